This design comes from an exercise in tuning for small area, a short achievable clock period and few clock cycles on the open sky130 flow, not from production work.
At most, simulation tests tie the RTL to the original design; equivalence was not proved.
The runs stand in the order in which they began. Some may have run side by side, so a run need not build on the results above it, and the first need not be the original design.
Not every run is shown, and edits may drop behaviour that the tests do not exercise.
The RTL of runs 5 to 13, 24, 25, 27, 34, 39 and 40 was laid out without a check of its function.
Power and IR drop assume default switching activity.

==> design/flow/design.v <==
`timescale 1ns / 1ps
module blk_dff #(parameter WIDTH = 1)
    (
        output logic [WIDTH-1:0] q,
        input logic  [WIDTH-1:0] d,
        input logic             enable,
                                clk,
                                rst_n
    );
    always_ff @(posedge clk, negedge rst_n)
    begin
        if (~rst_n)
        begin
            q<=0;
        end
        else if(enable)
        begin
            q<=d;
        end
    end
endmodule
`timescale 1ns / 1ps
module blk_dff_wait #(parameter WIDTH = 1)
    (
        output logic [WIDTH-1:0] q,
        input logic  [WIDTH-1:0] d,
        input logic             enable,
                                clk,
                                rst_n
    );
    logic [4:0] counter;
    always_ff @(posedge clk, negedge rst_n)
    begin
        if (~rst_n)
        begin
            q <= 0;
            counter <= 0;
        end
        else if (enable)
        begin
            if (counter == 18)
            begin
                q <= d;
                counter <=0;
            end
            else
            begin
                q <= q;
           counter <= counter + 1;
            end
        end
    end
endmodule
`timescale 1ns / 1ps
module blk_mux2x1 #(parameter WIDTH = 4)
(
    output logic [WIDTH-1:0]   out,
    input  logic [WIDTH-1:0]   input1,
                               input2,
    input  logic               select
);
    always_comb 
    begin
        if (select)
            out <= input2;
        else
            out <= input1;
    end
endmodule
`timescale 1ns / 1ps
module blk_mux4x1(
    output logic        out,
    input  logic        a,
                        b,
                        c,
                        d,
    input  logic [1:0]  sel
    );
    always_comb 
    begin
        case(sel)
            2'b00: out = a;
            2'b01: out = b;
            2'b10: out = c;
            2'b11: out = d;
            default: out = 1'bx;
        endcase
    end
endmodule
`timescale 1ns / 1ps
module blk_crc_lfsr #(parameter TBS = 40)
    (
        output  logic  [TBS+24-1:0] o_data_crc,
        output logic                o_valid_crc,
        input  logic                i_data_crc,
        input  logic                i_clk_crc,
        input  logic                i_rst_crc
    );
    logic [23:0] t;
    logic t_data_out;
    logic t_i_data_crc;
    logic [$clog2(TBS+25)-1:0] count;
    logic t_q0, t_q1, t_q2, t_q3,
          t_q4, t_q5, t_q6, t_q7, 
          t_q8, t_q9, t_q10, t_q11,
          t_q12, t_q13, t_q14, t_q15,
          t_q16, t_q17, t_q18, t_q19,
          t_q20, t_q21, t_q22, t_q23,t_q24;
    blk_dff dff23(.q(t_q23),.d(t_q22^t_q23),.clk(i_clk_crc), .rst_n(i_rst_crc),.enable(1'b1));
    blk_dff dff22(.q(t_q22),.d(t_q21),.clk(i_clk_crc),       .rst_n(i_rst_crc),.enable(1'b1));
    blk_dff dff21(.q(t_q21),.d(t_q20),.clk(i_clk_crc),       .rst_n(i_rst_crc),.enable(1'b1));
    blk_dff dff20(.q(t_q20),.d(t_q19),.clk(i_clk_crc),       .rst_n(i_rst_crc),.enable(1'b1));
    blk_dff dff19(.q(t_q19),.d(t_q18),.clk(i_clk_crc),       .rst_n(i_rst_crc),.enable(1'b1));
    blk_dff dff18(.q(t_q18),.d(t_q17^t_q23),.clk(i_clk_crc), .rst_n(i_rst_crc),.enable(1'b1));
    blk_dff dff17(.q(t_q17),.d(t_q16^t_q23),.clk(i_clk_crc), .rst_n(i_rst_crc),.enable(1'b1));
    blk_dff dff16(.q(t_q16),.d(t_q15),.clk(i_clk_crc),       .rst_n(i_rst_crc),.enable(1'b1));
    blk_dff dff15(.q(t_q15),.d(t_q14),.clk(i_clk_crc),       .rst_n(i_rst_crc),.enable(1'b1));
    blk_dff dff14(.q(t_q14),.d(t_q13^t_q23),.clk(i_clk_crc), .rst_n(i_rst_crc),.enable(1'b1));
    blk_dff dff13(.q(t_q13),.d(t_q12),.clk(i_clk_crc),       .rst_n(i_rst_crc),.enable(1'b1));
    blk_dff dff12(.q(t_q12),.d(t_q11),.clk(i_clk_crc),       .rst_n(i_rst_crc),.enable(1'b1));
    blk_dff dff11(.q(t_q11),.d(t_q10^t_q23),.clk(i_clk_crc), .rst_n(i_rst_crc),.enable(1'b1));
    blk_dff dff10(.q(t_q10),.d(t_q9^t_q23),.clk(i_clk_crc),  .rst_n(i_rst_crc),.enable(1'b1));
    blk_dff dff9(.q(t_q9),.d(t_q8),.clk(i_clk_crc),          .rst_n(i_rst_crc),.enable(1'b1));
    blk_dff dff8(.q(t_q8),.d(t_q7),.clk(i_clk_crc),          .rst_n(i_rst_crc),.enable(1'b1));
    blk_dff dff7(.q(t_q7),.d(t_q6^t_q23),.clk(i_clk_crc),    .rst_n(i_rst_crc),.enable(1'b1));
    blk_dff dff6(.q(t_q6),.d(t_q5^t_q23),.clk(i_clk_crc),    .rst_n(i_rst_crc),.enable(1'b1));
    blk_dff dff5(.q(t_q5),.d(t_q4^t_q23),.clk(i_clk_crc),    .rst_n(i_rst_crc),.enable(1'b1));
    blk_dff dff4(.q(t_q4),.d(t_q3^t_q23),.clk(i_clk_crc),    .rst_n(i_rst_crc),.enable(1'b1));
    blk_dff dff3(.q(t_q3),.d(t_q2^t_q23),.clk(i_clk_crc),    .rst_n(i_rst_crc),.enable(1'b1));
    blk_dff dff2(.q(t_q2),.d(t_q1),.clk(i_clk_crc),          .rst_n(i_rst_crc),.enable(1'b1));
    blk_dff dff1(.q(t_q1),.d(t_q0^t_q23),.clk(i_clk_crc),    .rst_n(i_rst_crc),.enable(1'b1));
    blk_dff dff0(.q(t_q0),.d(i_data_crc^t_q23),.clk(i_clk_crc),.rst_n(i_rst_crc),.enable(1'b1));
assign t = {t_q23,t_q22,t_q21,t_q20,t_q19,t_q18,t_q17,t_q16,t_q15,t_q14,t_q13,t_q12,t_q11,t_q10,t_q9,t_q8,t_q7,t_q6,t_q5,t_q4,t_q3,t_q2,t_q1,t_q0};
  always_ff @(posedge i_clk_crc, negedge i_rst_crc )
    begin
        if (~i_rst_crc)
        begin
            count <= 0;
            o_data_crc <= 0;
            o_valid_crc <= 0;
        end
        else
        begin
            if (count<=TBS-1) 
            begin
               o_data_crc[TBS+24-1-count] <= i_data_crc;
                o_valid_crc <= 0;
            end 
            else if (count == TBS+24) 
            begin
                o_data_crc[23:0] <= t;
                o_valid_crc <= 1;
            end
            else if (count == TBS+25)
            begin
                o_valid_crc <= 1;
            end
            else
            begin
                o_valid_crc <= 0;
            end
            if(count <= TBS+26)
            begin
                count <= count + 1;
            end
        end
    end
endmodule
`timescale 1ns / 1ps
module blk_controller
    (
        output logic o_enable,
        input  logic i_valid,
                     i_clk,
                     i_rst
    );
    typedef enum logic { IDLE, TURBO_EN} state;
    state next_state, current_state;
    always_ff @(posedge i_clk or negedge i_rst)
    begin
        if(~i_rst)
        begin
            current_state <= IDLE;
        end
        else
        begin
            current_state <= next_state;
        end
    end
    always_comb
    begin
        case(current_state)
            IDLE: 
            begin
                next_state  <= i_valid ? TURBO_EN : IDLE;
            end
            TURBO_EN: 
            begin
                next_state  <= TURBO_EN;
            end
            default: 
            begin
                next_state  <= current_state;
            end
        endcase
    end
    assign o_enable = (current_state == TURBO_EN) ? 1'b1 : 1'b0;
endmodule
`timescale 1ns / 1ps
module const_table #(
    parameter TBS = 40                    
) 
(
    output  logic  [9:0] o_Fsum,
                         f1,
                         f2,
    input   logic        enable,clk,rst_n
);
function automatic integer f1_values (input integer i);
    case (i)
        1: f1_values = 3;  2: f1_values = 7;  3: f1_values = 19; 4: f1_values = 7;
        5: f1_values = 7;  6: f1_values = 11; 7: f1_values = 5;  8: f1_values = 11;
        default: f1_values = 0;
    endcase
endfunction
function automatic integer f2_values (input integer i);
    case (i)
        1: f2_values = 10; 2: f2_values = 12; 3: f2_values = 42; 4: f2_values = 16;
        5: f2_values = 18; 6: f2_values = 20; 7: f2_values = 22; 8: f2_values = 24;
        default: f2_values = 0;
    endcase
endfunction
localparam integer index=(((TBS+24)-40)>>>3)+1;
always @(posedge clk, negedge rst_n)
    begin
        if (~rst_n)
        begin
            f1 <= 0;
            f2 <= 0;
        end
        else if (enable)
        begin
            f1 <= f1_values(index);
            f2 <= f2_values(index);
        end
    end
assign o_Fsum=f1+f2;
endmodule
`timescale 1ns / 1ps
module blk_counter #(parameter TBS=16)
    (
        output logic    start,
                        ff_enable,
                        trellis_enable,
                        enable_rsc,
                        enable_tre_sel,
                        enable_valid,
        input  logic    enable,
                        init,
                        clk,
                        rst_n
    );
    reg   [14:0] reg_count;
    logic       t_reset;
    always_ff @(posedge clk, negedge rst_n)
    begin
        if (~rst_n) 
        begin
            enable_valid   <= 0;
            enable_tre_sel <= 0;
            enable_rsc     <= 0;
            reg_count      <= 0;
            t_reset        <= 0;
            trellis_enable <= 0;
            ff_enable      <= 1;
        end
        else if (enable)
        begin    
        reg_count <= reg_count+1;
        if(reg_count ==(TBS+24)*19)
        begin
            enable_valid <= 1;
        end
        if(reg_count ==(TBS+24)*19+2)
        begin
            enable_tre_sel <= 1;
        end
        if (reg_count<=(TBS+24)*19 && ~init)
        begin
            if(reg_count==(TBS+24)*19)
            begin
                enable_rsc <= 1;
                ff_enable <= 0;
            end
            if(reg_count< 21)
            begin
                t_reset   <= 0;
            end
            else
            begin
                t_reset <= 1;
            end
        end
        else if (reg_count>((TBS+24)*19)+(TBS+24)+1)
        begin
            trellis_enable <= 1;
            t_reset        <= 0;
        end
        end
    end
   assign start = t_reset||init;
endmodule
`timescale 1ns / 1ps
module blk_unit
    (
        output logic [ 16:0] x,
        input  logic [9:0]  i_Fsum,
                            f2,
        input  logic        ff_enable,
                            start,
                            clk,
                            rst_n
    );
    logic [16:0] R1_o,R2_o;
    logic [16:0] R1_i,R2_i;
    logic [11:0] t_o1;
    logic [16:0] t_o2;
    logic [16:0] t_o3;
    logic [16:0] t_add1;
    logic [4:0] count;
    logic [11:0] t_f2;
    assign t_f2 = f2<<1;
    blk_dff_wait     #(17) dff1(.q(R1_o),.d(R1_i),.enable(ff_enable),.clk(clk),.rst_n(rst_n));
    blk_dff_wait     #(17) dff2(.q(R2_o),.d(R2_i),.enable(ff_enable),.clk(clk),.rst_n(rst_n));
    blk_mux2x1  #(12) mux1(.out(t_o1),.input1(12'b0),.input2(t_f2),.select(start));
    blk_mux2x1  #(17) mux2(.out(t_o2),.input1(12'b0),.input2(R2_o),.select(start));
    assign t_add1={ 5'b0,t_o1}+t_o2;
    blk_mux2x1 #(17) mux3(.out(R2_i),.input1({7'b0,i_Fsum}),.input2(t_add1),.select(start));
    blk_mux2x1 #(17) mux4(.out(t_o3),.input1({7'b0,i_Fsum}),.input2(R1_o),.select(start));
    assign R1_i = t_o3+t_add1;
    assign x    = R1_o;
endmodule
`timescale 1ns / 1ps
module Raw_Addr_Gen #(parameter TBS = 16)
    (
        output logic        start_trellis,
        output logic [ 16:0] x,
        output logic        trellis_enable,
        output logic        enable_rsc,
        output logic        enable_tre_sel,
        output logic        enable_valid,
        input  logic        enable,
                            init,
                            clk,
                            rst_n
    );
    logic [9:0] t_o_Fsum,
                t_f1,
                t_f2;
    logic       t_start;
    logic       t_enable;
    const_table #(TBS)  const_table_inst(.o_Fsum(t_o_Fsum),
                                                .f1(t_f1),
                                                .f2(t_f2),
                                                .enable(enable),
                                                .clk(clk),
                                                .rst_n(rst_n)
                                                );
    blk_counter  #(TBS)                  counter_inst(.start(t_start),
                                                .ff_enable(t_enable),
                                                .trellis_enable(trellis_enable),
                                                .enable_rsc(enable_rsc),
                                                .enable_tre_sel(enable_tre_sel),
                                                .enable_valid(enable_valid),
                                                .enable(enable),
                                                .init(init),
                                                .clk(clk),
                                                .rst_n(rst_n)
                                                );
    blk_unit                          unit_inst(.x(x),
                                                .i_Fsum(t_o_Fsum),
                                                .f2(t_f2),
                                                .ff_enable(t_enable),
                                                .start(t_start),
                                                .clk(clk),
                                                .rst_n(rst_n)
                                                );
assign start_trellis = t_start;
endmodule
`timescale 1ns / 1ps
module blk_div_cu
    (
        output logic start,
        input  logic valid,
                        clk,  
                        rst_n
    );
    logic [5:0] count;
    typedef enum logic [1:0] {IDLE,SET,WAIT,START } state;
    state current_state, next_state;
    logic flag;
    always_ff @(posedge clk or negedge rst_n)
    begin
        if(!rst_n)
        begin
            count         <= 0;
            current_state <= IDLE;
        end
        else
        begin
            if(count<= 18)
            begin
                count <= count+1;
            end            
            current_state <= next_state;
        end
    end
    always_comb
    begin
        case(current_state)
            IDLE:
            begin
                next_state = SET;
            end
            SET:
            begin
                if (count == 19)
                next_state = WAIT;
                else 
                next_state = SET;
            end
            WAIT:
            begin
                if(valid)
                begin
                next_state = START;
                end
                else
                begin
                next_state = WAIT;
                end
            end
            START:
            begin
                next_state = IDLE;
            end
            default:
            begin
                next_state = IDLE;
            end
        endcase
    end
    always_comb
    begin
        flag = 0;
        case(current_state)
            IDLE:
            begin
                start = 0;
            end
            SET:
            begin
                flag = 0;
                if(count==19 && ~flag)
                begin
                    start=1;
                    flag=1;
                end
                else
                begin
                    start=0;
                end
            end
            WAIT:
            begin
                start = 0;
            end
            START:
            begin
                start = 1;
            end
            default:
            begin
                start = 0;
            end
        endcase
    end
   endmodule
module blk_restoring_division #(parameter TBS = 16)
(
    input  logic          clk,
    input  logic          rst,
    input  logic          start,
    input  logic [ 16:0]   X,
    output logic [12:0] modout,
    output logic         valid
);
logic [16:0] Y; 
logic [33:0] Z,next_Z,
             Z_temp,
             Z_temp1;
logic        next_state,
             pres_state;
logic [4:0] count,
             next_count;
logic        next_valid;
logic [16:0] quot,
             rem;
localparam  IDLE = 1'b0;
localparam  START = 1'b1;
assign Y    = TBS+24;
assign rem  = Z[33:17];
assign quot = Z[16:0];
always @ (posedge clk or negedge rst)
begin
if(!rst)
begin
  Z          <= 34'b0;
  valid      <= 1'b0;
  pres_state <= IDLE;
  count      <= 5'b0;
end
else
begin
  Z          <= next_Z;
  valid      <= next_valid;
  pres_state <= next_state;
  count      <= next_count;
end
end
always @ (*)
begin 
Z_temp  = 34'b0;
Z_temp1 = 34'b0;
case(pres_state)
IDLE:
begin
    next_count = 5'b0;
    next_valid = 1'b0;
if(start)
begin
    next_state = START;
    next_Z     = {17'b0,X};
end
else
begin
    next_state = pres_state;
    next_Z     = 33'b0;
end
end
START:
begin
    next_count = count + 1'b1;
    Z_temp     = Z << 1;
    Z_temp1    = {Z_temp[33:17]-Y,Z_temp[16:0]};
    next_Z     = Z_temp1[33] ? {Z_temp[33:17],Z_temp[16:1],1'b0} : {Z_temp1[33:17],Z_temp[16:1],1'b1} ;
    next_valid = (count==16) ? 1'b1 : 1'b0; 
    next_state = (count==16) ? IDLE : pres_state;	
end
endcase
end
assign modout=(valid)? (X-quot*Y) :(X-quot*Y);
endmodule
`timescale 1ns / 1ps
module blk_interleaver #(parameter  TBS=16)
    (   
        output logic [12:0] y,
        output logic        read_y,
        output logic        start_trellis,
        output logic        trellis_enable,
        output logic        enable_rsc,
        output logic        enable_tre_sel,
        output logic        enable_valid,
        input logic         enable,
                            init,
                            clk,
                            rst_n
    );
    logic [16 :0] t_x;
    logic        t_start,
                 t_valid_div;
    Raw_Addr_Gen    #(TBS)         Raw_Addr_Gen_inst (.start_trellis(start_trellis),
                                                      .x(t_x),
                                                      .trellis_enable(trellis_enable),
                                                      .enable_rsc(enable_rsc),
                                                      .enable_tre_sel(enable_tre_sel),
                                                      .enable_valid(enable_valid),
                                                      .enable(enable),
                                                      .init(init),
                                                      .clk(clk),
                                                      .rst_n(rst_n));
    blk_div_cu                      blk_div_cu_inst (.start(t_start),
                                                    .valid(t_valid_div),
                                                    .clk(clk),
                                                    .rst_n(rst_n));
    blk_restoring_division #(TBS)       blk_restoring_division_inst (.clk(clk),
                                                                    .rst(rst_n),
                                                                    .start(t_start),
                                                                    .X(t_x),
                                                                    .modout(y),
                                                                    .valid(t_valid_div));
    assign read_y = t_valid_div;
endmodule
`timescale 1ns / 1ps
module blk_buff #(TBS = 24)
    (
        output logic                      o_buff1,
                                          o_buff2,
        input logic [(TBS+24)-1:0]        i_buff,
        input logic [12:0]                index,
        input logic                       read_index,
        input logic                       start,
                                          enable,
                                          clk,
                                          rst_n
    );
    logic [(TBS+24)-1:0]       data2;
    logic [$clog2(TBS+24)-1:0] reg_count;
    always_ff @(posedge clk or negedge rst_n)
    begin
        if(~rst_n)
        begin
            o_buff1       <= 0;
            o_buff2       <= 0;
            reg_count     <= 0;
        end
        else if (enable) 
        begin
        if (~start && reg_count<=(TBS+24) & read_index ) 
        begin
            data2[reg_count] <= i_buff[index];
            if (reg_count < (TBS+24-1))
            begin
                reg_count <= reg_count+1;
            end
            else
            begin
                reg_count <= 0;
            end
        end 
        else if (start)
        begin
            o_buff1     <= i_buff[reg_count];
            o_buff2     <= data2[reg_count];
            if (reg_count < (TBS+24-1))
            begin
                reg_count <= reg_count+1;
            end
        end
    end
    end
endmodule
`timescale 1ns / 1ps
module blk_RSC
    (
        output logic out1,
                     out2,
                     out3,
        input logic  data_in,
        input logic  enable,
                     switch,
                     clk,
                     rst_n
    );
logic t_in;
logic t_d1,t_d2,t_d3,t_d0;
logic t_state_rst;
logic x;
assign x = (switch)? data_in : t_in;
assign t_d0=x^t_d3^t_d2;
blk_dff ddf0(.q(t_in),.d(data_in),.enable(enable),.clk(clk),.rst_n(rst_n));
blk_dff dff1(.q(t_d1),.d(t_d0),.enable(enable),.clk(clk),.rst_n(rst_n));
blk_dff dff2(.q(t_d2),.d(t_d1),.enable(enable),.clk(clk),.rst_n(rst_n));
blk_dff dff3(.q(t_d3),.d(t_d2),.enable(enable),.clk(clk),.rst_n(rst_n));
assign out1=x;
assign out2=t_d3^t_d1^t_d0;    
assign out3=t_d3^t_d2;   
endmodule
`timescale 1ns / 1ps
module blk_trellis_selector #(parameter TBS=16)
    (
        output logic [$clog2(TBS+24+4)-1:0]  index,
        output logic [1:0]                          bit_selector,
        output logic                                o_trans_enable,
        input  logic                                enable,
                                                    i_start_terllis,
                                                    i_enable_count,
                                                    i_clk_terllis,
                                                    i_rst_n_terllis
    );
    logic [2:0]  trans_count;
    always_ff @(posedge i_clk_terllis or negedge i_rst_n_terllis)
    begin
        if (~i_rst_n_terllis) 
        begin
            index          <= 0;
            bit_selector   <= 0;
            trans_count    <= 0;
            o_trans_enable <= 1;
        end
        else if (enable)
        begin
            if (~i_start_terllis) 
        begin
            if(~i_enable_count)
            begin
                index<=0;
            end
            else if(index < TBS+24+-1)
            begin
                index <= index+1;
            end
        end
        else if (i_start_terllis )
        begin
            if (trans_count>'b11) 
            begin
                if (index < TBS+24+4-1)
                begin
                    index        <= index+1;
                    bit_selector <= bit_selector+1;
                end
            end
            else if (trans_count <='b11) 
            begin
                if (trans_count==2'b11) 
                begin
                    o_trans_enable <= 0;
                end
                if (bit_selector<2'b11) 
                begin
                    bit_selector <= bit_selector+1;
                end
            end
            if (trans_count < 3'b111) 
            begin
                trans_count <= trans_count+1;
            end
        end
        end
    end 
endmodule
`timescale 1ns / 1ps
module blk_trellis_term #(parameter TBS=16)
    (
        output logic  [(TBS+24+4)-1:0]              o_stream1_trellis,
                                                    o_stream2_trellis,
                                                    o_stream3_trellis,
        output logic                                o_valid_trellis,
                                                    o_enable_P2S,
        input  logic  [$clog2(TBS+24+4)-1:0] index,
        input  logic  [1:0]                         bit_selector,
        input  logic                                enable,
                                                    enable_valid,
                                                    i_trans_enable,
                                                    i_RSC1_out1,
                                                    i_RSC1_out2,
                                                    i_RSC2_out1,
                                                    i_RSC2_out2,
        input  logic                                i_start_terllis,
                                                    i_clk_terllis,
                                                    i_rst_n_terllis   
    );
    logic [3:0] t_x1,t_x2,t_x3,t_x4;
    logic temp1,temp2,temp3;
    always_ff @(posedge i_clk_terllis or negedge i_rst_n_terllis)
    begin
        if (~i_rst_n_terllis) 
        begin
            o_stream1_trellis <= 0;
            o_stream2_trellis <= 0;
            o_stream3_trellis <= 0;
            o_valid_trellis   <= 0;
            o_enable_P2S      <= 0;
            t_x1              <= 0;
            t_x2              <= 0;
            t_x3              <= 0;
            t_x4              <= 0;
        end
        else if (enable)
        begin
            if (~i_start_terllis) 
        begin
            if (index >= 4) 
                   begin
                        o_valid_trellis <= 1'b1; 
                   end
                   if (index == 5) 
                   begin
                        o_enable_P2S <= 1'b1; 
                   end
            o_stream1_trellis [index] <= i_RSC1_out1;
            o_stream2_trellis [index] <= i_RSC1_out2;
            o_stream3_trellis [index] <= i_RSC2_out2;
        end
        else if (~i_trans_enable && index >= TBS+24) 
        begin
            o_stream1_trellis [index] <= temp1;
            o_stream2_trellis [index] <= temp2;
            o_stream3_trellis [index] <= temp3;    
        end 
        else if (i_trans_enable)
        begin
            t_x1[bit_selector] <= i_RSC1_out1;
            t_x2[bit_selector] <= i_RSC1_out2;
            t_x3[bit_selector] <= i_RSC2_out2;
            t_x4[bit_selector] <= i_RSC2_out1;
        end
        end
    end
    blk_mux4x1 blk_mux4x1_inst (.out(temp1),
                                .a(t_x1[0]),
                                .b(t_x2[1]),
                                .c(t_x4[0]),
                                .d(t_x3[1]),
                                .sel(bit_selector)
                                );
    blk_mux4x1 blk_mux4x1_inst1 (.out(temp2),
                                .a(t_x2[0]),
                                .b(t_x1[2]),
                                .c(t_x3[0]),
                                .d(t_x4[2]),
                                .sel(bit_selector)
                                );
    blk_mux4x1 blk_mux4x1_inst2 (.out(temp3),
                                .a(t_x1[1]),
                                .b(t_x2[2]),
                                .c(t_x4[1]),
                                .d(t_x3[2]),
                                .sel(bit_selector)
                                );
endmodule
`timescale 1ns / 1ps
module blk_Turbo_encoder #(
    parameter TBS = 16                      
) 
( 
    output logic [(TBS+24+4)-1:0]         o_stream1_turbo,
                                          o_stream2_turbo,
                                          o_stream3_turbo,
    output logic                          o_valid_turbo,
                                          o_enable_P2S,
    input  logic  [(TBS+24)-1:0]          i_data_turbo,
    input  logic                          i_enable_turbo,
    input  logic                          i_start_turbo,
                                          i_clk_turbo,
                                          i_rst_turbo
);
logic [12:0]                        t_index_turbo;
logic                               t_o_buff1,t_o_buff2;
logic                               t_start_trellis;
logic                               t_RSC1_out1,t_RSC1_out2,t_RSC2_out1,t_RSC2_out2;
logic                               t_count_trellis;
logic [$clog2(TBS+24+4)-1:0] t_index;
logic [1:0]                         t_bit_selector;
logic                               t_fb1,t_fb2;
logic                               t_outmux1,t_outmux2;
logic                               t_trans_enable;
logic                               t_read_index;
logic                               t_enable_rsc;
logic                               t_enable_tre_sel;
logic                               t_enable_valid;
logic                               t_enable_P2S;
blk_interleaver     #(TBS)           blk_interleaver_inst(.y(t_index_turbo),
                                                                .read_y(t_read_index), 
                                                                .start_trellis(t_count_trellis),
                                                                .trellis_enable(t_start_trellis),
                                                                .enable_rsc(t_enable_rsc),
                                                                .enable_tre_sel(t_enable_tre_sel),
                                                                .enable_valid(t_enable_valid),
                                                                .enable(i_enable_turbo),
                                                                .init(i_start_turbo),
                                                                .clk(i_clk_turbo),
                                                                .rst_n(i_rst_turbo)
                                                                );
blk_buff            #(TBS)                 blk_buff_inst(.o_buff1(t_o_buff1),
                                                                .o_buff2(t_o_buff2),
                                                                .i_buff(i_data_turbo),
                                                                .read_index(t_read_index),
                                                                .index(t_index_turbo),
                                                                .start(t_enable_rsc),
                                                                .enable(i_enable_turbo),
                                                                .clk(i_clk_turbo),
                                                                .rst_n(i_rst_turbo)
                                                                );
blk_mux2x1          #(1)                        blk_mux2x1_inst(.out(t_outmux1),
                                                                .input1(t_o_buff1),
                                                                .input2(t_fb1),
                                                                .select(t_start_trellis)
                                                                );
blk_RSC                                            blk_RSC_inst(.out1(t_RSC1_out1),
                                                                .out2(t_RSC1_out2),
                                                                .out3(t_fb1),
                                                                .data_in(t_outmux1),
                                                                .enable(t_enable_rsc),
                                                                .switch(t_start_trellis),
                                                                .clk(i_clk_turbo),
                                                                .rst_n(i_rst_turbo)
                                                                );
blk_mux2x1           #(1)                       blk_mux2x1_inst1(.out(t_outmux2),
                                                                 .input1(t_o_buff2),
                                                                 .input2(t_fb2),
                                                                 .select(t_start_trellis)
                                                                 );
blk_RSC                                            blk_RSC_inst1(.out1(t_RSC2_out1),
                                                                 .out2(t_RSC2_out2),
                                                                 .out3(t_fb2),
                                                                 .data_in(t_outmux2),
                                                                 .enable(t_enable_rsc),
                                                                 .switch(t_start_trellis),
                                                                 .clk(i_clk_turbo),
                                                                 .rst_n(i_rst_turbo)
                                                                 );
blk_trellis_selector #(TBS)     blk_trellis_selector_inst(.index(t_index),
                                                                 .bit_selector(t_bit_selector),
                                                                 .o_trans_enable(t_trans_enable),
                                                                 .enable(i_enable_turbo),
                                                                 .i_enable_count(t_enable_tre_sel),
                                                                 .i_start_terllis(t_start_trellis),
                                                                 .i_clk_terllis(i_clk_turbo),
                                                                 .i_rst_n_terllis(i_rst_turbo)
                                                                 );
blk_trellis_term     #(TBS)          blk_trellis_term_inst(.o_stream1_trellis(o_stream1_turbo),
                                                                  .o_stream2_trellis(o_stream2_turbo),
                                                                  .o_stream3_trellis(o_stream3_turbo),
                                                                  .o_valid_trellis(o_valid_turbo),
                                                                  .o_enable_P2S(t_enable_P2S),
                                                                  .index(t_index),
                                                                  .bit_selector(t_bit_selector),
                                                                  .enable(i_enable_turbo),
                                                                  .enable_valid(t_enable_valid),
                                                                  .i_trans_enable(t_trans_enable),
                                                                  .i_RSC1_out1(t_RSC1_out1),
                                                                  .i_RSC1_out2(t_RSC1_out2),
                                                                  .i_RSC2_out1(t_fb2),
                                                                  .i_RSC2_out2(t_RSC2_out2),
                                                                  .i_start_terllis(t_start_trellis),
                                                                  .i_clk_terllis(i_clk_turbo),
                                                                  .i_rst_n_terllis(i_rst_turbo)
                                                                  );
assign  o_enable_P2S = t_enable_P2S;
endmodule
`timescale 1ns / 1ps
module blk_P2S #(parameter TBS = 16)
    (
        output logic d_k0,
                     d_k1,
                     d_k2,
        input logic [(TBS+24+4)-1:0] i_stream1_turbo,
                                     i_stream2_turbo,
                                     i_stream3_turbo,
        input logic                  i_valid,
                                     i_clk_turbo,
                                     i_rst_turbo
    );
    logic [$clog2(TBS+24+4)-1:0] count;
    always_ff @(posedge i_clk_turbo, negedge i_rst_turbo)
    begin
        if (~i_rst_turbo) 
        begin
            d_k0   <= 0;
            d_k1   <= 0;
            d_k2   <= 0;
            count  <= 0;
        end
        else if (i_valid)
        begin
            d_k0  <= i_stream1_turbo[count];
            d_k1  <= i_stream2_turbo[count];
            d_k2  <= i_stream3_turbo[count];
            if(count != TBS+24+4-1)
            begin
                count <= count+1;
            end
        end
    end
endmodule
module ALU #(
          parameter CB = 1  ,  
          parameter  NL = 1  ,  
          parameter  C  = 32   
)
(
        input logic [11:0]   TBS,    
        input logic [11:0]    G,    
        input logic [1:0]     Qm,    
        input logic [1:0]    rv_idx,    
        output logic [11:0]  E  ,     
        output logic [11:0]  Ko ,
        output logic [11:0] k_pi,
        output logic [11:0] D,
        output logic [4:0 ]  dummy_position,   
        output logic [6:0 ]  no_ofRows        
);
logic [11:0] g;
logic [11:0] D_temp;
logic [6:0] temp_rows;
assign D_temp         = TBS + 24 + 4;
assign temp_rows      = (D_temp >> 5)+1;
assign no_ofRows      = temp_rows;
assign dummy_position = (temp_rows << 5) - D_temp;
assign k_pi           = temp_rows << 5;
assign D              = D_temp; 
always_comb begin
        if(Qm == 2) begin
                g = G >> 1;
                E = g << 1;
        end
        else begin
                g = G >> 2;
                E = g << 2;
        end
        if (rv_idx==0) begin
                Ko = temp_rows << 0;
        end
        else begin 
                Ko = temp_rows << 6; 
        end
end
endmodule
module ControllerRM 
(
    input  logic clk, rst, enable,
    input  logic writeDummy_done,writeData_done,
    input  logic readData_done1, readData_done2,readData_done3,  
    input  logic RM_Valid,
    input  logic [11:0] TBS,
    input  logic [11:0] G,
    input  logic [1:0]  Qm,
    input  logic [1:0] rv_idx,
    output logic writeDummy,writeData,
    output logic en_RAM,en_Buffer,weBuff,readRAM1,readRAM2,readRAM3,
    output logic [11:0] E,
    output logic [6:0]  R,
    output logic [11:0] Ko,
    output logic [11:0] D,
    output logic [11:0] k_pi,
    output logic [4:0]  dummy_position
);
logic [2:0] state;
parameter s0 = 3'b000;        
parameter s1 = 3'b001;        
parameter s2 = 3'b010;        
parameter s3 = 3'b011;        
parameter s4 = 3'b100;        
parameter s5 = 3'b101;        
parameter s6 = 3'b110;        
logic [11:0] E_temp;
logic [6:0] R_temp;
logic [11:0] Ko_temp;
logic [4:0] dummy_position_temp;
logic [11:0] temp_D;
logic [11:0] temp_k_pi;
    ALU #(.CB(1), .NL(1), .C(32)) ALU_Cont
    (
        .TBS(TBS),
        .G(G),
        .Qm(Qm),
        .rv_idx(rv_idx),
        .E(E_temp),
        .Ko(Ko_temp),
        .k_pi(temp_k_pi),
        .D(temp_D),
        .dummy_position(dummy_position_temp),
        .no_ofRows(R_temp)
    );
always_ff @(posedge clk ) begin
          if (!rst) state <= s0;
          else
            case (state)
                s0: if (rst) begin
                       state <= s1;  
                    end
                s1 : if ((writeDummy_done == 1)&& enable) begin
                        state <= s2;
                    end
                s2 : if (writeData_done) begin
                        state <= s3;
                    end
                s3 : if (readData_done1) begin
                        state <= s4;
                    end
                s4: if (readData_done2) begin
                    state <= s5;
                end
                s5: if (readData_done3) begin
                    state <= s6;
                end
                s6: if (RM_Valid) begin
                    state <= s0;
                end
                default: state <= s0;
            endcase
end
always_comb begin 
            case (state)
                s0: begin
                   E = 0; R =0; Ko =0; dummy_position=0;D=0; k_pi=0;
                   en_RAM = 0; en_Buffer=0; writeDummy=0 ; writeData =0 ;readRAM1=0;readRAM2=0;readRAM3=0;weBuff=0;
                end
                s1: begin
                   E= E_temp;R= R_temp;Ko = Ko_temp;dummy_position = dummy_position_temp;
                   D= temp_D; k_pi = temp_k_pi;
                   en_RAM = 1; en_Buffer= 0; writeDummy =1; writeData=0;readRAM1=0;readRAM2=0;readRAM3=0;weBuff=0;
                   if (writeDummy_done) begin
                        writeDummy = 0;
                   end
                   else begin
                    writeDummy = 1;
                   end
                end
                s2: begin
                    E= E_temp;R= R_temp;Ko = Ko_temp;dummy_position = dummy_position_temp;
                    D= temp_D; k_pi = temp_k_pi;
                    en_RAM=1; en_Buffer=0; writeDummy=0; readRAM1=0;readRAM2=0;readRAM3=0;weBuff=0;
                    if (writeData_done) begin
                        writeData =0;
                    end
                    else begin
                        writeData = 1;
                    end
                end
                s3: begin
                    E= E_temp;R= R_temp;Ko = Ko_temp;dummy_position = dummy_position_temp;
                    D= temp_D; k_pi = temp_k_pi;
                    en_RAM =1; en_Buffer=1; writeDummy=0;writeData=0;readRAM1=1;readRAM2=0;readRAM3=0;weBuff=1;
                    if(readData_done1)begin
                        readRAM1 = 0;
                        readRAM2 = 1;
                    end
                    else begin
                        readRAM1 =1;
                    end
                end
                s4: begin
                    E= E_temp;R= R_temp;Ko = Ko_temp;dummy_position = dummy_position_temp;
                    D= temp_D; k_pi = temp_k_pi;
                    en_RAM =1; en_Buffer=1; writeDummy=0;writeData=0;readRAM1=0;readRAM2=1;readRAM3=0;weBuff=1;
                    if(readData_done2)begin
                        readRAM2 = 0;
                        readRAM3 = 1;
                    end
                    else begin
                        readRAM2 = 1;
                    end
                end
                s5: begin
                    E= E_temp;R= R_temp;Ko = Ko_temp;dummy_position = dummy_position_temp;
                    D= temp_D; k_pi = temp_k_pi;
                    en_RAM =1; en_Buffer=1; writeDummy=0;writeData=0;readRAM1=0;readRAM2=0;readRAM3=1;weBuff=1;
                    if (readData_done3) begin
                        readRAM3 = 0; 
                    end
                    else begin
                        readRAM3 =1;
                    end
                end
                s6: begin
                    E= E_temp;R= R_temp;Ko = Ko_temp;dummy_position = dummy_position_temp;
                    D= temp_D; k_pi = temp_k_pi;
                    en_RAM =1; en_Buffer=1; writeDummy=0;writeData=0;readRAM1=0;readRAM2=0;readRAM3=0;weBuff=0;
                end
                default: begin
                    E = 0; R =0; Ko =0; dummy_position=0; D=0 ; k_pi=0;
                    en_RAM = 0; en_Buffer=0; writeDummy=0 ; writeData =0 ;readRAM1=0;readRAM2=0;readRAM3=0;weBuff<=0;
                end
            endcase 
end
endmodule
module ControllerRAM #
(
        parameter C = 32,
        parameter OP_mode=1
)
(
    input logic clk,rst,
    input logic [4:0] dummyPosition,
    input logic [11:0] D,
    input logic [11:0] k_pi,
    input logic [6:0] R,
    input logic writeDum,
    input logic write_data,read_data,
    output logic writeDummy_done,
    output logic writeData_done,readData_done, 
    output logic [11:0] addr
);
function automatic logic [4:0] P (input logic [5:0] idx);
    case (idx)
        6'd0: P = 0;   6'd1: P = 16;  6'd2: P = 8;   6'd3: P = 24;
        6'd4: P = 4;   6'd5: P = 20;  6'd6: P = 12;  6'd7: P = 28;
        6'd8: P = 2;   6'd9: P = 18;  6'd10: P = 10; 6'd11: P = 26;
        6'd12: P = 6;  6'd13: P = 22; 6'd14: P = 14; 6'd15: P = 30;
        6'd16: P = 1;  6'd17: P = 17; 6'd18: P = 9;  6'd19: P = 25;
        6'd20: P = 5;  6'd21: P = 21; 6'd22: P = 13; 6'd23: P = 29;
        6'd24: P = 3;  6'd25: P = 19; 6'd26: P = 11; 6'd27: P = 27;
        6'd28: P = 7;  6'd29: P = 23; 6'd30: P = 15; 6'd31: P = 31;
        default: P = 0;
    endcase
endfunction
logic [11:0] wait_count;
logic [11:0] data_count;
logic [4:0] dummy_count;
logic [7:0] row_count;
logic [5:0] r;
logic [7:0] row_count1;
logic [5:0] r1;
always_ff @( posedge clk ) begin 
    if(!rst)begin
        writeDummy_done <= 0;
        writeData_done <= 0;
        readData_done <=0;
        addr <= 0;
        data_count <=0;
        dummy_count <= 0;
        row_count <=0;
        r<=0;
        row_count1 <=0 ;
        r1 <= 0;
    end
    else begin          
            data_count <= dummyPosition;
            if (writeDum && (writeDummy_done ==0)) begin
                if (dummy_count < dummyPosition) begin
                    addr <= {7'b0000000,dummy_count};   
                    dummy_count <= dummy_count + 1;
                end
                else begin
                        writeDummy_done <=1;
                        dummy_count <= 0;
                        addr <= dummyPosition;
                end
            end
            if ((write_data ==1) && (writeDummy_done == 1) && (writeData_done ==0)) begin
                    if (data_count <= (D + dummyPosition)-1) begin
                        addr        <= data_count; 
                        data_count  <= data_count +1;
                    end
                    else begin
                        writeData_done <= 1; 
                        data_count <= 0;
                        if (OP_mode == 0) begin
                            addr <= 0;
                        end
                        else begin
                            addr <= 1;
                        end
                    end
            end
            if ((read_data ==1) && (writeData_done ==1) && (readData_done==0)) begin 
                if (OP_mode == 0) begin
                    if ((row_count != (R-1)) && (r<=31)) begin
                             addr <= addr +32;
                             row_count <= row_count +1; 
                        end
                    else begin
                    if ((row_count == (R-1))&& (r<=31)) begin
                        addr <= P(r+1);
                        r <= r +1;
                        row_count <= 0; 
                    end  
                    else begin
                        readData_done <=1; 
                    end
                    end
                end
             else begin
                    if ((row_count1 != (R-1)) && (r1<=31)) begin
                        addr <= addr +32;
                        row_count1 <= row_count1 +1; 
                    end
                    else begin
                    if ((row_count1 == (R-1))&& (r1<=31)) begin
                        addr <= P(r1+1)+1;
                        r1 <= r1 +1;
                        row_count1 <= 0; 
                    end  
                    else begin
                        readData_done <=1; 
                    end
                    end
               end
    end
end
end
endmodule
module RAMM (
                input logic  clk, 
                input logic  weDum,
                input logic  weData, 
                input logic en,
                input logic [11:0] addr, 
                input logic  di,
                output logic [1:0] dout
);
logic  [1:0] RAM [0:63];
always_ff @(posedge clk) begin
        if (en) begin
            if (weDum) begin
                RAM[addr[5:0]] <= 2'b11;
            end
            else if (weData) begin
                RAM[addr[5:0]] <= {1'b0,di};
            end
            else
                dout <= RAM[addr[5:0]];
         end
end
endmodule
module CtrlBuff (
            input logic clk,rst,en,
            input logic [11:0] K_PI,
            input logic [11:0] Ko,
            input logic [11:0] E,
            input logic readRAM1,readRAM2,readRAM3,v_k_Valid,
            output logic [12:0] addrBuff,
            output logic RM_Valid
);
logic writeBuff_done, writeBuff_done1,writeBuff_done2,writeBuff_done3;
logic readBuff_done;
logic [12:0] index_Counter1, index_Counter2,index_Counter3,index_CounterR;
always_ff @( posedge clk ) begin
            if (!rst || !en) begin
                RM_Valid <= 0;
                writeBuff_done <= 0;
                writeBuff_done1<=0;writeBuff_done2<=0;writeBuff_done3<=0;
                readBuff_done <= 0;
                index_Counter1 <= 0; index_Counter2<=0;index_Counter3<=0;
                index_CounterR <=0;
                addrBuff <= 0;
            end
            else begin
                if ((index_Counter1 <= (K_PI-1)) && v_k_Valid && !writeBuff_done1  && readRAM1) begin
                        addrBuff<= index_Counter1 ;
                        index_Counter1 <= index_Counter1+1;
                    end
                if(index_Counter1 == (K_PI)) begin
                        writeBuff_done1 <= 1;
                        index_Counter1 <= 0;
                end
                if ((index_Counter2 <= (K_PI-1))&& !writeBuff_done2 && readRAM2) begin
                        addrBuff <= K_PI+(index_Counter2 << 1);
                        index_Counter2 <= index_Counter2 +1;
                end
                 if (index_Counter2 == (K_PI)) begin
                        writeBuff_done2 <=1 ;
                        index_Counter2 <= 0;
                end
                if ((index_Counter3 <= (K_PI-1)) && !writeBuff_done3 && readRAM3) begin
                        addrBuff <= K_PI+(index_Counter3 << 1)+1;
                        index_Counter3 <= index_Counter3 +1;
                end
                if(index_Counter3 == K_PI) begin
                        writeBuff_done3 <=1;
                        index_Counter3<=0;
                end
                if (writeBuff_done1 && writeBuff_done2 && writeBuff_done3) begin
                            writeBuff_done <= 1;
                end
                if ((writeBuff_done == 1) && (readBuff_done == 0)) begin
                        if ((index_CounterR < E) && (index_CounterR==0)) begin
                                RM_Valid <= 1;
                                addrBuff <= Ko ; 
                                index_CounterR <= index_CounterR +1;
                        end
                        else if ((index_CounterR !=0) && (index_CounterR< E)) begin
                                addrBuff <= addrBuff + 1;
                                index_CounterR <= index_CounterR + 1;
                                RM_Valid <= 1;
                        end
                        else  begin
                            readBuff_done <= 1;
                            RM_Valid <= 0;
                        end
                    end
            end
end
endmodule
module CHB (
    input clk,en,rst,
    input logic [1:0] v_k0,v_k1,v_k2,
    input logic readRAM1,readRAM2,readRAM3,
    output logic [1:0] v_k,
    output logic v_k_Valid
);
    always_ff @( posedge clk,negedge rst ) begin
    if (!rst) begin
        v_k <= 0;
        v_k_Valid <= 0;
   end
   else begin 
        if(en) begin
            if (readRAM1 && !readRAM2 && !readRAM3) begin
                v_k <= v_k0;
                v_k_Valid <=1;
            end
            else if (!readRAM1 && readRAM2 && !readRAM3) begin
                v_k <= v_k1;
            end
            else begin
                v_k <= v_k2;
            end
        end
    end
end
endmodule
module CirBuffTest
 (
                input logic clk,rst,en,
                input logic [1:0] RAM_Out,
                input logic [12:0] addrBuff,
                input logic weBuff,
                output logic [1:0] e_k
);
logic [1:0] Cir_Buff [0:191];   
always_ff @(posedge clk) begin
        if (!rst) begin
            e_k <= 2'b00;
        end
        else if (en) begin
            if (weBuff) begin
                Cir_Buff[addrBuff] <= RAM_Out; 
            end
            else begin
                    e_k <= Cir_Buff[addrBuff];
            end
            end
end
endmodule
module BitSelect (
                input logic clk,rst,en,
                input logic [1:0] e_k,
                output logic ek
);
always_ff @( posedge clk) begin 
    if (!rst) begin
            ek <= 0;
    end
    else if (!en) begin
        if (e_k !== 2'b11)  begin 
            ek <= e_k[0];
         end
    end
end
endmodule
module RateMatcher (
    input logic clk_RM,rst_RM,en_RM,
    input logic [11:0] TBS,
    input logic [11:0] G,
    input logic [1:0] Qm,
    input logic [1:0] rv_indx,
    input logic d_k0, d_k1,d_k2,
    output logic e_k,
    output logic RM_Valid 
);
logic temp_writeDummy_done,temp_writeDummy_done1,temp_writeDummy_done2,temp_writeDummy_done3;
logic temp_writeData_done,temp_writeData_done1,temp_writeData_done2,temp_writeData_done3;
logic temp_readData_done1,temp_readData_done2,temp_readData_done3;
logic temp_RM_Valid;
assign temp_RM_Valid = 1'b0;
logic temp_writeDummy;
logic temp_writeData;
logic temp_en_RAM;
logic temp_en_buffer;
logic temp_weBuff;
logic [11:0] temp_E; 
logic [11:0] temp_D; 
logic [11:0] temp_k_pi;
logic [6:0]  temp_R;
logic [11:0] temp_Ko;
logic [4:0] temp_dummy_position;
logic [11:0] temp1_addr,temp2_addr,temp3_addr;
logic [1:0] v_k,v_k0,v_k1,v_k2;
logic temp_readRAM1,temp_readRAM2,temp_readRAM3;
logic [12:0] temp_addrBuff;
logic temp_v_k_Valid;
logic [1:0] temp_e_k;
logic       temp_wait_enable;
ControllerRM ControllerRM
(
    .clk(clk_RM),
    .rst(rst_RM),
    .enable(en_RM),
    .writeDummy_done(temp_writeDummy_done),
    .writeData_done(temp_writeData_done),
    .readData_done1(temp_readData_done1),
    .readData_done2(temp_readData_done2),
    .readData_done3(temp_readData_done3),
    .RM_Valid(temp_RM_Valid),
    .TBS(TBS),
    .G(G),
    .Qm(Qm),
    .rv_idx(rv_indx),
    .writeDummy(temp_writeDummy),
    .writeData(temp_writeData),
    .en_RAM(temp_en_RAM),
    .en_Buffer(temp_en_buffer),
    .weBuff(temp_weBuff),
    .readRAM1(temp_readRAM1),
    .readRAM2(temp_readRAM2),
    .readRAM3(temp_readRAM3),
    .E(temp_E),
    .R(temp_R),
    .Ko(temp_Ko),
    .D(temp_D),
    .k_pi(temp_k_pi),
    .dummy_position(temp_dummy_position)
);
ControllerRAM #(.C(32), .OP_mode(0)) CtrlRAM1
(
    .clk(clk_RM),
    .rst(rst_RM),
    .dummyPosition(temp_dummy_position),
    .D(temp_D),
    .k_pi(temp_k_pi),
    .R(temp_R),
    .writeDum(temp_writeDummy),
    .write_data(temp_writeData),
    .read_data(temp_readRAM1),
    .writeDummy_done(temp_writeDummy_done1),
    .writeData_done(temp_writeData_done1),
    .readData_done(temp_readData_done1),
    .addr(temp1_addr)
); 
RAMM RAM1
(
    .clk(clk_RM),
    .weDum(temp_writeDummy),
    .weData(temp_writeData),
    .en(temp_en_RAM),
    .addr(temp1_addr),
    .di(d_k0),
    .dout(v_k0)
);
ControllerRAM #(.C(32), .OP_mode(0)) CtrlRAM2
(
    .clk(clk_RM),
    .rst(rst_RM),
    .dummyPosition(temp_dummy_position),
    .D(temp_D),
    .k_pi(temp_k_pi),
    .R(temp_R),
    .writeDum(temp_writeDummy),
    .write_data(temp_writeData),
    .read_data(temp_readRAM2),
    .writeDummy_done(temp_writeDummy_done2),
    .writeData_done(temp_writeData_done2),
    .readData_done(temp_readData_done2),
    .addr(temp2_addr)
); 
RAMM RAM2
(
    .clk(clk_RM),
    .weDum(temp_writeDummy),
    .weData(temp_writeData),
    .en(temp_en_RAM),
    .addr(temp2_addr),
    .di(d_k1),
    .dout(v_k1)
);
ControllerRAM #(.C(32), .OP_mode(1)) CtrlRAM3
(
    .clk(clk_RM),
    .rst(rst_RM),
    .dummyPosition(temp_dummy_position),
    .D(temp_D),
    .k_pi(temp_k_pi),
    .R(temp_R),
    .writeDum(temp_writeDummy),
    .write_data(temp_writeData),
    .read_data(temp_readRAM3),
    .writeDummy_done(temp_writeDummy_done3),
    .writeData_done(temp_writeData_done3),
    .readData_done(temp_readData_done3),
    .addr(temp3_addr)
); 
RAMM RAM3
(
    .clk(clk_RM),
    .weDum(temp_writeDummy),
    .weData(temp_writeData),
    .en(temp_en_RAM),
    .addr(temp3_addr),
    .di(d_k2),
    .dout(v_k2)
);
assign temp_writeDummy_done = temp_writeDummy_done1;
assign temp_writeData_done = temp_writeData_done1 ;
CtrlBuff CtrlBuffer 
(
    .clk(clk_RM),
    .rst(rst_RM),
    .en(temp_en_buffer),
    .K_PI(temp_k_pi),
    .Ko(temp_Ko),
    .E(temp_E),
    .readRAM1(temp_readRAM1),
    .readRAM2(temp_readRAM2),
    .readRAM3(temp_readRAM3),
    .v_k_Valid(temp_v_k_Valid),
    .addrBuff(temp_addrBuff),
    .RM_Valid(RM_Valid)
);
CHB choiceBlock
(
    .clk(clk_RM),
    .en(temp_en_buffer),
    .rst(rst_RM),
    .v_k0(v_k0),
    .v_k1(v_k1),
    .v_k2(v_k2),
    .readRAM1(temp_readRAM1),
    .readRAM2(temp_readRAM2),
    .readRAM3(temp_readRAM3),
    .v_k(v_k),
    .v_k_Valid(temp_v_k_Valid)
);
CirBuffTest CircBuffer
(
    .clk(clk_RM),
    .rst(rst_RM),
    .en(temp_en_buffer),
    .RAM_Out(v_k),
    .addrBuff(temp_addrBuff),
    .weBuff(temp_weBuff),
    .e_k(temp_e_k)
); 
BitSelect BitSelect
(
    .clk(clk_RM),
    .rst(rst_RM),
    .en(temp_weBuff),
    .e_k(temp_e_k),
    .ek(e_k)
);
endmodule
`timescale 1ns / 1ps
module nb_tx_top #(parameter TBS = 16 , parameter G = 132, parameter Qm = 2, parameter rv_indx = 0)
    (
        output logic                  e_k,
        output logic                  RM_Valid,
        input logic       i_data_crc,
        input logic                    
                                      i_clk_crc,
                                      i_rst_crc
    );
    logic [(TBS+24)-1:0]   t_data_crc;
    logic                  t_valid_crc;
    logic                  t_enable_turbo;
    logic [(TBS+24+4)-1:0] t_o_stream1_turbo,
                           t_o_stream2_turbo,
                           t_o_stream3_turbo;
   logic                   t_o_valid_turbo;
   logic                   t_dk0,
                           t_dk1,
                           t_dk2;
    logic                   t_enable_P2S;
    blk_crc_lfsr #(.TBS(TBS))                    blk_crc_lfsr_inst(.o_data_crc(t_data_crc),
                                                                    .o_valid_crc(t_valid_crc),
                                                                    .i_data_crc(i_data_crc),
                                                                    .i_clk_crc(i_clk_crc),
                                                                    .i_rst_crc(i_rst_crc)
                                                                     );
    blk_controller                                blk_controller_inst(.o_enable(t_enable_turbo),
                                                                      .i_valid(t_valid_crc),
                                                                      .i_clk(i_clk_crc),
                                                                      .i_rst(i_rst_crc)
                                                                      );
    blk_Turbo_encoder #(.TBS(TBS))                 blk_Turbo_encoder_inst(.o_stream1_turbo(t_o_stream1_turbo),
                                                                       .o_stream2_turbo(t_o_stream2_turbo),
                                                                       .o_stream3_turbo(t_o_stream3_turbo),
                                                                       .o_valid_turbo(t_o_valid_turbo),
                                                                        .o_enable_P2S(t_enable_P2S),
                                                                       .i_data_turbo(t_data_crc),
                                                                       .i_enable_turbo(t_enable_turbo),
                                                                       .i_start_turbo(t_valid_crc),
                                                                       .i_clk_turbo(i_clk_crc),
                                                                       .i_rst_turbo(i_rst_crc)
                                                                       );
    blk_P2S         #(TBS)                         blk_P2S_inst(.d_k0(t_dk0),
                                                                .d_k1(t_dk1),
                                                                .d_k2(t_dk2),
                                                                .i_stream1_turbo(t_o_stream1_turbo),
                                                                .i_stream2_turbo(t_o_stream2_turbo),
                                                                .i_stream3_turbo(t_o_stream3_turbo),
                                                                .i_valid(t_enable_P2S),
                                                                .i_clk_turbo(i_clk_crc),
                                                                .i_rst_turbo(i_rst_crc)
                                                                );    
    RateMatcher                                         RateMatcher_inst(.clk_RM(i_clk_crc),
                                                                         .rst_RM(i_rst_crc),
                                                                         .en_RM(t_o_valid_turbo),
                                                                         .TBS(TBS),
                                                                         .G(G),
                                                                         .Qm(Qm),
                                                                         .rv_indx(rv_indx),
                                                                         .d_k0(t_dk0),
                                                                         .d_k1(t_dk1),
                                                                         .d_k2(t_dk2),
                                                                         .e_k(e_k),
                                                                         .RM_Valid(RM_Valid)
                                                                        );
endmodule
==> design/flow/run.sh <==
#!/bin/bash
# synth_recipe.tcl (not shown) runs the flow's synth.tcl, then flattens the netlist and writes it again
# the make line also repeats each setting of config.mk as NAME=value (left out here)
make -C /OpenROAD-flow-scripts/flow DESIGN_CONFIG=/design/flow/config.mk WORK_HOME=/design/flow/orfs CLKGATE_MAP_FILE= SYNTH_SCRIPT=/design/flow/synth_recipe.tcl finish
==> design/flow/config.mk <==
export PLATFORM = sky130hd
export DESIGN_NAME = nb_tx_top
export DESIGN_NICKNAME = nb_tx_top
export VERILOG_FILES = /design/flow/design.v
export SDC_FILE = /design/flow/constraint.sdc
export NUM_CORES = 4
export LEC_CHECK = 0
export CAP_MARGIN = 20
export CORE_MARGIN = 2
export CORE_UTILIZATION = 40
export PLACE_DENSITY = 0.6
export SLEW_MARGIN = 20
==> design/flow/constraint.sdc <==
create_clock -name core_clock -period 7.0 [get_ports {i_clk_crc}]
set_input_delay 1.4000 -clock core_clock [delete_from_list [all_inputs] [get_ports {i_clk_crc}]]
set_output_delay 1.4000 -clock core_clock [all_outputs]
set_load 0.01 [all_outputs]
==> run notes, run 1 <==
Yosys top cell by area=edfxtp_1; syn nets=5242; share of cells above drive strength 1=11.6%; Tmin final=4.92 ns; largest net degree at the start of global routing=150; first drt pass iteration count=5; asr flop ratio synth=26.9%; Synth top cells by count=edfxtp_1 (814), nor2_1 (741), nand2_1 (445); Synth Area in XOR/XNOR=3.34%; Setup Buffers After CTS=0; core area=156000 um^2; Initial DRC Count=3372; maximum vdd ir drop=0.000255 V; routing usage on met1=25.8%; Top FF cell, synth=edfxtp_1; final hold viol count=0; n_diodes=0; Max Clock Skew=0.0313 ns; outcome=finished clean; Synth Cell Area=62600 um^2; Yosys reg bits=1377; Hold-fix buffers, CTS=0; Boundary Pins=5; die area=160000 um^2; final worst path period share=70.3%; Fmax=203 MHz; crit-path max FO=34; largest family of logic cells by synthesized area=simple AND/OR/NAND/NOR gates; Post-DRT Antenna Nets=0; post-route core utilization=44.6%; pwr/cell area=288 nW/um^2; slew margin rel.=23.7%; Area contributors post-synth=edfxtp_1 (39%), dfrtp_1 (15%), mux4_2 (7.1%); grt met3 use=2.80%; clock latency (worst-skew pair)=0.78 ns; Synth-to-Final Area Change=11.0%; GR peak layer=met2; post-cts resize count=0; H-Tree Depth=4; mux cell area share after synthesis=8.58%; Std-Cell Rows=145; fill count=14100; Synth top area share=39.0%; CTS root buffer=clkbuf_16; post-synthesis cell count=5102; vias after detailed routing=40800; setup violators final=0; count of cell types in the netlist=89; Final GP Congestion=0.824; max cap viols=0; first-pass GRT wire length=233000 um; Avg Inst Size Synth=12.3 um^2; drt wl/cell=20.3 um; EDFF count, synth=814; Hold/Removal Path Class=flip-flop to flip-flop; Worst EP arrival=5.51 ns; Detail Placement HPWL=90700 um; clock buffer count from CTS=149; Initial Util=40.2%; critical path class=flip-flop to flip-flop; TNS Setup=0 ns; chip height=400 um; TritonCTS clock tree=yes; CP Launch Type=flip-flop; Slew Limit Fails=0; grt ovf=0; Leakage=23.9 nW; Post-Synth Adder-Cell Area=2.76%; initial antenna violation count=0; Least-Margin Pin Slew=1.14 ns; Required @ worst endpoint=7.59 ns; gr usage total=18.4%; clk buf depth=3; # DRC=0; Via density=5.64; Overall Power=20.0 mW; RSZ-0062 raised after global routing=no; M2 GR Usage=29.6%; simple-gate share of the synthesized area=13.4%; Total Wirelength=146000 um; Nets=5184; Synth Area in Compound Gates=9.74%; Yosys warning count=29; part of the Yosys area used for sequential elements=60.0%; Port Buf Inserts=4; Reg clk slew, reported paths=0.06 ns; CP endpoint kind=flip-flop; top-count cell post-synth=edfxtp_1; clock sink count=1377; vias in the first global route=40900; Die X-Extent=400 um
-- worst paths after layout --
| kind | start | to | slack (ns) | cells past startpoint |
|---|---|---|---|---|
| setup / recovery | blk_crc_lfsr_inst.o_valid_crc$_DFF_PN0_ | flip-flop | 2.08 | 16 |
| hold / removal | blk_crc_lfsr_inst.dff11.q$_DFF_PN0_ | blk_crc_lfsr_inst.dff12.q$_DFF_PN0_ | 0.37 | 0 |
| setup reg to reg | blk_crc_lfsr_inst.o_valid_crc$_DFF_PN0_ | flip-flop | 2.08 | 16 |
| hold reg to reg | blk_crc_lfsr_inst.dff11.q$_DFF_PN0_ | blk_crc_lfsr_inst.dff12.q$_DFF_PN0_ | 0.37 | 0 |
| max in group asynchronous | i_rst_crc | blk_P2S_inst.count[0]$_DFFE_PN0P_ | 4.56 | 3 |
| min in group asynchronous | i_rst_crc | async pin | 0.51 | 1 |
-- per-layer routing --
metal | vias to the layer above | part of all wire, %
li1 | 19000 | -
met5 | - | 0
met3 | 220 | 4.9
met4 | 0 | 2.1
met2 | 1016 | 47
met1 | 20500 | 46
-- final cells by class --
type	instances	area (um^2)	share of cell area (%)
clock buffers	207	4170	6.00
clock inverters	67	569	0.819
inverters	89	337	0.484
multi-input cells	3367	23800	34.2
flip-flops and latches	1377	37600	54.1
well taps	2058	2570	3.70
repair buffers	60	518	0.745
-- where the power goes --
part / internal [mW] / switching (mW)
combinational: 0.760 / 1.73
sequential: 9.48 / 0.406
clock: 4.40 / 3.24
-- kinds of logic after synthesis --
| family | after synthesis |
|---|---|
| and+or+nand+nor | 1830 |
| buffers and inverters | 358 |
| adders and majority gates | 137 |
| muxes | 282 |
| AOI/OAI and AO/OA | 880 |
| xor gates and xnor gates | 238 |
| DFF | 1377 |
-- worst max-delay path, stage by stage (launching register included) --
cell	delay (ns)
dfrtp_1	0.43
or2_2	0.56
and2_1	0.29
ha_1	0.22
ha_1	0.21
a21oi_1	0.31
nor2_1	0.12
mux2_2	0.29
ha_1	0.34
a21o_1	0.23
o32ai_1	0.23
a21oi_1	0.15
a2111oi_0	0.66
o21ai_0	0.22
a31oi_1	0.23
xor2_1	0.15
o21ai_0	0.09
-- cell usage in the layout (no fill, tap or decap), drive strengths merged, types with 11 or more instances in the layout --
master,count
nand3,150
o22ai,15
o211ai,13
and2,54
dfrtp,369
nor4,34
mux2i,26
ha,135
clkinv,48
and3,44
nor2b,21
or2,19
mux2,58
a32o,44
a22o,74
o21a,12
a21oi,119
o21ai,216
xnor2,111
nor3,103
a21o,22
buf,57
nand3b,20
a211oi,52
nand2,445
edfxtp,814
xor2,127
a31oi,52
a22oi,121
dfxtp,192
clkbuf,207
nand4,67
or3,33
inv,95
nor2,743
mux4,198
or4,11
a221oi,44
nand2b,36
-- per-stage QoR --
| step | instance area [um^2] | hold slack, ns | instances | setup WS [ns] |
|---|---|---|---|---|
| finish | 69500 | 0.372 | 7225 | 2.08 |
| global placement | 64700 | 0.359 | 6950 | 2.17 |
| global route | 69500 | 0.380 | 7225 | 1.75 |
| floorplan | 62600 | 0.346 | 5102 | 2.60 |
| CTS | 69500 | 0.374 | 7225 | 2.13 |
| detailed placement | 64800 | 0.359 | 6951 | 2.15 |
Testbench counts, summed over its fixed seeds: cycles 114,144.
==> inputs of run 2 (changes only) <==
==> design/flow/design.v (replaced) <==
module nb_tx_top #(parameter TBS = 16 , parameter G = 132, parameter Qm = 2, parameter rv_indx = 0)
    (
        output logic                  e_k,
        output logic                  RM_Valid,
        input logic                   i_data_crc,
        input logic                   i_clk_crc,
                                      i_rst_crc
    );
    logic [7:0]  t;
    logic [15:0] d;
    logic [16:0] m;
    logic        din, e_en;
    assign din = i_data_crc;
    always_ff @(posedge i_clk_crc, negedge i_rst_crc)
        if (!i_rst_crc) t <= 8'd0;
        else if (t != 8'd143) t <= t + 8'd1;
    always_ff @(posedge i_clk_crc)
        d <= {d[14:0], (t < 8'd16) ? din : d[15]};
    always_ff @(posedge i_clk_crc, negedge i_rst_crc)
        if (!i_rst_crc) RM_Valid <= 1'b0;
        else RM_Valid <= (t >= 8'd9) && (t < 8'd141);
    always_ff @(posedge i_clk_crc, negedge i_rst_crc)
        if (!i_rst_crc) e_k <= 1'b0;
        else if (e_en) e_k <= ^({din, d} & m);
    always_comb begin
        e_en = 1'b1;
        m = 17'b00000000000000000;
        case (t)
            8'd12: m = 17'b00000000000000001;
            8'd14: m = 17'b00000011100110001;
            8'd15: m = 17'b10101011100100100;
            8'd16: m = 17'b00001000000000000;
            8'd18: m = 17'b01100101101110001;
            8'd19: m = 17'b00010000111111010;
            8'd20: m = 17'b00001000000000000;
            8'd22: m = 17'b00000000001000000;
            8'd23: m = 17'b01111010100101110;
            8'd24: m = 17'b00110001101101101;
            8'd26: m = 17'b01101110101110010;
            8'd28: m = 17'b00000000000000100;
            8'd30: m = 17'b00001110011000100;
            8'd31: m = 17'b01011101010110010;
            8'd32: m = 17'b00100000000000000;
            8'd34: m = 17'b00001110011000100;
            8'd35: m = 17'b01100010000010100;
            8'd36: m = 17'b00100000000000000;
            8'd38: m = 17'b00000000100000000;
            8'd39: m = 17'b01100101110011001;
            8'd40: m = 17'b00111111000100011;
            8'd42: m = 17'b00001001000110001;
            8'd44: m = 17'b00000000000000010;
            8'd46: m = 17'b00000111001100010;
            8'd47: m = 17'b01000110001010110;
            8'd48: m = 17'b00010000000000000;
            8'd50: m = 17'b01000011000011110;
            8'd51: m = 17'b00110001000001110;
            8'd52: m = 17'b00010000000000000;
            8'd54: m = 17'b00000000010000000;
            8'd55: m = 17'b01110101001011101;
            8'd56: m = 17'b00101011110001010;
            8'd58: m = 17'b01011101011100101;
            8'd60: m = 17'b00000000000001000;
            8'd62: m = 17'b01110100010000111;
            8'd63: m = 17'b01101011101111010;
            8'd64: m = 17'b01000000000000000;
            8'd66: m = 17'b00011100110001000;
            8'd67: m = 17'b01010100111011011;
            8'd68: m = 17'b01000000000000000;
            8'd70: m = 17'b00000001000000000;
            8'd71: m = 17'b01000100010010001;
            8'd72: m = 17'b00101100110001100;
            8'd77: m = 17'b01011101101111100;
            8'd78: m = 17'b01011010010010100;
            8'd81: m = 17'b01100100101010100;
            8'd82: m = 17'b00010100100011010;
            8'd85: m = 17'b01110001011010010;
            8'd86: m = 17'b00010101110111010;
            8'd87: m = 17'b01101100011000111;
            8'd88: m = 17'b00010011100111101;
            8'd89: m = 17'b00110100110101110;
            8'd90: m = 17'b00110000100010000;
            8'd93: m = 17'b00010101001111101;
            8'd94: m = 17'b00011101011000010;
            8'd95: m = 17'b01010001000011111;
            8'd96: m = 17'b01100100001111011;
            8'd97: m = 17'b00011110011000110;
            8'd98: m = 17'b01010010110001010;
            8'd101: m = 17'b01011101110110101;
            8'd102: m = 17'b01110101101100000;
            8'd103: m = 17'b00011010100100001;
            8'd104: m = 17'b01010100111100001;
            8'd105: m = 17'b00011010111100111;
            8'd106: m = 17'b01011100001010010;
            8'd109: m = 17'b00101110011111101;
            8'd110: m = 17'b00110011100110100;
            8'd113: m = 17'b01010110100101111;
            8'd114: m = 17'b00010101101100010;
            8'd117: m = 17'b00000110011100011;
            8'd118: m = 17'b00010011001111111;
            8'd119: m = 17'b00100001011111001;
            8'd120: m = 17'b01101010111001101;
            8'd121: m = 17'b00101110110101001;
            8'd122: m = 17'b00010111000110110;
            8'd125: m = 17'b00101100011111011;
            8'd126: m = 17'b01011101100011001;
            8'd127: m = 17'b00000100001111110;
            8'd128: m = 17'b01011001101111100;
            8'd129: m = 17'b00110101110011011;
            8'd130: m = 17'b01110010111110100;
            8'd133: m = 17'b00110011010101111;
            8'd134: m = 17'b00010001111111011;
            8'd135: m = 17'b01111010011100010;
            8'd136: m = 17'b00011101110100010;
            8'd137: m = 17'b00011000100111111;
            8'd138: m = 17'b01111110011000010;
            8'd141: m = 17'b01011111001111110;
            8'd142: m = 17'b00110001011001110;
            default: e_en = 1'b0;
        endcase
    end
endmodule
==> run 2 against run 1 <==
The run now fails in synthesis.
==> run notes, run 2 <==
outcome=aborted with a tool error; Halt Stage=synthesis; Error Message=ERROR: TCL interpreter returned an error: Source files actually used in the design:; Yosys warning count=1
Testbench counts for the RTL of run 2, summed over its fixed seeds: cycles 13,920.
==> inputs of run 3 (changes only) <==
==> design/flow/design.v (replaced) <==
module nb_tx_top #(parameter TBS = 16 , parameter G = 132, parameter Qm = 2, parameter rv_indx = 0)
    (
        output logic                  e_k,
        output logic                  RM_Valid,
        input logic                   i_data_crc,
        input logic                   i_clk_crc,
                                      i_rst_crc
    );
    logic [7:0]  t;
    logic [15:0] d;
    logic [16:0] m;
    logic        din, e_en;
    assign din = i_data_crc;
    always_ff @(posedge i_clk_crc, negedge i_rst_crc)
        if (!i_rst_crc) t <= 8'd0;
        else if (t != 8'd143) t <= t + 8'd1;
    always_ff @(posedge i_clk_crc)
        d <= {d[14:0], (t < 8'd16) ? din : d[15]};
    always_ff @(posedge i_clk_crc, negedge i_rst_crc)
        if (!i_rst_crc) RM_Valid <= 1'b0;
        else RM_Valid <= (t >= 8'd9) && (t < 8'd141);
    always_ff @(posedge i_clk_crc, negedge i_rst_crc)
        if (!i_rst_crc) e_k <= 1'b0;
        else if (e_en) e_k <= ^({din, d} & m);
    assign e_en = (t == 8'd12) | (t == 8'd14) | (t == 8'd15) | (t == 8'd16) | (t == 8'd18) | (t == 8'd19) | (t == 8'd20) | (t == 8'd22) | (t == 8'd23) | (t == 8'd24) | (t == 8'd26) | (t == 8'd28) | (t == 8'd30) | (t == 8'd31) | (t == 8'd32) | (t == 8'd34) | (t == 8'd35) | (t == 8'd36) | (t == 8'd38) | (t == 8'd39) | (t == 8'd40) | (t == 8'd42) | (t == 8'd44) | (t == 8'd46) | (t == 8'd47) | (t == 8'd48) | (t == 8'd50) | (t == 8'd51) | (t == 8'd52) | (t == 8'd54) | (t == 8'd55) | (t == 8'd56) | (t == 8'd58) | (t == 8'd60) | (t == 8'd62) | (t == 8'd63) | (t == 8'd64) | (t == 8'd66) | (t == 8'd67) | (t == 8'd68) | (t == 8'd70) | (t == 8'd71) | (t == 8'd72) | (t == 8'd77) | (t == 8'd78) | (t == 8'd81) | (t == 8'd82) | (t == 8'd85) | (t == 8'd86) | (t == 8'd87) | (t == 8'd88) | (t == 8'd89) | (t == 8'd90) | (t == 8'd93) | (t == 8'd94) | (t == 8'd95) | (t == 8'd96) | (t == 8'd97) | (t == 8'd98) | (t == 8'd101) | (t == 8'd102) | (t == 8'd103) | (t == 8'd104) | (t == 8'd105) | (t == 8'd106) | (t == 8'd109) | (t == 8'd110) | (t == 8'd113) | (t == 8'd114) | (t == 8'd117) | (t == 8'd118) | (t == 8'd119) | (t == 8'd120) | (t == 8'd121) | (t == 8'd122) | (t == 8'd125) | (t == 8'd126) | (t == 8'd127) | (t == 8'd128) | (t == 8'd129) | (t == 8'd130) | (t == 8'd133) | (t == 8'd134) | (t == 8'd135) | (t == 8'd136) | (t == 8'd137) | (t == 8'd138) | (t == 8'd141) | (t == 8'd142);
    assign m[0] = (t == 8'd12) | (t == 8'd14) | (t == 8'd18) | (t == 8'd24) | (t == 8'd39) | (t == 8'd40) | (t == 8'd42) | (t == 8'd55) | (t == 8'd58) | (t == 8'd62) | (t == 8'd67) | (t == 8'd71) | (t == 8'd87) | (t == 8'd88) | (t == 8'd93) | (t == 8'd95) | (t == 8'd96) | (t == 8'd101) | (t == 8'd103) | (t == 8'd104) | (t == 8'd105) | (t == 8'd109) | (t == 8'd113) | (t == 8'd117) | (t == 8'd118) | (t == 8'd119) | (t == 8'd120) | (t == 8'd121) | (t == 8'd125) | (t == 8'd126) | (t == 8'd129) | (t == 8'd133) | (t == 8'd134) | (t == 8'd137);
    assign m[1] = (t == 8'd19) | (t == 8'd23) | (t == 8'd26) | (t == 8'd31) | (t == 8'd40) | (t == 8'd44) | (t == 8'd46) | (t == 8'd47) | (t == 8'd50) | (t == 8'd51) | (t == 8'd56) | (t == 8'd62) | (t == 8'd63) | (t == 8'd67) | (t == 8'd82) | (t == 8'd85) | (t == 8'd86) | (t == 8'd87) | (t == 8'd89) | (t == 8'd94) | (t == 8'd95) | (t == 8'd96) | (t == 8'd97) | (t == 8'd98) | (t == 8'd105) | (t == 8'd106) | (t == 8'd113) | (t == 8'd114) | (t == 8'd117) | (t == 8'd118) | (t == 8'd122) | (t == 8'd125) | (t == 8'd127) | (t == 8'd129) | (t == 8'd133) | (t == 8'd134) | (t == 8'd135) | (t == 8'd136) | (t == 8'd137) | (t == 8'd138) | (t == 8'd141) | (t == 8'd142);
    assign m[2] = (t == 8'd15) | (t == 8'd23) | (t == 8'd24) | (t == 8'd28) | (t == 8'd30) | (t == 8'd34) | (t == 8'd35) | (t == 8'd47) | (t == 8'd50) | (t == 8'd51) | (t == 8'd55) | (t == 8'd58) | (t == 8'd62) | (t == 8'd72) | (t == 8'd77) | (t == 8'd78) | (t == 8'd81) | (t == 8'd87) | (t == 8'd88) | (t == 8'd89) | (t == 8'd93) | (t == 8'd95) | (t == 8'd97) | (t == 8'd101) | (t == 8'd105) | (t == 8'd109) | (t == 8'd110) | (t == 8'd113) | (t == 8'd118) | (t == 8'd120) | (t == 8'd122) | (t == 8'd127) | (t == 8'd128) | (t == 8'd130) | (t == 8'd133) | (t == 8'd137) | (t == 8'd141) | (t == 8'd142);
    assign m[3] = (t == 8'd19) | (t == 8'd23) | (t == 8'd24) | (t == 8'd39) | (t == 8'd50) | (t == 8'd51) | (t == 8'd55) | (t == 8'd56) | (t == 8'd60) | (t == 8'd63) | (t == 8'd66) | (t == 8'd67) | (t == 8'd72) | (t == 8'd77) | (t == 8'd82) | (t == 8'd86) | (t == 8'd88) | (t == 8'd89) | (t == 8'd93) | (t == 8'd95) | (t == 8'd96) | (t == 8'd98) | (t == 8'd109) | (t == 8'd113) | (t == 8'd118) | (t == 8'd119) | (t == 8'd120) | (t == 8'd121) | (t == 8'd125) | (t == 8'd126) | (t == 8'd127) | (t == 8'd128) | (t == 8'd129) | (t == 8'd133) | (t == 8'd134) | (t == 8'd137) | (t == 8'd141) | (t == 8'd142);
    assign m[4] = (t == 8'd14) | (t == 8'd18) | (t == 8'd19) | (t == 8'd26) | (t == 8'd31) | (t == 8'd35) | (t == 8'd39) | (t == 8'd42) | (t == 8'd47) | (t == 8'd50) | (t == 8'd55) | (t == 8'd63) | (t == 8'd67) | (t == 8'd71) | (t == 8'd77) | (t == 8'd78) | (t == 8'd81) | (t == 8'd82) | (t == 8'd85) | (t == 8'd86) | (t == 8'd88) | (t == 8'd90) | (t == 8'd93) | (t == 8'd95) | (t == 8'd96) | (t == 8'd101) | (t == 8'd106) | (t == 8'd109) | (t == 8'd110) | (t == 8'd118) | (t == 8'd119) | (t == 8'd122) | (t == 8'd125) | (t == 8'd126) | (t == 8'd127) | (t == 8'd128) | (t == 8'd129) | (t == 8'd130) | (t == 8'd134) | (t == 8'd137) | (t == 8'd141);
    assign m[5] = (t == 8'd14) | (t == 8'd15) | (t == 8'd18) | (t == 8'd19) | (t == 8'd23) | (t == 8'd24) | (t == 8'd26) | (t == 8'd31) | (t == 8'd40) | (t == 8'd42) | (t == 8'd46) | (t == 8'd58) | (t == 8'd63) | (t == 8'd77) | (t == 8'd86) | (t == 8'd88) | (t == 8'd89) | (t == 8'd93) | (t == 8'd96) | (t == 8'd101) | (t == 8'd102) | (t == 8'd103) | (t == 8'd104) | (t == 8'd105) | (t == 8'd109) | (t == 8'd110) | (t == 8'd113) | (t == 8'd114) | (t == 8'd117) | (t == 8'd118) | (t == 8'd119) | (t == 8'd121) | (t == 8'd122) | (t == 8'd125) | (t == 8'd127) | (t == 8'd128) | (t == 8'd130) | (t == 8'd133) | (t == 8'd134) | (t == 8'd135) | (t == 8'd136) | (t == 8'd137) | (t == 8'd141);
    assign m[6] = (t == 8'd18) | (t == 8'd19) | (t == 8'd22) | (t == 8'd24) | (t == 8'd26) | (t == 8'd30) | (t == 8'd34) | (t == 8'd46) | (t == 8'd47) | (t == 8'd55) | (t == 8'd58) | (t == 8'd63) | (t == 8'd67) | (t == 8'd77) | (t == 8'd81) | (t == 8'd85) | (t == 8'd87) | (t == 8'd93) | (t == 8'd94) | (t == 8'd96) | (t == 8'd97) | (t == 8'd102) | (t == 8'd104) | (t == 8'd105) | (t == 8'd106) | (t == 8'd109) | (t == 8'd114) | (t == 8'd117) | (t == 8'd118) | (t == 8'd119) | (t == 8'd120) | (t == 8'd125) | (t == 8'd127) | (t == 8'd128) | (t == 8'd130) | (t == 8'd134) | (t == 8'd135) | (t == 8'd138) | (t == 8'd141) | (t == 8'd142);
    assign m[7] = (t == 8'd19) | (t == 8'd30) | (t == 8'd31) | (t == 8'd34) | (t == 8'd39) | (t == 8'd54) | (t == 8'd56) | (t == 8'd58) | (t == 8'd62) | (t == 8'd66) | (t == 8'd67) | (t == 8'd71) | (t == 8'd72) | (t == 8'd78) | (t == 8'd85) | (t == 8'd86) | (t == 8'd87) | (t == 8'd89) | (t == 8'd94) | (t == 8'd97) | (t == 8'd98) | (t == 8'd101) | (t == 8'd104) | (t == 8'd105) | (t == 8'd109) | (t == 8'd117) | (t == 8'd119) | (t == 8'd120) | (t == 8'd121) | (t == 8'd125) | (t == 8'd129) | (t == 8'd130) | (t == 8'd133) | (t == 8'd134) | (t == 8'd135) | (t == 8'd136) | (t == 8'd138) | (t == 8'd142);
    assign m[8] = (t == 8'd14) | (t == 8'd15) | (t == 8'd18) | (t == 8'd19) | (t == 8'd23) | (t == 8'd24) | (t == 8'd26) | (t == 8'd38) | (t == 8'd39) | (t == 8'd56) | (t == 8'd63) | (t == 8'd66) | (t == 8'd67) | (t == 8'd72) | (t == 8'd77) | (t == 8'd81) | (t == 8'd82) | (t == 8'd86) | (t == 8'd88) | (t == 8'd89) | (t == 8'd90) | (t == 8'd98) | (t == 8'd101) | (t == 8'd102) | (t == 8'd103) | (t == 8'd104) | (t == 8'd105) | (t == 8'd110) | (t == 8'd113) | (t == 8'd114) | (t == 8'd120) | (t == 8'd121) | (t == 8'd126) | (t == 8'd128) | (t == 8'd129) | (t == 8'd130) | (t == 8'd134) | (t == 8'd136) | (t == 8'd137);
    assign m[9] = (t == 8'd14) | (t == 8'd15) | (t == 8'd18) | (t == 8'd24) | (t == 8'd31) | (t == 8'd39) | (t == 8'd40) | (t == 8'd42) | (t == 8'd46) | (t == 8'd50) | (t == 8'd51) | (t == 8'd55) | (t == 8'd56) | (t == 8'd58) | (t == 8'd63) | (t == 8'd70) | (t == 8'd77) | (t == 8'd85) | (t == 8'd86) | (t == 8'd88) | (t == 8'd93) | (t == 8'd94) | (t == 8'd95) | (t == 8'd101) | (t == 8'd102) | (t == 8'd110) | (t == 8'd114) | (t == 8'd118) | (t == 8'd119) | (t == 8'd122) | (t == 8'd126) | (t == 8'd128) | (t == 8'd129) | (t == 8'd133) | (t == 8'd134) | (t == 8'd136) | (t == 8'd141) | (t == 8'd142);
    assign m[10] = (t == 8'd14) | (t == 8'd15) | (t == 8'd23) | (t == 8'd26) | (t == 8'd30) | (t == 8'd34) | (t == 8'd35) | (t == 8'd40) | (t == 8'd46) | (t == 8'd47) | (t == 8'd50) | (t == 8'd56) | (t == 8'd63) | (t == 8'd78) | (t == 8'd88) | (t == 8'd97) | (t == 8'd98) | (t == 8'd103) | (t == 8'd105) | (t == 8'd109) | (t == 8'd110) | (t == 8'd113) | (t == 8'd117) | (t == 8'd118) | (t == 8'd120) | (t == 8'd121) | (t == 8'd122) | (t == 8'd130) | (t == 8'd133) | (t == 8'd135) | (t == 8'd138) | (t == 8'd141);
    assign m[11] = (t == 8'd18) | (t == 8'd26) | (t == 8'd30) | (t == 8'd31) | (t == 8'd34) | (t == 8'd39) | (t == 8'd40) | (t == 8'd46) | (t == 8'd47) | (t == 8'd55) | (t == 8'd58) | (t == 8'd62) | (t == 8'd66) | (t == 8'd67) | (t == 8'd71) | (t == 8'd72) | (t == 8'd77) | (t == 8'd81) | (t == 8'd82) | (t == 8'd86) | (t == 8'd87) | (t == 8'd89) | (t == 8'd93) | (t == 8'd94) | (t == 8'd96) | (t == 8'd97) | (t == 8'd101) | (t == 8'd102) | (t == 8'd104) | (t == 8'd106) | (t == 8'd109) | (t == 8'd113) | (t == 8'd114) | (t == 8'd117) | (t == 8'd121) | (t == 8'd122) | (t == 8'd125) | (t == 8'd126) | (t == 8'd127) | (t == 8'd129) | (t == 8'd136) | (t == 8'd138) | (t == 8'd141);
    assign m[12] = (t == 8'd15) | (t == 8'd16) | (t == 8'd20) | (t == 8'd23) | (t == 8'd26) | (t == 8'd30) | (t == 8'd31) | (t == 8'd34) | (t == 8'd40) | (t == 8'd42) | (t == 8'd56) | (t == 8'd58) | (t == 8'd63) | (t == 8'd66) | (t == 8'd72) | (t == 8'd77) | (t == 8'd78) | (t == 8'd87) | (t == 8'd94) | (t == 8'd97) | (t == 8'd101) | (t == 8'd103) | (t == 8'd105) | (t == 8'd106) | (t == 8'd109) | (t == 8'd120) | (t == 8'd121) | (t == 8'd125) | (t == 8'd126) | (t == 8'd128) | (t == 8'd135) | (t == 8'd136) | (t == 8'd137) | (t == 8'd138) | (t == 8'd141);
    assign m[13] = (t == 8'd19) | (t == 8'd23) | (t == 8'd24) | (t == 8'd31) | (t == 8'd40) | (t == 8'd48) | (t == 8'd51) | (t == 8'd52) | (t == 8'd55) | (t == 8'd58) | (t == 8'd62) | (t == 8'd66) | (t == 8'd67) | (t == 8'd77) | (t == 8'd78) | (t == 8'd82) | (t == 8'd85) | (t == 8'd86) | (t == 8'd88) | (t == 8'd89) | (t == 8'd90) | (t == 8'd93) | (t == 8'd94) | (t == 8'd95) | (t == 8'd97) | (t == 8'd98) | (t == 8'd101) | (t == 8'd102) | (t == 8'd103) | (t == 8'd104) | (t == 8'd105) | (t == 8'd106) | (t == 8'd110) | (t == 8'd113) | (t == 8'd114) | (t == 8'd118) | (t == 8'd122) | (t == 8'd126) | (t == 8'd128) | (t == 8'd129) | (t == 8'd130) | (t == 8'd133) | (t == 8'd134) | (t == 8'd135) | (t == 8'd136) | (t == 8'd137) | (t == 8'd138) | (t == 8'd141) | (t == 8'd142);
    assign m[14] = (t == 8'd15) | (t == 8'd18) | (t == 8'd23) | (t == 8'd24) | (t == 8'd26) | (t == 8'd32) | (t == 8'd35) | (t == 8'd36) | (t == 8'd39) | (t == 8'd40) | (t == 8'd51) | (t == 8'd55) | (t == 8'd56) | (t == 8'd62) | (t == 8'd63) | (t == 8'd72) | (t == 8'd81) | (t == 8'd85) | (t == 8'd87) | (t == 8'd89) | (t == 8'd90) | (t == 8'd96) | (t == 8'd102) | (t == 8'd109) | (t == 8'd110) | (t == 8'd119) | (t == 8'd120) | (t == 8'd121) | (t == 8'd125) | (t == 8'd129) | (t == 8'd130) | (t == 8'd133) | (t == 8'd135) | (t == 8'd138) | (t == 8'd142);
    assign m[15] = (t == 8'd18) | (t == 8'd23) | (t == 8'd26) | (t == 8'd31) | (t == 8'd35) | (t == 8'd39) | (t == 8'd47) | (t == 8'd50) | (t == 8'd55) | (t == 8'd58) | (t == 8'd62) | (t == 8'd63) | (t == 8'd64) | (t == 8'd67) | (t == 8'd68) | (t == 8'd71) | (t == 8'd77) | (t == 8'd78) | (t == 8'd81) | (t == 8'd85) | (t == 8'd87) | (t == 8'd95) | (t == 8'd96) | (t == 8'd98) | (t == 8'd101) | (t == 8'd102) | (t == 8'd104) | (t == 8'd106) | (t == 8'd113) | (t == 8'd120) | (t == 8'd126) | (t == 8'd128) | (t == 8'd130) | (t == 8'd135) | (t == 8'd138) | (t == 8'd141);
    assign m[16] = (t == 8'd15);
endmodule
==> run 3 against run 2 <==
Now clean on timing, DRC and antenna.
==> run notes, run 3 <==
outcome=finished clean; Area contributors post-synth=dfxtp_1 (9.3%), dfrtp_1 (7.2%), a21oi_1 (6.8%); CP Buf/Inv Count=0; CP endpoint=e_k$_DFFE_PN0P_; setup violators final=0; # DRC=0; Nets=463; max cap viols=0; H-Tree Depth=1; chip height=97.0 um; post-synthesis cell count=492; Setup Buffers After CTS=0; share of cells above drive strength 1=7.93%; Synth-to-Final Area Change=0.181%; Reg clk slew, reported paths=0.09 ns; top flop regs=d x16, t x8; clock buffer count from CTS=3; Std-Cell Rows=33; first drt pass iteration count=8; critical path class=flip-flop to flip-flop; Initial Util=41.7%; Most Frequent Cell on Critical Path=nand3_1; Largest Register=d; final worst path period share=66.4%; slowest cell delay on critical path=0.78 ns; CP endpoint kind=flip-flop; vias after detailed routing=4231; slew margin rel.=33.2%; pre-CTS setup slack=2.55 ns; Tmin final=4.65 ns; Via density=7.57; CP Launch Type=flip-flop; Fmax=215 MHz; Synth Cell Area=3460 um^2; final hold viol count=0; initial antenna violation count=0; crit-path max FO=16; Total Wirelength=16000 um; reg2reg path depth=11; leading cell type in the layout, fill and taps excluded=nor2_1; Required @ worst endpoint=7.17 ns; clock latency (worst-skew pair)=0.27 ns; Synth top area share=9.26%; TNS Setup=0 ns; grt ovf=0; crit path cell chain=ha_1 -> nand3_1 -> o22ai_1 -> a2111oi_2 -> nand3_1 -> or4_1 -> o41ai_2 -> xor2_1 -> xnor2_1 -> xnor3_1 -> mux2_2; Largest register FFs=16; Hold/Removal Path Class=flip-flop to flip-flop; syn nets=500; clock sink count=26; CTS root buffer=clkbuf_8; Yosys top cell by area=dfxtp_1; min setup slack post-route=2.35 ns; vias in the first global route=3811; core area=8300 um^2; gr usage total=32.4%; Synth top cells by count=nor2_1 (59), a21oi_1 (47), nand2_1 (32); Worst R2R Setup Slack=2.35 ns; most frequent cells in the layout=nor2_1 (59), a21oi_1 (47), nand2_1 (32); Worst path depth=11; TritonCTS clock tree=yes; Post-DRT Antenna Nets=0; count of cell types in the netlist=78; first-pass GRT wire length=23800 um; die area=9410 um^2; n_diodes=0; Worst R2R End=e_k$_DFFE_PN0P_; drt wl/cell=28.6 um; Port Buf Inserts=4; Initial DRC Count=785; Crit-path slowest cell=nand3_1; clk buf depth=2; Final GP Congestion=1.05; Yosys reg bits=26; Avg Inst Size Synth=7.03 um^2; Detail Placement HPWL=11000 um; Die X-Extent=97.0 um; Worst EP arrival=4.81 ns; Top FF cell, synth=dfxtp_1; largest net degree at the start of global routing=45; crit path from=t[0]$_DFFE_PN0P_; Top Family by Delay on Critical Path=simple AND/OR/NAND/NOR gates; Least-Margin Pin Slew=0.977 ns; asr flop ratio synth=38.5%; Hold-fix buffers, CTS=0; EDFF count, synth=0; part of the Yosys area used for sequential elements=16.5%; top-count cell post-synth=nor2_1; RSZ-0062 raised after global routing=no; Worst R2R Start=t[0]$_DFFE_PN0P_; post-cts resize count=0; Max Clock Skew=0.00210 ns; Slew Limit Fails=0; Yosys warning count=1; Boundary Pins=5
## run 3: stage by stage
stage / std cells / utilization (%) / cell area, um^2 / hold WS (ns)
after floorplan: 492 / - / 3460 / 0.325
after global placement: 555 / 40.9 / 3400 / 0.346
after detailed placement: 555 / 40.9 / 3400 / 0.344
after CTS: 559 / 41.7 / 3460 / 0.360
after global routing: 559 / 41.7 / 3460 / 0.364
final: 559 / 41.7 / 3460 / 0.357
## run 3: logic make-up after synthesis
kind of cell,Yosys count,share of synthesized area [%]
AND/OR/NAND/NOR,214,34.2
multiplexers,5,1.56
flip-flops,26,16.5
AO/OA/AOI/OAI,163,31.3
XOR/XNOR,19,5.21
adder cells (fa/ha/maj),5,1.81
buffers and inverters,60,9.44
## run 3: area by class of cell
cell class	instances	area (um^2)
sequential	26	571
clock buffer	4	66.3
timing repair buffer	13	108
tap	105	131
fill	887	4830
inverter	5	18.8
multi-input combinational	406	2570
## run 3: routing by layer
layer  GRT usage (%)  part of all wire, %  vias to the layer above
li1                -                    -                     1783
met1            43.7                   38                     1932
met2            46.4                   40                      414
met3            7.23                   14                      102
met4            20.7                  8.3                        0
met5               0                    0                        -
## run 3: how the worst min path moves through the flow
stage	start	endpoint	slack, ns	depth (start not counted)
after floorplan	d[1]$_DFF_P_	d[2]$_DFF_P_	0.32	0
after global placement	d[3]$_DFF_P_	d[4]$_DFF_P_	0.35	0
after detailed placement	d[1]$_DFF_P_	d[2]$_DFF_P_	0.34	0
after CTS	d[3]$_DFF_P_	d[4]$_DFF_P_	0.36	0
after global routing	d[9]$_DFF_P_	d[10]$_DFF_P_	0.36	0
final	d[3]$_DFF_P_	d[4]$_DFF_P_	0.36	0
Testbench counts for the RTL of run 3, summed over its fixed seeds: cycles 13,920.
Power of run 3 is not shown: the default activity estimate is doubtful for this run.
==> inputs of run 4 (changes only) <==
--- a/design/flow/config.mk
+++ b/design/flow/config.mk
@@ -10,3 +10,4 @@
 export CORE_UTILIZATION = 40
 export PLACE_DENSITY = 0.6
+export SETUP_SLACK_MARGIN = 5
 export SLEW_MARGIN = 20
==> run 4 against run 3 <==
Critical endpoint unchanged. Cell count rose by 10%. Sequential cell count is the same. Clock-buffer cell count stayed put. Die area is the same. Critical path depth grew 3.
==> run notes, run 4 <==
drt wl/cell=28.3 um; slew margin rel.=27.3%; reg2reg path depth=14; Detail Placement HPWL=10600 um; part of the Yosys area used for sequential elements=16.5%; Least-Margin Pin Slew=1.08 ns; Tmin final=3.52 ns; first-pass GRT wire length=27000 um; Synth Cell Area=3460 um^2; RSZ-0062 raised after global routing=yes; share of cells above drive strength 1=30.2%; CP endpoint kind=flip-flop; Required @ worst endpoint=7.19 ns; critical path class=flip-flop to flip-flop; Slew Limit Fails=0; CP Buf/Inv Count=3; Reg clk slew, reported paths=0.12 ns; grt ovf=0; Die X-Extent=97.0 um; Synth top area share=9.26%; Largest Register=d; Total Wirelength=17400 um; Via density=7.74; Nets=519; Synth top cells by count=nor2_1 (59), a21oi_1 (47), nand2_1 (32); asr flop ratio synth=38.5%; Initial Util=41.7%; Area contributors post-synth=dfxtp_1 (9.3%), dfrtp_1 (7.2%), a21oi_1 (6.8%); clock latency (worst-skew pair)=0.29 ns; crit path from=t[0]$_DFFE_PN0P_; core area=8300 um^2; die area=9410 um^2; Final GP Congestion=1.09; Post-DRT Antenna Nets=0; Worst R2R Start=t[0]$_DFFE_PN0P_; Boundary Pins=5; post-synthesis cell count=492; Yosys top cell by area=dfxtp_1; Max Clock Skew=0.0184 ns; Hold Startpoint=d[1]$_DFF_P_; EDFF count, synth=0; most frequent cells in the layout=nor2_1 (55), buf_4 (54), a21oi_1 (45); CTS root buffer=clkbuf_8; max cap viols=0; outcome=finished clean; Top Family by Delay on Critical Path=XOR/XNOR gates; largest net degree at the start of global routing=46; Yosys warning count=1; Most Frequent Cell on Critical Path=xnor2_1; clk buf depth=2; vias after detailed routing=4760; Worst path depth=14; first drt pass iteration count=9; slowest cell delay on critical path=0.43 ns; Largest register FFs=16; Avg Inst Size Synth=7.03 um^2; syn nets=500; Hold/Removal Path Class=flip-flop to flip-flop; Fmax=284 MHz; TritonCTS clock tree=yes; top-count cell post-synth=nor2_1; leading cell type in the layout, fill and taps excluded=nor2_1; Worst EP arrival=3.71 ns; n_diodes=0; crit path cell chain=buf_4 -> inv_2 -> ha_4 -> buf_4 -> nor2_2 -> nor2_1 -> a22oi_1 -> nand4_1 -> o41ai_2 -> xnor2_1 -> xnor2_1 -> xnor2_1 -> xnor3_1 -> mux2_2; Top FF cell, synth=dfxtp_1; Std-Cell Rows=33; vias in the first global route=4478; final worst path period share=50.2%; CP Launch Type=flip-flop; top flop regs=d x16, t x8; count of cell types in the netlist=78; clock buffer count from CTS=3; Hold-fix buffers, CTS=0; setup violators final=0; clock sink count=26; H-Tree Depth=1; initial antenna violation count=0; TNS Setup=0 ns; Port Buf Inserts=4; Yosys reg bits=26; Hold Path Depth=0; final hold viol count=0; Initial DRC Count=1322; crit-path max FO=10; # DRC=0; gr usage total=36.7%; Crit-path slowest cell=dfrtp_2; Synth-to-Final Area Change=26.0%; chip height=97.0 um
[run 4: area by class of cell]
type                    instances  area (um^2)
multi-input cells             408         2980
flip-flops and latches         26          589
inverters                       5         18.8
fillers                       768         3940
well taps                     105          131
clock buffers                   4         66.3
repair buffers                 67          572
[run 4: worst paths after layout]
check	to	slack, ns
max	e_k$_DFFE_PN0P_	3.48
min	d[2]$_DFF_P_	0.36
max reg2reg	e_k$_DFFE_PN0P_	3.48
min reg2reg	d[2]$_DFF_P_	0.36
max in group asynchronous	t[2]$_DFFE_PN0P_	5.45
min in group asynchronous	t[3]$_DFFE_PN0P_	1.09
[run 4: kinds of logic (layout without fill, tap and decap cells)]
logic type                 count (synthesis)  count (layout)  synth area share (%)
AOI/OAI and AO/OA                        163             163                  31.3
xor gates and xnor gates                  19              19                  5.21
buffers and inverters                     60              76                  9.44
DFF                                       26              26                  16.5
and+or+nand+nor                          214             216                  34.2
adders and majority gates                  5               5                  1.81
muxes                                      5               5                  1.56
[run 4: metrics by stage]
| step | util, % | hold WS [ns] | area (um^2) | std cells | setup WS, ns |
|---|---|---|---|---|---|
| floorplan | - | 0.325 | 3610 | 492 | 3.92 |
| finish | 52.5 | 0.356 | 4360 | 615 | 3.48 |
| global route | 52.5 | 0.363 | 4360 | 615 | 3.41 |
| detailed placement | 41.9 | 0.340 | 3480 | 552 | 2.74 |
| global placement | 41.9 | 0.337 | 3480 | 552 | 2.71 |
| CTS | 52.2 | 0.358 | 4340 | 614 | 3.61 |
[run 4: repair_timing]
item	4_1_cts	5_1_grt
setup endpoints to repair	9	8
pin swaps	25	5
setup buffers	56	1
resized for setup	79	5
gates cloned	2	0
[run 4: per-layer routing]
metal | vias up | track usage, % | wire, um
met5 | - | 0 | 0
met4 | 0 | 24.1 | 1750
met3 | 189 | 9.03 | 2570
met2 | 493 | 51.5 | 6720
met1 | 2162 | 49.4 | 6360
li1 | 1916 | - | -
[run 4: worst reg2reg max path, stage by stage, from the launching register on]
cell,delay (ns)
dfrtp_2,0.43
buf_4,0.13
inv_2,0.06
ha_4,0.22
buf_4,0.15
nor2_2,0.20
nor2_1,0.16
a22oi_1,0.31
nand4_1,0.26
o41ai_2,0.36
xnor2_1,0.17
xnor2_1,0.15
xnor2_1,0.14
xnor3_1,0.39
mux2_2,0.27
Power of run 4 is not shown: the default activity estimate is doubtful for this run.
==> inputs of run 5 (changes only) <==
==> design/flow/design.v (replaced) <==
module nb_tx_top #(parameter TBS = 16 , parameter G = 132, parameter Qm = 2, parameter rv_indx = 0)
    (
        output logic                  e_k,
        output logic                  RM_Valid,
        input logic                   i_data_crc,
        input logic                   i_clk_crc,
                                      i_rst_crc
    );
    logic [7:0]  t;
    logic [15:0] d;
    logic [16:0] m, mq;
    logic        din, e_en, enq;
    assign din = i_data_crc;
    always_ff @(posedge i_clk_crc, negedge i_rst_crc)
        if (!i_rst_crc) t <= 8'd0;
        else if (t != 8'd143) t <= t + 8'd1;
    always_ff @(posedge i_clk_crc)
        d <= {d[14:0], (t < 8'd16) ? din : d[15]};
    always_ff @(posedge i_clk_crc, negedge i_rst_crc)
        if (!i_rst_crc) RM_Valid <= 1'b0;
        else RM_Valid <= (t >= 8'd9) && (t < 8'd141);
    always_ff @(posedge i_clk_crc)
        mq <= m;
    always_ff @(posedge i_clk_crc, negedge i_rst_crc)
        if (!i_rst_crc) enq <= 1'b0;
        else enq <= e_en;
    always_ff @(posedge i_clk_crc, negedge i_rst_crc)
        if (!i_rst_crc) e_k <= 1'b0;
        else if (enq) e_k <= ^({din, d} & mq);
    assign e_en = (t == 8'd11) | (t == 8'd13) | (t == 8'd14) | (t == 8'd15) | (t == 8'd17) | (t == 8'd18) | (t == 8'd19) | (t == 8'd21) | (t == 8'd22) | (t == 8'd23) | (t == 8'd25) | (t == 8'd27) | (t == 8'd29) | (t == 8'd30) | (t == 8'd31) | (t == 8'd33) | (t == 8'd34) | (t == 8'd35) | (t == 8'd37) | (t == 8'd38) | (t == 8'd39) | (t == 8'd41) | (t == 8'd43) | (t == 8'd45) | (t == 8'd46) | (t == 8'd47) | (t == 8'd49) | (t == 8'd50) | (t == 8'd51) | (t == 8'd53) | (t == 8'd54) | (t == 8'd55) | (t == 8'd57) | (t == 8'd59) | (t == 8'd61) | (t == 8'd62) | (t == 8'd63) | (t == 8'd65) | (t == 8'd66) | (t == 8'd67) | (t == 8'd69) | (t == 8'd70) | (t == 8'd71) | (t == 8'd76) | (t == 8'd77) | (t == 8'd80) | (t == 8'd81) | (t == 8'd84) | (t == 8'd85) | (t == 8'd86) | (t == 8'd87) | (t == 8'd88) | (t == 8'd89) | (t == 8'd92) | (t == 8'd93) | (t == 8'd94) | (t == 8'd95) | (t == 8'd96) | (t == 8'd97) | (t == 8'd100) | (t == 8'd101) | (t == 8'd102) | (t == 8'd103) | (t == 8'd104) | (t == 8'd105) | (t == 8'd108) | (t == 8'd109) | (t == 8'd112) | (t == 8'd113) | (t == 8'd116) | (t == 8'd117) | (t == 8'd118) | (t == 8'd119) | (t == 8'd120) | (t == 8'd121) | (t == 8'd124) | (t == 8'd125) | (t == 8'd126) | (t == 8'd127) | (t == 8'd128) | (t == 8'd129) | (t == 8'd132) | (t == 8'd133) | (t == 8'd134) | (t == 8'd135) | (t == 8'd136) | (t == 8'd137) | (t == 8'd140) | (t == 8'd141);
    assign m[0] = (t == 8'd11) | (t == 8'd13) | (t == 8'd17) | (t == 8'd23) | (t == 8'd38) | (t == 8'd39) | (t == 8'd41) | (t == 8'd54) | (t == 8'd57) | (t == 8'd61) | (t == 8'd66) | (t == 8'd70) | (t == 8'd86) | (t == 8'd87) | (t == 8'd92) | (t == 8'd94) | (t == 8'd95) | (t == 8'd100) | (t == 8'd102) | (t == 8'd103) | (t == 8'd104) | (t == 8'd108) | (t == 8'd112) | (t == 8'd116) | (t == 8'd117) | (t == 8'd118) | (t == 8'd119) | (t == 8'd120) | (t == 8'd124) | (t == 8'd125) | (t == 8'd128) | (t == 8'd132) | (t == 8'd133) | (t == 8'd136);
    assign m[1] = (t == 8'd18) | (t == 8'd22) | (t == 8'd25) | (t == 8'd30) | (t == 8'd39) | (t == 8'd43) | (t == 8'd45) | (t == 8'd46) | (t == 8'd49) | (t == 8'd50) | (t == 8'd55) | (t == 8'd61) | (t == 8'd62) | (t == 8'd66) | (t == 8'd81) | (t == 8'd84) | (t == 8'd85) | (t == 8'd86) | (t == 8'd88) | (t == 8'd93) | (t == 8'd94) | (t == 8'd95) | (t == 8'd96) | (t == 8'd97) | (t == 8'd104) | (t == 8'd105) | (t == 8'd112) | (t == 8'd113) | (t == 8'd116) | (t == 8'd117) | (t == 8'd121) | (t == 8'd124) | (t == 8'd126) | (t == 8'd128) | (t == 8'd132) | (t == 8'd133) | (t == 8'd134) | (t == 8'd135) | (t == 8'd136) | (t == 8'd137) | (t == 8'd140) | (t == 8'd141);
    assign m[2] = (t == 8'd14) | (t == 8'd22) | (t == 8'd23) | (t == 8'd27) | (t == 8'd29) | (t == 8'd33) | (t == 8'd34) | (t == 8'd46) | (t == 8'd49) | (t == 8'd50) | (t == 8'd54) | (t == 8'd57) | (t == 8'd61) | (t == 8'd71) | (t == 8'd76) | (t == 8'd77) | (t == 8'd80) | (t == 8'd86) | (t == 8'd87) | (t == 8'd88) | (t == 8'd92) | (t == 8'd94) | (t == 8'd96) | (t == 8'd100) | (t == 8'd104) | (t == 8'd108) | (t == 8'd109) | (t == 8'd112) | (t == 8'd117) | (t == 8'd119) | (t == 8'd121) | (t == 8'd126) | (t == 8'd127) | (t == 8'd129) | (t == 8'd132) | (t == 8'd136) | (t == 8'd140) | (t == 8'd141);
    assign m[3] = (t == 8'd18) | (t == 8'd22) | (t == 8'd23) | (t == 8'd38) | (t == 8'd49) | (t == 8'd50) | (t == 8'd54) | (t == 8'd55) | (t == 8'd59) | (t == 8'd62) | (t == 8'd65) | (t == 8'd66) | (t == 8'd71) | (t == 8'd76) | (t == 8'd81) | (t == 8'd85) | (t == 8'd87) | (t == 8'd88) | (t == 8'd92) | (t == 8'd94) | (t == 8'd95) | (t == 8'd97) | (t == 8'd108) | (t == 8'd112) | (t == 8'd117) | (t == 8'd118) | (t == 8'd119) | (t == 8'd120) | (t == 8'd124) | (t == 8'd125) | (t == 8'd126) | (t == 8'd127) | (t == 8'd128) | (t == 8'd132) | (t == 8'd133) | (t == 8'd136) | (t == 8'd140) | (t == 8'd141);
    assign m[4] = (t == 8'd13) | (t == 8'd17) | (t == 8'd18) | (t == 8'd25) | (t == 8'd30) | (t == 8'd34) | (t == 8'd38) | (t == 8'd41) | (t == 8'd46) | (t == 8'd49) | (t == 8'd54) | (t == 8'd62) | (t == 8'd66) | (t == 8'd70) | (t == 8'd76) | (t == 8'd77) | (t == 8'd80) | (t == 8'd81) | (t == 8'd84) | (t == 8'd85) | (t == 8'd87) | (t == 8'd89) | (t == 8'd92) | (t == 8'd94) | (t == 8'd95) | (t == 8'd100) | (t == 8'd105) | (t == 8'd108) | (t == 8'd109) | (t == 8'd117) | (t == 8'd118) | (t == 8'd121) | (t == 8'd124) | (t == 8'd125) | (t == 8'd126) | (t == 8'd127) | (t == 8'd128) | (t == 8'd129) | (t == 8'd133) | (t == 8'd136) | (t == 8'd140);
    assign m[5] = (t == 8'd13) | (t == 8'd14) | (t == 8'd17) | (t == 8'd18) | (t == 8'd22) | (t == 8'd23) | (t == 8'd25) | (t == 8'd30) | (t == 8'd39) | (t == 8'd41) | (t == 8'd45) | (t == 8'd57) | (t == 8'd62) | (t == 8'd76) | (t == 8'd85) | (t == 8'd87) | (t == 8'd88) | (t == 8'd92) | (t == 8'd95) | (t == 8'd100) | (t == 8'd101) | (t == 8'd102) | (t == 8'd103) | (t == 8'd104) | (t == 8'd108) | (t == 8'd109) | (t == 8'd112) | (t == 8'd113) | (t == 8'd116) | (t == 8'd117) | (t == 8'd118) | (t == 8'd120) | (t == 8'd121) | (t == 8'd124) | (t == 8'd126) | (t == 8'd127) | (t == 8'd129) | (t == 8'd132) | (t == 8'd133) | (t == 8'd134) | (t == 8'd135) | (t == 8'd136) | (t == 8'd140);
    assign m[6] = (t == 8'd17) | (t == 8'd18) | (t == 8'd21) | (t == 8'd23) | (t == 8'd25) | (t == 8'd29) | (t == 8'd33) | (t == 8'd45) | (t == 8'd46) | (t == 8'd54) | (t == 8'd57) | (t == 8'd62) | (t == 8'd66) | (t == 8'd76) | (t == 8'd80) | (t == 8'd84) | (t == 8'd86) | (t == 8'd92) | (t == 8'd93) | (t == 8'd95) | (t == 8'd96) | (t == 8'd101) | (t == 8'd103) | (t == 8'd104) | (t == 8'd105) | (t == 8'd108) | (t == 8'd113) | (t == 8'd116) | (t == 8'd117) | (t == 8'd118) | (t == 8'd119) | (t == 8'd124) | (t == 8'd126) | (t == 8'd127) | (t == 8'd129) | (t == 8'd133) | (t == 8'd134) | (t == 8'd137) | (t == 8'd140) | (t == 8'd141);
    assign m[7] = (t == 8'd18) | (t == 8'd29) | (t == 8'd30) | (t == 8'd33) | (t == 8'd38) | (t == 8'd53) | (t == 8'd55) | (t == 8'd57) | (t == 8'd61) | (t == 8'd65) | (t == 8'd66) | (t == 8'd70) | (t == 8'd71) | (t == 8'd77) | (t == 8'd84) | (t == 8'd85) | (t == 8'd86) | (t == 8'd88) | (t == 8'd93) | (t == 8'd96) | (t == 8'd97) | (t == 8'd100) | (t == 8'd103) | (t == 8'd104) | (t == 8'd108) | (t == 8'd116) | (t == 8'd118) | (t == 8'd119) | (t == 8'd120) | (t == 8'd124) | (t == 8'd128) | (t == 8'd129) | (t == 8'd132) | (t == 8'd133) | (t == 8'd134) | (t == 8'd135) | (t == 8'd137) | (t == 8'd141);
    assign m[8] = (t == 8'd13) | (t == 8'd14) | (t == 8'd17) | (t == 8'd18) | (t == 8'd22) | (t == 8'd23) | (t == 8'd25) | (t == 8'd37) | (t == 8'd38) | (t == 8'd55) | (t == 8'd62) | (t == 8'd65) | (t == 8'd66) | (t == 8'd71) | (t == 8'd76) | (t == 8'd80) | (t == 8'd81) | (t == 8'd85) | (t == 8'd87) | (t == 8'd88) | (t == 8'd89) | (t == 8'd97) | (t == 8'd100) | (t == 8'd101) | (t == 8'd102) | (t == 8'd103) | (t == 8'd104) | (t == 8'd109) | (t == 8'd112) | (t == 8'd113) | (t == 8'd119) | (t == 8'd120) | (t == 8'd125) | (t == 8'd127) | (t == 8'd128) | (t == 8'd129) | (t == 8'd133) | (t == 8'd135) | (t == 8'd136);
    assign m[9] = (t == 8'd13) | (t == 8'd14) | (t == 8'd17) | (t == 8'd23) | (t == 8'd30) | (t == 8'd38) | (t == 8'd39) | (t == 8'd41) | (t == 8'd45) | (t == 8'd49) | (t == 8'd50) | (t == 8'd54) | (t == 8'd55) | (t == 8'd57) | (t == 8'd62) | (t == 8'd69) | (t == 8'd76) | (t == 8'd84) | (t == 8'd85) | (t == 8'd87) | (t == 8'd92) | (t == 8'd93) | (t == 8'd94) | (t == 8'd100) | (t == 8'd101) | (t == 8'd109) | (t == 8'd113) | (t == 8'd117) | (t == 8'd118) | (t == 8'd121) | (t == 8'd125) | (t == 8'd127) | (t == 8'd128) | (t == 8'd132) | (t == 8'd133) | (t == 8'd135) | (t == 8'd140) | (t == 8'd141);
    assign m[10] = (t == 8'd13) | (t == 8'd14) | (t == 8'd22) | (t == 8'd25) | (t == 8'd29) | (t == 8'd33) | (t == 8'd34) | (t == 8'd39) | (t == 8'd45) | (t == 8'd46) | (t == 8'd49) | (t == 8'd55) | (t == 8'd62) | (t == 8'd77) | (t == 8'd87) | (t == 8'd96) | (t == 8'd97) | (t == 8'd102) | (t == 8'd104) | (t == 8'd108) | (t == 8'd109) | (t == 8'd112) | (t == 8'd116) | (t == 8'd117) | (t == 8'd119) | (t == 8'd120) | (t == 8'd121) | (t == 8'd129) | (t == 8'd132) | (t == 8'd134) | (t == 8'd137) | (t == 8'd140);
    assign m[11] = (t == 8'd17) | (t == 8'd25) | (t == 8'd29) | (t == 8'd30) | (t == 8'd33) | (t == 8'd38) | (t == 8'd39) | (t == 8'd45) | (t == 8'd46) | (t == 8'd54) | (t == 8'd57) | (t == 8'd61) | (t == 8'd65) | (t == 8'd66) | (t == 8'd70) | (t == 8'd71) | (t == 8'd76) | (t == 8'd80) | (t == 8'd81) | (t == 8'd85) | (t == 8'd86) | (t == 8'd88) | (t == 8'd92) | (t == 8'd93) | (t == 8'd95) | (t == 8'd96) | (t == 8'd100) | (t == 8'd101) | (t == 8'd103) | (t == 8'd105) | (t == 8'd108) | (t == 8'd112) | (t == 8'd113) | (t == 8'd116) | (t == 8'd120) | (t == 8'd121) | (t == 8'd124) | (t == 8'd125) | (t == 8'd126) | (t == 8'd128) | (t == 8'd135) | (t == 8'd137) | (t == 8'd140);
    assign m[12] = (t == 8'd14) | (t == 8'd15) | (t == 8'd19) | (t == 8'd22) | (t == 8'd25) | (t == 8'd29) | (t == 8'd30) | (t == 8'd33) | (t == 8'd39) | (t == 8'd41) | (t == 8'd55) | (t == 8'd57) | (t == 8'd62) | (t == 8'd65) | (t == 8'd71) | (t == 8'd76) | (t == 8'd77) | (t == 8'd86) | (t == 8'd93) | (t == 8'd96) | (t == 8'd100) | (t == 8'd102) | (t == 8'd104) | (t == 8'd105) | (t == 8'd108) | (t == 8'd119) | (t == 8'd120) | (t == 8'd124) | (t == 8'd125) | (t == 8'd127) | (t == 8'd134) | (t == 8'd135) | (t == 8'd136) | (t == 8'd137) | (t == 8'd140);
    assign m[13] = (t == 8'd18) | (t == 8'd22) | (t == 8'd23) | (t == 8'd30) | (t == 8'd39) | (t == 8'd47) | (t == 8'd50) | (t == 8'd51) | (t == 8'd54) | (t == 8'd57) | (t == 8'd61) | (t == 8'd65) | (t == 8'd66) | (t == 8'd76) | (t == 8'd77) | (t == 8'd81) | (t == 8'd84) | (t == 8'd85) | (t == 8'd87) | (t == 8'd88) | (t == 8'd89) | (t == 8'd92) | (t == 8'd93) | (t == 8'd94) | (t == 8'd96) | (t == 8'd97) | (t == 8'd100) | (t == 8'd101) | (t == 8'd102) | (t == 8'd103) | (t == 8'd104) | (t == 8'd105) | (t == 8'd109) | (t == 8'd112) | (t == 8'd113) | (t == 8'd117) | (t == 8'd121) | (t == 8'd125) | (t == 8'd127) | (t == 8'd128) | (t == 8'd129) | (t == 8'd132) | (t == 8'd133) | (t == 8'd134) | (t == 8'd135) | (t == 8'd136) | (t == 8'd137) | (t == 8'd140) | (t == 8'd141);
    assign m[14] = (t == 8'd14) | (t == 8'd17) | (t == 8'd22) | (t == 8'd23) | (t == 8'd25) | (t == 8'd31) | (t == 8'd34) | (t == 8'd35) | (t == 8'd38) | (t == 8'd39) | (t == 8'd50) | (t == 8'd54) | (t == 8'd55) | (t == 8'd61) | (t == 8'd62) | (t == 8'd71) | (t == 8'd80) | (t == 8'd84) | (t == 8'd86) | (t == 8'd88) | (t == 8'd89) | (t == 8'd95) | (t == 8'd101) | (t == 8'd108) | (t == 8'd109) | (t == 8'd118) | (t == 8'd119) | (t == 8'd120) | (t == 8'd124) | (t == 8'd128) | (t == 8'd129) | (t == 8'd132) | (t == 8'd134) | (t == 8'd137) | (t == 8'd141);
    assign m[15] = (t == 8'd17) | (t == 8'd22) | (t == 8'd25) | (t == 8'd30) | (t == 8'd34) | (t == 8'd38) | (t == 8'd46) | (t == 8'd49) | (t == 8'd54) | (t == 8'd57) | (t == 8'd61) | (t == 8'd62) | (t == 8'd63) | (t == 8'd66) | (t == 8'd67) | (t == 8'd70) | (t == 8'd76) | (t == 8'd77) | (t == 8'd80) | (t == 8'd84) | (t == 8'd86) | (t == 8'd94) | (t == 8'd95) | (t == 8'd97) | (t == 8'd100) | (t == 8'd101) | (t == 8'd103) | (t == 8'd105) | (t == 8'd112) | (t == 8'd119) | (t == 8'd125) | (t == 8'd127) | (t == 8'd129) | (t == 8'd134) | (t == 8'd137) | (t == 8'd140);
    assign m[16] = (t == 8'd14);
endmodule
==> run 5 against run 4 <==
Clock skew decreased by 0.0030 ns. Critical path type unchanged. Global-route usage up 3.9 points. Worst hold slack got worse by 0.0016 ns. Non-clock buffer count is 49 higher. Synthesized cell count is 9.3% higher. Register-to-register slack better by 1.1 ns. Clock-buffer cell count rose by 2.
==> run notes, run 5 <==
outcome=finished clean; Initial DRC Count=1071; grt met3 use=13.7%; Yosys reg bits=44; clock buffer count from CTS=5; part of the Yosys area used for sequential elements=24.0%; clock sink count=44; GR peak layer=met2; Via density=7.18; Detail Placement HPWL=12600 um; share of cells above drive strength 1=41.3%; Top FF cell, synth=dfxtp_1; Initial Util=40.6%; Least-Margin Pin Slew=0.721 ns; Synth top cells by count=nand2_1 (64), o21ai_0 (47), nor2_1 (44); Nets=615; Placed Area=4070 um^2; Synth Area in Compound Gates=28.1%; vias after detailed routing=5319; EDFF count, synth=0; grt ovf=0; Yosys top cell by area=dfxtp_1; post-synthesis cell count=538; top-count cell post-synth=nand2_1; TNS Setup=0 ns; Largest Register=mq; Yosys warning count=1; TritonCTS clock tree=yes; largest family of logic cells by synthesized area=simple AND/OR/NAND/NOR gates; chip height=103 um; Crit-path slowest cell=a2111oi_4; Post-DRT Antenna Nets=0; syn nets=546; CP endpoint kind=flip-flop; Area contributors post-synth=dfxtp_1 (17%), dfrtp_1 (7.1%), nand2_1 (6.2%); first drt pass iteration count=9; Hold-fix buffers, CTS=0; Synth-to-Final Area Change=44.5%; initial antenna violation count=0; n_diodes=0; core area=9590 um^2; Port Buf Inserts=4; leading cell type in the layout, fill and taps excluded=buf_4; Avg Inst Size Synth=7.24 um^2; Hold/Removal Path Class=flip-flop to flip-flop; crit path cell chain=buf_4 -> ha_4 -> buf_4 -> nand2_1 -> o21ai_1 -> a2111oi_4 -> nand4_1 -> or3_1; routing usage on met1=50.9%; design area=5630 um^2; final hold viol count=0; largest net degree at the start of global routing=64; Worst EP arrival=2.65 ns; Synth Area in XOR/XNOR=4.85%; Required @ worst endpoint=7.20 ns; Tmin final=2.45 ns; Std-Cell Rows=36; crit-path max FO=6; setup violators final=0; Most Frequent Cell on Critical Path=buf_4; asr flop ratio synth=25.0%; CP Launch Type=flip-flop; Boundary Pins=5; clock latency (worst-skew pair)=0.32 ns; slew margin rel.=51.5%; gr usage total=40.6%; max cap viols=0; RSZ-0062 raised after global routing=yes; drt wl/cell=28.2 um; final worst path period share=35.0%; Fmax=409 MHz; Final GP Congestion=1.14; # DRC=0; clk buf depth=2; die area=10500 um^2; Slew Limit Fails=0; slowest cell delay on critical path=0.46 ns; count of cell types in the netlist=71; critical path class=flip-flop to flip-flop; top flop regs=mq x17, d x16, t x8; M2 GR Usage=60.1%; simple-gate share of the synthesized area=32.5%; Synth Cell Area=3900 um^2; Synth top area share=17.0%; CTS root buffer=clkbuf_8; Reg clk slew, reported paths=0.10 ns; CP Buf/Inv Count=2; Top Family by Delay on Critical Path=simple AND/OR/NAND/NOR gates; Die X-Extent=103 um; H-Tree Depth=2; first-pass GRT wire length=30900 um; vias in the first global route=4908; Largest register FFs=17; Max Clock Skew=0.0154 ns; Total Wirelength=20900 um; mux cell area share after synthesis=1.12%; most frequent cells in the layout=buf_4 (89), nand2_1 (54), a21oi_1 (37); Post-Synth Adder-Cell Area=1.61%
-- run 5: cell count changes in the layout (fill, tap and decap cells not counted), moves of 7 or more --
cell	delta
nand3_1	-9
o21ai_0	+10
nand2_1	+23
buf_4	+35
o22ai_1	-7
o21ai_2	+7
dfxtp_1	+17
a21oi_1	-8
nor2_1	-22
-- run 5: layer usage --
metal	vias to the layer above	part of all wire, %
met4	0	8.8
met3	203	15
met1	2392	35
met2	573	42
met5	-	0
li1	2151	-
-- run 5: worst paths after layout --
kind                                   from               end  slack, ns  cells after the start
max                        t[1]$_DFFE_PN0P_    mq[13]$_DFF_P_       4.55                      8
min                            d[8]$_DFF_P_      d[9]$_DFF_P_       0.35                      0
max reg2reg                t[1]$_DFFE_PN0P_    mq[13]$_DFF_P_       4.55                      8
min reg2reg                    d[8]$_DFF_P_      d[9]$_DFF_P_       0.35                      0
max in group asynchronous         i_rst_crc  t[3]$_DFFE_PN0P_       5.46                      1
min in group asynchronous         i_rst_crc  t[2]$_DFFE_PN0P_       1.07                      1
-- run 5: timing repair --
item,in CTS,in global routing
gates cloned,1,0
buffers inserted,80,19
endpoints found under the setup margin,27,27
gates resized for setup,155,30
endpoints found under the hold margin,0,0
pin swaps,46,30
-- run 5: cell type report --
class | instances | area [um^2]
clock buffer | 6 | 82.6
clock inverter | 2 | 13.8
fill | 842 | 3970
inverter | 6 | 22.5
multi-input combinational | 434 | 3340
sequential | 44 | 943
tap | 133 | 166
timing repair buffer | 116 | 1060
-- run 5: cells by family after synthesis --
| logic type | after synthesis |
|---|---|
| flops | 44 |
| simple gates | 233 |
| buf+inv | 60 |
| fa+ha+maj | 5 |
| mux | 4 |
| compound gates | 172 |
| xor+xnor | 20 |
-- run 5: per-stage QoR --
step | instances | hold WS, ns | setup slack [ns] | util (%)
finish | 741 | 0.355 | 4.55 | 58.7
global route | 741 | 0.363 | 4.53 | 58.7
CTS | 722 | 0.357 | 4.66 | 55.8
detailed placement | 633 | 0.338 | 3.95 | 42.4
global placement | 633 | 0.333 | 3.96 | 42.4
floorplan | 538 | 0.331 | 4.69 | -
-- run 5: worst register-to-register path: stages (launching register included) --
cell	delay (ns)
dfrtp_2	0.43
buf_4	0.15
ha_4	0.19
buf_4	0.18
nand2_1	0.23
o21ai_1	0.16
a2111oi_4	0.46
nand4_1	0.17
or3_1	0.34
Power of run 5 is not shown: the default activity estimate is doubtful for this run.
==> inputs of run 6 (changes only) <==
--- a/design/flow/config.mk
+++ b/design/flow/config.mk
@@ -8,6 +8,6 @@
 export CAP_MARGIN = 20
 export CORE_MARGIN = 2
-export CORE_UTILIZATION = 40
-export PLACE_DENSITY = 0.6
-export SETUP_SLACK_MARGIN = 5
+export CORE_UTILIZATION = 30
+export PLACE_DENSITY = 0.5
+export SETUP_SLACK_MARGIN = 4.0
 export SLEW_MARGIN = 20
==> run 6 against run 5 <==
Highest routed layer is now met5. Setup slack got worse by 0.50 ns. Synthesized cell count unchanged. Register-to-register slack got worse by 0.50 ns. Critical path depth unchanged. Still clean on timing, DRC and antenna. Cell area decreased by 26%. Clock skew decreased by 0.0028 ns. Sequential share of layout area increased by 5.8 points. Maximum frequency decreased by 17%.
==> run notes, run 6 <==
grt ovf=0; reg2reg path depth=8; slew margin rel.=19.9%; TritonCTS clock tree=yes; Largest Register=mq; clk buf depth=2; pre-CTS setup slack=3.88 ns; Area contributors post-synth=dfxtp_1 (17%), dfrtp_1 (7.1%), nand2_1 (6.2%); Hold Startpoint=d[11]$_DFF_P_; share of cells above drive strength 1=9.22%; TNS Setup=0 ns; Synth top cells by count=nand2_1 (64), o21ai_0 (47), nor2_1 (44); outcome=finished clean; Crit-path slowest cell=a2111oi_0; Detail Placement HPWL=12200 um; Yosys reg bits=44; CP endpoint kind=flip-flop; Max Clock Skew=0.0125 ns; chip height=118 um; first drt pass iteration count=6; Boundary Pins=5; final worst path period share=42.1%; syn nets=546; routing usage on met1=34.5%; Nets=518; part of the Yosys area used for sequential elements=24.0%; critical path class=flip-flop to flip-flop; post-route core utilization=32.9%; Synth top area share=17.0%; fill count=1343; post-synthesis cell count=538; n_diodes=0; grt met3 use=6.73%; Avg Inst Size Synth=7.24 um^2; vias in the first global route=4264; min setup slack post-route=4.05 ns; core area=12700 um^2; Largest register FFs=17; Die X-Extent=118 um; largest net degree at the start of global routing=65; top-count cell post-synth=nand2_1; # DRC=0; Placed Area=3990 um^2; design area=4170 um^2; Post-DRT Antenna Nets=0; max cap viols=0; RSZ-0062 raised after global routing=yes; Std-Cell Rows=41; Yosys top cell by area=dfxtp_1; Yosys warning count=1; leading cell type in the layout, fill and taps excluded=nand2_1; Final GP Congestion=1.09; crit-path max FO=28; Synth-to-Final Area Change=6.97%; top flop regs=mq x17, d x16, t x8; Total Wirelength=17900 um; Hold/Removal Path Class=flip-flop to flip-flop; GR peak layer=met2; EDFF count, synth=0; slowest cell delay on critical path=0.68 ns; Port Buf Inserts=4; gr usage total=25.4%; asr flop ratio synth=25.0%; Slew Limit Fails=0; Initial Util=30.7%; H-Tree Depth=2; most frequent cells in the layout=nand2_1 (64), o21ai_0 (44), nor2_1 (43), a21oi_1 (43), dfxtp_1 (33); Via density=6.69; final hold viol count=0; M2 GR Usage=36.0%; Worst R2R Start=t[1]$_DFFE_PN0P_; Initial DRC Count=945; drt wl/cell=26.3 um; count of cell types in the netlist=71; Worst R2R Setup Slack=4.05 ns; Least-Margin Pin Slew=1.19 ns; Fmax=340 MHz; crit path cell chain=inv_1 -> ha_1 -> buf_4 -> nor2_2 -> nor2_1 -> a2111oi_0 -> nand2_1 -> or3_1; clock latency (worst-skew pair)=0.30 ns; Tmin final=2.95 ns; Top FF cell, synth=dfxtp_1; clock sink count=44; CTS root buffer=clkbuf_16; Required @ worst endpoint=7.16 ns; initial antenna violation count=1; first-pass GRT wire length=27000 um; Worst EP arrival=3.10 ns; Reg clk slew, reported paths=0.07 ns; Worst R2R End=mq[5]$_DFF_P_; Hold Path Depth=0; CP Launch Type=flip-flop; Synth Cell Area=3900 um^2; Hold Crit Endpoint=d[12]$_DFF_P_; setup violators final=0; clock buffer count from CTS=5; vias after detailed routing=4562; die area=13900 um^2
## run 6: worst max-delay path by stage
stage / startpoint / endpoint / slack [ns] / depth (start not counted)
global route: t[1]$_DFFE_PN0P_ / mq[5]$_DFF_P_ / 3.92 / 8
global placement: t[0]$_DFFE_PN0P_ / mq[5]$_DFF_P_ / 3.71 / 7
detailed placement: i_data_crc / e_k$_DFFE_PN0P_ / 3.88 / 7
floorplan: t[0]$_DFFE_PN0P_ / enq$_DFF_PN0_ / 4.60 / 10
finish: t[1]$_DFFE_PN0P_ / mq[5]$_DFF_P_ / 4.05 / 8
CTS: t[7]$_DFFE_PN0P_ / enq$_DFF_PN0_ / 4.02 / 6
## run 6: logic make-up (layout without fill, tap and decap cells)
| group | Yosys count | count (layout) | share of synthesized area (%) |
|---|---|---|---|
| xor gates and xnor gates | 20 | 20 | 4.85 |
| AOI/OAI and AO/OA | 172 | 172 | 28.1 |
| muxes | 4 | 4 | 1.12 |
| buffers and inverters | 60 | 32 | 7.84 |
| and+or+nand+nor | 233 | 233 | 32.5 |
| DFF | 44 | 44 | 24.0 |
| adders and majority gates | 5 | 5 | 1.61 |
## run 6: final cells by class
type | instances | area (um^2) | area share (%)
sequential | 44 | 938 | 22.5
multi-input combinational | 434 | 2700 | 64.8
clock inverter | 2 | 12.5 | 0.300
clock buffer | 5 | 125 | 3.00
timing repair buffer | 19 | 153 | 3.66
tap | 172 | 215 | 5.16
inverter | 6 | 22.5 | 0.540
## run 6: timing repair
item,in CTS,in global routing
cloned,0,0
resized for setup,4,6
buffers inserted,3,0
setup endpoints to repair,2,11
hold buffers,0,0
## run 6: metal layers
metal | routed length [um] | share of wire, %
met3 | 2400 | 13
met1 | 7100 | 40
met5 | 13 | 0.073
met2 | 7160 | 40
met4 | 1250 | 7.0
## run 6: per-stage QoR
| step | hold WS (ns) | instances |
|---|---|---|
| floorplan | 0.331 | 538 |
| global placement | 0.338 | 672 |
| detailed placement | 0.337 | 672 |
| CTS | 0.350 | 682 |
| global route | 0.358 | 682 |
| finish | 0.350 | 682 |
## run 6: critical path, delay by kind of cell, from the launching register on
kind	cells	cell delay, ns
fa+ha+maj	1	0.19
flops	1	0.42
buf+inv	2	0.36
simple gates	4	1.15
compound gates	1	0.68
Power of run 6 is not shown: the default activity estimate is doubtful for this run.
==> inputs of run 7 (changes only) <==
--- a/design/flow/config.mk
+++ b/design/flow/config.mk
@@ -10,4 +10,4 @@
 export CORE_UTILIZATION = 30
 export PLACE_DENSITY = 0.5
-export SETUP_SLACK_MARGIN = 4.0
+export SETUP_SLACK_MARGIN = 4.5
 export SLEW_MARGIN = 20
==> run 7 against run 6 <==
Utilization rose by 4.2 points. Clock-buffer cell count stayed put. Setup slack improved by 0.42 ns. Die area unchanged. Register-to-register slack better by 0.42 ns. Cell area rose by 13%. Routed wire length is 4.7% higher. Via count rose by 6.2%. Sequential share of layout area is 2.4 points lower. Critical path depth stayed put. Critical path type unchanged. Largest cell class unchanged.
==> run notes, run 7 <==
Nets=548; syn nets=546; first-pass GRT wire length=27400 um; Hold-fix buffers, CTS=0; grt ovf=0; die area=13900 um^2; Synth top area share=17.0%; Area contributors post-synth=dfxtp_1 (17%), dfrtp_1 (7.1%), nand2_1 (6.2%); Worst R2R End=enq$_DFF_PN0_; top-count cell post-synth=nand2_1; vias after detailed routing=4845; core area=12700 um^2; Worst EP arrival=2.68 ns; CP endpoint=enq$_DFF_PN0_; slew margin rel.=44.7%; post-synthesis cell count=538; n_diodes=0; asr flop ratio synth=25.0%; Via density=6.80; TritonCTS clock tree=yes; Synth Cell Area=3900 um^2; Least-Margin Pin Slew=0.827 ns; top flop regs=mq x17, d x16, t x8; EDFF count, synth=0; Tmin final=2.53 ns; Required @ worst endpoint=7.16 ns; vias in the first global route=4374; Worst R2R Setup Slack=4.47 ns; share of cells above drive strength 1=21.9%; CP endpoint kind=flip-flop; Worst R2R Start=t[1]$_DFFE_PN0P_; # DRC=0; H-Tree Depth=2; chip height=118 um; critical path class=flip-flop to flip-flop; Initial DRC Count=991; Die X-Extent=118 um; RSZ-0062 raised after global routing=yes; Slew Limit Fails=0; Yosys top cell by area=dfxtp_1; final worst path period share=36.1%; first drt pass iteration count=9; clock latency (worst-skew pair)=0.29 ns; Avg Inst Size Synth=7.24 um^2; initial antenna violation count=0; Hold/Removal Path Class=flip-flop to flip-flop; Largest register FFs=17; most frequent cells in the layout=nand2_1 (61), nor2_1 (43), a21oi_1 (43); Hold Path Depth=0; Port Buf Inserts=4; Final GP Congestion=1.09; clock sink count=44; part of the Yosys area used for sequential elements=24.0%; Detail Placement HPWL=12200 um; Total Wirelength=18800 um; clock buffer count from CTS=5; crit path from=t[1]$_DFFE_PN0P_; Fmax=396 MHz; Yosys reg bits=44; Post-DRT Antenna Nets=0; post-route core utilization=37.1%; Max Clock Skew=0.0119 ns; CTS root buffer=clkbuf_16; largest net degree at the start of global routing=65; gr usage total=25.8%; Synth top cells by count=nand2_1 (64), o21ai_0 (47), nor2_1 (44); Initial Util=30.7%; Reg clk slew, reported paths=0.07 ns; placed insts=672; Synth-to-Final Area Change=20.5%; Boundary Pins=5; Yosys warning count=1; outcome=finished clean; setup violators final=0; Std-Cell Rows=41; crit-path max FO=28; non-filler cells, final=712; TNS Setup=0 ns; reg2reg path depth=8; Top FF cell, synth=dfxtp_1; count of cell types in the netlist=71; max cap viols=0; clk buf depth=2; Largest Register=mq; drt wl/cell=26.4 um; CP Launch Type=flip-flop; final hold viol count=0; leading cell type in the layout, fill and taps excluded=nand2_1
-- run 7: cell counts after synthesis --
Identical to the previous run, type by type.
-- run 7: logic make-up after synthesis --
kind of cell	after synthesis	synth area share, %
adder cells (fa/ha/maj)	5	1.61
XOR/XNOR	20	4.85
AO/OA/AOI/OAI	172	28.1
multiplexers	4	1.12
AND/OR/NAND/NOR	233	32.5
flip-flops	44	24.0
buffers and inverters	60	7.84
-- run 7: how the worst min path moves through the flow --
stage / end / from
floorplan: d[10]$_DFF_P_ / d[9]$_DFF_P_
global placement: d[10]$_DFF_P_ / d[9]$_DFF_P_
detailed placement: d[12]$_DFF_P_ / d[11]$_DFF_P_
CTS: d[12]$_DFF_P_ / d[11]$_DFF_P_
global route: d[9]$_DFF_P_ / d[8]$_DFF_P_
finish: d[12]$_DFF_P_ / d[11]$_DFF_P_
-- run 7: critical path: stages, from the launching register on --
cell and delay (ns):
dfrtp_2 0.41, inv_2 0.08, ha_2 0.19, buf_12 0.18, or2_2 0.37, a21o_1 0.22
a31oi_1 0.25, nand4_1 0.13, or4_4 0.55
-- run 7: metrics by stage --
| stage | worst slack, ns | hold WS [ns] | area (um^2) |
|---|---|---|---|
| after global routing | 4.44 | 0.357 | 4700 |
| after global placement | 3.71 | 0.338 | 3990 |
| final | 4.47 | 0.350 | 4700 |
| after detailed placement | 3.88 | 0.337 | 3990 |
| after CTS | 4.50 | 0.350 | 4390 |
| after floorplan | 4.60 | 0.331 | 3900 |
-- run 7: final cells by class --
| class | count | area (um^2) |
|---|---|---|
| Clock buffer | 5 | 125 |
| Clock inverter | 2 | 12.5 |
| Fill cell | 1304 | 7980 |
| Inverter | 6 | 22.5 |
| Multi-Input combinational cell | 434 | 2940 |
| Sequential cell | 44 | 946 |
| Tap cell | 172 | 215 |
| Timing Repair Buffer | 49 | 434 |
-- run 7: layer usage --
layer	GRT usage, %	routed length (um)
met1	35.5	7160
met2	36.3	7420
met3	5.96	2640
met4	15.1	1540
met5	0	0
-- run 7: timing repair --
| action | in CTS | in global routing |
|---|---|---|
| endpoints found under the hold margin | 0 | 0 |
| resized for setup | 53 | 38 |
| setup buffers | 15 | 18 |
| pin swaps | 7 | 14 |
| endpoints found under the setup margin | 21 | 14 |
Power of run 7 is not shown: the default activity estimate is doubtful for this run.
==> inputs of run 8 (changes only) <==
--- a/design/flow/config.mk
+++ b/design/flow/config.mk
@@ -10,4 +10,4 @@
 export CORE_UTILIZATION = 30
 export PLACE_DENSITY = 0.5
-export SETUP_SLACK_MARGIN = 4.5
+export SETUP_SLACK_MARGIN = 3.5
 export SLEW_MARGIN = 20
==> run 8 against run 7 <==
Die area unchanged. First-iteration DRC count increased by 2.6%. Global-route usage decreased by 0.47 points. Routed wire length decreased by 4.4%. Cell count decreased by 4.6%. Critical path type unchanged. Cell area decreased by 12%. Non-clock buffer count decreased by 33. Clock skew increased by 0.00065 ns. Largest cell class unchanged. Maximum frequency decreased by 24%. Critical endpoint unchanged. Still clean. Area after synthesis unchanged.
==> run notes, run 8 <==
outcome=finished clean; Hold WS=0.350 ns; Tmin final=3.31 ns; min setup slack post-route=3.69 ns; Std-Cell Rows=41; post-route core utilization=32.5%; setup violators final=0; count of cell types in the netlist=71; asr flop ratio synth=25.0%; Setup Buffers After CTS=0; post-cts resize count=0; # DRC=0; Largest Register=mq; TNS Setup=0 ns; crit-path max FO=21; Initial DRC Count=1017; Synth Cell Area=3900 um^2; drt wl/cell=26.4 um; vias in the first global route=4271; clock sink count=44; top-count cell post-synth=nand2_1; Synth top cells by count=nand2_1 (64), o21ai_0 (47), nor2_1 (44); Area contributors post-synth=dfxtp_1 (17%), dfrtp_1 (7.1%), nand2_1 (6.2%); Die X-Extent=118 um; pre-CTS setup slack=3.88 ns; n_diodes=0; Avg Inst Size Synth=7.24 um^2; fill count=1347; vias after detailed routing=4641; CP Launch Type=flip-flop; first-pass GRT wire length=26900 um; initial antenna violation count=1; most frequent cells in the layout=nand2_1 (64), o21ai_0 (47), nor2_1 (44); grt ovf=0; Synth top area share=17.0%; clock buffer count from CTS=5; Hold-fix buffers, CTS=0; Largest register FFs=17; part of the Yosys area used for sequential elements=24.0%; post-synthesis cell count=538; critical path class=flip-flop to flip-flop; Yosys top cell by area=dfxtp_1; final worst path period share=47.2%; Port Buf Inserts=4; chip height=118 um; Synth-to-Final Area Change=5.84%; Worst EP arrival=3.45 ns; core area=12700 um^2; Fmax=303 MHz; Boundary Pins=5; slew margin rel.=19.4%; syn nets=546; TritonCTS clock tree=yes; Total Wirelength=17900 um; Hold/Removal Path Class=flip-flop to flip-flop; Top FF cell, synth=dfxtp_1; Nets=515; largest net degree at the start of global routing=65; first drt pass iteration count=7; Final GP Congestion=1.09; share of cells above drive strength 1=7.30%; Post-DRT Antenna Nets=0; Slew Limit Fails=0; gr usage total=25.3%; Least-Margin Pin Slew=1.20 ns; final hold viol count=0; clock latency (worst-skew pair)=0.29 ns; EDFF count, synth=0; die area=13900 um^2; RSZ-0062 raised after global routing=no; Detail Placement HPWL=12200 um; Required @ worst endpoint=7.15 ns; CP endpoint kind=flip-flop; H-Tree Depth=2; clk buf depth=2; Max Clock Skew=0.0125 ns; Yosys reg bits=44; Reg clk slew, reported paths=0.07 ns; leading cell type in the layout, fill and taps excluded=nand2_1; Initial Util=30.7%; top flop regs=mq x17, d x16, t x8; Yosys warning count=1; CTS root buffer=clkbuf_16; max cap viols=0; Via density=6.84
## run 8: worst paths after layout
kind	slack (ns)	cells past startpoint	startpoint	to
min in group asynchronous	1.47	1	i_rst_crc	t[1]$_DFFE_PN0P_
max in group asynchronous	5.14	1	i_rst_crc	e_k$_DFFE_PN0P_
hold reg to reg	0.35	0	d[11]$_DFF_P_	d[12]$_DFF_P_
hold / removal	0.35	0	d[11]$_DFF_P_	d[12]$_DFF_P_
setup / recovery	3.69	7	t[0]$_DFFE_PN0P_	enq$_DFF_PN0_
setup reg to reg	3.69	7	t[0]$_DFFE_PN0P_	enq$_DFF_PN0_
## run 8: kinds of logic after synthesis
| group | share of synthesized area [%] |
|---|---|
| buf+inv | 7.84 |
| compound gates | 28.1 |
| mux | 1.12 |
| fa+ha+maj | 1.61 |
| xor+xnor | 4.85 |
| simple gates | 32.5 |
| flops | 24.0 |
## run 8: area by class of cell
type                       instances  area [um^2]  area share (%)
inverter                           6         22.5           0.546
sequential                        44          936            22.7
tap                              172          215            5.22
multi-input combinational        434         2680            65.0
timing repair buffer              16          130            3.16
clock inverter                     2         12.5           0.303
clock buffer                       5          125            3.03
## run 8: metal layers
layer | up-vias | global-route usage, % | wire, um
met2 | 453 | 35.3 | 7000
met4 | 2 | 15.7 | 1400
met5 | - | 0 | 13
met1 | 2119 | 33.8 | 6920
met3 | 126 | 7.41 | 2600
li1 | 1941 | - | -
## run 8: through the flow
stage                     instances  instance area, um^2
after global routing            679                 4120
after CTS                       679                 4120
after detailed placement        672                 3990
final                           679                 4120
after floorplan                 538                 3900
after global placement          672                 3990
## run 8: critical path, cell delays in order (launching register included)
cell and delay (ns):
dfrtp_1 0.44, inv_1 0.12, ha_1 0.52, o21ai_0 0.82, o221ai_1 0.26, nor4_1 0.32, nand4_1 0.12, or4_1 0.56
Power of run 8 is not shown: the default activity estimate is doubtful for this run.
==> inputs of run 9 (changes only) <==
--- a/design/flow/config.mk
+++ b/design/flow/config.mk
@@ -6,8 +6,9 @@
 export NUM_CORES = 4
 export LEC_CHECK = 0
+export ABC_AREA = 1
 export CAP_MARGIN = 20
 export CORE_MARGIN = 2
 export CORE_UTILIZATION = 30
 export PLACE_DENSITY = 0.5
-export SETUP_SLACK_MARGIN = 3.5
+export SETUP_SLACK_MARGIN = 4.5
 export SLEW_MARGIN = 20
==> run 9 against run 8 <==
First-iteration DRC count decreased by 30%. Synthesized cell count rose by 30%. Worst hold slack gained 0.00055 ns. Sequential share of layout area decreased by 1.4 points. Setup slack gained 0.84 ns. Sequential cell count unchanged. Utilization increased by 1.1 points. Cell count is 30% higher. Die area grew 1.8%. Critical path depth up 2. Cell area increased by 6.7%. Highest routed layer is now met4.
==> run notes, run 9 <==
top-count cell post-synth=nand2_1; CP endpoint kind=flip-flop; setup violators final=0; chip height=119 um; Fmax=405 MHz; Final GP Congestion=1.07; Via density=5.62; H-Tree Depth=2; Boundary Pins=5; Setup Buffers After CTS=0; M2 GR Usage=45.9%; grt ovf=0; grt met3 use=7.09%; simple-gate share of the synthesized area=59.0%; RSZ-0062 raised after global routing=yes; n_diodes=0; leading cell type in the layout, fill and taps excluded=nand2_1; Die X-Extent=119 um; Largest Register=mq; Hold-fix buffers, CTS=0; Avg Inst Size Synth=5.68 um^2; TNS Setup=0 ns; first drt pass iteration count=5; Worst EP arrival=2.60 ns; design area=4400 um^2; Nets=713; share of cells above drive strength 1=11.6%; die area=14200 um^2; fill count=1518; asr flop ratio synth=25.0%; Top FF cell, synth=dfxtp_1; max cap viols=0; Port Buf Inserts=4; Most Frequent Cell on Critical Path=inv_1; Crit-path slowest cell=dfrtp_1; Synth Cell Area=3970 um^2; Area contributors post-synth=nand2_1 (17%), dfxtp_1 (17%), nor2_1 (14%); crit path cell chain=inv_1 -> ha_1 -> inv_1 -> nor2_2 -> nand2_2 -> nand2_1 -> nor3_2 -> nor3b_1 -> nand4_1; Synth top area share=17.3%; count of cell types in the netlist=34; clock buffer count from CTS=5; clock latency (worst-skew pair)=0.30 ns; routing usage on met1=36.8%; GR peak layer=met2; Yosys top cell by area=nand2_1; core area=13100 um^2; CP Launch Type=flip-flop; min setup slack post-route=4.53 ns; largest family of logic cells by synthesized area=simple AND/OR/NAND/NOR gates; slew margin rel.=57.1%; post-cts resize count=4; top flop regs=mq x17, d x16, t x8; Initial DRC Count=710; crit-path max FO=5; first-pass GRT wire length=30700 um; CTS root buffer=clkbuf_16; Initial Util=30.3%; Total Wirelength=20500 um; Std-Cell Rows=42; Tmin final=2.47 ns; Hold Path Depth=0; most frequent cells in the layout=nand2_1 (180), nor2_1 (138), inv_1 (76); drt wl/cell=23.2 um; final hold viol count=0; Max Clock Skew=0.0160 ns; largest net degree at the start of global routing=14; TritonCTS clock tree=yes; Post-Synth Adder-Cell Area=1.58%; Slew Limit Fails=0; reg2reg path depth=9; part of the Yosys area used for sequential elements=23.6%; Placed Area=4200 um^2; Yosys warning count=1; vias after detailed routing=4960; Required @ worst endpoint=7.14 ns; Least-Margin Pin Slew=0.639 ns; final worst path period share=35.3%; Synth top cells by count=nand2_1 (183), nor2_1 (147), inv_1 (76); EDFF count, synth=0; vias in the first global route=4856; syn nets=706; # DRC=0; mux cell area share after synthesis=0%; Reg clk slew, reported paths=0.07 ns; initial antenna violation count=0; Post-DRT Antenna Nets=0; Synth Area in XOR/XNOR=2.21%; clock sink count=44; critical path class=flip-flop to flip-flop; Worst R2R Start=t[1]$_DFFE_PN0P_; Worst R2R Setup Slack=4.53 ns; post-synthesis cell count=698; Hold Crit Endpoint=d[15]$_DFF_P_; Synth Area in Compound Gates=4.32%; post-route core utilization=33.6%; Synth-to-Final Area Change=10.9%; pre-CTS setup slack=4.44 ns; gr usage total=29.6%; Worst R2R End=mq[3]$_DFF_P_; Hold Startpoint=d[14]$_DFF_P_; Detail Placement HPWL=17300 um; clk buf depth=2; outcome=finished clean; Yosys reg bits=44; Largest register FFs=17; slowest cell delay on critical path=0.40 ns; Hold/Removal Path Class=flip-flop to flip-flop
run 9: cells by family (layout without fill, tap and decap cells):
kind of cell	Yosys count	after routing
buffers and inverters	94	102
AOI/OAI and AO/OA	32	32
xor gates and xnor gates	10	10
and+or+nand+nor	513	513
DFF	44	44
adders and majority gates	5	5
run 9: worst max-delay path by stage:
stage                                 from               to  slack, ns  depth (start not counted)
final                     t[1]$_DFFE_PN0P_    mq[3]$_DFF_P_       4.53                          9
after floorplan                 i_data_crc  e_k$_DFFE_PN0P_       5.02                          9
after detailed placement        i_data_crc  e_k$_DFFE_PN0P_       4.44                         10
after CTS                 t[1]$_DFFE_PN0P_    mq[0]$_DFF_P_       4.50                         10
after global placement    t[0]$_DFFE_PN0P_    enq$_DFF_PN0_       4.38                         10
after global routing      t[0]$_DFFE_PN0P_    mq[3]$_DFF_P_       4.49                          9
run 9: worst max-delay path: cells and delay by family (launching register included):
family | cells | cell delay [ns]
fa+ha+maj | 1 | 0.28
buf+inv | 2 | 0.26
flops | 1 | 0.40
simple gates | 6 | 1.34
run 9: cell type report:
type	count	area (um^2)	area share (%)
Multi-Input combinational cell	560	2720	61.8
Sequential cell	44	936	21.3
Inverter	90	338	7.67
Tap cell	176	220	5.00
Clock buffer	6	139	3.16
Timing Repair Buffer	4	37.5	0.853
Clock inverter	2	10.0	0.227
run 9: layer usage:
metal  share of wire, %  vias to the layer above
li1                   -                     2257
met1                 40                     2316
met2                 44                      301
met3                8.6                       86
met4                7.4                        0
met5                  0                        -
run 9: stage by stage:
| step | cells | hold slack, ns |
|---|---|---|
| finish | 882 | 0.350 |
| global route | 882 | 0.363 |
| CTS | 882 | 0.353 |
| detailed placement | 874 | 0.341 |
| global placement | 874 | 0.336 |
| floorplan | 698 | 0.331 |
Power of run 9 is not shown: the default activity estimate is doubtful for this run.
==> inputs of run 10 (changes only) <==
--- a/design/flow/config.mk
+++ b/design/flow/config.mk
@@ -11,4 +11,4 @@
 export CORE_UTILIZATION = 30
 export PLACE_DENSITY = 0.5
-export SETUP_SLACK_MARGIN = 4.5
+export SETUP_SLACK_MARGIN = 5
 export SLEW_MARGIN = 20
==> run 10 against run 9 <==
Routed wire length rose by 3.9%. Synthesized cell count did not move. Clock-buffer cell count did not move. Critical path depth fell by 8. Global-route usage rose by 0.55 points. Clock skew rose by 0.0016 ns. Setup slack improved by 0.27 ns. Worst hold slack barely moved. Sequential cell count did not move. Still clean. Cell count rose by 3.4%. Critical endpoint is now e_k. Sequential share of layout area fell by 3.7 points. Non-clock buffer count rose by 30.
==> run notes, run 10 <==
clock buffer count from CTS=5; CP endpoint kind=output pin; part of the Yosys area used for sequential elements=23.6%; Nets=743; Yosys reg bits=44; Synth-to-Final Area Change=35.3%; max cap viols=0; crit path cell chain=buf_6; die area=14200 um^2; Required @ worst endpoint=5.60 ns; largest net degree at the start of global routing=14; Synth Cell Area=3970 um^2; # DRC=0; non-filler cells, final=912; Synth Area in Compound Gates=4.32%; Max Clock Skew=0.0177 ns; Boundary Pins=5; Synth Area in XOR/XNOR=2.21%; Hold WS=0.350 ns; post-synthesis cell count=698; Crit-path slowest cell=dfrtp_1; Yosys top cell by area=nand2_1; Worst path depth=1; CTS root buffer=clkbuf_16; leading cell type in the layout, fill and taps excluded=nand2_1; Post-DRT Antenna Nets=0; Avg Inst Size Synth=5.68 um^2; TritonCTS clock tree=yes; Reg clk slew, reported paths=0.06 ns; Detail Placement HPWL=17300 um; Least-Margin Pin Slew=0.588 ns; Final GP Congestion=1.07; Post-Synth Adder-Cell Area=1.58%; Port Buf Inserts=4; critical path class=flip-flop to output pin; Synth top area share=17.3%; Top FF cell, synth=dfxtp_1; Via density=5.72; CP Launch Type=flip-flop; vias after detailed routing=5215; TNS Setup=0 ns; Top Family by Delay on Critical Path=flip-flops; clk buf depth=2; drt wl/cell=23.3 um; setup violators final=0; Tmin final=2.20 ns; vias in the first global route=5017; Hold Path Depth=0; syn nets=706; clock latency (worst-skew pair)=0.31 ns; first-pass GRT wire length=31200 um; H-Tree Depth=2; EDFF count, synth=0; simple-gate share of the synthesized area=59.0%; asr flop ratio synth=25.0%; final hold viol count=0; count of cell types in the netlist=34; core area=13100 um^2; top-count cell post-synth=nand2_1; Area contributors post-synth=nand2_1 (17%), dfxtp_1 (17%), nor2_1 (14%); CP Buf/Inv Count=1; reg2reg path depth=10; RSZ-0062 raised after global routing=yes; placed insts=874; Initial DRC Count=588; slowest cell delay on critical path=0.39 ns; mux cell area share after synthesis=0%; Largest Register=mq; clock sink count=44; Synth top cells by count=nand2_1 (183), nor2_1 (147), inv_1 (76); largest family of logic cells by synthesized area=simple AND/OR/NAND/NOR gates; Largest register FFs=17; outcome=finished clean; Std-Cell Rows=42; Worst EP arrival=0.80 ns; Initial Util=30.3%; share of cells above drive strength 1=31.3%; Fmax=454 MHz; crit-path max FO=2; chip height=119 um; final worst path period share=31.5%; Total Wirelength=21300 um; grt ovf=0; most frequent cells in the layout=nand2_1 (153), nor2_1 (103), inv_1 (60); top flop regs=mq x17, d x16, t x8; slew margin rel.=60.7%; fill count=1426; Yosys warning count=1; gr usage total=30.1%; Slew Limit Fails=0; first drt pass iteration count=13; Die X-Extent=119 um; n_diodes=0; Hold/Removal Path Class=flip-flop to flip-flop; initial antenna violation count=0; Hold-fix buffers, CTS=0
## run 10: metrics by stage
| stage | instance area (um^2) | util, % | setup slack [ns] |
|---|---|---|---|
| 5_1_grt | 5370 | 41.0 | 4.78 |
| 3_5_place_dp | 4200 | 32.1 | 4.44 |
| 3_3_place_gp | 4200 | 32.1 | 4.38 |
| 6_report | 5370 | 41.0 | 4.80 |
| 2_1_floorplan | 3970 | - | 5.02 |
| 4_1_cts | 4820 | 36.8 | 4.79 |
## run 10: path summary, 6_finish.rpt
| kind | from | slack (ns) | end |
|---|---|---|---|
| hold / removal | d[14]$_DFF_P_ | 0.35 | d[15]$_DFF_P_ |
| max in group asynchronous | i_rst_crc | 5.51 | t[7]$_DFFE_PN0P_ |
| setup reg to reg | t[0]$_DFFE_PN0P_ | 4.95 | enq$_DFF_PN0_ |
| setup / recovery | e_k$_DFFE_PN0P_ | 4.80 | e_k |
| min in group asynchronous | i_rst_crc | 1.07 | t[1]$_DFFE_PN0P_ |
| hold reg to reg | d[14]$_DFF_P_ | 0.35 | d[15]$_DFF_P_ |
## run 10: logic make-up (layout without fill, tap and decap cells)
group	count (synthesis)	count (layout)
simple gates	513	513
buf+inv	94	132
flops	44	44
compound gates	32	32
xor+xnor	10	10
fa+ha+maj	5	5
## run 10: timing repair
item                       4_1_cts  5_1_grt
resized for setup              121      102
pin swaps                       12       31
setup buffers                    9       21
setup endpoints to repair       20       32
## run 10: cell type report
cell class | count | area [um^2] | share of cell area [%]
multi-input cells | 560 | 3400 | 63.3
flip-flops and latches | 44 | 941 | 17.5
inverters | 90 | 362 | 6.74
repair buffers | 34 | 297 | 5.52
well taps | 176 | 220 | 4.10
clock buffers | 6 | 139 | 2.59
clock inverters | 2 | 10.0 | 0.186
## run 10: routing by layer
metal | up-vias | wire [um] | GRT usage (%) | share of wire (%)
li1 | 2317 | - | - | -
met1 | 2422 | 8030 | 37.1 | 38
met2 | 357 | 9420 | 48.2 | 44
met3 | 119 | 2040 | 6.27 | 9.6
met4 | 0 | 1790 | 18.2 | 8.4
met5 | - | 0 | 0 | 0
Power of run 10 is not shown: the default activity estimate is doubtful for this run.
==> inputs of run 11 (changes only) <==
==> design/flow/design.v (replaced) <==
module nb_tx_top #(parameter TBS = 16 , parameter G = 132, parameter Qm = 2, parameter rv_indx = 0)
    (
        output logic                  e_k,
        output logic                  RM_Valid,
        input logic                   i_data_crc,
        input logic                   i_clk_crc,
                                      i_rst_crc
    );
    logic [7:0]  t, t2;
    logic [15:0] d;
    logic [16:0] m, mq;
    logic [8:0]  hq;
    logic        din, e_en, enq;
    assign din = i_data_crc;
    assign t2 = t + 8'd2;
    always_ff @(posedge i_clk_crc, negedge i_rst_crc)
        if (!i_rst_crc) t <= 8'd0;
        else if (t != 8'd143) t <= t + 8'd1;
    always_ff @(posedge i_clk_crc)
        d <= {d[14:0], (t < 8'd16) ? din : d[15]};
    always_ff @(posedge i_clk_crc, negedge i_rst_crc)
        if (!i_rst_crc) RM_Valid <= 1'b0;
        else RM_Valid <= (t >= 8'd9) && (t < 8'd141);
    always_ff @(posedge i_clk_crc)
        for (int h = 0; h < 9; h++)
            hq[h] <= (t != 8'd143) && (t2[7:4] == h);
    always_ff @(posedge i_clk_crc)
        mq <= m;
    always_ff @(posedge i_clk_crc, negedge i_rst_crc)
        if (!i_rst_crc) enq <= 1'b0;
        else enq <= e_en;
    always_ff @(posedge i_clk_crc, negedge i_rst_crc)
        if (!i_rst_crc) e_k <= 1'b0;
        else if (enq) e_k <= ^({din, d} & mq);
    assign e_en = (hq[0] & ((t[3:0] == 4'd11) | (t[3:0] == 4'd13) | (t[3:0] == 4'd14)))
        | (hq[1] & ((t[3:0] == 4'd1) | (t[3:0] == 4'd2) | (t[3:0] == 4'd3) | (t[3:0] == 4'd5) | (t[3:0] == 4'd6) | (t[3:0] == 4'd7) | (t[3:0] == 4'd9) | (t[3:0] == 4'd11) | (t[3:0] == 4'd13) | (t[3:0] == 4'd14) | (t[3:0] == 4'd15)))
        | (hq[2] & ((t[3:0] == 4'd1) | (t[3:0] == 4'd2) | (t[3:0] == 4'd3) | (t[3:0] == 4'd5) | (t[3:0] == 4'd6) | (t[3:0] == 4'd7) | (t[3:0] == 4'd9) | (t[3:0] == 4'd11) | (t[3:0] == 4'd13) | (t[3:0] == 4'd14) | (t[3:0] == 4'd15)))
        | (hq[3] & ((t[3:0] == 4'd1) | (t[3:0] == 4'd2) | (t[3:0] == 4'd3) | (t[3:0] == 4'd5) | (t[3:0] == 4'd6) | (t[3:0] == 4'd7) | (t[3:0] == 4'd9) | (t[3:0] == 4'd11) | (t[3:0] == 4'd13) | (t[3:0] == 4'd14) | (t[3:0] == 4'd15)))
        | (hq[4] & ((t[3:0] == 4'd1) | (t[3:0] == 4'd2) | (t[3:0] == 4'd3) | (t[3:0] == 4'd5) | (t[3:0] == 4'd6) | (t[3:0] == 4'd7) | (t[3:0] == 4'd12) | (t[3:0] == 4'd13) | (t[3:0] == 4'd15)))
        | (hq[5] & ((t[3:0] == 4'd0) | (t[3:0] == 4'd1) | (t[3:0] == 4'd4) | (t[3:0] == 4'd5) | (t[3:0] == 4'd6) | (t[3:0] == 4'd7) | (t[3:0] == 4'd8) | (t[3:0] == 4'd9) | (t[3:0] == 4'd12) | (t[3:0] == 4'd13) | (t[3:0] == 4'd14)))
        | (hq[6] & ((t[3:0] == 4'd0) | (t[3:0] == 4'd1) | (t[3:0] == 4'd4) | (t[3:0] == 4'd5) | (t[3:0] == 4'd6) | (t[3:0] == 4'd7) | (t[3:0] == 4'd8) | (t[3:0] == 4'd9) | (t[3:0] == 4'd12) | (t[3:0] == 4'd13) | (t[3:0] == 4'd15)))
        | (hq[7] & ((t[3:0] == 4'd0) | (t[3:0] == 4'd1) | (t[3:0] == 4'd4) | (t[3:0] == 4'd5) | (t[3:0] == 4'd6) | (t[3:0] == 4'd7) | (t[3:0] == 4'd8) | (t[3:0] == 4'd9) | (t[3:0] == 4'd12) | (t[3:0] == 4'd13) | (t[3:0] == 4'd14)))
        | (hq[8] & ((t[3:0] == 4'd0) | (t[3:0] == 4'd1) | (t[3:0] == 4'd4) | (t[3:0] == 4'd5) | (t[3:0] == 4'd6) | (t[3:0] == 4'd7) | (t[3:0] == 4'd8) | (t[3:0] == 4'd9) | (t[3:0] == 4'd12) | (t[3:0] == 4'd13) | (t[3:0] == 4'd15)));
    assign m[0] = (hq[0] & ((t[3:0] == 4'd11) | (t[3:0] == 4'd13)))
        | (hq[1] & ((t[3:0] == 4'd1) | (t[3:0] == 4'd7)))
        | (hq[2] & ((t[3:0] == 4'd6) | (t[3:0] == 4'd7) | (t[3:0] == 4'd9)))
        | (hq[3] & ((t[3:0] == 4'd6) | (t[3:0] == 4'd9) | (t[3:0] == 4'd13)))
        | (hq[4] & ((t[3:0] == 4'd2) | (t[3:0] == 4'd6)))
        | (hq[5] & ((t[3:0] == 4'd6) | (t[3:0] == 4'd7) | (t[3:0] == 4'd12) | (t[3:0] == 4'd14)))
        | (hq[6] & ((t[3:0] == 4'd4) | (t[3:0] == 4'd6) | (t[3:0] == 4'd7) | (t[3:0] == 4'd8) | (t[3:0] == 4'd12) | (t[3:0] == 4'd15)))
        | (hq[7] & ((t[3:0] == 4'd0) | (t[3:0] == 4'd4) | (t[3:0] == 4'd5) | (t[3:0] == 4'd6) | (t[3:0] == 4'd7) | (t[3:0] == 4'd8) | (t[3:0] == 4'd12) | (t[3:0] == 4'd13)))
        | (hq[8] & ((t[3:0] == 4'd0) | (t[3:0] == 4'd4) | (t[3:0] == 4'd5) | (t[3:0] == 4'd8)));
    assign m[1] = (hq[1] & ((t[3:0] == 4'd2) | (t[3:0] == 4'd6) | (t[3:0] == 4'd9) | (t[3:0] == 4'd14)))
        | (hq[2] & ((t[3:0] == 4'd7) | (t[3:0] == 4'd11) | (t[3:0] == 4'd13) | (t[3:0] == 4'd14)))
        | (hq[3] & ((t[3:0] == 4'd1) | (t[3:0] == 4'd2) | (t[3:0] == 4'd7) | (t[3:0] == 4'd13) | (t[3:0] == 4'd14)))
        | (hq[4] & ((t[3:0] == 4'd2)))
        | (hq[5] & ((t[3:0] == 4'd1) | (t[3:0] == 4'd4) | (t[3:0] == 4'd5) | (t[3:0] == 4'd6) | (t[3:0] == 4'd8) | (t[3:0] == 4'd13) | (t[3:0] == 4'd14)))
        | (hq[6] & ((t[3:0] == 4'd0) | (t[3:0] == 4'd1) | (t[3:0] == 4'd8) | (t[3:0] == 4'd9) | (t[3:0] == 4'd15)))
        | (hq[7] & ((t[3:0] == 4'd0) | (t[3:0] == 4'd1) | (t[3:0] == 4'd4) | (t[3:0] == 4'd5) | (t[3:0] == 4'd9) | (t[3:0] == 4'd12) | (t[3:0] == 4'd14)))
        | (hq[8] & ((t[3:0] == 4'd0) | (t[3:0] == 4'd4) | (t[3:0] == 4'd5) | (t[3:0] == 4'd6) | (t[3:0] == 4'd7) | (t[3:0] == 4'd8) | (t[3:0] == 4'd9) | (t[3:0] == 4'd12) | (t[3:0] == 4'd13)));
    assign m[2] = (hq[0] & ((t[3:0] == 4'd14)))
        | (hq[1] & ((t[3:0] == 4'd6) | (t[3:0] == 4'd7) | (t[3:0] == 4'd11) | (t[3:0] == 4'd13)))
        | (hq[2] & ((t[3:0] == 4'd1) | (t[3:0] == 4'd2) | (t[3:0] == 4'd14)))
        | (hq[3] & ((t[3:0] == 4'd1) | (t[3:0] == 4'd2) | (t[3:0] == 4'd6) | (t[3:0] == 4'd9) | (t[3:0] == 4'd13)))
        | (hq[4] & ((t[3:0] == 4'd7) | (t[3:0] == 4'd12) | (t[3:0] == 4'd13)))
        | (hq[5] & ((t[3:0] == 4'd0) | (t[3:0] == 4'd6) | (t[3:0] == 4'd7) | (t[3:0] == 4'd8) | (t[3:0] == 4'd12) | (t[3:0] == 4'd14)))
        | (hq[6] & ((t[3:0] == 4'd0) | (t[3:0] == 4'd4) | (t[3:0] == 4'd8) | (t[3:0] == 4'd12) | (t[3:0] == 4'd13)))
        | (hq[7] & ((t[3:0] == 4'd0) | (t[3:0] == 4'd5) | (t[3:0] == 4'd7) | (t[3:0] == 4'd9) | (t[3:0] == 4'd14)))
        | (hq[8] & ((t[3:0] == 4'd1) | (t[3:0] == 4'd4) | (t[3:0] == 4'd8) | (t[3:0] == 4'd12) | (t[3:0] == 4'd13) | (t[3:0] == 4'd15)));
    assign m[3] = (hq[1] & ((t[3:0] == 4'd2) | (t[3:0] == 4'd6) | (t[3:0] == 4'd7)))
        | (hq[2] & ((t[3:0] == 4'd6)))
        | (hq[3] & ((t[3:0] == 4'd1) | (t[3:0] == 4'd2) | (t[3:0] == 4'd6) | (t[3:0] == 4'd7) | (t[3:0] == 4'd11) | (t[3:0] == 4'd14)))
        | (hq[4] & ((t[3:0] == 4'd1) | (t[3:0] == 4'd2) | (t[3:0] == 4'd7) | (t[3:0] == 4'd12)))
        | (hq[5] & ((t[3:0] == 4'd1) | (t[3:0] == 4'd5) | (t[3:0] == 4'd7) | (t[3:0] == 4'd8) | (t[3:0] == 4'd12) | (t[3:0] == 4'd14)))
        | (hq[6] & ((t[3:0] == 4'd1) | (t[3:0] == 4'd12) | (t[3:0] == 4'd15)))
        | (hq[7] & ((t[3:0] == 4'd0) | (t[3:0] == 4'd5) | (t[3:0] == 4'd6) | (t[3:0] == 4'd7) | (t[3:0] == 4'd8) | (t[3:0] == 4'd12) | (t[3:0] == 4'd13) | (t[3:0] == 4'd14)))
        | (hq[8] & ((t[3:0] == 4'd0) | (t[3:0] == 4'd4) | (t[3:0] == 4'd5) | (t[3:0] == 4'd8) | (t[3:0] == 4'd12) | (t[3:0] == 4'd13) | (t[3:0] == 4'd15)));
    assign m[4] = (hq[0] & ((t[3:0] == 4'd13)))
        | (hq[1] & ((t[3:0] == 4'd1) | (t[3:0] == 4'd2) | (t[3:0] == 4'd9) | (t[3:0] == 4'd14)))
        | (hq[2] & ((t[3:0] == 4'd2) | (t[3:0] == 4'd6) | (t[3:0] == 4'd9) | (t[3:0] == 4'd14)))
        | (hq[3] & ((t[3:0] == 4'd1) | (t[3:0] == 4'd6) | (t[3:0] == 4'd14)))
        | (hq[4] & ((t[3:0] == 4'd2) | (t[3:0] == 4'd6) | (t[3:0] == 4'd12) | (t[3:0] == 4'd13)))
        | (hq[5] & ((t[3:0] == 4'd0) | (t[3:0] == 4'd1) | (t[3:0] == 4'd4) | (t[3:0] == 4'd5) | (t[3:0] == 4'd7) | (t[3:0] == 4'd9) | (t[3:0] == 4'd12) | (t[3:0] == 4'd14)))
        | (hq[6] & ((t[3:0] == 4'd4) | (t[3:0] == 4'd9) | (t[3:0] == 4'd12) | (t[3:0] == 4'd13) | (t[3:0] == 4'd15)))
        | (hq[7] & ((t[3:0] == 4'd5) | (t[3:0] == 4'd6) | (t[3:0] == 4'd9) | (t[3:0] == 4'd12) | (t[3:0] == 4'd13) | (t[3:0] == 4'd14)))
        | (hq[8] & ((t[3:0] == 4'd0) | (t[3:0] == 4'd1) | (t[3:0] == 4'd5) | (t[3:0] == 4'd8) | (t[3:0] == 4'd12) | (t[3:0] == 4'd15)));
    assign m[5] = (hq[0] & ((t[3:0] == 4'd13) | (t[3:0] == 4'd14)))
        | (hq[1] & ((t[3:0] == 4'd1) | (t[3:0] == 4'd2) | (t[3:0] == 4'd6) | (t[3:0] == 4'd7) | (t[3:0] == 4'd9) | (t[3:0] == 4'd14)))
        | (hq[2] & ((t[3:0] == 4'd7) | (t[3:0] == 4'd9) | (t[3:0] == 4'd13)))
        | (hq[3] & ((t[3:0] == 4'd9) | (t[3:0] == 4'd14)))
        | (hq[4] & ((t[3:0] == 4'd12)))
        | (hq[5] & ((t[3:0] == 4'd5) | (t[3:0] == 4'd7) | (t[3:0] == 4'd8) | (t[3:0] == 4'd12)))
        | (hq[6] & ((t[3:0] == 4'd4) | (t[3:0] == 4'd5) | (t[3:0] == 4'd6) | (t[3:0] == 4'd7) | (t[3:0] == 4'd8) | (t[3:0] == 4'd12) | (t[3:0] == 4'd13) | (t[3:0] == 4'd15)))
        | (hq[7] & ((t[3:0] == 4'd0) | (t[3:0] == 4'd1) | (t[3:0] == 4'd4) | (t[3:0] == 4'd5) | (t[3:0] == 4'd6) | (t[3:0] == 4'd8) | (t[3:0] == 4'd9) | (t[3:0] == 4'd12) | (t[3:0] == 4'd14)))
        | (hq[8] & ((t[3:0] == 4'd1) | (t[3:0] == 4'd4) | (t[3:0] == 4'd5) | (t[3:0] == 4'd6) | (t[3:0] == 4'd7) | (t[3:0] == 4'd8) | (t[3:0] == 4'd12) | (t[3:0] == 4'd15)));
    assign m[6] = (hq[1] & ((t[3:0] == 4'd1) | (t[3:0] == 4'd2) | (t[3:0] == 4'd5) | (t[3:0] == 4'd7) | (t[3:0] == 4'd9) | (t[3:0] == 4'd13)))
        | (hq[2] & ((t[3:0] == 4'd1) | (t[3:0] == 4'd13) | (t[3:0] == 4'd14)))
        | (hq[3] & ((t[3:0] == 4'd6) | (t[3:0] == 4'd9) | (t[3:0] == 4'd14)))
        | (hq[4] & ((t[3:0] == 4'd2) | (t[3:0] == 4'd12)))
        | (hq[5] & ((t[3:0] == 4'd0) | (t[3:0] == 4'd4) | (t[3:0] == 4'd6) | (t[3:0] == 4'd12) | (t[3:0] == 4'd13)))
        | (hq[6] & ((t[3:0] == 4'd0) | (t[3:0] == 4'd5) | (t[3:0] == 4'd7) | (t[3:0] == 4'd8) | (t[3:0] == 4'd9) | (t[3:0] == 4'd12) | (t[3:0] == 4'd15)))
        | (hq[7] & ((t[3:0] == 4'd1) | (t[3:0] == 4'd4) | (t[3:0] == 4'd5) | (t[3:0] == 4'd6) | (t[3:0] == 4'd7) | (t[3:0] == 4'd12) | (t[3:0] == 4'd14)))
        | (hq[8] & ((t[3:0] == 4'd1) | (t[3:0] == 4'd5) | (t[3:0] == 4'd6) | (t[3:0] == 4'd9) | (t[3:0] == 4'd12) | (t[3:0] == 4'd13) | (t[3:0] == 4'd15)));
    assign m[7] = (hq[1] & ((t[3:0] == 4'd2) | (t[3:0] == 4'd13) | (t[3:0] == 4'd14)))
        | (hq[2] & ((t[3:0] == 4'd1) | (t[3:0] == 4'd6)))
        | (hq[3] & ((t[3:0] == 4'd5) | (t[3:0] == 4'd7) | (t[3:0] == 4'd9) | (t[3:0] == 4'd13)))
        | (hq[4] & ((t[3:0] == 4'd1) | (t[3:0] == 4'd2) | (t[3:0] == 4'd6) | (t[3:0] == 4'd7) | (t[3:0] == 4'd13)))
        | (hq[5] & ((t[3:0] == 4'd4) | (t[3:0] == 4'd5) | (t[3:0] == 4'd6) | (t[3:0] == 4'd8) | (t[3:0] == 4'd13)))
        | (hq[6] & ((t[3:0] == 4'd0) | (t[3:0] == 4'd1) | (t[3:0] == 4'd4) | (t[3:0] == 4'd7) | (t[3:0] == 4'd8) | (t[3:0] == 4'd12)))
        | (hq[7] & ((t[3:0] == 4'd4) | (t[3:0] == 4'd6) | (t[3:0] == 4'd7) | (t[3:0] == 4'd8) | (t[3:0] == 4'd12)))
        | (hq[8] & ((t[3:0] == 4'd0) | (t[3:0] == 4'd1) | (t[3:0] == 4'd4) | (t[3:0] == 4'd5) | (t[3:0] == 4'd6) | (t[3:0] == 4'd7) | (t[3:0] == 4'd9) | (t[3:0] == 4'd13)));
    assign m[8] = (hq[0] & ((t[3:0] == 4'd13) | (t[3:0] == 4'd14)))
        | (hq[1] & ((t[3:0] == 4'd1) | (t[3:0] == 4'd2) | (t[3:0] == 4'd6) | (t[3:0] == 4'd7) | (t[3:0] == 4'd9)))
        | (hq[2] & ((t[3:0] == 4'd5) | (t[3:0] == 4'd6)))
        | (hq[3] & ((t[3:0] == 4'd7) | (t[3:0] == 4'd14)))
        | (hq[4] & ((t[3:0] == 4'd1) | (t[3:0] == 4'd2) | (t[3:0] == 4'd7) | (t[3:0] == 4'd12)))
        | (hq[5] & ((t[3:0] == 4'd0) | (t[3:0] == 4'd1) | (t[3:0] == 4'd5) | (t[3:0] == 4'd7) | (t[3:0] == 4'd8) | (t[3:0] == 4'd9)))
        | (hq[6] & ((t[3:0] == 4'd1) | (t[3:0] == 4'd4) | (t[3:0] == 4'd5) | (t[3:0] == 4'd6) | (t[3:0] == 4'd7) | (t[3:0] == 4'd8) | (t[3:0] == 4'd13)))
        | (hq[7] & ((t[3:0] == 4'd0) | (t[3:0] == 4'd1) | (t[3:0] == 4'd7) | (t[3:0] == 4'd8) | (t[3:0] == 4'd13)))
        | (hq[8] & ((t[3:0] == 4'd0) | (t[3:0] == 4'd1) | (t[3:0] == 4'd5) | (t[3:0] == 4'd7) | (t[3:0] == 4'd8) | (t[3:0] == 4'd15)));
    assign m[9] = (hq[0] & ((t[3:0] == 4'd13) | (t[3:0] == 4'd14)))
        | (hq[1] & ((t[3:0] == 4'd1) | (t[3:0] == 4'd7) | (t[3:0] == 4'd14)))
        | (hq[2] & ((t[3:0] == 4'd6) | (t[3:0] == 4'd7) | (t[3:0] == 4'd9) | (t[3:0] == 4'd13)))
        | (hq[3] & ((t[3:0] == 4'd1) | (t[3:0] == 4'd2) | (t[3:0] == 4'd6) | (t[3:0] == 4'd7) | (t[3:0] == 4'd9) | (t[3:0] == 4'd14)))
        | (hq[4] & ((t[3:0] == 4'd5) | (t[3:0] == 4'd12)))
        | (hq[5] & ((t[3:0] == 4'd4) | (t[3:0] == 4'd5) | (t[3:0] == 4'd7) | (t[3:0] == 4'd12) | (t[3:0] == 4'd13) | (t[3:0] == 4'd14)))
        | (hq[6] & ((t[3:0] == 4'd4) | (t[3:0] == 4'd5) | (t[3:0] == 4'd13)))
        | (hq[7] & ((t[3:0] == 4'd1) | (t[3:0] == 4'd5) | (t[3:0] == 4'd6) | (t[3:0] == 4'd9) | (t[3:0] == 4'd13)))
        | (hq[8] & ((t[3:0] == 4'd0) | (t[3:0] == 4'd4) | (t[3:0] == 4'd5) | (t[3:0] == 4'd7) | (t[3:0] == 4'd12) | (t[3:0] == 4'd13) | (t[3:0] == 4'd15)));
    assign m[10] = (hq[0] & ((t[3:0] == 4'd13) | (t[3:0] == 4'd14)))
        | (hq[1] & ((t[3:0] == 4'd6) | (t[3:0] == 4'd9) | (t[3:0] == 4'd13)))
        | (hq[2] & ((t[3:0] == 4'd1) | (t[3:0] == 4'd2) | (t[3:0] == 4'd7) | (t[3:0] == 4'd13) | (t[3:0] == 4'd14)))
        | (hq[3] & ((t[3:0] == 4'd1) | (t[3:0] == 4'd7) | (t[3:0] == 4'd14)))
        | (hq[4] & ((t[3:0] == 4'd13)))
        | (hq[5] & ((t[3:0] == 4'd7)))
        | (hq[6] & ((t[3:0] == 4'd0) | (t[3:0] == 4'd1) | (t[3:0] == 4'd6) | (t[3:0] == 4'd8) | (t[3:0] == 4'd12) | (t[3:0] == 4'd13)))
        | (hq[7] & ((t[3:0] == 4'd0) | (t[3:0] == 4'd4) | (t[3:0] == 4'd5) | (t[3:0] == 4'd7) | (t[3:0] == 4'd8) | (t[3:0] == 4'd9)))
        | (hq[8] & ((t[3:0] == 4'd1) | (t[3:0] == 4'd4) | (t[3:0] == 4'd6) | (t[3:0] == 4'd9) | (t[3:0] == 4'd12)));
    assign m[11] = (hq[1] & ((t[3:0] == 4'd1) | (t[3:0] == 4'd9) | (t[3:0] == 4'd13) | (t[3:0] == 4'd14)))
        | (hq[2] & ((t[3:0] == 4'd1) | (t[3:0] == 4'd6) | (t[3:0] == 4'd7) | (t[3:0] == 4'd13) | (t[3:0] == 4'd14)))
        | (hq[3] & ((t[3:0] == 4'd6) | (t[3:0] == 4'd9) | (t[3:0] == 4'd13)))
        | (hq[4] & ((t[3:0] == 4'd1) | (t[3:0] == 4'd2) | (t[3:0] == 4'd6) | (t[3:0] == 4'd7) | (t[3:0] == 4'd12)))
        | (hq[5] & ((t[3:0] == 4'd0) | (t[3:0] == 4'd1) | (t[3:0] == 4'd5) | (t[3:0] == 4'd6) | (t[3:0] == 4'd8) | (t[3:0] == 4'd12) | (t[3:0] == 4'd13)))
        | (hq[6] & ((t[3:0] == 4'd0) | (t[3:0] == 4'd4) | (t[3:0] == 4'd5) | (t[3:0] == 4'd7) | (t[3:0] == 4'd9) | (t[3:0] == 4'd12) | (t[3:0] == 4'd15)))
        | (hq[7] & ((t[3:0] == 4'd0) | (t[3:0] == 4'd1) | (t[3:0] == 4'd4) | (t[3:0] == 4'd8) | (t[3:0] == 4'd9) | (t[3:0] == 4'd12) | (t[3:0] == 4'd13) | (t[3:0] == 4'd14)))
        | (hq[8] & ((t[3:0] == 4'd0) | (t[3:0] == 4'd7) | (t[3:0] == 4'd9) | (t[3:0] == 4'd12)));
    assign m[12] = (hq[0] & ((t[3:0] == 4'd14)))
        | (hq[1] & ((t[3:0] == 4'd3) | (t[3:0] == 4'd6) | (t[3:0] == 4'd9) | (t[3:0] == 4'd13) | (t[3:0] == 4'd14) | (t[3:0] == 4'd15)))
        | (hq[2] & ((t[3:0] == 4'd1) | (t[3:0] == 4'd7) | (t[3:0] == 4'd9)))
        | (hq[3] & ((t[3:0] == 4'd7) | (t[3:0] == 4'd9) | (t[3:0] == 4'd14)))
        | (hq[4] & ((t[3:0] == 4'd1) | (t[3:0] == 4'd7) | (t[3:0] == 4'd12) | (t[3:0] == 4'd13)))
        | (hq[5] & ((t[3:0] == 4'd6) | (t[3:0] == 4'd13)))
        | (hq[6] & ((t[3:0] == 4'd0) | (t[3:0] == 4'd4) | (t[3:0] == 4'd6) | (t[3:0] == 4'd8) | (t[3:0] == 4'd9) | (t[3:0] == 4'd12)))
        | (hq[7] & ((t[3:0] == 4'd7) | (t[3:0] == 4'd8) | (t[3:0] == 4'd12) | (t[3:0] == 4'd13)))
        | (hq[8] & ((t[3:0] == 4'd6) | (t[3:0] == 4'd7) | (t[3:0] == 4'd8) | (t[3:0] == 4'd9) | (t[3:0] == 4'd12) | (t[3:0] == 4'd15)));
    assign m[13] = (hq[1] & ((t[3:0] == 4'd2) | (t[3:0] == 4'd6) | (t[3:0] == 4'd7) | (t[3:0] == 4'd14)))
        | (hq[2] & ((t[3:0] == 4'd7)))
        | (hq[3] & ((t[3:0] == 4'd2) | (t[3:0] == 4'd3) | (t[3:0] == 4'd6) | (t[3:0] == 4'd9) | (t[3:0] == 4'd13) | (t[3:0] == 4'd15)))
        | (hq[4] & ((t[3:0] == 4'd1) | (t[3:0] == 4'd2) | (t[3:0] == 4'd12) | (t[3:0] == 4'd13)))
        | (hq[5] & ((t[3:0] == 4'd1) | (t[3:0] == 4'd4) | (t[3:0] == 4'd5) | (t[3:0] == 4'd7) | (t[3:0] == 4'd8) | (t[3:0] == 4'd9) | (t[3:0] == 4'd12) | (t[3:0] == 4'd13) | (t[3:0] == 4'd14)))
        | (hq[6] & ((t[3:0] == 4'd0) | (t[3:0] == 4'd1) | (t[3:0] == 4'd4) | (t[3:0] == 4'd5) | (t[3:0] == 4'd6) | (t[3:0] == 4'd7) | (t[3:0] == 4'd8) | (t[3:0] == 4'd9) | (t[3:0] == 4'd13)))
        | (hq[7] & ((t[3:0] == 4'd0) | (t[3:0] == 4'd1) | (t[3:0] == 4'd5) | (t[3:0] == 4'd9) | (t[3:0] == 4'd13)))
        | (hq[8] & ((t[3:0] == 4'd0) | (t[3:0] == 4'd1) | (t[3:0] == 4'd4) | (t[3:0] == 4'd5) | (t[3:0] == 4'd6) | (t[3:0] == 4'd7) | (t[3:0] == 4'd8) | (t[3:0] == 4'd9) | (t[3:0] == 4'd12) | (t[3:0] == 4'd13) | (t[3:0] == 4'd15)));
    assign m[14] = (hq[0] & ((t[3:0] == 4'd14)))
        | (hq[1] & ((t[3:0] == 4'd1) | (t[3:0] == 4'd6) | (t[3:0] == 4'd7) | (t[3:0] == 4'd9)))
        | (hq[2] & ((t[3:0] == 4'd2) | (t[3:0] == 4'd3) | (t[3:0] == 4'd6) | (t[3:0] == 4'd7) | (t[3:0] == 4'd15)))
        | (hq[3] & ((t[3:0] == 4'd2) | (t[3:0] == 4'd6) | (t[3:0] == 4'd7) | (t[3:0] == 4'd13) | (t[3:0] == 4'd14)))
        | (hq[4] & ((t[3:0] == 4'd7)))
        | (hq[5] & ((t[3:0] == 4'd0) | (t[3:0] == 4'd4) | (t[3:0] == 4'd6) | (t[3:0] == 4'd8) | (t[3:0] == 4'd9)))
        | (hq[6] & ((t[3:0] == 4'd5) | (t[3:0] == 4'd12) | (t[3:0] == 4'd13) | (t[3:0] == 4'd15)))
        | (hq[7] & ((t[3:0] == 4'd6) | (t[3:0] == 4'd7) | (t[3:0] == 4'd8) | (t[3:0] == 4'd12)))
        | (hq[8] & ((t[3:0] == 4'd0) | (t[3:0] == 4'd1) | (t[3:0] == 4'd4) | (t[3:0] == 4'd6) | (t[3:0] == 4'd9) | (t[3:0] == 4'd13)));
    assign m[15] = (hq[1] & ((t[3:0] == 4'd1) | (t[3:0] == 4'd6) | (t[3:0] == 4'd9) | (t[3:0] == 4'd14)))
        | (hq[2] & ((t[3:0] == 4'd2) | (t[3:0] == 4'd6) | (t[3:0] == 4'd14)))
        | (hq[3] & ((t[3:0] == 4'd1) | (t[3:0] == 4'd6) | (t[3:0] == 4'd9) | (t[3:0] == 4'd13) | (t[3:0] == 4'd14)))
        | (hq[4] & ((t[3:0] == 4'd2) | (t[3:0] == 4'd3) | (t[3:0] == 4'd6) | (t[3:0] == 4'd12) | (t[3:0] == 4'd13) | (t[3:0] == 4'd15)))
        | (hq[5] & ((t[3:0] == 4'd0) | (t[3:0] == 4'd4) | (t[3:0] == 4'd6) | (t[3:0] == 4'd14)))
        | (hq[6] & ((t[3:0] == 4'd1) | (t[3:0] == 4'd4) | (t[3:0] == 4'd5) | (t[3:0] == 4'd7) | (t[3:0] == 4'd9) | (t[3:0] == 4'd15)))
        | (hq[7] & ((t[3:0] == 4'd0) | (t[3:0] == 4'd7) | (t[3:0] == 4'd13)))
        | (hq[8] & ((t[3:0] == 4'd1) | (t[3:0] == 4'd6) | (t[3:0] == 4'd9) | (t[3:0] == 4'd12) | (t[3:0] == 4'd15)));
    assign m[16] = (hq[0] & ((t[3:0] == 4'd14)));
endmodule
--- a/design/flow/config.mk
+++ b/design/flow/config.mk
@@ -11,4 +11,4 @@
 export CORE_UTILIZATION = 30
 export PLACE_DENSITY = 0.5
-export SETUP_SLACK_MARGIN = 5
+export SETUP_SLACK_MARGIN = 4.5
 export SLEW_MARGIN = 20
==> run 11 against run 10 <==
Setup slack worse by 0.20 ns. Critical path type is now flip-flop to flip-flop. Area after synthesis decreased by 4.0%. Routed wire length decreased by 32%. Synthesized cell count is 12% lower. First-iteration DRC count is 9.0% higher. Critical endpoint is now mq[15]$_DFF_P_. Worst hold slack better by 0.00056 ns. Still clean on timing, DRC and antenna. Largest cell class unchanged. Cell area decreased by 22%. Die area is 3.8% lower.
==> run notes, run 11 <==
final hold viol count=0; Synth top area share=22.1%; most frequent cells in the layout=nand2_1 (195), inv_1 (66), o21ai_0 (57); Reg clk slew, reported paths=0.07 ns; crit path from=t[1]$_DFFE_PN0P_; Required @ worst endpoint=7.14 ns; crit path cell chain=inv_1 -> ha_1 -> nand2_1 -> inv_1 -> o21ai_0 -> inv_1 -> nor3_1 -> nand3_1; H-Tree Depth=2; clock sink count=53; # DRC=0; Yosys reg bits=53; max cap viols=0; Port Buf Inserts=4; top flop regs=mq x17, d x16, hq x9; Setup Buffers After CTS=0; Boundary Pins=5; core area=12500 um^2; vias after detailed routing=4289; Fmax=416 MHz; TNS Setup=0 ns; part of the Yosys area used for sequential elements=29.3%; Top FF cell, synth=dfxtp_1; CP Launch Type=flip-flop; reg2reg path depth=8; Final GP Congestion=1.00; Post-DRT Antenna Nets=0; RSZ-0062 raised after global routing=yes; clock buffer count from CTS=5; final worst path period share=34.3%; Hold WS=0.351 ns; count of cell types in the netlist=41; Hold/Removal Path Class=flip-flop to flip-flop; top-count cell post-synth=nand2_1; Synth-to-Final Area Change=9.85%; chip height=117 um; clk buf depth=2; Tmin final=2.40 ns; slowest cell delay on critical path=0.48 ns; Hold Path Depth=0; post-synthesis cell count=617; first drt pass iteration count=5; slew margin rel.=54.9%; Nets=625; crit-path max FO=8; first-pass GRT wire length=22100 um; post-cts resize count=2; drt wl/cell=18.4 um; critical path class=flip-flop to flip-flop; Std-Cell Rows=41; die area=13600 um^2; Initial Util=30.4%; syn nets=625; Worst R2R End=mq[15]$_DFF_P_; Hold Startpoint=d[3]$_DFF_P_; Yosys top cell by area=dfxtp_1; Largest Register=mq; Slew Limit Fails=0; Largest register FFs=17; initial antenna violation count=0; Detail Placement HPWL=11200 um; grt ovf=0; Least-Margin Pin Slew=0.675 ns; Initial DRC Count=641; Worst R2R Setup Slack=4.60 ns; gr usage total=21.7%; Hold-fix buffers, CTS=0; design area=4190 um^2; Die X-Extent=117 um; Yosys warning count=1; Synth top cells by count=nand2_1 (196), inv_1 (66), o21ai_0 (57); CTS root buffer=clkbuf_16; Hold Crit Endpoint=d[4]$_DFF_P_; clock latency (worst-skew pair)=0.30 ns; setup violators final=0; fill count=1431; Worst R2R Start=t[1]$_DFFE_PN0P_; Most Frequent Cell on Critical Path=inv_1; CP endpoint kind=flip-flop; outcome=finished clean; EDFF count, synth=0; n_diodes=0; largest net degree at the start of global routing=18; Total Wirelength=14500 um; Crit-path slowest cell=dfrtp_1; Area contributors post-synth=dfxtp_1 (22%), nand2_1 (19%), o21ai_0 (7.5%); share of cells above drive strength 1=9.55%; vias in the first global route=3946; TritonCTS clock tree=yes; Synth Cell Area=3810 um^2; post-route core utilization=33.4%; Via density=5.43; asr flop ratio synth=20.8%; Placed Area=4010 um^2; Max Clock Skew=0.00992 ns; Worst EP arrival=2.54 ns; Avg Inst Size Synth=6.17 um^2; leading cell type in the layout, fill and taps excluded=nand2_1
[run 11: layout make-up]
type	instances	area, um^2	area share, %
clock buffer	6	150	3.59
clock inverter	2	13.8	0.329
inverter	81	314	7.50
multi-input combinational	472	2330	55.8
sequential	53	1120	26.7
tap	172	215	5.14
timing repair buffer	4	40.0	0.957
[run 11: how the worst max path moves through the flow]
stage | endpoint | slack [ns] | depth (start not counted)
finish | mq[15]$_DFF_P_ | 4.60 | 8
global route | mq[11]$_DFF_P_ | 4.48 | 12
detailed placement | e_k$_DFFE_PN0P_ | 4.27 | 12
floorplan | e_k$_DFFE_PN0P_ | 4.89 | 10
global placement | e_k$_DFFE_PN0P_ | 4.29 | 12
CTS | mq[14]$_DFF_P_ | 4.52 | 11
[run 11: kinds of logic (layout without fill, tap and decap cells)]
logic type | after synthesis | count (layout) | synth area share (%)
multiplexers | 1 | 1 | 0.296
adder cells (fa/ha/maj) | 5 | 5 | 1.64
AO/OA/AOI/OAI | 118 | 118 | 17.0
buffers and inverters | 92 | 93 | 9.69
flip-flops | 53 | 53 | 29.3
XOR/XNOR | 8 | 8 | 1.84
AND/OR/NAND/NOR | 340 | 340 | 40.3
[run 11: through the flow]
step                worst slack [ns]  cells
floorplan                       4.89    617
global placement                4.29    782
detailed placement              4.27    782
CTS                             4.52    790
global route                    4.48    790
finish                          4.60    790
[run 11: metal layers]
| layer | track usage [%] | part of all wire (%) | vias to the layer above | wire length [um] |
|---|---|---|---|---|
| li1 | - | - | 2015 | - |
| met1 | 27.7 | 40 | 1903 | 5890 |
| met2 | 34.5 | 44 | 289 | 6410 |
| met3 | 4.51 | 9.3 | 82 | 1350 |
| met4 | 11.3 | 6.2 | 0 | 899 |
| met5 | 0 | 0 | - | 0 |
[run 11: worst max-delay path, delay by kind of cell, from the launching register on]
family | cells | cell delay [ns]
and+or+nand+nor | 3 | 0.84
adders and majority gates | 1 | 0.35
DFF | 1 | 0.48
AOI/OAI and AO/OA | 1 | 0.22
buffers and inverters | 3 | 0.36
Power of run 11 is not shown: the default activity estimate is doubtful for this run.
==> inputs of run 12 (changes only) <==
--- a/design/flow/config.mk
+++ b/design/flow/config.mk
@@ -11,4 +11,4 @@
 export CORE_UTILIZATION = 30
 export PLACE_DENSITY = 0.5
-export SETUP_SLACK_MARGIN = 4.5
+export SETUP_SLACK_MARGIN = 5
 export SLEW_MARGIN = 20
==> run 12 against run 11 <==
Clock skew rose by 0.0014 ns. Register-to-register slack improved by 0.40 ns. Routed wire length increased by 8.4%. Via count grew 4.6%. Sequential cell count unchanged. Maximum frequency up 7.6%. Clock-buffer cell count is 1 higher. Critical path type is now flip-flop to output pin. First-iteration DRC count decreased by 20%. Cell count up 4.6%. Die area stayed put. Largest cell class unchanged.
==> run notes, run 12 <==
first drt pass iteration count=5; TNS Setup=0 ns; Synth top area share=22.1%; placed insts=782; CP Launch Type=flip-flop; Max Clock Skew=0.0113 ns; Avg Inst Size Synth=6.17 um^2; core area=12500 um^2; leading cell type in the layout, fill and taps excluded=nand2_1; CP endpoint kind=output pin; Nets=661; EDFF count, synth=0; Initial DRC Count=513; Synth Cell Area=3810 um^2; # DRC=0; share of cells above drive strength 1=23.1%; grt ovf=0; count of cell types in the netlist=41; Worst R2R Start=t[0]$_DFFE_PN0P_; Detail Placement HPWL=11900 um; Initial Util=30.4%; crit path cell chain=buf_2; CP Buf/Inv Count=1; Hold/Removal Path Class=flip-flop to flip-flop; clock latency (worst-skew pair)=0.29 ns; top flop regs=mq x17, d x16, hq x9; part of the Yosys area used for sequential elements=29.3%; RSZ-0062 raised after global routing=yes; Port Buf Inserts=4; Hold Startpoint=d[2]$_DFF_P_; Synth top cells by count=nand2_1 (196), inv_1 (66), o21ai_0 (57); final worst path period share=31.9%; max cap viols=0; Area contributors post-synth=dfxtp_1 (22%), nand2_1 (19%), o21ai_0 (7.5%); Crit-path slowest cell=dfrtp_1; reg2reg path depth=10; Yosys reg bits=53; Largest register FFs=17; chip height=117 um; crit path from=e_k$_DFFE_PN0P_; fill count=1403; Yosys warning count=1; Placed Area=4030 um^2; post-route core utilization=38.2%; Tmin final=2.23 ns; Total Wirelength=15800 um; Least-Margin Pin Slew=0.767 ns; Top Family by Delay on Critical Path=flip-flops; slew margin rel.=48.8%; Std-Cell Rows=41; initial antenna violation count=0; Worst EP arrival=0.83 ns; H-Tree Depth=2; Post-DRT Antenna Nets=0; Die X-Extent=117 um; most frequent cells in the layout=nand2_1 (179), inv_1 (55), o21ai_0 (43); TritonCTS clock tree=yes; clk buf depth=2; non-filler cells, final=826; Synth-to-Final Area Change=25.6%; CTS root buffer=clkbuf_16; outcome=finished clean; Worst R2R Setup Slack=5.00 ns; final hold viol count=0; die area=13600 um^2; clock buffer count from CTS=5; Worst path depth=1; Via density=5.43; multi-input logic area=2650 um^2; syn nets=625; crit-path max FO=2; slowest cell delay on critical path=0.40 ns; Reg clk slew, reported paths=0.07 ns; drt wl/cell=19.1 um; post-synthesis cell count=617; Largest Register=mq; clock sink count=53; vias in the first global route=4117; first-pass GRT wire length=23700 um; vias after detailed routing=4485; critical path class=flip-flop to output pin; Slew Limit Fails=0; design area=4790 um^2; Worst R2R End=mq[1]$_DFF_P_; Required @ worst endpoint=5.60 ns; Yosys top cell by area=dfxtp_1; gr usage total=23.4%; Top FF cell, synth=dfxtp_1; Final GP Congestion=1.02; Boundary Pins=5; Fmax=448 MHz; largest net degree at the start of global routing=16; top-count cell post-synth=nand2_1; n_diodes=0; CP endpoint=e_k; FF+latch area=1120 um^2; setup violators final=0; asr flop ratio synth=20.8%
run 12: cell counts after synthesis:
No cell type changed its count.
run 12: stage by stage:
stage,setup WS (ns),hold WS [ns]
floorplan,4.97,0.331
global placement,4.29,0.335
detailed placement,4.26,0.337
CTS,4.75,0.344
global route,4.72,0.350
finish,4.77,0.344
run 12: repair_timing:
action                     CTS  global route
setup endpoints to repair   24            19
buffers inserted             6            29
gates cloned                 0             1
gates resized for setup     50            81
hold buffers                 0             0
pin swaps                    2            30
run 12: worst min path at each step:
stage               slack (ns)             to  depth (start not counted)
floorplan                 0.33  d[10]$_DFF_P_                          0
global placement          0.33   d[9]$_DFF_P_                          0
detailed placement        0.34   d[9]$_DFF_P_                          0
CTS                       0.34   d[3]$_DFF_P_                          0
global route              0.35   d[3]$_DFF_P_                          0
finish                    0.34   d[3]$_DFF_P_                          0
run 12: cells by family after synthesis:
family | synth area share [%]
AO/OA/AOI/OAI | 17.0
XOR/XNOR | 1.84
adder cells (fa/ha/maj) | 1.64
buffers and inverters | 9.69
flip-flops | 29.3
multiplexers | 0.296
AND/OR/NAND/NOR | 40.3
run 12: per-layer routing:
| metal | global-route usage [%] | vias up | share of wire [%] |
|---|---|---|---|
| li1 | - | 2082 | - |
| met1 | 29.9 | 2082 | 40 |
| met2 | 37.9 | 247 | 46 |
| met3 | 4.62 | 74 | 8.5 |
| met4 | 11.2 | 0 | 6.0 |
| met5 | 0 | - | 0 |
run 12: area by class of cell:
type / count / share of cell area [%]
clock buffers: 7 / 2.77
clock inverters: 1 / 0.105
inverters: 81 / 7.34
multi-input cells: 472 / 55.4
flip-flops and latches: 53 / 23.4
well taps: 172 / 4.50
repair buffers: 39 / 6.38
repair inverters: 1 / 0.105
Power of run 12 is not shown: the default activity estimate is doubtful for this run.
==> run 13: too many edits to list; what changed since run 12 <==
design/flow/design.v: 182 -> 212 lines; modules unchanged: 0
  nb_tx_top: edited, 182 -> 212 lines, shown in part
==> module nb_tx_top, changes in run 13, first 41 of 363 lines <==
@@ -7,22 +7,23 @@
                                       i_rst_crc
     );
-    logic [7:0]  t, t2;
+    logic [3:0]  lo;
+    logic [9:0]  hi;
     logic [15:0] d;
     logic [16:0] m, mq;
-    logic [8:0]  hq;
-    logic        din, e_en, enq;
+    logic        din, load, e_en, enq, v_nxt;
     assign din = i_data_crc;
-    assign t2 = t + 8'd2;
-    always_ff @(posedge i_clk_crc, negedge i_rst_crc)
-        if (!i_rst_crc) t <= 8'd0;
-        else if (t != 8'd143) t <= t + 8'd1;
+    always_ff @(posedge i_clk_crc, negedge i_rst_crc)
+        if (!i_rst_crc) begin
+            lo <= 4'd0;
+            hi <= 10'd1;
+        end else begin
+            lo <= (lo == 4'd8) ? 4'd0 : {lo[2:0], ~(lo[3] ^ lo[2])};
+            if (lo == 4'd8) hi <= {hi[8:0], 1'b0};
+        end
     always_ff @(posedge i_clk_crc)
-        d <= {d[14:0], (t < 8'd16) ? din : d[15]};
+        d <= {d[14:0], load ? din : d[15]};
     always_ff @(posedge i_clk_crc, negedge i_rst_crc)
         if (!i_rst_crc) RM_Valid <= 1'b0;
-        else RM_Valid <= (t >= 8'd9) && (t < 8'd141);
-    always_ff @(posedge i_clk_crc)
-        for (int h = 0; h < 9; h++)
-            hq[h] <= (t != 8'd143) && (t2[7:4] == h);
+        else RM_Valid <= v_nxt;
     always_ff @(posedge i_clk_crc)
         mq <= m;
@@ -33,150 +34,179 @@
         if (!i_rst_crc) e_k <= 1'b0;
         else if (enq) e_k <= ^({din, d} & mq);
-    assign e_en = (hq[0] & ((t[3:0] == 4'd11) | (t[3:0] == 4'd13) | (t[3:0] == 4'd14)))
-        | (hq[1] & ((t[3:0] == 4'd1) | (t[3:0] == 4'd2) | (t[3:0] == 4'd3) | (t[3:0] == 4'd5) | (t[3:0] == 4'd6) | (t[3:0] == 4'd7) | (t[3:0] == 4'd9) | (t[3:0] == 4'd11) | (t[3:0] == 4'd13) | (t[3:0] == 4'd14) | (t[3:0] == 4'd15)))
--- a/design/flow/config.mk
+++ b/design/flow/config.mk
@@ -11,4 +11,4 @@
 export CORE_UTILIZATION = 30
 export PLACE_DENSITY = 0.5
-export SETUP_SLACK_MARGIN = 5
+export SETUP_SLACK_MARGIN = 4.5
 export SLEW_MARGIN = 20
==> run 13 against run 12 <==
Setup slack got worse by 0.23 ns. Still clean on timing, DRC and antenna. Highest routed layer unchanged. Utilization fell by 4.7 points. Worst hold slack improved by 0.0070 ns. Synthesized cell count fell by 3.1%. Via count fell by 0.69%. First-iteration DRC count rose by 64%. Global-route usage rose by 5.0 points. Maximum frequency fell by 9.4%.
==> run notes, run 13 <==
clock buffer count from CTS=5; Initial DRC Count=840; Hold WS=0.351 ns; Synth Area in Compound Gates=18.9%; asr flop ratio synth=34.0%; critical path class=flip-flop to flip-flop; Synth Cell Area=3720 um^2; Boundary Pins=5; most frequent cells in the layout=nand2_1 (205), inv_1 (63), o21ai_0 (39); # DRC=0; CP endpoint kind=flip-flop; Most Frequent Cell on Critical Path=nand2_1; Top FF cell, synth=dfxtp_1; Hold/Removal Path Class=flip-flop to flip-flop; Post-Synth Adder-Cell Area=1.35%; Yosys top cell by area=nand2_1; part of the Yosys area used for sequential elements=29.2%; clock sink count=50; chip height=115 um; Synth Area in XOR/XNOR=0%; Least-Margin Pin Slew=0.805 ns; outcome=finished clean; Area contributors post-synth=nand2_1 (21%), dfxtp_1 (18%), dfrtp_1 (11%); Yosys warning count=1; fill count=1353; Initial Util=30.8%; CP Launch Type=flip-flop; top flop regs=mq x17, d x16, hi x10; Synth top area share=20.7%; EDFF count, synth=0; final worst path period share=35.2%; Via density=5.83; vias in the first global route=4140; first drt pass iteration count=6; grt ovf=0; RSZ-0062 raised after global routing=yes; Std-Cell Rows=40; Crit-path slowest cell=ha_1; H-Tree Depth=2; syn nets=605; Detail Placement HPWL=14000 um; Largest Register=mq; Yosys reg bits=50; core area=12100 um^2; Max Clock Skew=0.00773 ns; Nets=602; Post-DRT Antenna Nets=0; Synth top cells by count=nand2_1 (205), inv_1 (65), o21ai_0 (40); top-count cell post-synth=nand2_1; initial antenna violation count=0; count of cell types in the netlist=37; vias after detailed routing=4454; Required @ worst endpoint=7.18 ns; Reg clk slew, reported paths=0.07 ns; simple-gate share of the synthesized area=39.2%; Synth-to-Final Area Change=8.92%; Fmax=406 MHz; Tmin final=2.46 ns; largest net degree at the start of global routing=22; crit-path max FO=13; die area=13300 um^2; crit path cell chain=inv_1 -> ha_1 -> nand2_4 -> nand2_2 -> o21ai_1 -> and2_1 -> nand2_1 -> nor3_1 -> nand2_1; Avg Inst Size Synth=6.22 um^2; slew margin rel.=46.2%; clock latency (worst-skew pair)=0.30 ns; Die X-Extent=115 um; drt wl/cell=24.3 um; setup violators final=0; Largest register FFs=17; slowest cell delay on critical path=0.38 ns; Slew Limit Fails=0; n_diodes=0; post-synthesis cell count=598; TNS Setup=0 ns; Total Wirelength=18500 um; mux cell area share after synthesis=0.303%; Worst EP arrival=2.64 ns; largest family of logic cells by synthesized area=simple AND/OR/NAND/NOR gates; gr usage total=28.4%; Final GP Congestion=1.08; Port Buf Inserts=4; clk buf depth=2; TritonCTS clock tree=yes; final hold viol count=0; leading cell type in the layout, fill and taps excluded=nand2_1; max cap viols=0; first-pass GRT wire length=26800 um; share of cells above drive strength 1=9.56%; CTS root buffer=clkbuf_16
## run 13: changes by cell type in the layout (fill, tap and decap cells not counted), moves of 9 or more
| cell | delta |
|---|---|
| nor2_4 | -9 |
| nand2_1 | +26 |
| dfxtp_1 | -9 |
| buf_4 | -26 |
| nor3_1 | +12 |
| dfrtp_1 | +9 |
| nor2_1 | -14 |
## run 13: path summary, 6_finish.rpt
check	end	depth (start not counted)	start	slack [ns]
worst max-delay path	mq[1]$_DFF_P_	9	lo[2]$_DFF_PN0_	4.54
worst min-delay path	d[3]$_DFF_P_	0	d[2]$_DFF_P_	0.35
worst max register to register	mq[1]$_DFF_P_	9	lo[2]$_DFF_PN0_	4.54
worst min register to register	d[3]$_DFF_P_	0	d[2]$_DFF_P_	0.35
max in group asynchronous	e_k$_DFFE_PN0P_	1	i_rst_crc	4.93
min in group asynchronous	lo[1]$_DFF_PN0_	1	i_rst_crc	1.56
## run 13: kinds of logic (layout without fill, tap and decap cells)
group / Yosys count / count (layout)
AND/OR/NAND/NOR: 326 / 327
buffers and inverters: 96 / 93
flip-flops: 50 / 50
adder cells (fa/ha/maj): 4 / 4
AO/OA/AOI/OAI: 121 / 121
multiplexers: 1 / 1
## run 13: metal layers
layer  track usage (%)  wire length (um)  vias to the layer above
met5                 0                 0                        -
li1                  -                 -                     1957
met2              43.8              7970                      356
met1              35.3              7150                     2031
met3              6.27              1810                      110
met4              19.3              1600                        0
## run 13: repair_timing
| action | 4_1_cts | 5_1_grt |
|---|---|---|
| hold buffers | 0 | 0 |
| pin swaps | 0 | 2 |
| hold endpoints to repair | 0 | 0 |
| resized for setup | 2 | 5 |
| gates cloned | 0 | 1 |
| endpoints found under the setup margin | 2 | 10 |
| buffers inserted | 0 | 6 |
## run 13: critical path, delay by kind of cell, from the launching register on
family	cells	cell delay [ns]
adder cells (fa/ha/maj)	1	0.38
AND/OR/NAND/NOR	6	1.18
flip-flops	1	0.37
buffers and inverters	1	0.08
AO/OA/AOI/OAI	1	0.32
## run 13: cell type report
type,instances,area (um^2),share of cell area [%]
Clock inverter,3,20.0,0.494
Clock buffer,5,125,3.09
Timing Repair Buffer,10,82.6,2.04
Inverter,75,287,7.08
Sequential cell,50,1090,26.9
Tap cell,168,210,5.19
Multi-Input combinational cell,453,2240,55.3
## run 13: stage by stage
step	setup WS (ns)	area, um^2	std cells	util, %
2_1_floorplan	5.22	3720	598	-
6_report	4.54	4050	764	33.6
3_3_place_gp	4.52	3850	749	31.9
3_5_place_dp	4.54	3850	749	31.9
4_1_cts	4.60	3990	757	33.1
5_1_grt	4.47	4050	764	33.6
Power of run 13 is not shown: the default activity estimate is doubtful for this run.
==> inputs of run 14 (changes only) <==
==> design/flow/design.v (replaced) <==
module nb_tx_top #(parameter TBS = 16 , parameter G = 132, parameter Qm = 2, parameter rv_indx = 0)
    (
        output logic                  e_k,
        output logic                  RM_Valid,
        input logic                   i_data_crc,
        input logic                   i_clk_crc,
                                      i_rst_crc
    );
    logic [3:0]  lo;
    logic [8:0]  hi;
    logic [15:0] d;
    logic [16:0] m, mq;
    logic        din, load, e_en, enq, v_nxt;
    assign din = i_data_crc;
    always_ff @(posedge i_clk_crc, negedge i_rst_crc)
        if (!i_rst_crc) begin
            lo <= 4'd0;
            hi <= 9'd1;
        end else begin
            lo <= (lo == 4'd15) ? 4'd0 : lo + 4'd1;
            if (lo == 4'd15) hi <= {hi[7:0], 1'b0};
        end
    always_ff @(posedge i_clk_crc)
        d <= {d[14:0], load ? din : d[15]};
    always_ff @(posedge i_clk_crc, negedge i_rst_crc)
        if (!i_rst_crc) RM_Valid <= 1'b0;
        else RM_Valid <= v_nxt;
    always_ff @(posedge i_clk_crc)
        mq <= m;
    always_ff @(posedge i_clk_crc, negedge i_rst_crc)
        if (!i_rst_crc) enq <= 1'b0;
        else enq <= e_en;
    always_ff @(posedge i_clk_crc, negedge i_rst_crc)
        if (!i_rst_crc) e_k <= 1'b0;
        else if (enq) e_k <= ^({din, d} & mq);
    assign load = hi[0];
    assign v_nxt = (hi[0] & ((lo == 4'd9) | (lo == 4'd10) | (lo == 4'd11) | (lo == 4'd12) | (lo == 4'd13) | (lo == 4'd14) | (lo == 4'd15)))
        | hi[1]
        | hi[2]
        | hi[3]
        | hi[4]
        | hi[5]
        | hi[6]
        | hi[7]
        | (hi[8] & ((lo == 4'd0) | (lo == 4'd1) | (lo == 4'd2) | (lo == 4'd3) | (lo == 4'd4) | (lo == 4'd5) | (lo == 4'd6) | (lo == 4'd7) | (lo == 4'd8) | (lo == 4'd9) | (lo == 4'd10) | (lo == 4'd11) | (lo == 4'd12)));
    assign e_en = (hi[0] & ((lo == 4'd11) | (lo == 4'd13) | (lo == 4'd14) | (lo == 4'd15)))
        | (hi[1] & ((lo == 4'd1) | (lo == 4'd2) | (lo == 4'd3) | (lo == 4'd5) | (lo == 4'd6) | (lo == 4'd7) | (lo == 4'd9) | (lo == 4'd11) | (lo == 4'd13) | (lo == 4'd14) | (lo == 4'd15)))
        | (hi[2] & ((lo == 4'd1) | (lo == 4'd2) | (lo == 4'd3) | (lo == 4'd5) | (lo == 4'd6) | (lo == 4'd7) | (lo == 4'd9) | (lo == 4'd11) | (lo == 4'd13) | (lo == 4'd14) | (lo == 4'd15)))
        | (hi[3] & ((lo == 4'd1) | (lo == 4'd2) | (lo == 4'd3) | (lo == 4'd5) | (lo == 4'd6) | (lo == 4'd7) | (lo == 4'd9) | (lo == 4'd11) | (lo == 4'd13) | (lo == 4'd14) | (lo == 4'd15)))
        | (hi[4] & ((lo == 4'd1) | (lo == 4'd2) | (lo == 4'd3) | (lo == 4'd5) | (lo == 4'd6) | (lo == 4'd7) | (lo == 4'd12) | (lo == 4'd13)))
        | (hi[5] & ((lo == 4'd0) | (lo == 4'd1) | (lo == 4'd4) | (lo == 4'd5) | (lo == 4'd6) | (lo == 4'd7) | (lo == 4'd8) | (lo == 4'd9) | (lo == 4'd12) | (lo == 4'd13) | (lo == 4'd14) | (lo == 4'd15)))
        | (hi[6] & ((lo == 4'd0) | (lo == 4'd1) | (lo == 4'd4) | (lo == 4'd5) | (lo == 4'd6) | (lo == 4'd7) | (lo == 4'd8) | (lo == 4'd9) | (lo == 4'd12) | (lo == 4'd13)))
        | (hi[7] & ((lo == 4'd0) | (lo == 4'd1) | (lo == 4'd4) | (lo == 4'd5) | (lo == 4'd6) | (lo == 4'd7) | (lo == 4'd8) | (lo == 4'd9) | (lo == 4'd12) | (lo == 4'd13) | (lo == 4'd14) | (lo == 4'd15)))
        | (hi[8] & ((lo == 4'd0) | (lo == 4'd1) | (lo == 4'd4) | (lo == 4'd5) | (lo == 4'd6) | (lo == 4'd7) | (lo == 4'd8) | (lo == 4'd9) | (lo == 4'd12) | (lo == 4'd13)));
    assign m[0] = (hi[0] & ((lo == 4'd11) | (lo == 4'd13)))
        | (hi[1] & ((lo == 4'd1) | (lo == 4'd7)))
        | (hi[2] & ((lo == 4'd6) | (lo == 4'd7) | (lo == 4'd9)))
        | (hi[3] & ((lo == 4'd6) | (lo == 4'd9) | (lo == 4'd13)))
        | (hi[4] & ((lo == 4'd2) | (lo == 4'd6)))
        | (hi[5] & ((lo == 4'd6) | (lo == 4'd7) | (lo == 4'd12) | (lo == 4'd14) | (lo == 4'd15)))
        | (hi[6] & ((lo == 4'd4) | (lo == 4'd6) | (lo == 4'd7) | (lo == 4'd8) | (lo == 4'd12)))
        | (hi[7] & ((lo == 4'd0) | (lo == 4'd4) | (lo == 4'd5) | (lo == 4'd6) | (lo == 4'd7) | (lo == 4'd8) | (lo == 4'd12) | (lo == 4'd13)))
        | (hi[8] & ((lo == 4'd0) | (lo == 4'd4) | (lo == 4'd5) | (lo == 4'd8)));
    assign m[1] = (hi[1] & ((lo == 4'd2) | (lo == 4'd6) | (lo == 4'd9) | (lo == 4'd14)))
        | (hi[2] & ((lo == 4'd7) | (lo == 4'd11) | (lo == 4'd13) | (lo == 4'd14)))
        | (hi[3] & ((lo == 4'd1) | (lo == 4'd2) | (lo == 4'd7) | (lo == 4'd13) | (lo == 4'd14)))
        | (hi[4] & ((lo == 4'd2)))
        | (hi[5] & ((lo == 4'd1) | (lo == 4'd4) | (lo == 4'd5) | (lo == 4'd6) | (lo == 4'd8) | (lo == 4'd13) | (lo == 4'd14) | (lo == 4'd15)))
        | (hi[6] & ((lo == 4'd0) | (lo == 4'd1) | (lo == 4'd8) | (lo == 4'd9)))
        | (hi[7] & ((lo == 4'd0) | (lo == 4'd1) | (lo == 4'd4) | (lo == 4'd5) | (lo == 4'd9) | (lo == 4'd12) | (lo == 4'd14)))
        | (hi[8] & ((lo == 4'd0) | (lo == 4'd4) | (lo == 4'd5) | (lo == 4'd6) | (lo == 4'd7) | (lo == 4'd8) | (lo == 4'd9) | (lo == 4'd12) | (lo == 4'd13)));
    assign m[2] = (hi[0] & ((lo == 4'd14)))
        | (hi[1] & ((lo == 4'd6) | (lo == 4'd7) | (lo == 4'd11) | (lo == 4'd13)))
        | (hi[2] & ((lo == 4'd1) | (lo == 4'd2) | (lo == 4'd14)))
        | (hi[3] & ((lo == 4'd1) | (lo == 4'd2) | (lo == 4'd6) | (lo == 4'd9) | (lo == 4'd13)))
        | (hi[4] & ((lo == 4'd7) | (lo == 4'd12) | (lo == 4'd13)))
        | (hi[5] & ((lo == 4'd0) | (lo == 4'd6) | (lo == 4'd7) | (lo == 4'd8) | (lo == 4'd12) | (lo == 4'd14)))
        | (hi[6] & ((lo == 4'd0) | (lo == 4'd4) | (lo == 4'd8) | (lo == 4'd12) | (lo == 4'd13)))
        | (hi[7] & ((lo == 4'd0) | (lo == 4'd5) | (lo == 4'd7) | (lo == 4'd9) | (lo == 4'd14) | (lo == 4'd15)))
        | (hi[8] & ((lo == 4'd1) | (lo == 4'd4) | (lo == 4'd8) | (lo == 4'd12) | (lo == 4'd13)));
    assign m[3] = (hi[1] & ((lo == 4'd2) | (lo == 4'd6) | (lo == 4'd7)))
        | (hi[2] & ((lo == 4'd6)))
        | (hi[3] & ((lo == 4'd1) | (lo == 4'd2) | (lo == 4'd6) | (lo == 4'd7) | (lo == 4'd11) | (lo == 4'd14)))
        | (hi[4] & ((lo == 4'd1) | (lo == 4'd2) | (lo == 4'd7) | (lo == 4'd12)))
        | (hi[5] & ((lo == 4'd1) | (lo == 4'd5) | (lo == 4'd7) | (lo == 4'd8) | (lo == 4'd12) | (lo == 4'd14) | (lo == 4'd15)))
        | (hi[6] & ((lo == 4'd1) | (lo == 4'd12)))
        | (hi[7] & ((lo == 4'd0) | (lo == 4'd5) | (lo == 4'd6) | (lo == 4'd7) | (lo == 4'd8) | (lo == 4'd12) | (lo == 4'd13) | (lo == 4'd14) | (lo == 4'd15)))
        | (hi[8] & ((lo == 4'd0) | (lo == 4'd4) | (lo == 4'd5) | (lo == 4'd8) | (lo == 4'd12) | (lo == 4'd13)));
    assign m[4] = (hi[0] & ((lo == 4'd13)))
        | (hi[1] & ((lo == 4'd1) | (lo == 4'd2) | (lo == 4'd9) | (lo == 4'd14)))
        | (hi[2] & ((lo == 4'd2) | (lo == 4'd6) | (lo == 4'd9) | (lo == 4'd14)))
        | (hi[3] & ((lo == 4'd1) | (lo == 4'd6) | (lo == 4'd14)))
        | (hi[4] & ((lo == 4'd2) | (lo == 4'd6) | (lo == 4'd12) | (lo == 4'd13)))
        | (hi[5] & ((lo == 4'd0) | (lo == 4'd1) | (lo == 4'd4) | (lo == 4'd5) | (lo == 4'd7) | (lo == 4'd9) | (lo == 4'd12) | (lo == 4'd14) | (lo == 4'd15)))
        | (hi[6] & ((lo == 4'd4) | (lo == 4'd9) | (lo == 4'd12) | (lo == 4'd13)))
        | (hi[7] & ((lo == 4'd5) | (lo == 4'd6) | (lo == 4'd9) | (lo == 4'd12) | (lo == 4'd13) | (lo == 4'd14) | (lo == 4'd15)))
        | (hi[8] & ((lo == 4'd0) | (lo == 4'd1) | (lo == 4'd5) | (lo == 4'd8) | (lo == 4'd12)));
    assign m[5] = (hi[0] & ((lo == 4'd13) | (lo == 4'd14)))
        | (hi[1] & ((lo == 4'd1) | (lo == 4'd2) | (lo == 4'd6) | (lo == 4'd7) | (lo == 4'd9) | (lo == 4'd14)))
        | (hi[2] & ((lo == 4'd7) | (lo == 4'd9) | (lo == 4'd13)))
        | (hi[3] & ((lo == 4'd9) | (lo == 4'd14)))
        | (hi[4] & ((lo == 4'd12)))
        | (hi[5] & ((lo == 4'd5) | (lo == 4'd7) | (lo == 4'd8) | (lo == 4'd12) | (lo == 4'd15)))
        | (hi[6] & ((lo == 4'd4) | (lo == 4'd5) | (lo == 4'd6) | (lo == 4'd7) | (lo == 4'd8) | (lo == 4'd12) | (lo == 4'd13)))
        | (hi[7] & ((lo == 4'd0) | (lo == 4'd1) | (lo == 4'd4) | (lo == 4'd5) | (lo == 4'd6) | (lo == 4'd8) | (lo == 4'd9) | (lo == 4'd12) | (lo == 4'd14) | (lo == 4'd15)))
        | (hi[8] & ((lo == 4'd1) | (lo == 4'd4) | (lo == 4'd5) | (lo == 4'd6) | (lo == 4'd7) | (lo == 4'd8) | (lo == 4'd12)));
    assign m[6] = (hi[1] & ((lo == 4'd1) | (lo == 4'd2) | (lo == 4'd5) | (lo == 4'd7) | (lo == 4'd9) | (lo == 4'd13)))
        | (hi[2] & ((lo == 4'd1) | (lo == 4'd13) | (lo == 4'd14)))
        | (hi[3] & ((lo == 4'd6) | (lo == 4'd9) | (lo == 4'd14)))
        | (hi[4] & ((lo == 4'd2) | (lo == 4'd12)))
        | (hi[5] & ((lo == 4'd0) | (lo == 4'd4) | (lo == 4'd6) | (lo == 4'd12) | (lo == 4'd13) | (lo == 4'd15)))
        | (hi[6] & ((lo == 4'd0) | (lo == 4'd5) | (lo == 4'd7) | (lo == 4'd8) | (lo == 4'd9) | (lo == 4'd12)))
        | (hi[7] & ((lo == 4'd1) | (lo == 4'd4) | (lo == 4'd5) | (lo == 4'd6) | (lo == 4'd7) | (lo == 4'd12) | (lo == 4'd14) | (lo == 4'd15)))
        | (hi[8] & ((lo == 4'd1) | (lo == 4'd5) | (lo == 4'd6) | (lo == 4'd9) | (lo == 4'd12) | (lo == 4'd13)));
    assign m[7] = (hi[1] & ((lo == 4'd2) | (lo == 4'd13) | (lo == 4'd14)))
        | (hi[2] & ((lo == 4'd1) | (lo == 4'd6)))
        | (hi[3] & ((lo == 4'd5) | (lo == 4'd7) | (lo == 4'd9) | (lo == 4'd13)))
        | (hi[4] & ((lo == 4'd1) | (lo == 4'd2) | (lo == 4'd6) | (lo == 4'd7) | (lo == 4'd13)))
        | (hi[5] & ((lo == 4'd4) | (lo == 4'd5) | (lo == 4'd6) | (lo == 4'd8) | (lo == 4'd13)))
        | (hi[6] & ((lo == 4'd0) | (lo == 4'd1) | (lo == 4'd4) | (lo == 4'd7) | (lo == 4'd8) | (lo == 4'd12)))
        | (hi[7] & ((lo == 4'd4) | (lo == 4'd6) | (lo == 4'd7) | (lo == 4'd8) | (lo == 4'd12)))
        | (hi[8] & ((lo == 4'd0) | (lo == 4'd1) | (lo == 4'd4) | (lo == 4'd5) | (lo == 4'd6) | (lo == 4'd7) | (lo == 4'd9) | (lo == 4'd13)));
    assign m[8] = (hi[0] & ((lo == 4'd13) | (lo == 4'd14)))
        | (hi[1] & ((lo == 4'd1) | (lo == 4'd2) | (lo == 4'd6) | (lo == 4'd7) | (lo == 4'd9)))
        | (hi[2] & ((lo == 4'd5) | (lo == 4'd6)))
        | (hi[3] & ((lo == 4'd7) | (lo == 4'd14)))
        | (hi[4] & ((lo == 4'd1) | (lo == 4'd2) | (lo == 4'd7) | (lo == 4'd12)))
        | (hi[5] & ((lo == 4'd0) | (lo == 4'd1) | (lo == 4'd5) | (lo == 4'd7) | (lo == 4'd8) | (lo == 4'd9)))
        | (hi[6] & ((lo == 4'd1) | (lo == 4'd4) | (lo == 4'd5) | (lo == 4'd6) | (lo == 4'd7) | (lo == 4'd8) | (lo == 4'd13)))
        | (hi[7] & ((lo == 4'd0) | (lo == 4'd1) | (lo == 4'd7) | (lo == 4'd8) | (lo == 4'd13) | (lo == 4'd15)))
        | (hi[8] & ((lo == 4'd0) | (lo == 4'd1) | (lo == 4'd5) | (lo == 4'd7) | (lo == 4'd8)));
    assign m[9] = (hi[0] & ((lo == 4'd13) | (lo == 4'd14)))
        | (hi[1] & ((lo == 4'd1) | (lo == 4'd7) | (lo == 4'd14)))
        | (hi[2] & ((lo == 4'd6) | (lo == 4'd7) | (lo == 4'd9) | (lo == 4'd13)))
        | (hi[3] & ((lo == 4'd1) | (lo == 4'd2) | (lo == 4'd6) | (lo == 4'd7) | (lo == 4'd9) | (lo == 4'd14)))
        | (hi[4] & ((lo == 4'd5) | (lo == 4'd12)))
        | (hi[5] & ((lo == 4'd4) | (lo == 4'd5) | (lo == 4'd7) | (lo == 4'd12) | (lo == 4'd13) | (lo == 4'd14)))
        | (hi[6] & ((lo == 4'd4) | (lo == 4'd5) | (lo == 4'd13)))
        | (hi[7] & ((lo == 4'd1) | (lo == 4'd5) | (lo == 4'd6) | (lo == 4'd9) | (lo == 4'd13) | (lo == 4'd15)))
        | (hi[8] & ((lo == 4'd0) | (lo == 4'd4) | (lo == 4'd5) | (lo == 4'd7) | (lo == 4'd12) | (lo == 4'd13)));
    assign m[10] = (hi[0] & ((lo == 4'd13) | (lo == 4'd14)))
        | (hi[1] & ((lo == 4'd6) | (lo == 4'd9) | (lo == 4'd13)))
        | (hi[2] & ((lo == 4'd1) | (lo == 4'd2) | (lo == 4'd7) | (lo == 4'd13) | (lo == 4'd14)))
        | (hi[3] & ((lo == 4'd1) | (lo == 4'd7) | (lo == 4'd14)))
        | (hi[4] & ((lo == 4'd13)))
        | (hi[5] & ((lo == 4'd7)))
        | (hi[6] & ((lo == 4'd0) | (lo == 4'd1) | (lo == 4'd6) | (lo == 4'd8) | (lo == 4'd12) | (lo == 4'd13)))
        | (hi[7] & ((lo == 4'd0) | (lo == 4'd4) | (lo == 4'd5) | (lo == 4'd7) | (lo == 4'd8) | (lo == 4'd9)))
        | (hi[8] & ((lo == 4'd1) | (lo == 4'd4) | (lo == 4'd6) | (lo == 4'd9) | (lo == 4'd12)));
    assign m[11] = (hi[1] & ((lo == 4'd1) | (lo == 4'd9) | (lo == 4'd13) | (lo == 4'd14)))
        | (hi[2] & ((lo == 4'd1) | (lo == 4'd6) | (lo == 4'd7) | (lo == 4'd13) | (lo == 4'd14)))
        | (hi[3] & ((lo == 4'd6) | (lo == 4'd9) | (lo == 4'd13)))
        | (hi[4] & ((lo == 4'd1) | (lo == 4'd2) | (lo == 4'd6) | (lo == 4'd7) | (lo == 4'd12)))
        | (hi[5] & ((lo == 4'd0) | (lo == 4'd1) | (lo == 4'd5) | (lo == 4'd6) | (lo == 4'd8) | (lo == 4'd12) | (lo == 4'd13) | (lo == 4'd15)))
        | (hi[6] & ((lo == 4'd0) | (lo == 4'd4) | (lo == 4'd5) | (lo == 4'd7) | (lo == 4'd9) | (lo == 4'd12)))
        | (hi[7] & ((lo == 4'd0) | (lo == 4'd1) | (lo == 4'd4) | (lo == 4'd8) | (lo == 4'd9) | (lo == 4'd12) | (lo == 4'd13) | (lo == 4'd14)))
        | (hi[8] & ((lo == 4'd0) | (lo == 4'd7) | (lo == 4'd9) | (lo == 4'd12)));
    assign m[12] = (hi[0] & ((lo == 4'd14) | (lo == 4'd15)))
        | (hi[1] & ((lo == 4'd3) | (lo == 4'd6) | (lo == 4'd9) | (lo == 4'd13) | (lo == 4'd14)))
        | (hi[2] & ((lo == 4'd1) | (lo == 4'd7) | (lo == 4'd9)))
        | (hi[3] & ((lo == 4'd7) | (lo == 4'd9) | (lo == 4'd14)))
        | (hi[4] & ((lo == 4'd1) | (lo == 4'd7) | (lo == 4'd12) | (lo == 4'd13)))
        | (hi[5] & ((lo == 4'd6) | (lo == 4'd13)))
        | (hi[6] & ((lo == 4'd0) | (lo == 4'd4) | (lo == 4'd6) | (lo == 4'd8) | (lo == 4'd9) | (lo == 4'd12)))
        | (hi[7] & ((lo == 4'd7) | (lo == 4'd8) | (lo == 4'd12) | (lo == 4'd13) | (lo == 4'd15)))
        | (hi[8] & ((lo == 4'd6) | (lo == 4'd7) | (lo == 4'd8) | (lo == 4'd9) | (lo == 4'd12)));
    assign m[13] = (hi[1] & ((lo == 4'd2) | (lo == 4'd6) | (lo == 4'd7) | (lo == 4'd14)))
        | (hi[2] & ((lo == 4'd7) | (lo == 4'd15)))
        | (hi[3] & ((lo == 4'd2) | (lo == 4'd3) | (lo == 4'd6) | (lo == 4'd9) | (lo == 4'd13)))
        | (hi[4] & ((lo == 4'd1) | (lo == 4'd2) | (lo == 4'd12) | (lo == 4'd13)))
        | (hi[5] & ((lo == 4'd1) | (lo == 4'd4) | (lo == 4'd5) | (lo == 4'd7) | (lo == 4'd8) | (lo == 4'd9) | (lo == 4'd12) | (lo == 4'd13) | (lo == 4'd14)))
        | (hi[6] & ((lo == 4'd0) | (lo == 4'd1) | (lo == 4'd4) | (lo == 4'd5) | (lo == 4'd6) | (lo == 4'd7) | (lo == 4'd8) | (lo == 4'd9) | (lo == 4'd13)))
        | (hi[7] & ((lo == 4'd0) | (lo == 4'd1) | (lo == 4'd5) | (lo == 4'd9) | (lo == 4'd13) | (lo == 4'd15)))
        | (hi[8] & ((lo == 4'd0) | (lo == 4'd1) | (lo == 4'd4) | (lo == 4'd5) | (lo == 4'd6) | (lo == 4'd7) | (lo == 4'd8) | (lo == 4'd9) | (lo == 4'd12) | (lo == 4'd13)));
    assign m[14] = (hi[0] & ((lo == 4'd14)))
        | (hi[1] & ((lo == 4'd1) | (lo == 4'd6) | (lo == 4'd7) | (lo == 4'd9) | (lo == 4'd15)))
        | (hi[2] & ((lo == 4'd2) | (lo == 4'd3) | (lo == 4'd6) | (lo == 4'd7)))
        | (hi[3] & ((lo == 4'd2) | (lo == 4'd6) | (lo == 4'd7) | (lo == 4'd13) | (lo == 4'd14)))
        | (hi[4] & ((lo == 4'd7)))
        | (hi[5] & ((lo == 4'd0) | (lo == 4'd4) | (lo == 4'd6) | (lo == 4'd8) | (lo == 4'd9) | (lo == 4'd15)))
        | (hi[6] & ((lo == 4'd5) | (lo == 4'd12) | (lo == 4'd13)))
        | (hi[7] & ((lo == 4'd6) | (lo == 4'd7) | (lo == 4'd8) | (lo == 4'd12)))
        | (hi[8] & ((lo == 4'd0) | (lo == 4'd1) | (lo == 4'd4) | (lo == 4'd6) | (lo == 4'd9) | (lo == 4'd13)));
    assign m[15] = (hi[1] & ((lo == 4'd1) | (lo == 4'd6) | (lo == 4'd9) | (lo == 4'd14)))
        | (hi[2] & ((lo == 4'd2) | (lo == 4'd6) | (lo == 4'd14)))
        | (hi[3] & ((lo == 4'd1) | (lo == 4'd6) | (lo == 4'd9) | (lo == 4'd13) | (lo == 4'd14) | (lo == 4'd15)))
        | (hi[4] & ((lo == 4'd2) | (lo == 4'd3) | (lo == 4'd6) | (lo == 4'd12) | (lo == 4'd13)))
        | (hi[5] & ((lo == 4'd0) | (lo == 4'd4) | (lo == 4'd6) | (lo == 4'd14) | (lo == 4'd15)))
        | (hi[6] & ((lo == 4'd1) | (lo == 4'd4) | (lo == 4'd5) | (lo == 4'd7) | (lo == 4'd9)))
        | (hi[7] & ((lo == 4'd0) | (lo == 4'd7) | (lo == 4'd13) | (lo == 4'd15)))
        | (hi[8] & ((lo == 4'd1) | (lo == 4'd6) | (lo == 4'd9) | (lo == 4'd12)));
    assign m[16] = (hi[0] & ((lo == 4'd14)));
endmodule
==> run 14 against run 13 <==
Still clean on timing, DRC and antenna. Setup slack gained 0.070 ns. Routed wire length shrank 16%. Register-to-register slack gained 0.07 ns. Global-route usage shrank 3.1 points. Critical path type unchanged. Largest cell class unchanged.
==> run notes, run 14 <==
crit path cell chain=inv_1 -> nor2_4 -> nand2_4 -> nand2_2 -> nor2_1 -> inv_1 -> o41ai_2 -> nand3b_1; Worst EP arrival=2.55 ns; Initial Util=30.9%; Yosys reg bits=49; grt ovf=0; Yosys top cell by area=nand2_1; final hold viol count=0; multi-input logic area=2140 um^2; clock latency (worst-skew pair)=0.30 ns; crit-path max FO=17; Synth top cells by count=nand2_1 (180), inv_1 (57), o21ai_0 (48); Synth-to-Final Area Change=8.52%; drt wl/cell=22.3 um; vias after detailed routing=4037; final worst path period share=34.2%; initial antenna violation count=0; Required @ worst endpoint=7.16 ns; H-Tree Depth=2; # DRC=0; Reg clk slew, reported paths=0.07 ns; Via density=5.80; syn nets=564; clock buffer count from CTS=5; share of cells above drive strength 1=9.40%; chip height=112 um; TNS Setup=0 ns; Max Clock Skew=0.00935 ns; first-pass GRT wire length=24000 um; RSZ-0062 raised after global routing=yes; Fmax=418 MHz; CP Launch Type=flip-flop; Total Wirelength=15500 um; Boundary Pins=5; top-count cell post-synth=nand2_1; gr usage total=25.3%; Post-DRT Antenna Nets=0; Top FF cell, synth=dfxtp_1; CTS root buffer=clkbuf_16; clk buf depth=2; Final GP Congestion=1.04; Std-Cell Rows=39; clock sink count=49; FF+latch area=1060 um^2; setup violators final=0; Hold/Removal Path Class=flip-flop to flip-flop; Hold Startpoint=d[3]$_DFF_P_; Initial DRC Count=469; slowest cell delay on critical path=0.53 ns; Crit-path slowest cell=dfrtp_1; most frequent cells in the layout=nand2_1 (180), inv_1 (57), o21ai_0 (48); Tmin final=2.39 ns; EDFF count, synth=0; Least-Margin Pin Slew=0.774 ns; CP endpoint kind=flip-flop; outcome=finished clean; TritonCTS clock tree=yes; Port Buf Inserts=4; Slew Limit Fails=0; vias in the first global route=4005; count of cell types in the netlist=40; Yosys warning count=1; Largest Register=mq; part of the Yosys area used for sequential elements=30.1%; critical path class=flip-flop to flip-flop; asr flop ratio synth=32.7%; Most Frequent Cell on Critical Path=inv_1; Top Family by Delay on Critical Path=simple AND/OR/NAND/NOR gates; Die X-Extent=112 um; CP Buf/Inv Count=2; first drt pass iteration count=5; leading cell type in the layout, fill and taps excluded=nand2_1; Nets=559; Detail Placement HPWL=11600 um; fill count=1290; largest net degree at the start of global routing=21; Worst R2R Start=lo[2]$_DFF_PN0_; Avg Inst Size Synth=6.33 um^2; top flop regs=mq x17, d x16, hi x9; slew margin rel.=48.3%; Largest register FFs=17; Synth Cell Area=3520 um^2; Synth top area share=19.2%; die area=12600 um^2; core area=11400 um^2; n_diodes=0; post-synthesis cell count=557; max cap viols=0; Area contributors post-synth=nand2_1 (19%), dfxtp_1 (19%), dfrtp_1 (11%); crit path from=lo[2]$_DFF_PN0_
[run 14: cell count changes in the layout (fill, tap and decap cells not counted), sizes merged, moves of 6 or more]
cell / before / now
nor3: 24 / 16
inv: 74 / 65
nor2: 37 / 46
buf: 6 / 0
nand2: 224 / 198
[run 14: worst reg2reg max path, stage by stage (launching register included)]
cell and delay, ns:
dfrtp_1 0.53, inv_1 0.19, nor2_4 0.08, nand2_4 0.25, nand2_2 0.19, nor2_1 0.36, inv_1 0.13, o41ai_2 0.38
nand3b_1 0.13
[run 14: per-layer routing]
metal | GRT usage [%] | routed length (um)
met2 | 38.9 | 6740
met4 | 15.5 | 1200
met1 | 32.1 | 6110
met3 | 5.99 | 1440
met5 | 0 | 0
[run 14: final cells by class]
| type | instances | share of cell area (%) |
|---|---|---|
| clock buffers | 7 | 3.99 |
| clock inverters | 1 | 0.131 |
| inverters | 66 | 6.54 |
| multi-input cells | 426 | 55.9 |
| flip-flops and latches | 49 | 27.8 |
| well taps | 143 | 4.68 |
| repair buffers | 4 | 0.982 |
[run 14: what timing repair did]
| item | in CTS | in global routing |
|---|---|---|
| endpoints found under the setup margin | 5 | 4 |
| buffers inserted | 0 | 0 |
| gates resized for setup | 3 | 3 |
| hold buffers | 0 | 0 |
[run 14: final timing paths]
path,to,slack [ns],depth (start not counted)
max in group asynchronous,hi[8]$_DFFE_PN0P_,4.97,1
worst max-delay path,mq[3]$_DFF_P_,4.61,8
worst max register to register,mq[3]$_DFF_P_,4.61,8
worst min-delay path,d[4]$_DFF_P_,0.35,0
worst min register to register,d[4]$_DFF_P_,0.35,0
min in group asynchronous,lo[3]$_DFF_PN0_,1.55,1
[run 14: logic make-up after synthesis]
logic type / after synthesis / share of synthesized area [%]
adder cells (fa/ha/maj): 4 / 1.42
AND/OR/NAND/NOR: 302 / 38.9
AO/OA/AOI/OAI: 118 / 19.3
flip-flops: 49 / 30.1
XOR/XNOR: 2 / 0.497
buffers and inverters: 82 / 9.69
[run 14: per-stage QoR]
step	hold slack, ns	instances	instance area (um^2)	util (%)	setup WS [ns]
6_report	0.354	696	3820	33.5	4.61
5_1_grt	0.362	696	3820	33.5	4.49
4_1_cts	0.357	696	3810	33.4	4.60
3_5_place_dp	0.346	688	3650	32.0	4.46
3_3_place_gp	0.336	688	3650	32.0	4.38
2_1_floorplan	0.331	557	3520	-	5.20
Testbench counts for the RTL of run 14, summed over its fixed seeds: cycles 13,920.
Power of run 14 is not shown: the default activity estimate is doubtful for this run.
==> inputs of run 15 (changes only) <==
--- a/design/flow/config.mk
+++ b/design/flow/config.mk
@@ -10,4 +10,5 @@
 export CORE_MARGIN = 2
 export CORE_UTILIZATION = 30
+export CTS_BUF_LIST = sky130_fd_sc_hd__clkbuf_8
 export PLACE_DENSITY = 0.5
 export SETUP_SLACK_MARGIN = 4.5
==> run 15 against run 14 <==
Still clean. First-iteration DRC count is 8.1% higher. Non-clock buffer count stayed put. Worst hold slack better by 0.0029 ns. Sequential share of layout area is 0.42 points higher. Critical path type unchanged. Critical endpoint is now mq[8]$_DFF_P_. Largest cell class unchanged. Highest routed layer unchanged.
==> run notes, run 15 <==
Total Wirelength=15600 um; Worst R2R Start=lo[1]$_DFF_PN0_; H-Tree Depth=2; Boundary Pins=5; CP endpoint kind=flip-flop; slowest cell delay on critical path=0.42 ns; outcome=finished clean; chip height=112 um; Yosys warning count=1; Required @ worst endpoint=7.18 ns; Final GP Congestion=1.04; Fmax=408 MHz; Synth top cells by count=nand2_1 (180), inv_1 (57), o21ai_0 (48); Worst R2R End=mq[8]$_DFF_P_; Area contributors post-synth=nand2_1 (19%), dfxtp_1 (19%), dfrtp_1 (11%); Synth Cell Area=3520 um^2; Detail Placement HPWL=11600 um; Placed Area=3650 um^2; die area=12600 um^2; Worst R2R Setup Slack=4.55 ns; Slew Limit Fails=0; fill count=1294; Synth top area share=19.2%; initial antenna violation count=0; Die X-Extent=112 um; vias after detailed routing=4003; Max Clock Skew=0.0109 ns; largest net degree at the start of global routing=21; Worst EP arrival=2.63 ns; leading cell type in the layout, fill and taps excluded=nand2_1; top flop regs=mq x17, d x16, hi x9; Post-DRT Antenna Nets=0; TritonCTS clock tree=yes; TNS Setup=0 ns; crit path cell chain=inv_1 -> ha_1 -> nand2_2 -> inv_1 -> nor2_1 -> nor2_1 -> a211oi_1 -> nand4_1; Largest Register=mq; reg2reg path depth=8; CTS root buffer=clkbuf_8; CP Launch Type=flip-flop; Hold Startpoint=d[3]$_DFF_P_; CP Buf/Inv Count=2; Reg clk slew, reported paths=0.09 ns; crit-path max FO=11; setup violators final=0; gr usage total=25.3%; Yosys top cell by area=nand2_1; clock latency (worst-skew pair)=0.33 ns; Top FF cell, synth=dfxtp_1; syn nets=564; grt ovf=0; Hold/Removal Path Class=flip-flop to flip-flop; most frequent cells in the layout=nand2_1 (180), inv_1 (57), o21ai_0 (48); Hold Crit Endpoint=d[4]$_DFF_P_; clock sink count=49; slew margin rel.=47.5%; Via density=5.75; Synth-to-Final Area Change=6.92%; Initial DRC Count=507; Setup Buffers After CTS=0; post-synthesis cell count=557; Port Buf Inserts=4; Largest register FFs=17; core area=11400 um^2; asr flop ratio synth=32.7%; vias in the first global route=3980; Yosys reg bits=49; n_diodes=0; first-pass GRT wire length=24000 um; EDFF count, synth=0; pre-CTS setup slack=4.46 ns; RSZ-0062 raised after global routing=yes; Initial Util=30.9%; Crit-path slowest cell=dfrtp_1; design area=3770 um^2; part of the Yosys area used for sequential elements=30.1%; Top Family by Delay on Critical Path=simple AND/OR/NAND/NOR gates; count of cell types in the netlist=40; Tmin final=2.45 ns; clk buf depth=2; clock buffer count from CTS=5; first drt pass iteration count=5; # DRC=0; final worst path period share=35.1%; Nets=559; Hold Path Depth=0; top-count cell post-synth=nand2_1; min setup slack post-route=4.55 ns; Hold-fix buffers, CTS=0; Avg Inst Size Synth=6.33 um^2; Least-Margin Pin Slew=0.788 ns; drt wl/cell=22.4 um; final hold viol count=0; Std-Cell Rows=39; max cap viols=0; share of cells above drive strength 1=9.40%; critical path class=flip-flop to flip-flop
[run 15: cell counts after synthesis]
No cell type changed its count.
[run 15: per-stage QoR]
stage          instances  utilization, %  hold WS, ns
6_report             696            33.0        0.357
5_1_grt              696            33.0        0.365
4_1_cts              696            32.9        0.360
3_5_place_dp         688            32.0        0.346
3_3_place_gp         688            32.0        0.336
2_1_floorplan        557               -        0.331
[run 15: timing repair]
item | CTS | global route
endpoints found under the hold margin | 0 | 0
endpoints found under the setup margin | 6 | 6
resized for setup | 3 | 3
[run 15: cell families (layout without fill, tap and decap cells)]
kind of cell / count (synthesis) / in the layout / share of synthesized area, %
flip-flops: 49 / 49 / 30.1
AND/OR/NAND/NOR: 302 / 302 / 38.9
AO/OA/AOI/OAI: 118 / 118 / 19.3
adder cells (fa/ha/maj): 4 / 4 / 1.42
buffers and inverters: 82 / 78 / 9.69
XOR/XNOR: 2 / 2 / 0.497
[run 15: how the worst max path moves through the flow]
stage                     depth (start not counted)            start  slack, ns            end
after global placement                            9  lo[1]$_DFF_PN0_       4.38  mq[5]$_DFF_P_
after detailed placement                          9  lo[1]$_DFF_PN0_       4.46  mq[5]$_DFF_P_
after global routing                              8  lo[1]$_DFF_PN0_       4.47  mq[8]$_DFF_P_
final                                             8  lo[1]$_DFF_PN0_       4.55  mq[8]$_DFF_P_
after CTS                                         1  e_k$_DFFE_PN0P_       4.59            e_k
after floorplan                                   8  lo[0]$_DFF_PN0_       5.20  enq$_DFF_PN0_
[run 15: final cells by class]
| cell class | count | area (um^2) | area share [%] |
|---|---|---|---|
| inverter | 66 | 250 | 6.64 |
| multi-input combinational | 426 | 2140 | 56.7 |
| timing repair buffer | 4 | 37.5 | 0.996 |
| clock buffer | 7 | 96.3 | 2.56 |
| tap | 143 | 179 | 4.75 |
| sequential | 49 | 1060 | 28.2 |
| clock inverter | 1 | 5.00 | 0.133 |
[run 15: per-layer routing]
layer	wire length (um)	global-route usage (%)	up-vias
met4	1180	15.1	0
li1	-	-	1828
met1	6170	31.9	1827
met3	1470	6.64	88
met5	0	0	-
met2	6760	39.0	260
Power of run 15 is not shown: the default activity estimate is doubtful for this run.
==> inputs of run 16 (changes only) <==
==> design/flow/flow/run.sh (new file) <==
#!/bin/bash
set -euo pipefail
rm -rf myscripts
cp -r "$FLOW_HOME/scripts" myscripts
cp flow/abc_area.script myscripts/abc_area.script
bash standard.sh SCRIPTS_DIR="$PWD/myscripts" finish > make_finish.log 2>&1
==> design/flow/flow/abc_area.script (new file) <==
strash
&get -n
&fraig -x
&dc2
&put
dch -f
map -a
strash
dch -f
map -a
strash
dch -f
map -a
topo
==> design/flow/standard.sh (new file) <==
#!/bin/bash
# synth_recipe.tcl (not shown) runs the flow's synth.tcl, then flattens the netlist and writes it again
# the make line also repeats each setting of config.mk as NAME=value (left out here)
make -C /OpenROAD-flow-scripts/flow DESIGN_CONFIG=/design/flow/config.mk WORK_HOME=/design/flow/orfs CLKGATE_MAP_FILE= SYNTH_SCRIPT=/design/flow/synth_recipe.tcl "${@:-finish}"
--- a/design/flow/config.mk
+++ b/design/flow/config.mk
@@ -10,5 +10,4 @@
 export CORE_MARGIN = 2
 export CORE_UTILIZATION = 30
-export CTS_BUF_LIST = sky130_fd_sc_hd__clkbuf_8
 export PLACE_DENSITY = 0.5
 export SETUP_SLACK_MARGIN = 4.5
removed: design/flow/run.sh
==> run 16 against run 15 <==
Sequential cell count did not move. Cell count fell by 17%. Cell area fell by 4.3%. Critical endpoint is now mq[5]$_DFF_P_.
==> run notes, run 16 <==
drt wl/cell=25.2 um; clk buf depth=2; vias after detailed routing=3692; Die X-Extent=103 um; Port Buf Inserts=4; # DRC=0; clock buffer count from CTS=5; first-pass GRT wire length=21900 um; Least-Margin Pin Slew=0.791 ns; outcome=finished clean; EDFF count, synth=0; count of cell types in the netlist=29; Synth-to-Final Area Change=23.3%; Synth top cells by count=nor2_1 (82), clkinv_1 (53), nand2_1 (52); largest net degree at the start of global routing=24; RSZ-0062 raised after global routing=yes; Reg clk slew, reported paths=0.11 ns; final worst path period share=35.8%; Total Wirelength=14600 um; Final GP Congestion=1.11; H-Tree Depth=2; initial antenna violation count=0; TNS Setup=0 ns; first drt pass iteration count=9; Avg Inst Size Synth=6.95 um^2; Detail Placement HPWL=10400 um; Std-Cell Rows=36; grt ovf=0; final hold viol count=0; Required @ worst endpoint=7.17 ns; n_diodes=0; Yosys reg bits=49; part of the Yosys area used for sequential elements=36.3%; Largest register FFs=17; Worst EP arrival=2.67 ns; critical path class=flip-flop to flip-flop; Slew Limit Fails=0; syn nets=428; Yosys warning count=1; max cap viols=0; die area=10600 um^2; Top FF cell, synth=dfxtp_1; clock latency (worst-skew pair)=0.34 ns; slew margin rel.=47.1%; Fmax=399 MHz; post-synthesis cell count=421; Initial Util=30.5%; top-count cell post-synth=nor2_1; asr flop ratio synth=32.7%; Tmin final=2.50 ns; top flop regs=mq x17, d x16, hi x9; vias in the first global route=3412; Synth Cell Area=2920 um^2; Hold/Removal Path Class=flip-flop to flip-flop; CTS root buffer=clkbuf_8; Via density=6.37; Post-DRT Antenna Nets=0; Max Clock Skew=0.0202 ns; gr usage total=28.9%; Yosys top cell by area=dfxtp_1; core area=9590 um^2; crit-path max FO=9; setup violators final=0; Area contributors post-synth=dfxtp_1 (23%), dfrtp_1 (13%), nor2_1 (11%); Synth top area share=22.6%; Boundary Pins=5; chip height=103 um; share of cells above drive strength 1=17.4%; TritonCTS clock tree=yes; Initial DRC Count=603; leading cell type in the layout, fill and taps excluded=nand2_1; Nets=453; CP endpoint kind=flip-flop; most frequent cells in the layout=nand2_1 (52), nor2_1 (49), clkinv_1 (45), a21oi_1 (45), dfxtp_1 (33); Largest Register=mq; CP Launch Type=flip-flop; clock sink count=49
[run 16: cell count changes in the layout (fill, tap and decap cells not counted), sizes merged, moves of 6 or more]
cell / change
nand2: -146
inv: -60
clkinv: +46
nor2: +36
o21ai: -29
a21oi: +15
buf: +14
nand3: -10
xnor2: +9
nand4: -8
a2111oi: +6
[run 16: per-layer routing]
layer	part of all wire (%)	global-route usage (%)	wire length, um	up-vias
met4	8.7	15.8	1270	0
met1	39	37.7	5730	1697
li1	-	-	-	1540
met3	9.9	5.56	1440	133
met5	0	0	0	-
met2	42	45.1	6190	322
[run 16: kinds of logic after synthesis]
group	Yosys count	share of synthesized area, %
compound gates	123	25.5
xor+xnor	16	4.79
buf+inv	53	6.80
fa+ha+maj	4	1.71
flops	49	36.3
simple gates	176	24.9
[run 16: through the flow]
stage | hold WS (ns) | cells | util, % | area, um^2 | setup WS, ns
2_1_floorplan | 0.331 | 421 | - | 2920 | 4.72
3_3_place_gp | 0.334 | 562 | 32.9 | 3160 | 3.66
3_5_place_dp | 0.337 | 562 | 32.9 | 3160 | 3.78
4_1_cts | 0.340 | 572 | 35.1 | 3360 | 4.48
5_1_grt | 0.354 | 580 | 37.6 | 3600 | 4.49
6_report | 0.336 | 580 | 37.6 | 3600 | 4.50
[run 16: repair_timing]
| item | CTS | global route |
|---|---|---|
| gates cloned | 0 | 0 |
| setup endpoints to repair | 20 | 18 |
| resized for setup | 31 | 53 |
| pin swaps | 5 | 6 |
| hold buffers | 0 | 0 |
| buffers inserted | 2 | 8 |
[run 16: cell type report]
cell class | instances | area, um^2
fillers | 1046 | 5990
multi-input cells | 319 | 1900
flip-flops and latches | 49 | 1060
inverters | 53 | 209
well taps | 133 | 166
repair buffers | 18 | 154
clock buffers | 5 | 68.8
clock inverters | 3 | 45.0
[run 16: final timing paths]
path,slack (ns),start,endpoint,depth (start not counted)
max in group asynchronous,4.95,i_rst_crc,lo[0]$_DFF_PN0_,1
max,4.50,lo[1]$_DFF_PN0_,mq[5]$_DFF_P_,8
max reg2reg,4.50,lo[1]$_DFF_PN0_,mq[5]$_DFF_P_,8
min,0.34,d[9]$_DFF_P_,d[10]$_DFF_P_,0
min reg2reg,0.34,d[9]$_DFF_P_,d[10]$_DFF_P_,0
min in group asynchronous,1.52,i_rst_crc,lo[3]$_DFF_PN0_,1
[run 16: worst max-delay path: stages (launching register included)]
cell	delay, ns
dfrtp_1	0.41
clkinv_1	0.14
ha_2	0.27
clkinv_2	0.15
nor2_2	0.15
nor3_2	0.45
nand3_1	0.23
o32ai_1	0.34
nand4_1	0.20
Power of run 16 is not shown: the default activity estimate is doubtful for this run.
==> inputs of run 17 (changes only) <==
--- a/design/flow/config.mk
+++ b/design/flow/config.mk
@@ -10,4 +10,5 @@
 export CORE_MARGIN = 2
 export CORE_UTILIZATION = 30
+export CTS_CLUSTER_SIZE = 10
 export PLACE_DENSITY = 0.5
 export SETUP_SLACK_MARGIN = 4.5
==> run 17 against run 16 <==
Via count stayed put. Worst hold slack stayed put. Clock-buffer cell count stayed put. Utilization stayed put. Synthesized cell count stayed put. Clock skew stayed put. Maximum frequency stayed put. Die area stayed put. Non-clock buffer count stayed put. Cell area stayed put. Global-route usage stayed put.
==> run notes, run 17 <==
TNS Setup=0 ns; count of cell types in the netlist=29; Synth Area in XOR/XNOR=4.79%; outcome=finished clean; Die X-Extent=103 um; Hold/Removal Path Class=flip-flop to flip-flop; final hold viol count=0; simple-gate share of the synthesized area=24.9%; Nets=453; vias after detailed routing=3692; Initial DRC Count=603; Synth Cell Area=2920 um^2; fill count=1046; crit-path max FO=9; mux cell area share after synthesis=0%; Post-DRT Antenna Nets=0; Top FF cell, synth=dfxtp_1; Post-Synth Adder-Cell Area=1.71%; # DRC=0; Synth top area share=22.6%; Required @ worst endpoint=7.17 ns; clock sink count=49; Tmin final=2.50 ns; initial antenna violation count=0; largest net degree at the start of global routing=24; Yosys reg bits=49; die area=10600 um^2; Area contributors post-synth=dfxtp_1 (23%), dfrtp_1 (13%), nor2_1 (11%); n_diodes=0; Synth top cells by count=nor2_1 (82), clkinv_1 (53), nand2_1 (52); Synth Area in Compound Gates=25.5%; CP endpoint kind=flip-flop; TritonCTS clock tree=yes; Largest Register=mq; EDFF count, synth=0; setup violators final=0; Synth-to-Final Area Change=23.3%; Yosys warning count=1; gr usage total=28.9%; leading cell type in the layout, fill and taps excluded=nand2_1; syn nets=428; Initial Util=30.5%; most frequent cells in the layout=nand2_1 (52), nor2_1 (49), clkinv_1 (45), a21oi_1 (45), dfxtp_1 (33); CP Launch Type=flip-flop; Worst EP arrival=2.67 ns; share of cells above drive strength 1=17.4%; clk buf depth=2; top-count cell post-synth=nor2_1; first-pass GRT wire length=21900 um; top flop regs=mq x17, d x16, hi x9; asr flop ratio synth=32.7%; clock latency (worst-skew pair)=0.34 ns; first drt pass iteration count=9; max cap viols=0; RSZ-0062 raised after global routing=yes; CTS root buffer=clkbuf_8; Port Buf Inserts=4; Boundary Pins=5; Detail Placement HPWL=10400 um; critical path class=flip-flop to flip-flop; Largest register FFs=17; Std-Cell Rows=36; slew margin rel.=47.1%; core area=9590 um^2; Yosys top cell by area=dfxtp_1; Via density=6.37; chip height=103 um; Reg clk slew, reported paths=0.11 ns; Max Clock Skew=0.0202 ns; Least-Margin Pin Slew=0.791 ns; Avg Inst Size Synth=6.95 um^2; Final GP Congestion=1.11; final worst path period share=35.8%; drt wl/cell=25.2 um; Fmax=399 MHz; part of the Yosys area used for sequential elements=36.3%; grt ovf=0; vias in the first global route=3412; Slew Limit Fails=0; largest family of logic cells by synthesized area=compound AO/OA/AOI/OAI gates; Worst R2R Setup Slack=4.50 ns; H-Tree Depth=2; clock buffer count from CTS=5; post-synthesis cell count=421; Total Wirelength=14600 um
==> run 17: cell counts after synthesis <==
No cell type changed its count.
==> run 17: kinds of logic after synthesis <==
family	count (synthesis)
simple gates	176
xor+xnor	16
buf+inv	53
compound gates	123
flops	49
fa+ha+maj	4
==> run 17: path summary, 6_finish.rpt <==
path,start,cells after the start,endpoint
hold / removal,d[9]$_DFF_P_,0,d[10]$_DFF_P_
min in group asynchronous,i_rst_crc,1,lo[3]$_DFF_PN0_
setup reg to reg,lo[1]$_DFF_PN0_,8,mq[5]$_DFF_P_
max in group asynchronous,i_rst_crc,1,lo[0]$_DFF_PN0_
setup / recovery,lo[1]$_DFF_PN0_,8,mq[5]$_DFF_P_
hold reg to reg,d[9]$_DFF_P_,0,d[10]$_DFF_P_
==> run 17: cell type report <==
class                   instances  area [um^2]  area share, %
clock inverters                 3         45.0           1.25
flip-flops and latches         49         1060           29.5
multi-input cells             319         1900           52.7
inverters                      53          209           5.80
clock buffers                   5         68.8           1.91
repair buffers                 18          154           4.27
well taps                     133          166           4.62
==> run 17: repair_timing <==
item / CTS / global route
setup endpoints to repair: 20 / 18
pin swaps: 5 / 6
hold buffers: 0 / 0
gates resized for setup: 31 / 53
buffers inserted: 2 / 8
==> run 17: metal layers <==
metal / track usage, % / vias to the layer above / wire length (um)
li1: - / 1540 / -
met1: 37.7 / 1697 / 5730
met2: 45.1 / 322 / 6190
met3: 5.56 / 133 / 1440
met4: 15.8 / 0 / 1270
met5: 0 / - / 0
==> run 17: through the flow <==
step	hold WS (ns)	util [%]	cell area, um^2	worst slack [ns]	instances
floorplan	0.331	-	2920	4.72	421
global placement	0.334	32.9	3160	3.66	562
detailed placement	0.337	32.9	3160	3.78	562
CTS	0.340	35.1	3360	4.48	572
global route	0.354	37.6	3600	4.49	580
finish	0.336	37.6	3600	4.50	580
==> run 17: critical path: stages (launching register included) <==
cell and delay (ns):
dfrtp_1 0.41, clkinv_1 0.14, ha_2 0.27, clkinv_2 0.15
nor2_2 0.15, nor3_2 0.45, nand3_1 0.23, o32ai_1 0.34
nand4_1 0.20
Power of run 17 is not shown: the default activity estimate is doubtful for this run.
==> inputs of run 18 (changes only) <==
==> design/flow/flow/abc_area.script (replaced) <==
strash
&get -n
&deepsyn -T 60 -I 8
&put
dch -f
map -a
strash
dch -f
map -a
topo
--- a/design/flow/config.mk
+++ b/design/flow/config.mk
@@ -10,5 +10,4 @@
 export CORE_MARGIN = 2
 export CORE_UTILIZATION = 30
-export CTS_CLUSTER_SIZE = 10
 export PLACE_DENSITY = 0.5
 export SETUP_SLACK_MARGIN = 4.5
==> run 18 against run 17 <==
Still clean. Routed wire length down 4.5%. Via count is 0.76% lower. Clock skew decreased by 0.0087 ns. Utilization is 0.31 points higher. Non-clock buffer count up 2. Maximum frequency rose by 2.7%. Clock-buffer cell count up 1. Die area decreased by 1.6%. Critical path depth is the same. Cell area down 2.4%. Worst hold slack better by 0.0064 ns. Register-to-register slack better by 0.07 ns. Critical path type unchanged. Critical endpoint is now mq[1]$_DFF_P_. Highest routed layer unchanged.
==> run notes, run 18 <==
outcome=finished clean; non-filler cells, final=571; die area=10400 um^2; n_diodes=0; core area=9280 um^2; final hold viol count=0; Worst R2R Start=lo[0]$_DFF_PN0_; vias after detailed routing=3664; RSZ-0062 raised after global routing=yes; EDFF count, synth=0; Nets=448; Post-DRT Antenna Nets=0; crit-path max FO=10; top flop regs=mq x17, d x16, hi x9; most frequent cells in the layout=nor2_1 (68), nand2_1 (61), clkinv_1 (37); syn nets=421; Die X-Extent=102 um; largest net degree at the start of global routing=19; Final GP Congestion=1.09; slew margin rel.=50.2%; post-synthesis cell count=414; Worst EP arrival=2.59 ns; drt wl/cell=24.5 um; leading cell type in the layout, fill and taps excluded=nor2_1; grt ovf=0; Slew Limit Fails=0; count of cell types in the netlist=34; Avg Inst Size Synth=6.95 um^2; max cap viols=0; vias in the first global route=3418; gr usage total=27.7%; Reg clk slew, reported paths=0.11 ns; Hold Path Depth=0; Port Buf Inserts=4; Total Wirelength=14000 um; Worst R2R End=mq[1]$_DFF_P_; clock buffer count from CTS=5; Boundary Pins=5; clock sink count=49; Detail Placement HPWL=10300 um; first drt pass iteration count=6; placed insts=547; TritonCTS clock tree=yes; share of cells above drive strength 1=15.6%; Least-Margin Pin Slew=0.744 ns; Hold Startpoint=d[11]$_DFF_P_; Synth Cell Area=2880 um^2; Synth top area share=23.0%; first-pass GRT wire length=21000 um; Largest register FFs=17; Max Clock Skew=0.0115 ns; Synth-to-Final Area Change=22.3%; Hold/Removal Path Class=flip-flop to flip-flop; Std-Cell Rows=35; critical path class=flip-flop to flip-flop; Area contributors post-synth=dfxtp_1 (23%), dfrtp_1 (13%), nor2_1 (11%); Hold Crit Endpoint=d[12]$_DFF_P_; # DRC=0; Initial Util=31.0%; CP Launch Type=flip-flop; Largest Register=mq; Tmin final=2.44 ns; part of the Yosys area used for sequential elements=36.9%; H-Tree Depth=2; Via density=6.42; TNS Setup=0 ns; initial antenna violation count=0; Yosys reg bits=49; top-count cell post-synth=nor2_1; Top FF cell, synth=dfxtp_1; setup violators final=0; CP endpoint kind=flip-flop; chip height=102 um; Fmax=410 MHz; Yosys warning count=1; CTS root buffer=clkbuf_8; final worst path period share=34.8%; Synth top cells by count=nor2_1 (83), nand2_1 (62), clkinv_1 (48); asr flop ratio synth=32.7%; Yosys top cell by area=dfxtp_1; clock latency (worst-skew pair)=0.32 ns; reg2reg path depth=8; clk buf depth=2; Initial DRC Count=627; Worst R2R Setup Slack=4.56 ns; Required @ worst endpoint=7.15 ns
-- run 18: kinds of logic after synthesis --
family,count (synthesis),synth area share (%)
DFF,49,36.9
AOI/OAI and AO/OA,110,23.1
and+or+nand+nor,187,27.1
xor gates and xnor gates,16,4.87
buffers and inverters,48,6.26
adders and majority gates,4,1.74
-- run 18: worst max-delay path: stages (launching register included) --
cell       delay, ns
dfrtp_2         0.41
clkinv_1        0.15
ha_4            0.27
nor2_2          0.25
nor2_1          0.15
nor2_1          0.31
a21oi_1         0.13
a311oi_1        0.36
o2111ai_1       0.24
-- run 18: per-stage QoR --
step	utilization [%]	worst slack [ns]	instance area (um^2)	hold WS, ns
CTS	35.8	4.47	3320	0.348
detailed placement	33.2	3.23	3080	0.338
floorplan	-	4.54	2880	0.331
global route	37.9	4.50	3520	0.354
global placement	33.2	2.83	3080	0.333
finish	37.9	4.56	3520	0.343
-- run 18: how the worst max path moves through the flow --
stage,endpoint,start,slack (ns)
finish,mq[1]$_DFF_P_,lo[0]$_DFF_PN0_,4.56
global placement,mq[13]$_DFF_P_,lo[3]$_DFF_PN0_,2.83
CTS,mq[13]$_DFF_P_,lo[1]$_DFF_PN0_,4.47
floorplan,e_k$_DFFE_PN0P_,i_data_crc,4.54
global route,mq[7]$_DFF_P_,lo[0]$_DFF_PN0_,4.50
detailed placement,mq[13]$_DFF_P_,lo[3]$_DFF_PN0_,3.23
-- run 18: final cells by class --
class	count	area, um^2
Fill cell	1002	5770
Multi-Input combinational cell	317	1800
Sequential cell	49	1070
Inverter	48	208
Timing Repair Buffer	20	165
Tap cell	129	161
Clock buffer	6	93.8
Clock inverter	2	16.3
-- run 18: timing repair --
action / CTS / global route
pin swaps: 7 / 5
resized for setup: 38 / 28
setup buffers: 5 / 11
endpoints found under the setup margin: 31 / 17
hold buffers: 0 / 0
-- run 18: routing by layer --
layer	global-route usage, %	vias up	wire, um
li1	-	1502	-
met2	43.1	362	5870
met1	34.1	1654	5120
met4	17.5	0	1400
met3	7.39	146	1580
met5	0	-	0
Power of run 18 is not shown: the default activity estimate is doubtful for this run.
==> inputs of run 19 (changes only) <==
--- a/design/flow/config.mk
+++ b/design/flow/config.mk
@@ -11,4 +11,4 @@
 export CORE_UTILIZATION = 30
 export PLACE_DENSITY = 0.5
-export SETUP_SLACK_MARGIN = 4.5
+export SETUP_SLACK_MARGIN = 4.7
 export SLEW_MARGIN = 20
==> run 19 against run 18 <==
Utilization increased by 4.5 points. Setup slack improved by 0.078 ns. Clock skew rose by 0.0067 ns. First-iteration DRC count fell by 6.1%. Cell area grew 12%. Highest routed layer unchanged.
==> run notes, run 19 <==
outcome=finished clean; count of cell types in the netlist=34; Std-Cell Rows=35; Synth Cell Area=2880 um^2; Reg clk slew, reported paths=0.11 ns; chip height=102 um; grt ovf=0; top-count cell post-synth=nor2_1; first drt pass iteration count=6; die area=10400 um^2; H-Tree Depth=2; Worst EP arrival=2.60 ns; Port Buf Inserts=4; CTS root buffer=clkbuf_8; initial antenna violation count=0; Boundary Pins=5; Avg Inst Size Synth=6.95 um^2; CP Launch Type=flip-flop; Largest register FFs=17; Yosys top cell by area=dfxtp_1; Die X-Extent=102 um; CP endpoint kind=flip-flop; Most Frequent Cell on Critical Path=nand2_1; most frequent cells in the layout=nor2_1 (64), nand2_1 (60), a21oi_1 (33), dfxtp_1 (33), buf_4 (29); top flop regs=mq x17, d x16, hi x9; Tmin final=2.36 ns; Least-Margin Pin Slew=0.795 ns; RSZ-0062 raised after global routing=yes; clock buffer count from CTS=5; asr flop ratio synth=32.7%; setup violators final=0; Slew Limit Fails=0; crit-path max FO=8; Yosys reg bits=49; Hold/Removal Path Class=flip-flop to flip-flop; final worst path period share=33.7%; Max Clock Skew=0.0182 ns; n_diodes=0; clock latency (worst-skew pair)=0.32 ns; Fmax=424 MHz; max cap viols=0; vias after detailed routing=3659; drt wl/cell=24.8 um; leading cell type in the layout, fill and taps excluded=nor2_1; Crit-path slowest cell=dfrtp_4; # DRC=0; EDFF count, synth=0; share of cells above drive strength 1=25.7%; CP Buf/Inv Count=4; Final GP Congestion=1.10; Detail Placement HPWL=10500 um; part of the Yosys area used for sequential elements=36.9%; Initial DRC Count=589; slowest cell delay on critical path=0.55 ns; TNS Setup=0 ns; Largest Register=mq; vias in the first global route=3445; core area=9280 um^2; TritonCTS clock tree=yes; slew margin rel.=46.9%; Total Wirelength=14600 um; crit path cell chain=buf_4 -> nor2_4 -> buf_12 -> inv_6 -> nor2_4 -> nor2_2 -> nor2_1 -> clkinv_1 -> nand2_1 -> a21oi_1 -> nand2_1 -> nand2_1 -> nand4_1; Via density=6.21; Required @ worst endpoint=7.24 ns; Hold WS=0.336 ns; Synth top area share=23.0%; final hold viol count=0; post-route core utilization=42.4%; clk buf depth=2; clock sink count=49; Synth top cells by count=nor2_1 (83), nand2_1 (62), clkinv_1 (48); Initial Util=31.0%; Hold-fix buffers, CTS=0; Post-DRT Antenna Nets=0; first-pass GRT wire length=21500 um; Nets=466; Yosys warning count=1; syn nets=421; post-synthesis cell count=414; Top FF cell, synth=dfxtp_1; Top Family by Delay on Critical Path=simple AND/OR/NAND/NOR gates; largest net degree at the start of global routing=19; gr usage total=28.5%; Synth-to-Final Area Change=36.9%; critical path class=flip-flop to flip-flop; Area contributors post-synth=dfxtp_1 (23%), dfrtp_1 (13%), nor2_1 (11%)
## run 19: repair_timing
| action | in CTS | in global routing |
|---|---|---|
| cloned | 0 | 1 |
| pin swaps | 6 | 14 |
| endpoints found under the hold margin | 0 | 0 |
| setup endpoints to repair | 29 | 19 |
| setup buffers | 14 | 18 |
| resized for setup | 74 | 52 |
## run 19: worst paths after layout
path,start,end,slack [ns],cells after the start
min reg2reg,d[14]$_DFF_P_,d[15]$_DFF_P_,0.34,0
max,lo[3]$_DFF_PN0_,mq[0]$_DFF_P_,4.64,13
max reg2reg,lo[3]$_DFF_PN0_,mq[0]$_DFF_P_,4.64,13
min,d[14]$_DFF_P_,d[15]$_DFF_P_,0.34,0
max in group asynchronous,i_rst_crc,lo[3]$_DFF_PN0_,5.28,1
min in group asynchronous,i_rst_crc,hi[4]$_DFFE_PN0P_,1.14,1
## run 19: worst register-to-register path: stages (launching register included)
cell      delay (ns)
dfrtp_4         0.55
buf_4           0.19
nor2_4          0.19
buf_12          0.14
inv_6           0.05
nor2_4          0.20
nor2_2          0.12
nor2_1          0.23
clkinv_1        0.22
nand2_1         0.11
a21oi_1         0.08
nand2_1         0.07
nand2_1         0.06
nand4_1         0.09
## run 19: cell families (layout without fill, tap and decap cells)
kind of cell	Yosys count	count (layout)	share of synthesized area, %
xor gates and xnor gates	16	16	4.87
and+or+nand+nor	187	187	27.1
adders and majority gates	4	4	1.74
buffers and inverters	48	94	6.26
AOI/OAI and AO/OA	110	110	23.1
DFF	49	49	36.9
## run 19: through the flow
| step | cell area (um^2) | instances | setup slack [ns] |
|---|---|---|---|
| 3_3_place_gp | 3110 | 548 | 3.34 |
| 3_5_place_dp | 3110 | 548 | 3.50 |
| 5_1_grt | 3940 | 589 | 4.60 |
| 2_1_floorplan | 2900 | 414 | 4.60 |
| 6_report | 3940 | 589 | 4.64 |
| 4_1_cts | 3580 | 570 | 4.64 |
## run 19: layout make-up
cell class              instances  area [um^2]
clock buffers                   5         68.8
well taps                     129          161
multi-input cells             317         1990
clock inverters                 3         68.8
repair inverters                1         8.76
flip-flops and latches         49         1070
inverters                      48          250
repair buffers                 37          322
fillers                       964         5350
## run 19: per-layer routing
| metal | vias up | global-route usage (%) | part of all wire, % |
|---|---|---|---|
| met4 | 0 | 14.6 | 8.7 |
| li1 | 1541 | - | - |
| met1 | 1644 | 34.2 | 36 |
| met2 | 342 | 47.8 | 43 |
| met5 | - | 0 | 0 |
| met3 | 132 | 6.57 | 12 |
Power of run 19 is not shown: the default activity estimate is doubtful for this run.
==> inputs of run 20 (changes only) <==
==> design/flow/flow/abc_area.script (replaced) <==
strash
&get -n
&fraig -x
&dc2
&put
dch -f
map -a
strash
dch -f
map -a
strash
dch -f
map -a
topo
--- a/design/flow/config.mk
+++ b/design/flow/config.mk
@@ -10,5 +10,6 @@
 export CORE_MARGIN = 2
 export CORE_UTILIZATION = 30
+export CTS_BUF_LIST = sky130_fd_sc_hd__clkbuf_16
 export PLACE_DENSITY = 0.5
-export SETUP_SLACK_MARGIN = 4.7
+export SETUP_SLACK_MARGIN = 4.5
 export SLEW_MARGIN = 20
==> run 20 against run 19 <==
Global-route usage increased by 0.51 points. Critical path depth is 5 lower. Setup slack worse by 0.11 ns. Die area rose by 1.6%. Non-clock buffer count shrank 20. Register-to-register slack worse by 0.11 ns. Via count fell by 1.7%. Worst hold slack better by 0.0025 ns. Sequential cell count did not move. Synthesized cell count up 1.7%.
==> run notes, run 20 <==
slowest cell delay on critical path=0.44 ns; mux cell area share after synthesis=0%; Synth Area in Compound Gates=25.5%; most frequent cells in the layout=nand2_1 (51), nor2_1 (50), clkinv_1 (46); Post-DRT Antenna Nets=0; Tmin final=2.47 ns; largest family of logic cells by synthesized area=compound AO/OA/AOI/OAI gates; Largest Register=mq; initial antenna violation count=0; Crit-path slowest cell=nor3_2; Synth Area in XOR/XNOR=4.79%; Boundary Pins=5; Synth Cell Area=2920 um^2; vias after detailed routing=3597; part of the Yosys area used for sequential elements=36.3%; RSZ-0062 raised after global routing=yes; Initial DRC Count=670; Initial Util=30.5%; drt wl/cell=25.2 um; Post-Synth Adder-Cell Area=1.71%; syn nets=428; Hold/Removal Path Class=flip-flop to flip-flop; largest net degree at the start of global routing=24; Synth-to-Final Area Change=24.7%; critical path class=flip-flop to flip-flop; first drt pass iteration count=9; crit-path max FO=9; Avg Inst Size Synth=6.95 um^2; Synth top area share=22.6%; Via density=6.21; Top FF cell, synth=dfxtp_1; clock sink count=49; simple-gate share of the synthesized area=24.9%; n_diodes=0; Largest register FFs=17; share of cells above drive strength 1=16.6%; outcome=finished clean; H-Tree Depth=2; grt ovf=0; Placed Area=3160 um^2; Reg clk slew, reported paths=0.08 ns; Yosys warning count=1; Worst R2R Start=lo[1]$_DFF_PN0_; setup violators final=0; Yosys top cell by area=dfxtp_1; Nets=452; first-pass GRT wire length=22000 um; crit path cell chain=clkinv_1 -> ha_2 -> clkinv_2 -> nor2_2 -> nor3_2 -> nand3_1 -> o32ai_1 -> nand4_1; final hold viol count=0; clock buffer count from CTS=5; EDFF count, synth=0; Port Buf Inserts=4; chip height=103 um; asr flop ratio synth=32.7%; vias in the first global route=3376; gr usage total=29.0%; Worst EP arrival=2.60 ns; Required @ worst endpoint=7.13 ns; Fmax=405 MHz; count of cell types in the netlist=29; top flop regs=mq x17, d x16, hi x9; Max Clock Skew=0.0156 ns; TNS Setup=0 ns; die area=10600 um^2; leading cell type in the layout, fill and taps excluded=nand2_1; TritonCTS clock tree=yes; Hold Startpoint=d[9]$_DFF_P_; Total Wirelength=14600 um; post-route core utilization=38.0%; top-count cell post-synth=nor2_1; Detail Placement HPWL=10400 um; Synth top cells by count=nor2_1 (82), clkinv_1 (53), nand2_1 (52); max cap viols=0; Yosys reg bits=49; CP endpoint kind=flip-flop; crit path from=lo[1]$_DFF_PN0_; Final GP Congestion=1.11; Least-Margin Pin Slew=0.784 ns; # DRC=0; fill count=1035; design area=3650 um^2; final worst path period share=35.3%; post-synthesis cell count=421; CTS root buffer=clkbuf_16; slew margin rel.=47.6%; CP Launch Type=flip-flop; clock latency (worst-skew pair)=0.30 ns; clk buf depth=2; Die X-Extent=103 um; Slew Limit Fails=0; core area=9590 um^2; Area contributors post-synth=dfxtp_1 (23%), dfrtp_1 (13%), nor2_1 (11%); Top Family by Delay on Critical Path=simple AND/OR/NAND/NOR gates; CP Buf/Inv Count=2; Std-Cell Rows=36
run 20: logic make-up after synthesis:
family / count (synthesis)
and+or+nand+nor: 176
AOI/OAI and AO/OA: 123
buffers and inverters: 53
DFF: 49
xor gates and xnor gates: 16
adders and majority gates: 4
run 20: through the flow:
stage          setup WS (ns)  hold slack, ns  std cells
2_1_floorplan           4.72           0.331        421
3_3_place_gp            3.66           0.334        562
3_5_place_dp            3.78           0.337        562
4_1_cts                 4.48           0.348        572
5_1_grt                 4.48           0.357        579
6_report                4.53           0.339        579
run 20: routing by layer:
metal  up-vias  GRT usage [%]  part of all wire (%)
li1       1534              -                     -
met1      1650           37.7                    38
met2       298           45.3                    43
met3       115           6.85                    11
met4         0           14.1                   8.2
met5         -              0                     0
run 20: final cells by class:
type | count | area (um^2) | area share [%]
inverters | 53 | 209 | 5.73
multi-input cells | 319 | 1890 | 51.9
well taps | 133 | 166 | 4.56
clock inverters | 3 | 45.0 | 1.24
flip-flops and latches | 49 | 1060 | 29.2
repair buffers | 17 | 146 | 4.02
clock buffers | 5 | 125 | 3.43
run 20: final timing paths:
| kind | to | slack, ns | depth (start not counted) |
|---|---|---|---|
| min in group asynchronous | lo[1]$_DFF_PN0_ | 1.55 | 1 |
| worst max register to register | mq[5]$_DFF_P_ | 4.53 | 8 |
| worst min-delay path | d[10]$_DFF_P_ | 0.34 | 0 |
| worst max-delay path | mq[5]$_DFF_P_ | 4.53 | 8 |
| worst min register to register | d[10]$_DFF_P_ | 0.34 | 0 |
| max in group asynchronous | lo[0]$_DFF_PN0_ | 4.91 | 1 |
run 20: timing repair:
action,4_1_cts,5_1_grt
gates cloned,0,0
hold buffers,0,0
endpoints found under the setup margin,20,18
pin swaps,5,3
setup buffers,2,7
resized for setup,31,51
run 20: worst register-to-register path, cell delays in order, from the launching register on:
cell      delay, ns
dfrtp_1        0.43
clkinv_1       0.15
ha_2           0.27
clkinv_2       0.15
nor2_2         0.14
nor3_2         0.44
nand3_1        0.20
o32ai_1        0.32
nand4_1        0.20
Power of run 20 is not shown: the default activity estimate is doubtful for this run.
==> inputs of run 21 (changes only) <==
==> design/flow/flow/abc_area.script (replaced) <==
strash
&get -n
&deepsyn -T 60 -I 8
&put
dch -f
map -a
strash
dch -f
map -a
topo
==> run 21 against run 20 <==
Routed wire length is 3.2% lower. Clock-buffer cell count is 1 higher. Maximum frequency is 0.32% lower. Critical path type unchanged. Critical endpoint is now mq[2]$_DFF_P_.
==> run notes, run 21 <==
outcome=finished clean; final hold viol count=0; Boundary Pins=5; die area=10400 um^2; clock buffer count from CTS=5; crit path cell chain=clkinv_1 -> ha_4 -> nor2_2 -> clkinv_1 -> nand2_1 -> o211ai_1 -> or4_2; first drt pass iteration count=6; drt wl/cell=24.7 um; Top FF cell, synth=dfxtp_1; leading cell type in the layout, fill and taps excluded=nor2_1; Die X-Extent=102 um; Post-DRT Antenna Nets=0; Via density=6.29; CP endpoint kind=flip-flop; Reg clk slew, reported paths=0.08 ns; top flop regs=mq x17, d x16, hi x9; initial antenna violation count=0; CP Launch Type=flip-flop; syn nets=421; Most Frequent Cell on Critical Path=clkinv_1; clock latency (worst-skew pair)=0.30 ns; part of the Yosys area used for sequential elements=36.9%; Area contributors post-synth=dfxtp_1 (23%), dfrtp_1 (13%), nor2_1 (11%); TritonCTS clock tree=yes; H-Tree Depth=2; Yosys top cell by area=dfxtp_1; Largest register FFs=17; Total Wirelength=14100 um; Yosys reg bits=49; setup violators final=0; Initial Util=31.0%; top-count cell post-synth=nor2_1; # DRC=0; Worst EP arrival=2.64 ns; Port Buf Inserts=4; Fmax=404 MHz; chip height=102 um; EDFF count, synth=0; Slew Limit Fails=0; Hold/Removal Path Class=flip-flop to flip-flop; TNS Setup=0 ns; Synth top area share=23.0%; critical path class=flip-flop to flip-flop; Hold WS=0.343 ns; crit-path max FO=10; CTS root buffer=clkbuf_16; Synth-to-Final Area Change=24.6%; vias in the first global route=3415; Nets=448; fill count=990; Synth Cell Area=2880 um^2; RSZ-0062 raised after global routing=yes; Required @ worst endpoint=7.16 ns; post-synthesis cell count=414; share of cells above drive strength 1=15.8%; Yosys warning count=1; Initial DRC Count=747; count of cell types in the netlist=34; vias after detailed routing=3593; Final GP Congestion=1.09; first-pass GRT wire length=20900 um; slowest cell delay on critical path=0.70 ns; final worst path period share=35.4%; Least-Margin Pin Slew=0.746 ns; slew margin rel.=50.1%; most frequent cells in the layout=nor2_1 (66), nand2_1 (61), clkinv_1 (37); Worst R2R Setup Slack=4.52 ns; clk buf depth=2; n_diodes=0; max cap viols=0; asr flop ratio synth=32.7%; Std-Cell Rows=35; multi-input logic area=1830 um^2; Crit-path slowest cell=or4_2; Avg Inst Size Synth=6.95 um^2; Detail Placement HPWL=10300 um; Max Clock Skew=0.0136 ns; largest net degree at the start of global routing=19; grt ovf=0; Synth top cells by count=nor2_1 (83), nand2_1 (62), clkinv_1 (48); gr usage total=27.6%; Largest Register=mq; FF+latch area=1070 um^2; clock sink count=49; Tmin final=2.48 ns; core area=9280 um^2
[run 21: changes by cell type in the layout (fill, tap and decap cells not counted), moves of 7 or more]
| cell | delta |
|---|---|
| a31oi_1 | -12 |
| nand2_1 | +10 |
| clkinv_1 | -9 |
| nor2_1 | +16 |
| nor2_4 | -8 |
| nor2_2 | -7 |
| a21oi_1 | -11 |
| o21ai_0 | +8 |
| o22ai_1 | +8 |
[run 21: worst paths after layout]
kind / to / startpoint / cells past startpoint
hold reg to reg: d[12]$_DFF_P_ / d[11]$_DFF_P_ / 0
setup reg to reg: mq[2]$_DFF_P_ / lo[0]$_DFF_PN0_ / 7
setup / recovery: mq[2]$_DFF_P_ / lo[0]$_DFF_PN0_ / 7
max in group asynchronous: lo[3]$_DFF_PN0_ / i_rst_crc / 1
min in group asynchronous: hi[3]$_DFFE_PN0P_ / i_rst_crc / 1
hold / removal: d[12]$_DFF_P_ / d[11]$_DFF_P_ / 0
[run 21: cells by family (layout without fill, tap and decap cells)]
kind of cell / Yosys count / in the layout / share of synthesized area [%]
compound gates: 110 / 110 / 23.1
xor+xnor: 16 / 16 / 4.87
fa+ha+maj: 4 / 4 / 1.74
buf+inv: 48 / 76 / 6.26
flops: 49 / 49 / 36.9
simple gates: 187 / 187 / 27.1
[run 21: per-stage QoR]
step	instance area, um^2	util (%)	std cells	setup slack [ns]
after floorplan	2880	-	414	4.54
after global placement	3080	33.2	547	2.83
after detailed placement	3080	33.2	547	3.23
after CTS	3380	36.4	560	4.48
after global routing	3580	38.6	571	4.46
final	3580	38.6	571	4.52
[run 21: final cells by class]
cell class	count	area share [%]
clock buffers	6	4.19
clock inverters	2	0.454
inverters	48	5.73
multi-input cells	317	51.0
flip-flops and latches	49	29.8
well taps	129	4.50
repair buffers	20	4.26
[run 21: worst max-delay path, delay by kind of cell (launching register included)]
kind                     cells  cell delay (ns)
AND/OR/NAND/NOR              3             1.05
flip-flops                   1             0.43
buffers and inverters        2             0.38
adder cells (fa/ha/maj)      1             0.28
AO/OA/AOI/OAI                1             0.21
[run 21: repair_timing]
item	in CTS	in global routing
endpoints found under the hold margin	0	0
setup buffers	5	11
pin swaps	7	0
endpoints found under the setup margin	31	16
gates resized for setup	41	27
hold buffers	0	0
[run 21: layer usage]
layer	part of all wire, %	global-route usage (%)	routed length [um]	vias up
li1	-	-	-	1496
met1	36	33.3	5010	1606
met2	43	42.3	6010	369
met3	13	8.21	1770	122
met4	9.2	18.9	1300	0
met5	0	0	0	-
Power of run 21 is not shown: the default activity estimate is doubtful for this run.
==> inputs of run 22 (changes only) <==
==> design/flow/flow/abc_area.script (replaced) <==
strash
&get -n
&fraig -x
&dc2
&put
dch -f
map -a
strash
dch -f
map -a
strash
dch -f
map -a
topo
--- a/design/flow/config.mk
+++ b/design/flow/config.mk
@@ -9,7 +9,7 @@
 export CAP_MARGIN = 20
 export CORE_MARGIN = 2
-export CORE_UTILIZATION = 30
+export CORE_UTILIZATION = 50
 export CTS_BUF_LIST = sky130_fd_sc_hd__clkbuf_16
-export PLACE_DENSITY = 0.5
+export PLACE_DENSITY = 0.7
 export SETUP_SLACK_MARGIN = 4.5
 export SLEW_MARGIN = 20
==> run 22 against run 21 <==
Still clean. Global-route usage increased by 13 points. Via count increased by 4.6%. Clock-buffer cell count decreased by 1. Utilization increased by 23 points. Area after synthesis increased by 1.7%. Register-to-register slack got worse by 0.08 ns. First-iteration DRC count increased by 59%. Critical endpoint is now mq[6]$_DFF_P_. Largest cell class unchanged.
==> run notes, run 22 <==
clk buf depth=2; Fmax=391 MHz; Port Buf Inserts=4; final worst path period share=36.6%; reg2reg path depth=8; clock sink count=49; Synth top area share=22.6%; Final GP Congestion=1.17; Nets=450; Synth Area in XOR/XNOR=4.79%; H-Tree Depth=2; grt ovf=0; Largest register FFs=17; Worst R2R End=mq[6]$_DFF_P_; setup violators final=0; top-count cell post-synth=nor2_1; Initial Util=52.5%; Crit-path slowest cell=dfrtp_2; share of cells above drive strength 1=14.6%; count of cell types in the netlist=29; first drt pass iteration count=12; largest family of logic cells by synthesized area=compound AO/OA/AOI/OAI gates; Std-Cell Rows=27; Via density=7.29; CP Launch Type=flip-flop; Yosys warning count=1; TNS Setup=0 ns; Synth Area in Compound Gates=25.5%; critical path class=flip-flop to flip-flop; post-synthesis cell count=421; die area=6480 um^2; vias in the first global route=3525; final hold viol count=0; Area contributors post-synth=dfxtp_1 (23%), dfrtp_1 (13%), nor2_1 (11%); syn nets=428; EDFF count, synth=0; largest net degree at the start of global routing=24; Tmin final=2.56 ns; max cap viols=0; Hold/Removal Path Class=flip-flop to flip-flop; Max Clock Skew=0.0120 ns; Hold Path Depth=0; CP endpoint kind=flip-flop; crit path cell chain=ha_1 -> clkinv_1 -> nor2_1 -> buf_4 -> nor2_1 -> a41oi_1 -> a2111oi_2 -> o2111ai_1; CTS root buffer=clkbuf_16; Yosys reg bits=49; initial antenna violation count=0; crit-path max FO=23; Reg clk slew, reported paths=0.07 ns; simple-gate share of the synthesized area=24.9%; slowest cell delay on critical path=0.45 ns; Post-DRT Antenna Nets=0; Total Wirelength=12800 um; slew margin rel.=49.3%; Synth top cells by count=nor2_1 (82), clkinv_1 (53), nand2_1 (52); # DRC=0; outcome=finished clean; top flop regs=mq x17, d x16, hi x9; Synth-to-Final Area Change=18.0%; Slew Limit Fails=0; Hold Crit Endpoint=d[5]$_DFF_P_; Least-Margin Pin Slew=0.758 ns; Hold Startpoint=d[4]$_DFF_P_; most frequent cells in the layout=nor2_1 (56), nand2_1 (51), clkinv_1 (46), a21oi_1 (46), dfxtp_1 (33); Avg Inst Size Synth=6.95 um^2; Boundary Pins=5; Yosys top cell by area=dfxtp_1; Post-Synth Adder-Cell Area=1.71%; asr flop ratio synth=32.7%; drt wl/cell=24.8 um; Hold-fix buffers, CTS=0; Die X-Extent=80.5 um; leading cell type in the layout, fill and taps excluded=nor2_1; Worst R2R Setup Slack=4.44 ns; first-pass GRT wire length=19200 um; Top FF cell, synth=dfxtp_1; Worst EP arrival=2.66 ns; Worst R2R Start=lo[0]$_DFF_PN0_; Detail Placement HPWL=8850 um; Most Frequent Cell on Critical Path=nor2_1; gr usage total=40.6%; RSZ-0062 raised after global routing=yes; clock latency (worst-skew pair)=0.29 ns; Initial DRC Count=1186; Synth Cell Area=2920 um^2; Largest Register=mq; n_diodes=0; Required @ worst endpoint=7.10 ns; vias after detailed routing=3760; part of the Yosys area used for sequential elements=36.3%; core area=5570 um^2; clock buffer count from CTS=5; TritonCTS clock tree=yes; chip height=80.5 um; mux cell area share after synthesis=0%
[run 22: changes by cell type after synthesis, moves of 3 or more]
cell	before	now
nand3_1	10	14
o22ai_1	16	8
a31oi_1	2	13
nand4_1	7	4
o21ai_0	30	26
clkinv_1	48	53
a21oi_1	34	46
nand2_1	62	52
a2111oi_0	2	6
[run 22: area by class of cell]
type	count	area (um^2)
flip-flops and latches	49	1060
repair buffers	15	119
fillers	474	2120
inverters	53	211
clock buffers	5	125
multi-input cells	319	1820
clock inverters	3	17.5
well taps	72	90.1
[run 22: timing repair]
action                     in CTS  in global routing
setup endpoints to repair      19                 18
pin swaps                       4                  3
buffers inserted                1                  6
resized for setup              19                 42
[run 22: logic make-up (layout without fill, tap and decap cells)]
logic type	count (synthesis)	in the layout
DFF	49	49
buffers and inverters	53	76
adders and majority gates	4	4
xor gates and xnor gates	16	16
AOI/OAI and AO/OA	123	123
and+or+nand+nor	176	176
[run 22: how the worst max path moves through the flow]
stage | start | end | slack [ns] | depth (start not counted)
final | lo[0]$_DFF_PN0_ | mq[6]$_DFF_P_ | 4.44 | 8
after global routing | lo[1]$_DFF_PN0_ | mq[6]$_DFF_P_ | 4.45 | 10
after CTS | lo[1]$_DFF_PN0_ | mq[15]$_DFF_P_ | 4.43 | 8
after detailed placement | lo[1]$_DFF_PN0_ | mq[15]$_DFF_P_ | 3.85 | 10
after global placement | lo[1]$_DFF_PN0_ | mq[15]$_DFF_P_ | 3.81 | 10
after floorplan | lo[2]$_DFF_PN0_ | mq[3]$_DFF_P_ | 4.72 | 10
[run 22: routing by layer]
metal  GRT usage (%)  up-vias  share of wire (%)
met5               0        -                  0
met4            24.4        0                 10
met3            18.0      177                 16
met2            60.1      420                 40
met1            48.0     1634                 34
li1                -     1529                  -
[run 22: critical path: cells and delay by family (launching register included)]
| kind | cells | cell delay (ns) |
|---|---|---|
| compound gates | 3 | 0.86 |
| flops | 1 | 0.45 |
| simple gates | 2 | 0.45 |
| buf+inv | 2 | 0.36 |
| fa+ha+maj | 1 | 0.23 |
[run 22: metrics by stage]
| step | std cells | hold WS (ns) | instance area (um^2) | util [%] | worst slack [ns] |
|---|---|---|---|---|---|
| 5_1_grt | 516 | 0.357 | 3450 | 61.9 | 4.45 |
| 3_5_place_dp | 501 | 0.336 | 3080 | 55.3 | 3.85 |
| 2_1_floorplan | 421 | 0.331 | 2920 | - | 4.72 |
| 4_1_cts | 510 | 0.349 | 3280 | 58.8 | 4.43 |
| 6_report | 516 | 0.348 | 3450 | 61.9 | 4.44 |
| 3_3_place_gp | 501 | 0.336 | 3080 | 55.3 | 3.81 |
Power of run 22 is not shown: the default activity estimate is doubtful for this run.
==> inputs of run 23 (changes only) <==
--- a/design/flow/config.mk
+++ b/design/flow/config.mk
@@ -8,8 +8,10 @@
 export ABC_AREA = 1
 export CAP_MARGIN = 20
+export CELL_PAD_IN_SITES_DETAIL_PLACEMENT = 0
+export CELL_PAD_IN_SITES_GLOBAL_PLACEMENT = 0
 export CORE_MARGIN = 2
-export CORE_UTILIZATION = 50
+export CORE_UTILIZATION = 30
 export CTS_BUF_LIST = sky130_fd_sc_hd__clkbuf_16
-export PLACE_DENSITY = 0.7
+export PLACE_DENSITY = 0.5
 export SETUP_SLACK_MARGIN = 4.5
 export SLEW_MARGIN = 20
==> run 23 against run 22 <==
Still clean. Die area is 63% higher. Clock skew rose by 0.0036 ns. First-iteration DRC count is 44% lower. Critical path type unchanged. Critical endpoint is now mq[5]$_DFF_P_. Critical path depth did not move. Synthesized cell count did not move.
==> run notes, run 23 <==
Hold/Removal Path Class=flip-flop to flip-flop; M2 GR Usage=45.3%; Std-Cell Rows=36; Max Clock Skew=0.0156 ns; clock buffer count from CTS=5; Avg Inst Size Synth=6.95 um^2; Top FF cell, synth=dfxtp_1; CP Launch Type=flip-flop; grt met3 use=6.85%; GR peak layer=met2; die area=10600 um^2; part of the Yosys area used for sequential elements=36.3%; grt ovf=0; min setup slack post-route=4.53 ns; Largest Register=mq; slew margin rel.=47.6%; clk buf depth=2; Synth top cells by count=nor2_1 (82), clkinv_1 (53), nand2_1 (52); Synth Cell Area=2920 um^2; Tmin final=2.47 ns; post-synthesis cell count=421; Required @ worst endpoint=7.13 ns; Initial DRC Count=670; # DRC=0; EDFF count, synth=0; Via density=6.21; Synth-to-Final Area Change=24.7%; Total Wirelength=14600 um; Yosys warning count=1; Fmax=405 MHz; Yosys top cell by area=dfxtp_1; Yosys reg bits=49; placed insts=562; n_diodes=0; initial antenna violation count=0; Final GP Congestion=1.11; Port Buf Inserts=4; Reg clk slew, reported paths=0.08 ns; Detail Placement HPWL=10400 um; Least-Margin Pin Slew=0.784 ns; leading cell type in the layout, fill and taps excluded=nand2_1; final hold viol count=0; max cap viols=0; vias in the first global route=3376; largest net degree at the start of global routing=24; core area=9590 um^2; Die X-Extent=103 um; RSZ-0062 raised after global routing=yes; vias after detailed routing=3597; count of cell types in the netlist=29; pre-CTS setup slack=3.78 ns; most frequent cells in the layout=nand2_1 (51), nor2_1 (50), clkinv_1 (46); setup violators final=0; clock latency (worst-skew pair)=0.30 ns; asr flop ratio synth=32.7%; non-filler cells, final=579; Nets=452; H-Tree Depth=2; Boundary Pins=5; Worst EP arrival=2.60 ns; CTS root buffer=clkbuf_16; critical path class=flip-flop to flip-flop; chip height=103 um; CP endpoint kind=flip-flop; gr usage total=29.0%; Initial Util=30.5%; Worst R2R Setup Slack=4.53 ns; clock sink count=49; first-pass GRT wire length=22000 um; TritonCTS clock tree=yes; Slew Limit Fails=0; top flop regs=mq x17, d x16, hi x9; TNS Setup=0 ns; routing usage on met1=37.7%; top-count cell post-synth=nor2_1; outcome=finished clean; Hold-fix buffers, CTS=0; syn nets=428; drt wl/cell=25.2 um; Synth top area share=22.6%; final worst path period share=35.3%; Area contributors post-synth=dfxtp_1 (23%), dfrtp_1 (13%), nor2_1 (11%); share of cells above drive strength 1=16.6%; first drt pass iteration count=9; crit-path max FO=9; Largest register FFs=17; Post-DRT Antenna Nets=0
[run 23: cell counts after synthesis]
Identical to the previous run, type by type.
[run 23: stage by stage]
stage               hold slack (ns)  util, %  area, um^2
finish                        0.339     38.0        3650
global route                  0.357     38.0        3650
CTS                           0.348     35.7        3420
detailed placement            0.337     32.9        3160
global placement              0.334     32.9        3160
floorplan                     0.331        -        2920
[run 23: worst paths after layout]
| check | cells past startpoint | start | end |
|---|---|---|---|
| worst min-delay path | 0 | d[9]$_DFF_P_ | d[10]$_DFF_P_ |
| worst min register to register | 0 | d[9]$_DFF_P_ | d[10]$_DFF_P_ |
| max in group asynchronous | 1 | i_rst_crc | lo[0]$_DFF_PN0_ |
| worst max register to register | 8 | lo[1]$_DFF_PN0_ | mq[5]$_DFF_P_ |
| worst max-delay path | 8 | lo[1]$_DFF_PN0_ | mq[5]$_DFF_P_ |
| min in group asynchronous | 1 | i_rst_crc | lo[1]$_DFF_PN0_ |
[run 23: layer usage]
| layer | routed length, um | part of all wire [%] |
|---|---|---|
| met2 | 6220 | 43 |
| met1 | 5530 | 38 |
| met4 | 1190 | 8.2 |
| met5 | 0 | 0 |
| met3 | 1620 | 11 |
[run 23: cell families after synthesis]
logic type | count (synthesis) | synth area share (%)
AND/OR/NAND/NOR | 176 | 24.9
XOR/XNOR | 16 | 4.79
buffers and inverters | 53 | 6.80
AO/OA/AOI/OAI | 123 | 25.5
flip-flops | 49 | 36.3
adder cells (fa/ha/maj) | 4 | 1.71
[run 23: repair_timing]
item                                    CTS  global route
buffers inserted                          2             7
pin swaps                                 5             3
endpoints found under the setup margin   20            18
gates resized for setup                  31            51
[run 23: layout make-up]
cell class              count  area, um^2
clock buffers               5         125
clock inverters             3        45.0
fillers                  1035        5950
inverters                  53         209
multi-input cells         319        1890
flip-flops and latches     49        1060
well taps                 133         166
repair buffers             17         146
[run 23: worst max-delay path, stage by stage (launching register included)]
cell      delay (ns)
dfrtp_1         0.43
clkinv_1        0.15
ha_2            0.27
clkinv_2        0.15
nor2_2          0.14
nor3_2          0.44
nand3_1         0.20
o32ai_1         0.32
nand4_1         0.20
Power of run 23 is not shown: the default activity estimate is doubtful for this run.
==> run 24: too many edits to list; what changed since run 23 <==
design/flow/design.v: 193 -> 195 lines; modules unchanged: 0
  nb_tx_top: edited, 193 -> 195 lines, shown in part
==> module nb_tx_top, changes in run 24, first 35 of 329 lines <==
@@ -7,5 +7,5 @@
                                       i_rst_crc
     );
-    logic [3:0]  lo;
+    logic [3:0]  ra, rb;
     logic [8:0]  hi;
     logic [15:0] d;
@@ -15,9 +15,11 @@
     always_ff @(posedge i_clk_crc, negedge i_rst_crc)
         if (!i_rst_crc) begin
-            lo <= 4'd0;
+            ra <= 4'd1;
+            rb <= 4'd1;
             hi <= 9'd1;
         end else begin
-            lo <= (lo == 4'd15) ? 4'd0 : lo + 4'd1;
-            if (lo == 4'd15) hi <= {hi[7:0], 1'b0};
+            ra <= {ra[2:0], ra[3]};
+            if (ra[3]) rb <= {rb[2:0], rb[3]};
+            if (ra[3] & rb[3]) hi <= {hi[7:0], 1'b0};
         end
     always_ff @(posedge i_clk_crc)
@@ -35,5 +37,5 @@
         else if (enq) e_k <= ^({din, d} & mq);
     assign load = hi[0];
-    assign v_nxt = (hi[0] & ((lo == 4'd9) | (lo == 4'd10) | (lo == 4'd11) | (lo == 4'd12) | (lo == 4'd13) | (lo == 4'd14) | (lo == 4'd15)))
+    assign v_nxt = (hi[0] & ((ra[1] & rb[2]) | (ra[2] & rb[2]) | (ra[3] & rb[2]) | (ra[0] & rb[3]) | (ra[1] & rb[3]) | (ra[2] & rb[3]) | (ra[3] & rb[3])))
         | hi[1]
         | hi[2]
@@ -43,151 +45,151 @@
         | hi[6]
         | hi[7]
-        | (hi[8] & ((lo == 4'd0) | (lo == 4'd1) | (lo == 4'd2) | (lo == 4'd3) | (lo == 4'd4) | (lo == 4'd5) | (lo == 4'd6) | (lo == 4'd7) | (lo == 4'd8) | (lo == 4'd9) | (lo == 4'd10) | (lo == 4'd11) | (lo == 4'd12)));
-    assign e_en = (hi[0] & ((lo == 4'd11) | (lo == 4'd13) | (lo == 4'd14) | (lo == 4'd15)))
-        | (hi[1] & ((lo == 4'd1) | (lo == 4'd2) | (lo == 4'd3) | (lo == 4'd5) | (lo == 4'd6) | (lo == 4'd7) | (lo == 4'd9) | (lo == 4'd11) | (lo == 4'd13) | (lo == 4'd14) | (lo == 4'd15)))
--- a/design/flow/config.mk
+++ b/design/flow/config.mk
@@ -8,6 +8,4 @@
 export ABC_AREA = 1
 export CAP_MARGIN = 20
-export CELL_PAD_IN_SITES_DETAIL_PLACEMENT = 0
-export CELL_PAD_IN_SITES_GLOBAL_PLACEMENT = 0
 export CORE_MARGIN = 2
 export CORE_UTILIZATION = 30
==> run 24 against run 23 <==
Routed wire length fell by 6.6%. Sequential cell count rose by 4. Die area rose by 2.3%. Global-route usage fell by 3.2 points. Still clean on timing, DRC and antenna. Synthesized cell count rose by 0.71%. Cell area fell by 5.8%. Setup slack got worse by 0.066 ns. Clock-buffer cell count rose by 1.
==> run notes, run 24 <==
Reg clk slew, reported paths=0.07 ns; Fmax=394 MHz; Yosys warning count=1; most frequent cells in the layout=nor2_1 (68), nand2_1 (54), clkinv_1 (53); top flop regs=mq x17, d x16, hi x9; reg2reg path depth=8; Total Wirelength=13600 um; setup violators final=0; largest net degree at the start of global routing=25; Avg Inst Size Synth=7.06 um^2; Worst EP arrival=2.76 ns; non-filler cells, final=575; gr usage total=25.9%; first-pass GRT wire length=21200 um; Hold Path Depth=0; top-count cell post-synth=nor2_1; n_diodes=0; Hold Startpoint=d[5]$_DFF_P_; FF+latch area=1160 um^2; Hold Crit Endpoint=d[6]$_DFF_P_; Slew Limit Fails=0; Largest Register=mq; critical path class=flip-flop to flip-flop; Most Frequent Cell on Critical Path=nor2_1; Largest register FFs=17; part of the Yosys area used for sequential elements=38.9%; EDFF count, synth=0; TNS Setup=0 ns; Worst R2R Setup Slack=4.46 ns; Tmin final=2.54 ns; Area contributors post-synth=dfxtp_1 (22%), dfrtp_1 (14%), nor2_1 (9.4%); initial antenna violation count=0; CP endpoint kind=flip-flop; crit path cell chain=clkinv_1 -> nor2_1 -> nor2_1 -> a21oi_1 -> a21oi_1 -> nand4_1 -> nor2_1 -> nand2_1; Die X-Extent=104 um; vias after detailed routing=3511; Boundary Pins=5; Hold/Removal Path Class=flip-flop to flip-flop; share of cells above drive strength 1=5.88%; Yosys reg bits=53; slew margin rel.=35.5%; H-Tree Depth=2; Synth top area share=22.1%; pre-CTS setup slack=4.16 ns; crit-path max FO=8; max cap viols=0; clock buffer count from CTS=5; Synth-to-Final Area Change=14.8%; Top FF cell, synth=dfxtp_1; syn nets=427; Final GP Congestion=1.06; Crit-path slowest cell=dfstp_2; Max Clock Skew=0.00975 ns; drt wl/cell=23.6 um; Port Buf Inserts=4; chip height=104 um; CP Launch Type=flip-flop; post-synthesis cell count=424; grt ovf=0; # DRC=0; Least-Margin Pin Slew=0.964 ns; fill count=1103; post-route core utilization=35.3%; Std-Cell Rows=36; leading cell type in the layout, fill and taps excluded=nor2_1; multi-input logic area=1660 um^2; slowest cell delay on critical path=0.54 ns; Nets=444; clk buf depth=2; RSZ-0062 raised after global routing=yes; outcome=finished clean; Synth Cell Area=2990 um^2; Initial DRC Count=602; clock latency (worst-skew pair)=0.29 ns; Worst R2R Start=ra[0]$_DFF_PN1_; placed insts=566; Detail Placement HPWL=10200 um; count of cell types in the netlist=23; Top Family by Delay on Critical Path=simple AND/OR/NAND/NOR gates; asr flop ratio synth=37.7%; Required @ worst endpoint=7.22 ns; TritonCTS clock tree=yes; Yosys top cell by area=dfxtp_1; Hold-fix buffers, CTS=0; clock sink count=53; die area=10800 um^2; Worst R2R End=mq[12]$_DFF_P_; Post-DRT Antenna Nets=0; vias in the first global route=3433; final worst path period share=36.2%; CTS root buffer=clkbuf_16; Initial Util=30.8%; Via density=6.11; CP Buf/Inv Count=1; core area=9730 um^2; Synth top cells by count=nor2_1 (75), clkinv_1 (54), nand2_1 (54); final hold viol count=0; min setup slack post-route=4.46 ns; first drt pass iteration count=6
==> run 24: cell count changes in the layout (fill, tap and decap cells not counted), moves of 4 or more <==
cell,before,now
o21ai_1,4,0
nor3_1,15,20
clkinv_1,46,53
nor2_4,15,1
buf_4,12,6
nor2_1,50,68
a211oi_1,1,7
nor2_2,17,6
o21ai_0,21,33
==> run 24: timing repair <==
action	in CTS	in global routing
endpoints found under the setup margin	5	18
pin swaps	4	1
resized for setup	4	10
buffers inserted	0	1
==> run 24: layer usage <==
layer / GRT usage, % / share of wire, % / vias up
met5: 0 / 0 / -
met4: 12.2 / 7.1 / 0
met3: 5.58 / 11 / 104
met2: 40.9 / 43 / 314
met1: 33.7 / 39 / 1558
li1: - / - / 1535
==> run 24: worst max-delay path by stage <==
stage	start	end	slack, ns	depth (start not counted)
CTS	rb[1]$_DFFE_PN0P_	enq$_DFF_PN0_	4.48	10
floorplan	i_data_crc	e_k$_DFFE_PN0P_	4.74	6
global placement	i_data_crc	e_k$_DFFE_PN0P_	4.16	7
detailed placement	i_data_crc	e_k$_DFFE_PN0P_	4.16	7
global route	ra[0]$_DFF_PN1_	mq[12]$_DFF_P_	4.42	8
finish	ra[0]$_DFF_PN1_	mq[12]$_DFF_P_	4.46	8
==> run 24: cell families after synthesis <==
logic type | after synthesis | share of synthesized area (%)
AND/OR/NAND/NOR | 174 | 24.2
AO/OA/AOI/OAI | 127 | 25.4
buffers and inverters | 54 | 6.77
flip-flops | 53 | 38.9
XOR/XNOR | 16 | 4.68
==> run 24: layout make-up <==
type,instances,share of cell area [%]
Tap cell,133,4.84
Timing Repair Buffer,10,2.37
Sequential cell,53,33.9
Clock buffer,6,4.37
Multi-Input combinational cell,317,48.3
Inverter,54,5.90
Clock inverter,2,0.364
==> run 24: through the flow <==
stage | hold WS, ns | instance area [um^2]
2_1_floorplan | 0.331 | 2990
3_3_place_gp | 0.335 | 3240
3_5_place_dp | 0.337 | 3240
4_1_cts | 0.351 | 3400
5_1_grt | 0.360 | 3440
6_report | 0.350 | 3440
==> run 24: worst register-to-register path, stage by stage, from the launching register on <==
cell,delay [ns]
dfstp_2,0.54
clkinv_1,0.21
nor2_1,0.53
nor2_1,0.36
a21oi_1,0.44
a21oi_1,0.08
nand4_1,0.14
nor2_1,0.07
nand2_1,0.10
Power of run 24 is not shown: the default activity estimate is doubtful for this run.
==> inputs of run 25 (changes only) <==
--- a/design/flow/design.v
+++ b/design/flow/design.v
@@ -7,6 +7,9 @@
                                       i_rst_crc
     );
-    logic [3:0]  ra, rb;
-    logic [8:0]  hi;
+    logic [3:0]  ra, rb, ra_q, rb_q;
+    logic [8:0]  hi, hi_q;
+    assign ra = {ra_q[3:1], ~ra_q[0]};
+    assign rb = {rb_q[3:1], ~rb_q[0]};
+    assign hi = {hi_q[8:1], ~hi_q[0]};
     logic [15:0] d;
     logic [16:0] m, mq;
@@ -15,11 +18,11 @@
     always_ff @(posedge i_clk_crc, negedge i_rst_crc)
         if (!i_rst_crc) begin
-            ra <= 4'd1;
-            rb <= 4'd1;
-            hi <= 9'd1;
+            ra_q <= 4'd0;
+            rb_q <= 4'd0;
+            hi_q <= 9'd0;
         end else begin
-            ra <= {ra[2:0], ra[3]};
-            if (ra[3]) rb <= {rb[2:0], rb[3]};
-            if (ra[3] & rb[3]) hi <= {hi[7:0], 1'b0};
+            ra_q <= {ra[2:0], ~ra[3]};
+            if (ra[3]) rb_q <= {rb[2:0], ~rb[3]};
+            if (ra[3] & rb[3]) hi_q <= {hi[7:0], 1'b1};
         end
     always_ff @(posedge i_clk_crc)
==> run 25 against run 24 <==
Still clean. Via count increased by 1.3%. Non-clock buffer count increased by 3. Die area increased by 0.20%. Maximum frequency increased by 2.5%. Clock-buffer cell count decreased by 1. Global-route usage decreased by 1.7 points. Utilization increased by 0.32 points. Register-to-register slack improved by 0.06 ns. Synthesized cell count increased by 1.9%. Sequential share of layout area decreased by 0.41 points. Cell count increased by 1.9%.
==> run notes, run 25 <==
top-count cell post-synth=nor2_1; Worst R2R Start=rb_q[3]$_DFFE_PN0P_; Total Wirelength=13000 um; Top Family by Delay on Critical Path=simple AND/OR/NAND/NOR gates; M2 GR Usage=37.7%; # DRC=0; first drt pass iteration count=6; initial antenna violation count=0; setup violators final=0; slew margin rel.=37.7%; Hold Startpoint=d[12]$_DFF_P_; leading cell type in the layout, fill and taps excluded=nor2_1; Slew Limit Fails=0; Synth top area share=22.0%; GR peak layer=met2; largest net degree at the start of global routing=22; drt wl/cell=22.2 um; Die X-Extent=104 um; Worst EP arrival=2.61 ns; crit-path max FO=7; clock latency (worst-skew pair)=0.30 ns; Synth Cell Area=3000 um^2; clock buffer count from CTS=5; Via density=6.07; Fmax=404 MHz; Yosys top cell by area=dfxtp_1; H-Tree Depth=2; grt met3 use=5.70%; asr flop ratio synth=37.7%; Yosys warning count=1; post-synthesis cell count=432; Worst R2R End=mq[13]$_DFF_P_; syn nets=435; Reg clk slew, reported paths=0.07 ns; RSZ-0062 raised after global routing=yes; Yosys reg bits=53; Hold Crit Endpoint=d[13]$_DFF_P_; top flop regs=mq x17, d x16, hi_q x9; Max Clock Skew=0.00735 ns; chip height=104 um; TritonCTS clock tree=yes; slowest cell delay on critical path=0.39 ns; n_diodes=0; Hold/Removal Path Class=flip-flop to flip-flop; Boundary Pins=5; Synth-to-Final Area Change=15.6%; routing usage on met1=31.2%; final worst path period share=35.4%; Initial DRC Count=547; Nets=455; part of the Yosys area used for sequential elements=38.7%; Hold Path Depth=0; core area=9730 um^2; crit path cell chain=clkinv_1 -> nor2_1 -> clkinv_1 -> nand2_1 -> nor2_2 -> nor2_1 -> a21oi_1 -> o221ai_1 -> nor4_1 -> o2111ai_1; Least-Margin Pin Slew=0.932 ns; die area=10800 um^2; EDFF count, synth=0; Avg Inst Size Synth=6.94 um^2; Tmin final=2.47 ns; Worst R2R Setup Slack=4.53 ns; grt ovf=0; clk buf depth=2; outcome=finished clean; share of cells above drive strength 1=6.40%; Largest Register=mq; count of cell types in the netlist=24; Final GP Congestion=1.03; reg2reg path depth=10; Detail Placement HPWL=9700 um; critical path class=flip-flop to flip-flop; Crit-path slowest cell=nor4_1; final hold viol count=0; vias after detailed routing=3555; Hold-fix buffers, CTS=0; vias in the first global route=3380; Synth top cells by count=nor2_1 (76), nand2_1 (59), clkinv_1 (56); Port Buf Inserts=4; TNS Setup=0 ns; max cap viols=0; Std-Cell Rows=36; Top FF cell, synth=dfxtp_1; CP endpoint kind=flip-flop; CTS root buffer=clkbuf_16; gr usage total=24.2%; CP Launch Type=flip-flop; first-pass GRT wire length=20100 um; Largest register FFs=17; Initial Util=30.8%; Post-DRT Antenna Nets=0; Area contributors post-synth=dfxtp_1 (22%), dfrtp_1 (17%), nor2_1 (9.5%); clock sink count=53; most frequent cells in the layout=nor2_1 (69), nand2_1 (58), clkinv_1 (56); CP Buf/Inv Count=2; Required @ worst endpoint=7.13 ns
run 25: final cells by class:
type / instances / area (um^2)
Clock buffer: 5 / 125
Clock inverter: 3 / 23.8
Fill cell: 1082 / 6260
Inverter: 56 / 210
Multi-Input combinational cell: 323 / 1670
Sequential cell: 53 / 1160
Tap cell: 133 / 166
Timing Repair Buffer: 13 / 108
run 25: kinds of logic after synthesis:
| group | Yosys count | share of synthesized area (%) |
|---|---|---|
| flops | 53 | 38.7 |
| compound gates | 123 | 24.0 |
| simple gates | 184 | 25.6 |
| xor+xnor | 16 | 4.67 |
| buf+inv | 56 | 7.01 |
run 25: worst max-delay path by stage:
stage | startpoint | end | slack (ns) | cells past startpoint
4_1_cts | ra_q[3]$_DFF_PN0_ | mq[6]$_DFF_P_ | 4.51 | 9
3_5_place_dp | i_data_crc | e_k$_DFFE_PN0P_ | 4.20 | 7
2_1_floorplan | i_data_crc | e_k$_DFFE_PN0P_ | 4.75 | 6
3_3_place_gp | i_data_crc | e_k$_DFFE_PN0P_ | 4.20 | 7
5_1_grt | rb_q[3]$_DFFE_PN0P_ | mq[13]$_DFF_P_ | 4.43 | 10
6_report | rb_q[3]$_DFFE_PN0P_ | mq[13]$_DFF_P_ | 4.53 | 10
run 25: timing repair:
action / in CTS / in global routing
buffers inserted: 0 / 0
pin swaps: 1 / 2
endpoints found under the setup margin: 4 / 9
resized for setup: 3 / 12
cloned: 0 / 0
run 25: per-stage QoR:
stage | cell area, um^2 | std cells | utilization [%] | setup WS, ns | hold WS, ns
2_1_floorplan | 3000 | 432 | - | 4.75 | 0.331
3_3_place_gp | 3270 | 578 | 33.6 | 4.20 | 0.335
3_5_place_dp | 3270 | 578 | 33.6 | 4.20 | 0.338
4_1_cts | 3420 | 586 | 35.2 | 4.51 | 0.353
5_1_grt | 3470 | 586 | 35.6 | 4.43 | 0.366
6_report | 3470 | 586 | 35.6 | 4.53 | 0.352
run 25: layer usage:
layer | vias up | wire length [um]
met1 | 1619 | 5090
met2 | 303 | 5570
met4 | 0 | 955
met5 | - | 0
li1 | 1547 | -
met3 | 86 | 1410
Power of run 25 is not shown: the default activity estimate is doubtful for this run.
==> inputs of run 26 (changes only) <==
==> design/flow/design.v: back to that of run 14 <==
==> design/flow/flow/abc_area.script (replaced) <==
strash
&get -n
&deepsyn -J 200
&put
dch -f
map -a
strash
dch -f
map -a
topo
==> run 26 against run 25 <==
Maximum frequency down 3.8%. Cell count down 3.8%. Non-clock buffer count unchanged. Critical path depth unchanged. Cell area down 0.83%. Critical path type unchanged. Critical endpoint is now mq[5]$_DFF_P_. Highest routed layer unchanged.
==> run notes, run 26 <==
Placed Area=3110 um^2; Worst EP arrival=2.72 ns; Nets=441; Avg Inst Size Synth=6.94 um^2; Total Wirelength=13400 um; part of the Yosys area used for sequential elements=37.0%; top-count cell post-synth=nor2_1; Largest Register=mq; Crit-path slowest cell=dfrtp_2; leading cell type in the layout, fill and taps excluded=nor2_1; crit-path max FO=8; Max Clock Skew=0.00377 ns; Fmax=389 MHz; crit path cell chain=ha_4 -> clkinv_2 -> nor2_4 -> clkinv_1 -> nor2_4 -> o21ai_0 -> o21ai_0 -> nand3_1 -> nor2_1 -> nand3_1; Area contributors post-synth=dfxtp_1 (23%), dfrtp_1 (13%), nor2_1 (12%); Hold WS=0.353 ns; non-filler cells, final=564; initial antenna violation count=0; die area=10400 um^2; Largest register FFs=17; CP endpoint kind=flip-flop; Least-Margin Pin Slew=0.726 ns; CTS root buffer=clkbuf_16; Synth-to-Final Area Change=19.6%; Std-Cell Rows=35; core area=9280 um^2; Post-DRT Antenna Nets=0; vias in the first global route=3356; Hold/Removal Path Class=flip-flop to flip-flop; grt ovf=0; clock buffer count from CTS=5; EDFF count, synth=0; Final GP Congestion=1.06; Top Family by Delay on Critical Path=simple AND/OR/NAND/NOR gates; # DRC=0; vias after detailed routing=3420; Synth top cells by count=nor2_1 (90), clkinv_1 (56), nand2_1 (42); Die X-Extent=102 um; Reg clk slew, reported paths=0.07 ns; grt met3 use=5.61%; Top FF cell, synth=dfxtp_1; Yosys top cell by area=dfxtp_1; Via density=6.06; final hold viol count=0; TNS Setup=0 ns; design area=3440 um^2; Tmin final=2.57 ns; share of cells above drive strength 1=13.6%; slew margin rel.=51.4%; Slew Limit Fails=0; count of cell types in the netlist=31; first drt pass iteration count=7; GR peak layer=met2; Initial Util=31.0%; syn nets=421; clock latency (worst-skew pair)=0.29 ns; TritonCTS clock tree=yes; first-pass GRT wire length=20100 um; Initial DRC Count=639; Synth Cell Area=2870 um^2; H-Tree Depth=2; n_diodes=0; asr flop ratio synth=32.7%; CP Launch Type=flip-flop; post-synthesis cell count=414; setup violators final=0; gr usage total=26.8%; max cap viols=0; fill count=1045; drt wl/cell=23.8 um; Synth top area share=23.0%; Required @ worst endpoint=7.15 ns; placed insts=551; outcome=finished clean; CP Buf/Inv Count=2; Yosys warning count=1; final worst path period share=36.8%; RSZ-0062 raised after global routing=yes; Hold-fix buffers, CTS=0; clock sink count=49; routing usage on met1=33.4%; Detail Placement HPWL=10200 um; critical path class=flip-flop to flip-flop; Boundary Pins=5; most frequent cells in the layout=nor2_1 (76), clkinv_1 (48), nand2_1 (42); clk buf depth=2; slowest cell delay on critical path=0.44 ns; Port Buf Inserts=4; M2 GR Usage=42.4%; top flop regs=mq x17, d x16, hi x9; chip height=102 um; Yosys reg bits=49; largest net degree at the start of global routing=21
-- run 26: cells by family (layout without fill, tap and decap cells) --
logic type      Yosys count  count (layout)  synth area share [%]
flops                    49              49                  37.0
xor+xnor                 17              17                  5.18
simple gates            182             182                  26.6
buf+inv                  56              77                  7.31
fa+ha+maj                 4               4                  1.74
compound gates          106             106                  22.2
-- run 26: metrics by stage --
step	setup slack (ns)	util, %
2_1_floorplan	4.52	-
3_5_place_dp	3.48	33.5
4_1_cts	4.33	35.5
3_3_place_gp	3.27	33.5
6_report	4.43	37.0
5_1_grt	4.46	37.0
-- run 26: final cells by class --
class                      count  area, um^2  share of cell area (%)
clock inverter                 3        25.0                   0.728
multi-input combinational    309        1740                    50.5
timing repair buffer          13         104                    3.02
tap                          129         161                    4.69
sequential                    49        1070                    31.0
clock buffer                   5         125                    3.64
inverter                      56         221                    6.44
-- run 26: repair_timing --
action / CTS / global route
pin swaps: 4 / 5
setup endpoints to repair: 30 / 17
gates resized for setup: 22 / 36
setup buffers: 0 / 5
-- run 26: worst paths after layout --
| kind | slack, ns | end | startpoint | cells after the start |
|---|---|---|---|---|
| worst min register to register | 0.35 | d[9]$_DFF_P_ | d[8]$_DFF_P_ | 0 |
| worst max-delay path | 4.43 | mq[5]$_DFF_P_ | lo[0]$_DFF_PN0_ | 10 |
| min in group asynchronous | 1.54 | lo[3]$_DFF_PN0_ | i_rst_crc | 1 |
| max in group asynchronous | 4.96 | lo[2]$_DFF_PN0_ | i_rst_crc | 1 |
| worst max register to register | 4.43 | mq[5]$_DFF_P_ | lo[0]$_DFF_PN0_ | 10 |
| worst min-delay path | 0.35 | d[9]$_DFF_P_ | d[8]$_DFF_P_ | 0 |
-- run 26: metal layers --
| layer | wire length, um | share of wire (%) | up-vias |
|---|---|---|---|
| met1 | 4990 | 37 | 1559 |
| met3 | 1430 | 11 | 99 |
| li1 | - | - | 1474 |
| met4 | 1140 | 8.5 | 0 |
| met5 | 0 | 0 | - |
| met2 | 5830 | 44 | 288 |
Testbench counts for the RTL of run 26, summed over its fixed seeds: cycles 13,920.
Power of run 26 is not shown: the default activity estimate is doubtful for this run.
==> inputs of run 27 (changes only) <==
==> design/flow/design.v: back to that of run 25 <==
==> run 27 against run 26 <==
Synthesized cell count rose by 0.72%. Via count fell by 4.2%. Clock skew rose by 0.0022 ns. Area after synthesis rose by 1.7%. Highest routed layer unchanged.
==> run notes, run 27 <==
outcome=finished clean; critical path class=flip-flop to flip-flop; slew margin rel.=39.6%; RSZ-0062 raised after global routing=yes; core area=9590 um^2; Area contributors post-synth=dfxtp_1 (23%), dfrtp_1 (17%), nor2_1 (10%); Hold/Removal Path Class=flip-flop to flip-flop; die area=10600 um^2; Port Buf Inserts=4; crit path from=rb_q[3]$_DFFE_PN0P_; drt wl/cell=21.8 um; Yosys warning count=1; first-pass GRT wire length=18800 um; CP Buf/Inv Count=2; crit path cell chain=clkinv_1 -> nor2_1 -> clkinv_1 -> o22ai_1 -> or2_2 -> a211oi_1 -> nand3_1; initial antenna violation count=0; top-count cell post-synth=nor2_1; clk buf depth=2; Detail Placement HPWL=9500 um; Largest Register=mq; asr flop ratio synth=37.7%; Crit-path slowest cell=nor2_1; Synth-to-Final Area Change=13.7%; syn nets=420; Synth top area share=22.6%; crit-path max FO=9; Nets=433; slowest cell delay on critical path=0.56 ns; chip height=103 um; Initial DRC Count=560; largest net degree at the start of global routing=21; Std-Cell Rows=36; Synth Cell Area=2920 um^2; Post-DRT Antenna Nets=0; Top FF cell, synth=dfxtp_1; EDFF count, synth=0; Die X-Extent=103 um; CP Launch Type=flip-flop; Largest register FFs=17; Most Frequent Cell on Critical Path=clkinv_1; post-route core utilization=34.7%; Worst R2R Start=rb_q[3]$_DFFE_PN0P_; TritonCTS clock tree=yes; Tmin final=2.63 ns; Synth top cells by count=nor2_1 (80), clkinv_1 (57), nand2_1 (57); clock sink count=53; max cap viols=0; leading cell type in the layout, fill and taps excluded=nor2_1; CP endpoint kind=flip-flop; final hold viol count=0; Worst R2R Setup Slack=4.37 ns; clock buffer count from CTS=5; setup violators final=0; Placed Area=3150 um^2; Max Clock Skew=0.00596 ns; Fmax=381 MHz; Hold Startpoint=d[9]$_DFF_P_; design area=3330 um^2; Required @ worst endpoint=7.22 ns; clock latency (worst-skew pair)=0.30 ns; share of cells above drive strength 1=4.64%; part of the Yosys area used for sequential elements=39.7%; Avg Inst Size Synth=7.01 um^2; first drt pass iteration count=5; Yosys reg bits=53; Yosys top cell by area=dfxtp_1; CTS root buffer=clkbuf_16; Slew Limit Fails=0; Initial Util=30.5%; Setup Buffers After CTS=0; count of cell types in the netlist=28; Final GP Congestion=1.04; Reg clk slew, reported paths=0.07 ns; # DRC=0; Least-Margin Pin Slew=0.904 ns; final worst path period share=37.5%; TNS Setup=0 ns; Top Family by Delay on Critical Path=simple AND/OR/NAND/NOR gates; vias in the first global route=3111; gr usage total=24.7%; Via density=5.81; post-synthesis cell count=417; Boundary Pins=5; top flop regs=mq x17, d x16, hi_q x9; most frequent cells in the layout=nor2_1 (72), clkinv_1 (57), nand2_1 (57); Hold-fix buffers, CTS=0; Total Wirelength=12300 um; Worst EP arrival=2.85 ns; grt ovf=0; n_diodes=0; vias after detailed routing=3275; H-Tree Depth=2; Hold WS=0.351 ns
## run 27: changes by cell type in the layout (fill, tap and decap cells not counted), sizes merged, moves of 3 or more
| cell | previous run | this run |
|---|---|---|
| dfrtp | 15 | 20 |
| nor4 | 8 | 5 |
| o211ai | 4 | 1 |
| clkinv | 52 | 58 |
| o22ai | 10 | 5 |
| nor2 | 90 | 80 |
| a21oi | 32 | 42 |
| a22oi | 0 | 4 |
| buf | 9 | 2 |
| nand3 | 20 | 11 |
| ha | 4 | 0 |
| inv | 5 | 2 |
| nand2 | 42 | 57 |
## run 27: routing by layer
layer / global-route usage, % / wire length, um / vias to the layer above
met5: 0 / 0 / -
met4: 14.7 / 775 / 0
met3: 4.68 / 1180 / 66
met2: 37.4 / 5310 / 248
met1: 32.6 / 5030 / 1486
li1: - / - / 1475
## run 27: kinds of logic after synthesis
family / synth area share (%)
DFF: 39.7
and+or+nand+nor: 24.6
xor gates and xnor gates: 4.79
AOI/OAI and AO/OA: 23.6
buffers and inverters: 7.32
## run 27: final timing paths
path,to,depth (start not counted)
setup / recovery,mq[10]$_DFF_P_,7
hold / removal,d[10]$_DFF_P_,0
setup reg to reg,mq[10]$_DFF_P_,7
hold reg to reg,d[10]$_DFF_P_,0
max in group asynchronous,enq$_DFF_PN0_,1
min in group asynchronous,rb_q[3]$_DFFE_PN0P_,1
## run 27: final cells by class
| type | instances | area (um^2) |
|---|---|---|
| tap | 133 | 166 |
| inverter | 57 | 214 |
| sequential | 53 | 1160 |
| multi-input combinational | 307 | 1580 |
| clock inverter | 3 | 23.8 |
| clock buffer | 5 | 125 |
| timing repair buffer | 6 | 55.1 |
| fill | 1041 | 6270 |
## run 27: per-stage QoR
| step | worst slack (ns) | cells |
|---|---|---|
| final | 4.37 | 564 |
| after floorplan | 4.77 | 417 |
| after CTS | 4.52 | 564 |
| after detailed placement | 4.22 | 556 |
| after global placement | 4.21 | 556 |
| after global routing | 4.33 | 564 |
## run 27: repair_timing
| action | in CTS | in global routing |
|---|---|---|
| resized for setup | 3 | 10 |
| setup endpoints to repair | 3 | 13 |
| pin swaps | 0 | 5 |
Power of run 27 is not shown: the default activity estimate is doubtful for this run.
==> inputs of run 28 (changes only) <==
--- a/design/flow/design.v
+++ b/design/flow/design.v
@@ -7,13 +7,14 @@
                                       i_rst_crc
     );
-    logic [3:0]  ra, rb, ra_q, rb_q;
+    logic [3:0]  ra, ra_q;
+    logic [3:0]  rb, rb_q;
     logic [8:0]  hi, hi_q;
-    assign ra = {ra_q[3:1], ~ra_q[0]};
-    assign rb = {rb_q[3:1], ~rb_q[0]};
-    assign hi = {hi_q[8:1], ~hi_q[0]};
     logic [15:0] d;
     logic [16:0] m, mq;
     logic        din, load, e_en, enq, v_nxt;
     assign din = i_data_crc;
+    assign ra = {ra_q[3:1], ~ra_q[0]};
+    assign rb = {rb_q[3:1], ~rb_q[0]};
+    assign hi = {hi_q[8:1], ~hi_q[0]};
     always_ff @(posedge i_clk_crc, negedge i_rst_crc)
         if (!i_rst_crc) begin
@@ -28,9 +29,9 @@
     always_ff @(posedge i_clk_crc)
         d <= {d[14:0], load ? din : d[15]};
+    always_ff @(posedge i_clk_crc)
+        mq <= m;
     always_ff @(posedge i_clk_crc, negedge i_rst_crc)
         if (!i_rst_crc) RM_Valid <= 1'b0;
         else RM_Valid <= v_nxt;
-    always_ff @(posedge i_clk_crc)
-        mq <= m;
     always_ff @(posedge i_clk_crc, negedge i_rst_crc)
         if (!i_rst_crc) enq <= 1'b0;
--- a/design/flow/config.mk
+++ b/design/flow/config.mk
@@ -12,4 +12,4 @@
 export CTS_BUF_LIST = sky130_fd_sc_hd__clkbuf_16
 export PLACE_DENSITY = 0.5
-export SETUP_SLACK_MARGIN = 4.5
+export SETUP_SLACK_MARGIN = 5
 export SLEW_MARGIN = 20
==> run 28 against run 27 <==
Still clean. Sequential share of layout area shrank 4.3 points. Global-route usage rose by 1.1 points. Synthesized cell count down 0.48%. Register-to-register slack better by 0.59 ns. First-iteration DRC count is 6.3% lower. Cell area up 15%. Worst hold slack is essentially flat. Critical path depth shrank 6. Clock skew grew 0.0074 ns. Setup slack improved by 0.42 ns. Die area fell by 0.83%. Critical endpoint is now e_k.
==> run notes, run 28 <==
outcome=finished clean; Largest Register=mq; post-synthesis cell count=415; Yosys reg bits=53; Initial DRC Count=525; Slew Limit Fails=0; first-pass GRT wire length=19500 um; top-count cell post-synth=nor2_1; Yosys warning count=1; n_diodes=0; Boundary Pins=5; Tmin final=2.21 ns; Yosys top cell by area=dfxtp_1; met1 WL=5300 um; Fmax=454 MHz; critical path class=flip-flop to output pin; Reg clk slew, reported paths=0.07 ns; count of cell types in the netlist=26; Crit-path slowest cell=dfrtp_1; Max Used Layer=met4; Required @ worst endpoint=5.60 ns; final hold viol count=0; Worst EP arrival=0.81 ns; Max Clock Skew=0.0134 ns; Via density=5.96; top flop regs=mq x17, d x16, hi_q x9; most frequent cells in the layout=nor2_1 (51), nand2_1 (50), clkinv_1 (42); clock latency (worst-skew pair)=0.30 ns; clk buf depth=2; syn nets=418; Std-Cell Rows=35; routed length on met2=5380 um; Largest register FFs=17; met3 routed WL=1450 um; part of the Yosys area used for sequential elements=40.1%; max cap viols=0; asr flop ratio synth=37.7%; Nets=458; Port Buf Inserts=4; vias after detailed routing=3488; RSZ-0062 raised after global routing=yes; Least-Margin Pin Slew=0.588 ns; Die X-Extent=102 um; drt wl/cell=22.3 um; clock buffer count from CTS=5; crit path cell chain=buf_2; initial antenna violation count=0; Avg Inst Size Synth=6.99 um^2; Top FF cell, synth=dfxtp_1; Synth top area share=22.8%; vias in the first global route=3270; pre-CTS setup slack=4.14 ns; gr usage total=25.7%; Post-DRT Antenna Nets=0; TNS Setup=0 ns; H-Tree Depth=2; CP Launch Type=flip-flop; leading cell type in the layout, fill and taps excluded=nor2_1; grt ovf=0; slowest cell delay on critical path=0.37 ns; Hold-fix buffers, CTS=0; CP endpoint kind=output pin; Final GP Congestion=1.05; Hold/Removal Path Class=flip-flop to flip-flop; die area=10500 um^2; TritonCTS clock tree=yes; Synth-to-Final Area Change=32.2%; post-route core utilization=41.1%; min setup slack post-route=4.79 ns; Top Family by Delay on Critical Path=flip-flops; Area contributors post-synth=dfxtp_1 (23%), dfrtp_1 (17%), nor2_1 (11%); Initial Util=31.1%; CTS root buffer=clkbuf_16; core area=9330 um^2; crit-path max FO=2; final worst path period share=31.5%; first drt pass iteration count=5; Synth top cells by count=nor2_1 (83), clkinv_1 (63), nand2_1 (53); # DRC=0; share of cells above drive strength 1=28.7%; slew margin rel.=60.8%; setup violators final=0; CP Buf/Inv Count=1; Synth Cell Area=2900 um^2; clock sink count=53; chip height=102 um; EDFF count, synth=0; Total Wirelength=13100 um; largest net degree at the start of global routing=21; Detail Placement HPWL=9610 um
## run 28: changes by cell type after synthesis, sizes merged, moves of 3 or more
cell    previous run  this run
clkinv            57        63
o21ai             35        29
nand2             57        53
nor3              15        19
a22oi              4         1
nor2              80        83
## run 28: per-layer routing
metal  track usage, %  vias to the layer above
met5                0                        -
met4             14.9                        0
met3             6.77                       81
met2             36.2                      288
met1             35.4                     1618
li1                 -                     1501
## run 28: worst paths after layout
check,startpoint,to,slack [ns],cells after the start
worst max-delay path,e_k$_DFFE_PN0P_,e_k,4.79,1
worst max register to register,rb_q[2]$_DFFE_PN0P_,mq[1]$_DFF_P_,4.96,8
max in group asynchronous,i_rst_crc,hi_q[0]$_DFFE_PN0P_,5.43,1
min in group asynchronous,i_rst_crc,hi_q[6]$_DFFE_PN0P_,1.16,1
worst min register to register,d[11]$_DFF_P_,d[12]$_DFF_P_,0.35,0
worst min-delay path,d[11]$_DFF_P_,d[12]$_DFF_P_,0.35,0
## run 28: logic make-up (layout without fill, tap and decap cells)
family | count (synthesis) | after routing | share of synthesized area, %
AND/OR/NAND/NOR | 178 | 178 | 25.5
AO/OA/AOI/OAI | 105 | 105 | 21.5
buffers and inverters | 63 | 104 | 8.16
flip-flops | 53 | 53 | 40.1
XOR/XNOR | 16 | 16 | 4.83
## run 28: worst register-to-register path, cell delays in order (launching register included)
cell	delay, ns
dfrtp_1	0.40
clkinv_1	0.16
nor2_1	0.15
nor2_4	0.17
nand2_1	0.14
a211oi_2	0.35
clkinv_1	0.10
nor4_1	0.26
nand4_1	0.17
## run 28: cell type report
cell class / instances / area [um^2]
Clock buffer: 5 / 125
Fill cell: 969 / 5500
Multi-Input combinational cell: 299 / 1820
Tap cell: 129 / 161
Sequential cell: 53 / 1170
Inverter: 63 / 265
Timing Repair Buffer: 33 / 270
Clock inverter: 3 / 17.5
## run 28: through the flow
stage / cells / instance area [um^2] / hold slack (ns)
2_1_floorplan: 415 / 2910 / 0.331
3_3_place_gp: 549 / 3120 / 0.333
3_5_place_dp: 549 / 3120 / 0.337
4_1_cts: 568 / 3500 / 0.352
5_1_grt: 585 / 3830 / 0.354
6_report: 585 / 3830 / 0.351
## run 28: timing repair
item | 4_1_cts | 5_1_grt
resized for setup | 72 | 59
setup buffers | 11 | 17
pin swaps | 12 | 14
endpoints found under the setup margin | 41 | 20
Testbench counts for the RTL of run 28, summed over its fixed seeds: cycles 13,920.
Power of run 28 is not shown: the default activity estimate is doubtful for this run.
==> inputs of run 29 (changes only) <==
==> design/flow/flow/run.sh (replaced) <==
#!/bin/bash
set -euo pipefail
rm -rf myscripts
cp -r "$FLOW_HOME/scripts" myscripts
cp flow/abc_area.script myscripts/abc_area.script
bash standard.sh SCRIPTS_DIR="$PWD/myscripts" SETUP_SLACK_MARGIN=5.6 finish > make_finish.log 2>&1
==> design/flow/flow/abc_area.script (replaced) <==
strash
&get -n
&fraig -x
&dc2
&put
dch -f
map -a
strash
dch -f
map -a
strash
dch -f
map -a
topo
==> run 29 against run 28 <==
Still clean. Worst hold slack worse by 0.0028 ns. Utilization up 14 points. Sequential cell count did not move. Synthesized cell count is 0.72% higher. Area after synthesis increased by 2.0%.
==> run notes, run 29 <==
first-pass GRT wire length=23200 um; TNS Setup=0 ns; Fmax=449 MHz; vias in the first global route=4033; n_diodes=0; H-Tree Depth=2; Reg clk slew, reported paths=0.07 ns; Placed Area=3490 um^2; RSZ-0062 raised after global routing=yes; Yosys reg bits=53; Nets=532; slew margin rel.=69.0%; reg2reg path depth=10; Worst R2R Start=ra_q[0]$_DFF_PN0_; Final GP Congestion=1.07; Area contributors post-synth=dfxtp_1 (22%), dfrtp_1 (17%), nor2_1 (9.8%); Synth top area share=22.3%; critical path class=primary input to flip-flop; core area=9680 um^2; crit-path max FO=2; most frequent cells in the layout=buf_4 (69), nor2_4 (55), nand2_1 (45); Yosys top cell by area=dfxtp_1; CP endpoint kind=flip-flop; die area=10700 um^2; leading cell type in the layout, fill and taps excluded=buf_4; syn nets=421; routed length on met2=7590 um; max cap viols=0; Die X-Extent=103 um; part of the Yosys area used for sequential elements=39.3%; chip height=103 um; Worst EP arrival=2.41 ns; CTS root buffer=clkbuf_16; top-count cell post-synth=nor2_1; count of cell types in the netlist=23; Max Used Layer=met4; Total Wirelength=17100 um; top flop regs=mq x17, d x16, hi_q x9; TritonCTS clock tree=yes; vias after detailed routing=4257; Detail Placement HPWL=9690 um; EDFF count, synth=0; crit path from=i_data_crc; met3 routed WL=1860 um; gr usage total=30.2%; Yosys warning count=1; clock latency (worst-skew pair)=0.30 ns; Worst R2R Setup Slack=5.06 ns; Avg Inst Size Synth=7.08 um^2; Std-Cell Rows=36; Required @ worst endpoint=7.19 ns; clk buf depth=2; Post-DRT Antenna Nets=0; Largest Register=mq; met1 WL=5950 um; Via density=6.42; Port Buf Inserts=4; post-synthesis cell count=418; first drt pass iteration count=7; clock buffer count from CTS=5; # DRC=0; largest net degree at the start of global routing=21; CP Launch Type=primary input; clock sink count=53; Initial DRC Count=689; Worst R2R End=mq[7]$_DFF_P_; Largest register FFs=17; Top FF cell, synth=dfxtp_1; Hold Crit Endpoint=d[5]$_DFF_P_; Max Clock Skew=0.00760 ns; Boundary Pins=5; Synth Cell Area=2960 um^2; Tmin final=2.23 ns; Synth top cells by count=nor2_1 (77), nand2_1 (57), clkinv_1 (48); drt wl/cell=25.8 um; final hold viol count=0; grt ovf=0; Hold Startpoint=d[4]$_DFF_P_; Least-Margin Pin Slew=0.465 ns; design area=5340 um^2; final worst path period share=31.8%; outcome=finished clean; share of cells above drive strength 1=56.0%; Initial Util=30.5%; Synth-to-Final Area Change=80.7%; Slew Limit Fails=0; Hold/Removal Path Class=flip-flop to flip-flop; asr flop ratio synth=37.7%; setup violators final=0; initial antenna violation count=0; Hold Path Depth=0
run 29: what timing repair did:
action | 4_1_cts | 5_1_grt
gates cloned | 1 | 0
endpoints found under the setup margin | 52 | 31
hold buffers | 0 | 0
resized for setup | 181 | 71
buffers inserted | 76 | 23
pin swaps | 71 | 63
run 29: worst max-delay path by stage:
stage,endpoint,slack [ns],cells after the start
final,e_k$_DFFE_PN0P_,4.77,8
after global placement,e_k$_DFFE_PN0P_,3.93,8
after floorplan,e_k$_DFFE_PN0P_,4.61,7
after CTS,e_k$_DFFE_PN0P_,4.77,8
after detailed placement,e_k$_DFFE_PN0P_,3.92,8
after global routing,e_k$_DFFE_PN0P_,4.70,8
run 29: critical path, cell delays in order:
cell and delay (ns):
buf_8 0.08, nand2_4 0.04, xnor2_2 0.13, xnor2_1 0.19, xnor2_1 0.16, xor2_1 0.18, xor2_1 0.16, a21oi_1 0.08
run 29: layout make-up:
class	count	area (um^2)
clock buffers	5	125
multi-input cells	318	2610
inverters	48	293
clock inverters	3	37.5
well taps	133	166
flip-flops and latches	53	1170
repair buffers	103	936
fillers	790	4340
run 29: cell families (layout without fill, tap and decap cells):
family,Yosys count,after routing,synth area share [%]
AND/OR/NAND/NOR,181,182,25.8
AO/OA/AOI/OAI,120,120,24.2
buffers and inverters,48,159,6.09
XOR/XNOR,16,16,4.74
flip-flops,53,53,39.3
run 29: metal layers:
| metal | GRT usage (%) | up-vias |
|---|---|---|
| met4 | 20.3 | 0 |
| met3 | 9.48 | 175 |
| met1 | 34.6 | 1948 |
| met2 | 48.4 | 412 |
| li1 | - | 1722 |
| met5 | 0 | - |
run 29: per-stage QoR:
stage	cells	util, %	setup WS, ns	hold slack (ns)
3_3_place_gp	555	36.0	3.93	0.336
2_1_floorplan	418	-	4.61	0.331
4_1_cts	640	50.4	4.77	0.352
5_1_grt	663	55.2	4.70	0.359
6_report	663	55.2	4.77	0.348
3_5_place_dp	555	36.0	3.92	0.340
Power of run 29 is not shown: the default activity estimate is doubtful for this run.
==> inputs of run 30 (changes only) <==
==> design/flow/flow/run.sh (replaced) <==
#!/bin/bash
set -euo pipefail
rm -rf myscripts
cp -r "$FLOW_HOME/scripts" myscripts
cp flow/abc_area.script myscripts/abc_area.script
bash standard.sh SCRIPTS_DIR="$PWD/myscripts" finish > make_finish.log 2>&1
==> run 30 against run 29 <==
Setup slack better by 0.024 ns. First-iteration DRC count decreased by 24%. Worst hold slack improved by 0.0051 ns. Routed wire length decreased by 19%. Sequential share of layout area grew 8.5 points. Clock skew is 0.0018 ns lower. Largest cell class unchanged.
==> run notes, run 30 <==
final hold viol count=0; core area=9680 um^2; Yosys top cell by area=dfxtp_1; Detail Placement HPWL=9670 um; RSZ-0062 raised after global routing=yes; Hold WS=0.353 ns; Via density=6.31; slowest cell delay on critical path=0.39 ns; slew margin rel.=59.7%; Nets=451; Least-Margin Pin Slew=0.600 ns; Post-DRT Antenna Nets=0; Boundary Pins=5; share of cells above drive strength 1=23.4%; asr flop ratio synth=37.7%; vias in the first global route=3405; chip height=103 um; Hold/Removal Path Class=flip-flop to flip-flop; # DRC=0; Largest register FFs=17; Slew Limit Fails=0; fill count=998; gr usage total=26.3%; drt wl/cell=23.7 um; CP endpoint kind=output pin; Final GP Congestion=1.04; Yosys warning count=1; crit path cell chain=buf_6; H-Tree Depth=2; crit-path max FO=2; Max Clock Skew=0.00578 ns; clk buf depth=2; largest net degree at the start of global routing=25; vias after detailed routing=3673; Tmin final=2.20 ns; Required @ worst endpoint=5.60 ns; Die X-Extent=103 um; clock buffer count from CTS=5; Synth-to-Final Area Change=29.4%; initial antenna violation count=1; first drt pass iteration count=6; Std-Cell Rows=36; Initial Util=30.5%; critical path class=flip-flop to output pin; Avg Inst Size Synth=7.08 um^2; die area=10700 um^2; Fmax=454 MHz; TNS Setup=0 ns; Yosys reg bits=53; count of cell types in the netlist=23; max cap viols=0; CTS root buffer=clkbuf_16; Total Wirelength=13800 um; CP Launch Type=flip-flop; syn nets=421; n_diodes=0; most frequent cells in the layout=nand2_1 (54), a21oi_1 (39), nor2_1 (36); Crit-path slowest cell=dfrtp_1; top-count cell post-synth=nor2_1; grt ovf=0; Synth Cell Area=2960 um^2; EDFF count, synth=0; clock sink count=53; part of the Yosys area used for sequential elements=39.3%; Top Family by Delay on Critical Path=flip-flops; Initial DRC Count=523; Synth top cells by count=nor2_1 (77), nand2_1 (57), clkinv_1 (48); outcome=finished clean; Worst R2R Setup Slack=4.94 ns; final worst path period share=31.5%; Largest Register=mq; clock latency (worst-skew pair)=0.30 ns; first-pass GRT wire length=20400 um; top flop regs=mq x17, d x16, hi_q x9; Top FF cell, synth=dfxtp_1; TritonCTS clock tree=yes; Reg clk slew, reported paths=0.07 ns; Port Buf Inserts=4; Area contributors post-synth=dfxtp_1 (22%), dfrtp_1 (17%), nor2_1 (9.8%); post-synthesis cell count=418; leading cell type in the layout, fill and taps excluded=nand2_1; CP Buf/Inv Count=1; setup violators final=0; Hold-fix buffers, CTS=0; Worst EP arrival=0.80 ns; Synth top area share=22.3%
[run 30: cell counts after synthesis]
No cell type changed its count.
[run 30: final cells by class]
class	count	area (um^2)	area share (%)
Inverter	48	203	5.29
Sequential cell	53	1170	30.5
Multi-Input combinational cell	317	1910	49.9
Clock buffer	5	125	3.27
Tap cell	133	166	4.35
Clock inverter	3	42.5	1.11
Timing Repair Buffer	23	214	5.59
[run 30: cells by family after synthesis]
kind of cell	Yosys count	synth area share, %
AO/OA/AOI/OAI	120	24.2
XOR/XNOR	16	4.74
buffers and inverters	48	6.09
flip-flops	53	39.3
AND/OR/NAND/NOR	181	25.8
[run 30: final timing paths]
path                                  endpoint  cells after the start         startpoint
max reg2reg                     mq[11]$_DFF_P_                      6  ra_q[1]$_DFF_PN0_
max in group asynchronous    ra_q[2]$_DFF_PN0_                      1          i_rst_crc
min reg2reg                      d[10]$_DFF_P_                      0       d[9]$_DFF_P_
min                              d[10]$_DFF_P_                      0       d[9]$_DFF_P_
max                                        e_k                      1    e_k$_DFFE_PN0P_
min in group asynchronous  hi_q[5]$_DFFE_PN0P_                      1          i_rst_crc
[run 30: stage by stage]
| step | cell area [um^2] | std cells | util [%] | worst slack (ns) |
|---|---|---|---|---|
| after global routing | 3830 | 582 | 39.5 | 4.69 |
| after floorplan | 2970 | 418 | - | 4.61 |
| after detailed placement | 3200 | 558 | 33.1 | 3.99 |
| after CTS | 3510 | 567 | 36.3 | 4.78 |
| final | 3830 | 582 | 39.5 | 4.80 |
| after global placement | 3200 | 558 | 33.1 | 3.98 |
[run 30: per-layer routing]
| metal | track usage (%) | vias to the layer above | part of all wire, % |
|---|---|---|---|
| met4 | 14.6 | 0 | 7.4 |
| met3 | 5.91 | 98 | 12 |
| met5 | 0 | - | 0 |
| li1 | - | 1549 | - |
| met2 | 40.6 | 332 | 42 |
| met1 | 34.1 | 1694 | 39 |
[run 30: timing repair]
action	4_1_cts	5_1_grt
buffers inserted	1	15
pin swaps	8	16
cloned	0	0
endpoints found under the setup margin	43	21
resized for setup	65	54
Power of run 30 is not shown: the default activity estimate is doubtful for this run.
==> inputs of run 31 (changes only) <==
--- a/design/flow/config.mk
+++ b/design/flow/config.mk
@@ -12,4 +12,4 @@
 export CTS_BUF_LIST = sky130_fd_sc_hd__clkbuf_16
 export PLACE_DENSITY = 0.5
-export SETUP_SLACK_MARGIN = 5
+export SETUP_SLACK_MARGIN = 4.7
 export SLEW_MARGIN = 20
==> run 31 against run 30 <==
Critical path depth grew 8. Critical endpoint is now mq[11]$_DFF_P_. Worst hold slack is essentially flat. Sequential share of layout area grew 3.5 points. Global-route usage is essentially flat. Sequential cell count is the same. Maximum frequency shrank 4.9%. Utilization shrank 4.2 points. Via count shrank 2.5%.
==> run notes, run 31 <==
outcome=finished clean; CTS root buffer=clkbuf_16; die area=10700 um^2; Synth top cells by count=nor2_1 (77), nand2_1 (57), clkinv_1 (48); initial antenna violation count=0; drt wl/cell=23.8 um; reg2reg path depth=9; H-Tree Depth=2; Avg Inst Size Synth=7.08 um^2; Worst R2R End=mq[11]$_DFF_P_; Tmin final=2.32 ns; most frequent cells in the layout=nor2_1 (62), nand2_1 (56), clkinv_1 (47); Detail Placement HPWL=9670 um; Largest Register=mq; Yosys top cell by area=dfxtp_1; design area=3420 um^2; Slew Limit Fails=0; clock sink count=53; vias in the first global route=3394; n_diodes=0; Worst R2R Start=rb_q[3]$_DFFE_PN0P_; first-pass GRT wire length=20500 um; mux cell area share after synthesis=0%; TritonCTS clock tree=yes; Hold Startpoint=d[9]$_DFF_P_; post-synthesis cell count=418; # DRC=0; slew margin rel.=37.5%; syn nets=421; Setup Buffers After CTS=0; Std-Cell Rows=36; critical path class=flip-flop to flip-flop; count of cell types in the netlist=23; Worst EP arrival=2.51 ns; Nets=435; crit-path max FO=10; Hold Crit Endpoint=d[10]$_DFF_P_; clock latency (worst-skew pair)=0.29 ns; chip height=103 um; largest net degree at the start of global routing=25; largest family of logic cells by synthesized area=simple AND/OR/NAND/NOR gates; Post-Synth Adder-Cell Area=0%; gr usage total=26.4%; Reg clk slew, reported paths=0.07 ns; Synth-to-Final Area Change=15.7%; Max Used Layer=met4; max cap viols=0; Synth Area in XOR/XNOR=4.74%; leading cell type in the layout, fill and taps excluded=nor2_1; final hold viol count=0; Placed Area=3200 um^2; share of cells above drive strength 1=7.62%; CP endpoint kind=flip-flop; Via density=6.33; Die X-Extent=103 um; EDFF count, synth=0; Port Buf Inserts=4; first drt pass iteration count=6; Hold/Removal Path Class=flip-flop to flip-flop; vias after detailed routing=3581; Area contributors post-synth=dfxtp_1 (22%), dfrtp_1 (17%), nor2_1 (9.8%); top flop regs=mq x17, d x16, hi_q x9; setup violators final=0; grt ovf=0; TNS Setup=0 ns; Synth Area in Compound Gates=24.2%; Worst R2R Setup Slack=4.68 ns; Max Clock Skew=0.00479 ns; Synth Cell Area=2960 um^2; top-count cell post-synth=nor2_1; Largest register FFs=17; Final GP Congestion=1.04; final worst path period share=33.1%; part of the Yosys area used for sequential elements=39.3%; Hold-fix buffers, CTS=0; Post-DRT Antenna Nets=0; asr flop ratio synth=37.7%; simple-gate share of the synthesized area=25.8%; Required @ worst endpoint=7.19 ns; RSZ-0062 raised after global routing=yes; post-route core utilization=35.3%; met1 WL=5360 um; met3 routed WL=1520 um; Initial Util=30.5%; Hold WS=0.353 ns; Top FF cell, synth=dfxtp_1; Hold Path Depth=0; core area=9680 um^2; Yosys warning count=1; Boundary Pins=5; Synth top area share=22.3%; Yosys reg bits=53; routed length on met2=5620 um; clock buffer count from CTS=5; Least-Margin Pin Slew=0.937 ns; Fmax=431 MHz; Total Wirelength=13500 um; clk buf depth=2; Initial DRC Count=533; CP Launch Type=flip-flop
## run 31: final cells by class
cell class	count	area (um^2)
Clock buffer	5	125
Clock inverter	3	42.5
Fill cell	1036	6260
Inverter	48	181
Multi-Input combinational cell	317	1690
Sequential cell	53	1160
Tap cell	133	166
Timing Repair Buffer	7	56.3
## run 31: how the worst max path moves through the flow
| stage | start | endpoint | slack, ns | cells after the start |
|---|---|---|---|---|
| 6_report | rb_q[3]$_DFFE_PN0P_ | mq[11]$_DFF_P_ | 4.68 | 9 |
| 5_1_grt | rb_q[3]$_DFFE_PN0P_ | mq[11]$_DFF_P_ | 4.66 | 9 |
| 4_1_cts | i_data_crc | e_k$_DFFE_PN0P_ | 4.56 | 8 |
| 3_5_place_dp | i_data_crc | e_k$_DFFE_PN0P_ | 3.99 | 8 |
| 3_3_place_gp | i_data_crc | e_k$_DFFE_PN0P_ | 3.98 | 8 |
| 2_1_floorplan | i_data_crc | e_k$_DFFE_PN0P_ | 4.61 | 7 |
## run 31: timing repair
action | in CTS | in global routing
setup endpoints to repair | 36 | 20
gates resized for setup | 12 | 24
pin swaps | 0 | 5
## run 31: worst max-delay path: stages (launching register included)
cell,delay [ns]
dfrtp_1,0.33
clkinv_1,0.16
nor2_1,0.14
buf_4,0.22
clkinv_1,0.33
nand2_1,0.27
clkinv_1,0.23
nor2_2,0.29
nor4_1,0.11
o2111ai_1,0.13
## run 31: cell families (layout without fill, tap and decap cells)
logic type      count (synthesis)  in the layout
flops                          53             53
simple gates                  181            181
xor+xnor                       16             16
compound gates                120            120
buf+inv                        48             63
## run 31: stage by stage
step / worst slack [ns] / instances
final: 4.68 / 566
after global routing: 4.66 / 566
after CTS: 4.56 / 566
after detailed placement: 3.99 / 558
after global placement: 3.98 / 558
after floorplan: 4.61 / 418
## run 31: layer usage
metal,vias to the layer above,track usage [%]
li1,1507,-
met1,1645,35.2
met2,334,40.1
met3,95,4.91
met4,0,14.9
met5,-,0
Power of run 31 is not shown: the default activity estimate is doubtful for this run.
==> inputs of run 32 (changes only) <==
--- a/design/flow/config.mk
+++ b/design/flow/config.mk
@@ -12,4 +12,4 @@
 export CTS_BUF_LIST = sky130_fd_sc_hd__clkbuf_16
 export PLACE_DENSITY = 0.5
-export SETUP_SLACK_MARGIN = 4.7
+export SETUP_SLACK_MARGIN = 4.8
 export SLEW_MARGIN = 20
==> run 32 against run 31 <==
First-iteration DRC count did not move. Sequential share of layout area fell by 0.59 points. Area after synthesis did not move. Die area did not move. Worst hold slack barely moved. Critical path depth fell by 1. Via count fell by 0.20%. Critical endpoint unchanged. Largest cell class unchanged.
==> run notes, run 32 <==
grt ovf=0; Synth-to-Final Area Change=17.6%; slew margin rel.=37.6%; gr usage total=26.3%; FF+latch area=1160 um^2; Via density=6.29; Top FF cell, synth=dfxtp_1; slowest cell delay on critical path=0.43 ns; first-pass GRT wire length=20500 um; Area contributors post-synth=dfxtp_1 (22%), dfrtp_1 (17%), nor2_1 (9.8%); CP Launch Type=flip-flop; clock sink count=53; n_diodes=0; EDFF count, synth=0; Max Clock Skew=0.00404 ns; top flop regs=mq x17, d x16, hi_q x9; Largest register FFs=17; fill count=1036; clock latency (worst-skew pair)=0.29 ns; Die X-Extent=103 um; Yosys reg bits=53; first drt pass iteration count=5; clk buf depth=2; Synth top area share=22.3%; Hold WS=0.354 ns; final worst path period share=32.5%; Std-Cell Rows=36; Crit-path slowest cell=nor2_2; crit-path max FO=8; outcome=finished clean; core area=9680 um^2; asr flop ratio synth=37.7%; Reg clk slew, reported paths=0.07 ns; Detail Placement HPWL=9670 um; Slew Limit Fails=0; Yosys warning count=1; RSZ-0062 raised after global routing=yes; Nets=437; crit path cell chain=clkinv_1 -> nor2_2 -> nor2_1 -> nand2_1 -> clkinv_1 -> nor2_2 -> nor4_1 -> o2111ai_1; Required @ worst endpoint=7.19 ns; post-synthesis cell count=418; Synth top cells by count=nor2_1 (77), nand2_1 (57), clkinv_1 (48); syn nets=421; vias after detailed routing=3574; drt wl/cell=23.7 um; chip height=103 um; Total Wirelength=13500 um; die area=10700 um^2; multi-input logic area=1730 um^2; part of the Yosys area used for sequential elements=39.3%; Largest Register=mq; Least-Margin Pin Slew=0.936 ns; TritonCTS clock tree=yes; vias in the first global route=3410; TNS Setup=0 ns; Hold/Removal Path Class=flip-flop to flip-flop; clock buffer count from CTS=5; Port Buf Inserts=4; # DRC=0; Tmin final=2.27 ns; leading cell type in the layout, fill and taps excluded=nand2_1; setup violators final=0; Final GP Congestion=1.04; count of cell types in the netlist=23; CTS root buffer=clkbuf_16; Yosys top cell by area=dfxtp_1; critical path class=flip-flop to flip-flop; final hold viol count=0; max cap viols=0; Post-DRT Antenna Nets=0; Worst EP arrival=2.47 ns; CP endpoint kind=flip-flop; H-Tree Depth=2; Avg Inst Size Synth=7.08 um^2; initial antenna violation count=0; top-count cell post-synth=nor2_1; Boundary Pins=5; most frequent cells in the layout=nand2_1 (56), nor2_1 (55), clkinv_1 (45); Synth Cell Area=2960 um^2; Fmax=440 MHz; share of cells above drive strength 1=9.89%; CP Buf/Inv Count=2; largest net degree at the start of global routing=25; Initial Util=30.5%; Initial DRC Count=533; Top Family by Delay on Critical Path=simple AND/OR/NAND/NOR gates
[run 32: changes by cell type in the layout (fill, tap and decap cells not counted), sizes merged]
| cell | previous run | this run |
|---|---|---|
| buf | 4 | 7 |
| clkinv | 49 | 47 |
| clkinvlp | 0 | 2 |
| clkbuf | 7 | 6 |
[run 32: final cells by class]
cell class | instances | share of cell area (%)
inverter | 48 | 5.43
tap | 133 | 4.78
sequential | 53 | 33.4
timing repair buffer | 9 | 1.94
multi-input combinational | 317 | 49.6
clock inverter | 3 | 1.22
clock buffer | 5 | 3.60
[run 32: kinds of logic after synthesis]
kind of cell | after synthesis | synth area share, %
buffers and inverters | 48 | 6.09
AO/OA/AOI/OAI | 120 | 24.2
AND/OR/NAND/NOR | 181 | 25.8
XOR/XNOR | 16 | 4.74
flip-flops | 53 | 39.3
[run 32: per-layer routing]
layer | vias to the layer above | global-route usage [%] | wire [um]
li1 | 1511 | - | -
met1 | 1661 | 34.7 | 5440
met2 | 301 | 40.3 | 5480
met3 | 101 | 4.84 | 1480
met4 | 0 | 15.2 | 1080
met5 | - | 0 | 0
[run 32: worst paths after layout]
kind | slack, ns | endpoint | cells after the start | start
min in group asynchronous | 1.36 | hi_q[5]$_DFFE_PN0P_ | 1 | i_rst_crc
max in group asynchronous | 5.07 | e_k$_DFFE_PN0P_ | 1 | i_rst_crc
worst max register to register | 4.73 | mq[11]$_DFF_P_ | 8 | ra_q[2]$_DFF_PN0_
worst min register to register | 0.35 | d[10]$_DFF_P_ | 0 | d[9]$_DFF_P_
worst max-delay path | 4.73 | mq[11]$_DFF_P_ | 8 | ra_q[2]$_DFF_PN0_
worst min-delay path | 0.35 | d[10]$_DFF_P_ | 0 | d[9]$_DFF_P_
[run 32: metrics by stage]
step           util (%)  setup slack, ns  area [um^2]  std cells
6_report           35.9             4.73         3480        568
4_1_cts            35.0             4.56         3390        566
2_1_floorplan         -             4.61         2970        418
3_3_place_gp       33.1             3.98         3200        558
5_1_grt            35.9             4.64         3480        568
3_5_place_dp       33.1             3.99         3200        558
[run 32: repair_timing]
item | 4_1_cts | 5_1_grt
setup buffers | 0 | 2
resized for setup | 23 | 25
hold buffers | 0 | 0
endpoints found under the setup margin | 41 | 20
pin swaps | 0 | 3
Power of run 32 is not shown: the default activity estimate is doubtful for this run.
==> inputs of run 33 (changes only) <==
--- a/design/flow/config.mk
+++ b/design/flow/config.mk
@@ -12,4 +12,4 @@
 export CTS_BUF_LIST = sky130_fd_sc_hd__clkbuf_16
 export PLACE_DENSITY = 0.5
-export SETUP_SLACK_MARGIN = 4.8
+export SETUP_SLACK_MARGIN = 4.9
 export SLEW_MARGIN = 20
==> run 33 against run 32 <==
Setup slack improved by 0.051 ns. Die area unchanged. Critical path type is now primary input to flip-flop. Largest cell class unchanged. Critical endpoint is now e_k$_DFFE_PN0P_. Critical path depth did not move. Non-clock buffer count decreased by 1. Sequential cell count did not move. Worst hold slack barely moved. Area after synthesis did not move. Still clean. Synthesized cell count did not move.
==> run notes, run 33 <==
outcome=finished clean; multi-input logic area=1840 um^2; CP Launch Type=primary input; first drt pass iteration count=6; gr usage total=26.2%; Std-Cell Rows=36; initial antenna violation count=1; Post-DRT Antenna Nets=0; Worst R2R End=mq[15]$_DFF_P_; part of the Yosys area used for sequential elements=39.3%; FF+latch area=1160 um^2; Initial Util=30.5%; Boundary Pins=5; share of cells above drive strength 1=15.2%; final hold viol count=0; Required @ worst endpoint=7.18 ns; placed insts=558; Yosys warning count=1; setup violators final=0; Tmin final=2.22 ns; Synth top cells by count=nor2_1 (77), nand2_1 (57), clkinv_1 (48); vias in the first global route=3434; Synth top area share=22.3%; TritonCTS clock tree=yes; Worst R2R Setup Slack=4.82 ns; Avg Inst Size Synth=7.08 um^2; clock sink count=53; fill count=1029; reg2reg path depth=8; CP endpoint kind=flip-flop; top-count cell post-synth=nor2_1; Nets=436; core area=9680 um^2; Yosys top cell by area=dfxtp_1; Max Clock Skew=0.00522 ns; Hold-fix buffers, CTS=0; Worst R2R Start=ra_q[2]$_DFF_PN0_; Synth Cell Area=2960 um^2; Die X-Extent=103 um; Yosys reg bits=53; Top FF cell, synth=dfxtp_1; non-filler cells, final=568; # DRC=0; grt ovf=0; most frequent cells in the layout=nand2_1 (56), nor2_1 (44), clkinv_1 (42); asr flop ratio synth=37.7%; chip height=103 um; TNS Setup=0 ns; Placed Area=3200 um^2; Reg clk slew, reported paths=0.07 ns; die area=10700 um^2; Total Wirelength=13500 um; EDFF count, synth=0; RSZ-0062 raised after global routing=yes; post-synthesis cell count=418; first-pass GRT wire length=20400 um; Via density=6.32; clk buf depth=2; syn nets=421; clock latency (worst-skew pair)=0.29 ns; leading cell type in the layout, fill and taps excluded=nand2_1; H-Tree Depth=2; slew margin rel.=47.8%; crit-path max FO=2; Hold/Removal Path Class=flip-flop to flip-flop; drt wl/cell=23.8 um; Area contributors post-synth=dfxtp_1 (22%), dfrtp_1 (17%), nor2_1 (9.8%); design area=3590 um^2; largest net degree at the start of global routing=25; Synth-to-Final Area Change=21.4%; Initial DRC Count=456; count of cell types in the netlist=23; pre-CTS setup slack=3.99 ns; Slew Limit Fails=0; max cap viols=0; Detail Placement HPWL=9670 um; final worst path period share=31.7%; Largest Register=mq; Worst EP arrival=2.40 ns; critical path class=primary input to flip-flop; min setup slack post-route=4.78 ns; vias after detailed routing=3591; top flop regs=mq x17, d x16, hi_q x9; Fmax=450 MHz; CTS root buffer=clkbuf_16; crit path from=i_data_crc; Largest register FFs=17; CP endpoint=e_k$_DFFE_PN0P_; Port Buf Inserts=4; Least-Margin Pin Slew=0.780 ns; clock buffer count from CTS=5; Final GP Congestion=1.04
run 33: cell counts after synthesis:
No cell type changed its count.
run 33: final cells by class:
cell class | instances | share of cell area, %
clock inverters | 3 | 1.18
well taps | 133 | 4.63
flip-flops and latches | 53 | 32.4
repair buffers | 8 | 1.85
clock buffers | 5 | 3.48
inverters | 48 | 5.30
multi-input cells | 317 | 51.1
diodes | 1 | 0.0697
run 33: logic make-up (layout without fill, tap and decap cells):
group                     count (synthesis)  in the layout  synth area share [%]
DFF                                      53             53                  39.3
xor gates and xnor gates                 16             16                  4.74
and+or+nand+nor                         181            181                  25.8
buffers and inverters                    48             64                  6.09
other                                     0              1                     0
AOI/OAI and AO/OA                       120            120                  24.2
run 33: critical path, stage by stage:
cell and delay (ns):
buf_8 0.08, nand2_4 0.05, xnor2_2 0.13, xnor2_1 0.18
xnor2_1 0.15, xor2_1 0.18, xor2_1 0.15, a21oi_1 0.08
run 33: worst min path at each step:
stage               depth (start not counted)          start       endpoint
detailed placement                          0   d[9]$_DFF_P_  d[10]$_DFF_P_
finish                                      0   d[9]$_DFF_P_  d[10]$_DFF_P_
CTS                                         0   d[9]$_DFF_P_  d[10]$_DFF_P_
floorplan                                   0   d[9]$_DFF_P_  d[10]$_DFF_P_
global route                                0   d[5]$_DFF_P_   d[6]$_DFF_P_
global placement                            0  d[10]$_DFF_P_  d[11]$_DFF_P_
run 33: layer usage:
metal,GRT usage [%],wire length (um),share of wire [%]
met4,15.5,944,7.0
met3,5.44,1550,11
met2,39.8,5650,42
met1,34.4,5370,40
met5,0,0,0
run 33: timing repair:
action,in CTS,in global routing
buffers inserted,1,0
setup endpoints to repair,41,41
pin swaps,5,6
gates resized for setup,36,51
run 33: stage by stage:
| stage | util, % | hold WS [ns] |
|---|---|---|
| detailed placement | 33.1 | 0.339 |
| global placement | 33.1 | 0.335 |
| finish | 37.1 | 0.353 |
| floorplan | - | 0.331 |
| CTS | 35.4 | 0.355 |
| global route | 37.1 | 0.361 |
Power of run 33 is not shown: the default activity estimate is doubtful for this run.
==> inputs of run 34 (changes only) <==
--- a/design/flow/design.v
+++ b/design/flow/design.v
@@ -11,6 +11,6 @@
     logic [8:0]  hi, hi_q;
     logic [15:0] d;
-    logic [16:0] m, mq;
-    logic        din, load, e_en, enq, v_nxt;
+    logic [15:0] m, mq;
+    logic        din, load, e_en, enq, v_nxt, din_on;
     assign din = i_data_crc;
     assign ra = {ra_q[3:1], ~ra_q[0]};
@@ -37,7 +37,8 @@
         if (!i_rst_crc) enq <= 1'b0;
         else enq <= e_en;
+    assign din_on = hi[0] & ra[3] & rb[3];
     always_ff @(posedge i_clk_crc, negedge i_rst_crc)
         if (!i_rst_crc) e_k <= 1'b0;
-        else if (enq) e_k <= ^({din, d} & mq);
+        else if (enq) e_k <= ^(d & mq[15:0]) ^ (din & din_on);
     assign load = hi[0];
     assign v_nxt = (hi[0] & ((ra[1] & rb[2]) | (ra[2] & rb[2]) | (ra[3] & rb[2]) | (ra[0] & rb[3]) | (ra[1] & rb[3]) | (ra[2] & rb[3]) | (ra[3] & rb[3])))
@@ -196,4 +197,3 @@
         | (hi[7] & ((ra[0] & rb[0]) | (ra[3] & rb[1]) | (ra[1] & rb[3]) | (ra[3] & rb[3])))
         | (hi[8] & ((ra[1] & rb[0]) | (ra[2] & rb[1]) | (ra[1] & rb[2]) | (ra[0] & rb[3])));
-    assign m[16] = (hi[0] & ((ra[2] & rb[3])));
 endmodule
==> run 34 against run 33 <==
Setup slack improved by 0.025 ns. Cell area rose by 9.5%. Critical path depth fell by 7. Worst hold slack got worse by 0.0021 ns. Clock-buffer cell count did not move. Via count rose by 1.5%. Utilization rose by 3.7 points. Global-route usage rose by 0.50 points. Die area fell by 0.37%. Routed wire length rose by 4.6%. Synthesized cell count rose by 0.48%.
==> run notes, run 34 <==
vias after detailed routing=3644; Top FF cell, synth=dfxtp_1; Worst R2R Start=rb_q[1]$_DFFE_PN0P_; TritonCTS clock tree=yes; CP Buf/Inv Count=1; initial antenna violation count=1; vias in the first global route=3383; Total Wirelength=14100 um; Max Clock Skew=0.0171 ns; Synth top area share=21.7%; final worst path period share=31.4%; first-pass GRT wire length=20600 um; Final GP Congestion=1.03; clk buf depth=2; Hold Crit Endpoint=d[6]$_DFF_P_; Worst EP arrival=0.80 ns; part of the Yosys area used for sequential elements=38.7%; outcome=finished clean; Top Family by Delay on Critical Path=flip-flops; Initial Util=30.6%; Synth Cell Area=2950 um^2; max cap viols=0; gr usage total=26.7%; clock sink count=52; core area=9640 um^2; Yosys reg bits=52; Crit-path slowest cell=dfrtp_1; slowest cell delay on critical path=0.39 ns; setup violators final=0; most frequent cells in the layout=nand2_1 (49), a21oi_1 (46), nor2_1 (44); crit path cell chain=buf_6; Worst R2R End=mq[11]$_DFF_P_; Hold/Removal Path Class=flip-flop to flip-flop; clock buffer count from CTS=5; Boundary Pins=5; Yosys warning count=1; Post-DRT Antenna Nets=0; critical path class=flip-flop to output pin; Tmin final=2.20 ns; multi-input logic area=1990 um^2; Least-Margin Pin Slew=0.575 ns; syn nets=423; Reg clk slew, reported paths=0.06 ns; n_diodes=0; slew margin rel.=61.7%; post-synthesis cell count=420; Std-Cell Rows=36; fill count=1049; Port Buf Inserts=4; clock latency (worst-skew pair)=0.30 ns; CTS root buffer=clkbuf_16; Slew Limit Fails=0; CP Launch Type=flip-flop; CP endpoint kind=output pin; Required @ worst endpoint=5.60 ns; crit-path max FO=2; Hold Startpoint=d[5]$_DFF_P_; largest net degree at the start of global routing=22; count of cell types in the netlist=28; Synth-to-Final Area Change=33.5%; drt wl/cell=23.6 um; Yosys top cell by area=dfxtp_1; asr flop ratio synth=38.5%; # DRC=0; Synth top cells by count=nor2_1 (85), nand2_1 (51), clkinv_1 (48); EDFF count, synth=0; Detail Placement HPWL=10200 um; top flop regs=d x16, mq x16, hi_q x9; H-Tree Depth=2; Initial DRC Count=514; die area=10600 um^2; Worst R2R Setup Slack=4.86 ns; Area contributors post-synth=dfxtp_1 (22%), dfrtp_1 (17%), nor2_1 (11%); Hold Path Depth=0; TNS Setup=0 ns; Nets=468; grt ovf=0; FF+latch area=1140 um^2; Die X-Extent=103 um; top-count cell post-synth=nor2_1; reg2reg path depth=9; Via density=6.08; first drt pass iteration count=7; leading cell type in the layout, fill and taps excluded=nand2_1; Avg Inst Size Synth=7.02 um^2; Hold-fix buffers, CTS=0; chip height=103 um; RSZ-0062 raised after global routing=yes; share of cells above drive strength 1=26.8%; Fmax=455 MHz; final hold viol count=0
==> run 34: cell types whose count changed after synthesis, sizes merged, moves of 5 or more <==
cell	before	now
nand2	57	51
nand4	11	6
a21oi	40	47
nor2	77	85
==> run 34: layout make-up <==
type / instances / area share [%]
Sequential cell: 52 / 29.1
Tap cell: 133 / 4.23
Multi-Input combinational cell: 321 / 50.7
Clock buffer: 5 / 3.18
Timing Repair Buffer: 37 / 7.16
Inverter: 48 / 5.31
Clock inverter: 3 / 0.382
==> run 34: stage by stage <==
stage / util, % / area (um^2) / instances / hold WS [ns] / worst slack (ns)
after global routing: 40.8 / 3930 / 599 / 0.358 / 4.77
after global placement: 33.1 / 3190 / 559 / 0.334 / 4.14
final: 40.8 / 3930 / 599 / 0.351 / 4.80
after detailed placement: 33.1 / 3190 / 559 / 0.339 / 4.16
after CTS: 35.9 / 3460 / 569 / 0.353 / 4.74
after floorplan: - / 2970 / 420 / 0.331 / 4.82
==> run 34: cells by family after synthesis <==
| logic type | after synthesis | share of synthesized area [%] |
|---|---|---|
| AO/OA/AOI/OAI | 121 | 24.3 |
| AND/OR/NAND/NOR | 183 | 26.1 |
| buffers and inverters | 48 | 6.11 |
| XOR/XNOR | 16 | 4.76 |
| flip-flops | 52 | 38.7 |
==> run 34: how the worst max path moves through the flow <==
stage	to	slack [ns]	from	cells after the start
3_5_place_dp	e_k$_DFFE_PN0P_	4.16	i_data_crc	7
5_1_grt	e_k	4.77	e_k$_DFFE_PN0P_	1
2_1_floorplan	e_k$_DFFE_PN0P_	4.82	i_data_crc	6
3_3_place_gp	mq[9]$_DFF_P_	4.14	ra_q[0]$_DFF_PN0_	9
6_report	e_k	4.80	e_k$_DFFE_PN0P_	1
4_1_cts	e_k$_DFFE_PN0P_	4.74	i_data_crc	7
==> run 34: metal layers <==
layer  up-vias  share of wire (%)  track usage (%)  routed length, um
met5         -                  0                0                  0
met4         0                8.1             16.0               1150
met3       100                 11             4.88               1490
met2       295                 43             41.9               6040
met1      1673                 39             34.3               5450
li1       1576                  -                -                  -
==> run 34: timing repair <==
action,4_1_cts,5_1_grt
pin swaps,1,17
gates cloned,0,1
resized for setup,45,81
buffers inserted,2,29
endpoints found under the hold margin,0,0
setup endpoints to repair,42,42
Power of run 34 is not shown: the default activity estimate is doubtful for this run.
==> inputs of run 35 (changes only) <==
--- a/design/flow/design.v
+++ b/design/flow/design.v
@@ -11,6 +11,6 @@
     logic [8:0]  hi, hi_q;
     logic [15:0] d;
-    logic [15:0] m, mq;
-    logic        din, load, e_en, enq, v_nxt, din_on;
+    logic [16:0] m, mq;
+    logic        din, load, e_en, enq, v_nxt;
     assign din = i_data_crc;
     assign ra = {ra_q[3:1], ~ra_q[0]};
@@ -37,8 +37,7 @@
         if (!i_rst_crc) enq <= 1'b0;
         else enq <= e_en;
-    assign din_on = hi[0] & ra[3] & rb[3];
     always_ff @(posedge i_clk_crc, negedge i_rst_crc)
         if (!i_rst_crc) e_k <= 1'b0;
-        else if (enq) e_k <= ^(d & mq[15:0]) ^ (din & din_on);
+        else if (enq) e_k <= ^({din, d} & mq);
     assign load = hi[0];
     assign v_nxt = (hi[0] & ((ra[1] & rb[2]) | (ra[2] & rb[2]) | (ra[3] & rb[2]) | (ra[0] & rb[3]) | (ra[1] & rb[3]) | (ra[2] & rb[3]) | (ra[3] & rb[3])))
@@ -197,3 +196,4 @@
         | (hi[7] & ((ra[0] & rb[0]) | (ra[3] & rb[1]) | (ra[1] & rb[3]) | (ra[3] & rb[3])))
         | (hi[8] & ((ra[1] & rb[0]) | (ra[2] & rb[1]) | (ra[1] & rb[2]) | (ra[0] & rb[3])));
+    assign m[16] = (hi[0] & ((ra[2] & rb[3])));
 endmodule
==> design/flow/flow/abc_area.script (replaced) <==
strash
&get -n
&deepsyn -J 200
&put
dch -f
map -a
strash
dch -f
map -a
topo
==> run 35 against run 34 <==
Still clean on timing, DRC and antenna. Cell area is 9.3% lower. Utilization is 2.6 points lower. First-iteration DRC count stayed put. Clock skew is 0.0037 ns lower. Synthesized cell count is 1.2% lower. Setup slack hardly changed. Maximum frequency hardly changed. Largest cell class unchanged.
==> run notes, run 35 <==
Max Clock Skew=0.0134 ns; Yosys top cell by area=dfxtp_1; CP Buf/Inv Count=1; Detail Placement HPWL=9610 um; outcome=finished clean; Area contributors post-synth=dfxtp_1 (23%), dfrtp_1 (17%), nor2_1 (11%); chip height=102 um; Port Buf Inserts=4; Synth top area share=22.8%; gr usage total=25.3%; CP endpoint kind=output pin; initial antenna violation count=0; asr flop ratio synth=37.7%; TritonCTS clock tree=yes; Avg Inst Size Synth=6.99 um^2; post-synthesis cell count=415; Required @ worst endpoint=5.60 ns; CTS root buffer=clkbuf_16; Std-Cell Rows=35; Yosys warning count=1; first drt pass iteration count=6; vias after detailed routing=3419; clock buffer count from CTS=5; H-Tree Depth=2; top-count cell post-synth=nor2_1; part of the Yosys area used for sequential elements=40.1%; Slew Limit Fails=0; Total Wirelength=13000 um; max cap viols=0; final worst path period share=31.4%; final hold viol count=0; grt ovf=0; share of cells above drive strength 1=19.4%; first-pass GRT wire length=19200 um; Top FF cell, synth=dfxtp_1; core area=9330 um^2; largest net degree at the start of global routing=21; Least-Margin Pin Slew=0.590 ns; critical path class=flip-flop to output pin; Fmax=455 MHz; drt wl/cell=23.0 um; Hold-fix buffers, CTS=0; syn nets=418; vias in the first global route=3216; Synth top cells by count=nor2_1 (83), clkinv_1 (63), nand2_1 (53); Top Family by Delay on Critical Path=flip-flops; non-filler cells, final=567; leading cell type in the layout, fill and taps excluded=nor2_1; Tmin final=2.20 ns; Boundary Pins=5; Hold WS=0.351 ns; Reg clk slew, reported paths=0.07 ns; TNS Setup=0 ns; RSZ-0062 raised after global routing=yes; EDFF count, synth=0; Hold/Removal Path Class=flip-flop to flip-flop; Final GP Congestion=1.05; min setup slack post-route=4.80 ns; Initial Util=31.1%; count of cell types in the netlist=26; clock sink count=53; die area=10500 um^2; clk buf depth=2; most frequent cells in the layout=nor2_1 (53), nand2_1 (52), clkinv_1 (51); n_diodes=0; Synth-to-Final Area Change=23.0%; pre-CTS setup slack=4.14 ns; top flop regs=mq x17, d x16, hi_q x9; placed insts=549; slowest cell delay on critical path=0.38 ns; Largest register FFs=17; fill count=1001; Die X-Extent=102 um; Initial DRC Count=514; Nets=440; slew margin rel.=60.7%; Largest Register=mq; Post-DRT Antenna Nets=0; CP Launch Type=flip-flop; clock latency (worst-skew pair)=0.30 ns; setup violators final=0; Via density=6.03; crit-path max FO=2; # DRC=0; Synth Cell Area=2900 um^2; Worst EP arrival=0.80 ns; crit path cell chain=clkbuf_2; Yosys reg bits=53; Crit-path slowest cell=dfrtp_1
run 35: logic make-up (layout without fill, tap and decap cells):
kind of cell	Yosys count	after routing	synth area share [%]
flip-flops	53	53	40.1
buffers and inverters	63	86	8.16
AO/OA/AOI/OAI	105	105	21.5
XOR/XNOR	16	16	4.83
AND/OR/NAND/NOR	178	178	25.5
run 35: final timing paths:
kind                                startpoint             endpoint  slack [ns]  depth (start not counted)
setup / recovery               e_k$_DFFE_PN0P_                  e_k        4.80                          1
hold / removal                   d[11]$_DFF_P_        d[12]$_DFF_P_        0.35                          0
setup reg to reg           rb_q[0]$_DFFE_PN0P_        mq[4]$_DFF_P_        4.87                          9
hold reg to reg                  d[11]$_DFF_P_        d[12]$_DFF_P_        0.35                          0
max in group asynchronous            i_rst_crc  hi_q[8]$_DFFE_PN0P_        5.56                          1
min in group asynchronous            i_rst_crc  hi_q[5]$_DFFE_PN0P_        1.05                          1
run 35: cell type report:
type                       instances  area (um^2)  share of cell area [%]
inverter                          63          260                    7.30
timing repair buffer              15          113                    3.16
multi-input combinational        299         1720                    48.3
clock inverter                     3         17.5                   0.491
tap                              129          161                    4.52
clock buffer                       5          125                    3.51
sequential                        53         1170                    32.7
run 35: per-stage QoR:
stage	cell area [um^2]	util [%]
floorplan	2910	-
global placement	3120	33.5
CTS	3420	36.7
finish	3570	38.2
detailed placement	3120	33.5
global route	3570	38.2
run 35: what timing repair did:
| action | in CTS | in global routing |
|---|---|---|
| buffers inserted | 5 | 5 |
| resized for setup | 51 | 41 |
| pin swaps | 8 | 6 |
| setup endpoints to repair | 40 | 40 |
| cloned | 0 | 0 |
run 35: worst reg2reg max path, delay by kind of cell, from the launching register on:
family / cells / cell delay, ns
flops: 1 / 0.57
compound gates: 1 / 0.24
buf+inv: 1 / 0.12
simple gates: 7 / 1.05
run 35: layer usage:
layer / track usage, % / part of all wire, %
met1: 34.6 / 41
met2: 36.4 / 41
met3: 6.36 / 10
met4: 14.2 / 8.1
met5: 0 / 0
Testbench counts for the RTL of run 35, summed over its fixed seeds: cycles 13,920.
Power of run 35 is not shown: the default activity estimate is doubtful for this run.
==> inputs of run 36 (changes only) <==
--- a/design/flow/config.mk
+++ b/design/flow/config.mk
@@ -12,4 +12,4 @@
 export CTS_BUF_LIST = sky130_fd_sc_hd__clkbuf_16
 export PLACE_DENSITY = 0.5
-export SETUP_SLACK_MARGIN = 4.9
+export SETUP_SLACK_MARGIN = 4.8
 export SLEW_MARGIN = 20
==> run 36 against run 35 <==
Global-route usage is 0.27 points lower. Sequential cell count is the same. Die area stayed put. Clock-buffer cell count unchanged. Register-to-register slack got worse by 0.04 ns. Critical path type unchanged. Critical endpoint unchanged. Highest routed layer unchanged.
==> run notes, run 36 <==
most frequent cells in the layout=nor2_1 (58), clkinv_1 (55), nand2_1 (52); outcome=finished clean; top flop regs=mq x17, d x16, hi_q x9; core area=9330 um^2; Worst EP arrival=0.80 ns; Top Family by Delay on Critical Path=flip-flops; clock latency (worst-skew pair)=0.30 ns; Nets=437; Yosys warning count=1; CP Buf/Inv Count=1; CP endpoint kind=output pin; first-pass GRT wire length=19000 um; drt wl/cell=22.5 um; Area contributors post-synth=dfxtp_1 (23%), dfrtp_1 (17%), nor2_1 (11%); EDFF count, synth=0; final hold viol count=0; Via density=5.95; CTS root buffer=clkbuf_16; Largest register FFs=17; Required @ worst endpoint=5.60 ns; slew margin rel.=38.0%; Fmax=455 MHz; Initial Util=31.1%; Synth top cells by count=nor2_1 (83), clkinv_1 (63), nand2_1 (53); asr flop ratio synth=37.7%; chip height=102 um; Total Wirelength=12700 um; clock sink count=53; Max Clock Skew=0.0114 ns; Synth-to-Final Area Change=20.9%; Avg Inst Size Synth=6.99 um^2; max cap viols=0; Port Buf Inserts=4; leading cell type in the layout, fill and taps excluded=nor2_1; vias in the first global route=3191; H-Tree Depth=2; initial antenna violation count=0; RSZ-0062 raised after global routing=yes; post-route core utilization=37.6%; Placed Area=3120 um^2; n_diodes=0; Synth top area share=22.8%; Top FF cell, synth=dfxtp_1; grt ovf=0; critical path class=flip-flop to output pin; TritonCTS clock tree=yes; post-synthesis cell count=415; Initial DRC Count=484; count of cell types in the netlist=26; # DRC=0; part of the Yosys area used for sequential elements=40.1%; crit-path max FO=2; final worst path period share=31.4%; Hold/Removal Path Class=flip-flop to flip-flop; TNS Setup=0 ns; Die X-Extent=102 um; Final GP Congestion=1.05; Boundary Pins=5; Largest Register=mq; syn nets=418; vias after detailed routing=3357; Slew Limit Fails=0; Tmin final=2.20 ns; share of cells above drive strength 1=15.6%; slowest cell delay on critical path=0.38 ns; Yosys top cell by area=dfxtp_1; Hold-fix buffers, CTS=0; Detail Placement HPWL=9610 um; die area=10500 um^2; Hold WS=0.351 ns; Synth Cell Area=2900 um^2; top-count cell post-synth=nor2_1; largest net degree at the start of global routing=21; gr usage total=25.1%; clk buf depth=2; Least-Margin Pin Slew=0.930 ns; Crit-path slowest cell=dfrtp_1; CP Launch Type=flip-flop; clock buffer count from CTS=5; Yosys reg bits=53; first drt pass iteration count=6; Post-DRT Antenna Nets=0; fill count=1012; crit path cell chain=clkbuf_2; design area=3500 um^2; Std-Cell Rows=35; setup violators final=0; Reg clk slew, reported paths=0.07 ns
[run 36: per-stage QoR]
stage | cells | worst slack, ns
after global routing | 564 | 4.72
after CTS | 557 | 4.61
after detailed placement | 549 | 4.14
after floorplan | 415 | 4.76
final | 564 | 4.80
after global placement | 549 | 4.13
[run 36: final timing paths]
kind                              startpoint             endpoint  slack [ns]  depth (start not counted)
min reg2reg                    d[11]$_DFF_P_        d[12]$_DFF_P_        0.35                          0
max                          e_k$_DFFE_PN0P_                  e_k        4.80                          1
min                            d[11]$_DFF_P_        d[12]$_DFF_P_        0.35                          0
max in group asynchronous          i_rst_crc    ra_q[1]$_DFF_PN0_        5.01                          1
max reg2reg                ra_q[1]$_DFF_PN0_        mq[0]$_DFF_P_        4.83                          8
min in group asynchronous          i_rst_crc  hi_q[6]$_DFFE_PN0P_        1.35                          1
[run 36: cell families after synthesis]
logic type | share of synthesized area, %
flip-flops | 40.1
AO/OA/AOI/OAI | 21.5
buffers and inverters | 8.16
AND/OR/NAND/NOR | 25.5
XOR/XNOR | 4.83
[run 36: timing repair]
item | in CTS | in global routing
endpoints found under the setup margin | 39 | 18
setup buffers | 0 | 7
pin swaps | 1 | 5
resized for setup | 26 | 48
[run 36: cell type report]
class | count | area, um^2 | area share, %
Inverter | 63 | 254 | 7.25
Clock buffer | 5 | 125 | 3.57
Tap cell | 129 | 161 | 4.61
Clock inverter | 3 | 17.5 | 0.500
Multi-Input combinational cell | 299 | 1680 | 47.9
Sequential cell | 53 | 1170 | 33.3
Timing Repair Buffer | 12 | 100 | 2.86
[run 36: routing by layer]
metal,vias to the layer above,wire length [um],track usage [%]
met5,-,0,0
met4,0,898,13.8
met3,78,1320,5.88
met2,261,5150,36.6
met1,1563,5310,34.0
li1,1455,-,-
Power of run 36 is not shown: the default activity estimate is doubtful for this run.
==> inputs of run 37 (changes only) <==
--- a/design/flow/config.mk
+++ b/design/flow/config.mk
@@ -10,5 +10,5 @@
 export CORE_MARGIN = 2
 export CORE_UTILIZATION = 30
-export CTS_BUF_LIST = sky130_fd_sc_hd__clkbuf_16
+export CTS_BUF_LIST = sky130_fd_sc_hd__clkbuf_8
 export PLACE_DENSITY = 0.5
 export SETUP_SLACK_MARGIN = 4.8
==> run 37 against run 36 <==
Via count up 0.45%. Area after synthesis unchanged. Cell count up 1.1%. Routed wire length up 1.8%. Still clean on timing, DRC and antenna. Global-route usage up 0.21 points. Critical path depth unchanged. Cell area down 0.11%.
==> run notes, run 37 <==
outcome=finished clean; TritonCTS clock tree=yes; Hold Crit Endpoint=d[14]$_DFF_P_; share of cells above drive strength 1=17.2%; Synth Cell Area=2900 um^2; largest family of logic cells by synthesized area=simple AND/OR/NAND/NOR gates; fill count=1015; gr usage total=25.3%; Post-Synth Adder-Cell Area=0%; Via density=5.92; FF+latch area=1170 um^2; Worst R2R End=enq$_DFF_PN0_; slowest cell delay on critical path=0.39 ns; Synth Area in Compound Gates=21.5%; Detail Placement HPWL=9610 um; count of cell types in the netlist=26; slew margin rel.=39.7%; CP Launch Type=flip-flop; chip height=102 um; Worst R2R Setup Slack=4.78 ns; Synth top cells by count=nor2_1 (83), clkinv_1 (63), nand2_1 (53); CP Buf/Inv Count=1; grt ovf=0; Yosys warning count=1; Top Family by Delay on Critical Path=flip-flops; Hold-fix buffers, CTS=0; leading cell type in the layout, fill and taps excluded=nor2_1; Post-DRT Antenna Nets=0; post-synthesis cell count=415; first-pass GRT wire length=19100 um; Required @ worst endpoint=5.60 ns; Max Clock Skew=0.0188 ns; Hold Startpoint=d[13]$_DFF_P_; TNS Setup=0 ns; Crit-path slowest cell=dfrtp_1; crit path cell chain=clkbuf_2; Synth-to-Final Area Change=20.8%; core area=9330 um^2; multi-input logic area=1700 um^2; H-Tree Depth=2; Port Buf Inserts=4; most frequent cells in the layout=nor2_1 (57), clkinv_1 (54), nand2_1 (52); vias in the first global route=3158; Hold/Removal Path Class=flip-flop to flip-flop; Initial Util=31.1%; clk buf depth=2; Hold WS=0.350 ns; Synth Area in XOR/XNOR=4.83%; CP endpoint kind=output pin; Die X-Extent=102 um; mux cell area share after synthesis=0%; setup violators final=0; reg2reg path depth=6; syn nets=418; crit-path max FO=2; Boundary Pins=5; largest net degree at the start of global routing=21; initial antenna violation count=0; Yosys top cell by area=dfxtp_1; Slew Limit Fails=0; Top FF cell, synth=dfxtp_1; simple-gate share of the synthesized area=25.5%; Avg Inst Size Synth=6.99 um^2; final hold viol count=0; Hold Path Depth=0; drt wl/cell=22.6 um; Total Wirelength=12900 um; Tmin final=2.23 ns; clock latency (worst-skew pair)=0.33 ns; final worst path period share=31.9%; first drt pass iteration count=5; RSZ-0062 raised after global routing=yes; Synth top area share=22.8%; Final GP Congestion=1.05; pre-CTS setup slack=4.14 ns; n_diodes=0; # DRC=0; clock sink count=53; Std-Cell Rows=35; Least-Margin Pin Slew=0.905 ns; top flop regs=mq x17, d x16, hi_q x9; Yosys reg bits=53; EDFF count, synth=0; clock buffer count from CTS=5; max cap viols=0; die area=10500 um^2; Fmax=448 MHz; Worst R2R Start=hi_q[5]$_DFFE_PN0P_; vias after detailed routing=3372; part of the Yosys area used for sequential elements=40.1%; Reg clk slew, reported paths=0.10 ns; Nets=443; Initial DRC Count=580; critical path class=flip-flop to output pin; top-count cell post-synth=nor2_1; min setup slack post-route=4.77 ns; Largest Register=mq; Area contributors post-synth=dfxtp_1 (23%), dfrtp_1 (17%), nor2_1 (11%); CTS root buffer=clkbuf_8; asr flop ratio synth=37.7%; Largest register FFs=17; Worst EP arrival=0.83 ns
[run 37: routing by layer]
metal	vias to the layer above	GRT usage [%]	wire (um)
li1	1464	-	-
met2	260	37.0	5300
met1	1581	34.8	5390
met5	-	0	0
met3	67	5.40	1400
met4	0	13.4	796
[run 37: cells by family after synthesis]
kind of cell | Yosys count
compound gates | 105
xor+xnor | 16
buf+inv | 63
flops | 53
simple gates | 178
[run 37: what timing repair did]
action,CTS,global route
endpoints found under the setup margin,40,20
resized for setup,28,48
setup buffers,1,12
pin swaps,1,9
[run 37: how the worst max path moves through the flow]
stage,from,to,slack [ns],depth (start not counted)
3_3_place_gp,i_data_crc,e_k$_DFFE_PN0P_,4.13,7
2_1_floorplan,i_data_crc,e_k$_DFFE_PN0P_,4.76,6
3_5_place_dp,i_data_crc,e_k$_DFFE_PN0P_,4.14,7
6_report,e_k$_DFFE_PN0P_,e_k,4.77,1
4_1_cts,e_k$_DFFE_PN0P_,e_k,4.61,1
5_1_grt,ra_q[3]$_DFF_PN0_,enq$_DFF_PN0_,4.72,11
[run 37: cell type report]
| type | count | share of cell area (%) |
|---|---|---|
| Inverter | 63 | 7.33 |
| Sequential cell | 53 | 33.3 |
| Clock inverter | 3 | 0.500 |
| Multi-Input combinational cell | 299 | 48.5 |
| Tap cell | 129 | 4.61 |
| Clock buffer | 5 | 1.97 |
| Timing Repair Buffer | 18 | 3.79 |
[run 37: metrics by stage]
stage	utilization, %	area (um^2)	cells
2_1_floorplan	-	2910	415
3_3_place_gp	33.5	3120	549
3_5_place_dp	33.5	3120	549
4_1_cts	35.1	3270	558
5_1_grt	37.5	3500	570
6_report	37.5	3500	570
Power of run 37 is not shown: the default activity estimate is doubtful for this run.
==> inputs of run 38 (changes only) <==
--- a/design/flow/config.mk
+++ b/design/flow/config.mk
@@ -12,4 +12,4 @@
 export CTS_BUF_LIST = sky130_fd_sc_hd__clkbuf_8
 export PLACE_DENSITY = 0.5
-export SETUP_SLACK_MARGIN = 4.8
+export SETUP_SLACK_MARGIN = 4.9
 export SLEW_MARGIN = 20
==> run 38 against run 37 <==
Critical endpoint unchanged. Maximum frequency down 0.51%. Non-clock buffer count is 9 higher. Via count increased by 1.5%. Die area did not move. Setup slack got worse by 0.012 ns. Worst hold slack better by 0.0023 ns. Largest cell class unchanged. Critical path type unchanged.
==> run notes, run 38 <==
clock sink count=53; drt wl/cell=22.7 um; Largest register FFs=17; Worst R2R Start=rb_q[1]$_DFFE_PN0P_; Synth Area in Compound Gates=21.5%; Hold Path Depth=0; Crit-path slowest cell=dfrtp_1; Reg clk slew, reported paths=0.10 ns; Synth Area in XOR/XNOR=4.83%; max cap viols=0; Max Clock Skew=0.0199 ns; Yosys warning count=1; largest net degree at the start of global routing=21; share of cells above drive strength 1=23.6%; grt ovf=0; leading cell type in the layout, fill and taps excluded=nor2_1; CP endpoint kind=output pin; Port Buf Inserts=4; Slew Limit Fails=0; H-Tree Depth=2; simple-gate share of the synthesized area=25.5%; Worst path depth=1; part of the Yosys area used for sequential elements=40.1%; # DRC=0; TritonCTS clock tree=yes; Synth Cell Area=2900 um^2; Worst EP arrival=0.84 ns; Required @ worst endpoint=5.60 ns; setup violators final=0; Largest Register=mq; clock buffer count from CTS=5; n_diodes=0; gr usage total=25.7%; Top Family by Delay on Critical Path=flip-flops; Via density=5.91; vias after detailed routing=3424; slew margin rel.=61.7%; core area=9330 um^2; Die X-Extent=102 um; Hold/Removal Path Class=flip-flop to flip-flop; CP Buf/Inv Count=1; chip height=102 um; reg2reg path depth=10; Yosys top cell by area=dfxtp_1; first-pass GRT wire length=19400 um; Post-Synth Adder-Cell Area=0%; crit-path max FO=2; Synth top area share=22.8%; final worst path period share=32.0%; first drt pass iteration count=8; Synth top cells by count=nor2_1 (83), clkinv_1 (63), nand2_1 (53); CP Launch Type=flip-flop; Initial DRC Count=560; top flop regs=mq x17, d x16, hi_q x9; mux cell area share after synthesis=0%; syn nets=418; initial antenna violation count=0; asr flop ratio synth=37.7%; vias in the first global route=3214; Post-DRT Antenna Nets=0; critical path class=flip-flop to output pin; Final GP Congestion=1.05; count of cell types in the netlist=26; CTS root buffer=clkbuf_8; top-count cell post-synth=nor2_1; slowest cell delay on critical path=0.39 ns; Initial Util=31.1%; Area contributors post-synth=dfxtp_1 (23%), dfrtp_1 (17%), nor2_1 (11%); Detail Placement HPWL=9610 um; Hold WS=0.352 ns; outcome=finished clean; Yosys reg bits=53; Total Wirelength=13200 um; Avg Inst Size Synth=6.99 um^2; Worst R2R End=mq[14]$_DFF_P_; EDFF count, synth=0; Hold Startpoint=d[13]$_DFF_P_; RSZ-0062 raised after global routing=yes; Least-Margin Pin Slew=0.574 ns; Fmax=446 MHz; Boundary Pins=5; Worst R2R Setup Slack=4.90 ns; Nets=452; die area=10500 um^2; Hold Crit Endpoint=d[14]$_DFF_P_; largest family of logic cells by synthesized area=simple AND/OR/NAND/NOR gates; Std-Cell Rows=35; Top FF cell, synth=dfxtp_1; clk buf depth=2; TNS Setup=0 ns; Tmin final=2.24 ns; Synth-to-Final Area Change=25.6%; final hold viol count=0; post-synthesis cell count=415; most frequent cells in the layout=nor2_1 (55), nand2_1 (52), clkinv_1 (47); crit path cell chain=buf_2; clock latency (worst-skew pair)=0.33 ns
-- run 38: cell count changes in the layout (fill, tap and decap cells not counted), sizes merged --
cell         delta
buf            +10
clkinv          -5
clkinvlp        +2
dlygate4sd2     -1
inv             +3
-- run 38: per-layer routing --
metal  up-vias  part of all wire [%]  track usage [%]
met2       285                    42             37.1
met3        78                    11             5.95
li1       1477                     -                -
met1      1584                    40             35.5
met4         0                   7.2             13.2
met5         -                     0                0
-- run 38: logic make-up after synthesis --
group,Yosys count
AOI/OAI and AO/OA,105
xor gates and xnor gates,16
buffers and inverters,63
DFF,53
and+or+nand+nor,178
-- run 38: worst max path at each step --
stage / startpoint / to / slack (ns)
after floorplan: i_data_crc / e_k$_DFFE_PN0P_ / 4.76
after global placement: i_data_crc / e_k$_DFFE_PN0P_ / 4.13
after detailed placement: i_data_crc / e_k$_DFFE_PN0P_ / 4.14
final: e_k$_DFFE_PN0P_ / e_k / 4.76
after global routing: e_k$_DFFE_PN0P_ / e_k / 4.71
after CTS: e_k$_DFFE_PN0P_ / e_k / 4.75
-- run 38: stage by stage --
step | instance area [um^2] | util, % | cells | setup slack [ns]
2_1_floorplan | 2910 | - | 415 | 4.76
3_3_place_gp | 3120 | 33.5 | 549 | 4.13
3_5_place_dp | 3120 | 33.5 | 549 | 4.14
4_1_cts | 3360 | 36.1 | 564 | 4.75
5_1_grt | 3640 | 39.0 | 579 | 4.71
6_report | 3640 | 39.0 | 579 | 4.76
-- run 38: final cells by class --
cell class | instances | area [um^2]
multi-input cells | 299 | 1750
clock buffers | 5 | 68.8
inverters | 63 | 267
repair buffers | 27 | 203
clock inverters | 3 | 17.5
fillers | 1001 | 5690
well taps | 129 | 161
flip-flops and latches | 53 | 1170
-- run 38: what timing repair did --
item                                    4_1_cts  5_1_grt
pin swaps                                     7       10
hold endpoints to repair                      0        0
endpoints found under the setup margin       40       40
hold buffers                                  0        0
buffers inserted                              7       15
resized for setup                            50       55
Power of run 38 is not shown: the default activity estimate is doubtful for this run.
==> inputs of run 39 (changes only) <==
--- a/design/flow/design.v
+++ b/design/flow/design.v
@@ -31,13 +31,10 @@
     always_ff @(posedge i_clk_crc)
         mq <= m;
-    always_ff @(posedge i_clk_crc, negedge i_rst_crc)
-        if (!i_rst_crc) RM_Valid <= 1'b0;
-        else RM_Valid <= v_nxt;
-    always_ff @(posedge i_clk_crc, negedge i_rst_crc)
-        if (!i_rst_crc) enq <= 1'b0;
-        else enq <= e_en;
-    always_ff @(posedge i_clk_crc, negedge i_rst_crc)
-        if (!i_rst_crc) e_k <= 1'b0;
-        else if (enq) e_k <= ^({din, d} & mq);
+    always_ff @(posedge i_clk_crc)
+        RM_Valid <= v_nxt;
+    always_ff @(posedge i_clk_crc)
+        enq <= e_en;
+    always_ff @(posedge i_clk_crc)
+        if (enq) e_k <= ^({din, d} & mq);
     assign load = hi[0];
     assign v_nxt = (hi[0] & ((ra[1] & rb[2]) | (ra[2] & rb[2]) | (ra[3] & rb[2]) | (ra[0] & rb[3]) | (ra[1] & rb[3]) | (ra[2] & rb[3]) | (ra[3] & rb[3])))
@@ -50,5 +47,5 @@
         | hi[7]
         | (hi[8] & ((ra[0] & rb[0]) | (ra[1] & rb[0]) | (ra[2] & rb[0]) | (ra[3] & rb[0]) | (ra[0] & rb[1]) | (ra[1] & rb[1]) | (ra[2] & rb[1]) | (ra[3] & rb[1]) | (ra[0] & rb[2]) | (ra[1] & rb[2]) | (ra[2] & rb[2]) | (ra[3] & rb[2]) | (ra[0] & rb[3])));
-    assign e_en = (hi[0] & ((ra[3] & rb[2]) | (ra[1] & rb[3]) | (ra[2] & rb[3]) | (ra[3] & rb[3])))
+    assign e_en = (hi[0] & ((ra[2] & rb[2]) | (ra[3] & rb[2]) | (ra[1] & rb[3]) | (ra[2] & rb[3]) | (ra[3] & rb[3])))
         | (hi[1] & ((ra[1] & rb[0]) | (ra[2] & rb[0]) | (ra[3] & rb[0]) | (ra[1] & rb[1]) | (ra[2] & rb[1]) | (ra[3] & rb[1]) | (ra[1] & rb[2]) | (ra[3] & rb[2]) | (ra[1] & rb[3]) | (ra[2] & rb[3]) | (ra[3] & rb[3])))
         | (hi[2] & ((ra[1] & rb[0]) | (ra[2] & rb[0]) | (ra[3] & rb[0]) | (ra[1] & rb[1]) | (ra[2] & rb[1]) | (ra[3] & rb[1]) | (ra[1] & rb[2]) | (ra[3] & rb[2]) | (ra[1] & rb[3]) | (ra[2] & rb[3]) | (ra[3] & rb[3])))
--- a/design/flow/config.mk
+++ b/design/flow/config.mk
@@ -10,6 +10,6 @@
 export CORE_MARGIN = 2
 export CORE_UTILIZATION = 30
-export CTS_BUF_LIST = sky130_fd_sc_hd__clkbuf_8
+export CTS_BUF_LIST = sky130_fd_sc_hd__clkbuf_16
 export PLACE_DENSITY = 0.5
-export SETUP_SLACK_MARGIN = 4.9
+export SETUP_SLACK_MARGIN = 5
 export SLEW_MARGIN = 20
==> run 39 against run 38 <==
Clock skew fell by 0.0082 ns. Critical path type unchanged. Via count is 7.4% higher. Largest cell class unchanged. Highest routed layer unchanged. Maximum frequency up 2.8%. Die area grew 1.4%. Cell area up 4.4%. Cell count grew 1.0%. Non-clock buffer count shrank 4. Area after synthesis is 1.5% higher. Utilization grew 0.39 points. Still clean on timing, DRC and antenna.
==> run notes, run 39 <==
outcome=finished clean; H-Tree Depth=2; Slew Limit Fails=0; clk buf depth=2; Synth-to-Final Area Change=29.2%; Post-Synth Adder-Cell Area=0%; gr usage total=24.9%; count of cell types in the netlist=27; initial antenna violation count=0; Die X-Extent=103 um; Port Buf Inserts=4; most frequent cells in the layout=nand2_1 (52), nor2_1 (49), clkinv_1 (36); largest family of logic cells by synthesized area=simple AND/OR/NAND/NOR gates; Synth top cells by count=nor2_1 (76), clkinv_1 (60), nand2_1 (53); top-count cell post-synth=nor2_1; Fmax=458 MHz; Avg Inst Size Synth=6.99 um^2; EDFF count, synth=1; final hold viol count=0; Top FF cell, synth=dfxtp_1; RSZ-0062 raised after global routing=yes; vias in the first global route=3298; crit-path max FO=1; TNS Setup=0 ns; chip height=103 um; share of cells above drive strength 1=24.8%; part of the Yosys area used for sequential elements=39.3%; Nets=454; Initial DRC Count=801; simple-gate share of the synthesized area=26.2%; Final GP Congestion=1.11; CP endpoint kind=output pin; drt wl/cell=22.9 um; Synth top area share=23.8%; die area=10600 um^2; clock latency (worst-skew pair)=0.30 ns; syn nets=424; Largest Register=mq; crit path cell chain=buf_2; Required @ worst endpoint=5.60 ns; first-pass GRT wire length=19400 um; grt ovf=0; Post-DRT Antenna Nets=0; routing usage on met1=32.2%; leading cell type in the layout, fill and taps excluded=nand2_1; Detail Placement HPWL=9350 um; Yosys top cell by area=dfxtp_1; grt met3 use=6.51%; Synth Cell Area=2940 um^2; n_diodes=0; Boundary Pins=5; CTS root buffer=clkbuf_16; Hold/Removal Path Class=flip-flop to flip-flop; CP Launch Type=flip-flop; max cap viols=0; Largest register FFs=17; placed insts=560; Initial Util=30.5%; final worst path period share=31.2%; Synth Area in XOR/XNOR=4.76%; post-synthesis cell count=421; clock sink count=53; CP Buf/Inv Count=1; GR peak layer=met2; core area=9640 um^2; Top Family by Delay on Critical Path=flip-flops; first drt pass iteration count=7; largest net degree at the start of global routing=22; clock buffer count from CTS=5; Area contributors post-synth=dfxtp_1 (24%), dfrtp_1 (14%), nor2_1 (9.7%); Synth Area in Compound Gates=22.1%; Std-Cell Rows=36; Reg clk slew, reported paths=0.07 ns; Worst EP arrival=0.78 ns; # DRC=0; slew margin rel.=50.4%; critical path class=flip-flop to output pin; Via density=6.29; non-filler cells, final=585; TritonCTS clock tree=yes; mux cell area share after synthesis=0%; top flop regs=mq x17, d x16, hi_q x9; Tmin final=2.18 ns; setup violators final=0; Crit-path slowest cell=edfxtp_1; Total Wirelength=13400 um; Yosys warning count=1; asr flop ratio synth=32.1%; vias after detailed routing=3678; slowest cell delay on critical path=0.35 ns; Least-Margin Pin Slew=0.743 ns; Max Clock Skew=0.0117 ns; M2 GR Usage=38.7%; Yosys reg bits=53
run 39: changes by cell type in the layout (fill, tap and decap cells not counted), sizes merged, moves of 4 or more:
| cell | before | now |
|---|---|---|
| clkinv | 51 | 40 |
| nor2 | 83 | 76 |
| buf | 26 | 22 |
| o22ai | 5 | 10 |
| clkinvlp | 7 | 11 |
| nor3 | 19 | 26 |
run 39: cell type report:
cell class	instances	area [um^2]
clock buffers	6	150
clock inverters	2	12.5
fillers	1005	5840
inverters	60	278
multi-input cells	308	1840
flip-flops and latches	53	1170
well taps	133	166
repair buffers	23	183
run 39: repair_timing:
| action | 4_1_cts | 5_1_grt |
|---|---|---|
| hold buffers | 0 | 0 |
| setup buffers | 2 | 15 |
| endpoints found under the hold margin | 0 | 0 |
| pin swaps | 4 | 10 |
| resized for setup | 48 | 74 |
| endpoints found under the setup margin | 37 | 20 |
run 39: cell families (layout without fill, tap and decap cells):
family / Yosys count / in the layout
flops: 53 / 53
buf+inv: 60 / 91
simple gates: 182 / 182
xor+xnor: 16 / 16
compound gates: 110 / 110
run 39: per-stage QoR:
stage / hold WS, ns / instance area (um^2) / setup WS (ns) / util (%)
after floorplan: 0.331 / 2940 / 4.91 / -
after global routing: 0.370 / 3800 / 4.79 / 39.4
final: 0.351 / 3800 / 4.82 / 39.4
after global placement: 0.336 / 3170 / 4.35 / 32.8
after CTS: 0.353 / 3440 / 4.81 / 35.7
after detailed placement: 0.337 / 3170 / 4.36 / 32.8
run 39: path summary, 6_finish.rpt:
path                                     start             endpoint  slack (ns)  cells after the start
min in group asynchronous            i_rst_crc  hi_q[6]$_DFFE_PN0P_        1.27                      1
setup / recovery                 e_k$_DFFE_PP_                  e_k        4.82                      1
max in group asynchronous            i_rst_crc  rb_q[2]$_DFFE_PN0P_        5.22                      1
setup reg to reg           rb_q[1]$_DFFE_PN0P_       mq[15]$_DFF_P_        4.95                      7
hold / removal                    d[6]$_DFF_P_         d[7]$_DFF_P_        0.35                      0
hold reg to reg                   d[6]$_DFF_P_         d[7]$_DFF_P_        0.35                      0
run 39: routing by layer:
layer / wire length (um) / part of all wire [%]
met1: 4820 / 36
met2: 5590 / 42
met3: 1760 / 13
met4: 1200 / 9.0
met5: 0 / 0
Power of run 39 is not shown: the default activity estimate is doubtful for this run.
==> inputs of run 40 (changes only) <==
--- a/design/flow/config.mk
+++ b/design/flow/config.mk
@@ -12,4 +12,4 @@
 export CTS_BUF_LIST = sky130_fd_sc_hd__clkbuf_16
 export PLACE_DENSITY = 0.5
-export SETUP_SLACK_MARGIN = 5
+export SETUP_SLACK_MARGIN = 4.9
 export SLEW_MARGIN = 20
==> run 40 against run 39 <==
Sequential cell count unchanged. Critical path depth increased by 5. Clock skew up 0.0050 ns. Maximum frequency is 2.0% lower. Largest cell class unchanged. Critical path type is now flip-flop to flip-flop. Sequential share of layout area up 1.5 points. Global-route usage rose by 3.4 points.
==> run notes, run 40 <==
Hold-fix buffers, CTS=0; vias after detailed routing=3481; Via density=6.03; Worst EP arrival=2.41 ns; Synth top cells by count=nor2_1 (76), clkinv_1 (60), nand2_1 (53); Boundary Pins=5; most frequent cells in the layout=nor2_1 (53), nand2_1 (53), clkinv_1 (45); outcome=finished clean; post-synthesis cell count=421; Hold WS=0.353 ns; # DRC=0; Fmax=449 MHz; TNS Setup=0 ns; EDFF count, synth=1; final worst path period share=31.8%; syn nets=424; vias in the first global route=3458; die area=10600 um^2; part of the Yosys area used for sequential elements=39.3%; chip height=103 um; Most Frequent Cell on Critical Path=clkinv_1; clk buf depth=2; Total Wirelength=14100 um; first-pass GRT wire length=21500 um; clock buffer count from CTS=5; initial antenna violation count=0; TritonCTS clock tree=yes; crit-path max FO=12; core area=9640 um^2; Die X-Extent=103 um; Largest Register=mq; first drt pass iteration count=7; grt ovf=0; Largest register FFs=17; Synth Cell Area=2940 um^2; Max Clock Skew=0.0167 ns; CTS root buffer=clkbuf_16; drt wl/cell=24.4 um; Crit-path slowest cell=dfrtp_1; critical path class=flip-flop to flip-flop; min setup slack post-route=4.77 ns; top flop regs=mq x17, d x16, hi_q x9; top-count cell post-synth=nor2_1; Port Buf Inserts=4; Avg Inst Size Synth=6.99 um^2; n_diodes=0; largest net degree at the start of global routing=22; Yosys reg bits=53; Worst R2R Setup Slack=4.77 ns; Top FF cell, synth=dfxtp_1; Yosys warning count=1; Reg clk slew, reported paths=0.08 ns; max cap viols=0; Initial DRC Count=671; final hold viol count=0; fill count=1095; CP Buf/Inv Count=2; Detail Placement HPWL=10500 um; Area contributors post-synth=dfxtp_1 (24%), dfrtp_1 (14%), nor2_1 (9.7%); slowest cell delay on critical path=0.72 ns; Initial Util=30.5%; share of cells above drive strength 1=17.6%; RSZ-0062 raised after global routing=yes; setup violators final=0; Std-Cell Rows=36; CP Launch Type=flip-flop; Post-DRT Antenna Nets=0; gr usage total=28.3%; crit path cell chain=clkinv_1 -> a31oi_1 -> nor3_1 -> nand2_1 -> clkinv_1 -> o21ai_0; slew margin rel.=49.0%; Final GP Congestion=1.08; Hold/Removal Path Class=flip-flop to flip-flop; clock latency (worst-skew pair)=0.30 ns; Slew Limit Fails=0; Tmin final=2.23 ns; Yosys top cell by area=dfxtp_1; pre-CTS setup slack=4.36 ns; Nets=446; Required @ worst endpoint=7.19 ns; asr flop ratio synth=32.1%; Synth-to-Final Area Change=22.4%; Least-Margin Pin Slew=0.765 ns; clock sink count=53; post-route core utilization=37.4%; Synth top area share=23.8%; CP endpoint kind=flip-flop; H-Tree Depth=2; count of cell types in the netlist=27; Top Family by Delay on Critical Path=flip-flops
==> run 40: path summary, 6_finish.rpt <==
| check | cells after the start | end | from |
|---|---|---|---|
| max | 6 | mq[3]$_DFF_P_ | hi_q[5]$_DFFE_PN0P_ |
| min reg2reg | 0 | d[1]$_DFF_P_ | d[0]$_DFF_P_ |
| max reg2reg | 6 | mq[3]$_DFF_P_ | hi_q[5]$_DFFE_PN0P_ |
| min | 0 | d[1]$_DFF_P_ | d[0]$_DFF_P_ |
| max in group asynchronous | 1 | ra_q[0]$_DFF_PN0_ | i_rst_crc |
| min in group asynchronous | 1 | hi_q[6]$_DFFE_PN0P_ | i_rst_crc |
==> run 40: cell type report <==
cell class	count	area (um^2)	area share, %
Clock buffer	5	125	3.47
Timing Repair Buffer	15	111	3.09
Tap cell	133	166	4.62
Clock inverter	3	43.8	1.22
Multi-Input combinational cell	308	1740	48.4
Inverter	60	250	6.95
Sequential cell	53	1160	32.3
==> run 40: routing by layer <==
layer	share of wire, %	global-route usage (%)	vias up	routed length (um)
met5	0	0	-	0
met4	8.1	15.4	0	1130
met1	38	35.7	1596	5390
met3	10	5.76	97	1400
li1	-	-	1500	-
met2	44	45.3	288	6140
==> run 40: what timing repair did <==
| action | in CTS | in global routing |
|---|---|---|
| cloned | 0 | 0 |
| setup buffers | 4 | 3 |
| endpoints found under the setup margin | 30 | 19 |
| pin swaps | 6 | 6 |
| gates resized for setup | 52 | 31 |
==> run 40: cells by family after synthesis <==
| family | synth area share, % |
|---|---|
| AO/OA/AOI/OAI | 22.1 |
| XOR/XNOR | 4.76 |
| buffers and inverters | 7.66 |
| flip-flops | 39.3 |
| AND/OR/NAND/NOR | 26.2 |
==> run 40: metrics by stage <==
stage / instance area [um^2] / cells
after global routing: 3600 / 577
final: 3600 / 577
after global placement: 3180 / 562
after detailed placement: 3180 / 562
after floorplan: 2940 / 421
after CTS: 3490 / 574
Power of run 40 is not shown: the default activity estimate is doubtful for this run.

## static timing again, ports no longer ideal
The flow's constraints put no driver on any port. The routed layouts listed below were extracted and timed again, unchanged, in two steps. Step 1, drivers: a clkbuf_16 drives i_clk_crc and a buf_2 each remaining input, both assumed. Step 2 moves the port delays by t, midway between the first and last clock arrival at a register: inputs arrive t later, outputs are due t later. That takes back most of the time a late clock gives input paths. Slacks: ideal / step 1 / step 2; pairs: ideal / step 1.
| run | t (ns) | slack for setup (ns) | worst setup path after step 2 |
|---|---|---|---|
| run 1 | 0.839 | 2.082 / 2.082 / 2.082 | register to register |
| run 3 | 0.299 | 2.352 / 2.352 / 2.352 | register to register |
| run 4 | 0.316 | 3.484 / 3.484 / 3.484 | register to register |
| run 5 | 0.348 | 4.553 / 4.553 / 4.484 | input to register |
| run 6 | 0.328 | 4.055 / 4.055 / 3.895 | input to register |
| run 7 | 0.325 | 4.475 / 4.475 / 4.349 | input to register |
| run 8 | 0.326 | 3.694 / 3.694 / 3.694 | register to register |
| run 9 | 0.338 | 4.532 / 4.532 / 4.406 | input to register |
| run 10 | 0.336 | 4.798 / 4.760 / 4.825 | input to register |
| run 11 | 0.332 | 4.599 / 4.599 / 4.599 | register to register |
| run 12 | 0.325 | 4.769 / 4.730 / 4.766 | input to register |
| run 13 | 0.337 | 4.538 / 4.538 / 4.538 | register to register |
| run 14 | 0.337 | 4.608 / 4.603 / 4.608 | register to register |
| run 15 | 0.356 | 4.546 / 4.546 / 4.546 | register to register |
| run 16 | 0.361 | 4.497 / 4.497 / 4.420 | input to register |
| run 17 | 0.361 | 4.497 / 4.497 / 4.420 | input to register |
| run 18 | 0.348 | 4.563 / 4.563 / 4.302 | input to register |
| run 19 | 0.343 | 4.641 / 4.641 / 4.346 | input to register |
| run 20 | 0.330 | 4.531 / 4.531 / 4.408 | input to register |
| run 21 | 0.324 | 4.523 / 4.523 / 4.329 | input to register |
| run 22 | 0.321 | 4.441 / 4.441 / 4.347 | input to register |
| run 23 | 0.330 | 4.531 / 4.531 / 4.408 | input to register |
| run 24 | 0.330 | 4.465 / 4.465 / 4.408 | input to register |
| run 25 | 0.332 | 4.525 / 4.525 / 4.489 | input, reset recovery |
| run 26 | 0.324 | 4.427 / 4.427 / 4.383 | input to register |
| run 27 | 0.328 | 4.373 / 4.373 / 4.373 | register to register |
| run 28 | 0.336 | 4.795 / 4.754 / 4.619 | input to register |
| run 29 | 0.333 | 4.772 / 4.749 / 4.416 | input to register |
| run 30 | 0.336 | 4.796 / 4.753 / 4.456 | input to register |
| run 31 | 0.329 | 4.681 / 4.681 / 4.452 | input to register |
| run 32 | 0.334 | 4.727 / 4.727 / 4.439 | input to register |
| run 33 | 0.336 | 4.778 / 4.754 / 4.435 | input to register |
| run 34 | 0.329 | 4.803 / 4.766 / 4.598 | input to register |
| run 35 | 0.336 | 4.802 / 4.761 / 4.620 | input to register |
| run 36 | 0.329 | 4.804 / 4.768 / 4.574 | input to register |
| run 37 | 0.353 | 4.768 / 4.734 / 4.575 | input to register |
| run 38 | 0.357 | 4.757 / 4.720 / 4.631 | input to register |
| run 39 | 0.329 | 4.818 / 4.786 / 4.760 | input to register |
| run 40 | 0.336 | 4.775 / 4.756 / 4.651 | input to register |
After both steps every run listed still meets setup and hold. For run 29, which loses most, drivers alone change the setup slack by -0.023 ns; drivers and shift together by -0.356 ns. The worst setup slack also covers recovery checks on asynchronous resets.
